What follows belongs to an exercise in optimizing a design on an open flow for small area; a production flow would make more cautious choices.
RTL that was checked went through simulation tests only; none was proved equivalent to the original.
The runs stand in the order in which they began. Some may have run side by side, so a run need not build on the results above it, and the first need not be the original design.
Some runs may be left out. An edit can pass the tests and still lose a function that they never use.
Only the layout flow was run in run 6; the RTL was not checked for function there.

[run.sh]
#!/bin/bash
# synth_recipe.tcl (not shown) runs the flow's synth.tcl, then flattens the netlist and writes it again
# the make line also repeats each setting of config.mk as NAME=value (left out here)
make -C /OpenROAD-flow-scripts/flow DESIGN_CONFIG=/design/flow/config.mk WORK_HOME=/design/flow/orfs CLKGATE_MAP_FILE= SYNTH_SCRIPT=/design/flow/synth_recipe.tcl finish
[design.v]
`timescale 1ns / 1ps
module csm (
    input wire clk,
    input wire rst,
    input wire signed [15:0] x_in,
    input wire signed [16:0] coeff,
    output reg signed [31:0] y_out
);
    wire [15:0] abs_coeff = coeff[15:0];
    wire sign = coeff[16];
    wire signed [16:0] x = x_in;
    wire signed [16:0] x_s1 = x >>> 1;
    wire signed [16:0] x_s2 = x >>> 2;
    wire signed [16:0] bcs[0:7];
    assign bcs[0] = 0;
    assign bcs[1] = x_s2;
    assign bcs[2] = x_s1;
    assign bcs[3] = x_s1 + x_s2;
    assign bcs[4] = x;
    assign bcs[5] = x + x_s2;
    assign bcs[6] = x + x_s1;
    assign bcs[7] = x + x_s1 + x_s2;
    wire [2:0] sel[0:4];
    assign sel[0] = abs_coeff[15:13];
    assign sel[1] = abs_coeff[12:10];
    assign sel[2] = abs_coeff[9:7];
    assign sel[3] = abs_coeff[6:4];
    assign sel[4] = abs_coeff[3:1];
    wire sel6 = abs_coeff[0];
    reg signed [16:0] r[0:5];
    reg sign_s1;
    always @(posedge clk or posedge rst) begin
        if (rst) begin
            r[0] <= 0; r[1] <= 0; r[2] <= 0;
            r[3] <= 0; r[4] <= 0; r[5] <= 0;
            sign_s1 <= 0;
        end else begin
            r[0] <= bcs[sel[0]];
            r[1] <= bcs[sel[1]];
            r[2] <= bcs[sel[2]];
            r[3] <= bcs[sel[3]];
            r[4] <= bcs[sel[4]];
            r[5] <= sel6 ? bcs[4] : 0;
            sign_s1 <= sign;
        end
    end
    reg signed [31:0] sr[0:5];
    reg sign_s2;
    always @(posedge clk or posedge rst) begin
        if (rst) begin
            sr[0] <= 0; sr[1] <= 0; sr[2] <= 0;
            sr[3] <= 0; sr[4] <= 0; sr[5] <= 0;
            sign_s2 <= 0;
        end else begin
            sr[0] <= r[0] >>> 1;
            sr[1] <= r[1] >>> 4;
            sr[2] <= r[2] >>> 7;
            sr[3] <= r[3] >>> 10;
            sr[4] <= r[4] >>> 13;
            sr[5] <= r[5] >>> 16;
            sign_s2 <= sign_s1;
        end
    end
    wire signed [31:0] sum = sr[0] + sr[1] + sr[2] + sr[3] + sr[4] + sr[5];
    always @(posedge clk or posedge rst) begin
        if (rst)
            y_out <= 0;
        else
            y_out <= sign_s2 ? -sum : sum;
    end
endmodule
`timescale 1ns /1ps
module fir_csm #(
    parameter N = 16
)(
    input wire clk,
    input wire rst,
    input wire data_valid,
    input wire signed [15:0] x_in,
    output reg signed [31:0] y_out
);
     function automatic signed [16:0] get_coeff(input integer index);
    case (index)
        0: get_coeff = 17'b1_0000000010110100;
        1: get_coeff = 17'b0_0000000010100100;
        2: get_coeff = 17'b0_0000001101010111;
        3: get_coeff = 17'b1_0000000001110100;
        4: get_coeff = 17'b1_0000110110011101;
        5: get_coeff = 17'b1_0000011111000110;
        6: get_coeff = 17'b0_0010101110000011;
        7: get_coeff = 17'b0_0110011100001101;
        8: get_coeff = 17'b0_0110011100001101;
        9: get_coeff = 17'b0_0010101110000011;
        10: get_coeff = 17'b1_0000011111000110;
        11: get_coeff = 17'b1_0000110110011101;
        12: get_coeff = 17'b1_0000000001110100;
        13: get_coeff = 17'b0_0000001101010111;
        14: get_coeff = 17'b0_0000000010100100;
        15: get_coeff = 17'b1_0000000010110100;
        default: get_coeff = 17'sd0;
    endcase
endfunction
    reg signed [15:0] shift_reg[0:N-1];
 wire signed [15:0] gated_input [N-1:0];
generate
    for (genvar i = 0; i < N; i=i+1) begin : input_gate
        assign gated_input[i] = data_valid ? shift_reg[i] : 16'sd0;
    end
endgenerate
wire signed [31:0] tap_outputs [N-1:0];
generate
    for (genvar i = 0; i < N; i=i+1) begin : taps
    csm tap_inst (
        .clk(clk),
        .rst(rst),
        .x_in(gated_input[i]),
        .coeff(get_coeff(i)),
        .y_out(tap_outputs[i])
    );
end
endgenerate
    integer j;
    always @(posedge clk or posedge rst) begin
        if (rst) begin
            for (j = 0; j < N; j = j + 1)
                shift_reg[j] <= 0;
        end else if (data_valid) begin
            shift_reg[0] <= x_in;
            for (j = 1; j < N; j = j + 1)
                shift_reg[j] <= shift_reg[j-1];
        end
    end
    reg [2:0] valid_pipe;
    always @(posedge clk or posedge rst)
        if (rst) valid_pipe <= 0;
        else valid_pipe <= {valid_pipe[1:0], data_valid};
    integer k;
    reg signed [31:0] sum;
    always @(posedge clk or posedge rst) begin
        if (rst)
            y_out <= 0;
        else if (valid_pipe[2]) begin
            sum = 0;
            for (k = 0; k < N; k = k + 1)
                sum = sum + tap_outputs[k];
            y_out <= sum;
        end
    end
endmodule
[config.mk]
export PLATFORM = sky130hd
export DESIGN_NAME = fir_csm
export DESIGN_NICKNAME = fir_csm
export VERILOG_FILES = /design/flow/design.v
export SDC_FILE = /design/flow/constraint.sdc
export NUM_CORES = 4
export LEC_CHECK = 0
export CAP_MARGIN = 20
export CORE_MARGIN = 2
export CORE_UTILIZATION = 40
export PLACE_DENSITY = 0.6
export SLEW_MARGIN = 20
[constraint.sdc]
create_clock -name core_clock -period 10.0 [get_ports {clk}]
set_input_delay 2.0000 -clock core_clock [delete_from_list [all_inputs] [get_ports {clk}]]
set_output_delay 2.0000 -clock core_clock [all_outputs]
set_load 0.01 [all_outputs]
==> results of run 1 <==
## metrics by stage
step	instance area (µm²)	utilization (%)	setup WS, ns
final	80100	44.8	2.73
after global placement	75500	42.2	2.88
after floorplan	72200	-	-8.51
after CTS	80100	44.8	2.83
after detailed placement	75500	42.2	2.83
after global routing	80100	44.8	2.33
## final cells by class
class | instances | area, µm² | share of cell area (%)
clock buffer | 183 | 3870 | 4.83
tap | 2355 | 2950 | 3.68
multi-input combinational | 3978 | 38600 | 48.2
timing repair buffer | 77 | 807 | 1.01
clock inverter | 63 | 728 | 0.909
sequential | 1195 | 29900 | 37.3
inverter | 866 | 3250 | 4.06
## worst max-delay path, cell delays in order, from the launching register on
cell      delay (ns)
dfrtp_1         0.38
clkinv_1        0.82
fa_1            0.93
inv_1           0.10
fa_1            0.50
inv_1           0.06
fa_1            0.51
inv_1           0.05
fa_1            0.47
fa_1            0.55
inv_1           0.06
fa_1            0.53
inv_1           0.05
ha_1            0.38
a21oi_1         0.24
nand2b_1        0.08
a211o_1         0.31
nand3_1         0.19
a31oi_1         0.22
a311oi_1        0.37
xnor2_1         0.10
mux2_2          0.27
## cell usage after synthesis (33+ instances only)
library cell / instances / area share [%]
a211oi_1: 33 / 0.34
a21o_1: 127 / 1.3
a21oi_1: 295 / 2.0
and2_1: 238 / 2.1
clkbuf_1: 98 / 0.51
dfrtp_1: 1195 / 41
fa_1: 632 / 18
ha_1: 593 / 10
inv_1: 862 / 4.5
mux2_2: 272 / 4.2
nand2_1: 306 / 1.6
nand2b_1: 37 / 0.32
nand3_1: 57 / 0.40
nor2_1: 170 / 0.88
nor2b_1: 44 / 0.38
nor3_1: 59 / 0.41
o21a_1: 35 / 0.36
o21ai_0: 226 / 1.6
o21bai_1: 78 / 0.81
or3_1: 37 / 0.32
xnor2_1: 306 / 3.7
xor2_1: 99 / 1.2
## placed cells by master, fill, tap and decap left out, types with 9 or more instances in the layout
cell type / netlist / layout
fa_1: 632 / 632
clkbuf_16: 0 / 135
xnor2_1: 306 / 306
clkinv_2: 0 / 26
ha_1: 593 / 593
o21bai_1: 78 / 78
nand4_1: 21 / 21
nand3b_1: 10 / 10
clkdlybuf4s50_1: 0 / 49
clkbuf_8: 1 / 31
buf_4: 0 / 19
xor2_1: 99 / 99
bufinv_16: 0 / 9
o21a_1: 35 / 35
a21o_1: 127 / 127
nor2b_1: 44 / 44
nor3_1: 59 / 59
a21oi_1: 295 / 295
or3_1: 37 / 37
clkbuf_1: 98 / 17
a211o_1: 11 / 11
nand2b_1: 37 / 37
o2111ai_1: 11 / 11
inv_1: 862 / 858
dfrtp_1: 1195 / 1194
inv_6: 0 / 9
mux2_2: 272 / 272
o31ai_1: 15 / 15
a21boi_0: 9 / 9
o21ai_0: 226 / 226
nand2_1: 306 / 306
and2_1: 238 / 238
o21ai_1: 17 / 17
nand3_1: 57 / 57
o211ai_1: 18 / 18
a31oi_1: 28 / 28
nor2_1: 170 / 170
or2_2: 32 / 32
a211oi_1: 33 / 33
and3_1: 17 / 17
## logic make-up (layout without fill, tap and decap cells)
group,count (synthesis),in the layout
mux,275,275
other cells,1,1
buf+inv,974,1189
simple gates,1068,1068
fa+ha+maj,1225,1225
compound gates,1004,1004
xor+xnor,405,405
flops,1195,1195
## per-layer routing
layer  global-route usage [%]  routed length [µm]  up-vias
met1                     25.8               76300    21400
met4                     6.26                5340        4
met2                     27.7               71800      623
met5                        0                  27        -
li1                         -                   -    20500
met3                     2.48                5260      223
## final timing paths
check	slack, ns	to	start	cells past startpoint
worst max-delay path	2.73	y_out[26]$_DFFE_PP0P_	taps[14].tap_inst.y_out[30]$_DFF_PP0_	21
worst min-delay path	0.33	taps[14].tap_inst.sr[2][6]$_DFF_PP0_	taps[14].tap_inst.r[2][13]$_DFF_PP0_	0
worst max register to register	2.73	y_out[26]$_DFFE_PP0P_	taps[14].tap_inst.y_out[30]$_DFF_PP0_	21
worst min register to register	0.33	taps[14].tap_inst.sr[2][6]$_DFF_PP0_	taps[14].tap_inst.r[2][13]$_DFF_PP0_	0
max in group asynchronous	6.27	taps[9].tap_inst.sr[2][4]$_DFF_PP0_	rst	4
min in group asynchronous	1.65	taps[2].tap_inst.sr[2][4]$_DFF_PP0_	rst	2
==> notes.md, run 1 <==
- Status: no timing/DRC/antenna violations
- Postcts setup bufs: 0
- Post-synthesis compound-gate area fraction: 8.86%
- Routed wire per std cell: 18.2 µm
- GPL Wtd Cong: 0.909
- CTS Hold Bufs: 0
- First-pass GRT wire length: 258000 µm
- Kind of critical path: reg -> reg
- 1st-iter DRT viols: 2389
- Hold WC Path Type: reg -> reg
- Die height: 429 µm
- Worst slew pin tran: 1.10 ns
- Syn Inst Count: 6147
- Setup crit end kind: flop
- Synth warn: 6
- Sequential share of the synthesized area: 41.4%
- CTS H-tree lvls: 4
- Clk root buf: clkbuf_16
- Worst-Skew Late Latency: 0.80 ns
- WHS: 0.329 ns
- Die area: 0.184 mm²
- Worst endpoint data arrival time: 7.95 ns
- Row count: 155
- Antenna cells: 0
- Width of the die: 429 µm
- Total GRT Usage: 17.9%
- Post-synth EDFFs: 0
- Async SR Flop Fraction: 100%
- Post-layout nets: 7496
- Dominant combinational cell family by area after synthesis: adder cells
- Pins over their slew limit: 0
- Clk buf depth: 3
- IO buf count: 50
- Worst slew margin: 26.5%
- CTS tree: built
- RSZ-0062 raised after global routing: no
- Fin cells: 8717
- Final ANT Viol Nets: 0
- P&R area growth vs syn: 11.0%
- Setup violations, final: 0
- Max-cap viol count: 0
- Clock sink total: 1195
- Post-Route Setup TNS: 0 ns
- DRC viols: 0
- Largest net degree at the start of global routing: 162
- Core footprint: 0.179 mm²
- Drt total wl: 159000 µm
- Register bit total from synthesis: 1195
- Total number of vias: 42700
- Worst-path clk slew: 0.06 ns
- Placed Cells: 8470
- Filler Cells Inserted: 16300
- TritonCTS Buffers: 134
- Layout cells sized above 1: 9.53%
- Crit Path Max Fanout: 21
- XOR/XNOR Fraction of Synth Area: 4.91%
- Skew final: 0.0361 ns
- Starting Density: 40.4%
- Synth Area per Inst: 11.7 µm²
- CP startpoint kind: flop
- Average vias per placed instance: 4.90
- Io pins: 51
- Tmin final: 7.27 ns
- Post-cts resize count: 0
- Fmax: 138 MHz
- GRT overflow: 0
- Hpwl dp: 125000 µm
- Required time of the critical path: 10.68 ns
- Initial antenna violation count: 3
- Number of flip-flops in the largest register: 348
- Ys flop type: dfrtp_1
- Top flop regs: taps.tap_inst.y_out: 348 flops, taps.tap_inst.r: 278 flops, taps.tap_inst.sr: 278 flops
- Post-Syn Area: 0.0722 mm²
- Post-Synth Simple-Gate Area: 7.60%
- Cell variety after synth: 94
- DRT Pass-1 Iters: 7
- Adder-cell share of the synthesized area: 27.8%
- Multiplexer share of the synthesized area: 4.29%
- Endpoints failing hold: 0
- Vias in the first global route: 45200
- Largest Register: taps.tap_inst.y_out
- Period utilization: 72.7%
Power of run 1 is not shown: default switching activity piles up to over one toggle a cycle in this logic, so the estimate is an artifact.
==> run 2, diff against run 1 <==
==> design.v (replaced) <==
`timescale 1ns / 1ps
module csm #(
    parameter [16:0] COEFF = 17'd0
)(
    input  wire signed [15:0] x_in,
    output wire signed [17:0] p
);
    wire signed [16:0] x  = x_in;
    wire signed [16:0] x1 = x >>> 1;
    wire signed [16:0] x2 = x >>> 2;
    function automatic signed [16:0] bcs(input [2:0] k);
        bcs = (k[2] ? x : 17'sd0) + (k[1] ? x1 : 17'sd0) + (k[0] ? x2 : 17'sd0);
    endfunction
    wire signed [17:0] pm = (bcs(COEFF[15:13]) >>> 1) + (bcs(COEFF[12:10]) >>> 4)
                          + (bcs(COEFF[9:7]) >>> 7) + (bcs(COEFF[6:4]) >>> 10)
                          + (bcs(COEFF[3:1]) >>> 13) + ((COEFF[0] ? x : 17'sd0) >>> 16);
    assign p = COEFF[16] ? -pm : pm;
endmodule
`timescale 1ns / 1ps
module fir_csm #(
    parameter N = 16
)(
    input wire clk,
    input wire rst,
    input wire data_valid,
    input wire signed [15:0] x_in,
    output wire signed [31:0] y_out
);
    function automatic [16:0] get_coeff(input integer index);
        case (index)
            0: get_coeff = 17'b1_0000000010110100;
            1: get_coeff = 17'b0_0000000010100100;
            2: get_coeff = 17'b0_0000001101010111;
            3: get_coeff = 17'b1_0000000001110100;
            4: get_coeff = 17'b1_0000110110011101;
            5: get_coeff = 17'b1_0000011111000110;
            6: get_coeff = 17'b0_0010101110000011;
            7: get_coeff = 17'b0_0110011100001101;
            8: get_coeff = 17'b0_0110011100001101;
            9: get_coeff = 17'b0_0010101110000011;
            10: get_coeff = 17'b1_0000011111000110;
            11: get_coeff = 17'b1_0000110110011101;
            12: get_coeff = 17'b1_0000000001110100;
            13: get_coeff = 17'b0_0000001101010111;
            14: get_coeff = 17'b0_0000000010100100;
            15: get_coeff = 17'b1_0000000010110100;
            default: get_coeff = 17'd0;
        endcase
    endfunction
    function automatic integer rw(input integer k);
        case (k)
            0,1,2,3,4,5,6,7: rw = 17;
            8: rw = 16;
            9: rw = 15;
            10,11: rw = 13;
            12,13: rw = 11;
            14: rw = 9;
            default: rw = 8;
        endcase
    endfunction
    reg signed [15:0] xa, xb, xc;
    reg va, vb, vc;
    always @(posedge clk) begin
        xa <= x_in;
        xb <= xa;
        xc <= xb;
    end
    always @(posedge clk or posedge rst)
        if (rst) {va, vb, vc} <= 3'b0;
        else {va, vb, vc} <= {data_valid, va, vb};
    wire signed [17:0] p [0:N-1];
    wire signed [16:0] r [0:N];
    assign r[N] = 17'sd0;
    genvar i;
    generate
        for (i = 0; i < N; i = i + 1) begin : taps
            csm #(.COEFF(get_coeff(i))) mul (.x_in(xc), .p(p[i]));
            reg signed [rw(i)-1:0] acc;
            wire signed [16:0] nxt = r[i+1] + p[i];
            always @(posedge clk or posedge rst)
                if (rst) acc <= 0;
                else if (vc) acc <= nxt[rw(i)-1:0];
            assign r[i] = acc;
        end
    endgenerate
    reg signed [16:0] yr;
    always @(posedge clk or posedge rst)
        if (rst) yr <= 17'sd0;
        else if (vc) yr <= r[0];
    assign y_out = yr;
endmodule
==> notes.md, run 2 <==
- Status: no timing/DRC/antenna violations
- TritonCTS Buffers: 40
- FF+latch area: 0.00727 mm²
- Reg2reg start: xc[2]$_DFF_P_
- Fmax: 111 MHz
- Postcts setup bufs: 0
- Largest Register: taps.acc
- RSZ-0062 raised after global routing: no
- Clk buf depth: 3
- Max-cap viol count: 0
- Worst reg2reg path depth: 36
- CTS Hold Bufs: 0
- Post-layout nets: 3616
- CTS H-tree lvls: 2
- Setup crit end kind: flop
- Layout cells sized above 1: 10.0%
- Core footprint: 0.0716 mm²
- Width of the die: 273 µm
- Dominant combinational cell family by area after synthesis: adder cells
- CTS tree: built
- P&R area growth vs syn: 10.0%
- Clock sink total: 300
- Most frequent cells in the layout: 415 x ha_1, 251 x dfrtp_1, 233 x xnor2_1
- Worst Hold Path Cells: 0
- R2R Setup Slk: 0.97 ns
- Tmin final: 9.03 ns
- Ys flop type: dfrtp_1
- Multiplexer share of the synthesized area: 7.06%
- Io pins: 51
- Top cell type's share of synthesized area: 21.7%
- Pins over their slew limit: 0
- Required time of the critical path: 10.44 ns
- Post-synth EDFFs: 0
- Number of flip-flops in the largest register: 232
- Worst-Skew Late Latency: 0.58 ns
- Row count: 98
- Endpoints failing hold: 0
- WHS Endpoint: xc[8]$_DFF_P_
- XOR/XNOR Fraction of Synth Area: 9.34%
- Setup slack at placement: 1.12 ns
- Total number of vias: 22100
- GRT overflow: 0
- DRT Pass-1 Iters: 6
- 1st-iter DRT viols: 1166
- Worst endpoint data arrival time: 9.47 ns
- Initial antenna violation count: 0
- DRC viols: 0
- Slowest stage cell on the critical path: fa_1
- Gr busiest metal: met2
- Fin cells: 4051
- Crit Path Max Fanout: 7
- Clk root buf: clkbuf_16
- Vias in the first global route: 21700
- Placed Cells: 3981
- Sequential share of the synthesized area: 25.1%
- Filler Cells Inserted: 6998
- Met2 usage: 32.4%
- Hold WC Path Type: reg -> reg
- Post-Syn Area: 0.0290 mm²
- Post-synthesis compound-gate area fraction: 18.3%
- First-pass GRT wire length: 117000 µm
- Drt total wl: 73000 µm
- Skew final: 0.0264 ns
- Hpwl dp: 57100 µm
- Count leader, synth: ha_1
- Antenna cells: 0
- Kind of critical path: reg -> reg
- Worst slew pin tran: 0.967 ns
- Hold path start: xb[8]$_DFF_P_
- Post-cts resize count: 0
- PnR worst setup slack: 0.971 ns
- M3 GR Usage: 2.41%
- Area taken by multi-input logic gates: 0.0207 mm²
- Crit-path most repeated cell: ha_1
- GPL Wtd Cong: 0.903
- Synth area leader: dfrtp_1
- Routed wire per std cell: 18.0 µm
- Post-Route Setup TNS: 0 ns
- Most common cell after layout, fill and taps aside: ha_1
- Async SR Flop Fraction: 84.0%
- Cell variety after synth: 80
- Synth Area per Inst: 9.56 µm²
- Die area: 0.0747 mm²
- Worst slew margin: 35.4%
- Average vias per placed instance: 5.45
- Register bit total from synthesis: 300
- Reg2Reg Capture Point: taps[6].acc[16]$_DFFE_PP0P_
- IO buf count: 50
- Worst path max stage delay: 0.44 ns
- WHS: 0.316 ns
- Main area contributors after synthesis: dfrtp_1 22%, ha_1 18%, fa_1 7.5%
- Setup violations, final: 0
- Synth warn: 9
- M1 GR Usage: 26.6%
- CP startpoint kind: flop
- Syn Inst Count: 3034
- Post-Synth Simple-Gate Area: 11.1%
- Die height: 273 µm
- Adder-cell share of the synthesized area: 25.4%
- Final ANT Viol Nets: 0
- Worst-path clk slew: 0.06 ns
- Total GRT Usage: 19.5%
- Post-synth top cells: 415 x ha_1, 252 x dfrtp_1, 233 x xnor2_1
- Largest net degree at the start of global routing: 149
- Top flop regs: taps.acc: 232 flops, yr: 17 flops
- Period utilization: 90.3%
- Starting Density: 40.5%
## run 2: layout make-up
cell class | count | share of cell area, %
multi-input cells | 2463 | 64.7
flip-flops and latches | 300 | 22.8
clock buffers | 58 | 3.73
well taps | 950 | 3.73
inverters | 197 | 2.34
repair buffers | 71 | 2.10
clock inverters | 12 | 0.549
## run 2: how the worst max path moves through the flow
stage,start,endpoint,slack [ns],cells past startpoint
after CTS,xc[2]$_DFF_P_,taps[6].acc[16]$_DFFE_PP0P_,1.01,36
final,xc[2]$_DFF_P_,taps[6].acc[16]$_DFFE_PP0P_,0.97,36
after global placement,xc[2]$_DFF_P_,taps[6].acc[16]$_DFFE_PP0P_,1.15,36
after global routing,xc[2]$_DFF_P_,taps[6].acc[16]$_DFFE_PP0P_,0.39,36
after floorplan,xc[15]$_DFF_P_,taps[6].acc[16]$_DFFE_PP0P_,0.76,23
after detailed placement,xc[2]$_DFF_P_,taps[6].acc[16]$_DFFE_PP0P_,1.12,36
## run 2: kinds of logic (layout without fill, tap and decap cells)
family	after synthesis	in the layout
compound gates	786	786
simple gates	668	668
fa+ha+maj	524	524
xor+xnor	303	303
flops	300	300
buf+inv	271	338
mux	182	182
## run 2: critical path, delay by kind of cell (launching register included)
kind | cells | cell delay, ns
AO/OA/AOI/OAI | 15 | 3.90
flip-flops | 1 | 0.40
adder cells (fa/ha/maj) | 7 | 2.46
AND/OR/NAND/NOR | 9 | 1.07
buffers and inverters | 1 | 0.11
XOR/XNOR | 4 | 0.93
## run 2: routing by layer
layer | wire length (µm) | vias to the layer above | part of all wire (%)
met1 | 35000 | 10600 | 48
met3 | 2200 | 101 | 3.0
li1 | - | 11100 | -
met5 | 0 | - | 0
met4 | 1890 | 0 | 2.6
met2 | 33900 | 320 | 46
## run 2: through the flow
step / util, % / cell area [µm²]
after global placement: 42.6 / 30500
after CTS: 44.5 / 31900
after global routing: 44.6 / 31900
after floorplan: - / 29000
final: 44.6 / 31900
after detailed placement: 42.6 / 30500
Power of run 2 is left out for the same reason.
==> run 3, diff against run 2 <==
==> design.v (replaced) <==
`timescale 1ns / 1ps
module csm_fa (input wire a, input wire b, input wire c, output wire s, output wire co);
    assign s = a ^ b ^ c;
    assign co = (a & b) | (a & c) | (b & c);
endmodule
module csm_ha (input wire a, input wire b, output wire s, output wire co);
    assign s = a ^ b;
    assign co = a & b;
endmodule
module csm_hc (input wire a, input wire b, output wire s, output wire co);
    assign s = ~(a ^ b);
    assign co = a | b;
endmodule
`timescale 1ns / 1ps
module fir_csm #(
    parameter N = 16
)(
    input wire clk,
    input wire rst,
    input wire data_valid,
    input wire signed [15:0] x_in,
    output wire signed [31:0] y_out
);
    reg [15:0] xa, xb, xc;
    reg [11:0] cr;
    reg va, vb, vc;
    reg first;
    reg [16:0] yr;
    reg [16:0] r0;
    reg [16:0] r1;
    reg [16:0] r2;
    reg [16:0] r3;
    reg [16:0] r4;
    reg [16:0] r5;
    reg [16:0] r6;
    reg [16:0] r7;
    reg [15:0] r8;
    reg [14:0] r9;
    reg [12:0] r10;
    reg [12:0] r11;
    reg [10:0] r12;
    reg [10:0] r13;
    reg [8:0] r14;
    reg [7:0] r15;
    wire [15:0] x = xc;
    always @(posedge clk or posedge rst)
        if (rst) {va, vb, vc} <= 3'b000;
        else {va, vb, vc} <= {data_valid, va, vb};
    always @(posedge clk or posedge rst)
        if (rst) first <= 1'b1;
        else if (vc) first <= 1'b0;
    wire n1 = xb[1] & xb[2];
    wire n2 = (xb[2] & xb[3]) | (xb[2] & n1) | (xb[3] & n1);
    wire n3 = (xb[3] & xb[4]) | (xb[3] & n2) | (xb[4] & n2);
    wire n4 = (xb[4] & xb[5]) | (xb[4] & n3) | (xb[5] & n3);
    wire n5 = (xb[5] & xb[6]) | (xb[5] & n4) | (xb[6] & n4);
    wire n6 = (xb[6] & xb[7]) | (xb[6] & n5) | (xb[7] & n5);
    wire n7 = (xb[7] & xb[8]) | (xb[7] & n6) | (xb[8] & n6);
    wire n8 = (xb[8] & xb[9]) | (xb[8] & n7) | (xb[9] & n7);
    wire n9 = (xb[9] & xb[10]) | (xb[9] & n8) | (xb[10] & n8);
    wire n10 = (xb[10] & xb[11]) | (xb[10] & n9) | (xb[11] & n9);
    wire n11 = (xb[11] & xb[12]) | (xb[11] & n10) | (xb[12] & n10);
    wire n12 = (xb[12] & xb[13]) | (xb[12] & n11) | (xb[13] & n11);
    wire n13 = (xb[13] & xb[14]) | (xb[13] & n12) | (xb[14] & n12);
    wire n14 = xb[0] & xb[1];
    wire n15 = (xb[1] & xb[2]) | (xb[1] & n14) | (xb[2] & n14);
    wire n16 = (xb[2] & xb[3]) | (xb[2] & n15) | (xb[3] & n15);
    wire n17 = (xb[3] & xb[4]) | (xb[3] & n16) | (xb[4] & n16);
    wire n18 = (xb[4] & xb[5]) | (xb[4] & n17) | (xb[5] & n17);
    wire n19 = (xb[5] & xb[6]) | (xb[5] & n18) | (xb[6] & n18);
    wire n20 = (xb[6] & xb[7]) | (xb[6] & n19) | (xb[7] & n19);
    wire n21 = (xb[7] & xb[8]) | (xb[7] & n20) | (xb[8] & n20);
    wire n22 = (xb[8] & xb[9]) | (xb[8] & n21) | (xb[9] & n21);
    wire n23 = (xb[9] & xb[10]) | (xb[9] & n22) | (xb[10] & n22);
    wire n24 = (xb[10] & xb[11]) | (xb[10] & n23) | (xb[11] & n23);
    wire n25 = (xb[11] & xb[12]) | (xb[11] & n24) | (xb[12] & n24);
    wire n26 = (xb[12] & xb[13]) | (xb[12] & n25) | (xb[13] & n25);
    wire n27 = xb[0] & xb[2];
    wire n28 = (xb[1] & xb[3]) | (xb[1] & n27) | (xb[3] & n27);
    wire n29 = (xb[2] & xb[4]) | (xb[2] & n28) | (xb[4] & n28);
    wire n30 = (xb[3] & xb[5]) | (xb[3] & n29) | (xb[5] & n29);
    wire n31 = (xb[4] & xb[6]) | (xb[4] & n30) | (xb[6] & n30);
    wire n32 = (xb[5] & xb[7]) | (xb[5] & n31) | (xb[7] & n31);
    wire n33 = (xb[6] & xb[8]) | (xb[6] & n32) | (xb[8] & n32);
    wire n34 = (xb[7] & xb[9]) | (xb[7] & n33) | (xb[9] & n33);
    wire n35 = (xb[8] & xb[10]) | (xb[8] & n34) | (xb[10] & n34);
    wire n36 = (xb[9] & xb[11]) | (xb[9] & n35) | (xb[11] & n35);
    wire n37, n38;
    csm_fa un37 (.a(xb[0]), .b(xb[1]), .c(xb[2]), .s(n37), .co(n38));
    wire n39, n40;
    csm_fa un39 (.a(xb[1]), .b(xb[2]), .c(xb[3]), .s(n39), .co(n40));
    wire n41, n42;
    csm_fa un41 (.a(xb[2]), .b(xb[3]), .c(xb[4]), .s(n41), .co(n42));
    wire n43, n44;
    csm_fa un43 (.a(xb[3]), .b(xb[4]), .c(xb[5]), .s(n43), .co(n44));
    wire n45, n46;
    csm_fa un45 (.a(xb[4]), .b(xb[5]), .c(xb[6]), .s(n45), .co(n46));
    wire n47, n48;
    csm_fa un47 (.a(xb[5]), .b(xb[6]), .c(xb[7]), .s(n47), .co(n48));
    wire n49, n50;
    csm_fa un49 (.a(xb[6]), .b(xb[7]), .c(xb[8]), .s(n49), .co(n50));
    wire n51, n52;
    csm_fa un51 (.a(xb[7]), .b(xb[8]), .c(xb[9]), .s(n51), .co(n52));
    wire n53, n54;
    csm_fa un53 (.a(xb[8]), .b(xb[9]), .c(xb[10]), .s(n53), .co(n54));
    wire n55, n56;
    csm_fa un55 (.a(xb[9]), .b(xb[10]), .c(xb[11]), .s(n55), .co(n56));
    wire n57 = n39 & n38;
    wire n58 = (n41 & n40) | (n41 & n57) | (n40 & n57);
    wire n59 = (n43 & n42) | (n43 & n58) | (n42 & n58);
    wire n60 = (n45 & n44) | (n45 & n59) | (n44 & n59);
    wire n61 = (n47 & n46) | (n47 & n60) | (n46 & n60);
    wire n62 = (n49 & n48) | (n49 & n61) | (n48 & n61);
    wire n63 = (n51 & n50) | (n51 & n62) | (n50 & n62);
    wire n64 = (n53 & n52) | (n53 & n63) | (n52 & n63);
    wire n65 = (n55 & n54) | (n55 & n64) | (n54 & n64);
    wire [11:0] c_nxt = {n65, n56, n62, n50, n36, n26, n20, n13, n10, n7, n4, n1};
    always @(posedge clk) begin
        xa <= x_in;
        xb <= xa;
        xc <= {xb[15:2], 2'b00};
        cr <= c_nxt;
    end
    wire n66, n67;
    csm_fa un66 (.a(x[9]), .b(x[11]), .c(x[12]), .s(n66), .co(n67));
    wire n68, n69;
    csm_fa un68 (.a(cr[3]), .b(x[14]), .c(n66), .s(n68), .co(n69));
    wire n70, n71;
    csm_fa un70 (.a(x[10]), .b(x[12]), .c(x[13]), .s(n70), .co(n71));
    wire n72, n73;
    csm_fa un72 (.a(~x[15]), .b(n67), .c(n70), .s(n72), .co(n73));
    wire n74, n75;
    csm_ha un74 (.a(~n69), .b(~n72), .s(n74), .co(n75));
    wire n76, n77;
    csm_fa un76 (.a(x[11]), .b(x[13]), .c(x[14]), .s(n76), .co(n77));
    wire n78, n79;
    csm_fa un78 (.a(n71), .b(n76), .c(n73), .s(n78), .co(n79));
    wire n80, n81;
    csm_ha un80 (.a(n75), .b(~n78), .s(n80), .co(n81));
    wire n82, n83;
    csm_fa un82 (.a(x[12]), .b(x[14]), .c(~x[15]), .s(n82), .co(n83));
    wire n84, n85;
    csm_fa un84 (.a(n77), .b(n82), .c(n79), .s(n84), .co(n85));
    wire n86, n87;
    csm_ha un86 (.a(n81), .b(~n84), .s(n86), .co(n87));
    wire n88, n89;
    csm_fa un88 (.a(x[13]), .b(~x[15]), .c(n83), .s(n88), .co(n89));
    wire n90, n91;
    csm_fa un90 (.a(n88), .b(n85), .c(~n87), .s(n90), .co(n91));
    wire n92, n93;
    csm_fa un92 (.a(x[14]), .b(n89), .c(n91), .s(n92), .co(n93));
    wire n94, n95;
    csm_ha un94 (.a(x[15]), .b(~n93), .s(n94), .co(n95));
    wire n96, n97;
    csm_fa un96 (.a(x[9]), .b(x[11]), .c(x[14]), .s(n96), .co(n97));
    wire n98, n99;
    csm_fa un98 (.a(x[10]), .b(x[12]), .c(~x[15]), .s(n98), .co(n99));
    wire n100, n101;
    csm_ha un100 (.a(n97), .b(n98), .s(n100), .co(n101));
    wire n102, n103;
    csm_fa un102 (.a(x[11]), .b(x[13]), .c(n99), .s(n102), .co(n103));
    wire n104, n105;
    csm_ha un104 (.a(n101), .b(n102), .s(n104), .co(n105));
    wire n106, n107;
    csm_fa un106 (.a(x[12]), .b(x[14]), .c(n103), .s(n106), .co(n107));
    wire n108, n109;
    csm_ha un108 (.a(n105), .b(n106), .s(n108), .co(n109));
    wire n110, n111;
    csm_fa un110 (.a(x[13]), .b(~x[15]), .c(n107), .s(n110), .co(n111));
    wire n112, n113;
    csm_ha un112 (.a(n109), .b(n110), .s(n112), .co(n113));
    wire n114, n115;
    csm_fa un114 (.a(x[14]), .b(n111), .c(n113), .s(n114), .co(n115));
    wire n116, n117;
    csm_ha un116 (.a(~x[15]), .b(n115), .s(n116), .co(n117));
    wire n118, n119;
    csm_fa un118 (.a(x[7]), .b(x[8]), .c(cr[5]), .s(n118), .co(n119));
    wire n120, n121;
    csm_fa un120 (.a(x[10]), .b(x[12]), .c(cr[7]), .s(n120), .co(n121));
    wire n122, n123;
    csm_fa un122 (.a(x[14]), .b(~x[15]), .c(cr[4]), .s(n122), .co(n123));
    wire n124, n125;
    csm_fa un124 (.a(~x[15]), .b(n118), .c(n120), .s(n124), .co(n125));
    wire n126, n127;
    csm_ha un126 (.a(n122), .b(n124), .s(n126), .co(n127));
    wire n128, n129;
    csm_fa un128 (.a(x[8]), .b(x[9]), .c(x[11]), .s(n128), .co(n129));
    wire n130, n131;
    csm_fa un130 (.a(x[13]), .b(~x[15]), .c(n119), .s(n130), .co(n131));
    wire n132, n133;
    csm_fa un132 (.a(n121), .b(n123), .c(n128), .s(n132), .co(n133));
    wire n134, n135;
    csm_fa un134 (.a(n125), .b(n130), .c(n132), .s(n134), .co(n135));
    wire n136, n137;
    csm_ha un136 (.a(n127), .b(n134), .s(n136), .co(n137));
    wire n138, n139;
    csm_fa un138 (.a(x[9]), .b(x[10]), .c(x[12]), .s(n138), .co(n139));
    wire n140, n141;
    csm_fa un140 (.a(x[14]), .b(n129), .c(n138), .s(n140), .co(n141));
    wire n142, n143;
    csm_fa un142 (.a(n131), .b(n133), .c(n140), .s(n142), .co(n143));
    wire n144, n145;
    csm_fa un144 (.a(n135), .b(n142), .c(n137), .s(n144), .co(n145));
    wire n146, n147;
    csm_fa un146 (.a(x[10]), .b(x[11]), .c(x[13]), .s(n146), .co(n147));
    wire n148, n149;
    csm_fa un148 (.a(~x[15]), .b(n139), .c(n146), .s(n148), .co(n149));
    wire n150, n151;
    csm_fa un150 (.a(n141), .b(n148), .c(n143), .s(n150), .co(n151));
    wire n152, n153;
    csm_ha un152 (.a(n150), .b(n145), .s(n152), .co(n153));
    wire n154, n155;
    csm_fa un154 (.a(x[11]), .b(x[12]), .c(x[14]), .s(n154), .co(n155));
    wire n156, n157;
    csm_fa un156 (.a(n147), .b(n154), .c(n149), .s(n156), .co(n157));
    wire n158, n159;
    csm_fa un158 (.a(n156), .b(n151), .c(n153), .s(n158), .co(n159));
    wire n160, n161;
    csm_fa un160 (.a(x[12]), .b(x[13]), .c(~x[15]), .s(n160), .co(n161));
    wire n162, n163;
    csm_fa un162 (.a(n155), .b(n160), .c(n157), .s(n162), .co(n163));
    wire n164, n165;
    csm_ha un164 (.a(n162), .b(n159), .s(n164), .co(n165));
    wire n166, n167;
    csm_fa un166 (.a(x[13]), .b(x[14]), .c(n161), .s(n166), .co(n167));
    wire n168, n169;
    csm_fa un168 (.a(n166), .b(n163), .c(n165), .s(n168), .co(n169));
    wire n170, n171;
    csm_fa un170 (.a(x[14]), .b(~x[15]), .c(n167), .s(n170), .co(n171));
    wire n172, n173;
    csm_ha un172 (.a(n170), .b(n169), .s(n172), .co(n173));
    wire n174, n175;
    csm_fa un174 (.a(~x[15]), .b(n171), .c(n173), .s(n174), .co(n175));
    wire n176, n177;
    csm_fa un176 (.a(x[10]), .b(x[11]), .c(x[12]), .s(n176), .co(n177));
    wire n178, n179;
    csm_fa un178 (.a(cr[10]), .b(cr[11]), .c(x[14]), .s(n178), .co(n179));
    wire n180, n181;
    csm_ha un180 (.a(~n176), .b(~n178), .s(n180), .co(n181));
    wire n182, n183;
    csm_fa un182 (.a(x[11]), .b(x[12]), .c(x[13]), .s(n182), .co(n183));
    wire n184, n185;
    csm_fa un184 (.a(~x[15]), .b(n177), .c(n179), .s(n184), .co(n185));
    wire n186, n187;
    csm_fa un186 (.a(n182), .b(~n181), .c(n184), .s(n186), .co(n187));
    wire n188, n189;
    csm_fa un188 (.a(x[12]), .b(x[13]), .c(x[14]), .s(n188), .co(n189));
    wire n190, n191;
    csm_fa un190 (.a(n183), .b(n188), .c(n185), .s(n190), .co(n191));
    wire n192, n193;
    csm_ha un192 (.a(~n190), .b(~n187), .s(n192), .co(n193));
    wire n194, n195;
    csm_fa un194 (.a(x[13]), .b(x[14]), .c(~x[15]), .s(n194), .co(n195));
    wire n196, n197;
    csm_fa un196 (.a(n189), .b(n194), .c(n191), .s(n196), .co(n197));
    wire n198, n199;
    csm_ha un198 (.a(n193), .b(~n196), .s(n198), .co(n199));
    wire n200, n201;
    csm_fa un200 (.a(x[14]), .b(~x[15]), .c(n195), .s(n200), .co(n201));
    wire n202, n203;
    csm_fa un202 (.a(n200), .b(n197), .c(~n199), .s(n202), .co(n203));
    wire n204, n205;
    csm_fa un204 (.a(~x[15]), .b(n201), .c(n203), .s(n204), .co(n205));
    wire n206, n207;
    csm_fa un206 (.a(x[5]), .b(x[6]), .c(cr[1]), .s(n206), .co(n207));
    wire n208, n209;
    csm_fa un208 (.a(x[8]), .b(x[9]), .c(cr[2]), .s(n208), .co(n209));
    wire n210, n211;
    csm_fa un210 (.a(x[12]), .b(x[13]), .c(x[14]), .s(n210), .co(n211));
    wire n212, n213;
    csm_fa un212 (.a(cr[6]), .b(~x[15]), .c(n206), .s(n212), .co(n213));
    wire n214, n215;
    csm_fa un214 (.a(n208), .b(n210), .c(n212), .s(n214), .co(n215));
    wire n216, n217;
    csm_fa un216 (.a(x[6]), .b(x[7]), .c(x[9]), .s(n216), .co(n217));
    wire n218, n219;
    csm_fa un218 (.a(x[10]), .b(x[13]), .c(x[14]), .s(n218), .co(n219));
    wire n220, n221;
    csm_fa un220 (.a(~x[15]), .b(n207), .c(n209), .s(n220), .co(n221));
    wire n222, n223;
    csm_fa un222 (.a(n211), .b(n216), .c(n218), .s(n222), .co(n223));
    wire n224, n225;
    csm_fa un224 (.a(n213), .b(n220), .c(n222), .s(n224), .co(n225));
    wire n226, n227;
    csm_ha un226 (.a(~n215), .b(~n224), .s(n226), .co(n227));
    wire n228, n229;
    csm_fa un228 (.a(x[7]), .b(x[8]), .c(x[10]), .s(n228), .co(n229));
    wire n230, n231;
    csm_fa un230 (.a(x[11]), .b(x[14]), .c(~x[15]), .s(n230), .co(n231));
    wire n232, n233;
    csm_fa un232 (.a(n217), .b(n219), .c(n228), .s(n232), .co(n233));
    wire n234, n235;
    csm_fa un234 (.a(n230), .b(n221), .c(n223), .s(n234), .co(n235));
    wire n236, n237;
    csm_fa un236 (.a(n232), .b(n225), .c(n234), .s(n236), .co(n237));
    wire n238, n239;
    csm_ha un238 (.a(n227), .b(~n236), .s(n238), .co(n239));
    wire n240, n241;
    csm_fa un240 (.a(x[8]), .b(x[9]), .c(x[11]), .s(n240), .co(n241));
    wire n242, n243;
    csm_fa un242 (.a(x[12]), .b(~x[15]), .c(n229), .s(n242), .co(n243));
    wire n244, n245;
    csm_fa un244 (.a(n231), .b(n240), .c(n233), .s(n244), .co(n245));
    wire n246, n247;
    csm_fa un246 (.a(n242), .b(n235), .c(n244), .s(n246), .co(n247));
    wire n248, n249;
    csm_fa un248 (.a(n237), .b(n246), .c(~n239), .s(n248), .co(n249));
    wire n250, n251;
    csm_fa un250 (.a(x[9]), .b(x[10]), .c(x[12]), .s(n250), .co(n251));
    wire n252, n253;
    csm_fa un252 (.a(x[13]), .b(n241), .c(n250), .s(n252), .co(n253));
    wire n254, n255;
    csm_fa un254 (.a(n243), .b(n252), .c(n245), .s(n254), .co(n255));
    wire n256, n257;
    csm_fa un256 (.a(n254), .b(n247), .c(n249), .s(n256), .co(n257));
    wire n258, n259;
    csm_fa un258 (.a(x[10]), .b(x[11]), .c(x[13]), .s(n258), .co(n259));
    wire n260, n261;
    csm_fa un260 (.a(x[14]), .b(n251), .c(n258), .s(n260), .co(n261));
    wire n262, n263;
    csm_fa un262 (.a(n253), .b(n260), .c(n255), .s(n262), .co(n263));
    wire n264, n265;
    csm_ha un264 (.a(~n262), .b(~n257), .s(n264), .co(n265));
    wire n266, n267;
    csm_fa un266 (.a(x[11]), .b(x[12]), .c(x[14]), .s(n266), .co(n267));
    wire n268, n269;
    csm_fa un268 (.a(~x[15]), .b(n259), .c(n266), .s(n268), .co(n269));
    wire n270, n271;
    csm_fa un270 (.a(n261), .b(n268), .c(n263), .s(n270), .co(n271));
    wire n272, n273;
    csm_ha un272 (.a(~n270), .b(n265), .s(n272), .co(n273));
    wire n274, n275;
    csm_fa un274 (.a(x[12]), .b(x[13]), .c(~x[15]), .s(n274), .co(n275));
    wire n276, n277;
    csm_fa un276 (.a(n267), .b(n274), .c(n269), .s(n276), .co(n277));
    wire n278, n279;
    csm_fa un278 (.a(n276), .b(n271), .c(~n273), .s(n278), .co(n279));
    wire n280, n281;
    csm_fa un280 (.a(x[13]), .b(x[14]), .c(n275), .s(n280), .co(n281));
    wire n282, n283;
    csm_fa un282 (.a(n280), .b(n277), .c(n279), .s(n282), .co(n283));
    wire n284, n285;
    csm_fa un284 (.a(x[14]), .b(~x[15]), .c(n281), .s(n284), .co(n285));
    wire n286, n287;
    csm_ha un286 (.a(~n284), .b(~n283), .s(n286), .co(n287));
    wire n288, n289;
    csm_fa un288 (.a(x[15]), .b(~n285), .c(n287), .s(n288), .co(n289));
    wire n290, n291;
    csm_fa un290 (.a(x[6]), .b(x[7]), .c(x[8]), .s(n290), .co(n291));
    wire n292, n293;
    csm_fa un292 (.a(x[9]), .b(cr[8]), .c(cr[9]), .s(n292), .co(n293));
    wire n294, n295;
    csm_fa un294 (.a(x[10]), .b(x[14]), .c(cr[4]), .s(n294), .co(n295));
    wire n296, n297;
    csm_fa un296 (.a(~x[15]), .b(n290), .c(n292), .s(n296), .co(n297));
    wire n298, n299;
    csm_ha un298 (.a(~n294), .b(~n296), .s(n298), .co(n299));
    wire n300, n301;
    csm_fa un300 (.a(x[7]), .b(x[8]), .c(x[9]), .s(n300), .co(n301));
    wire n302, n303;
    csm_fa un302 (.a(x[10]), .b(x[11]), .c(~x[15]), .s(n302), .co(n303));
    wire n304, n305;
    csm_fa un304 (.a(n291), .b(n293), .c(n295), .s(n304), .co(n305));
    wire n306, n307;
    csm_fa un306 (.a(n300), .b(n302), .c(n297), .s(n306), .co(n307));
    wire n308, n309;
    csm_fa un308 (.a(n304), .b(~n299), .c(n306), .s(n308), .co(n309));
    wire n310, n311;
    csm_fa un310 (.a(x[8]), .b(x[9]), .c(x[10]), .s(n310), .co(n311));
    wire n312, n313;
    csm_fa un312 (.a(x[11]), .b(x[12]), .c(n301), .s(n312), .co(n313));
    wire n314, n315;
    csm_fa un314 (.a(n303), .b(n310), .c(n305), .s(n314), .co(n315));
    wire n316, n317;
    csm_fa un316 (.a(n312), .b(n307), .c(n314), .s(n316), .co(n317));
    wire n318, n319;
    csm_ha un318 (.a(~n316), .b(~n309), .s(n318), .co(n319));
    wire n320, n321;
    csm_fa un320 (.a(x[9]), .b(x[10]), .c(x[11]), .s(n320), .co(n321));
    wire n322, n323;
    csm_fa un322 (.a(x[12]), .b(x[13]), .c(n311), .s(n322), .co(n323));
    wire n324, n325;
    csm_fa un324 (.a(n320), .b(n313), .c(n322), .s(n324), .co(n325));
    wire n326, n327;
    csm_fa un326 (.a(n315), .b(n324), .c(n317), .s(n326), .co(n327));
    wire n328, n329;
    csm_ha un328 (.a(n319), .b(~n326), .s(n328), .co(n329));
    wire n330, n331;
    csm_fa un330 (.a(x[10]), .b(x[11]), .c(x[12]), .s(n330), .co(n331));
    wire n332, n333;
    csm_fa un332 (.a(x[13]), .b(x[14]), .c(n321), .s(n332), .co(n333));
    wire n334, n335;
    csm_fa un334 (.a(n330), .b(n323), .c(n332), .s(n334), .co(n335));
    wire n336, n337;
    csm_fa un336 (.a(n325), .b(n334), .c(n327), .s(n336), .co(n337));
    wire n338, n339;
    csm_ha un338 (.a(n329), .b(~n336), .s(n338), .co(n339));
    wire n340, n341;
    csm_fa un340 (.a(x[11]), .b(x[12]), .c(x[13]), .s(n340), .co(n341));
    wire n342, n343;
    csm_fa un342 (.a(x[14]), .b(~x[15]), .c(n331), .s(n342), .co(n343));
    wire n344, n345;
    csm_fa un344 (.a(n340), .b(n333), .c(n342), .s(n344), .co(n345));
    wire n346, n347;
    csm_fa un346 (.a(n335), .b(n344), .c(n337), .s(n346), .co(n347));
    wire n348, n349;
    csm_ha un348 (.a(n339), .b(~n346), .s(n348), .co(n349));
    wire n350, n351;
    csm_fa un350 (.a(x[12]), .b(x[13]), .c(x[14]), .s(n350), .co(n351));
    wire n352, n353;
    csm_fa un352 (.a(~x[15]), .b(n341), .c(n350), .s(n352), .co(n353));
    wire n354, n355;
    csm_fa un354 (.a(n343), .b(n352), .c(n345), .s(n354), .co(n355));
    wire n356, n357;
    csm_fa un356 (.a(n354), .b(n347), .c(~n349), .s(n356), .co(n357));
    wire n358, n359;
    csm_fa un358 (.a(x[13]), .b(x[14]), .c(~x[15]), .s(n358), .co(n359));
    wire n360, n361;
    csm_fa un360 (.a(n351), .b(n358), .c(n353), .s(n360), .co(n361));
    wire n362, n363;
    csm_fa un362 (.a(n360), .b(n355), .c(n357), .s(n362), .co(n363));
    wire n364, n365;
    csm_fa un364 (.a(x[14]), .b(~x[15]), .c(n359), .s(n364), .co(n365));
    wire n366, n367;
    csm_fa un366 (.a(n364), .b(n361), .c(n363), .s(n366), .co(n367));
    wire n368, n369;
    csm_fa un368 (.a(~x[15]), .b(n365), .c(n367), .s(n368), .co(n369));
    wire n370, n371;
    csm_fa un370 (.a(x[3]), .b(x[5]), .c(x[7]), .s(n370), .co(n371));
    wire n372, n373;
    csm_fa un372 (.a(x[8]), .b(x[9]), .c(cr[8]), .s(n372), .co(n373));
    wire n374, n375;
    csm_fa un374 (.a(~cr[9]), .b(x[15]), .c(x[15]), .s(n374), .co(n375));
    wire n376, n377;
    csm_fa un376 (.a(n370), .b(n372), .c(~n374), .s(n376), .co(n377));
    wire n378, n379;
    csm_fa un378 (.a(x[4]), .b(x[6]), .c(x[8]), .s(n378), .co(n379));
    wire n380, n381;
    csm_fa un380 (.a(x[9]), .b(x[10]), .c(n371), .s(n380), .co(n381));
    wire n382, n383;
    csm_fa un382 (.a(n373), .b(~n375), .c(n378), .s(n382), .co(n383));
    wire n384, n385;
    csm_fa un384 (.a(n380), .b(n377), .c(n382), .s(n384), .co(n385));
    wire n386, n387;
    csm_fa un386 (.a(x[5]), .b(x[7]), .c(x[9]), .s(n386), .co(n387));
    wire n388, n389;
    csm_fa un388 (.a(x[10]), .b(x[11]), .c(n379), .s(n388), .co(n389));
    wire n390, n391;
    csm_fa un390 (.a(n386), .b(n381), .c(n388), .s(n390), .co(n391));
    wire n392, n393;
    csm_fa un392 (.a(n383), .b(n390), .c(n385), .s(n392), .co(n393));
    wire n394, n395;
    csm_fa un394 (.a(x[6]), .b(x[8]), .c(x[10]), .s(n394), .co(n395));
    wire n396, n397;
    csm_fa un396 (.a(x[11]), .b(x[12]), .c(n387), .s(n396), .co(n397));
    wire n398, n399;
    csm_fa un398 (.a(n394), .b(n389), .c(n396), .s(n398), .co(n399));
    wire n400, n401;
    csm_fa un400 (.a(n391), .b(n398), .c(n393), .s(n400), .co(n401));
    wire n402, n403;
    csm_fa un402 (.a(x[7]), .b(x[9]), .c(x[11]), .s(n402), .co(n403));
    wire n404, n405;
    csm_fa un404 (.a(x[12]), .b(x[13]), .c(n395), .s(n404), .co(n405));
    wire n406, n407;
    csm_fa un406 (.a(n402), .b(n397), .c(n404), .s(n406), .co(n407));
    wire n408, n409;
    csm_fa un408 (.a(n399), .b(n406), .c(n401), .s(n408), .co(n409));
    wire n410, n411;
    csm_fa un410 (.a(x[8]), .b(x[10]), .c(x[12]), .s(n410), .co(n411));
    wire n412, n413;
    csm_fa un412 (.a(x[13]), .b(x[14]), .c(n403), .s(n412), .co(n413));
    wire n414, n415;
    csm_fa un414 (.a(n410), .b(n405), .c(n412), .s(n414), .co(n415));
    wire n416, n417;
    csm_fa un416 (.a(n407), .b(n414), .c(n409), .s(n416), .co(n417));
    wire n418, n419;
    csm_fa un418 (.a(x[9]), .b(x[11]), .c(x[13]), .s(n418), .co(n419));
    wire n420, n421;
    csm_fa un420 (.a(x[14]), .b(~x[15]), .c(n411), .s(n420), .co(n421));
    wire n422, n423;
    csm_fa un422 (.a(n418), .b(n413), .c(n420), .s(n422), .co(n423));
    wire n424, n425;
    csm_fa un424 (.a(n415), .b(n422), .c(n417), .s(n424), .co(n425));
    wire n426, n427;
    csm_fa un426 (.a(x[10]), .b(x[12]), .c(x[14]), .s(n426), .co(n427));
    wire n428, n429;
    csm_fa un428 (.a(~x[15]), .b(n419), .c(n426), .s(n428), .co(n429));
    wire n430, n431;
    csm_fa un430 (.a(n421), .b(n428), .c(n423), .s(n430), .co(n431));
    wire n432, n433;
    csm_ha un432 (.a(n430), .b(n425), .s(n432), .co(n433));
    wire n434, n435;
    csm_fa un434 (.a(x[11]), .b(x[13]), .c(~x[15]), .s(n434), .co(n435));
    wire n436, n437;
    csm_fa un436 (.a(n427), .b(n434), .c(n429), .s(n436), .co(n437));
    wire n438, n439;
    csm_fa un438 (.a(n436), .b(n431), .c(n433), .s(n438), .co(n439));
    wire n440, n441;
    csm_fa un440 (.a(x[12]), .b(x[14]), .c(n435), .s(n440), .co(n441));
    wire n442, n443;
    csm_fa un442 (.a(n440), .b(n437), .c(n439), .s(n442), .co(n443));
    wire n444, n445;
    csm_ha un444 (.a(n438), .b(n442), .s(n444), .co(n445));
    wire n446, n447;
    csm_fa un446 (.a(x[13]), .b(~x[15]), .c(n441), .s(n446), .co(n447));
    wire n448, n449;
    csm_fa un448 (.a(n446), .b(n443), .c(n445), .s(n448), .co(n449));
    wire n450, n451;
    csm_fa un450 (.a(x[14]), .b(n447), .c(n449), .s(n450), .co(n451));
    wire n452, n453;
    csm_ha un452 (.a(x[15]), .b(~n451), .s(n452), .co(n453));
    wire n454, n455;
    csm_fa un454 (.a(x[2]), .b(x[3]), .c(cr[0]), .s(n454), .co(n455));
    wire n456, n457;
    csm_fa un456 (.a(x[6]), .b(x[7]), .c(x[8]), .s(n456), .co(n457));
    wire n458, n459;
    csm_fa un458 (.a(cr[5]), .b(x[13]), .c(x[14]), .s(n458), .co(n459));
    wire n460, n461;
    csm_fa un460 (.a(cr[6]), .b(~x[15]), .c(n454), .s(n460), .co(n461));
    wire n462, n463;
    csm_fa un462 (.a(n456), .b(n458), .c(n460), .s(n462), .co(n463));
    wire n464, n465;
    csm_fa un464 (.a(x[3]), .b(x[4]), .c(x[7]), .s(n464), .co(n465));
    wire n466, n467;
    csm_fa un466 (.a(x[8]), .b(x[9]), .c(x[14]), .s(n466), .co(n467));
    wire n468, n469;
    csm_fa un468 (.a(~x[15]), .b(n455), .c(n457), .s(n468), .co(n469));
    wire n470, n471;
    csm_fa un470 (.a(n459), .b(n464), .c(n466), .s(n470), .co(n471));
    wire n472, n473;
    csm_fa un472 (.a(n461), .b(n468), .c(n470), .s(n472), .co(n473));
    wire n474, n475;
    csm_fa un474 (.a(n463), .b(n462), .c(n472), .s(n474), .co(n475));
    wire n476, n477;
    csm_fa un476 (.a(x[4]), .b(x[5]), .c(x[8]), .s(n476), .co(n477));
    wire n478, n479;
    csm_fa un478 (.a(x[9]), .b(x[10]), .c(~x[15]), .s(n478), .co(n479));
    wire n480, n481;
    csm_fa un480 (.a(n465), .b(n467), .c(n476), .s(n480), .co(n481));
    wire n482, n483;
    csm_fa un482 (.a(n478), .b(n469), .c(n471), .s(n482), .co(n483));
    wire n484, n485;
    csm_fa un484 (.a(n480), .b(n473), .c(n482), .s(n484), .co(n485));
    wire n486, n487;
    csm_ha un486 (.a(n475), .b(n484), .s(n486), .co(n487));
    wire n488, n489;
    csm_fa un488 (.a(x[5]), .b(x[6]), .c(x[9]), .s(n488), .co(n489));
    wire n490, n491;
    csm_fa un490 (.a(x[10]), .b(x[11]), .c(n477), .s(n490), .co(n491));
    wire n492, n493;
    csm_fa un492 (.a(n479), .b(n488), .c(n481), .s(n492), .co(n493));
    wire n494, n495;
    csm_fa un494 (.a(n490), .b(n483), .c(n492), .s(n494), .co(n495));
    wire n496, n497;
    csm_fa un496 (.a(n485), .b(n494), .c(n487), .s(n496), .co(n497));
    wire n498, n499;
    csm_fa un498 (.a(x[6]), .b(x[7]), .c(x[10]), .s(n498), .co(n499));
    wire n500, n501;
    csm_fa un500 (.a(x[11]), .b(x[12]), .c(n489), .s(n500), .co(n501));
    wire n502, n503;
    csm_fa un502 (.a(n498), .b(n491), .c(n500), .s(n502), .co(n503));
    wire n504, n505;
    csm_fa un504 (.a(n493), .b(n502), .c(n495), .s(n504), .co(n505));
    wire n506, n507;
    csm_ha un506 (.a(n504), .b(n497), .s(n506), .co(n507));
    wire n508, n509;
    csm_fa un508 (.a(x[7]), .b(x[8]), .c(x[11]), .s(n508), .co(n509));
    wire n510, n511;
    csm_fa un510 (.a(x[12]), .b(x[13]), .c(n499), .s(n510), .co(n511));
    wire n512, n513;
    csm_fa un512 (.a(n508), .b(n501), .c(n510), .s(n512), .co(n513));
    wire n514, n515;
    csm_fa un514 (.a(n503), .b(n512), .c(n505), .s(n514), .co(n515));
    wire n516, n517;
    csm_ha un516 (.a(n514), .b(n507), .s(n516), .co(n517));
    wire n518, n519;
    csm_fa un518 (.a(x[8]), .b(x[9]), .c(x[12]), .s(n518), .co(n519));
    wire n520, n521;
    csm_fa un520 (.a(x[13]), .b(x[14]), .c(n509), .s(n520), .co(n521));
    wire n522, n523;
    csm_fa un522 (.a(n518), .b(n511), .c(n520), .s(n522), .co(n523));
    wire n524, n525;
    csm_fa un524 (.a(n513), .b(n522), .c(n515), .s(n524), .co(n525));
    wire n526, n527;
    csm_ha un526 (.a(n517), .b(n524), .s(n526), .co(n527));
    wire n528, n529;
    csm_fa un528 (.a(x[9]), .b(x[10]), .c(x[13]), .s(n528), .co(n529));
    wire n530, n531;
    csm_fa un530 (.a(x[14]), .b(~x[15]), .c(n519), .s(n530), .co(n531));
    wire n532, n533;
    csm_fa un532 (.a(n528), .b(n521), .c(n530), .s(n532), .co(n533));
    wire n534, n535;
    csm_fa un534 (.a(n523), .b(n532), .c(n525), .s(n534), .co(n535));
    wire n536, n537;
    csm_ha un536 (.a(~n527), .b(~n534), .s(n536), .co(n537));
    wire n538, n539;
    csm_fa un538 (.a(x[10]), .b(x[11]), .c(x[14]), .s(n538), .co(n539));
    wire n540, n541;
    csm_fa un540 (.a(~x[15]), .b(n529), .c(n538), .s(n540), .co(n541));
    wire n542, n543;
    csm_fa un542 (.a(n531), .b(n540), .c(n533), .s(n542), .co(n543));
    wire n544, n545;
    csm_fa un544 (.a(n542), .b(n535), .c(~n537), .s(n544), .co(n545));
    wire n546, n547;
    csm_fa un546 (.a(x[11]), .b(x[12]), .c(~x[15]), .s(n546), .co(n547));
    wire n548, n549;
    csm_fa un548 (.a(n539), .b(n546), .c(n541), .s(n548), .co(n549));
    wire n550, n551;
    csm_fa un550 (.a(n548), .b(n543), .c(n545), .s(n550), .co(n551));
    wire n552, n553;
    csm_fa un552 (.a(x[12]), .b(x[13]), .c(n547), .s(n552), .co(n553));
    wire n554, n555;
    csm_fa un554 (.a(n552), .b(n549), .c(n551), .s(n554), .co(n555));
    wire n556, n557;
    csm_fa un556 (.a(x[13]), .b(x[14]), .c(n553), .s(n556), .co(n557));
    wire n558, n559;
    csm_ha un558 (.a(~n556), .b(~n555), .s(n558), .co(n559));
    wire n560, n561;
    csm_fa un560 (.a(x[14]), .b(~x[15]), .c(n557), .s(n560), .co(n561));
    wire n562, n563;
    csm_ha un562 (.a(~n560), .b(n559), .s(n562), .co(n563));
    wire n564, n565;
    csm_fa un564 (.a(x[15]), .b(~n561), .c(n563), .s(n564), .co(n565));
    wire [16:0] m1 = {(r1[16] & ~first), (r1[15] | first), (r1[14] | first), (r1[13] | first), (r1[12] | first), (r1[11] | first), (r1[10] | first), (r1[9] | first), (r1[8] | first), (r1[7] | first), (r1[6] & ~first), (r1[5] | first), (r1[4] & ~first), (r1[3] | first), (r1[2] & ~first), (r1[1] & ~first), (r1[0] | first)};
    wire [16:0] m2 = {(r2[16] & ~first), (r2[15] | first), (r2[14] | first), (r2[13] | first), (r2[12] | first), (r2[11] | first), (r2[10] | first), (r2[9] | first), (r2[8] | first), (r2[7] & ~first), (r2[6] | first), (r2[5] & ~first), (r2[4] | first), (r2[3] & ~first), (r2[2] | first), (r2[1] | first), (r2[0] | first)};
    wire [16:0] m3 = {(r3[16] & ~first), (r3[15] | first), (r3[14] | first), (r3[13] | first), (r3[12] | first), (r3[11] | first), (r3[10] | first), (r3[9] & ~first), (r3[8] | first), (r3[7] | first), (~r3[6] & ~first), (~r3[5] | first), (~r3[4] & ~first), (~r3[3] | first), (~r3[2] & ~first), (~r3[1] | first), (r3[0] | first)};
    wire [16:0] m4 = {(r4[16] & ~first), (r4[15] | first), (r4[14] | first), (r4[13] | first), (r4[12] | first), (r4[11] | first), (r4[10] | first), (r4[9] & ~first), (r4[8] | first), (r4[7] & ~first), (r4[6] | first), (r4[5] | first), (r4[4] | first), (r4[3] & ~first), (r4[2] & ~first), (r4[1] | first), (r4[0] | first)};
    wire [16:0] m5 = {(r5[16] & ~first), (r5[15] | first), (r5[14] | first), (r5[13] | first), (r5[12] | first), (r5[11] & ~first), (~r5[10] | first), (~r5[9] | first), (~r5[8] & ~first), (~r5[7] | first), (~r5[6] & ~first), (~r5[5] | first), (~r5[4] & ~first), (~r5[3] | first), (~r5[2] & ~first), (~r5[1] & ~first), (r5[0] | first)};
    wire [16:0] m6 = {(r6[16] & ~first), (r6[15] | first), (r6[14] | first), (~r6[13] | first), (~r6[12] | first), (~r6[11] & ~first), (~r6[10] & ~first), (~r6[9] | first), (~r6[8] & ~first), (r6[7] | first), (r6[6] | first), (r6[5] & ~first), (r6[4] & ~first), (r6[3] | first), (r6[2] & ~first), (r6[1] | first), (r6[0] & ~first)};
    wire [16:0] m7 = {(r7[16] & ~first), (r7[15] | first), (r7[14] | first), (r7[13] & ~first), (r7[12] & ~first), (r7[11] | first), (r7[10] | first), (r7[9] & ~first), (r7[8] & ~first), (r7[7] & ~first), (r7[6] & ~first), (r7[5] & ~first), (r7[4] & ~first), (r7[3] | first), (r7[2] & ~first), (r7[1] & ~first), (r7[0] & ~first)};
    wire [15:0] m8 = {(~r8[15] | first), (~r8[14] & ~first), (~r8[13] & ~first), (~r8[12] & ~first), (~r8[11] & ~first), (~r8[10] & ~first), (~r8[9] & ~first), (~r8[8] & ~first), (~r8[7] & ~first), (r8[6] & ~first), (r8[5] & ~first), (r8[4] & ~first), (r8[3] & ~first), (r8[2] & ~first), (r8[1] & ~first), (r8[0] & ~first)};
    wire [14:0] m9 = {(r9[14] & ~first), (r9[13] | first), (~r9[12] | first), (r9[11] & ~first), (r9[10] & ~first), (r9[9] | first), (r9[8] | first), (r9[7] | first), (r9[6] | first), (r9[5] | first), (r9[4] | first), (r9[3] | first), (r9[2] & ~first), (r9[1] & ~first), (r9[0] & ~first)};
    wire [12:0] m10 = {(r10[12] & ~first), (r10[11] | first), (~r10[10] | first), (~r10[9] & ~first), (~r10[8] | first), (~r10[7] & ~first), (~r10[6] & ~first), (~r10[5] | first), (~r10[4] | first), (~r10[3] & ~first), (~r10[2] | first), (~r10[1] | first), (r10[0] & ~first)};
    wire [12:0] m11 = {(r11[12] & ~first), (r11[11] | first), (~r11[10] & ~first), (~r11[9] & ~first), (~r11[8] | first), (~r11[7] & ~first), (r11[6] | first), (r11[5] & ~first), (r11[4] | first), (r11[3] & ~first), (r11[2] | first), (r11[1] | first), (r11[0] | first)};
    wire [10:0] m12 = {(r12[10] & ~first), (r12[9] | first), (r12[8] & ~first), (r12[7] | first), (~r12[6] & ~first), (~r12[5] & ~first), (~r12[4] & ~first), (~r12[3] | first), (~r12[2] | first), (~r12[1] & ~first), (r12[0] | first)};
    wire [10:0] m13 = {(r13[10] & ~first), (r13[9] | first), (r13[8] & ~first), (r13[7] & ~first), (r13[6] | first), (r13[5] & ~first), (r13[4] | first), (r13[3] & ~first), (r13[2] | first), (r13[1] & ~first), (r13[0] | first)};
    wire [8:0] m14 = {(r14[8] & ~first), (r14[7] | first), (r14[6] & ~first), (r14[5] | first), (r14[4] & ~first), (r14[3] | first), (r14[2] & ~first), (r14[1] & ~first), (r14[0] | first)};
    wire [7:0] m15 = {(r15[7] & ~first), (r15[6] | first), (~r15[5] & ~first), (~r15[4] | first), (r15[3] & ~first), (r15[2] | first), (r15[1] | first), (~r15[0] | first)};
    wire [7:0] s15 = {n95, n94, n92, n90, n86, n80, n74, n68};
    wire n566, n567;
    csm_ha un566 (.a(m15[0]), .b(n96), .s(n566), .co(n567));
    wire n568, n569;
    csm_fa un568 (.a(m15[1]), .b(n567), .c(n100), .s(n568), .co(n569));
    wire n570, n571;
    csm_fa un570 (.a(m15[2]), .b(n104), .c(n569), .s(n570), .co(n571));
    wire n572, n573;
    csm_fa un572 (.a(m15[3]), .b(n108), .c(n571), .s(n572), .co(n573));
    wire n574, n575;
    csm_fa un574 (.a(m15[4]), .b(n112), .c(n573), .s(n574), .co(n575));
    wire n576, n577;
    csm_fa un576 (.a(m15[5]), .b(n575), .c(n114), .s(n576), .co(n577));
    wire n578, n579;
    csm_fa un578 (.a(m15[6]), .b(n116), .c(n577), .s(n578), .co(n579));
    wire n580, n581;
    csm_fa un580 (.a(m15[7]), .b(n117), .c(n579), .s(n580), .co(n581));
    wire [8:0] s14 = {n581, n580, n578, n576, n574, n572, n570, n568, n566};
    wire n582, n583;
    csm_ha un582 (.a(m14[0]), .b(n126), .s(n582), .co(n583));
    wire n584, n585;
    csm_fa un584 (.a(m14[1]), .b(n583), .c(n136), .s(n584), .co(n585));
    wire n586, n587;
    csm_fa un586 (.a(m14[2]), .b(n585), .c(n144), .s(n586), .co(n587));
    wire n588, n589;
    csm_fa un588 (.a(m14[3]), .b(n152), .c(n587), .s(n588), .co(n589));
    wire n590, n591;
    csm_fa un590 (.a(m14[4]), .b(n158), .c(n589), .s(n590), .co(n591));
    wire n592, n593;
    csm_fa un592 (.a(m14[5]), .b(n164), .c(n591), .s(n592), .co(n593));
    wire n594, n595;
    csm_fa un594 (.a(m14[6]), .b(n168), .c(n593), .s(n594), .co(n595));
    wire n596, n597;
    csm_fa un596 (.a(m14[7]), .b(n172), .c(n595), .s(n596), .co(n597));
    wire n598, n599;
    csm_fa un598 (.a(m14[8]), .b(n174), .c(n597), .s(n598), .co(n599));
    wire n600, n601;
    csm_ha un600 (.a(n175), .b(n599), .s(n600), .co(n601));
    wire [10:0] s13 = {n601, n600, n598, n596, n594, n592, n590, n588, n586, n584, n582};
    wire n602, n603;
    csm_ha un602 (.a(m13[0]), .b(n180), .s(n602), .co(n603));
    wire n604, n605;
    csm_fa un604 (.a(~m13[1]), .b(~n603), .c(n186), .s(n604), .co(n605));
    wire n606, n607;
    csm_fa un606 (.a(~m13[2]), .b(~n192), .c(n605), .s(n606), .co(n607));
    wire n608, n609;
    csm_fa un608 (.a(~m13[3]), .b(~n198), .c(n607), .s(n608), .co(n609));
    wire n610, n611;
    csm_fa un610 (.a(~m13[4]), .b(n202), .c(n609), .s(n610), .co(n611));
    wire n612, n613;
    csm_fa un612 (.a(~m13[5]), .b(n204), .c(n611), .s(n612), .co(n613));
    wire n614, n615;
    csm_fa un614 (.a(~m13[6]), .b(n205), .c(n613), .s(n614), .co(n615));
    wire n616, n617;
    csm_ha un616 (.a(m13[7]), .b(~n615), .s(n616), .co(n617));
    wire n618, n619;
    csm_ha un618 (.a(m13[8]), .b(n617), .s(n618), .co(n619));
    wire n620, n621;
    csm_ha un620 (.a(m13[9]), .b(n619), .s(n620), .co(n621));
    wire n622 = m13[10] ^ n621;
    wire [10:0] s12 = {n622, n620, n618, n616, n614, n612, n610, n608, n606, n604, n602};
    wire n623, n624;
    csm_ha un623 (.a(m12[0]), .b(~n214), .s(n623), .co(n624));
    wire n625, n626;
    csm_fa un625 (.a(m12[1]), .b(n624), .c(n226), .s(n625), .co(n626));
    wire n627, n628;
    csm_fa un627 (.a(m12[2]), .b(n238), .c(n626), .s(n627), .co(n628));
    wire n629, n630;
    csm_fa un629 (.a(m12[3]), .b(n628), .c(~n248), .s(n629), .co(n630));
    wire n631, n632;
    csm_fa un631 (.a(m12[4]), .b(~n256), .c(n630), .s(n631), .co(n632));
    wire n633, n634;
    csm_fa un633 (.a(m12[5]), .b(n264), .c(n632), .s(n633), .co(n634));
    wire n635, n636;
    csm_fa un635 (.a(m12[6]), .b(n272), .c(n634), .s(n635), .co(n636));
    wire n637, n638;
    csm_fa un637 (.a(~m12[7]), .b(n278), .c(~n636), .s(n637), .co(n638));
    wire n639, n640;
    csm_fa un639 (.a(~m12[8]), .b(n282), .c(n638), .s(n639), .co(n640));
    wire n641, n642;
    csm_fa un641 (.a(~m12[9]), .b(~n286), .c(n640), .s(n641), .co(n642));
    wire n643, n644;
    csm_fa un643 (.a(~m12[10]), .b(~n288), .c(n642), .s(n643), .co(n644));
    wire n645, n646;
    csm_ha un645 (.a(n289), .b(~n644), .s(n645), .co(n646));
    wire [12:0] s11 = {n646, n645, n643, n641, n639, n637, n635, n633, n631, n629, n627, n625, n623};
    wire n647, n648;
    csm_ha un647 (.a(m11[0]), .b(n298), .s(n647), .co(n648));
    wire n649, n650;
    csm_fa un649 (.a(~m11[1]), .b(~n648), .c(n308), .s(n649), .co(n650));
    wire n651, n652;
    csm_fa un651 (.a(~m11[2]), .b(~n318), .c(n650), .s(n651), .co(n652));
    wire n653, n654;
    csm_fa un653 (.a(~m11[3]), .b(~n328), .c(n652), .s(n653), .co(n654));
    wire n655, n656;
    csm_fa un655 (.a(~m11[4]), .b(~n338), .c(n654), .s(n655), .co(n656));
    wire n657, n658;
    csm_fa un657 (.a(~m11[5]), .b(~n348), .c(n656), .s(n657), .co(n658));
    wire n659, n660;
    csm_fa un659 (.a(~m11[6]), .b(n356), .c(n658), .s(n659), .co(n660));
    wire n661, n662;
    csm_fa un661 (.a(~m11[7]), .b(n362), .c(n660), .s(n661), .co(n662));
    wire n663, n664;
    csm_fa un663 (.a(~m11[8]), .b(n366), .c(n662), .s(n663), .co(n664));
    wire n665, n666;
    csm_fa un665 (.a(~m11[9]), .b(n368), .c(n664), .s(n665), .co(n666));
    wire n667, n668;
    csm_fa un667 (.a(~m11[10]), .b(n369), .c(n666), .s(n667), .co(n668));
    wire n669, n670;
    csm_ha un669 (.a(m11[11]), .b(~n668), .s(n669), .co(n670));
    wire n671 = m11[12] ^ n670;
    wire [12:0] s10 = {n671, n669, n667, n665, n663, n661, n659, n657, n655, n653, n651, n649, n647};
    wire n672, n673;
    csm_ha un672 (.a(m10[0]), .b(n376), .s(n672), .co(n673));
    wire n674, n675;
    csm_fa un674 (.a(m10[1]), .b(n673), .c(n384), .s(n674), .co(n675));
    wire n676, n677;
    csm_fa un676 (.a(m10[2]), .b(n392), .c(n675), .s(n676), .co(n677));
    wire n678, n679;
    csm_fa un678 (.a(m10[3]), .b(n400), .c(n677), .s(n678), .co(n679));
    wire n680, n681;
    csm_fa un680 (.a(m10[4]), .b(n408), .c(n679), .s(n680), .co(n681));
    wire n682, n683;
    csm_fa un682 (.a(m10[5]), .b(n416), .c(n681), .s(n682), .co(n683));
    wire n684, n685;
    csm_fa un684 (.a(m10[6]), .b(n424), .c(n683), .s(n684), .co(n685));
    wire n686, n687;
    csm_fa un686 (.a(m10[7]), .b(n432), .c(n685), .s(n686), .co(n687));
    wire n688, n689;
    csm_fa un688 (.a(m10[8]), .b(~n438), .c(n687), .s(n688), .co(n689));
    wire n690, n691;
    csm_fa un690 (.a(m10[9]), .b(n689), .c(n444), .s(n690), .co(n691));
    wire n692, n693;
    csm_fa un692 (.a(m10[10]), .b(n691), .c(n448), .s(n692), .co(n693));
    wire n694, n695;
    csm_fa un694 (.a(m10[11]), .b(n450), .c(n693), .s(n694), .co(n695));
    wire n696, n697;
    csm_fa un696 (.a(~m10[12]), .b(n452), .c(~n695), .s(n696), .co(n697));
    wire n698, n699;
    csm_ha un698 (.a(~n453), .b(~n697), .s(n698), .co(n699));
    wire [14:0] s9 = {n699, n698, n696, n694, n692, n690, n688, n686, n684, n682, n680, n678, n676, n674, n672};
    wire n700, n701;
    csm_ha un700 (.a(m9[0]), .b(~n462), .s(n700), .co(n701));
    wire n702, n703;
    csm_fa un702 (.a(m9[1]), .b(n701), .c(n474), .s(n702), .co(n703));
    wire n704, n705;
    csm_fa un704 (.a(m9[2]), .b(n486), .c(n703), .s(n704), .co(n705));
    wire n706, n707;
    csm_fa un706 (.a(m9[3]), .b(n496), .c(n705), .s(n706), .co(n707));
    wire n708, n709;
    csm_fa un708 (.a(m9[4]), .b(n506), .c(n707), .s(n708), .co(n709));
    wire n710, n711;
    csm_fa un710 (.a(m9[5]), .b(n516), .c(n709), .s(n710), .co(n711));
    wire n712, n713;
    csm_fa un712 (.a(m9[6]), .b(n526), .c(n711), .s(n712), .co(n713));
    wire n714, n715;
    csm_fa un714 (.a(~m9[7]), .b(n536), .c(~n713), .s(n714), .co(n715));
    wire n716, n717;
    csm_fa un716 (.a(~m9[8]), .b(~n544), .c(n715), .s(n716), .co(n717));
    wire n718, n719;
    csm_fa un718 (.a(~m9[9]), .b(~n550), .c(n717), .s(n718), .co(n719));
    wire n720, n721;
    csm_fa un720 (.a(~m9[10]), .b(~n554), .c(n719), .s(n720), .co(n721));
    wire n722, n723;
    csm_fa un722 (.a(~m9[11]), .b(n558), .c(n721), .s(n722), .co(n723));
    wire n724, n725;
    csm_fa un724 (.a(~m9[12]), .b(n562), .c(n723), .s(n724), .co(n725));
    wire n726, n727;
    csm_fa un726 (.a(~m9[13]), .b(n564), .c(n725), .s(n726), .co(n727));
    wire n728, n729;
    csm_fa un728 (.a(~m9[14]), .b(n565), .c(n727), .s(n728), .co(n729));
    wire [15:0] s8 = {n729, n728, n726, n724, n722, n720, n718, n716, n714, n712, n710, n708, n706, n704, n702, n700};
    wire n730, n731;
    csm_ha un730 (.a(m8[0]), .b(~n462), .s(n730), .co(n731));
    wire n732, n733;
    csm_fa un732 (.a(m8[1]), .b(n731), .c(n474), .s(n732), .co(n733));
    wire n734, n735;
    csm_fa un734 (.a(m8[2]), .b(n486), .c(n733), .s(n734), .co(n735));
    wire n736, n737;
    csm_fa un736 (.a(m8[3]), .b(n496), .c(n735), .s(n736), .co(n737));
    wire n738, n739;
    csm_fa un738 (.a(m8[4]), .b(n506), .c(n737), .s(n738), .co(n739));
    wire n740, n741;
    csm_fa un740 (.a(m8[5]), .b(n516), .c(n739), .s(n740), .co(n741));
    wire n742, n743;
    csm_fa un742 (.a(m8[6]), .b(n526), .c(n741), .s(n742), .co(n743));
    wire n744, n745;
    csm_fa un744 (.a(m8[7]), .b(~n536), .c(n743), .s(n744), .co(n745));
    wire n746, n747;
    csm_fa un746 (.a(m8[8]), .b(n544), .c(n745), .s(n746), .co(n747));
    wire n748, n749;
    csm_fa un748 (.a(m8[9]), .b(n550), .c(n747), .s(n748), .co(n749));
    wire n750, n751;
    csm_fa un750 (.a(m8[10]), .b(n554), .c(n749), .s(n750), .co(n751));
    wire n752, n753;
    csm_fa un752 (.a(m8[11]), .b(~n558), .c(n751), .s(n752), .co(n753));
    wire n754, n755;
    csm_fa un754 (.a(m8[12]), .b(~n562), .c(n753), .s(n754), .co(n755));
    wire n756, n757;
    csm_fa un756 (.a(m8[13]), .b(~n564), .c(n755), .s(n756), .co(n757));
    wire n758, n759;
    csm_fa un758 (.a(m8[14]), .b(~n565), .c(n757), .s(n758), .co(n759));
    wire n760, n761;
    csm_ha un760 (.a(m8[15]), .b(n759), .s(n760), .co(n761));
    wire [16:0] s7 = {n761, n760, n758, n756, n754, n752, n750, n748, n746, n744, n742, n740, n738, n736, n734, n732, n730};
    wire n762, n763;
    csm_ha un762 (.a(m7[0]), .b(n376), .s(n762), .co(n763));
    wire n764, n765;
    csm_fa un764 (.a(m7[1]), .b(n763), .c(n384), .s(n764), .co(n765));
    wire n766, n767;
    csm_fa un766 (.a(m7[2]), .b(n392), .c(n765), .s(n766), .co(n767));
    wire n768, n769;
    csm_fa un768 (.a(m7[3]), .b(n400), .c(n767), .s(n768), .co(n769));
    wire n770, n771;
    csm_fa un770 (.a(m7[4]), .b(n408), .c(n769), .s(n770), .co(n771));
    wire n772, n773;
    csm_fa un772 (.a(m7[5]), .b(n416), .c(n771), .s(n772), .co(n773));
    wire n774, n775;
    csm_fa un774 (.a(m7[6]), .b(n424), .c(n773), .s(n774), .co(n775));
    wire n776, n777;
    csm_fa un776 (.a(m7[7]), .b(n432), .c(n775), .s(n776), .co(n777));
    wire n778, n779;
    csm_fa un778 (.a(~m7[8]), .b(n438), .c(~n777), .s(n778), .co(n779));
    wire n780, n781;
    csm_fa un780 (.a(~m7[9]), .b(n779), .c(~n444), .s(n780), .co(n781));
    wire n782, n783;
    csm_fa un782 (.a(~m7[10]), .b(~n448), .c(n781), .s(n782), .co(n783));
    wire n784, n785;
    csm_fa un784 (.a(~m7[11]), .b(~n450), .c(n783), .s(n784), .co(n785));
    wire n786, n787;
    csm_fa un786 (.a(~m7[12]), .b(n452), .c(n785), .s(n786), .co(n787));
    wire n788, n789;
    csm_fa un788 (.a(~m7[13]), .b(n453), .c(n787), .s(n788), .co(n789));
    wire n790, n791;
    csm_ha un790 (.a(m7[14]), .b(~n789), .s(n790), .co(n791));
    wire n792, n793;
    csm_ha un792 (.a(m7[15]), .b(n791), .s(n792), .co(n793));
    wire n794 = m7[16] ^ n793;
    wire [16:0] s6 = {n794, n792, n790, n788, n786, n784, n782, n780, n778, n776, n774, n772, n770, n768, n766, n764, n762};
    wire n795, n796;
    csm_ha un795 (.a(m6[0]), .b(n298), .s(n795), .co(n796));
    wire n797, n798;
    csm_fa un797 (.a(~m6[1]), .b(~n796), .c(n308), .s(n797), .co(n798));
    wire n799, n800;
    csm_fa un799 (.a(~m6[2]), .b(~n318), .c(n798), .s(n799), .co(n800));
    wire n801, n802;
    csm_fa un801 (.a(~m6[3]), .b(~n328), .c(n800), .s(n801), .co(n802));
    wire n803, n804;
    csm_fa un803 (.a(~m6[4]), .b(~n338), .c(n802), .s(n803), .co(n804));
    wire n805, n806;
    csm_fa un805 (.a(~m6[5]), .b(~n348), .c(n804), .s(n805), .co(n806));
    wire n807, n808;
    csm_fa un807 (.a(~m6[6]), .b(n356), .c(n806), .s(n807), .co(n808));
    wire n809, n810;
    csm_fa un809 (.a(~m6[7]), .b(n362), .c(n808), .s(n809), .co(n810));
    wire n811, n812;
    csm_fa un811 (.a(~m6[8]), .b(n366), .c(n810), .s(n811), .co(n812));
    wire n813, n814;
    csm_fa un813 (.a(~m6[9]), .b(n368), .c(n812), .s(n813), .co(n814));
    wire n815, n816;
    csm_fa un815 (.a(~m6[10]), .b(n369), .c(n814), .s(n815), .co(n816));
    wire n817, n818;
    csm_ha un817 (.a(m6[11]), .b(~n816), .s(n817), .co(n818));
    wire n819, n820;
    csm_ha un819 (.a(m6[12]), .b(n818), .s(n819), .co(n820));
    wire n821, n822;
    csm_ha un821 (.a(m6[13]), .b(n820), .s(n821), .co(n822));
    wire n823, n824;
    csm_ha un823 (.a(m6[14]), .b(n822), .s(n823), .co(n824));
    wire n825, n826;
    csm_ha un825 (.a(m6[15]), .b(n824), .s(n825), .co(n826));
    wire n827 = m6[16] ^ n826;
    wire [16:0] s5 = {n827, n825, n823, n821, n819, n817, n815, n813, n811, n809, n807, n805, n803, n801, n799, n797, n795};
    wire n828, n829;
    csm_ha un828 (.a(m5[0]), .b(~n214), .s(n828), .co(n829));
    wire n830, n831;
    csm_fa un830 (.a(m5[1]), .b(n829), .c(n226), .s(n830), .co(n831));
    wire n832, n833;
    csm_fa un832 (.a(m5[2]), .b(n238), .c(n831), .s(n832), .co(n833));
    wire n834, n835;
    csm_fa un834 (.a(m5[3]), .b(n833), .c(~n248), .s(n834), .co(n835));
    wire n836, n837;
    csm_fa un836 (.a(m5[4]), .b(~n256), .c(n835), .s(n836), .co(n837));
    wire n838, n839;
    csm_fa un838 (.a(m5[5]), .b(n264), .c(n837), .s(n838), .co(n839));
    wire n840, n841;
    csm_fa un840 (.a(m5[6]), .b(n272), .c(n839), .s(n840), .co(n841));
    wire n842, n843;
    csm_fa un842 (.a(m5[7]), .b(~n278), .c(n841), .s(n842), .co(n843));
    wire n844, n845;
    csm_fa un844 (.a(m5[8]), .b(~n282), .c(n843), .s(n844), .co(n845));
    wire n846, n847;
    csm_fa un846 (.a(m5[9]), .b(n286), .c(n845), .s(n846), .co(n847));
    wire n848, n849;
    csm_fa un848 (.a(m5[10]), .b(n288), .c(n847), .s(n848), .co(n849));
    wire n850, n851;
    csm_fa un850 (.a(m5[11]), .b(n289), .c(n849), .s(n850), .co(n851));
    wire n852, n853;
    csm_ha un852 (.a(m5[12]), .b(n851), .s(n852), .co(n853));
    wire n854, n855;
    csm_ha un854 (.a(m5[13]), .b(n853), .s(n854), .co(n855));
    wire n856, n857;
    csm_ha un856 (.a(m5[14]), .b(n855), .s(n856), .co(n857));
    wire n858, n859;
    csm_ha un858 (.a(m5[15]), .b(n857), .s(n858), .co(n859));
    wire n860 = m5[16] ^ n859;
    wire [16:0] s4 = {n860, n858, n856, n854, n852, n850, n848, n846, n844, n842, n840, n838, n836, n834, n832, n830, n828};
    wire n861, n862;
    csm_ha un861 (.a(m4[0]), .b(n180), .s(n861), .co(n862));
    wire n863, n864;
    csm_fa un863 (.a(~m4[1]), .b(~n862), .c(n186), .s(n863), .co(n864));
    wire n865, n866;
    csm_fa un865 (.a(~m4[2]), .b(~n192), .c(n864), .s(n865), .co(n866));
    wire n867, n868;
    csm_fa un867 (.a(~m4[3]), .b(~n198), .c(n866), .s(n867), .co(n868));
    wire n869, n870;
    csm_fa un869 (.a(~m4[4]), .b(n202), .c(n868), .s(n869), .co(n870));
    wire n871, n872;
    csm_fa un871 (.a(~m4[5]), .b(n204), .c(n870), .s(n871), .co(n872));
    wire n873, n874;
    csm_fa un873 (.a(~m4[6]), .b(n205), .c(n872), .s(n873), .co(n874));
    wire n875, n876;
    csm_ha un875 (.a(m4[7]), .b(~n874), .s(n875), .co(n876));
    wire n877, n878;
    csm_ha un877 (.a(m4[8]), .b(n876), .s(n877), .co(n878));
    wire n879, n880;
    csm_ha un879 (.a(m4[9]), .b(n878), .s(n879), .co(n880));
    wire n881, n882;
    csm_ha un881 (.a(m4[10]), .b(n880), .s(n881), .co(n882));
    wire n883, n884;
    csm_ha un883 (.a(m4[11]), .b(n882), .s(n883), .co(n884));
    wire n885, n886;
    csm_ha un885 (.a(m4[12]), .b(n884), .s(n885), .co(n886));
    wire n887, n888;
    csm_ha un887 (.a(m4[13]), .b(n886), .s(n887), .co(n888));
    wire n889, n890;
    csm_ha un889 (.a(m4[14]), .b(n888), .s(n889), .co(n890));
    wire n891, n892;
    csm_ha un891 (.a(m4[15]), .b(n890), .s(n891), .co(n892));
    wire n893 = m4[16] ^ n892;
    wire [16:0] s3 = {n893, n891, n889, n887, n885, n883, n881, n879, n877, n875, n873, n871, n869, n867, n865, n863, n861};
    wire n894, n895;
    csm_ha un894 (.a(m3[0]), .b(n126), .s(n894), .co(n895));
    wire n896, n897;
    csm_fa un896 (.a(m3[1]), .b(n895), .c(n136), .s(n896), .co(n897));
    wire n898, n899;
    csm_fa un898 (.a(m3[2]), .b(n897), .c(n144), .s(n898), .co(n899));
    wire n900, n901;
    csm_fa un900 (.a(m3[3]), .b(n152), .c(n899), .s(n900), .co(n901));
    wire n902, n903;
    csm_fa un902 (.a(m3[4]), .b(n158), .c(n901), .s(n902), .co(n903));
    wire n904, n905;
    csm_fa un904 (.a(m3[5]), .b(n164), .c(n903), .s(n904), .co(n905));
    wire n906, n907;
    csm_fa un906 (.a(m3[6]), .b(n168), .c(n905), .s(n906), .co(n907));
    wire n908, n909;
    csm_fa un908 (.a(m3[7]), .b(n172), .c(n907), .s(n908), .co(n909));
    wire n910, n911;
    csm_fa un910 (.a(m3[8]), .b(n174), .c(n909), .s(n910), .co(n911));
    wire n912, n913;
    csm_fa un912 (.a(m3[9]), .b(n175), .c(n911), .s(n912), .co(n913));
    wire n914, n915;
    csm_ha un914 (.a(m3[10]), .b(n913), .s(n914), .co(n915));
    wire n916, n917;
    csm_ha un916 (.a(m3[11]), .b(n915), .s(n916), .co(n917));
    wire n918, n919;
    csm_ha un918 (.a(m3[12]), .b(n917), .s(n918), .co(n919));
    wire n920, n921;
    csm_ha un920 (.a(m3[13]), .b(n919), .s(n920), .co(n921));
    wire n922, n923;
    csm_ha un922 (.a(m3[14]), .b(n921), .s(n922), .co(n923));
    wire n924, n925;
    csm_ha un924 (.a(m3[15]), .b(n923), .s(n924), .co(n925));
    wire n926 = m3[16] ^ n925;
    wire [16:0] s2 = {n926, n924, n922, n920, n918, n916, n914, n912, n910, n908, n906, n904, n902, n900, n898, n896, n894};
    wire n927, n928;
    csm_ha un927 (.a(m2[0]), .b(n96), .s(n927), .co(n928));
    wire n929, n930;
    csm_fa un929 (.a(m2[1]), .b(n928), .c(n100), .s(n929), .co(n930));
    wire n931, n932;
    csm_fa un931 (.a(m2[2]), .b(n104), .c(n930), .s(n931), .co(n932));
    wire n933, n934;
    csm_fa un933 (.a(m2[3]), .b(n108), .c(n932), .s(n933), .co(n934));
    wire n935, n936;
    csm_fa un935 (.a(m2[4]), .b(n112), .c(n934), .s(n935), .co(n936));
    wire n937, n938;
    csm_fa un937 (.a(m2[5]), .b(n936), .c(n114), .s(n937), .co(n938));
    wire n939, n940;
    csm_fa un939 (.a(m2[6]), .b(n116), .c(n938), .s(n939), .co(n940));
    wire n941, n942;
    csm_fa un941 (.a(m2[7]), .b(n117), .c(n940), .s(n941), .co(n942));
    wire n943, n944;
    csm_ha un943 (.a(m2[8]), .b(n942), .s(n943), .co(n944));
    wire n945, n946;
    csm_ha un945 (.a(m2[9]), .b(n944), .s(n945), .co(n946));
    wire n947, n948;
    csm_ha un947 (.a(m2[10]), .b(n946), .s(n947), .co(n948));
    wire n949, n950;
    csm_ha un949 (.a(m2[11]), .b(n948), .s(n949), .co(n950));
    wire n951, n952;
    csm_ha un951 (.a(m2[12]), .b(n950), .s(n951), .co(n952));
    wire n953, n954;
    csm_ha un953 (.a(m2[13]), .b(n952), .s(n953), .co(n954));
    wire n955, n956;
    csm_ha un955 (.a(m2[14]), .b(n954), .s(n955), .co(n956));
    wire n957, n958;
    csm_ha un957 (.a(m2[15]), .b(n956), .s(n957), .co(n958));
    wire n959 = m2[16] ^ n958;
    wire [16:0] s1 = {n959, n957, n955, n953, n951, n949, n947, n945, n943, n941, n939, n937, n935, n933, n931, n929, n927};
    wire n960, n961;
    csm_ha un960 (.a(m1[0]), .b(~n68), .s(n960), .co(n961));
    wire n962, n963;
    csm_fa un962 (.a(m1[1]), .b(n961), .c(n74), .s(n962), .co(n963));
    wire n964, n965;
    csm_fa un964 (.a(m1[2]), .b(n80), .c(n963), .s(n964), .co(n965));
    wire n966, n967;
    csm_fa un966 (.a(m1[3]), .b(n86), .c(n965), .s(n966), .co(n967));
    wire n968, n969;
    csm_fa un968 (.a(~m1[4]), .b(~n967), .c(n90), .s(n968), .co(n969));
    wire n970, n971;
    csm_fa un970 (.a(~m1[5]), .b(n92), .c(n969), .s(n970), .co(n971));
    wire n972, n973;
    csm_fa un972 (.a(~m1[6]), .b(~n94), .c(n971), .s(n972), .co(n973));
    wire n974, n975;
    csm_fa un974 (.a(~m1[7]), .b(~n95), .c(n973), .s(n974), .co(n975));
    wire n976, n977;
    csm_ha un976 (.a(m1[8]), .b(~n975), .s(n976), .co(n977));
    wire n978, n979;
    csm_ha un978 (.a(m1[9]), .b(n977), .s(n978), .co(n979));
    wire n980, n981;
    csm_ha un980 (.a(m1[10]), .b(n979), .s(n980), .co(n981));
    wire n982, n983;
    csm_ha un982 (.a(m1[11]), .b(n981), .s(n982), .co(n983));
    wire n984, n985;
    csm_ha un984 (.a(m1[12]), .b(n983), .s(n984), .co(n985));
    wire n986, n987;
    csm_ha un986 (.a(m1[13]), .b(n985), .s(n986), .co(n987));
    wire n988, n989;
    csm_ha un988 (.a(m1[14]), .b(n987), .s(n988), .co(n989));
    wire n990, n991;
    csm_ha un990 (.a(m1[15]), .b(n989), .s(n990), .co(n991));
    wire n992 = m1[16] ^ n991;
    wire [16:0] s0 = {n992, n990, n988, n986, n984, n982, n980, n978, n976, n974, n972, n970, n968, n966, n964, n962, n960};
    always @(posedge clk)
        if (vc) begin
            r0 <= s0;
            r1 <= s1;
            r2 <= s2;
            r3 <= s3;
            r4 <= s4;
            r5 <= s5;
            r6 <= s6;
            r7 <= s7;
            r8 <= s8;
            r9 <= s9;
            r10 <= s10;
            r11 <= s11;
            r12 <= s12;
            r13 <= s13;
            r14 <= s14;
            r15 <= s15;
        end
    always @(posedge clk or posedge rst)
        if (rst) yr <= 17'd0;
        else if (vc) yr <= first ? 17'd0 : (r0 ^ 17'b10000000011110000);
    assign y_out = {{15{yr[16]}}, yr};
endmodule
--- a/config.mk
+++ b/config.mk
@@ -12 +12,2 @@
 export SLEW_MARGIN = 20
+export SYNTH_HIERARCHICAL = 1
==> notes.md, run 3 <==
- Status: no timing/DRC/antenna violations
- Worst endpoint data arrival time: 9.06 ns
- Clk buf depth: 3
- Clock sink total: 311
- Post-Syn Area: 0.0199 mm²
- Period utilization: 87.7%
- Kind of critical path: reg -> reg
- Top cell type's share of synthesized area: 37.0%
- Die height: 227 µm
- Initial antenna violation count: 0
- Final ANT Viol Nets: 0
- Worst-Skew Late Latency: 0.55 ns
- Hpwl dp: 24800 µm
- Average vias per placed instance: 4.64
- Filler Cells Inserted: 4331
- Routed wire per std cell: 17.1 µm
- RSZ-0062 raised after global routing: no
- CTS tree: built
- Cell variety after synth: 43
- Register bit total from synthesis: 311
- Vias in the first global route: 10700
- Total GRT Usage: 14.8%
- Total number of vias: 9395
- CTS H-tree lvls: 2
- DRC viols: 0
- P&R area growth vs syn: 12.7%
- Async SR Flop Fraction: 6.75%
- Io pins: 51
- Die area: 0.0515 mm²
- Post-synth top cells: 367 x fa_1, 232 x edfxtp_1, 115 x inv_1
- Worst-path clk slew: 0.06 ns
- Fmax: 114 MHz
- Ys flop type: edfxtp_1
- Layout cells sized above 1: 6.55%
- GPL Wtd Cong: 0.795
- Row count: 81
- Main area contributors after synthesis: fa_1 37%, edfxtp_1 35%, ha_1 6.4%
- Post-synth EDFFs: 232
- Required time of the critical path: 10.29 ns
- Largest net degree at the start of global routing: 78
- Synth warn: 7
- Hold path start: xa[1]$_DFF_P_
- Hold WC Path Type: reg -> reg
- Clk root buf: clkbuf_16
- Skew final: 0.0161 ns
- Worst slew margin: 35.6%
- Most common cell after layout, fill and taps aside: fa_1
- Crit Path Max Fanout: 8
- Area taken by multi-input logic gates: 0.0105 mm²
- Pins over their slew limit: 0
- GRT overflow: 0
- Synth Area per Inst: 15.6 µm²
- CP startpoint kind: flop
- 1st-iter DRT viols: 555
- Sequential share of the synthesized area: 43.6%
- Post-cts resize count: 0
- Starting Density: 40.6%
- Tmin final: 8.77 ns
- FF+latch area: 0.00867 mm²
- Syn Inst Count: 1271
- Width of the die: 227 µm
- First-pass GRT wire length: 58400 µm
- CP Launch Point: xc[7]$_DFF_P_
- CTS Hold Bufs: 0
- TritonCTS Buffers: 38
- Setup crit end kind: flop
- Drt total wl: 34500 µm
- Max-cap viol count: 0
- Most frequent cells in the layout: 367 x fa_1, 232 x edfxtp_1, 114 x inv_1
- Reg2reg start: xc[7]$_DFF_P_
- Core footprint: 0.0490 mm²
- Postcts setup bufs: 0
- Antenna cells: 0
- Worst slew pin tran: 0.966 ns
- Post-layout nets: 1818
- Post-Route Setup TNS: 0 ns
- Endpoints failing hold: 0
- IO buf count: 50
- Count leader, synth: fa_1
- Setup violations, final: 0
- Synth area leader: fa_1
- DRT Pass-1 Iters: 4
[run 3: cell count changes in the layout (fill, tap and decap cells not counted), sizes merged, moves of 100 or more]
cell,delta
ha,-313
fa,+258
dfrtp,-232
edfxtp,+232
xnor2,-224
a21oi,-221
mux2,-181
nor2,-163
nand2,-112
a21o,-100
[run 3: routing by layer]
metal	track usage, %	wire length [µm]	up-vias
li1	-	-	4257
met3	2.28	1180	51
met5	0	0	-
met2	22.8	16500	100
met4	4.73	799	0
met1	21.7	16000	4987
[run 3: stage by stage]
step | setup WS, ns | instance area (µm²) | hold slack [ns] | std cells | utilization (%)
final | 1.23 | 22400 | 0.317 | 2023 | 45.7
after global routing | 0.878 | 22400 | 0.328 | 2023 | 45.7
after detailed placement | 1.17 | 21100 | 0.312 | 1954 | 43.1
after floorplan | 0.275 | 19900 | 0.310 | 1271 | -
after global placement | 1.25 | 21100 | 0.312 | 1954 | 43.1
after CTS | 1.16 | 22400 | 0.321 | 2023 | 45.7
[run 3: worst max-delay path, stage by stage, from the launching register on]
cell,delay (ns)
dfxtp_1,0.66
fa_1,0.55
fa_1,0.55
fa_1,0.43
fa_1,0.49
fa_1,0.41
fa_1,0.39
fa_1,0.44
fa_1,0.41
fa_1,0.40
fa_1,0.40
fa_1,0.39
fa_1,0.39
fa_1,0.39
fa_1,0.38
fa_1,0.39
fa_1,0.39
fa_1,0.38
fa_1,0.38
ha_1,0.27
[run 3: cells by family (layout without fill, tap and decap cells)]
| family | Yosys count | count (layout) | synth area share, % |
|---|---|---|---|
| adder cells (fa/ha/maj) | 470 | 470 | 43.5 |
| flip-flops | 311 | 311 | 43.6 |
| AND/OR/NAND/NOR | 253 | 253 | 7.02 |
| buffers and inverters | 162 | 250 | 3.37 |
| AO/OA/AOI/OAI | 66 | 66 | 2.21 |
| XOR/XNOR | 9 | 9 | 0.397 |
[run 3: worst paths after layout]
kind	to	slack (ns)	cells after the start
setup / recovery	r7[15]$_DFFE_PP_	1.23	19
hold / removal	xb[1]$_DFF_P_	0.32	0
setup reg to reg	r7[15]$_DFFE_PP_	1.23	19
hold reg to reg	xb[1]$_DFF_P_	0.32	0
max in group asynchronous	vc$_DFF_PP0_	7.54	2
min in group asynchronous	yr[16]$_DFFE_PP0P_	1.90	2
[run 3: area by class of cell]
cell class / instances / area share [%]
inverter: 115 / 1.93
clock inverter: 14 / 0.542
multi-input combinational: 798 / 47.1
sequential: 311 / 38.7
clock buffer: 55 / 5.25
tap: 664 / 3.71
timing repair buffer: 66 / 2.77
[run 3: modules after synthesis, one instance, submodules excluded]
module / flops+latches / cells inside
fir_csm: 311 / 802
csm_fa: 0 / 1
csm_ha: 0 / 1
Power of run 3 is not shown: the default activity estimate is doubtful for this run.
==> run 4, diff against run 3 <==
--- a/config.mk
+++ b/config.mk
@@ -10,2 +10,4 @@
 export CORE_UTILIZATION = 40
+export CTS_BUF_LIST = sky130_fd_sc_hd__clkbuf_2 sky130_fd_sc_hd__clkbuf_4
+export CTS_CLUSTER_SIZE = 30
 export PLACE_DENSITY = 0.6
==> notes.md, run 4 <==
- Total number of vias: 9684
- Most frequent cells in the layout: 367 x fa_1, 232 x edfxtp_1, 130 x clkbuf_4
- Core footprint: 0.0490 mm²
- Register bit total from synthesis: 311
- Postcts setup bufs: 0
- Post-synth EDFFs: 232
- Worst-Skew Late Latency: 0.83 ns
- Row count: 81
- Post-Route Setup TNS: 0 ns
- Clk buf depth: 3
- Kind of critical path: reg -> reg
- CTS Hold Bufs: 0
- Post-cts resize count: 0
- Main area contributors after synthesis: fa_1 37%, edfxtp_1 35%, ha_1 6.4%
- Worst slew margin: 35.6%
- Final ANT Viol Nets: 0
- Met2 usage: 23.3%
- Period utilization: 88.3%
- DRT Pass-1 Iters: 4
- Worst endpoint data arrival time: 9.36 ns
- Vias in the first global route: 11100
- Largest net degree at the start of global routing: 78
- Hpwl dp: 24800 µm
- DRC viols: 0
- CTS H-tree lvls: 3
- TritonCTS Buffers: 91
- Die area: 0.0515 mm²
- Status: no timing/DRC/antenna violations
- Most common cell after layout, fill and taps aside: fa_1
- Layout cells sized above 1: 11.8%
- Routed wire per std cell: 16.7 µm
- Tmin final: 8.83 ns
- Sequential share of the synthesized area: 43.6%
- Worst-path clk slew: 0.06 ns
- Async SR Flop Fraction: 6.75%
- GRT overflow: 0
- Synth area leader: fa_1
- CP Launch Point: xc[7]$_DFF_P_
- Syn Inst Count: 1271
- Setup crit end kind: flop
- Hold WC Path Type: reg -> reg
- Post-synth top cells: 367 x fa_1, 232 x edfxtp_1, 115 x inv_1
- IO buf count: 50
- GPL Wtd Cong: 0.795
- Synth warn: 7
- Synth Area per Inst: 15.6 µm²
- M1 GR Usage: 21.2%
- Pins over their slew limit: 0
- M3 GR Usage: 3.43%
- RSZ-0062 raised after global routing: no
- Setup violations, final: 0
- Starting Density: 40.6%
- Placed Cells: 1954
- Io pins: 51
- Worst slew pin tran: 0.967 ns
- CTS tree: built
- Max-cap viol count: 0
- Width of the die: 227 µm
- Post-layout nets: 1871
- CP startpoint kind: flop
- Fmax: 113 MHz
- Total GRT Usage: 15.3%
- Ys flop type: edfxtp_1
- Count leader, synth: fa_1
- Crit Path Max Fanout: 8
- Placed Area: 0.0211 mm²
- P&R area growth vs syn: 12.0%
- Endpoints failing hold: 0
- Required time of the critical path: 10.53 ns
- Average vias per placed instance: 4.56
- Post-Syn Area: 0.0199 mm²
- Initial antenna violation count: 1
- Reg2reg start: xc[7]$_DFF_P_
- First-pass GRT wire length: 59600 µm
- Die height: 227 µm
- 1st-iter DRT viols: 445
- Gr busiest metal: met2
- Cell variety after synth: 43
- Fin area: 0.0223 mm²
- Skew final: 0.0607 ns
- Drt total wl: 35400 µm
- Clock sink total: 311
- Fin cells: 2122
- Hold path start: xa[1]$_DFF_P_
- Top cell type's share of synthesized area: 37.0%
- Clk root buf: clkbuf_4
run 4: logic make-up after synthesis:
logic type      Yosys count  synth area share (%)
buf+inv                 162                  3.37
fa+ha+maj               470                  43.5
flops                   311                  43.6
xor+xnor                  9                 0.397
simple gates            253                  7.02
compound gates           66                  2.21
run 4: worst paths after layout:
path	endpoint	slack [ns]	cells past startpoint
setup / recovery	r7[15]$_DFFE_PP_	1.17	19
hold / removal	xb[1]$_DFF_P_	0.29	0
setup reg to reg	r7[15]$_DFFE_PP_	1.17	19
hold reg to reg	xb[1]$_DFF_P_	0.29	0
max in group asynchronous	vc$_DFF_PP0_	7.78	2
min in group asynchronous	vb$_DFF_PP0_	1.61	2
run 4: metal layers:
layer,vias up,share of wire (%)
li1,4434,-
met1,5065,46
met2,127,48
met3,58,3.9
met4,0,2.2
met5,-,0
run 4: area by class of cell:
cell class,instances,area (µm²)
clock buffers,130,976
fillers,4399,26700
multi-input cells,798,10500
repair buffers,66,621
flip-flops and latches,311,8670
diodes,1,2.50
well taps,664,831
inverters,115,432
clock inverters,37,183
run 4: metrics by stage:
step           hold slack [ns]  worst slack [ns]  util, %
6_report                 0.293              1.17     45.5
5_1_grt                  0.302             0.834     45.5
4_1_cts                  0.290              1.10     45.5
3_5_place_dp             0.312              1.17     43.1
3_3_place_gp             0.312              1.25     43.1
2_1_floorplan            0.310             0.275        -
run 4: critical path: stages (launching register included):
cell	delay, ns
dfxtp_1	0.67
fa_1	0.56
fa_1	0.55
fa_1	0.43
fa_1	0.49
fa_1	0.41
fa_1	0.39
fa_1	0.44
fa_1	0.41
fa_1	0.40
fa_1	0.39
fa_1	0.39
fa_1	0.39
fa_1	0.39
fa_1	0.40
fa_1	0.40
fa_1	0.40
fa_1	0.38
fa_1	0.38
ha_1	0.27
run 4: Yosys stat by module, one instance, submodules excluded:
module   cells inside  copies in the design
fir_csm           802                     1
csm_fa              1                   367
csm_ha              1                   102
Power of run 4 is not shown: the default activity estimate is doubtful for this run.
==> run 5, diff against run 4 <==
--- a/config.mk
+++ b/config.mk
@@ -10,4 +10,3 @@
 export CORE_UTILIZATION = 40
-export CTS_BUF_LIST = sky130_fd_sc_hd__clkbuf_2 sky130_fd_sc_hd__clkbuf_4
-export CTS_CLUSTER_SIZE = 30
+export CTS_BUF_LIST = sky130_fd_sc_hd__clkbuf_4
 export PLACE_DENSITY = 0.6
==> notes.md, run 5 <==
- Endpoints failing hold: 0
- Worst endpoint data arrival time: 9.36 ns
- IO buf count: 50
- Worst Hold Path Cells: 0
- Post-synth EDFFs: 232
- Most frequent cells in the layout: 367 x fa_1, 232 x edfxtp_1, 130 x clkbuf_4
- Drt total wl: 35400 µm
- Slowest stage cell on the critical path: dfxtp_1
- Syn Inst Count: 1271
- Worst-Skew Late Latency: 0.83 ns
- Synth Area per Inst: 15.6 µm²
- R2R Setup Slk: 1.17 ns
- Post-synthesis compound-gate area fraction: 2.21%
- Fin area: 0.0223 mm²
- Vias in the first global route: 11100
- Worst slew margin: 35.6%
- Io pins: 51
- TritonCTS Buffers: 91
- Ys flop type: edfxtp_1
- Postcts setup bufs: 0
- Adder-cell share of the synthesized area: 43.5%
- Worst-path clk slew: 0.06 ns
- Instance count on the critical path: 19
- Total GRT Usage: 15.3%
- Synth area leader: fa_1
- FF+latch area: 0.00867 mm²
- Period utilization: 88.3%
- Core footprint: 0.0490 mm²
- Fmax: 113 MHz
- Post-layout nets: 1871
- Required time of the critical path: 10.53 ns
- Skew final: 0.0607 ns
- GRT overflow: 0
- Worst reg2reg path depth: 19
- Filler Cells Inserted: 4399
- DRT Pass-1 Iters: 4
- CTS tree: built
- Pins over their slew limit: 0
- Largest net degree at the start of global routing: 78
- Most common cell after layout, fill and taps aside: fa_1
- Hpwl dp: 24800 µm
- GPL Wtd Cong: 0.795
- Hold WC Path Type: reg -> reg
- Status: no timing/DRC/antenna violations
- Clock sink total: 311
- Crit Path Max Fanout: 8
- Post-cts resize count: 0
- Crit-path cells: fa_1 -> fa_1 -> fa_1 -> fa_1 -> fa_1 -> fa_1 -> fa_1 -> fa_1 -> fa_1 -> fa_1 -> fa_1 -> fa_1 -> fa_1 -> fa_1 -> fa_1 -> fa_1 -> fa_1 -> fa_1 -> ha_1
- Tmin final: 8.83 ns
- Post-Route Setup TNS: 0 ns
- Layout cells sized above 1: 11.8%
- Worst path max stage delay: 0.67 ns
- CP delay by family, top: adder cells
- Worst slew pin tran: 0.967 ns
- Synth warn: 7
- Main area contributors after synthesis: fa_1 37%, edfxtp_1 35%, ha_1 6.4%
- Multiplexer share of the synthesized area: 0%
- Initial antenna violation count: 1
- 1st-iter DRT viols: 445
- Routed wire per std cell: 16.7 µm
- CTS H-tree lvls: 3
- Max-cap viol count: 0
- Placed Area: 0.0211 mm²
- Sequential share of the synthesized area: 43.6%
- Dominant combinational cell family by area after synthesis: adder cells
- Final ANT Viol Nets: 0
- Die area: 0.0515 mm²
- CP bufs+invs: 0
- Post-synth top cells: 367 x fa_1, 232 x edfxtp_1, 115 x inv_1
- Post-Synth Simple-Gate Area: 7.02%
- Setup crit end kind: flop
- Area taken by multi-input logic gates: 0.0105 mm²
- Setup violations, final: 0
- Kind of critical path: reg -> reg
- CTS Hold Bufs: 0
- XOR/XNOR Fraction of Synth Area: 0.397%
- Die height: 227 µm
- Register bit total from synthesis: 311
- RSZ-0062 raised after global routing: no
- Starting Density: 40.6%
- Crit-path most repeated cell: fa_1
- DRC viols: 0
- P&R area growth vs syn: 12.0%
- Count leader, synth: fa_1
- Async SR Flop Fraction: 6.75%
- Total number of vias: 9684
- Clk buf depth: 3
- Cell variety after synth: 43
- First-pass GRT wire length: 59600 µm
- Row count: 81
- Width of the die: 227 µm
- Post-Syn Area: 0.0199 mm²
- Top cell type's share of synthesized area: 37.0%
- Clk root buf: clkbuf_4
- Average vias per placed instance: 4.56
- CP startpoint kind: flop
run 5: cell counts in the layout (fill, tap and decap cells not counted):
Identical to the previous run, type by type.
run 5: cell families (layout without fill, tap and decap cells):
kind of cell               count (synthesis)  in the layout
xor gates and xnor gates                   9              9
and+or+nand+nor                          253            253
buffers and inverters                    162            348
AOI/OAI and AO/OA                         66             66
DFF                                      311            311
other                                      0              1
adders and majority gates                470            470
run 5: path summary, 6_finish.rpt:
path                          startpoint                to
max                        xc[7]$_DFF_P_  r7[15]$_DFFE_PP_
max in group asynchronous            rst      vc$_DFF_PP0_
min in group asynchronous            rst      vb$_DFF_PP0_
max reg2reg                xc[7]$_DFF_P_  r7[15]$_DFFE_PP_
min reg2reg                xa[1]$_DFF_P_     xb[1]$_DFF_P_
min                        xa[1]$_DFF_P_     xb[1]$_DFF_P_
run 5: cell type report:
| cell class | instances | area share (%) |
|---|---|---|
| Sequential cell | 311 | 38.9 |
| Timing Repair Buffer | 66 | 2.79 |
| Clock buffer | 130 | 4.38 |
| Clock inverter | 37 | 0.821 |
| Tap cell | 664 | 3.73 |
| Inverter | 115 | 1.94 |
| Antenna cell | 1 | 0.0112 |
| Multi-Input combinational cell | 798 | 47.4 |
run 5: per-module statistics from Yosys, one instance, submodules excluded:
module   cells inside  flops+latches
fir_csm           802            311
csm_ha              1              0
csm_fa              1              0
run 5: metal layers:
| metal | track usage (%) | part of all wire (%) |
|---|---|---|
| met1 | 21.2 | 46 |
| met2 | 23.3 | 48 |
| met3 | 3.43 | 3.9 |
| met4 | 6.05 | 2.2 |
| met5 | 0 | 0 |
run 5: stage by stage:
step	util (%)	setup WS, ns	instances	hold slack [ns]
after global routing	45.5	0.834	2122	0.302
after global placement	43.1	1.25	1954	0.312
after floorplan	-	0.275	1271	0.310
after CTS	45.5	1.10	2121	0.290
final	45.5	1.17	2122	0.293
after detailed placement	43.1	1.17	1954	0.312
Power of run 5 is not shown: the default activity estimate is doubtful for this run.
==> run 6: too many edits to list; what changed since run 5 <==
design.v: 1105 -> 1065 lines; modules unchanged: 3
  fir_csm: edited, 1091 -> 1051 lines, shown in part
==> module fir_csm, changes in run 6, first 35 of 1718 lines <==
@@ -110,959 +110,919 @@
     wire n66, n67;
-    csm_fa un66 (.a(x[9]), .b(x[11]), .c(x[12]), .s(n66), .co(n67));
+    csm_fa un66 (.a(x[7]), .b(x[8]), .c(cr[5]), .s(n66), .co(n67));
     wire n68, n69;
-    csm_fa un68 (.a(cr[3]), .b(x[14]), .c(n66), .s(n68), .co(n69));
+    csm_fa un68 (.a(x[8]), .b(x[9]), .c(n67), .s(n68), .co(n69));
     wire n70, n71;
-    csm_fa un70 (.a(x[10]), .b(x[12]), .c(x[13]), .s(n70), .co(n71));
+    csm_fa un70 (.a(x[9]), .b(x[10]), .c(n69), .s(n70), .co(n71));
     wire n72, n73;
-    csm_fa un72 (.a(~x[15]), .b(n67), .c(n70), .s(n72), .co(n73));
+    csm_fa un72 (.a(x[10]), .b(x[11]), .c(n71), .s(n72), .co(n73));
     wire n74, n75;
-    csm_ha un74 (.a(~n69), .b(~n72), .s(n74), .co(n75));
+    csm_fa un74 (.a(x[11]), .b(x[12]), .c(n73), .s(n74), .co(n75));
     wire n76, n77;
-    csm_fa un76 (.a(x[11]), .b(x[13]), .c(x[14]), .s(n76), .co(n77));
+    csm_fa un76 (.a(x[12]), .b(x[13]), .c(n75), .s(n76), .co(n77));
     wire n78, n79;
-    csm_fa un78 (.a(n71), .b(n76), .c(n73), .s(n78), .co(n79));
+    csm_fa un78 (.a(x[13]), .b(x[14]), .c(n77), .s(n78), .co(n79));
     wire n80, n81;
-    csm_ha un80 (.a(n75), .b(~n78), .s(n80), .co(n81));
+    csm_fa un80 (.a(x[14]), .b(~x[15]), .c(n79), .s(n80), .co(n81));
     wire n82, n83;
-    csm_fa un82 (.a(x[12]), .b(x[14]), .c(~x[15]), .s(n82), .co(n83));
+    csm_ha un82 (.a(~x[15]), .b(n81), .s(n82), .co(n83));
     wire n84, n85;
-    csm_fa un84 (.a(n77), .b(n82), .c(n79), .s(n84), .co(n85));
+    csm_fa un84 (.a(~cr[5]), .b(x[9]), .c(cr[8]), .s(n84), .co(n85));
     wire n86, n87;
-    csm_ha un86 (.a(n81), .b(~n84), .s(n86), .co(n87));
+    csm_fa un86 (.a(cr[9]), .b(n66), .c(n84), .s(n86), .co(n87));
     wire n88, n89;
--- a/config.mk
+++ b/config.mk
@@ -9,5 +9,7 @@
 export CORE_MARGIN = 2
-export CORE_UTILIZATION = 40
-export CTS_BUF_LIST = sky130_fd_sc_hd__clkbuf_4
-export PLACE_DENSITY = 0.6
+export CORE_UTILIZATION = 60
+export CTS_BUF_LIST = sky130_fd_sc_hd__clkbuf_16
+export CTS_CLUSTER_DIAMETER = 100
+export CTS_CLUSTER_SIZE = 30
+export PLACE_DENSITY = 0.75
 export SLEW_MARGIN = 20
==> notes.md, run 6 <==
- IO buf count: 50
- WHS: 0.312 ns
- Post-cts resize count: 0
- Largest net degree at the start of global routing: 171
- Synth Area per Inst: 15.4 µm²
- Post-Syn Area: 0.0193 mm²
- Synth area leader: edfxtp_1
- Worst reg2reg path depth: 21
- CP startpoint kind: flop
- Routed wire per std cell: 18.8 µm
- GPL Wtd Cong: 0.860
- Antenna cells: 0
- Worst slew pin tran: 0.977 ns
- Required time of the critical path: 10.28 ns
- Endpoints failing hold: 0
- Crit Path Max Fanout: 8
- Fmax: 107 MHz
- CTS Hold Bufs: 0
- Clk buf depth: 3
- Clk root buf: clkbuf_16
- Tmin final: 9.36 ns
- Layout cells sized above 1: 9.10%
- Period utilization: 93.6%
- P&R area growth vs syn: 6.84%
- Status: no timing/DRC/antenna violations
- Average vias per placed instance: 5.36
- Setup crit end kind: flop
- Syn Inst Count: 1256
- Total GRT Usage: 20.6%
- DRT Pass-1 Iters: 5
- Worst-path clk slew: 0.11 ns
- TritonCTS Buffers: 14
- Kind of critical path: reg -> reg
- 1st-iter DRT viols: 583
- First-pass GRT wire length: 52900 µm
- DRC viols: 0
- GRT overflow: 0
- Skew final: 0.0298 ns
- Width of the die: 183 µm
- Starting Density: 61.0%
- Placed Area: 0.0202 mm²
- CTS H-tree lvls: 1
- Final ANT Viol Nets: 0
- Row count: 65
- Sequential share of the synthesized area: 44.9%
- Io pins: 51
- Top cell type's share of synthesized area: 36.1%
- Synth warn: 7
- Die area: 0.0336 mm²
- Worst endpoint data arrival time: 9.63 ns
- Max-cap viol count: 0
- CTS tree: built
- Post-layout nets: 1754
- Post-synth EDFFs: 232
- Hpwl dp: 24400 µm
- RSZ-0062 raised after global routing: no
- Clock sink total: 311
- Main area contributors after synthesis: edfxtp_1 36%, fa_1 34%, ha_1 8.0%
- Total number of vias: 9108
- Worst slew margin: 34.9%
- Worst Hold Path Cells: 0
- Worst-Skew Late Latency: 0.52 ns
- Post-synth top cells: 323 x fa_1, 232 x edfxtp_1, 123 x ha_1
- Cell variety after synth: 44
- Vias in the first global route: 10100
- Postcts setup bufs: 0
- Fin util: 65.1%
- Hold WC Path Type: reg -> reg
- Core footprint: 0.0316 mm²
- Initial antenna violation count: 0
- Ys flop type: edfxtp_1
- Async SR Flop Fraction: 6.75%
- Most frequent cells in the layout: 323 x fa_1, 232 x edfxtp_1, 128 x inv_1
- Most common cell after layout, fill and taps aside: fa_1
- Setup violations, final: 0
- Register bit total from synthesis: 311
- Die height: 183 µm
- Fin area: 0.0206 mm²
- Drt total wl: 32000 µm
- Pins over their slew limit: 0
- Count leader, synth: fa_1
- Post-Route Setup TNS: 0 ns
run 6: cells by family after synthesis:
group	share of synthesized area, %
XOR/XNOR	0.681
AND/OR/NAND/NOR	7.28
adder cells (fa/ha/maj)	41.6
flip-flops	44.9
buffers and inverters	3.61
AO/OA/AOI/OAI	1.95
run 6: worst paths after layout:
check / start / slack [ns] / endpoint
worst max-delay path: xc[8]$_DFF_P_ / 0.64 / r7[15]$_DFFE_PP_
worst min-delay path: xa[9]$_DFF_P_ / 0.31 / xb[9]$_DFF_P_
max in group asynchronous: rst / 7.53 / vc$_DFF_PP0_
worst max register to register: xc[8]$_DFF_P_ / 0.64 / r7[15]$_DFFE_PP_
worst min register to register: xa[9]$_DFF_P_ / 0.31 / xb[9]$_DFF_P_
min in group asynchronous: rst / 1.91 / yr[10]$_DFFE_PP0P_
run 6: Yosys stat by module, one instance, submodules excluded:
module   flops+latches  cells  copies in the design
csm_ha               0      1                   123
fir_csm            311    810                     1
csm_fa               0      1                   323
run 6: cell type report:
type                       count  area, µm²
inverter                     122        458
tap                          402        503
multi-input combinational    775       9940
clock inverter                 9       46.3
timing repair buffer          65        626
fill                        2238      11000
sequential                   311       8660
clock buffer                  15        375
run 6: layer usage:
layer | vias to the layer above | GRT usage [%] | routed length [µm]
met5 | - | 0 | 0
met4 | 0 | 3.01 | 342
met3 | 28 | 3.99 | 1900
met2 | 185 | 34.2 | 15700
met1 | 4751 | 29.6 | 14000
li1 | 4144 | - | -
run 6: metrics by stage:
stage          instances  worst slack (ns)
2_1_floorplan       1256             0.132
3_3_place_gp        1675             0.781
3_5_place_dp        1675             0.615
4_1_cts             1699             0.570
5_1_grt             1699             0.354
6_report            1699             0.643
run 6: worst max-delay path: stages (launching register included):
cell,delay [ns]
dfxtp_1,0.49
fa_1,0.49
fa_1,0.39
fa_1,0.54
fa_1,0.48
fa_1,0.48
fa_1,0.43
fa_1,0.41
fa_1,0.40
fa_1,0.40
fa_1,0.41
fa_1,0.39
fa_1,0.45
ha_1,0.21
fa_1,0.37
fa_1,0.51
fa_1,0.40
fa_1,0.44
ha_1,0.32
fa_1,0.41
fa_1,0.40
ha_1,0.28
Power of run 6 is not shown: the default activity estimate is doubtful for this run.
## Run 7: large edit since run 6, in outline
design.v: 1065 -> 1061 lines; modules unchanged: 3
  fir_csm: edited, 1051 -> 1047 lines, shown in part
==> module fir_csm, changes in run 7, first 36 of 1270 lines <==
@@ -215,115 +215,115 @@
     wire n171, n172;
-    csm_ha un171 (.a(~n167), .b(~n169), .s(n171), .co(n172));
+    csm_fa un171 (.a(~x[15]), .b(n155), .c(n170), .s(n171), .co(n172));
     wire n173, n174;
-    csm_fa un173 (.a(~x[15]), .b(n155), .c(n170), .s(n173), .co(n174));
+    csm_ha un173 (.a(n159), .b(n172), .s(n173), .co(n174));
     wire n175, n176;
-    csm_ha un175 (.a(n172), .b(~n173), .s(n175), .co(n176));
+    csm_ha un175 (.a(n174), .b(n161), .s(n175), .co(n176));
     wire n177, n178;
-    csm_fa un177 (.a(n159), .b(n174), .c(~n176), .s(n177), .co(n178));
-    wire n179, n180;
-    csm_ha un179 (.a(n161), .b(n178), .s(n179), .co(n180));
-    wire n181, n182;
-    csm_ha un181 (.a(~n163), .b(~n180), .s(n181), .co(n182));
-    wire n183 = n164 ^ ~n182;
+    csm_ha un177 (.a(n163), .b(n176), .s(n177), .co(n178));
+    wire n179 = n164 ^ n178;
+    wire n180, n181;
+    csm_fa un180 (.a(x[10]), .b(x[12]), .c(cr[7]), .s(n180), .co(n181));
+    wire n182, n183;
+    csm_fa un182 (.a(x[14]), .b(~x[15]), .c(cr[4]), .s(n182), .co(n183));
     wire n184, n185;
-    csm_fa un184 (.a(x[10]), .b(x[12]), .c(cr[7]), .s(n184), .co(n185));
+    csm_fa un184 (.a(~x[15]), .b(n66), .c(n180), .s(n184), .co(n185));
     wire n186, n187;
-    csm_fa un186 (.a(x[14]), .b(~x[15]), .c(cr[4]), .s(n186), .co(n187));
+    csm_ha un186 (.a(n182), .b(n184), .s(n186), .co(n187));
     wire n188, n189;
-    csm_fa un188 (.a(~x[15]), .b(n66), .c(n184), .s(n188), .co(n189));
+    csm_fa un188 (.a(x[11]), .b(x[13]), .c(~x[15]), .s(n188), .co(n189));
     wire n190, n191;
-    csm_ha un190 (.a(n186), .b(n188), .s(n190), .co(n191));
+    csm_fa un190 (.a(n181), .b(n183), .c(n188), .s(n190), .co(n191));
     wire n192, n193;
==> notes.md, run 7 <==
- Most frequent cells in the layout: 321 x fa_1, 232 x edfxtp_1, 123 x ha_1
- Io pins: 51
- Setup crit end kind: flop
- Worst slew margin: 31.6%
- Antenna cells: 0
- Core footprint: 0.0314 mm²
- Clock sink total: 311
- Synth Area per Inst: 15.7 µm²
- Synth warn: 7
- Kind of critical path: reg -> reg
- Most common cell after layout, fill and taps aside: fa_1
- Initial antenna violation count: 0
- 1st-iter DRT viols: 622
- Worst slew pin tran: 1.03 ns
- Layout cells sized above 1: 8.32%
- Register bit total from synthesis: 311
- Endpoints failing hold: 0
- Setup violations, final: 0
- Total number of vias: 8931
- Max-cap viol count: 0
- Synth area leader: edfxtp_1
- Largest net degree at the start of global routing: 174
- Ys flop type: edfxtp_1
- Syn Inst Count: 1211
- Count leader, synth: fa_1
- GRT overflow: 0
- Clk buf depth: 3
- Sequential share of the synthesized area: 45.4%
- CP startpoint kind: flop
- DRC viols: 0
- RSZ-0062 raised after global routing: no
- Postcts setup bufs: 0
- Vias in the first global route: 9940
- CTS Hold Bufs: 0
- Post-Syn Area: 0.0190 mm²
- Top cell type's share of synthesized area: 36.6%
- Tmin final: 9.61 ns
- Skew final: 0.0263 ns
- Width of the die: 182 µm
- Crit-path cells: fa_1 -> fa_1 -> fa_1 -> fa_1 -> fa_1 -> fa_1 -> fa_1 -> fa_1 -> fa_1 -> fa_1 -> fa_1 -> fa_1 -> inv_1 -> ha_1 -> inv_1 -> fa_1 -> fa_1 -> ha_1 -> fa_1 -> fa_1 -> ha_1 -> fa_1 -> fa_1 -> ha_1
- P&R area growth vs syn: 7.23%
- Drt total wl: 32000 µm
- CTS tree: built
- TritonCTS Buffers: 15
- Fmax: 104 MHz
- CP delay by family, top: adder cells
- DRT Pass-1 Iters: 4
- Hpwl dp: 24300 µm
- Worst-Skew Late Latency: 0.52 ns
- Worst endpoint data arrival time: 9.86 ns
- Starting Density: 60.7%
- Post-Route Setup TNS: 0 ns
- Slowest stage cell on the critical path: dfxtp_1
- Routed wire per std cell: 19.4 µm
- Required time of the critical path: 10.26 ns
- Main area contributors after synthesis: edfxtp_1 37%, fa_1 34%, ha_1 8.1%
- CTS H-tree lvls: 1
- Post-synth EDFFs: 232
- Post-synth top cells: 321 x fa_1, 232 x edfxtp_1, 123 x ha_1
- Total GRT Usage: 21.1%
- Cell variety after synth: 44
- IO buf count: 50
- Post-cts resize count: 0
- Worst-path clk slew: 0.09 ns
- First-pass GRT wire length: 54000 µm
- Die height: 182 µm
- Post-layout nets: 1706
- Status: no timing/DRC/antenna violations
- Async SR Flop Fraction: 6.75%
- Worst path max stage delay: 0.72 ns
- GPL Wtd Cong: 0.836
- Average vias per placed instance: 5.41
- Crit Path Max Fanout: 8
- Pins over their slew limit: 0
- Filler Cells Inserted: 2190
- Die area: 0.0332 mm²
- CP bufs+invs: 2
- Final ANT Viol Nets: 0
- Crit-path most repeated cell: fa_1
- Period utilization: 96.1%
- Clk root buf: clkbuf_16
- Hold WC Path Type: reg -> reg
- Row count: 65
[run 7: final timing paths]
path / start / endpoint / slack (ns) / cells after the start
max: xc[7]$_DFF_P_ / r7[15]$_DFFE_PP_ / 0.39 / 24
min: xb[15]$_DFF_P_ / xc[15]$_DFF_P_ / 0.33 / 0
max reg2reg: xc[7]$_DFF_P_ / r7[15]$_DFFE_PP_ / 0.39 / 24
min reg2reg: xb[15]$_DFF_P_ / xc[15]$_DFF_P_ / 0.33 / 0
max in group asynchronous: rst / vc$_DFF_PP0_ / 7.52 / 2
min in group asynchronous: rst / yr[2]$_DFFE_PP0P_ / 1.91 / 2
[run 7: through the flow]
step / setup WS [ns] / hold slack [ns] / utilization [%] / area, µm² / instances
6_report: 0.395 / 0.333 / 65.1 / 20400 / 1652
5_1_grt: 0.0439 / 0.341 / 65.1 / 20400 / 1652
4_1_cts: 0.273 / 0.334 / 65.1 / 20400 / 1652
3_5_place_dp: 0.289 / 0.312 / 63.5 / 19900 / 1628
3_3_place_gp: 0.480 / 0.311 / 63.5 / 19900 / 1628
2_1_floorplan: 0.103 / 0.310 / - / 19100 / 1211
[run 7: per-module statistics from Yosys (local to each module, per instance)]
module   copies in the design  area [µm²]  flops+latches  cells
csm_ha                    123        12.5              0      1
csm_fa                    321        20.0              0      1
fir_csm                     1       11100            311    767
[run 7: area by class of cell]
class | instances | area, µm² | share of cell area, %
clock buffers | 15 | 375 | 1.84
multi-input cells | 770 | 9840 | 48.2
repair buffers | 64 | 618 | 3.03
inverters | 81 | 308 | 1.51
clock inverters | 9 | 111 | 0.545
flip-flops and latches | 311 | 8660 | 42.4
well taps | 402 | 503 | 2.46
[run 7: kinds of logic after synthesis]
family	Yosys count	share of synthesized area (%)
AO/OA/AOI/OAI	58	2.00
XOR/XNOR	15	0.690
adder cells (fa/ha/maj)	446	41.9
buffers and inverters	130	2.88
flip-flops	311	45.4
AND/OR/NAND/NOR	251	7.06
[run 7: worst register-to-register path: stages (launching register included)]
cell and delay (ns):
dfxtp_1 0.72, fa_1 0.54, fa_1 0.60, fa_1 0.44
fa_1 0.39, fa_1 0.38, fa_1 0.39, fa_1 0.39
fa_1 0.39, fa_1 0.39, fa_1 0.38, fa_1 0.39
fa_1 0.45, inv_1 0.07, ha_1 0.13, inv_1 0.04
fa_1 0.38, fa_1 0.44, ha_1 0.20, fa_1 0.38
fa_1 0.45, ha_1 0.33, fa_1 0.41, fa_1 0.40
ha_1 0.27
[run 7: metal layers]
metal	part of all wire [%]	track usage, %
met5	0	0
met1	45	31.6
met3	2.8	2.04
met4	1.9	4.10
met2	50	34.8
Power of run 7 is not shown: the default activity estimate is doubtful for this run.
==> run 8, diff against run 7 <==
==> design.v (replaced) <==
`timescale 1ns / 1ps
module csm_fa (input wire a, input wire b, input wire c, output wire s, output wire co);
    assign s = a ^ b ^ c;
    assign co = (a & b) | (a & c) | (b & c);
endmodule
module csm_ha (input wire a, input wire b, output wire s, output wire co);
    assign s = a ^ b;
    assign co = a & b;
endmodule
module csm_hc (input wire a, input wire b, output wire s, output wire co);
    assign s = ~(a ^ b);
    assign co = a | b;
endmodule
`timescale 1ns / 1ps
module fir_csm #(
    parameter N = 16
)(
    input wire clk,
    input wire rst,
    input wire data_valid,
    input wire signed [15:0] x_in,
    output wire signed [31:0] y_out
);
    reg [15:0] xa, xb, xc;
    reg [6:0] cr;
    reg [15:1] a1;
    reg va, vb, vc;
    reg first;
    reg [16:0] yr;
    reg [16:0] r0;
    reg [16:0] r1;
    reg [16:0] r2;
    reg [16:0] r3;
    reg [16:0] r4;
    reg [16:0] r5;
    reg [16:0] r6;
    reg [16:0] r7;
    reg [15:0] r8;
    reg [14:0] r9;
    reg [12:0] r10;
    reg [12:0] r11;
    reg [10:0] r12;
    reg [10:0] r13;
    reg [8:0] r14;
    reg [7:0] r15;
    wire [15:0] x = xc;
    always @(posedge clk or posedge rst)
        if (rst) {va, vb, vc} <= 3'b000;
        else {va, vb, vc} <= {data_valid, va, vb};
    always @(posedge clk or posedge rst)
        if (rst) first <= 1'b1;
        else if (vc) first <= 1'b0;
    wire n1 = xb[0] & xb[1];
    wire n2 = (xb[1] & xb[2]) | (xb[1] & n1) | (xb[2] & n1);
    wire n3 = (xb[2] & xb[3]) | (xb[2] & n2) | (xb[3] & n2);
    wire n4 = (xb[3] & xb[4]) | (xb[3] & n3) | (xb[4] & n3);
    wire n5 = (xb[4] & xb[5]) | (xb[4] & n4) | (xb[5] & n4);
    wire n6 = (xb[5] & xb[6]) | (xb[5] & n5) | (xb[6] & n5);
    wire n7 = (xb[6] & xb[7]) | (xb[6] & n6) | (xb[7] & n6);
    wire n8 = (xb[7] & xb[8]) | (xb[7] & n7) | (xb[8] & n7);
    wire n9 = (xb[8] & xb[9]) | (xb[8] & n8) | (xb[9] & n8);
    wire n10 = (xb[9] & xb[10]) | (xb[9] & n9) | (xb[10] & n9);
    wire n11 = (xb[10] & xb[11]) | (xb[10] & n10) | (xb[11] & n10);
    wire n12 = (xb[11] & xb[12]) | (xb[11] & n11) | (xb[12] & n11);
    wire n13 = (xb[12] & xb[13]) | (xb[12] & n12) | (xb[13] & n12);
    wire n14 = xb[0] & xb[2];
    wire n15 = (xb[1] & xb[3]) | (xb[1] & n14) | (xb[3] & n14);
    wire n16 = (xb[2] & xb[4]) | (xb[2] & n15) | (xb[4] & n15);
    wire n17 = (xb[3] & xb[5]) | (xb[3] & n16) | (xb[5] & n16);
    wire n18 = (xb[4] & xb[6]) | (xb[4] & n17) | (xb[6] & n17);
    wire n19 = (xb[5] & xb[7]) | (xb[5] & n18) | (xb[7] & n18);
    wire n20 = (xb[6] & xb[8]) | (xb[6] & n19) | (xb[8] & n19);
    wire n21 = (xb[7] & xb[9]) | (xb[7] & n20) | (xb[9] & n20);
    wire n22 = (xb[8] & xb[10]) | (xb[8] & n21) | (xb[10] & n21);
    wire n23 = (xb[9] & xb[11]) | (xb[9] & n22) | (xb[11] & n22);
    wire n24, n25;
    csm_fa un24 (.a(xb[0]), .b(xb[1]), .c(xb[2]), .s(n24), .co(n25));
    wire n26, n27;
    csm_fa un26 (.a(xb[1]), .b(xb[2]), .c(xb[3]), .s(n26), .co(n27));
    wire n28, n29;
    csm_fa un28 (.a(xb[2]), .b(xb[3]), .c(xb[4]), .s(n28), .co(n29));
    wire n30, n31;
    csm_fa un30 (.a(xb[3]), .b(xb[4]), .c(xb[5]), .s(n30), .co(n31));
    wire n32, n33;
    csm_fa un32 (.a(xb[4]), .b(xb[5]), .c(xb[6]), .s(n32), .co(n33));
    wire n34, n35;
    csm_fa un34 (.a(xb[5]), .b(xb[6]), .c(xb[7]), .s(n34), .co(n35));
    wire n36, n37;
    csm_fa un36 (.a(xb[6]), .b(xb[7]), .c(xb[8]), .s(n36), .co(n37));
    wire n38, n39;
    csm_fa un38 (.a(xb[7]), .b(xb[8]), .c(xb[9]), .s(n38), .co(n39));
    wire n40, n41;
    csm_fa un40 (.a(xb[8]), .b(xb[9]), .c(xb[10]), .s(n40), .co(n41));
    wire n42, n43;
    csm_fa un42 (.a(xb[9]), .b(xb[10]), .c(xb[11]), .s(n42), .co(n43));
    wire n44 = n26 & n25;
    wire n45 = (n28 & n27) | (n28 & n44) | (n27 & n44);
    wire n46 = (n30 & n29) | (n30 & n45) | (n29 & n45);
    wire n47 = (n32 & n31) | (n32 & n46) | (n31 & n46);
    wire n48 = (n34 & n33) | (n34 & n47) | (n33 & n47);
    wire n49 = (n36 & n35) | (n36 & n48) | (n35 & n48);
    wire n50 = (n38 & n37) | (n38 & n49) | (n37 & n49);
    wire n51 = (n40 & n39) | (n40 & n50) | (n39 & n50);
    wire n52 = (n42 & n41) | (n42 & n51) | (n41 & n51);
    wire n53, n54;
    csm_ha un53 (.a(xb[1]), .b(xb[2]), .s(n53), .co(n54));
    wire n55, n56;
    csm_fa un55 (.a(xb[2]), .b(xb[3]), .c(n54), .s(n55), .co(n56));
    wire n57, n58;
    csm_fa un57 (.a(xb[3]), .b(xb[4]), .c(n56), .s(n57), .co(n58));
    wire n59, n60;
    csm_fa un59 (.a(xb[4]), .b(xb[5]), .c(n58), .s(n59), .co(n60));
    wire n61, n62;
    csm_fa un61 (.a(xb[5]), .b(xb[6]), .c(n60), .s(n61), .co(n62));
    wire n63, n64;
    csm_fa un63 (.a(xb[6]), .b(xb[7]), .c(n62), .s(n63), .co(n64));
    wire n65, n66;
    csm_fa un65 (.a(xb[7]), .b(xb[8]), .c(n64), .s(n65), .co(n66));
    wire n67, n68;
    csm_fa un67 (.a(xb[8]), .b(xb[9]), .c(n66), .s(n67), .co(n68));
    wire n69, n70;
    csm_fa un69 (.a(xb[9]), .b(xb[10]), .c(n68), .s(n69), .co(n70));
    wire n71, n72;
    csm_fa un71 (.a(xb[10]), .b(xb[11]), .c(n70), .s(n71), .co(n72));
    wire n73, n74;
    csm_fa un73 (.a(xb[11]), .b(xb[12]), .c(n72), .s(n73), .co(n74));
    wire n75, n76;
    csm_fa un75 (.a(xb[12]), .b(xb[13]), .c(n74), .s(n75), .co(n76));
    wire n77, n78;
    csm_fa un77 (.a(xb[13]), .b(xb[14]), .c(n76), .s(n77), .co(n78));
    wire n79, n80;
    csm_fa un79 (.a(xb[14]), .b(xb[15]), .c(n78), .s(n79), .co(n80));
    wire n81, n82;
    csm_fa un81 (.a(xb[15]), .b(xb[15]), .c(n80), .s(n81), .co(n82));
    wire n83 = xb[15] ^ xb[15] ^ n82;
    wire [15:1] a1_nxt = {n83, n81, n79, n77, n75, n73, n71, n69, n67, n65, n63, n61, n59, n57, n55};
    wire [6:0] c_nxt = {n52, n43, n49, n37, n23, n13, n7};
    always @(posedge clk) begin
        xa <= x_in;
        xb <= xa;
        xc <= {xb[15:2], 2'b00};
        cr <= c_nxt;
        a1 <= a1_nxt;
    end
    wire n84, n85;
    csm_fa un84 (.a(x[7]), .b(x[8]), .c(cr[0]), .s(n84), .co(n85));
    wire n86, n87;
    csm_fa un86 (.a(x[8]), .b(x[9]), .c(n85), .s(n86), .co(n87));
    wire n88, n89;
    csm_fa un88 (.a(x[9]), .b(x[10]), .c(n87), .s(n88), .co(n89));
    wire n90, n91;
    csm_fa un90 (.a(x[10]), .b(x[11]), .c(n89), .s(n90), .co(n91));
    wire n92, n93;
    csm_fa un92 (.a(x[11]), .b(x[12]), .c(n91), .s(n92), .co(n93));
    wire n94, n95;
    csm_fa un94 (.a(x[12]), .b(x[13]), .c(n93), .s(n94), .co(n95));
    wire n96, n97;
    csm_fa un96 (.a(x[13]), .b(x[14]), .c(n95), .s(n96), .co(n97));
    wire n98, n99;
    csm_fa un98 (.a(x[14]), .b(~x[15]), .c(n97), .s(n98), .co(n99));
    wire n100, n101;
    csm_ha un100 (.a(~x[15]), .b(n99), .s(n100), .co(n101));
    wire n102, n103;
    csm_fa un102 (.a(~cr[0]), .b(x[9]), .c(cr[3]), .s(n102), .co(n103));
    wire n104, n105;
    csm_fa un104 (.a(cr[4]), .b(n84), .c(n102), .s(n104), .co(n105));
    wire n106, n107;
    csm_fa un106 (.a(x[10]), .b(n103), .c(n86), .s(n106), .co(n107));
    wire n108, n109;
    csm_ha un108 (.a(n105), .b(n106), .s(n108), .co(n109));
    wire n110, n111;
    csm_fa un110 (.a(x[11]), .b(n107), .c(n88), .s(n110), .co(n111));
    wire n112, n113;
    csm_ha un112 (.a(n109), .b(n110), .s(n112), .co(n113));
    wire n114, n115;
    csm_fa un114 (.a(x[12]), .b(n90), .c(n111), .s(n114), .co(n115));
    wire n116, n117;
    csm_ha un116 (.a(n113), .b(n114), .s(n116), .co(n117));
    wire n118, n119;
    csm_fa un118 (.a(x[13]), .b(n92), .c(n115), .s(n118), .co(n119));
    wire n120, n121;
    csm_ha un120 (.a(n117), .b(n118), .s(n120), .co(n121));
    wire n122, n123;
    csm_fa un122 (.a(x[14]), .b(n94), .c(n119), .s(n122), .co(n123));
    wire n124, n125;
    csm_ha un124 (.a(n121), .b(n122), .s(n124), .co(n125));
    wire n126, n127;
    csm_fa un126 (.a(~x[15]), .b(n96), .c(n123), .s(n126), .co(n127));
    wire n128, n129;
    csm_ha un128 (.a(n125), .b(n126), .s(n128), .co(n129));
    wire n130, n131;
    csm_fa un130 (.a(n98), .b(n127), .c(n129), .s(n130), .co(n131));
    wire n132, n133;
    csm_ha un132 (.a(n100), .b(n131), .s(n132), .co(n133));
    wire n134 = n101 ^ n133;
    wire n135, n136;
    csm_fa un135 (.a(x[13]), .b(x[14]), .c(cr[1]), .s(n135), .co(n136));
    wire n137, n138;
    csm_ha un137 (.a(~x[15]), .b(n135), .s(n137), .co(n138));
    wire n139, n140;
    csm_fa un139 (.a(x[14]), .b(~x[15]), .c(n136), .s(n139), .co(n140));
    wire n141, n142;
    csm_ha un141 (.a(n138), .b(n139), .s(n141), .co(n142));
    wire n143, n144;
    csm_fa un143 (.a(~x[15]), .b(n140), .c(n142), .s(n143), .co(n144));
    wire n145, n146;
    csm_fa un145 (.a(x[9]), .b(x[11]), .c(x[14]), .s(n145), .co(n146));
    wire n147, n148;
    csm_fa un147 (.a(x[10]), .b(x[12]), .c(~x[15]), .s(n147), .co(n148));
    wire n149, n150;
    csm_ha un149 (.a(n146), .b(n147), .s(n149), .co(n150));
    wire n151, n152;
    csm_fa un151 (.a(x[11]), .b(x[13]), .c(n148), .s(n151), .co(n152));
    wire n153, n154;
    csm_ha un153 (.a(n150), .b(n151), .s(n153), .co(n154));
    wire n155, n156;
    csm_fa un155 (.a(x[12]), .b(x[14]), .c(n152), .s(n155), .co(n156));
    wire n157, n158;
    csm_ha un157 (.a(n154), .b(n155), .s(n157), .co(n158));
    wire n159, n160;
    csm_fa un159 (.a(x[13]), .b(~x[15]), .c(n156), .s(n159), .co(n160));
    wire n161, n162;
    csm_ha un161 (.a(n158), .b(n159), .s(n161), .co(n162));
    wire n163, n164;
    csm_fa un163 (.a(x[14]), .b(n160), .c(n162), .s(n163), .co(n164));
    wire n165, n166;
    csm_ha un165 (.a(~x[15]), .b(n164), .s(n165), .co(n166));
    wire n167, n168;
    csm_fa un167 (.a(x[9]), .b(a1[10]), .c(x[14]), .s(n167), .co(n168));
    wire n169, n170;
    csm_fa un169 (.a(x[10]), .b(a1[11]), .c(~x[15]), .s(n169), .co(n170));
    wire n171, n172;
    csm_ha un171 (.a(n168), .b(n169), .s(n171), .co(n172));
    wire n173, n174;
    csm_fa un173 (.a(x[11]), .b(a1[12]), .c(n170), .s(n173), .co(n174));
    wire n175, n176;
    csm_ha un175 (.a(n172), .b(n173), .s(n175), .co(n176));
    wire n177, n178;
    csm_fa un177 (.a(x[12]), .b(a1[13]), .c(n174), .s(n177), .co(n178));
    wire n179, n180;
    csm_ha un179 (.a(n176), .b(n177), .s(n179), .co(n180));
    wire n181, n182;
    csm_fa un181 (.a(x[13]), .b(a1[14]), .c(n178), .s(n181), .co(n182));
    wire n183, n184;
    csm_ha un183 (.a(n180), .b(n181), .s(n183), .co(n184));
    wire n185, n186;
    csm_fa un185 (.a(x[14]), .b(~a1[15]), .c(n182), .s(n185), .co(n186));
    wire n187, n188;
    csm_ha un187 (.a(n184), .b(n185), .s(n187), .co(n188));
    wire n189, n190;
    csm_fa un189 (.a(~x[15]), .b(n186), .c(n188), .s(n189), .co(n190));
    wire n191, n192;
    csm_fa un191 (.a(x[10]), .b(x[12]), .c(cr[2]), .s(n191), .co(n192));
    wire n193, n194;
    csm_fa un193 (.a(a1[13]), .b(~x[15]), .c(n84), .s(n193), .co(n194));
    wire n195, n196;
    csm_ha un195 (.a(n191), .b(n193), .s(n195), .co(n196));
    wire n197, n198;
    csm_fa un197 (.a(x[11]), .b(x[13]), .c(a1[14]), .s(n197), .co(n198));
    wire n199, n200;
    csm_fa un199 (.a(n192), .b(n197), .c(n86), .s(n199), .co(n200));
    wire n201, n202;
    csm_fa un201 (.a(n194), .b(n196), .c(n199), .s(n201), .co(n202));
    wire n203, n204;
    csm_fa un203 (.a(x[12]), .b(x[14]), .c(~a1[15]), .s(n203), .co(n204));
    wire n205, n206;
    csm_fa un205 (.a(n198), .b(n203), .c(n200), .s(n205), .co(n206));
    wire n207, n208;
    csm_fa un207 (.a(n88), .b(n205), .c(n202), .s(n207), .co(n208));
    wire n209, n210;
    csm_fa un209 (.a(x[13]), .b(~x[15]), .c(n204), .s(n209), .co(n210));
    wire n211, n212;
    csm_fa un211 (.a(n209), .b(n90), .c(n206), .s(n211), .co(n212));
    wire n213, n214;
    csm_ha un213 (.a(n211), .b(n208), .s(n213), .co(n214));
    wire n215, n216;
    csm_fa un215 (.a(x[14]), .b(n210), .c(n92), .s(n215), .co(n216));
    wire n217, n218;
    csm_fa un217 (.a(n212), .b(n214), .c(n215), .s(n217), .co(n218));
    wire n219, n220;
    csm_fa un219 (.a(~x[15]), .b(n94), .c(n216), .s(n219), .co(n220));
    wire n221, n222;
    csm_ha un221 (.a(n218), .b(n219), .s(n221), .co(n222));
    wire n223, n224;
    csm_fa un223 (.a(n96), .b(n220), .c(n222), .s(n223), .co(n224));
    wire n225, n226;
    csm_ha un225 (.a(n98), .b(n224), .s(n225), .co(n226));
    wire n227, n228;
    csm_ha un227 (.a(n100), .b(n226), .s(n227), .co(n228));
    wire n229 = n101 ^ n228;
    wire n230, n231;
    csm_fa un230 (.a(x[10]), .b(x[11]), .c(x[12]), .s(n230), .co(n231));
    wire n232, n233;
    csm_fa un232 (.a(cr[5]), .b(cr[6]), .c(x[14]), .s(n232), .co(n233));
    wire n234, n235;
    csm_ha un234 (.a(n230), .b(n232), .s(n234), .co(n235));
    wire n236, n237;
    csm_fa un236 (.a(x[11]), .b(x[12]), .c(x[13]), .s(n236), .co(n237));
    wire n238, n239;
    csm_fa un238 (.a(~x[15]), .b(n231), .c(n233), .s(n238), .co(n239));
    wire n240, n241;
    csm_fa un240 (.a(n236), .b(n235), .c(n238), .s(n240), .co(n241));
    wire n242, n243;
    csm_fa un242 (.a(x[12]), .b(x[13]), .c(x[14]), .s(n242), .co(n243));
    wire n244, n245;
    csm_fa un244 (.a(n237), .b(n242), .c(n239), .s(n244), .co(n245));
    wire n246, n247;
    csm_ha un246 (.a(n241), .b(n244), .s(n246), .co(n247));
    wire n248, n249;
    csm_fa un248 (.a(x[13]), .b(x[14]), .c(~x[15]), .s(n248), .co(n249));
    wire n250, n251;
    csm_fa un250 (.a(n243), .b(n248), .c(n245), .s(n250), .co(n251));
    wire n252, n253;
    csm_ha un252 (.a(n247), .b(n250), .s(n252), .co(n253));
    wire n254, n255;
    csm_fa un254 (.a(x[14]), .b(~x[15]), .c(n249), .s(n254), .co(n255));
    wire n256, n257;
    csm_fa un256 (.a(n254), .b(n251), .c(n253), .s(n256), .co(n257));
    wire n258, n259;
    csm_fa un258 (.a(~x[15]), .b(n255), .c(n257), .s(n258), .co(n259));
    wire n260, n261;
    csm_fa un260 (.a(a1[4]), .b(a1[7]), .c(x[12]), .s(n260), .co(n261));
    wire n262, n263;
    csm_ha un262 (.a(n260), .b(n137), .s(n262), .co(n263));
    wire n264, n265;
    csm_fa un264 (.a(a1[5]), .b(a1[8]), .c(x[13]), .s(n264), .co(n265));
    wire n266, n267;
    csm_fa un266 (.a(n261), .b(n264), .c(n263), .s(n266), .co(n267));
    wire n268, n269;
    csm_ha un268 (.a(n141), .b(n266), .s(n268), .co(n269));
    wire n270, n271;
    csm_fa un270 (.a(a1[6]), .b(a1[9]), .c(x[14]), .s(n270), .co(n271));
    wire n272, n273;
    csm_fa un272 (.a(n265), .b(n270), .c(n267), .s(n272), .co(n273));
    wire n274, n275;
    csm_fa un274 (.a(n143), .b(n269), .c(n272), .s(n274), .co(n275));
    wire n276, n277;
    csm_fa un276 (.a(a1[7]), .b(a1[10]), .c(~x[15]), .s(n276), .co(n277));
    wire n278, n279;
    csm_fa un278 (.a(n271), .b(n276), .c(n144), .s(n278), .co(n279));
    wire n280, n281;
    csm_fa un280 (.a(n273), .b(n278), .c(n275), .s(n280), .co(n281));
    wire n282, n283;
    csm_fa un282 (.a(a1[8]), .b(a1[11]), .c(n277), .s(n282), .co(n283));
    wire n284, n285;
    csm_fa un284 (.a(n282), .b(n279), .c(n281), .s(n284), .co(n285));
    wire n286, n287;
    csm_fa un286 (.a(a1[9]), .b(a1[12]), .c(n283), .s(n286), .co(n287));
    wire n288, n289;
    csm_ha un288 (.a(n286), .b(n285), .s(n288), .co(n289));
    wire n290, n291;
    csm_fa un290 (.a(a1[10]), .b(a1[13]), .c(n287), .s(n290), .co(n291));
    wire n292, n293;
    csm_ha un292 (.a(n290), .b(n289), .s(n292), .co(n293));
    wire n294, n295;
    csm_fa un294 (.a(a1[11]), .b(a1[14]), .c(n291), .s(n294), .co(n295));
    wire n296, n297;
    csm_ha un296 (.a(n294), .b(n293), .s(n296), .co(n297));
    wire n298, n299;
    csm_fa un298 (.a(a1[12]), .b(~a1[15]), .c(n295), .s(n298), .co(n299));
    wire n300, n301;
    csm_ha un300 (.a(n298), .b(n297), .s(n300), .co(n301));
    wire n302, n303;
    csm_fa un302 (.a(a1[13]), .b(n299), .c(n301), .s(n302), .co(n303));
    wire n304, n305;
    csm_ha un304 (.a(a1[14]), .b(n303), .s(n304), .co(n305));
    wire n306 = ~a1[15] ^ n305;
    wire n307, n308;
    csm_fa un307 (.a(x[6]), .b(x[10]), .c(a1[13]), .s(n307), .co(n308));
    wire n309, n310;
    csm_ha un309 (.a(n307), .b(n104), .s(n309), .co(n310));
    wire n311, n312;
    csm_fa un311 (.a(x[7]), .b(x[11]), .c(a1[14]), .s(n311), .co(n312));
    wire n313, n314;
    csm_fa un313 (.a(n308), .b(n311), .c(n310), .s(n313), .co(n314));
    wire n315, n316;
    csm_ha un315 (.a(n108), .b(n313), .s(n315), .co(n316));
    wire n317, n318;
    csm_fa un317 (.a(x[8]), .b(x[12]), .c(~a1[15]), .s(n317), .co(n318));
    wire n319, n320;
    csm_fa un319 (.a(n312), .b(n317), .c(n314), .s(n319), .co(n320));
    wire n321, n322;
    csm_fa un321 (.a(n316), .b(n112), .c(n319), .s(n321), .co(n322));
    wire n323, n324;
    csm_fa un323 (.a(x[9]), .b(x[13]), .c(n318), .s(n323), .co(n324));
    wire n325, n326;
    csm_fa un325 (.a(n323), .b(n320), .c(n116), .s(n325), .co(n326));
    wire n327, n328;
    csm_ha un327 (.a(n322), .b(n325), .s(n327), .co(n328));
    wire n329, n330;
    csm_fa un329 (.a(x[10]), .b(x[14]), .c(n324), .s(n329), .co(n330));
    wire n331, n332;
    csm_fa un331 (.a(n329), .b(n120), .c(n326), .s(n331), .co(n332));
    wire n333, n334;
    csm_ha un333 (.a(n328), .b(n331), .s(n333), .co(n334));
    wire n335, n336;
    csm_fa un335 (.a(x[11]), .b(~x[15]), .c(n330), .s(n335), .co(n336));
    wire n337, n338;
    csm_fa un337 (.a(n335), .b(n124), .c(n332), .s(n337), .co(n338));
    wire n339, n340;
    csm_ha un339 (.a(n334), .b(n337), .s(n339), .co(n340));
    wire n341, n342;
    csm_fa un341 (.a(x[12]), .b(n336), .c(n128), .s(n341), .co(n342));
    wire n343, n344;
    csm_fa un343 (.a(n338), .b(n340), .c(n341), .s(n343), .co(n344));
    wire n345, n346;
    csm_fa un345 (.a(x[13]), .b(n342), .c(n130), .s(n345), .co(n346));
    wire n347, n348;
    csm_ha un347 (.a(n344), .b(n345), .s(n347), .co(n348));
    wire n349, n350;
    csm_fa un349 (.a(x[14]), .b(n132), .c(n346), .s(n349), .co(n350));
    wire n351, n352;
    csm_ha un351 (.a(n348), .b(n349), .s(n351), .co(n352));
    wire n353, n354;
    csm_fa un353 (.a(~x[15]), .b(n134), .c(n350), .s(n353), .co(n354));
    wire n355, n356;
    csm_ha un355 (.a(n352), .b(n353), .s(n355), .co(n356));
    wire n357 = n354 ^ n356;
    wire n358, n359;
    csm_fa un358 (.a(x[3]), .b(x[5]), .c(~x[15]), .s(n358), .co(n359));
    wire n360, n361;
    csm_fa un360 (.a(~x[15]), .b(n358), .c(n104), .s(n360), .co(n361));
    wire n362, n363;
    csm_fa un362 (.a(x[4]), .b(x[6]), .c(n359), .s(n362), .co(n363));
    wire n364, n365;
    csm_fa un364 (.a(n362), .b(n361), .c(n108), .s(n364), .co(n365));
    wire n366, n367;
    csm_fa un366 (.a(x[5]), .b(x[7]), .c(n363), .s(n366), .co(n367));
    wire n368, n369;
    csm_fa un368 (.a(n366), .b(n112), .c(n365), .s(n368), .co(n369));
    wire n370, n371;
    csm_fa un370 (.a(x[6]), .b(x[8]), .c(n367), .s(n370), .co(n371));
    wire n372, n373;
    csm_fa un372 (.a(n370), .b(n116), .c(n369), .s(n372), .co(n373));
    wire n374, n375;
    csm_fa un374 (.a(x[7]), .b(x[9]), .c(n371), .s(n374), .co(n375));
    wire n376, n377;
    csm_fa un376 (.a(n374), .b(n120), .c(n373), .s(n376), .co(n377));
    wire n378, n379;
    csm_fa un378 (.a(x[8]), .b(x[10]), .c(n375), .s(n378), .co(n379));
    wire n380, n381;
    csm_fa un380 (.a(n378), .b(n124), .c(n377), .s(n380), .co(n381));
    wire n382, n383;
    csm_fa un382 (.a(x[9]), .b(x[11]), .c(n379), .s(n382), .co(n383));
    wire n384, n385;
    csm_fa un384 (.a(n382), .b(n128), .c(n381), .s(n384), .co(n385));
    wire n386, n387;
    csm_fa un386 (.a(x[10]), .b(x[12]), .c(n383), .s(n386), .co(n387));
    wire n388, n389;
    csm_fa un388 (.a(n386), .b(n385), .c(n130), .s(n388), .co(n389));
    wire n390, n391;
    csm_fa un390 (.a(x[11]), .b(x[13]), .c(n387), .s(n390), .co(n391));
    wire n392, n393;
    csm_fa un392 (.a(n390), .b(n132), .c(n389), .s(n392), .co(n393));
    wire n394, n395;
    csm_fa un394 (.a(x[12]), .b(x[14]), .c(n391), .s(n394), .co(n395));
    wire n396, n397;
    csm_fa un396 (.a(n394), .b(n134), .c(n393), .s(n396), .co(n397));
    wire n398, n399;
    csm_fa un398 (.a(x[13]), .b(~x[15]), .c(n395), .s(n398), .co(n399));
    wire n400, n401;
    csm_ha un400 (.a(n398), .b(n397), .s(n400), .co(n401));
    wire n402, n403;
    csm_fa un402 (.a(x[14]), .b(n399), .c(n401), .s(n402), .co(n403));
    wire n404, n405;
    csm_ha un404 (.a(x[15]), .b(~n403), .s(n404), .co(n405));
    wire n406, n407;
    csm_fa un406 (.a(a1[1]), .b(x[6]), .c(n84), .s(n406), .co(n407));
    wire n408, n409;
    csm_ha un408 (.a(~n137), .b(~n406), .s(n408), .co(n409));
    wire n410, n411;
    csm_fa un410 (.a(a1[2]), .b(x[7]), .c(n86), .s(n410), .co(n411));
    wire n412, n413;
    csm_fa un412 (.a(n407), .b(n141), .c(n410), .s(n412), .co(n413));
    wire n414, n415;
    csm_ha un414 (.a(n409), .b(~n412), .s(n414), .co(n415));
    wire n416, n417;
    csm_fa un416 (.a(a1[3]), .b(x[8]), .c(n411), .s(n416), .co(n417));
    wire n418, n419;
    csm_fa un418 (.a(n88), .b(n143), .c(n416), .s(n418), .co(n419));
    wire n420, n421;
    csm_fa un420 (.a(n413), .b(~n415), .c(n418), .s(n420), .co(n421));
    wire n422, n423;
    csm_fa un422 (.a(a1[4]), .b(x[9]), .c(n144), .s(n422), .co(n423));
    wire n424, n425;
    csm_fa un424 (.a(n90), .b(n417), .c(n422), .s(n424), .co(n425));
    wire n426, n427;
    csm_fa un426 (.a(n419), .b(n424), .c(n421), .s(n426), .co(n427));
    wire n428, n429;
    csm_fa un428 (.a(a1[5]), .b(x[10]), .c(n423), .s(n428), .co(n429));
    wire n430, n431;
    csm_fa un430 (.a(n92), .b(n425), .c(n428), .s(n430), .co(n431));
    wire n432, n433;
    csm_fa un432 (.a(n430), .b(n427), .c(n426), .s(n432), .co(n433));
    wire n434, n435;
    csm_fa un434 (.a(a1[6]), .b(x[11]), .c(n429), .s(n434), .co(n435));
    wire n436, n437;
    csm_fa un436 (.a(n94), .b(n431), .c(n434), .s(n436), .co(n437));
    wire n438, n439;
    csm_ha un438 (.a(n436), .b(n433), .s(n438), .co(n439));
    wire n440, n441;
    csm_fa un440 (.a(a1[7]), .b(x[12]), .c(n435), .s(n440), .co(n441));
    wire n442, n443;
    csm_fa un442 (.a(n96), .b(n437), .c(n440), .s(n442), .co(n443));
    wire n444, n445;
    csm_ha un444 (.a(~n442), .b(~n439), .s(n444), .co(n445));
    wire n446, n447;
    csm_fa un446 (.a(a1[8]), .b(x[13]), .c(n441), .s(n446), .co(n447));
    wire n448, n449;
    csm_fa un448 (.a(n98), .b(n443), .c(n446), .s(n448), .co(n449));
    wire n450, n451;
    csm_ha un450 (.a(~n448), .b(n445), .s(n450), .co(n451));
    wire n452, n453;
    csm_fa un452 (.a(a1[9]), .b(x[14]), .c(n100), .s(n452), .co(n453));
    wire n454, n455;
    csm_fa un454 (.a(n447), .b(n452), .c(n449), .s(n454), .co(n455));
    wire n456, n457;
    csm_ha un456 (.a(~n451), .b(n454), .s(n456), .co(n457));
    wire n458, n459;
    csm_fa un458 (.a(a1[10]), .b(~x[15]), .c(n101), .s(n458), .co(n459));
    wire n460, n461;
    csm_fa un460 (.a(n453), .b(n458), .c(n455), .s(n460), .co(n461));
    wire n462, n463;
    csm_ha un462 (.a(n457), .b(n460), .s(n462), .co(n463));
    wire n464, n465;
    csm_fa un464 (.a(a1[11]), .b(n459), .c(n461), .s(n464), .co(n465));
    wire n466, n467;
    csm_ha un466 (.a(n463), .b(n464), .s(n466), .co(n467));
    wire n468, n469;
    csm_fa un468 (.a(a1[12]), .b(n465), .c(n467), .s(n468), .co(n469));
    wire n470, n471;
    csm_fa un470 (.a(a1[13]), .b(n469), .c(n468), .s(n470), .co(n471));
    wire n472, n473;
    csm_ha un472 (.a(a1[14]), .b(n471), .s(n472), .co(n473));
    wire n474 = ~a1[15] ^ n473;
    wire [16:0] m1 = {(r1[16] & ~first), (r1[15] | first), (r1[14] | first), (r1[13] | first), (r1[12] | first), (r1[11] | first), (r1[10] | first), (r1[9] | first), (r1[8] | first), (r1[7] & ~first), (r1[6] | first), (r1[5] | first), (r1[4] & ~first), (r1[3] & ~first), (r1[2] & ~first), (r1[1] | first), (r1[0] | first)};
    wire [16:0] m2 = {(r2[16] & ~first), (r2[15] | first), (r2[14] | first), (r2[13] | first), (r2[12] | first), (r2[11] | first), (r2[10] | first), (r2[9] | first), (r2[8] | first), (r2[7] & ~first), (r2[6] & ~first), (r2[5] & ~first), (r2[4] | first), (r2[3] & ~first), (r2[2] & ~first), (r2[1] & ~first), (r2[0] | first)};
    wire [16:0] m3 = {(r3[16] & ~first), (r3[15] | first), (r3[14] | first), (r3[13] | first), (r3[12] | first), (r3[11] | first), (r3[10] | first), (r3[9] & ~first), (r3[8] | first), (r3[7] & ~first), (~r3[6] | first), (~r3[5] | first), (~r3[4] & ~first), (~r3[3] & ~first), (~r3[2] | first), (~r3[1] & ~first), (r3[0] & ~first)};
    wire [16:0] m4 = {(r4[16] & ~first), (r4[15] | first), (r4[14] | first), (r4[13] | first), (r4[12] | first), (~r4[11] | first), (r4[10] | first), (r4[9] & ~first), (r4[8] | first), (r4[7] & ~first), (r4[6] & ~first), (r4[5] & ~first), (r4[4] | first), (r4[3] | first), (r4[2] | first), (r4[1] | first), (r4[0] | first)};
    wire [16:0] m5 = {(r5[16] & ~first), (r5[15] | first), (r5[14] | first), (r5[13] | first), (r5[12] | first), (r5[11] & ~first), (~r5[10] | first), (~r5[9] | first), (~r5[8] & ~first), (~r5[7] & ~first), (~r5[6] & ~first), (~r5[5] | first), (~r5[4] & ~first), (~r5[3] | first), (~r5[2] | first), (~r5[1] | first), (r5[0] | first)};
    wire [16:0] m6 = {(r6[16] & ~first), (r6[15] | first), (r6[14] | first), (~r6[13] | first), (~r6[12] | first), (r6[11] & ~first), (r6[10] & ~first), (r6[9] | first), (r6[8] & ~first), (r6[7] & ~first), (r6[6] & ~first), (r6[5] & ~first), (r6[4] | first), (r6[3] & ~first), (r6[2] | first), (r6[1] & ~first), (r6[0] | first)};
    wire [16:0] m7 = {(r7[16] & ~first), (r7[15] | first), (r7[14] | first), (r7[13] & ~first), (r7[12] & ~first), (r7[11] | first), (r7[10] | first), (r7[9] & ~first), (r7[8] & ~first), (r7[7] & ~first), (r7[6] | first), (r7[5] & ~first), (r7[4] | first), (r7[3] & ~first), (r7[2] & ~first), (r7[1] | first), (r7[0] & ~first)};
    wire [15:0] m8 = {(r8[15] | first), (r8[14] & ~first), (r8[13] & ~first), (r8[12] & ~first), (~r8[11] & ~first), (~r8[10] & ~first), (~r8[9] & ~first), (~r8[8] & ~first), (~r8[7] & ~first), (~r8[6] & ~first), (~r8[5] & ~first), (~r8[4] & ~first), (~r8[3] & ~first), (~r8[2] & ~first), (~r8[1] & ~first), (r8[0] & ~first)};
    wire [14:0] m9 = {(r9[14] & ~first), (r9[13] | first), (~r9[12] | first), (r9[11] & ~first), (r9[10] & ~first), (r9[9] | first), (r9[8] | first), (r9[7] | first), (r9[6] & ~first), (r9[5] | first), (r9[4] & ~first), (r9[3] | first), (r9[2] | first), (r9[1] | first), (r9[0] & ~first)};
    wire [12:0] m10 = {(r10[12] & ~first), (r10[11] | first), (~r10[10] | first), (~r10[9] & ~first), (~r10[8] | first), (~r10[7] | first), (~r10[6] | first), (~r10[5] | first), (~r10[4] & ~first), (~r10[3] | first), (~r10[2] & ~first), (~r10[1] | first), (r10[0] | first)};
    wire [12:0] m11 = {(r11[12] & ~first), (r11[11] | first), (~r11[10] & ~first), (~r11[9] & ~first), (~r11[8] | first), (~r11[7] | first), (r11[6] | first), (r11[5] & ~first), (r11[4] | first), (r11[3] & ~first), (r11[2] & ~first), (r11[1] & ~first), (r11[0] | first)};
    wire [10:0] m12 = {(r12[10] & ~first), (r12[9] | first), (r12[8] & ~first), (r12[7] | first), (~r12[6] | first), (~r12[5] | first), (~r12[4] & ~first), (~r12[3] & ~first), (~r12[2] & ~first), (~r12[1] & ~first), (r12[0] | first)};
    wire [10:0] m13 = {(r13[10] & ~first), (r13[9] | first), (r13[8] & ~first), (r13[7] | first), (r13[6] & ~first), (r13[5] & ~first), (r13[4] | first), (r13[3] | first), (r13[2] | first), (r13[1] & ~first), (r13[0] & ~first)};
    wire [8:0] m14 = {(r14[8] & ~first), (r14[7] | first), (r14[6] | first), (r14[5] | first), (r14[4] & ~first), (r14[3] | first), (r14[2] | first), (r14[1] | first), (r14[0] | first)};
    wire [7:0] m15 = {(~r15[7] | first), (~r15[6] & ~first), (~r15[5] & ~first), (~r15[4] | first), (~r15[3] | first), (~r15[2] | first), (~r15[1] & ~first), (~r15[0] | first)};
    wire [7:0] s15 = {n190, n189, n187, n183, n179, n175, n171, n167};
    wire n475, n476;
    csm_ha un475 (.a(m15[0]), .b(n145), .s(n475), .co(n476));
    wire n477, n478;
    csm_fa un477 (.a(m15[1]), .b(n476), .c(n149), .s(n477), .co(n478));
    wire n479, n480;
    csm_fa un479 (.a(m15[2]), .b(n153), .c(n478), .s(n479), .co(n480));
    wire n481, n482;
    csm_fa un481 (.a(m15[3]), .b(n157), .c(n480), .s(n481), .co(n482));
    wire n483, n484;
    csm_fa un483 (.a(m15[4]), .b(n161), .c(n482), .s(n483), .co(n484));
    wire n485, n486;
    csm_fa un485 (.a(m15[5]), .b(n484), .c(n163), .s(n485), .co(n486));
    wire n487, n488;
    csm_fa un487 (.a(m15[6]), .b(n165), .c(n486), .s(n487), .co(n488));
    wire n489, n490;
    csm_fa un489 (.a(m15[7]), .b(n166), .c(n488), .s(n489), .co(n490));
    wire [8:0] s14 = {n490, n489, n487, n485, n483, n481, n479, n477, n475};
    wire n491, n492;
    csm_ha un491 (.a(m14[0]), .b(n195), .s(n491), .co(n492));
    wire n493, n494;
    csm_fa un493 (.a(m14[1]), .b(n492), .c(n201), .s(n493), .co(n494));
    wire n495, n496;
    csm_fa un495 (.a(m14[2]), .b(n207), .c(n494), .s(n495), .co(n496));
    wire n497, n498;
    csm_fa un497 (.a(m14[3]), .b(n213), .c(n496), .s(n497), .co(n498));
    wire n499, n500;
    csm_fa un499 (.a(m14[4]), .b(n217), .c(n498), .s(n499), .co(n500));
    wire n501, n502;
    csm_fa un501 (.a(m14[5]), .b(n221), .c(n500), .s(n501), .co(n502));
    wire n503, n504;
    csm_fa un503 (.a(m14[6]), .b(n223), .c(n502), .s(n503), .co(n504));
    wire n505, n506;
    csm_fa un505 (.a(m14[7]), .b(n225), .c(n504), .s(n505), .co(n506));
    wire n507, n508;
    csm_fa un507 (.a(m14[8]), .b(n227), .c(n506), .s(n507), .co(n508));
    wire n509, n510;
    csm_ha un509 (.a(n229), .b(n508), .s(n509), .co(n510));
    wire [10:0] s13 = {n510, n509, n507, n505, n503, n501, n499, n497, n495, n493, n491};
    wire n511, n512;
    csm_ha un511 (.a(m13[0]), .b(~n234), .s(n511), .co(n512));
    wire n513, n514;
    csm_fa un513 (.a(~m13[1]), .b(~n512), .c(n240), .s(n513), .co(n514));
    wire n515, n516;
    csm_fa un515 (.a(~m13[2]), .b(n246), .c(n514), .s(n515), .co(n516));
    wire n517, n518;
    csm_fa un517 (.a(~m13[3]), .b(n252), .c(n516), .s(n517), .co(n518));
    wire n519, n520;
    csm_fa un519 (.a(~m13[4]), .b(n256), .c(n518), .s(n519), .co(n520));
    wire n521, n522;
    csm_fa un521 (.a(~m13[5]), .b(n258), .c(n520), .s(n521), .co(n522));
    wire n523, n524;
    csm_fa un523 (.a(~m13[6]), .b(n259), .c(n522), .s(n523), .co(n524));
    wire n525, n526;
    csm_ha un525 (.a(m13[7]), .b(~n524), .s(n525), .co(n526));
    wire n527, n528;
    csm_ha un527 (.a(m13[8]), .b(n526), .s(n527), .co(n528));
    wire n529, n530;
    csm_ha un529 (.a(m13[9]), .b(n528), .s(n529), .co(n530));
    wire n531 = m13[10] ^ n530;
    wire [10:0] s12 = {n531, n529, n527, n525, n523, n521, n519, n517, n515, n513, n511};
    wire n532, n533;
    csm_ha un532 (.a(m12[0]), .b(~n262), .s(n532), .co(n533));
    wire n534, n535;
    csm_fa un534 (.a(m12[1]), .b(n533), .c(~n268), .s(n534), .co(n535));
    wire n536, n537;
    csm_fa un536 (.a(m12[2]), .b(n535), .c(~n274), .s(n536), .co(n537));
    wire n538, n539;
    csm_fa un538 (.a(m12[3]), .b(~n280), .c(n537), .s(n538), .co(n539));
    wire n540, n541;
    csm_fa un540 (.a(m12[4]), .b(~n284), .c(n539), .s(n540), .co(n541));
    wire n542, n543;
    csm_fa un542 (.a(m12[5]), .b(~n288), .c(n541), .s(n542), .co(n543));
    wire n544, n545;
    csm_fa un544 (.a(m12[6]), .b(~n292), .c(n543), .s(n544), .co(n545));
    wire n546, n547;
    csm_fa un546 (.a(~m12[7]), .b(n296), .c(~n545), .s(n546), .co(n547));
    wire n548, n549;
    csm_fa un548 (.a(~m12[8]), .b(n300), .c(n547), .s(n548), .co(n549));
    wire n550, n551;
    csm_fa un550 (.a(~m12[9]), .b(n302), .c(n549), .s(n550), .co(n551));
    wire n552, n553;
    csm_fa un552 (.a(~m12[10]), .b(n304), .c(n551), .s(n552), .co(n553));
    wire n554, n555;
    csm_ha un554 (.a(~n306), .b(~n553), .s(n554), .co(n555));
    wire [12:0] s11 = {n555, n554, n552, n550, n548, n546, n544, n542, n540, n538, n536, n534, n532};
    wire n556, n557;
    csm_ha un556 (.a(m11[0]), .b(~n309), .s(n556), .co(n557));
    wire n558, n559;
    csm_fa un558 (.a(~m11[1]), .b(~n557), .c(n315), .s(n558), .co(n559));
    wire n560, n561;
    csm_fa un560 (.a(~m11[2]), .b(n559), .c(n321), .s(n560), .co(n561));
    wire n562, n563;
    csm_fa un562 (.a(~m11[3]), .b(n561), .c(n327), .s(n562), .co(n563));
    wire n564, n565;
    csm_fa un564 (.a(~m11[4]), .b(n563), .c(n333), .s(n564), .co(n565));
    wire n566, n567;
    csm_fa un566 (.a(~m11[5]), .b(n339), .c(n565), .s(n566), .co(n567));
    wire n568, n569;
    csm_fa un568 (.a(~m11[6]), .b(n567), .c(n343), .s(n568), .co(n569));
    wire n570, n571;
    csm_fa un570 (.a(~m11[7]), .b(n347), .c(n569), .s(n570), .co(n571));
    wire n572, n573;
    csm_fa un572 (.a(~m11[8]), .b(n351), .c(n571), .s(n572), .co(n573));
    wire n574, n575;
    csm_fa un574 (.a(~m11[9]), .b(n355), .c(n573), .s(n574), .co(n575));
    wire n576, n577;
    csm_fa un576 (.a(~m11[10]), .b(n357), .c(n575), .s(n576), .co(n577));
    wire n578, n579;
    csm_ha un578 (.a(m11[11]), .b(~n577), .s(n578), .co(n579));
    wire n580 = m11[12] ^ n579;
    wire [12:0] s10 = {n580, n578, n576, n574, n572, n570, n568, n566, n564, n562, n560, n558, n556};
    wire n581, n582;
    csm_ha un581 (.a(m10[0]), .b(n360), .s(n581), .co(n582));
    wire n583, n584;
    csm_fa un583 (.a(m10[1]), .b(n582), .c(n364), .s(n583), .co(n584));
    wire n585, n586;
    csm_fa un585 (.a(m10[2]), .b(n368), .c(n584), .s(n585), .co(n586));
    wire n587, n588;
    csm_fa un587 (.a(m10[3]), .b(n372), .c(n586), .s(n587), .co(n588));
    wire n589, n590;
    csm_fa un589 (.a(m10[4]), .b(n376), .c(n588), .s(n589), .co(n590));
    wire n591, n592;
    csm_fa un591 (.a(m10[5]), .b(n380), .c(n590), .s(n591), .co(n592));
    wire n593, n594;
    csm_fa un593 (.a(m10[6]), .b(n384), .c(n592), .s(n593), .co(n594));
    wire n595, n596;
    csm_fa un595 (.a(m10[7]), .b(n594), .c(n388), .s(n595), .co(n596));
    wire n597, n598;
    csm_fa un597 (.a(m10[8]), .b(n392), .c(n596), .s(n597), .co(n598));
    wire n599, n600;
    csm_fa un599 (.a(m10[9]), .b(n396), .c(n598), .s(n599), .co(n600));
    wire n601, n602;
    csm_fa un601 (.a(m10[10]), .b(n400), .c(n600), .s(n601), .co(n602));
    wire n603, n604;
    csm_fa un603 (.a(m10[11]), .b(n402), .c(n602), .s(n603), .co(n604));
    wire n605, n606;
    csm_fa un605 (.a(~m10[12]), .b(n404), .c(~n604), .s(n605), .co(n606));
    wire n607, n608;
    csm_ha un607 (.a(~n405), .b(~n606), .s(n607), .co(n608));
    wire [14:0] s9 = {n608, n607, n605, n603, n601, n599, n597, n595, n593, n591, n589, n587, n585, n583, n581};
    wire n609, n610;
    csm_ha un609 (.a(m9[0]), .b(~n408), .s(n609), .co(n610));
    wire n611, n612;
    csm_fa un611 (.a(~m9[1]), .b(~n610), .c(n414), .s(n611), .co(n612));
    wire n613, n614;
    csm_fa un613 (.a(~m9[2]), .b(n612), .c(~n420), .s(n613), .co(n614));
    wire n615, n616;
    csm_fa un615 (.a(~m9[3]), .b(n426), .c(n614), .s(n615), .co(n616));
    wire n617, n618;
    csm_fa un617 (.a(~m9[4]), .b(~n432), .c(n616), .s(n617), .co(n618));
    wire n619, n620;
    csm_fa un619 (.a(~m9[5]), .b(~n438), .c(n618), .s(n619), .co(n620));
    wire n621, n622;
    csm_fa un621 (.a(~m9[6]), .b(n444), .c(n620), .s(n621), .co(n622));
    wire n623, n624;
    csm_fa un623 (.a(~m9[7]), .b(n450), .c(n622), .s(n623), .co(n624));
    wire n625, n626;
    csm_fa un625 (.a(~m9[8]), .b(~n456), .c(n624), .s(n625), .co(n626));
    wire n627, n628;
    csm_fa un627 (.a(~m9[9]), .b(~n462), .c(n626), .s(n627), .co(n628));
    wire n629, n630;
    csm_fa un629 (.a(~m9[10]), .b(~n466), .c(n628), .s(n629), .co(n630));
    wire n631, n632;
    csm_fa un631 (.a(~m9[11]), .b(n468), .c(n630), .s(n631), .co(n632));
    wire n633, n634;
    csm_fa un633 (.a(m9[12]), .b(n470), .c(~n632), .s(n633), .co(n634));
    wire n635, n636;
    csm_fa un635 (.a(m9[13]), .b(n472), .c(n634), .s(n635), .co(n636));
    wire n637, n638;
    csm_fa un637 (.a(m9[14]), .b(n474), .c(n636), .s(n637), .co(n638));
    wire [15:0] s8 = {n638, n637, n635, n633, n631, n629, n627, n625, n623, n621, n619, n617, n615, n613, n611, n609};
    wire n639, n640;
    csm_ha un639 (.a(m8[0]), .b(~n408), .s(n639), .co(n640));
    wire n641, n642;
    csm_fa un641 (.a(m8[1]), .b(n640), .c(~n414), .s(n641), .co(n642));
    wire n643, n644;
    csm_fa un643 (.a(m8[2]), .b(n642), .c(n420), .s(n643), .co(n644));
    wire n645, n646;
    csm_fa un645 (.a(m8[3]), .b(~n426), .c(n644), .s(n645), .co(n646));
    wire n647, n648;
    csm_fa un647 (.a(m8[4]), .b(n432), .c(n646), .s(n647), .co(n648));
    wire n649, n650;
    csm_fa un649 (.a(m8[5]), .b(n438), .c(n648), .s(n649), .co(n650));
    wire n651, n652;
    csm_fa un651 (.a(m8[6]), .b(~n444), .c(n650), .s(n651), .co(n652));
    wire n653, n654;
    csm_fa un653 (.a(m8[7]), .b(~n450), .c(n652), .s(n653), .co(n654));
    wire n655, n656;
    csm_fa un655 (.a(m8[8]), .b(n456), .c(n654), .s(n655), .co(n656));
    wire n657, n658;
    csm_fa un657 (.a(m8[9]), .b(n462), .c(n656), .s(n657), .co(n658));
    wire n659, n660;
    csm_fa un659 (.a(m8[10]), .b(n466), .c(n658), .s(n659), .co(n660));
    wire n661, n662;
    csm_fa un661 (.a(m8[11]), .b(~n468), .c(n660), .s(n661), .co(n662));
    wire n663, n664;
    csm_fa un663 (.a(m8[12]), .b(n470), .c(n662), .s(n663), .co(n664));
    wire n665, n666;
    csm_fa un665 (.a(m8[13]), .b(n472), .c(n664), .s(n665), .co(n666));
    wire n667, n668;
    csm_fa un667 (.a(m8[14]), .b(n474), .c(n666), .s(n667), .co(n668));
    wire n669, n670;
    csm_ha un669 (.a(m8[15]), .b(n668), .s(n669), .co(n670));
    wire [16:0] s7 = {n670, n669, n667, n665, n663, n661, n659, n657, n655, n653, n651, n649, n647, n645, n643, n641, n639};
    wire n671, n672;
    csm_ha un671 (.a(m7[0]), .b(n360), .s(n671), .co(n672));
    wire n673, n674;
    csm_fa un673 (.a(m7[1]), .b(n672), .c(n364), .s(n673), .co(n674));
    wire n675, n676;
    csm_fa un675 (.a(m7[2]), .b(n368), .c(n674), .s(n675), .co(n676));
    wire n677, n678;
    csm_fa un677 (.a(m7[3]), .b(n372), .c(n676), .s(n677), .co(n678));
    wire n679, n680;
    csm_fa un679 (.a(m7[4]), .b(n376), .c(n678), .s(n679), .co(n680));
    wire n681, n682;
    csm_fa un681 (.a(m7[5]), .b(n380), .c(n680), .s(n681), .co(n682));
    wire n683, n684;
    csm_fa un683 (.a(m7[6]), .b(n384), .c(n682), .s(n683), .co(n684));
    wire n685, n686;
    csm_fa un685 (.a(m7[7]), .b(n684), .c(n388), .s(n685), .co(n686));
    wire n687, n688;
    csm_fa un687 (.a(m7[8]), .b(n392), .c(n686), .s(n687), .co(n688));
    wire n689, n690;
    csm_fa un689 (.a(m7[9]), .b(n396), .c(n688), .s(n689), .co(n690));
    wire n691, n692;
    csm_fa un691 (.a(m7[10]), .b(n400), .c(n690), .s(n691), .co(n692));
    wire n693, n694;
    csm_fa un693 (.a(m7[11]), .b(n402), .c(n692), .s(n693), .co(n694));
    wire n695, n696;
    csm_fa un695 (.a(~m7[12]), .b(n404), .c(~n694), .s(n695), .co(n696));
    wire n697, n698;
    csm_fa un697 (.a(~m7[13]), .b(n405), .c(n696), .s(n697), .co(n698));
    wire n699, n700;
    csm_ha un699 (.a(m7[14]), .b(~n698), .s(n699), .co(n700));
    wire n701, n702;
    csm_ha un701 (.a(m7[15]), .b(n700), .s(n701), .co(n702));
    wire n703 = m7[16] ^ n702;
    wire [16:0] s6 = {n703, n701, n699, n697, n695, n693, n691, n689, n687, n685, n683, n681, n679, n677, n675, n673, n671};
    wire n704, n705;
    csm_ha un704 (.a(m6[0]), .b(~n309), .s(n704), .co(n705));
    wire n706, n707;
    csm_fa un706 (.a(~m6[1]), .b(~n705), .c(n315), .s(n706), .co(n707));
    wire n708, n709;
    csm_fa un708 (.a(~m6[2]), .b(n707), .c(n321), .s(n708), .co(n709));
    wire n710, n711;
    csm_fa un710 (.a(~m6[3]), .b(n709), .c(n327), .s(n710), .co(n711));
    wire n712, n713;
    csm_fa un712 (.a(~m6[4]), .b(n711), .c(n333), .s(n712), .co(n713));
    wire n714, n715;
    csm_fa un714 (.a(~m6[5]), .b(n339), .c(n713), .s(n714), .co(n715));
    wire n716, n717;
    csm_fa un716 (.a(~m6[6]), .b(n715), .c(n343), .s(n716), .co(n717));
    wire n718, n719;
    csm_fa un718 (.a(~m6[7]), .b(n347), .c(n717), .s(n718), .co(n719));
    wire n720, n721;
    csm_fa un720 (.a(~m6[8]), .b(n351), .c(n719), .s(n720), .co(n721));
    wire n722, n723;
    csm_fa un722 (.a(~m6[9]), .b(n355), .c(n721), .s(n722), .co(n723));
    wire n724, n725;
    csm_fa un724 (.a(~m6[10]), .b(n357), .c(n723), .s(n724), .co(n725));
    wire n726, n727;
    csm_ha un726 (.a(m6[11]), .b(~n725), .s(n726), .co(n727));
    wire n728, n729;
    csm_ha un728 (.a(m6[12]), .b(n727), .s(n728), .co(n729));
    wire n730, n731;
    csm_ha un730 (.a(m6[13]), .b(n729), .s(n730), .co(n731));
    wire n732, n733;
    csm_ha un732 (.a(m6[14]), .b(n731), .s(n732), .co(n733));
    wire n734, n735;
    csm_ha un734 (.a(m6[15]), .b(n733), .s(n734), .co(n735));
    wire n736 = m6[16] ^ n735;
    wire [16:0] s5 = {n736, n734, n732, n730, n728, n726, n724, n722, n720, n718, n716, n714, n712, n710, n708, n706, n704};
    wire n737, n738;
    csm_ha un737 (.a(m5[0]), .b(~n262), .s(n737), .co(n738));
    wire n739, n740;
    csm_fa un739 (.a(m5[1]), .b(n738), .c(~n268), .s(n739), .co(n740));
    wire n741, n742;
    csm_fa un741 (.a(m5[2]), .b(n740), .c(~n274), .s(n741), .co(n742));
    wire n743, n744;
    csm_fa un743 (.a(m5[3]), .b(~n280), .c(n742), .s(n743), .co(n744));
    wire n745, n746;
    csm_fa un745 (.a(m5[4]), .b(~n284), .c(n744), .s(n745), .co(n746));
    wire n747, n748;
    csm_fa un747 (.a(m5[5]), .b(~n288), .c(n746), .s(n747), .co(n748));
    wire n749, n750;
    csm_fa un749 (.a(m5[6]), .b(~n292), .c(n748), .s(n749), .co(n750));
    wire n751, n752;
    csm_fa un751 (.a(m5[7]), .b(~n296), .c(n750), .s(n751), .co(n752));
    wire n753, n754;
    csm_fa un753 (.a(m5[8]), .b(~n300), .c(n752), .s(n753), .co(n754));
    wire n755, n756;
    csm_fa un755 (.a(m5[9]), .b(~n302), .c(n754), .s(n755), .co(n756));
    wire n757, n758;
    csm_fa un757 (.a(m5[10]), .b(~n304), .c(n756), .s(n757), .co(n758));
    wire n759, n760;
    csm_fa un759 (.a(~m5[11]), .b(n306), .c(~n758), .s(n759), .co(n760));
    wire n761, n762;
    csm_ha un761 (.a(m5[12]), .b(~n760), .s(n761), .co(n762));
    wire n763, n764;
    csm_ha un763 (.a(m5[13]), .b(n762), .s(n763), .co(n764));
    wire n765, n766;
    csm_ha un765 (.a(m5[14]), .b(n764), .s(n765), .co(n766));
    wire n767, n768;
    csm_ha un767 (.a(m5[15]), .b(n766), .s(n767), .co(n768));
    wire n769 = m5[16] ^ n768;
    wire [16:0] s4 = {n769, n767, n765, n763, n761, n759, n757, n755, n753, n751, n749, n747, n745, n743, n741, n739, n737};
    wire n770, n771;
    csm_ha un770 (.a(m4[0]), .b(~n234), .s(n770), .co(n771));
    wire n772, n773;
    csm_fa un772 (.a(~m4[1]), .b(~n771), .c(n240), .s(n772), .co(n773));
    wire n774, n775;
    csm_fa un774 (.a(~m4[2]), .b(n246), .c(n773), .s(n774), .co(n775));
    wire n776, n777;
    csm_fa un776 (.a(~m4[3]), .b(n252), .c(n775), .s(n776), .co(n777));
    wire n778, n779;
    csm_fa un778 (.a(~m4[4]), .b(n256), .c(n777), .s(n778), .co(n779));
    wire n780, n781;
    csm_fa un780 (.a(~m4[5]), .b(n258), .c(n779), .s(n780), .co(n781));
    wire n782, n783;
    csm_fa un782 (.a(~m4[6]), .b(n259), .c(n781), .s(n782), .co(n783));
    wire n784, n785;
    csm_ha un784 (.a(m4[7]), .b(~n783), .s(n784), .co(n785));
    wire n786, n787;
    csm_ha un786 (.a(m4[8]), .b(n785), .s(n786), .co(n787));
    wire n788, n789;
    csm_ha un788 (.a(m4[9]), .b(n787), .s(n788), .co(n789));
    wire n790, n791;
    csm_ha un790 (.a(m4[10]), .b(n789), .s(n790), .co(n791));
    wire n792, n793;
    csm_ha un792 (.a(m4[11]), .b(n791), .s(n792), .co(n793));
    wire n794, n795;
    csm_ha un794 (.a(m4[12]), .b(n793), .s(n794), .co(n795));
    wire n796, n797;
    csm_ha un796 (.a(m4[13]), .b(n795), .s(n796), .co(n797));
    wire n798, n799;
    csm_ha un798 (.a(m4[14]), .b(n797), .s(n798), .co(n799));
    wire n800, n801;
    csm_ha un800 (.a(m4[15]), .b(n799), .s(n800), .co(n801));
    wire n802 = m4[16] ^ n801;
    wire [16:0] s3 = {n802, n800, n798, n796, n794, n792, n790, n788, n786, n784, n782, n780, n778, n776, n774, n772, n770};
    wire n803, n804;
    csm_ha un803 (.a(m3[0]), .b(n195), .s(n803), .co(n804));
    wire n805, n806;
    csm_fa un805 (.a(m3[1]), .b(n804), .c(n201), .s(n805), .co(n806));
    wire n807, n808;
    csm_fa un807 (.a(m3[2]), .b(n207), .c(n806), .s(n807), .co(n808));
    wire n809, n810;
    csm_fa un809 (.a(m3[3]), .b(n213), .c(n808), .s(n809), .co(n810));
    wire n811, n812;
    csm_fa un811 (.a(m3[4]), .b(n217), .c(n810), .s(n811), .co(n812));
    wire n813, n814;
    csm_fa un813 (.a(m3[5]), .b(n221), .c(n812), .s(n813), .co(n814));
    wire n815, n816;
    csm_fa un815 (.a(m3[6]), .b(n223), .c(n814), .s(n815), .co(n816));
    wire n817, n818;
    csm_fa un817 (.a(m3[7]), .b(n225), .c(n816), .s(n817), .co(n818));
    wire n819, n820;
    csm_fa un819 (.a(m3[8]), .b(n227), .c(n818), .s(n819), .co(n820));
    wire n821, n822;
    csm_fa un821 (.a(m3[9]), .b(n229), .c(n820), .s(n821), .co(n822));
    wire n823, n824;
    csm_ha un823 (.a(m3[10]), .b(n822), .s(n823), .co(n824));
    wire n825, n826;
    csm_ha un825 (.a(m3[11]), .b(n824), .s(n825), .co(n826));
    wire n827, n828;
    csm_ha un827 (.a(m3[12]), .b(n826), .s(n827), .co(n828));
    wire n829, n830;
    csm_ha un829 (.a(m3[13]), .b(n828), .s(n829), .co(n830));
    wire n831, n832;
    csm_ha un831 (.a(m3[14]), .b(n830), .s(n831), .co(n832));
    wire n833, n834;
    csm_ha un833 (.a(m3[15]), .b(n832), .s(n833), .co(n834));
    wire n835 = m3[16] ^ n834;
    wire [16:0] s2 = {n835, n833, n831, n829, n827, n825, n823, n821, n819, n817, n815, n813, n811, n809, n807, n805, n803};
    wire n836, n837;
    csm_ha un836 (.a(m2[0]), .b(n145), .s(n836), .co(n837));
    wire n838, n839;
    csm_fa un838 (.a(m2[1]), .b(n837), .c(n149), .s(n838), .co(n839));
    wire n840, n841;
    csm_fa un840 (.a(m2[2]), .b(n153), .c(n839), .s(n840), .co(n841));
    wire n842, n843;
    csm_fa un842 (.a(m2[3]), .b(n157), .c(n841), .s(n842), .co(n843));
    wire n844, n845;
    csm_fa un844 (.a(m2[4]), .b(n161), .c(n843), .s(n844), .co(n845));
    wire n846, n847;
    csm_fa un846 (.a(m2[5]), .b(n845), .c(n163), .s(n846), .co(n847));
    wire n848, n849;
    csm_fa un848 (.a(m2[6]), .b(n165), .c(n847), .s(n848), .co(n849));
    wire n850, n851;
    csm_fa un850 (.a(m2[7]), .b(n166), .c(n849), .s(n850), .co(n851));
    wire n852, n853;
    csm_ha un852 (.a(m2[8]), .b(n851), .s(n852), .co(n853));
    wire n854, n855;
    csm_ha un854 (.a(m2[9]), .b(n853), .s(n854), .co(n855));
    wire n856, n857;
    csm_ha un856 (.a(m2[10]), .b(n855), .s(n856), .co(n857));
    wire n858, n859;
    csm_ha un858 (.a(m2[11]), .b(n857), .s(n858), .co(n859));
    wire n860, n861;
    csm_ha un860 (.a(m2[12]), .b(n859), .s(n860), .co(n861));
    wire n862, n863;
    csm_ha un862 (.a(m2[13]), .b(n861), .s(n862), .co(n863));
    wire n864, n865;
    csm_ha un864 (.a(m2[14]), .b(n863), .s(n864), .co(n865));
    wire n866, n867;
    csm_ha un866 (.a(m2[15]), .b(n865), .s(n866), .co(n867));
    wire n868 = m2[16] ^ n867;
    wire [16:0] s1 = {n868, n866, n864, n862, n860, n858, n856, n854, n852, n850, n848, n846, n844, n842, n840, n838, n836};
    wire n869, n870;
    csm_ha un869 (.a(m1[0]), .b(~n167), .s(n869), .co(n870));
    wire n871, n872;
    csm_fa un871 (.a(~m1[1]), .b(n171), .c(~n870), .s(n871), .co(n872));
    wire n873, n874;
    csm_fa un873 (.a(~m1[2]), .b(n175), .c(n872), .s(n873), .co(n874));
    wire n875, n876;
    csm_fa un875 (.a(~m1[3]), .b(n179), .c(n874), .s(n875), .co(n876));
    wire n877, n878;
    csm_fa un877 (.a(~m1[4]), .b(n183), .c(n876), .s(n877), .co(n878));
    wire n879, n880;
    csm_fa un879 (.a(~m1[5]), .b(n187), .c(n878), .s(n879), .co(n880));
    wire n881, n882;
    csm_fa un881 (.a(~m1[6]), .b(n189), .c(n880), .s(n881), .co(n882));
    wire n883, n884;
    csm_fa un883 (.a(~m1[7]), .b(n190), .c(n882), .s(n883), .co(n884));
    wire n885, n886;
    csm_ha un885 (.a(m1[8]), .b(~n884), .s(n885), .co(n886));
    wire n887, n888;
    csm_ha un887 (.a(m1[9]), .b(n886), .s(n887), .co(n888));
    wire n889, n890;
    csm_ha un889 (.a(m1[10]), .b(n888), .s(n889), .co(n890));
    wire n891, n892;
    csm_ha un891 (.a(m1[11]), .b(n890), .s(n891), .co(n892));
    wire n893, n894;
    csm_ha un893 (.a(m1[12]), .b(n892), .s(n893), .co(n894));
    wire n895, n896;
    csm_ha un895 (.a(m1[13]), .b(n894), .s(n895), .co(n896));
    wire n897, n898;
    csm_ha un897 (.a(m1[14]), .b(n896), .s(n897), .co(n898));
    wire n899, n900;
    csm_ha un899 (.a(m1[15]), .b(n898), .s(n899), .co(n900));
    wire n901 = m1[16] ^ n900;
    wire [16:0] s0 = {n901, n899, n897, n895, n893, n891, n889, n887, n885, n883, n881, n879, n877, n875, n873, n871, n869};
    always @(posedge clk)
        if (vc) begin
            r0 <= s0;
            r1 <= s1;
            r2 <= s2;
            r3 <= s3;
            r4 <= s4;
            r5 <= s5;
            r6 <= s6;
            r7 <= s7;
            r8 <= s8;
            r9 <= s9;
            r10 <= s10;
            r11 <= s11;
            r12 <= s12;
            r13 <= s13;
            r14 <= s14;
            r15 <= s15;
        end
    always @(posedge clk or posedge rst)
        if (rst) yr <= 17'd0;
        else if (vc) yr <= first ? 17'd0 : (r0 ^ 17'b10000000011111110);
    assign y_out = {{15{yr[16]}}, yr};
endmodule
==> notes.md, run 8 <==
- Synth warn: 7
- CTS Hold Bufs: 0
- Ys flop type: edfxtp_1
- Post-synth top cells: 307 x fa_1, 232 x edfxtp_1, 120 x ha_1
- Clk root buf: clkbuf_16
- CP startpoint kind: flop
- Total number of vias: 8801
- Slowest stage cell on the critical path: fa_1
- TritonCTS Buffers: 15
- 1st-iter DRT viols: 587
- P&R area growth vs syn: 7.04%
- Main area contributors after synthesis: edfxtp_1 37%, fa_1 33%, ha_1 8.0%
- Kind of critical path: reg -> reg
- Post-Syn Area: 0.0188 mm²
- Post-cts resize count: 0
- Post-layout nets: 1660
- Hold path start: xa[13]$_DFF_P_
- Layout cells sized above 1: 3.03%
- CTS tree: built
- Drt total wl: 31600 µm
- Routed wire per std cell: 19.5 µm
- Skew final: 0.0304 ns
- Crit-path cells: fa_1 -> fa_1 -> fa_1 -> fa_1 -> fa_1 -> fa_1 -> fa_1 -> fa_1 -> fa_1 -> fa_1 -> fa_1 -> fa_1 -> fa_1 -> fa_1 -> fa_1 -> fa_1 -> fa_1 -> fa_1 -> fa_1 -> ha_1
- Required time of the critical path: 10.27 ns
- Tmin final: 9.14 ns
- Count leader, synth: fa_1
- First-pass GRT wire length: 51600 µm
- Filler Cells Inserted: 2201
- Width of the die: 181 µm
- Core footprint: 0.0307 mm²
- Postcts setup bufs: 0
- CP delay by family, top: adder cells
- XOR/XNOR Fraction of Synth Area: 0.651%
- CP bufs+invs: 0
- Io pins: 51
- Row count: 64
- Final ANT Viol Nets: 0
- Crit Path Max Fanout: 5
- Worst endpoint data arrival time: 9.41 ns
- Starting Density: 61.3%
- Initial antenna violation count: 0
- Status: no timing/DRC/antenna violations
- Hpwl dp: 23300 µm
- CTS H-tree lvls: 1
- Post-synth EDFFs: 232
- Adder-cell share of the synthesized area: 40.8%
- Worst slew margin: 29.1%
- Vias in the first global route: 9710
- DRT Pass-1 Iters: 5
- Setup crit end kind: flop
- Die area: 0.0328 mm²
- Average vias per placed instance: 5.44
- Fin util: 65.6%
- Hold WC Path Type: reg -> reg
- Period utilization: 91.4%
- Endpoints failing hold: 0
- Worst-path clk slew: 0.12 ns
- Worst-Skew Late Latency: 0.52 ns
- Clk buf depth: 3
- RSZ-0062 raised after global routing: no
- Pins over their slew limit: 0
- Dominant combinational cell family by area after synthesis: adder cells
- Fmax: 109 MHz
- IO buf count: 50
- Max-cap viol count: 0
- Largest net degree at the start of global routing: 192
- GPL Wtd Cong: 0.838
- Multiplexer share of the synthesized area: 0%
- Post-Route Setup TNS: 0 ns
- Sequential share of the synthesized area: 46.9%
- Reg2reg start: xc[7]$_DFF_P_
- Most common cell after layout, fill and taps aside: fa_1
- Post-Synth Simple-Gate Area: 7.06%
- Async SR Flop Fraction: 6.56%
- Worst slew pin tran: 1.06 ns
- Crit-path most repeated cell: fa_1
- Synth area leader: edfxtp_1
- Synth Area per Inst: 16.0 µm²
- Register bit total from synthesis: 320
- Post-synthesis compound-gate area fraction: 1.83%
- Die height: 181 µm
- Clock sink total: 320
- Worst path max stage delay: 0.60 ns
- Top cell type's share of synthesized area: 37.0%
- Setup violations, final: 0
- Most frequent cells in the layout: 307 x fa_1, 232 x edfxtp_1, 120 x ha_1
- DRC viols: 0
- GRT overflow: 0
- Antenna cells: 0
- CP Launch Point: xc[7]$_DFF_P_
- Cell variety after synth: 38
- Total GRT Usage: 20.5%
- Syn Inst Count: 1179
-- run 8: changes by cell type after synthesis, sizes merged, moves of 3 or more --
cell	previous run	this run
fa	321	307
or2	62	66
nand2b	60	68
buf	19	26
nor2	73	58
clkbuf	30	17
dfxtp	58	67
ha	123	120
xor2	6	3
-- run 8: layer usage --
layer / up-vias / wire (µm) / share of wire (%) / global-route usage, %
met5: - / 0 / 0 / 0
li1: 3940 / - / - / -
met4: 0 / 415 / 1.3 / 3.12
met1: 4689 / 14200 / 45 / 30.7
met3: 21 / 1030 / 3.3 / 2.12
met2: 151 / 16000 / 51 / 34.0
-- run 8: metrics by stage --
step	std cells	area (µm²)	setup WS (ns)	hold slack [ns]
finish	1618	20200	0.865	0.337
global placement	1593	19700	0.969	0.310
global route	1618	20200	0.607	0.342
CTS	1618	20200	0.821	0.338
floorplan	1179	18800	0.778	0.310
detailed placement	1593	19700	0.839	0.312
-- run 8: worst paths after layout --
path	to	cells after the start	slack [ns]
max	r7[15]$_DFFE_PP_	20	0.86
min	xb[13]$_DFF_P_	0	0.34
max reg2reg	r7[15]$_DFFE_PP_	20	0.86
min reg2reg	xb[13]$_DFF_P_	0	0.34
max in group asynchronous	vc$_DFF_PP0_	2	7.53
min in group asynchronous	yr[4]$_DFFE_PP0P_	2	1.91
-- run 8: kinds of logic after synthesis --
group                      count (synthesis)
buffers and inverters                    122
and+or+nand+nor                          242
adders and majority gates                431
xor gates and xnor gates                  14
DFF                                      320
AOI/OAI and AO/OA                         50
-- run 8: final cells by class --
type	instances	area [µm²]	share of cell area (%)
clock inverter	9	60.1	0.298
inverter	79	297	1.47
clock buffer	16	400	1.98
sequential	320	8840	43.8
tap	396	495	2.46
timing repair buffer	61	596	2.95
multi-input combinational	737	9490	47.0
-- run 8: per-module statistics from Yosys, one instance, submodules excluded --
module	cells inside	times used	area [µm²]	flops+latches
csm_ha	1	120	12.5	0
csm_fa	1	307	20.0	0
fir_csm	752	1	11200	320
Power of run 8 is not shown: the default activity estimate is doubtful for this run.
==> run 9, diff against run 8 <==
==> design.v (replaced) <==
`timescale 1ns / 1ps
module csm_fa (input wire a, input wire b, input wire c, output wire s, output wire co);
    assign s = a ^ b ^ c;
    assign co = (a & b) | (a & c) | (b & c);
endmodule
module csm_ha (input wire a, input wire b, output wire s, output wire co);
    assign s = a ^ b;
    assign co = a & b;
endmodule
module csm_hc (input wire a, input wire b, output wire s, output wire co);
    assign s = ~(a ^ b);
    assign co = a | b;
endmodule
`timescale 1ns / 1ps
module fir_csm #(
    parameter N = 16
)(
    input wire clk,
    input wire rst,
    input wire data_valid,
    input wire signed [15:0] x_in,
    output wire signed [31:0] y_out
);
    reg [15:0] xa, xb, xc;
    reg [3:0] cr;
    reg [15:1] a1;
    reg va, vb, vc;
    reg first;
    reg [16:0] yr;
    reg [16:0] r0;
    reg [16:0] r1;
    reg [16:0] r2;
    reg [16:0] r3;
    reg [16:0] r4;
    reg [16:0] r5;
    reg [16:0] r6;
    reg [16:0] r7;
    reg [15:0] r8;
    reg [14:0] r9;
    reg [12:0] r10;
    reg [12:0] r11;
    reg [10:0] r12;
    reg [10:0] r13;
    reg [8:0] r14;
    reg [7:0] r15;
    wire [15:0] x = xc;
    always @(posedge clk or posedge rst)
        if (rst) {va, vb, vc} <= 3'b000;
        else {va, vb, vc} <= {data_valid, va, vb};
    always @(posedge clk or posedge rst)
        if (rst) first <= 1'b1;
        else if (vc) first <= 1'b0;
    wire n1 = xb[0] & xb[1];
    wire n2 = (xb[1] & xb[2]) | (xb[1] & n1) | (xb[2] & n1);
    wire n3 = (xb[2] & xb[3]) | (xb[2] & n2) | (xb[3] & n2);
    wire n4 = (xb[3] & xb[4]) | (xb[3] & n3) | (xb[4] & n3);
    wire n5 = (xb[4] & xb[5]) | (xb[4] & n4) | (xb[5] & n4);
    wire n6 = (xb[5] & xb[6]) | (xb[5] & n5) | (xb[6] & n5);
    wire n7 = (xb[6] & xb[7]) | (xb[6] & n6) | (xb[7] & n6);
    wire n8 = (xb[7] & xb[8]) | (xb[7] & n7) | (xb[8] & n7);
    wire n9 = (xb[8] & xb[9]) | (xb[8] & n8) | (xb[9] & n8);
    wire n10 = (xb[9] & xb[10]) | (xb[9] & n9) | (xb[10] & n9);
    wire n11 = (xb[10] & xb[11]) | (xb[10] & n10) | (xb[11] & n10);
    wire n12 = (xb[11] & xb[12]) | (xb[11] & n11) | (xb[12] & n11);
    wire n13 = (xb[12] & xb[13]) | (xb[12] & n12) | (xb[13] & n12);
    wire n14 = xb[0] & xb[2];
    wire n15 = (xb[1] & xb[3]) | (xb[1] & n14) | (xb[3] & n14);
    wire n16 = (xb[2] & xb[4]) | (xb[2] & n15) | (xb[4] & n15);
    wire n17 = (xb[3] & xb[5]) | (xb[3] & n16) | (xb[5] & n16);
    wire n18 = (xb[4] & xb[6]) | (xb[4] & n17) | (xb[6] & n17);
    wire n19 = (xb[5] & xb[7]) | (xb[5] & n18) | (xb[7] & n18);
    wire n20 = (xb[6] & xb[8]) | (xb[6] & n19) | (xb[8] & n19);
    wire n21 = (xb[7] & xb[9]) | (xb[7] & n20) | (xb[9] & n20);
    wire n22 = (xb[8] & xb[10]) | (xb[8] & n21) | (xb[10] & n21);
    wire n23 = (xb[9] & xb[11]) | (xb[9] & n22) | (xb[11] & n22);
    wire n24, n25;
    csm_ha un24 (.a(xb[1]), .b(xb[2]), .s(n24), .co(n25));
    wire n26, n27;
    csm_fa un26 (.a(xb[2]), .b(xb[3]), .c(n25), .s(n26), .co(n27));
    wire n28, n29;
    csm_fa un28 (.a(xb[3]), .b(xb[4]), .c(n27), .s(n28), .co(n29));
    wire n30, n31;
    csm_fa un30 (.a(xb[4]), .b(xb[5]), .c(n29), .s(n30), .co(n31));
    wire n32, n33;
    csm_fa un32 (.a(xb[5]), .b(xb[6]), .c(n31), .s(n32), .co(n33));
    wire n34, n35;
    csm_fa un34 (.a(xb[6]), .b(xb[7]), .c(n33), .s(n34), .co(n35));
    wire n36, n37;
    csm_fa un36 (.a(xb[7]), .b(xb[8]), .c(n35), .s(n36), .co(n37));
    wire n38, n39;
    csm_fa un38 (.a(xb[8]), .b(xb[9]), .c(n37), .s(n38), .co(n39));
    wire n40, n41;
    csm_fa un40 (.a(xb[9]), .b(xb[10]), .c(n39), .s(n40), .co(n41));
    wire n42, n43;
    csm_fa un42 (.a(xb[10]), .b(xb[11]), .c(n41), .s(n42), .co(n43));
    wire n44, n45;
    csm_fa un44 (.a(xb[11]), .b(xb[12]), .c(n43), .s(n44), .co(n45));
    wire n46, n47;
    csm_fa un46 (.a(xb[12]), .b(xb[13]), .c(n45), .s(n46), .co(n47));
    wire n48, n49;
    csm_fa un48 (.a(xb[13]), .b(xb[14]), .c(n47), .s(n48), .co(n49));
    wire n50, n51;
    csm_fa un50 (.a(xb[14]), .b(xb[15]), .c(n49), .s(n50), .co(n51));
    wire n52, n53;
    csm_fa un52 (.a(xb[15]), .b(xb[15]), .c(n51), .s(n52), .co(n53));
    wire n54 = xb[15] ^ xb[15] ^ n53;
    wire [15:1] a1_nxt = {n54, n52, n50, n48, n46, n44, n42, n40, n38, n36, n34, n32, n30, n28, n26};
    wire n55 = xb[0] & n24;
    wire n56 = (xb[1] & n26) | (xb[1] & n55) | (n26 & n55);
    wire n57 = (xb[2] & n28) | (xb[2] & n56) | (n28 & n56);
    wire n58 = (xb[3] & n30) | (xb[3] & n57) | (n30 & n57);
    wire n59 = (xb[4] & n32) | (xb[4] & n58) | (n32 & n58);
    wire n60 = (xb[5] & n34) | (xb[5] & n59) | (n34 & n59);
    wire n61 = (xb[6] & n36) | (xb[6] & n60) | (n36 & n60);
    wire [3:0] c_nxt = {n61, n23, n13, n7};
    always @(posedge clk) begin
        xa <= x_in;
        xb <= xa;
        xc <= {xb[15:2], 2'b00};
        cr <= c_nxt;
        a1 <= a1_nxt;
    end
    wire n62, n63;
    csm_fa un62 (.a(x[7]), .b(x[8]), .c(cr[0]), .s(n62), .co(n63));
    wire n64, n65;
    csm_fa un64 (.a(x[8]), .b(x[9]), .c(n63), .s(n64), .co(n65));
    wire n66, n67;
    csm_fa un66 (.a(x[9]), .b(x[10]), .c(n65), .s(n66), .co(n67));
    wire n68, n69;
    csm_fa un68 (.a(x[10]), .b(x[11]), .c(n67), .s(n68), .co(n69));
    wire n70, n71;
    csm_fa un70 (.a(x[11]), .b(x[12]), .c(n69), .s(n70), .co(n71));
    wire n72, n73;
    csm_fa un72 (.a(x[12]), .b(x[13]), .c(n71), .s(n72), .co(n73));
    wire n74, n75;
    csm_fa un74 (.a(x[13]), .b(x[14]), .c(n73), .s(n74), .co(n75));
    wire n76, n77;
    csm_fa un76 (.a(x[14]), .b(~x[15]), .c(n75), .s(n76), .co(n77));
    wire n78, n79;
    csm_ha un78 (.a(~x[15]), .b(n77), .s(n78), .co(n79));
    wire n80, n81;
    csm_fa un80 (.a(x[7]), .b(a1[7]), .c(cr[3]), .s(n80), .co(n81));
    wire n82, n83;
    csm_fa un82 (.a(x[8]), .b(a1[8]), .c(n81), .s(n82), .co(n83));
    wire n84, n85;
    csm_fa un84 (.a(x[9]), .b(a1[9]), .c(n83), .s(n84), .co(n85));
    wire n86, n87;
    csm_fa un86 (.a(x[10]), .b(a1[10]), .c(n85), .s(n86), .co(n87));
    wire n88, n89;
    csm_fa un88 (.a(x[11]), .b(a1[11]), .c(n87), .s(n88), .co(n89));
    wire n90, n91;
    csm_fa un90 (.a(x[12]), .b(a1[12]), .c(n89), .s(n90), .co(n91));
    wire n92, n93;
    csm_fa un92 (.a(x[13]), .b(a1[13]), .c(n91), .s(n92), .co(n93));
    wire n94, n95;
    csm_fa un94 (.a(x[14]), .b(a1[14]), .c(n93), .s(n94), .co(n95));
    wire n96, n97;
    csm_fa un96 (.a(~x[15]), .b(~a1[15]), .c(n95), .s(n96), .co(n97));
    wire n98, n99;
    csm_fa un98 (.a(x[13]), .b(x[14]), .c(cr[1]), .s(n98), .co(n99));
    wire n100, n101;
    csm_ha un100 (.a(~x[15]), .b(n98), .s(n100), .co(n101));
    wire n102, n103;
    csm_fa un102 (.a(x[14]), .b(~x[15]), .c(n99), .s(n102), .co(n103));
    wire n104, n105;
    csm_ha un104 (.a(n101), .b(n102), .s(n104), .co(n105));
    wire n106, n107;
    csm_fa un106 (.a(~x[15]), .b(n103), .c(n105), .s(n106), .co(n107));
    wire n108, n109;
    csm_fa un108 (.a(x[9]), .b(x[11]), .c(x[14]), .s(n108), .co(n109));
    wire n110, n111;
    csm_fa un110 (.a(x[10]), .b(x[12]), .c(~x[15]), .s(n110), .co(n111));
    wire n112, n113;
    csm_ha un112 (.a(n109), .b(n110), .s(n112), .co(n113));
    wire n114, n115;
    csm_fa un114 (.a(x[11]), .b(x[13]), .c(n111), .s(n114), .co(n115));
    wire n116, n117;
    csm_ha un116 (.a(n113), .b(n114), .s(n116), .co(n117));
    wire n118, n119;
    csm_fa un118 (.a(x[12]), .b(x[14]), .c(n115), .s(n118), .co(n119));
    wire n120, n121;
    csm_ha un120 (.a(n117), .b(n118), .s(n120), .co(n121));
    wire n122, n123;
    csm_fa un122 (.a(x[13]), .b(~x[15]), .c(n119), .s(n122), .co(n123));
    wire n124, n125;
    csm_ha un124 (.a(n121), .b(n122), .s(n124), .co(n125));
    wire n126, n127;
    csm_fa un126 (.a(x[14]), .b(n123), .c(n125), .s(n126), .co(n127));
    wire n128, n129;
    csm_ha un128 (.a(~x[15]), .b(n127), .s(n128), .co(n129));
    wire n130, n131;
    csm_fa un130 (.a(x[9]), .b(a1[10]), .c(x[14]), .s(n130), .co(n131));
    wire n132, n133;
    csm_fa un132 (.a(x[10]), .b(a1[11]), .c(~x[15]), .s(n132), .co(n133));
    wire n134, n135;
    csm_ha un134 (.a(n131), .b(n132), .s(n134), .co(n135));
    wire n136, n137;
    csm_fa un136 (.a(x[11]), .b(a1[12]), .c(n133), .s(n136), .co(n137));
    wire n138, n139;
    csm_ha un138 (.a(n135), .b(n136), .s(n138), .co(n139));
    wire n140, n141;
    csm_fa un140 (.a(x[12]), .b(a1[13]), .c(n137), .s(n140), .co(n141));
    wire n142, n143;
    csm_ha un142 (.a(n139), .b(n140), .s(n142), .co(n143));
    wire n144, n145;
    csm_fa un144 (.a(x[13]), .b(a1[14]), .c(n141), .s(n144), .co(n145));
    wire n146, n147;
    csm_ha un146 (.a(n143), .b(n144), .s(n146), .co(n147));
    wire n148, n149;
    csm_fa un148 (.a(x[14]), .b(~a1[15]), .c(n145), .s(n148), .co(n149));
    wire n150, n151;
    csm_ha un150 (.a(n147), .b(n148), .s(n150), .co(n151));
    wire n152, n153;
    csm_fa un152 (.a(~x[15]), .b(n149), .c(n151), .s(n152), .co(n153));
    wire n154, n155;
    csm_fa un154 (.a(x[10]), .b(x[12]), .c(cr[2]), .s(n154), .co(n155));
    wire n156, n157;
    csm_fa un156 (.a(a1[13]), .b(~x[15]), .c(n62), .s(n156), .co(n157));
    wire n158, n159;
    csm_ha un158 (.a(n154), .b(n156), .s(n158), .co(n159));
    wire n160, n161;
    csm_fa un160 (.a(x[11]), .b(x[13]), .c(a1[14]), .s(n160), .co(n161));
    wire n162, n163;
    csm_fa un162 (.a(n155), .b(n160), .c(n64), .s(n162), .co(n163));
    wire n164, n165;
    csm_fa un164 (.a(n157), .b(n159), .c(n162), .s(n164), .co(n165));
    wire n166, n167;
    csm_fa un166 (.a(x[12]), .b(x[14]), .c(~a1[15]), .s(n166), .co(n167));
    wire n168, n169;
    csm_fa un168 (.a(n161), .b(n166), .c(n163), .s(n168), .co(n169));
    wire n170, n171;
    csm_fa un170 (.a(n66), .b(n168), .c(n165), .s(n170), .co(n171));
    wire n172, n173;
    csm_fa un172 (.a(x[13]), .b(~x[15]), .c(n167), .s(n172), .co(n173));
    wire n174, n175;
    csm_fa un174 (.a(n172), .b(n68), .c(n169), .s(n174), .co(n175));
    wire n176, n177;
    csm_ha un176 (.a(n174), .b(n171), .s(n176), .co(n177));
    wire n178, n179;
    csm_fa un178 (.a(x[14]), .b(n173), .c(n70), .s(n178), .co(n179));
    wire n180, n181;
    csm_fa un180 (.a(n175), .b(n177), .c(n178), .s(n180), .co(n181));
    wire n182, n183;
    csm_fa un182 (.a(~x[15]), .b(n72), .c(n179), .s(n182), .co(n183));
    wire n184, n185;
    csm_ha un184 (.a(n181), .b(n182), .s(n184), .co(n185));
    wire n186, n187;
    csm_fa un186 (.a(n74), .b(n183), .c(n185), .s(n186), .co(n187));
    wire n188, n189;
    csm_ha un188 (.a(n76), .b(n187), .s(n188), .co(n189));
    wire n190, n191;
    csm_ha un190 (.a(n78), .b(n189), .s(n190), .co(n191));
    wire n192 = n79 ^ n191;
    wire n193, n194;
    csm_ha un193 (.a(x[14]), .b(n86), .s(n193), .co(n194));
    wire n195, n196;
    csm_fa un195 (.a(~x[15]), .b(n194), .c(n88), .s(n195), .co(n196));
    wire n197, n198;
    csm_ha un197 (.a(n90), .b(n196), .s(n197), .co(n198));
    wire n199, n200;
    csm_ha un199 (.a(n198), .b(n92), .s(n199), .co(n200));
    wire n201, n202;
    csm_ha un201 (.a(n200), .b(n94), .s(n201), .co(n202));
    wire n203, n204;
    csm_ha un203 (.a(n202), .b(n96), .s(n203), .co(n204));
    wire n205 = n97 ^ n204;
    wire n206, n207;
    csm_fa un206 (.a(a1[4]), .b(a1[7]), .c(x[12]), .s(n206), .co(n207));
    wire n208, n209;
    csm_ha un208 (.a(n206), .b(n100), .s(n208), .co(n209));
    wire n210, n211;
    csm_fa un210 (.a(a1[5]), .b(a1[8]), .c(x[13]), .s(n210), .co(n211));
    wire n212, n213;
    csm_fa un212 (.a(n207), .b(n210), .c(n209), .s(n212), .co(n213));
    wire n214, n215;
    csm_ha un214 (.a(n104), .b(n212), .s(n214), .co(n215));
    wire n216, n217;
    csm_fa un216 (.a(a1[6]), .b(a1[9]), .c(x[14]), .s(n216), .co(n217));
    wire n218, n219;
    csm_fa un218 (.a(n211), .b(n216), .c(n213), .s(n218), .co(n219));
    wire n220, n221;
    csm_fa un220 (.a(n106), .b(n215), .c(n218), .s(n220), .co(n221));
    wire n222, n223;
    csm_fa un222 (.a(a1[7]), .b(a1[10]), .c(~x[15]), .s(n222), .co(n223));
    wire n224, n225;
    csm_fa un224 (.a(n217), .b(n222), .c(n107), .s(n224), .co(n225));
    wire n226, n227;
    csm_fa un226 (.a(n219), .b(n224), .c(n221), .s(n226), .co(n227));
    wire n228, n229;
    csm_fa un228 (.a(a1[8]), .b(a1[11]), .c(n223), .s(n228), .co(n229));
    wire n230, n231;
    csm_fa un230 (.a(n228), .b(n225), .c(n227), .s(n230), .co(n231));
    wire n232, n233;
    csm_fa un232 (.a(a1[9]), .b(a1[12]), .c(n229), .s(n232), .co(n233));
    wire n234, n235;
    csm_ha un234 (.a(n232), .b(n231), .s(n234), .co(n235));
    wire n236, n237;
    csm_fa un236 (.a(a1[10]), .b(a1[13]), .c(n233), .s(n236), .co(n237));
    wire n238, n239;
    csm_ha un238 (.a(n236), .b(n235), .s(n238), .co(n239));
    wire n240, n241;
    csm_fa un240 (.a(a1[11]), .b(a1[14]), .c(n237), .s(n240), .co(n241));
    wire n242, n243;
    csm_ha un242 (.a(n240), .b(n239), .s(n242), .co(n243));
    wire n244, n245;
    csm_fa un244 (.a(a1[12]), .b(~a1[15]), .c(n241), .s(n244), .co(n245));
    wire n246, n247;
    csm_ha un246 (.a(n244), .b(n243), .s(n246), .co(n247));
    wire n248, n249;
    csm_fa un248 (.a(a1[13]), .b(n245), .c(n247), .s(n248), .co(n249));
    wire n250, n251;
    csm_ha un250 (.a(a1[14]), .b(n249), .s(n250), .co(n251));
    wire n252 = ~a1[15] ^ n251;
    wire n253, n254;
    csm_fa un253 (.a(x[6]), .b(x[10]), .c(a1[13]), .s(n253), .co(n254));
    wire n255, n256;
    csm_ha un255 (.a(n80), .b(n253), .s(n255), .co(n256));
    wire n257, n258;
    csm_fa un257 (.a(x[7]), .b(x[11]), .c(a1[14]), .s(n257), .co(n258));
    wire n259, n260;
    csm_fa un259 (.a(n254), .b(n257), .c(n256), .s(n259), .co(n260));
    wire n261, n262;
    csm_ha un261 (.a(n82), .b(n259), .s(n261), .co(n262));
    wire n263, n264;
    csm_fa un263 (.a(x[8]), .b(x[12]), .c(~a1[15]), .s(n263), .co(n264));
    wire n265, n266;
    csm_fa un265 (.a(n258), .b(n263), .c(n260), .s(n265), .co(n266));
    wire n267, n268;
    csm_fa un267 (.a(n84), .b(n262), .c(n265), .s(n267), .co(n268));
    wire n269, n270;
    csm_fa un269 (.a(x[9]), .b(x[13]), .c(n264), .s(n269), .co(n270));
    wire n271, n272;
    csm_fa un271 (.a(n269), .b(n266), .c(n86), .s(n271), .co(n272));
    wire n273, n274;
    csm_ha un273 (.a(n268), .b(n271), .s(n273), .co(n274));
    wire n275, n276;
    csm_fa un275 (.a(x[10]), .b(x[14]), .c(n270), .s(n275), .co(n276));
    wire n277, n278;
    csm_fa un277 (.a(n275), .b(n88), .c(n272), .s(n277), .co(n278));
    wire n279, n280;
    csm_ha un279 (.a(n274), .b(n277), .s(n279), .co(n280));
    wire n281, n282;
    csm_fa un281 (.a(x[11]), .b(~x[15]), .c(n276), .s(n281), .co(n282));
    wire n283, n284;
    csm_fa un283 (.a(n281), .b(n90), .c(n278), .s(n283), .co(n284));
    wire n285, n286;
    csm_ha un285 (.a(n280), .b(n283), .s(n285), .co(n286));
    wire n287, n288;
    csm_fa un287 (.a(x[12]), .b(n282), .c(n92), .s(n287), .co(n288));
    wire n289, n290;
    csm_fa un289 (.a(n284), .b(n286), .c(n287), .s(n289), .co(n290));
    wire n291, n292;
    csm_fa un291 (.a(x[13]), .b(n94), .c(n288), .s(n291), .co(n292));
    wire n293, n294;
    csm_fa un293 (.a(n290), .b(n291), .c(n289), .s(n293), .co(n294));
    wire n295, n296;
    csm_fa un295 (.a(x[14]), .b(n96), .c(n292), .s(n295), .co(n296));
    wire n297, n298;
    csm_fa un297 (.a(n295), .b(n294), .c(n293), .s(n297), .co(n298));
    wire n299, n300;
    csm_fa un299 (.a(~x[15]), .b(n97), .c(n296), .s(n299), .co(n300));
    wire n301, n302;
    csm_fa un301 (.a(n299), .b(n298), .c(n297), .s(n301), .co(n302));
    wire n303 = n300 ^ n302 ^ n301;
    wire n304, n305;
    csm_fa un304 (.a(x[3]), .b(x[5]), .c(~x[15]), .s(n304), .co(n305));
    wire n306, n307;
    csm_fa un306 (.a(~x[15]), .b(n80), .c(n304), .s(n306), .co(n307));
    wire n308, n309;
    csm_fa un308 (.a(x[4]), .b(x[6]), .c(n305), .s(n308), .co(n309));
    wire n310, n311;
    csm_fa un310 (.a(n82), .b(n307), .c(n308), .s(n310), .co(n311));
    wire n312, n313;
    csm_fa un312 (.a(x[5]), .b(x[7]), .c(n309), .s(n312), .co(n313));
    wire n314, n315;
    csm_fa un314 (.a(n311), .b(n84), .c(n312), .s(n314), .co(n315));
    wire n316, n317;
    csm_fa un316 (.a(x[6]), .b(x[8]), .c(n313), .s(n316), .co(n317));
    wire n318, n319;
    csm_fa un318 (.a(n86), .b(n316), .c(n315), .s(n318), .co(n319));
    wire n320, n321;
    csm_fa un320 (.a(x[7]), .b(x[9]), .c(n317), .s(n320), .co(n321));
    wire n322, n323;
    csm_fa un322 (.a(n88), .b(n320), .c(n319), .s(n322), .co(n323));
    wire n324, n325;
    csm_fa un324 (.a(x[8]), .b(x[10]), .c(n321), .s(n324), .co(n325));
    wire n326, n327;
    csm_fa un326 (.a(n90), .b(n324), .c(n323), .s(n326), .co(n327));
    wire n328, n329;
    csm_fa un328 (.a(x[9]), .b(x[11]), .c(n325), .s(n328), .co(n329));
    wire n330, n331;
    csm_fa un330 (.a(n92), .b(n328), .c(n327), .s(n330), .co(n331));
    wire n332, n333;
    csm_fa un332 (.a(x[10]), .b(x[12]), .c(n329), .s(n332), .co(n333));
    wire n334, n335;
    csm_fa un334 (.a(n94), .b(n331), .c(n332), .s(n334), .co(n335));
    wire n336, n337;
    csm_fa un336 (.a(x[11]), .b(x[13]), .c(n333), .s(n336), .co(n337));
    wire n338, n339;
    csm_fa un338 (.a(n96), .b(n335), .c(n336), .s(n338), .co(n339));
    wire n340, n341;
    csm_fa un340 (.a(x[12]), .b(x[14]), .c(n97), .s(n340), .co(n341));
    wire n342, n343;
    csm_fa un342 (.a(n337), .b(n339), .c(n340), .s(n342), .co(n343));
    wire n344, n345;
    csm_fa un344 (.a(x[13]), .b(~x[15]), .c(n341), .s(n344), .co(n345));
    wire n346, n347;
    csm_ha un346 (.a(n343), .b(n344), .s(n346), .co(n347));
    wire n348, n349;
    csm_fa un348 (.a(x[14]), .b(n345), .c(n347), .s(n348), .co(n349));
    wire n350, n351;
    csm_ha un350 (.a(x[15]), .b(~n349), .s(n350), .co(n351));
    wire n352, n353;
    csm_fa un352 (.a(a1[1]), .b(x[6]), .c(n62), .s(n352), .co(n353));
    wire n354, n355;
    csm_ha un354 (.a(~n100), .b(~n352), .s(n354), .co(n355));
    wire n356, n357;
    csm_fa un356 (.a(a1[2]), .b(x[7]), .c(n64), .s(n356), .co(n357));
    wire n358, n359;
    csm_fa un358 (.a(n353), .b(n104), .c(n356), .s(n358), .co(n359));
    wire n360, n361;
    csm_ha un360 (.a(n355), .b(~n358), .s(n360), .co(n361));
    wire n362, n363;
    csm_fa un362 (.a(a1[3]), .b(x[8]), .c(n357), .s(n362), .co(n363));
    wire n364, n365;
    csm_fa un364 (.a(n66), .b(n106), .c(n362), .s(n364), .co(n365));
    wire n366, n367;
    csm_fa un366 (.a(n359), .b(~n361), .c(n364), .s(n366), .co(n367));
    wire n368, n369;
    csm_fa un368 (.a(a1[4]), .b(x[9]), .c(n107), .s(n368), .co(n369));
    wire n370, n371;
    csm_fa un370 (.a(n68), .b(n363), .c(n368), .s(n370), .co(n371));
    wire n372, n373;
    csm_fa un372 (.a(n365), .b(n370), .c(n367), .s(n372), .co(n373));
    wire n374, n375;
    csm_fa un374 (.a(a1[5]), .b(x[10]), .c(n369), .s(n374), .co(n375));
    wire n376, n377;
    csm_fa un376 (.a(n70), .b(n371), .c(n374), .s(n376), .co(n377));
    wire n378, n379;
    csm_ha un378 (.a(~n376), .b(~n373), .s(n378), .co(n379));
    wire n380, n381;
    csm_fa un380 (.a(a1[6]), .b(x[11]), .c(n375), .s(n380), .co(n381));
    wire n382, n383;
    csm_fa un382 (.a(n72), .b(n377), .c(n380), .s(n382), .co(n383));
    wire n384, n385;
    csm_ha un384 (.a(n382), .b(~n379), .s(n384), .co(n385));
    wire n386, n387;
    csm_fa un386 (.a(a1[7]), .b(x[12]), .c(n381), .s(n386), .co(n387));
    wire n388, n389;
    csm_fa un388 (.a(n74), .b(n383), .c(n386), .s(n388), .co(n389));
    wire n390, n391;
    csm_ha un390 (.a(n388), .b(n385), .s(n390), .co(n391));
    wire n392, n393;
    csm_fa un392 (.a(a1[8]), .b(x[13]), .c(n387), .s(n392), .co(n393));
    wire n394, n395;
    csm_fa un394 (.a(n76), .b(n389), .c(n392), .s(n394), .co(n395));
    wire n396, n397;
    csm_ha un396 (.a(~n391), .b(~n394), .s(n396), .co(n397));
    wire n398, n399;
    csm_fa un398 (.a(a1[9]), .b(x[14]), .c(n78), .s(n398), .co(n399));
    wire n400, n401;
    csm_fa un400 (.a(n393), .b(n398), .c(n395), .s(n400), .co(n401));
    wire n402, n403;
    csm_ha un402 (.a(~n397), .b(n400), .s(n402), .co(n403));
    wire n404, n405;
    csm_fa un404 (.a(a1[10]), .b(~x[15]), .c(n79), .s(n404), .co(n405));
    wire n406, n407;
    csm_fa un406 (.a(n399), .b(n404), .c(n401), .s(n406), .co(n407));
    wire n408, n409;
    csm_ha un408 (.a(n403), .b(n406), .s(n408), .co(n409));
    wire n410, n411;
    csm_fa un410 (.a(a1[11]), .b(n405), .c(n407), .s(n410), .co(n411));
    wire n412, n413;
    csm_ha un412 (.a(n409), .b(n410), .s(n412), .co(n413));
    wire n414, n415;
    csm_fa un414 (.a(a1[12]), .b(n411), .c(n413), .s(n414), .co(n415));
    wire n416, n417;
    csm_fa un416 (.a(a1[13]), .b(n415), .c(n414), .s(n416), .co(n417));
    wire n418, n419;
    csm_ha un418 (.a(a1[14]), .b(n417), .s(n418), .co(n419));
    wire n420 = ~a1[15] ^ n419;
    wire [16:0] m1 = {(r1[16] & ~first), (r1[15] | first), (r1[14] | first), (r1[13] | first), (r1[12] | first), (r1[11] | first), (r1[10] | first), (r1[9] | first), (r1[8] | first), (r1[7] & ~first), (r1[6] | first), (r1[5] | first), (r1[4] & ~first), (r1[3] & ~first), (r1[2] & ~first), (r1[1] | first), (r1[0] | first)};
    wire [16:0] m2 = {(r2[16] & ~first), (r2[15] | first), (r2[14] | first), (r2[13] | first), (r2[12] | first), (r2[11] | first), (r2[10] | first), (r2[9] | first), (r2[8] | first), (r2[7] & ~first), (r2[6] & ~first), (r2[5] & ~first), (r2[4] | first), (r2[3] & ~first), (r2[2] & ~first), (r2[1] & ~first), (r2[0] | first)};
    wire [16:0] m3 = {(r3[16] & ~first), (r3[15] | first), (r3[14] | first), (r3[13] | first), (r3[12] | first), (r3[11] | first), (r3[10] | first), (r3[9] & ~first), (r3[8] | first), (r3[7] & ~first), (~r3[6] | first), (~r3[5] | first), (~r3[4] & ~first), (~r3[3] & ~first), (~r3[2] | first), (~r3[1] & ~first), (r3[0] & ~first)};
    wire [16:0] m4 = {(r4[16] & ~first), (r4[15] | first), (r4[14] | first), (r4[13] | first), (r4[12] | first), (~r4[11] | first), (r4[10] | first), (r4[9] & ~first), (r4[8] | first), (r4[7] & ~first), (r4[6] & ~first), (r4[5] | first), (r4[4] & ~first), (r4[3] & ~first), (r4[2] | first), (r4[1] | first), (r4[0] | first)};
    wire [16:0] m5 = {(r5[16] & ~first), (r5[15] | first), (r5[14] | first), (r5[13] | first), (r5[12] | first), (r5[11] & ~first), (~r5[10] | first), (~r5[9] | first), (~r5[8] & ~first), (~r5[7] & ~first), (~r5[6] & ~first), (~r5[5] | first), (~r5[4] | first), (~r5[3] & ~first), (~r5[2] | first), (~r5[1] | first), (r5[0] | first)};
    wire [16:0] m6 = {(r6[16] & ~first), (r6[15] | first), (r6[14] | first), (~r6[13] | first), (~r6[12] | first), (r6[11] & ~first), (r6[10] & ~first), (r6[9] | first), (r6[8] & ~first), (r6[7] & ~first), (r6[6] & ~first), (r6[5] & ~first), (r6[4] | first), (r6[3] | first), (r6[2] | first), (r6[1] & ~first), (r6[0] & ~first)};
    wire [16:0] m7 = {(r7[16] & ~first), (r7[15] | first), (r7[14] | first), (r7[13] & ~first), (r7[12] & ~first), (r7[11] | first), (r7[10] | first), (r7[9] & ~first), (r7[8] & ~first), (r7[7] & ~first), (r7[6] & ~first), (r7[5] & ~first), (r7[4] | first), (r7[3] | first), (r7[2] & ~first), (r7[1] | first), (r7[0] & ~first)};
    wire [15:0] m8 = {(r8[15] | first), (r8[14] & ~first), (r8[13] & ~first), (r8[12] & ~first), (~r8[11] & ~first), (~r8[10] & ~first), (~r8[9] & ~first), (~r8[8] & ~first), (~r8[7] & ~first), (~r8[6] & ~first), (~r8[5] & ~first), (~r8[4] & ~first), (~r8[3] & ~first), (~r8[2] & ~first), (~r8[1] & ~first), (r8[0] & ~first)};
    wire [14:0] m9 = {(r9[14] & ~first), (r9[13] | first), (~r9[12] | first), (r9[11] & ~first), (r9[10] & ~first), (r9[9] | first), (r9[8] | first), (r9[7] | first), (r9[6] | first), (r9[5] | first), (r9[4] & ~first), (r9[3] & ~first), (r9[2] | first), (r9[1] | first), (r9[0] & ~first)};
    wire [12:0] m10 = {(r10[12] & ~first), (r10[11] | first), (r10[10] | first), (r10[9] & ~first), (r10[8] | first), (r10[7] | first), (~r10[6] | first), (~r10[5] | first), (~r10[4] & ~first), (~r10[3] & ~first), (~r10[2] | first), (~r10[1] & ~first), (r10[0] & ~first)};
    wire [12:0] m11 = {(r11[12] & ~first), (r11[11] | first), (~r11[10] & ~first), (~r11[9] & ~first), (~r11[8] | first), (~r11[7] | first), (r11[6] | first), (r11[5] & ~first), (r11[4] & ~first), (r11[3] | first), (r11[2] & ~first), (r11[1] & ~first), (r11[0] | first)};
    wire [10:0] m12 = {(r12[10] & ~first), (r12[9] | first), (r12[8] & ~first), (r12[7] | first), (~r12[6] | first), (~r12[5] & ~first), (~r12[4] | first), (~r12[3] | first), (~r12[2] & ~first), (~r12[1] & ~first), (r12[0] | first)};
    wire [10:0] m13 = {(r13[10] & ~first), (r13[9] | first), (r13[8] & ~first), (r13[7] | first), (r13[6] & ~first), (r13[5] & ~first), (r13[4] | first), (r13[3] | first), (r13[2] | first), (r13[1] & ~first), (r13[0] & ~first)};
    wire [8:0] m14 = {(r14[8] & ~first), (r14[7] | first), (r14[6] | first), (r14[5] | first), (r14[4] & ~first), (r14[3] | first), (r14[2] | first), (r14[1] | first), (r14[0] | first)};
    wire [7:0] m15 = {(~r15[7] | first), (~r15[6] & ~first), (~r15[5] & ~first), (~r15[4] | first), (~r15[3] | first), (~r15[2] | first), (~r15[1] & ~first), (~r15[0] | first)};
    wire [7:0] s15 = {n153, n152, n150, n146, n142, n138, n134, n130};
    wire n421, n422;
    csm_ha un421 (.a(m15[0]), .b(n108), .s(n421), .co(n422));
    wire n423, n424;
    csm_fa un423 (.a(m15[1]), .b(n422), .c(n112), .s(n423), .co(n424));
    wire n425, n426;
    csm_fa un425 (.a(m15[2]), .b(n116), .c(n424), .s(n425), .co(n426));
    wire n427, n428;
    csm_fa un427 (.a(m15[3]), .b(n120), .c(n426), .s(n427), .co(n428));
    wire n429, n430;
    csm_fa un429 (.a(m15[4]), .b(n124), .c(n428), .s(n429), .co(n430));
    wire n431, n432;
    csm_fa un431 (.a(m15[5]), .b(n430), .c(n126), .s(n431), .co(n432));
    wire n433, n434;
    csm_fa un433 (.a(m15[6]), .b(n128), .c(n432), .s(n433), .co(n434));
    wire n435, n436;
    csm_fa un435 (.a(m15[7]), .b(n129), .c(n434), .s(n435), .co(n436));
    wire [8:0] s14 = {n436, n435, n433, n431, n429, n427, n425, n423, n421};
    wire n437, n438;
    csm_ha un437 (.a(m14[0]), .b(n158), .s(n437), .co(n438));
    wire n439, n440;
    csm_fa un439 (.a(m14[1]), .b(n438), .c(n164), .s(n439), .co(n440));
    wire n441, n442;
    csm_fa un441 (.a(m14[2]), .b(n170), .c(n440), .s(n441), .co(n442));
    wire n443, n444;
    csm_fa un443 (.a(m14[3]), .b(n176), .c(n442), .s(n443), .co(n444));
    wire n445, n446;
    csm_fa un445 (.a(m14[4]), .b(n180), .c(n444), .s(n445), .co(n446));
    wire n447, n448;
    csm_fa un447 (.a(m14[5]), .b(n184), .c(n446), .s(n447), .co(n448));
    wire n449, n450;
    csm_fa un449 (.a(m14[6]), .b(n186), .c(n448), .s(n449), .co(n450));
    wire n451, n452;
    csm_fa un451 (.a(m14[7]), .b(n188), .c(n450), .s(n451), .co(n452));
    wire n453, n454;
    csm_fa un453 (.a(m14[8]), .b(n190), .c(n452), .s(n453), .co(n454));
    wire n455, n456;
    csm_ha un455 (.a(n192), .b(n454), .s(n455), .co(n456));
    wire [10:0] s13 = {n456, n455, n453, n451, n449, n447, n445, n443, n441, n439, n437};
    wire n457, n458;
    csm_ha un457 (.a(m13[0]), .b(~n193), .s(n457), .co(n458));
    wire n459, n460;
    csm_fa un459 (.a(~m13[1]), .b(~n458), .c(n195), .s(n459), .co(n460));
    wire n461, n462;
    csm_fa un461 (.a(~m13[2]), .b(n197), .c(n460), .s(n461), .co(n462));
    wire n463, n464;
    csm_fa un463 (.a(~m13[3]), .b(n199), .c(n462), .s(n463), .co(n464));
    wire n465, n466;
    csm_fa un465 (.a(~m13[4]), .b(n201), .c(n464), .s(n465), .co(n466));
    wire n467, n468;
    csm_fa un467 (.a(~m13[5]), .b(n203), .c(n466), .s(n467), .co(n468));
    wire n469, n470;
    csm_fa un469 (.a(~m13[6]), .b(n205), .c(n468), .s(n469), .co(n470));
    wire n471, n472;
    csm_ha un471 (.a(m13[7]), .b(~n470), .s(n471), .co(n472));
    wire n473, n474;
    csm_ha un473 (.a(m13[8]), .b(n472), .s(n473), .co(n474));
    wire n475, n476;
    csm_ha un475 (.a(m13[9]), .b(n474), .s(n475), .co(n476));
    wire n477 = m13[10] ^ n476;
    wire [10:0] s12 = {n477, n475, n473, n471, n469, n467, n465, n463, n461, n459, n457};
    wire n478, n479;
    csm_ha un478 (.a(m12[0]), .b(~n208), .s(n478), .co(n479));
    wire n480, n481;
    csm_fa un480 (.a(m12[1]), .b(n479), .c(~n214), .s(n480), .co(n481));
    wire n482, n483;
    csm_fa un482 (.a(m12[2]), .b(n481), .c(~n220), .s(n482), .co(n483));
    wire n484, n485;
    csm_fa un484 (.a(m12[3]), .b(~n226), .c(n483), .s(n484), .co(n485));
    wire n486, n487;
    csm_fa un486 (.a(m12[4]), .b(~n230), .c(n485), .s(n486), .co(n487));
    wire n488, n489;
    csm_fa un488 (.a(m12[5]), .b(~n234), .c(n487), .s(n488), .co(n489));
    wire n490, n491;
    csm_fa un490 (.a(m12[6]), .b(~n238), .c(n489), .s(n490), .co(n491));
    wire n492, n493;
    csm_fa un492 (.a(~m12[7]), .b(n242), .c(~n491), .s(n492), .co(n493));
    wire n494, n495;
    csm_fa un494 (.a(~m12[8]), .b(n246), .c(n493), .s(n494), .co(n495));
    wire n496, n497;
    csm_fa un496 (.a(~m12[9]), .b(n248), .c(n495), .s(n496), .co(n497));
    wire n498, n499;
    csm_fa un498 (.a(~m12[10]), .b(n250), .c(n497), .s(n498), .co(n499));
    wire n500, n501;
    csm_ha un500 (.a(~n252), .b(~n499), .s(n500), .co(n501));
    wire [12:0] s11 = {n501, n500, n498, n496, n494, n492, n490, n488, n486, n484, n482, n480, n478};
    wire n502, n503;
    csm_ha un502 (.a(m11[0]), .b(~n255), .s(n502), .co(n503));
    wire n504, n505;
    csm_fa un504 (.a(~m11[1]), .b(~n503), .c(n261), .s(n504), .co(n505));
    wire n506, n507;
    csm_fa un506 (.a(~m11[2]), .b(n505), .c(n267), .s(n506), .co(n507));
    wire n508, n509;
    csm_fa un508 (.a(~m11[3]), .b(n273), .c(n507), .s(n508), .co(n509));
    wire n510, n511;
    csm_fa un510 (.a(~m11[4]), .b(n279), .c(n509), .s(n510), .co(n511));
    wire n512, n513;
    csm_fa un512 (.a(~m11[5]), .b(n285), .c(n511), .s(n512), .co(n513));
    wire n514, n515;
    csm_fa un514 (.a(~m11[6]), .b(n513), .c(~n289), .s(n514), .co(n515));
    wire n516, n517;
    csm_fa un516 (.a(m11[7]), .b(n293), .c(~n515), .s(n516), .co(n517));
    wire n518, n519;
    csm_fa un518 (.a(m11[8]), .b(n297), .c(n517), .s(n518), .co(n519));
    wire n520, n521;
    csm_fa un520 (.a(m11[9]), .b(n301), .c(n519), .s(n520), .co(n521));
    wire n522, n523;
    csm_fa un522 (.a(m11[10]), .b(n303), .c(n521), .s(n522), .co(n523));
    wire n524, n525;
    csm_ha un524 (.a(m11[11]), .b(n523), .s(n524), .co(n525));
    wire n526 = m11[12] ^ n525;
    wire [12:0] s10 = {n526, n524, n522, n520, n518, n516, n514, n512, n510, n508, n506, n504, n502};
    wire n527, n528;
    csm_ha un527 (.a(m10[0]), .b(n306), .s(n527), .co(n528));
    wire n529, n530;
    csm_fa un529 (.a(m10[1]), .b(n528), .c(n310), .s(n529), .co(n530));
    wire n531, n532;
    csm_fa un531 (.a(m10[2]), .b(n314), .c(n530), .s(n531), .co(n532));
    wire n533, n534;
    csm_fa un533 (.a(m10[3]), .b(n318), .c(n532), .s(n533), .co(n534));
    wire n535, n536;
    csm_fa un535 (.a(m10[4]), .b(n322), .c(n534), .s(n535), .co(n536));
    wire n537, n538;
    csm_fa un537 (.a(m10[5]), .b(n326), .c(n536), .s(n537), .co(n538));
    wire n539, n540;
    csm_fa un539 (.a(m10[6]), .b(n330), .c(n538), .s(n539), .co(n540));
    wire n541, n542;
    csm_fa un541 (.a(m10[7]), .b(n334), .c(n540), .s(n541), .co(n542));
    wire n543, n544;
    csm_fa un543 (.a(m10[8]), .b(n338), .c(n542), .s(n543), .co(n544));
    wire n545, n546;
    csm_fa un545 (.a(m10[9]), .b(n342), .c(n544), .s(n545), .co(n546));
    wire n547, n548;
    csm_fa un547 (.a(m10[10]), .b(n346), .c(n546), .s(n547), .co(n548));
    wire n549, n550;
    csm_fa un549 (.a(m10[11]), .b(n348), .c(n548), .s(n549), .co(n550));
    wire n551, n552;
    csm_fa un551 (.a(~m10[12]), .b(n350), .c(~n550), .s(n551), .co(n552));
    wire n553, n554;
    csm_ha un553 (.a(~n351), .b(~n552), .s(n553), .co(n554));
    wire [14:0] s9 = {n554, n553, n551, n549, n547, n545, n543, n541, n539, n537, n535, n533, n531, n529, n527};
    wire n555, n556;
    csm_ha un555 (.a(m9[0]), .b(~n354), .s(n555), .co(n556));
    wire n557, n558;
    csm_fa un557 (.a(~m9[1]), .b(~n556), .c(n360), .s(n557), .co(n558));
    wire n559, n560;
    csm_fa un559 (.a(~m9[2]), .b(n558), .c(~n366), .s(n559), .co(n560));
    wire n561, n562;
    csm_fa un561 (.a(~m9[3]), .b(~n372), .c(n560), .s(n561), .co(n562));
    wire n563, n564;
    csm_fa un563 (.a(~m9[4]), .b(n378), .c(n562), .s(n563), .co(n564));
    wire n565, n566;
    csm_fa un565 (.a(~m9[5]), .b(~n384), .c(n564), .s(n565), .co(n566));
    wire n567, n568;
    csm_fa un567 (.a(~m9[6]), .b(~n390), .c(n566), .s(n567), .co(n568));
    wire n569, n570;
    csm_fa un569 (.a(~m9[7]), .b(n396), .c(n568), .s(n569), .co(n570));
    wire n571, n572;
    csm_fa un571 (.a(~m9[8]), .b(~n402), .c(n570), .s(n571), .co(n572));
    wire n573, n574;
    csm_fa un573 (.a(~m9[9]), .b(~n408), .c(n572), .s(n573), .co(n574));
    wire n575, n576;
    csm_fa un575 (.a(~m9[10]), .b(~n412), .c(n574), .s(n575), .co(n576));
    wire n577, n578;
    csm_fa un577 (.a(~m9[11]), .b(n414), .c(n576), .s(n577), .co(n578));
    wire n579, n580;
    csm_fa un579 (.a(m9[12]), .b(n416), .c(~n578), .s(n579), .co(n580));
    wire n581, n582;
    csm_fa un581 (.a(m9[13]), .b(n418), .c(n580), .s(n581), .co(n582));
    wire n583, n584;
    csm_fa un583 (.a(m9[14]), .b(n420), .c(n582), .s(n583), .co(n584));
    wire [15:0] s8 = {n584, n583, n581, n579, n577, n575, n573, n571, n569, n567, n565, n563, n561, n559, n557, n555};
    wire n585, n586;
    csm_ha un585 (.a(m8[0]), .b(~n354), .s(n585), .co(n586));
    wire n587, n588;
    csm_fa un587 (.a(m8[1]), .b(n586), .c(~n360), .s(n587), .co(n588));
    wire n589, n590;
    csm_fa un589 (.a(m8[2]), .b(n588), .c(n366), .s(n589), .co(n590));
    wire n591, n592;
    csm_fa un591 (.a(m8[3]), .b(n372), .c(n590), .s(n591), .co(n592));
    wire n593, n594;
    csm_fa un593 (.a(m8[4]), .b(~n378), .c(n592), .s(n593), .co(n594));
    wire n595, n596;
    csm_fa un595 (.a(m8[5]), .b(n384), .c(n594), .s(n595), .co(n596));
    wire n597, n598;
    csm_fa un597 (.a(m8[6]), .b(n390), .c(n596), .s(n597), .co(n598));
    wire n599, n600;
    csm_fa un599 (.a(m8[7]), .b(~n396), .c(n598), .s(n599), .co(n600));
    wire n601, n602;
    csm_fa un601 (.a(m8[8]), .b(n402), .c(n600), .s(n601), .co(n602));
    wire n603, n604;
    csm_fa un603 (.a(m8[9]), .b(n408), .c(n602), .s(n603), .co(n604));
    wire n605, n606;
    csm_fa un605 (.a(m8[10]), .b(n412), .c(n604), .s(n605), .co(n606));
    wire n607, n608;
    csm_fa un607 (.a(m8[11]), .b(~n414), .c(n606), .s(n607), .co(n608));
    wire n609, n610;
    csm_fa un609 (.a(m8[12]), .b(n416), .c(n608), .s(n609), .co(n610));
    wire n611, n612;
    csm_fa un611 (.a(m8[13]), .b(n418), .c(n610), .s(n611), .co(n612));
    wire n613, n614;
    csm_fa un613 (.a(m8[14]), .b(n420), .c(n612), .s(n613), .co(n614));
    wire n615, n616;
    csm_ha un615 (.a(m8[15]), .b(n614), .s(n615), .co(n616));
    wire [16:0] s7 = {n616, n615, n613, n611, n609, n607, n605, n603, n601, n599, n597, n595, n593, n591, n589, n587, n585};
    wire n617, n618;
    csm_ha un617 (.a(m7[0]), .b(n306), .s(n617), .co(n618));
    wire n619, n620;
    csm_fa un619 (.a(m7[1]), .b(n618), .c(n310), .s(n619), .co(n620));
    wire n621, n622;
    csm_fa un621 (.a(m7[2]), .b(n314), .c(n620), .s(n621), .co(n622));
    wire n623, n624;
    csm_fa un623 (.a(m7[3]), .b(n318), .c(n622), .s(n623), .co(n624));
    wire n625, n626;
    csm_fa un625 (.a(m7[4]), .b(n322), .c(n624), .s(n625), .co(n626));
    wire n627, n628;
    csm_fa un627 (.a(m7[5]), .b(n326), .c(n626), .s(n627), .co(n628));
    wire n629, n630;
    csm_fa un629 (.a(m7[6]), .b(n330), .c(n628), .s(n629), .co(n630));
    wire n631, n632;
    csm_fa un631 (.a(m7[7]), .b(n334), .c(n630), .s(n631), .co(n632));
    wire n633, n634;
    csm_fa un633 (.a(m7[8]), .b(n338), .c(n632), .s(n633), .co(n634));
    wire n635, n636;
    csm_fa un635 (.a(m7[9]), .b(n342), .c(n634), .s(n635), .co(n636));
    wire n637, n638;
    csm_fa un637 (.a(m7[10]), .b(n346), .c(n636), .s(n637), .co(n638));
    wire n639, n640;
    csm_fa un639 (.a(m7[11]), .b(n348), .c(n638), .s(n639), .co(n640));
    wire n641, n642;
    csm_fa un641 (.a(~m7[12]), .b(n350), .c(~n640), .s(n641), .co(n642));
    wire n643, n644;
    csm_fa un643 (.a(~m7[13]), .b(n351), .c(n642), .s(n643), .co(n644));
    wire n645, n646;
    csm_ha un645 (.a(m7[14]), .b(~n644), .s(n645), .co(n646));
    wire n647, n648;
    csm_ha un647 (.a(m7[15]), .b(n646), .s(n647), .co(n648));
    wire n649 = m7[16] ^ n648;
    wire [16:0] s6 = {n649, n647, n645, n643, n641, n639, n637, n635, n633, n631, n629, n627, n625, n623, n621, n619, n617};
    wire n650, n651;
    csm_ha un650 (.a(m6[0]), .b(~n255), .s(n650), .co(n651));
    wire n652, n653;
    csm_fa un652 (.a(~m6[1]), .b(~n651), .c(n261), .s(n652), .co(n653));
    wire n654, n655;
    csm_fa un654 (.a(~m6[2]), .b(n653), .c(n267), .s(n654), .co(n655));
    wire n656, n657;
    csm_fa un656 (.a(~m6[3]), .b(n273), .c(n655), .s(n656), .co(n657));
    wire n658, n659;
    csm_fa un658 (.a(~m6[4]), .b(n279), .c(n657), .s(n658), .co(n659));
    wire n660, n661;
    csm_fa un660 (.a(~m6[5]), .b(n285), .c(n659), .s(n660), .co(n661));
    wire n662, n663;
    csm_fa un662 (.a(~m6[6]), .b(n661), .c(~n289), .s(n662), .co(n663));
    wire n664, n665;
    csm_fa un664 (.a(~m6[7]), .b(~n293), .c(n663), .s(n664), .co(n665));
    wire n666, n667;
    csm_fa un666 (.a(~m6[8]), .b(~n297), .c(n665), .s(n666), .co(n667));
    wire n668, n669;
    csm_fa un668 (.a(~m6[9]), .b(~n301), .c(n667), .s(n668), .co(n669));
    wire n670, n671;
    csm_fa un670 (.a(~m6[10]), .b(~n303), .c(n669), .s(n670), .co(n671));
    wire n672, n673;
    csm_ha un672 (.a(m6[11]), .b(~n671), .s(n672), .co(n673));
    wire n674, n675;
    csm_ha un674 (.a(m6[12]), .b(n673), .s(n674), .co(n675));
    wire n676, n677;
    csm_ha un676 (.a(m6[13]), .b(n675), .s(n676), .co(n677));
    wire n678, n679;
    csm_ha un678 (.a(m6[14]), .b(n677), .s(n678), .co(n679));
    wire n680, n681;
    csm_ha un680 (.a(m6[15]), .b(n679), .s(n680), .co(n681));
    wire n682 = m6[16] ^ n681;
    wire [16:0] s5 = {n682, n680, n678, n676, n674, n672, n670, n668, n666, n664, n662, n660, n658, n656, n654, n652, n650};
    wire n683, n684;
    csm_ha un683 (.a(m5[0]), .b(~n208), .s(n683), .co(n684));
    wire n685, n686;
    csm_fa un685 (.a(m5[1]), .b(n684), .c(~n214), .s(n685), .co(n686));
    wire n687, n688;
    csm_fa un687 (.a(m5[2]), .b(n686), .c(~n220), .s(n687), .co(n688));
    wire n689, n690;
    csm_fa un689 (.a(m5[3]), .b(~n226), .c(n688), .s(n689), .co(n690));
    wire n691, n692;
    csm_fa un691 (.a(m5[4]), .b(~n230), .c(n690), .s(n691), .co(n692));
    wire n693, n694;
    csm_fa un693 (.a(m5[5]), .b(~n234), .c(n692), .s(n693), .co(n694));
    wire n695, n696;
    csm_fa un695 (.a(m5[6]), .b(~n238), .c(n694), .s(n695), .co(n696));
    wire n697, n698;
    csm_fa un697 (.a(m5[7]), .b(~n242), .c(n696), .s(n697), .co(n698));
    wire n699, n700;
    csm_fa un699 (.a(m5[8]), .b(~n246), .c(n698), .s(n699), .co(n700));
    wire n701, n702;
    csm_fa un701 (.a(m5[9]), .b(~n248), .c(n700), .s(n701), .co(n702));
    wire n703, n704;
    csm_fa un703 (.a(m5[10]), .b(~n250), .c(n702), .s(n703), .co(n704));
    wire n705, n706;
    csm_fa un705 (.a(~m5[11]), .b(n252), .c(~n704), .s(n705), .co(n706));
    wire n707, n708;
    csm_ha un707 (.a(m5[12]), .b(~n706), .s(n707), .co(n708));
    wire n709, n710;
    csm_ha un709 (.a(m5[13]), .b(n708), .s(n709), .co(n710));
    wire n711, n712;
    csm_ha un711 (.a(m5[14]), .b(n710), .s(n711), .co(n712));
    wire n713, n714;
    csm_ha un713 (.a(m5[15]), .b(n712), .s(n713), .co(n714));
    wire n715 = m5[16] ^ n714;
    wire [16:0] s4 = {n715, n713, n711, n709, n707, n705, n703, n701, n699, n697, n695, n693, n691, n689, n687, n685, n683};
    wire n716, n717;
    csm_ha un716 (.a(m4[0]), .b(~n193), .s(n716), .co(n717));
    wire n718, n719;
    csm_fa un718 (.a(~m4[1]), .b(~n717), .c(n195), .s(n718), .co(n719));
    wire n720, n721;
    csm_fa un720 (.a(~m4[2]), .b(n197), .c(n719), .s(n720), .co(n721));
    wire n722, n723;
    csm_fa un722 (.a(~m4[3]), .b(n199), .c(n721), .s(n722), .co(n723));
    wire n724, n725;
    csm_fa un724 (.a(~m4[4]), .b(n201), .c(n723), .s(n724), .co(n725));
    wire n726, n727;
    csm_fa un726 (.a(~m4[5]), .b(n203), .c(n725), .s(n726), .co(n727));
    wire n728, n729;
    csm_fa un728 (.a(~m4[6]), .b(n205), .c(n727), .s(n728), .co(n729));
    wire n730, n731;
    csm_ha un730 (.a(m4[7]), .b(~n729), .s(n730), .co(n731));
    wire n732, n733;
    csm_ha un732 (.a(m4[8]), .b(n731), .s(n732), .co(n733));
    wire n734, n735;
    csm_ha un734 (.a(m4[9]), .b(n733), .s(n734), .co(n735));
    wire n736, n737;
    csm_ha un736 (.a(m4[10]), .b(n735), .s(n736), .co(n737));
    wire n738, n739;
    csm_ha un738 (.a(m4[11]), .b(n737), .s(n738), .co(n739));
    wire n740, n741;
    csm_ha un740 (.a(m4[12]), .b(n739), .s(n740), .co(n741));
    wire n742, n743;
    csm_ha un742 (.a(m4[13]), .b(n741), .s(n742), .co(n743));
    wire n744, n745;
    csm_ha un744 (.a(m4[14]), .b(n743), .s(n744), .co(n745));
    wire n746, n747;
    csm_ha un746 (.a(m4[15]), .b(n745), .s(n746), .co(n747));
    wire n748 = m4[16] ^ n747;
    wire [16:0] s3 = {n748, n746, n744, n742, n740, n738, n736, n734, n732, n730, n728, n726, n724, n722, n720, n718, n716};
    wire n749, n750;
    csm_ha un749 (.a(m3[0]), .b(n158), .s(n749), .co(n750));
    wire n751, n752;
    csm_fa un751 (.a(m3[1]), .b(n750), .c(n164), .s(n751), .co(n752));
    wire n753, n754;
    csm_fa un753 (.a(m3[2]), .b(n170), .c(n752), .s(n753), .co(n754));
    wire n755, n756;
    csm_fa un755 (.a(m3[3]), .b(n176), .c(n754), .s(n755), .co(n756));
    wire n757, n758;
    csm_fa un757 (.a(m3[4]), .b(n180), .c(n756), .s(n757), .co(n758));
    wire n759, n760;
    csm_fa un759 (.a(m3[5]), .b(n184), .c(n758), .s(n759), .co(n760));
    wire n761, n762;
    csm_fa un761 (.a(m3[6]), .b(n186), .c(n760), .s(n761), .co(n762));
    wire n763, n764;
    csm_fa un763 (.a(m3[7]), .b(n188), .c(n762), .s(n763), .co(n764));
    wire n765, n766;
    csm_fa un765 (.a(m3[8]), .b(n190), .c(n764), .s(n765), .co(n766));
    wire n767, n768;
    csm_fa un767 (.a(m3[9]), .b(n192), .c(n766), .s(n767), .co(n768));
    wire n769, n770;
    csm_ha un769 (.a(m3[10]), .b(n768), .s(n769), .co(n770));
    wire n771, n772;
    csm_ha un771 (.a(m3[11]), .b(n770), .s(n771), .co(n772));
    wire n773, n774;
    csm_ha un773 (.a(m3[12]), .b(n772), .s(n773), .co(n774));
    wire n775, n776;
    csm_ha un775 (.a(m3[13]), .b(n774), .s(n775), .co(n776));
    wire n777, n778;
    csm_ha un777 (.a(m3[14]), .b(n776), .s(n777), .co(n778));
    wire n779, n780;
    csm_ha un779 (.a(m3[15]), .b(n778), .s(n779), .co(n780));
    wire n781 = m3[16] ^ n780;
    wire [16:0] s2 = {n781, n779, n777, n775, n773, n771, n769, n767, n765, n763, n761, n759, n757, n755, n753, n751, n749};
    wire n782, n783;
    csm_ha un782 (.a(m2[0]), .b(n108), .s(n782), .co(n783));
    wire n784, n785;
    csm_fa un784 (.a(m2[1]), .b(n783), .c(n112), .s(n784), .co(n785));
    wire n786, n787;
    csm_fa un786 (.a(m2[2]), .b(n116), .c(n785), .s(n786), .co(n787));
    wire n788, n789;
    csm_fa un788 (.a(m2[3]), .b(n120), .c(n787), .s(n788), .co(n789));
    wire n790, n791;
    csm_fa un790 (.a(m2[4]), .b(n124), .c(n789), .s(n790), .co(n791));
    wire n792, n793;
    csm_fa un792 (.a(m2[5]), .b(n791), .c(n126), .s(n792), .co(n793));
    wire n794, n795;
    csm_fa un794 (.a(m2[6]), .b(n128), .c(n793), .s(n794), .co(n795));
    wire n796, n797;
    csm_fa un796 (.a(m2[7]), .b(n129), .c(n795), .s(n796), .co(n797));
    wire n798, n799;
    csm_ha un798 (.a(m2[8]), .b(n797), .s(n798), .co(n799));
    wire n800, n801;
    csm_ha un800 (.a(m2[9]), .b(n799), .s(n800), .co(n801));
    wire n802, n803;
    csm_ha un802 (.a(m2[10]), .b(n801), .s(n802), .co(n803));
    wire n804, n805;
    csm_ha un804 (.a(m2[11]), .b(n803), .s(n804), .co(n805));
    wire n806, n807;
    csm_ha un806 (.a(m2[12]), .b(n805), .s(n806), .co(n807));
    wire n808, n809;
    csm_ha un808 (.a(m2[13]), .b(n807), .s(n808), .co(n809));
    wire n810, n811;
    csm_ha un810 (.a(m2[14]), .b(n809), .s(n810), .co(n811));
    wire n812, n813;
    csm_ha un812 (.a(m2[15]), .b(n811), .s(n812), .co(n813));
    wire n814 = m2[16] ^ n813;
    wire [16:0] s1 = {n814, n812, n810, n808, n806, n804, n802, n800, n798, n796, n794, n792, n790, n788, n786, n784, n782};
    wire n815, n816;
    csm_ha un815 (.a(m1[0]), .b(~n130), .s(n815), .co(n816));
    wire n817, n818;
    csm_fa un817 (.a(~m1[1]), .b(n134), .c(~n816), .s(n817), .co(n818));
    wire n819, n820;
    csm_fa un819 (.a(~m1[2]), .b(n138), .c(n818), .s(n819), .co(n820));
    wire n821, n822;
    csm_fa un821 (.a(~m1[3]), .b(n142), .c(n820), .s(n821), .co(n822));
    wire n823, n824;
    csm_fa un823 (.a(~m1[4]), .b(n146), .c(n822), .s(n823), .co(n824));
    wire n825, n826;
    csm_fa un825 (.a(~m1[5]), .b(n150), .c(n824), .s(n825), .co(n826));
    wire n827, n828;
    csm_fa un827 (.a(~m1[6]), .b(n152), .c(n826), .s(n827), .co(n828));
    wire n829, n830;
    csm_fa un829 (.a(~m1[7]), .b(n153), .c(n828), .s(n829), .co(n830));
    wire n831, n832;
    csm_ha un831 (.a(m1[8]), .b(~n830), .s(n831), .co(n832));
    wire n833, n834;
    csm_ha un833 (.a(m1[9]), .b(n832), .s(n833), .co(n834));
    wire n835, n836;
    csm_ha un835 (.a(m1[10]), .b(n834), .s(n835), .co(n836));
    wire n837, n838;
    csm_ha un837 (.a(m1[11]), .b(n836), .s(n837), .co(n838));
    wire n839, n840;
    csm_ha un839 (.a(m1[12]), .b(n838), .s(n839), .co(n840));
    wire n841, n842;
    csm_ha un841 (.a(m1[13]), .b(n840), .s(n841), .co(n842));
    wire n843, n844;
    csm_ha un843 (.a(m1[14]), .b(n842), .s(n843), .co(n844));
    wire n845, n846;
    csm_ha un845 (.a(m1[15]), .b(n844), .s(n845), .co(n846));
    wire n847 = m1[16] ^ n846;
    wire [16:0] s0 = {n847, n845, n843, n841, n839, n837, n835, n833, n831, n829, n827, n825, n823, n821, n819, n817, n815};
    always @(posedge clk)
        if (vc) begin
            r0 <= s0;
            r1 <= s1;
            r2 <= s2;
            r3 <= s3;
            r4 <= s4;
            r5 <= s5;
            r6 <= s6;
            r7 <= s7;
            r8 <= s8;
            r9 <= s9;
            r10 <= s10;
            r11 <= s11;
            r12 <= s12;
            r13 <= s13;
            r14 <= s14;
            r15 <= s15;
        end
    always @(posedge clk or posedge rst)
        if (rst) yr <= 17'd0;
        else if (vc) yr <= first ? 17'd0 : (r0 ^ 17'b10000000011111110);
    assign y_out = {{15{yr[16]}}, yr};
endmodule
==> flow/run.sh (new file) <==
#!/bin/bash
# The standard layout (standard.sh: ORFS synthesis to finish, unchanged
# synthesis), except that the buffers ORFS puts on every input and output
# port are made from the smallest buffer cell. Tool output goes to standard.log.
set -o pipefail
export BUFFER_PORTS_ARGS="-buffer_cell sky130_fd_sc_hd__buf_1"
bash standard.sh > standard.log 2>&1
==> standard.sh (new file) <==
#!/bin/bash
# synth_recipe.tcl (not shown) runs the flow's synth.tcl, then flattens the netlist and writes it again
# the make line also repeats each setting of config.mk as NAME=value (left out here)
make -C /OpenROAD-flow-scripts/flow DESIGN_CONFIG=/design/flow/config.mk WORK_HOME=/design/flow/orfs CLKGATE_MAP_FILE= SYNTH_SCRIPT=/design/flow/synth_recipe.tcl "${@:-finish}"
--- a/config.mk
+++ b/config.mk
@@ -7,2 +7,3 @@
 export LEC_CHECK = 0
+export ABC_AREA = 1
 export CAP_MARGIN = 20
@@ -10,5 +11,5 @@
 export CORE_UTILIZATION = 60
-export CTS_BUF_LIST = sky130_fd_sc_hd__clkbuf_16
-export CTS_CLUSTER_DIAMETER = 100
-export CTS_CLUSTER_SIZE = 30
+export CTS_BUF_LIST = sky130_fd_sc_hd__clkbuf_8
+export CTS_CLUSTER_DIAMETER = 70
+export CTS_CLUSTER_SIZE = 16
 export PLACE_DENSITY = 0.75
removed: run.sh
==> notes.md, run 9 <==
- Io pins: 51
- Kind of critical path: reg -> reg
- Fin util: 64.5%
- CP startpoint kind: flop
- P&R area growth vs syn: 5.58%
- Post-Syn Area: 0.0182 mm²
- Post-cts resize count: 0
- Placed Area: 0.0188 mm²
- Setup crit end kind: flop
- Postcts setup bufs: 0
- CTS Hold Bufs: 0
- Async SR Flop Fraction: 6.62%
- Sequential share of the synthesized area: 48.2%
- Endpoints failing hold: 0
- Worst endpoint data arrival time: 9.35 ns
- Tmin final: 9.04 ns
- Skew final: 0.0243 ns
- Ys flop type: edfxtp_1
- Main area contributors after synthesis: edfxtp_1 38%, fa_1 32%, ha_1 7.8%
- Count leader, synth: fa_1
- Crit-path cells: fa_1 -> fa_1 -> fa_1 -> fa_1 -> fa_1 -> fa_1 -> fa_1 -> fa_1 -> fa_1 -> fa_1 -> fa_1 -> fa_1 -> fa_1 -> fa_1 -> fa_1 -> fa_1 -> fa_1 -> fa_1 -> fa_1 -> ha_1
- Total number of vias: 8820
- CP delay by family, top: adder cells
- Worst slew pin tran: 1.01 ns
- Routed wire per std cell: 18.4 µm
- TritonCTS Buffers: 25
- Slowest stage cell on the critical path: fa_1
- Synth warn: 7
- Total GRT Usage: 21.0%
- Worst path max stage delay: 0.51 ns
- Period utilization: 90.4%
- Worst slew margin: 32.8%
- Die height: 178 µm
- GPL Wtd Cong: 0.860
- RSZ-0062 raised after global routing: no
- Clock sink total: 317
- Register bit total from synthesis: 317
- Width of the die: 178 µm
- Worst-Skew Late Latency: 0.58 ns
- Hpwl dp: 22900 µm
- Top cell type's share of synthesized area: 38.3%
- CTS tree: built
- Final ANT Viol Nets: 0
- Drt total wl: 30700 µm
- Most common cell after layout, fill and taps aside: fa_1
- DRC viols: 0
- First-pass GRT wire length: 50500 µm
- DRT Pass-1 Iters: 7
- Required time of the critical path: 10.31 ns
- Row count: 63
- Post-Route Setup TNS: 0 ns
- Post-layout nets: 1685
- Hold WC Path Type: reg -> reg
- Core footprint: 0.0298 mm²
- Clk root buf: clkbuf_8
- Filler Cells Inserted: 2140
- CP bufs+invs: 0
- Fin area: 0.0192 mm²
- Layout cells sized above 1: 8.59%
- Post-synth EDFFs: 232
- Pins over their slew limit: 0
- Antenna cells: 0
- R2R Setup Slk: 0.96 ns
- Vias in the first global route: 9602
- CTS H-tree lvls: 1
- Die area: 0.0318 mm²
- Status: no timing/DRC/antenna violations
- GRT overflow: 0
- 1st-iter DRT viols: 627
- Crit Path Max Fanout: 7
- Clk buf depth: 3
- Cell variety after synth: 24
- Worst-path clk slew: 0.10 ns
- Most frequent cells in the layout: 288 x fa_1, 232 x edfxtp_1, 144 x inv_1
- Post-synth top cells: 288 x fa_1, 232 x edfxtp_1, 132 x inv_1
- IO buf count: 50
- Setup violations, final: 0
- Starting Density: 61.1%
- Average vias per placed instance: 5.28
- Crit-path most repeated cell: fa_1
- Initial antenna violation count: 0
- Largest net degree at the start of global routing: 81
- Max-cap viol count: 0
- Fmax: 111 MHz
- Synth area leader: edfxtp_1
- Synth Area per Inst: 15.0 µm²
- Syn Inst Count: 1218
## run 9: path summary, 6_finish.rpt
path,depth (start not counted),from,to
hold / removal,0,xa[9]$_DFF_P_,xb[9]$_DFF_P_
min in group asynchronous,2,rst,va$_DFF_PP0_
setup / recovery,20,xc[8]$_DFF_P_,r7[15]$_DFFE_PP_
setup reg to reg,20,xc[8]$_DFF_P_,r7[15]$_DFFE_PP_
max in group asynchronous,2,rst,vc$_DFF_PP0_
hold reg to reg,0,xa[9]$_DFF_P_,xb[9]$_DFF_P_
## run 9: layout make-up
type / instances / area, µm² / area share [%]
clock buffers: 25 / 344 / 1.79
clock inverters: 18 / 119 / 0.618
inverters: 132 / 495 / 2.58
multi-input cells: 727 / 8720 / 45.4
flip-flops and latches: 317 / 8780 / 45.7
well taps: 390 / 488 / 2.54
repair buffers: 62 / 278 / 1.44
## run 9: modules after synthesis, one instance, submodules excluded
module	flops+latches	cells inside
csm_ha	0	1
csm_fa	0	1
fir_csm	317	817
## run 9: logic make-up (layout without fill, tap and decap cells)
kind of cell	count (synthesis)	count (layout)	share of synthesized area (%)
AOI/OAI and AO/OA	33	33	1.02
xor gates and xnor gates	15	15	0.721
adders and majority gates	401	401	39.4
buffers and inverters	174	237	3.93
DFF	317	317	48.2
and+or+nand+nor	278	278	6.72
## run 9: worst reg2reg max path, stage by stage, from the launching register on
cell and delay [ns]:
dfxtp_1 0.48, fa_1 0.48, fa_1 0.50, fa_1 0.40, fa_1 0.51, fa_1 0.44, fa_1 0.39, fa_1 0.49
fa_1 0.45, fa_1 0.41, fa_1 0.40, fa_1 0.39, fa_1 0.42, fa_1 0.42, fa_1 0.39, fa_1 0.39
fa_1 0.39, fa_1 0.38, fa_1 0.38, fa_1 0.39, ha_1 0.28
## run 9: per-stage QoR
stage          std cells  hold slack [ns]  setup slack, ns
6_report            1671            0.328            0.958
3_3_place_gp        1628            0.310             1.13
5_1_grt             1671            0.339            0.740
2_1_floorplan       1218            0.310             1.01
3_5_place_dp        1628            0.312            0.959
4_1_cts             1671            0.334            0.921
## run 9: per-layer routing
layer / share of wire (%) / global-route usage [%]
met1: 44 / 31.0
met2: 49 / 34.8
met3: 4.9 / 2.81
met4: 1.6 / 3.56
met5: 0 / 0
Power of run 9 is not shown: default switching activity piles up to over one toggle a cycle in this logic, so the estimate is an artifact.
==> run 10, diff against run 9 <==
--- a/config.mk
+++ b/config.mk
@@ -10,7 +10,7 @@
 export CORE_MARGIN = 2
-export CORE_UTILIZATION = 60
+export CORE_UTILIZATION = 75
 export CTS_BUF_LIST = sky130_fd_sc_hd__clkbuf_8
-export CTS_CLUSTER_DIAMETER = 70
-export CTS_CLUSTER_SIZE = 16
-export PLACE_DENSITY = 0.75
+export CTS_CLUSTER_DIAMETER = 60
+export CTS_CLUSTER_SIZE = 20
+export PLACE_DENSITY = 0.85
 export SLEW_MARGIN = 20
==> notes.md, run 10 <==
- Skew final: 0.0299 ns
- Worst-path clk slew: 0.11 ns
- Period utilization: 89.8%
- Most common cell after layout, fill and taps aside: fa_1
- Worst-Skew Late Latency: 0.59 ns
- Crit-path most repeated cell: fa_1
- Required time of the critical path: 10.34 ns
- Antenna cells: 0
- Clock sink total: 317
- Worst path max stage delay: 0.51 ns
- CTS Hold Bufs: 0
- CTS tree: built
- Postcts setup bufs: 0
- Drt total wl: 32300 µm
- Clk buf depth: 3
- Fin cells: 1606
- Ys flop type: edfxtp_1
- R2R Setup Slk: 1.02 ns
- Async SR Flop Fraction: 6.62%
- Tmin final: 8.98 ns
- Slowest stage cell on the critical path: fa_1
- First-pass GRT wire length: 53300 µm
- GRT overflow: 0
- Fmax: 111 MHz
- DRC viols: 0
- Synth warn: 7
- Post-cts resize count: 0
- Worst slew pin tran: 1.05 ns
- Cell variety after synth: 24
- Hpwl dp: 24000 µm
- Placed Cells: 1559
- Top cell type's share of synthesized area: 38.3%
- P&R area growth vs syn: 5.92%
- Post-layout nets: 1683
- Post-synth EDFFs: 232
- Clk root buf: clkbuf_8
- CTS H-tree lvls: 1
- Setup violations, final: 0
- Io pins: 51
- Die area: 0.0255 mm²
- Main area contributors after synthesis: edfxtp_1 38%, fa_1 32%, ha_1 7.8%
- Starting Density: 75.5%
- Total number of vias: 9073
- Routed wire per std cell: 20.1 µm
- Synth area leader: edfxtp_1
- Post-Syn Area: 0.0182 mm²
- Status: no timing/DRC/antenna violations
- Largest net degree at the start of global routing: 121
- Initial antenna violation count: 0
- Layout cells sized above 1: 9.52%
- Pins over their slew limit: 0
- Average vias per placed instance: 5.65
- CP delay by family, top: adder cells
- Worst slew margin: 29.8%
- Hold WC Path Type: reg -> reg
- Count leader, synth: fa_1
- CP bufs+invs: 0
- Die height: 160 µm
- Worst endpoint data arrival time: 9.32 ns
- Max-cap viol count: 0
- TritonCTS Buffers: 26
- 1st-iter DRT viols: 741
- Register bit total from synthesis: 317
- Crit Path Max Fanout: 7
- Endpoints failing hold: 0
- Synth Area per Inst: 15.0 µm²
- Kind of critical path: reg -> reg
- IO buf count: 50
- Core footprint: 0.0241 mm²
- Sequential share of the synthesized area: 48.2%
- CP startpoint kind: flop
- DRT Pass-1 Iters: 5
- Row count: 57
- Fin util: 80.0%
- GPL Wtd Cong: 0.851
- Most frequent cells in the layout: 288 x fa_1, 232 x edfxtp_1, 133 x inv_1
- Final ANT Viol Nets: 0
- Vias in the first global route: 10400
- Total GRT Usage: 27.5%
- Post-Route Setup TNS: 0 ns
- Crit-path cells: fa_1 -> fa_1 -> fa_1 -> fa_1 -> fa_1 -> fa_1 -> fa_1 -> fa_1 -> fa_1 -> fa_1 -> fa_1 -> fa_1 -> fa_1 -> fa_1 -> fa_1 -> fa_1 -> fa_1 -> fa_1 -> fa_1 -> ha_1
- RSZ-0062 raised after global routing: no
- Syn Inst Count: 1218
- Width of the die: 160 µm
- Post-synth top cells: 288 x fa_1, 232 x edfxtp_1, 132 x inv_1
- Setup crit end kind: flop
[run 10: cell counts after synthesis]
Identical to the previous run, type by type.
[run 10: logic make-up (layout without fill, tap and decap cells)]
family	Yosys count	in the layout	synth area share, %
compound gates	33	33	1.02
xor+xnor	15	15	0.721
fa+ha+maj	401	401	39.4
buf+inv	174	238	3.93
flops	317	317	48.2
simple gates	278	278	6.72
[run 10: worst reg2reg max path: stages, from the launching register on]
cell and delay, ns:
dfxtp_1 0.49, fa_1 0.48, fa_1 0.51, fa_1 0.40
fa_1 0.52, fa_1 0.44, fa_1 0.41, fa_1 0.49
fa_1 0.45, fa_1 0.39, fa_1 0.40, fa_1 0.39
fa_1 0.40, fa_1 0.39, fa_1 0.38, fa_1 0.39
fa_1 0.39, fa_1 0.39, fa_1 0.39, fa_1 0.38
ha_1 0.28
[run 10: final cells by class]
cell class	instances	area [µm²]
flip-flops and latches	317	8780
multi-input cells	727	8720
fillers	1290	4820
inverters	132	495
well taps	324	405
clock buffers	28	385
repair buffers	59	268
clock inverters	19	233
[run 10: final timing paths]
check                                    start           endpoint  cells past startpoint
worst min-delay path            xa[13]$_DFF_P_     xb[13]$_DFF_P_                      0
worst max-delay path             xc[8]$_DFF_P_   r7[15]$_DFFE_PP_                     20
max in group asynchronous                  rst       vc$_DFF_PP0_                      2
worst min register to register  xa[13]$_DFF_P_     xb[13]$_DFF_P_                      0
min in group asynchronous                  rst  yr[2]$_DFFE_PP0P_                      2
worst max register to register   xc[8]$_DFF_P_   r7[15]$_DFFE_PP_                     20
[run 10: stage by stage]
step	setup WS, ns	hold WS (ns)	cell area, µm²
2_1_floorplan	1.01	0.310	18200
3_3_place_gp	1.15	0.310	18700
3_5_place_dp	1.05	0.312	18700
4_1_cts	1.00	0.336	19300
5_1_grt	0.733	0.340	19300
6_report	1.02	0.336	19300
[run 10: per-layer routing]
layer,up-vias,share of wire [%],GRT usage [%],wire (µm)
li1,4014,-,-,-
met1,4722,40,37.6,12800
met2,277,52,46.5,16700
met3,60,6.7,5.56,2150
met4,0,2.2,7.13,701
met5,-,0,0,0
[run 10: Yosys stat by module, one instance, submodules excluded]
module   cell area, µm²  cells inside  copies in the design  flip-flops and latches
fir_csm           11000           817                     1                     317
csm_ha             12.5             1                   113                       0
csm_fa             20.0             1                   288                       0
Power of run 10 is left out for the same reason.
==> run 11, diff against run 10 <==
==> design.v (replaced) <==
`timescale 1ns / 1ps
module csm_fa (input wire a, input wire b, input wire c, output wire s, output wire co);
    assign s = a ^ b ^ c;
    assign co = (a & b) | (a & c) | (b & c);
endmodule
module csm_ha (input wire a, input wire b, output wire s, output wire co);
    assign s = a ^ b;
    assign co = a & b;
endmodule
module csm_hc (input wire a, input wire b, output wire s, output wire co);
    assign s = ~(a ^ b);
    assign co = a | b;
endmodule
`timescale 1ns / 1ps
module fir_csm #(
    parameter N = 16
)(
    input wire clk,
    input wire rst,
    input wire data_valid,
    input wire signed [15:0] x_in,
    output wire signed [31:0] y_out
);
    reg [15:0] xa, xb, xc;
    reg [3:0] cr;
    reg [15:1] a1;
    reg va, vb, vc;
    reg first;
    reg [16:0] yr;
    reg [16:0] r0;
    reg [16:0] r1;
    reg [16:0] r2;
    reg [16:0] r3;
    reg [16:0] r4;
    reg [16:0] r5;
    reg [16:0] r6;
    reg [16:0] r7;
    reg [15:0] r8;
    reg [14:0] r9;
    reg [12:0] r10;
    reg [12:0] r11;
    reg [10:0] r12;
    reg [10:0] r13;
    reg [8:0] r14;
    reg [7:0] r15;
    reg dc1;
    reg dc3;
    wire [15:0] x = xc;
    always @(posedge clk or posedge rst)
        if (rst) {va, vb, vc} <= 3'b000;
        else {va, vb, vc} <= {data_valid, va, vb};
    always @(posedge clk or posedge rst)
        if (rst) first <= 1'b1;
        else if (vc) first <= 1'b0;
    wire n1 = xb[0] & xb[1];
    wire n2 = (xb[1] & xb[2]) | (xb[1] & n1) | (xb[2] & n1);
    wire n3 = (xb[2] & xb[3]) | (xb[2] & n2) | (xb[3] & n2);
    wire n4 = (xb[3] & xb[4]) | (xb[3] & n3) | (xb[4] & n3);
    wire n5 = (xb[4] & xb[5]) | (xb[4] & n4) | (xb[5] & n4);
    wire n6 = (xb[5] & xb[6]) | (xb[5] & n5) | (xb[6] & n5);
    wire n7 = (xb[6] & xb[7]) | (xb[6] & n6) | (xb[7] & n6);
    wire n8 = (xb[7] & xb[8]) | (xb[7] & n7) | (xb[8] & n7);
    wire n9 = (xb[8] & xb[9]) | (xb[8] & n8) | (xb[9] & n8);
    wire n10 = (xb[9] & xb[10]) | (xb[9] & n9) | (xb[10] & n9);
    wire n11 = (xb[10] & xb[11]) | (xb[10] & n10) | (xb[11] & n10);
    wire n12 = (xb[11] & xb[12]) | (xb[11] & n11) | (xb[12] & n11);
    wire n13 = (xb[12] & xb[13]) | (xb[12] & n12) | (xb[13] & n12);
    wire n14 = xb[0] & xb[2];
    wire n15 = (xb[1] & xb[3]) | (xb[1] & n14) | (xb[3] & n14);
    wire n16 = (xb[2] & xb[4]) | (xb[2] & n15) | (xb[4] & n15);
    wire n17 = (xb[3] & xb[5]) | (xb[3] & n16) | (xb[5] & n16);
    wire n18 = (xb[4] & xb[6]) | (xb[4] & n17) | (xb[6] & n17);
    wire n19 = (xb[5] & xb[7]) | (xb[5] & n18) | (xb[7] & n18);
    wire n20 = (xb[6] & xb[8]) | (xb[6] & n19) | (xb[8] & n19);
    wire n21 = (xb[7] & xb[9]) | (xb[7] & n20) | (xb[9] & n20);
    wire n22 = (xb[8] & xb[10]) | (xb[8] & n21) | (xb[10] & n21);
    wire n23 = (xb[9] & xb[11]) | (xb[9] & n22) | (xb[11] & n22);
    wire n24, n25;
    csm_ha un24 (.a(xb[1]), .b(xb[2]), .s(n24), .co(n25));
    wire n26, n27;
    csm_fa un26 (.a(xb[2]), .b(xb[3]), .c(n25), .s(n26), .co(n27));
    wire n28, n29;
    csm_fa un28 (.a(xb[3]), .b(xb[4]), .c(n27), .s(n28), .co(n29));
    wire n30, n31;
    csm_fa un30 (.a(xb[4]), .b(xb[5]), .c(n29), .s(n30), .co(n31));
    wire n32, n33;
    csm_fa un32 (.a(xb[5]), .b(xb[6]), .c(n31), .s(n32), .co(n33));
    wire n34, n35;
    csm_fa un34 (.a(xb[6]), .b(xb[7]), .c(n33), .s(n34), .co(n35));
    wire n36, n37;
    csm_fa un36 (.a(xb[7]), .b(xb[8]), .c(n35), .s(n36), .co(n37));
    wire n38, n39;
    csm_fa un38 (.a(xb[8]), .b(xb[9]), .c(n37), .s(n38), .co(n39));
    wire n40, n41;
    csm_fa un40 (.a(xb[9]), .b(xb[10]), .c(n39), .s(n40), .co(n41));
    wire n42, n43;
    csm_fa un42 (.a(xb[10]), .b(xb[11]), .c(n41), .s(n42), .co(n43));
    wire n44, n45;
    csm_fa un44 (.a(xb[11]), .b(xb[12]), .c(n43), .s(n44), .co(n45));
    wire n46, n47;
    csm_fa un46 (.a(xb[12]), .b(xb[13]), .c(n45), .s(n46), .co(n47));
    wire n48, n49;
    csm_fa un48 (.a(xb[13]), .b(xb[14]), .c(n47), .s(n48), .co(n49));
    wire n50, n51;
    csm_fa un50 (.a(xb[14]), .b(xb[15]), .c(n49), .s(n50), .co(n51));
    wire n52, n53;
    csm_fa un52 (.a(xb[15]), .b(xb[15]), .c(n51), .s(n52), .co(n53));
    wire n54 = xb[15] ^ xb[15] ^ n53;
    wire [15:1] a1_nxt = {n54, n52, n50, n48, n46, n44, n42, n40, n38, n36, n34, n32, n30, n28, n26};
    wire n55 = xb[0] & n24;
    wire n56 = (xb[1] & n26) | (xb[1] & n55) | (n26 & n55);
    wire n57 = (xb[2] & n28) | (xb[2] & n56) | (n28 & n56);
    wire n58 = (xb[3] & n30) | (xb[3] & n57) | (n30 & n57);
    wire n59 = (xb[4] & n32) | (xb[4] & n58) | (n32 & n58);
    wire n60 = (xb[5] & n34) | (xb[5] & n59) | (n34 & n59);
    wire n61 = (xb[6] & n36) | (xb[6] & n60) | (n36 & n60);
    wire [3:0] c_nxt = {n61, n23, n13, n7};
    always @(posedge clk) begin
        xa <= x_in;
        xb <= xa;
        xc <= {xb[15:2], 2'b00};
        cr <= c_nxt;
        a1 <= a1_nxt;
    end
    wire n62, n63;
    csm_fa un62 (.a(x[7]), .b(x[8]), .c(cr[0]), .s(n62), .co(n63));
    wire n64, n65;
    csm_fa un64 (.a(x[8]), .b(x[9]), .c(n63), .s(n64), .co(n65));
    wire n66, n67;
    csm_fa un66 (.a(x[9]), .b(x[10]), .c(n65), .s(n66), .co(n67));
    wire n68, n69;
    csm_fa un68 (.a(x[10]), .b(x[11]), .c(n67), .s(n68), .co(n69));
    wire n70, n71;
    csm_fa un70 (.a(x[11]), .b(x[12]), .c(n69), .s(n70), .co(n71));
    wire n72, n73;
    csm_fa un72 (.a(x[12]), .b(x[13]), .c(n71), .s(n72), .co(n73));
    wire n74, n75;
    csm_fa un74 (.a(x[13]), .b(x[14]), .c(n73), .s(n74), .co(n75));
    wire n76, n77;
    csm_fa un76 (.a(x[14]), .b(~x[15]), .c(n75), .s(n76), .co(n77));
    wire n78, n79;
    csm_ha un78 (.a(~x[15]), .b(n77), .s(n78), .co(n79));
    wire n80, n81;
    csm_fa un80 (.a(x[7]), .b(a1[7]), .c(cr[3]), .s(n80), .co(n81));
    wire n82, n83;
    csm_fa un82 (.a(x[8]), .b(a1[8]), .c(n81), .s(n82), .co(n83));
    wire n84, n85;
    csm_fa un84 (.a(x[9]), .b(a1[9]), .c(n83), .s(n84), .co(n85));
    wire n86, n87;
    csm_fa un86 (.a(x[10]), .b(a1[10]), .c(n85), .s(n86), .co(n87));
    wire n88, n89;
    csm_fa un88 (.a(x[11]), .b(a1[11]), .c(n87), .s(n88), .co(n89));
    wire n90, n91;
    csm_fa un90 (.a(x[12]), .b(a1[12]), .c(n89), .s(n90), .co(n91));
    wire n92, n93;
    csm_fa un92 (.a(x[13]), .b(a1[13]), .c(n91), .s(n92), .co(n93));
    wire n94, n95;
    csm_fa un94 (.a(x[14]), .b(a1[14]), .c(n93), .s(n94), .co(n95));
    wire n96, n97;
    csm_fa un96 (.a(~x[15]), .b(~a1[15]), .c(n95), .s(n96), .co(n97));
    wire n98, n99;
    csm_fa un98 (.a(x[13]), .b(x[14]), .c(cr[1]), .s(n98), .co(n99));
    wire n100, n101;
    csm_ha un100 (.a(~x[15]), .b(n98), .s(n100), .co(n101));
    wire n102, n103;
    csm_fa un102 (.a(x[14]), .b(~x[15]), .c(n99), .s(n102), .co(n103));
    wire n104, n105;
    csm_ha un104 (.a(n101), .b(n102), .s(n104), .co(n105));
    wire n106, n107;
    csm_fa un106 (.a(~x[15]), .b(n103), .c(n105), .s(n106), .co(n107));
    wire n108, n109;
    csm_fa un108 (.a(x[9]), .b(x[11]), .c(x[14]), .s(n108), .co(n109));
    wire n110, n111;
    csm_fa un110 (.a(x[10]), .b(x[12]), .c(~x[15]), .s(n110), .co(n111));
    wire n112, n113;
    csm_ha un112 (.a(n109), .b(n110), .s(n112), .co(n113));
    wire n114, n115;
    csm_fa un114 (.a(x[11]), .b(x[13]), .c(n111), .s(n114), .co(n115));
    wire n116, n117;
    csm_ha un116 (.a(n113), .b(n114), .s(n116), .co(n117));
    wire n118, n119;
    csm_fa un118 (.a(x[12]), .b(x[14]), .c(n115), .s(n118), .co(n119));
    wire n120, n121;
    csm_ha un120 (.a(n117), .b(n118), .s(n120), .co(n121));
    wire n122, n123;
    csm_fa un122 (.a(x[13]), .b(~x[15]), .c(n119), .s(n122), .co(n123));
    wire n124, n125;
    csm_ha un124 (.a(n121), .b(n122), .s(n124), .co(n125));
    wire n126, n127;
    csm_fa un126 (.a(x[14]), .b(n123), .c(n125), .s(n126), .co(n127));
    wire n128, n129;
    csm_ha un128 (.a(~x[15]), .b(n127), .s(n128), .co(n129));
    wire n130, n131;
    csm_fa un130 (.a(x[9]), .b(a1[10]), .c(x[14]), .s(n130), .co(n131));
    wire n132, n133;
    csm_fa un132 (.a(x[10]), .b(a1[11]), .c(~x[15]), .s(n132), .co(n133));
    wire n134, n135;
    csm_ha un134 (.a(n131), .b(n132), .s(n134), .co(n135));
    wire n136, n137;
    csm_fa un136 (.a(x[11]), .b(a1[12]), .c(n133), .s(n136), .co(n137));
    wire n138, n139;
    csm_ha un138 (.a(n135), .b(n136), .s(n138), .co(n139));
    wire n140, n141;
    csm_fa un140 (.a(x[12]), .b(a1[13]), .c(n137), .s(n140), .co(n141));
    wire n142, n143;
    csm_ha un142 (.a(n139), .b(n140), .s(n142), .co(n143));
    wire n144, n145;
    csm_fa un144 (.a(x[13]), .b(a1[14]), .c(n141), .s(n144), .co(n145));
    wire n146, n147;
    csm_ha un146 (.a(n143), .b(n144), .s(n146), .co(n147));
    wire n148, n149;
    csm_fa un148 (.a(x[14]), .b(~a1[15]), .c(n145), .s(n148), .co(n149));
    wire n150, n151;
    csm_ha un150 (.a(n147), .b(n148), .s(n150), .co(n151));
    wire n152, n153;
    csm_fa un152 (.a(~x[15]), .b(n149), .c(n151), .s(n152), .co(n153));
    wire n154, n155;
    csm_fa un154 (.a(x[10]), .b(x[12]), .c(cr[2]), .s(n154), .co(n155));
    wire n156, n157;
    csm_fa un156 (.a(a1[13]), .b(~x[15]), .c(n62), .s(n156), .co(n157));
    wire n158, n159;
    csm_ha un158 (.a(n154), .b(n156), .s(n158), .co(n159));
    wire n160, n161;
    csm_fa un160 (.a(x[11]), .b(x[13]), .c(a1[14]), .s(n160), .co(n161));
    wire n162, n163;
    csm_fa un162 (.a(n155), .b(n160), .c(n64), .s(n162), .co(n163));
    wire n164, n165;
    csm_fa un164 (.a(n157), .b(n159), .c(n162), .s(n164), .co(n165));
    wire n166, n167;
    csm_fa un166 (.a(x[12]), .b(x[14]), .c(~a1[15]), .s(n166), .co(n167));
    wire n168, n169;
    csm_fa un168 (.a(n161), .b(n166), .c(n163), .s(n168), .co(n169));
    wire n170, n171;
    csm_fa un170 (.a(n66), .b(n168), .c(n165), .s(n170), .co(n171));
    wire n172, n173;
    csm_fa un172 (.a(x[13]), .b(~x[15]), .c(n167), .s(n172), .co(n173));
    wire n174, n175;
    csm_fa un174 (.a(n172), .b(n68), .c(n169), .s(n174), .co(n175));
    wire n176, n177;
    csm_ha un176 (.a(n174), .b(n171), .s(n176), .co(n177));
    wire n178, n179;
    csm_fa un178 (.a(x[14]), .b(n173), .c(n70), .s(n178), .co(n179));
    wire n180, n181;
    csm_fa un180 (.a(n175), .b(n177), .c(n178), .s(n180), .co(n181));
    wire n182, n183;
    csm_fa un182 (.a(~x[15]), .b(n72), .c(n179), .s(n182), .co(n183));
    wire n184, n185;
    csm_ha un184 (.a(n181), .b(n182), .s(n184), .co(n185));
    wire n186, n187;
    csm_fa un186 (.a(n74), .b(n183), .c(n185), .s(n186), .co(n187));
    wire n188, n189;
    csm_ha un188 (.a(n76), .b(n187), .s(n188), .co(n189));
    wire n190, n191;
    csm_ha un190 (.a(n78), .b(n189), .s(n190), .co(n191));
    wire n192 = n79 ^ n191;
    wire n193, n194;
    csm_ha un193 (.a(x[14]), .b(n86), .s(n193), .co(n194));
    wire n195, n196;
    csm_fa un195 (.a(~x[15]), .b(n194), .c(n88), .s(n195), .co(n196));
    wire n197, n198;
    csm_ha un197 (.a(n90), .b(n196), .s(n197), .co(n198));
    wire n199, n200;
    csm_ha un199 (.a(n198), .b(n92), .s(n199), .co(n200));
    wire n201, n202;
    csm_ha un201 (.a(n200), .b(n94), .s(n201), .co(n202));
    wire n203, n204;
    csm_ha un203 (.a(n202), .b(n96), .s(n203), .co(n204));
    wire n205 = n97 ^ n204;
    wire n206, n207;
    csm_fa un206 (.a(a1[4]), .b(a1[7]), .c(x[12]), .s(n206), .co(n207));
    wire n208, n209;
    csm_ha un208 (.a(n206), .b(n100), .s(n208), .co(n209));
    wire n210, n211;
    csm_fa un210 (.a(a1[5]), .b(a1[8]), .c(x[13]), .s(n210), .co(n211));
    wire n212, n213;
    csm_fa un212 (.a(n207), .b(n210), .c(n209), .s(n212), .co(n213));
    wire n214, n215;
    csm_ha un214 (.a(n104), .b(n212), .s(n214), .co(n215));
    wire n216, n217;
    csm_fa un216 (.a(a1[6]), .b(a1[9]), .c(x[14]), .s(n216), .co(n217));
    wire n218, n219;
    csm_fa un218 (.a(n211), .b(n216), .c(n213), .s(n218), .co(n219));
    wire n220, n221;
    csm_fa un220 (.a(n106), .b(n215), .c(n218), .s(n220), .co(n221));
    wire n222, n223;
    csm_fa un222 (.a(a1[7]), .b(a1[10]), .c(~x[15]), .s(n222), .co(n223));
    wire n224, n225;
    csm_fa un224 (.a(n217), .b(n222), .c(n107), .s(n224), .co(n225));
    wire n226, n227;
    csm_fa un226 (.a(n219), .b(n224), .c(n221), .s(n226), .co(n227));
    wire n228, n229;
    csm_fa un228 (.a(a1[8]), .b(a1[11]), .c(n223), .s(n228), .co(n229));
    wire n230, n231;
    csm_fa un230 (.a(n228), .b(n225), .c(n227), .s(n230), .co(n231));
    wire n232, n233;
    csm_fa un232 (.a(a1[9]), .b(a1[12]), .c(n229), .s(n232), .co(n233));
    wire n234, n235;
    csm_ha un234 (.a(n232), .b(n231), .s(n234), .co(n235));
    wire n236, n237;
    csm_fa un236 (.a(a1[10]), .b(a1[13]), .c(n233), .s(n236), .co(n237));
    wire n238, n239;
    csm_ha un238 (.a(n236), .b(n235), .s(n238), .co(n239));
    wire n240, n241;
    csm_fa un240 (.a(a1[11]), .b(a1[14]), .c(n237), .s(n240), .co(n241));
    wire n242, n243;
    csm_ha un242 (.a(n240), .b(n239), .s(n242), .co(n243));
    wire n244, n245;
    csm_fa un244 (.a(a1[12]), .b(~a1[15]), .c(n241), .s(n244), .co(n245));
    wire n246, n247;
    csm_ha un246 (.a(n244), .b(n243), .s(n246), .co(n247));
    wire n248, n249;
    csm_fa un248 (.a(a1[13]), .b(n245), .c(n247), .s(n248), .co(n249));
    wire n250, n251;
    csm_ha un250 (.a(a1[14]), .b(n249), .s(n250), .co(n251));
    wire n252 = ~a1[15] ^ n251;
    wire n253, n254;
    csm_fa un253 (.a(x[6]), .b(x[10]), .c(a1[13]), .s(n253), .co(n254));
    wire n255, n256;
    csm_ha un255 (.a(n80), .b(n253), .s(n255), .co(n256));
    wire n257, n258;
    csm_fa un257 (.a(x[7]), .b(x[11]), .c(a1[14]), .s(n257), .co(n258));
    wire n259, n260;
    csm_fa un259 (.a(n254), .b(n257), .c(n256), .s(n259), .co(n260));
    wire n261, n262;
    csm_ha un261 (.a(n82), .b(n259), .s(n261), .co(n262));
    wire n263, n264;
    csm_fa un263 (.a(x[8]), .b(x[12]), .c(~a1[15]), .s(n263), .co(n264));
    wire n265, n266;
    csm_fa un265 (.a(n258), .b(n263), .c(n260), .s(n265), .co(n266));
    wire n267, n268;
    csm_fa un267 (.a(n84), .b(n262), .c(n265), .s(n267), .co(n268));
    wire n269, n270;
    csm_fa un269 (.a(x[9]), .b(x[13]), .c(n264), .s(n269), .co(n270));
    wire n271, n272;
    csm_fa un271 (.a(n269), .b(n266), .c(n86), .s(n271), .co(n272));
    wire n273, n274;
    csm_ha un273 (.a(n268), .b(n271), .s(n273), .co(n274));
    wire n275, n276;
    csm_fa un275 (.a(x[10]), .b(x[14]), .c(n270), .s(n275), .co(n276));
    wire n277, n278;
    csm_fa un277 (.a(n275), .b(n88), .c(n272), .s(n277), .co(n278));
    wire n279, n280;
    csm_ha un279 (.a(n274), .b(n277), .s(n279), .co(n280));
    wire n281, n282;
    csm_fa un281 (.a(x[11]), .b(~x[15]), .c(n276), .s(n281), .co(n282));
    wire n283, n284;
    csm_fa un283 (.a(n281), .b(n90), .c(n278), .s(n283), .co(n284));
    wire n285, n286;
    csm_ha un285 (.a(n280), .b(n283), .s(n285), .co(n286));
    wire n287, n288;
    csm_fa un287 (.a(x[12]), .b(n282), .c(n92), .s(n287), .co(n288));
    wire n289, n290;
    csm_fa un289 (.a(n284), .b(n286), .c(n287), .s(n289), .co(n290));
    wire n291, n292;
    csm_fa un291 (.a(x[13]), .b(n94), .c(n288), .s(n291), .co(n292));
    wire n293, n294;
    csm_ha un293 (.a(n290), .b(n291), .s(n293), .co(n294));
    wire n295, n296;
    csm_fa un295 (.a(x[14]), .b(n96), .c(n292), .s(n295), .co(n296));
    wire n297, n298;
    csm_ha un297 (.a(n294), .b(n295), .s(n297), .co(n298));
    wire n299, n300;
    csm_fa un299 (.a(~x[15]), .b(n97), .c(n296), .s(n299), .co(n300));
    wire n301, n302;
    csm_ha un301 (.a(n298), .b(n299), .s(n301), .co(n302));
    wire n303, n304;
    csm_ha un303 (.a(~n300), .b(~n302), .s(n303), .co(n304));
    wire n305, n306;
    csm_fa un305 (.a(x[3]), .b(x[5]), .c(~x[15]), .s(n305), .co(n306));
    wire n307, n308;
    csm_fa un307 (.a(~x[15]), .b(n80), .c(n305), .s(n307), .co(n308));
    wire n309, n310;
    csm_fa un309 (.a(x[4]), .b(x[6]), .c(n306), .s(n309), .co(n310));
    wire n311, n312;
    csm_fa un311 (.a(n82), .b(n308), .c(n309), .s(n311), .co(n312));
    wire n313, n314;
    csm_fa un313 (.a(x[5]), .b(x[7]), .c(n310), .s(n313), .co(n314));
    wire n315, n316;
    csm_fa un315 (.a(n312), .b(n84), .c(n313), .s(n315), .co(n316));
    wire n317, n318;
    csm_fa un317 (.a(x[6]), .b(x[8]), .c(n314), .s(n317), .co(n318));
    wire n319, n320;
    csm_fa un319 (.a(n86), .b(n317), .c(n316), .s(n319), .co(n320));
    wire n321, n322;
    csm_fa un321 (.a(x[7]), .b(x[9]), .c(n318), .s(n321), .co(n322));
    wire n323, n324;
    csm_fa un323 (.a(n88), .b(n321), .c(n320), .s(n323), .co(n324));
    wire n325, n326;
    csm_fa un325 (.a(x[8]), .b(x[10]), .c(n322), .s(n325), .co(n326));
    wire n327, n328;
    csm_fa un327 (.a(n90), .b(n325), .c(n324), .s(n327), .co(n328));
    wire n329, n330;
    csm_fa un329 (.a(x[9]), .b(x[11]), .c(n326), .s(n329), .co(n330));
    wire n331, n332;
    csm_fa un331 (.a(n92), .b(n329), .c(n328), .s(n331), .co(n332));
    wire n333, n334;
    csm_fa un333 (.a(x[10]), .b(x[12]), .c(n330), .s(n333), .co(n334));
    wire n335, n336;
    csm_fa un335 (.a(n94), .b(n332), .c(n333), .s(n335), .co(n336));
    wire n337, n338;
    csm_fa un337 (.a(x[11]), .b(x[13]), .c(n334), .s(n337), .co(n338));
    wire n339, n340;
    csm_fa un339 (.a(n96), .b(n336), .c(n337), .s(n339), .co(n340));
    wire n341, n342;
    csm_fa un341 (.a(x[12]), .b(x[14]), .c(n97), .s(n341), .co(n342));
    wire n343, n344;
    csm_fa un343 (.a(n338), .b(n340), .c(n341), .s(n343), .co(n344));
    wire n345, n346;
    csm_fa un345 (.a(x[13]), .b(~x[15]), .c(n342), .s(n345), .co(n346));
    wire n347, n348;
    csm_ha un347 (.a(n344), .b(n345), .s(n347), .co(n348));
    wire n349, n350;
    csm_fa un349 (.a(x[14]), .b(n346), .c(n348), .s(n349), .co(n350));
    wire n351, n352;
    csm_ha un351 (.a(x[15]), .b(~n350), .s(n351), .co(n352));
    wire n353, n354;
    csm_fa un353 (.a(a1[1]), .b(x[6]), .c(n62), .s(n353), .co(n354));
    wire n355, n356;
    csm_ha un355 (.a(~n100), .b(~n353), .s(n355), .co(n356));
    wire n357, n358;
    csm_fa un357 (.a(a1[2]), .b(x[7]), .c(n64), .s(n357), .co(n358));
    wire n359, n360;
    csm_fa un359 (.a(n354), .b(n104), .c(n357), .s(n359), .co(n360));
    wire n361, n362;
    csm_ha un361 (.a(n356), .b(~n359), .s(n361), .co(n362));
    wire n363, n364;
    csm_fa un363 (.a(a1[3]), .b(x[8]), .c(n358), .s(n363), .co(n364));
    wire n365, n366;
    csm_fa un365 (.a(n66), .b(n106), .c(n363), .s(n365), .co(n366));
    wire n367, n368;
    csm_fa un367 (.a(n360), .b(~n362), .c(n365), .s(n367), .co(n368));
    wire n369, n370;
    csm_fa un369 (.a(a1[4]), .b(x[9]), .c(n107), .s(n369), .co(n370));
    wire n371, n372;
    csm_fa un371 (.a(n68), .b(n364), .c(n369), .s(n371), .co(n372));
    wire n373, n374;
    csm_fa un373 (.a(n366), .b(n371), .c(n368), .s(n373), .co(n374));
    wire n375, n376;
    csm_fa un375 (.a(a1[5]), .b(x[10]), .c(n370), .s(n375), .co(n376));
    wire n377, n378;
    csm_fa un377 (.a(n70), .b(n372), .c(n375), .s(n377), .co(n378));
    wire n379, n380;
    csm_ha un379 (.a(~n377), .b(~n374), .s(n379), .co(n380));
    wire n381, n382;
    csm_fa un381 (.a(a1[6]), .b(x[11]), .c(n376), .s(n381), .co(n382));
    wire n383, n384;
    csm_fa un383 (.a(n72), .b(n378), .c(n381), .s(n383), .co(n384));
    wire n385, n386;
    csm_ha un385 (.a(n383), .b(~n380), .s(n385), .co(n386));
    wire n387, n388;
    csm_fa un387 (.a(a1[7]), .b(x[12]), .c(n382), .s(n387), .co(n388));
    wire n389, n390;
    csm_fa un389 (.a(n74), .b(n384), .c(n387), .s(n389), .co(n390));
    wire n391, n392;
    csm_ha un391 (.a(~n389), .b(~n386), .s(n391), .co(n392));
    wire n393, n394;
    csm_fa un393 (.a(a1[8]), .b(x[13]), .c(n388), .s(n393), .co(n394));
    wire n395, n396;
    csm_fa un395 (.a(n76), .b(n390), .c(n393), .s(n395), .co(n396));
    wire n397, n398;
    csm_ha un397 (.a(n392), .b(~n395), .s(n397), .co(n398));
    wire n399, n400;
    csm_fa un399 (.a(a1[9]), .b(x[14]), .c(n78), .s(n399), .co(n400));
    wire n401, n402;
    csm_fa un401 (.a(n394), .b(n399), .c(n396), .s(n401), .co(n402));
    wire n403, n404;
    csm_ha un403 (.a(~n398), .b(n401), .s(n403), .co(n404));
    wire n405, n406;
    csm_fa un405 (.a(a1[10]), .b(~x[15]), .c(n79), .s(n405), .co(n406));
    wire n407, n408;
    csm_fa un407 (.a(n400), .b(n405), .c(n402), .s(n407), .co(n408));
    wire n409, n410;
    csm_ha un409 (.a(n404), .b(n407), .s(n409), .co(n410));
    wire n411, n412;
    csm_fa un411 (.a(a1[11]), .b(n406), .c(n408), .s(n411), .co(n412));
    wire n413, n414;
    csm_ha un413 (.a(~n410), .b(~n411), .s(n413), .co(n414));
    wire n415, n416;
    csm_fa un415 (.a(a1[12]), .b(n412), .c(~n414), .s(n415), .co(n416));
    wire n417, n418;
    csm_ha un417 (.a(a1[13]), .b(n416), .s(n417), .co(n418));
    wire n419, n420;
    csm_ha un419 (.a(a1[14]), .b(n418), .s(n419), .co(n420));
    wire n421 = ~a1[15] ^ n420;
    wire [16:0] m1 = {(r1[16] & ~first), (r1[15] | first), (r1[14] | first), (r1[13] | first), (r1[12] | first), (r1[11] | first), (r1[10] | first), (r1[9] | first), (r1[8] | first), (r1[7] & ~first), (r1[6] | first), (r1[5] | first), (r1[4] & ~first), (r1[3] & ~first), (r1[2] & ~first), (r1[1] | first), (r1[0] | first)};
    wire mdc1 = dc1 & ~first;
    wire [16:0] m2 = {(r2[16] & ~first), (r2[15] | first), (r2[14] | first), (r2[13] | first), (r2[12] | first), (r2[11] | first), (r2[10] | first), (r2[9] | first), (r2[8] | first), (r2[7] & ~first), (r2[6] & ~first), (r2[5] & ~first), (r2[4] | first), (r2[3] & ~first), (r2[2] & ~first), (r2[1] & ~first), (r2[0] | first)};
    wire [16:0] m3 = {(r3[16] & ~first), (r3[15] | first), (r3[14] | first), (r3[13] | first), (r3[12] | first), (r3[11] | first), (r3[10] | first), (r3[9] & ~first), (r3[8] | first), (r3[7] & ~first), (~r3[6] | first), (~r3[5] | first), (~r3[4] & ~first), (~r3[3] & ~first), (~r3[2] | first), (~r3[1] & ~first), (r3[0] & ~first)};
    wire mdc3 = ~dc3 & ~first;
    wire [16:0] m4 = {(r4[16] & ~first), (r4[15] | first), (r4[14] | first), (r4[13] | first), (r4[12] | first), (r4[11] | first), (r4[10] | first), (r4[9] & ~first), (r4[8] | first), (r4[7] & ~first), (r4[6] & ~first), (r4[5] | first), (r4[4] & ~first), (r4[3] & ~first), (r4[2] | first), (r4[1] | first), (r4[0] | first)};
    wire [16:0] m5 = {(r5[16] & ~first), (r5[15] | first), (r5[14] | first), (r5[13] | first), (r5[12] | first), (~r5[11] & ~first), (~r5[10] | first), (~r5[9] | first), (~r5[8] & ~first), (~r5[7] & ~first), (~r5[6] & ~first), (~r5[5] | first), (~r5[4] | first), (~r5[3] & ~first), (~r5[2] | first), (~r5[1] | first), (r5[0] | first)};
    wire [16:0] m6 = {(r6[16] & ~first), (r6[15] | first), (r6[14] | first), (~r6[13] | first), (~r6[12] & ~first), (r6[11] | first), (r6[10] | first), (r6[9] | first), (r6[8] & ~first), (r6[7] & ~first), (r6[6] | first), (r6[5] & ~first), (r6[4] | first), (r6[3] | first), (r6[2] | first), (r6[1] & ~first), (r6[0] & ~first)};
    wire [16:0] m7 = {(r7[16] & ~first), (r7[15] | first), (r7[14] | first), (r7[13] & ~first), (r7[12] & ~first), (r7[11] | first), (r7[10] & ~first), (r7[9] & ~first), (r7[8] & ~first), (r7[7] & ~first), (r7[6] | first), (r7[5] & ~first), (r7[4] | first), (r7[3] | first), (r7[2] & ~first), (r7[1] | first), (r7[0] & ~first)};
    wire [15:0] m8 = {(r8[15] | first), (r8[14] & ~first), (r8[13] & ~first), (r8[12] & ~first), (~r8[11] & ~first), (~r8[10] & ~first), (~r8[9] & ~first), (~r8[8] & ~first), (~r8[7] & ~first), (~r8[6] & ~first), (~r8[5] & ~first), (~r8[4] & ~first), (~r8[3] & ~first), (~r8[2] & ~first), (~r8[1] & ~first), (r8[0] & ~first)};
    wire [14:0] m9 = {(r9[14] & ~first), (r9[13] | first), (~r9[12] | first), (r9[11] & ~first), (r9[10] | first), (r9[9] | first), (r9[8] | first), (r9[7] | first), (r9[6] & ~first), (r9[5] | first), (r9[4] & ~first), (r9[3] & ~first), (r9[2] | first), (r9[1] | first), (r9[0] & ~first)};
    wire [12:0] m10 = {(r10[12] | first), (r10[11] & ~first), (r10[10] & ~first), (~r10[9] & ~first), (~r10[8] | first), (~r10[7] | first), (~r10[6] & ~first), (~r10[5] | first), (~r10[4] & ~first), (~r10[3] & ~first), (~r10[2] | first), (~r10[1] & ~first), (r10[0] & ~first)};
    wire [12:0] m11 = {(r11[12] & ~first), (r11[11] | first), (~r11[10] & ~first), (~r11[9] & ~first), (~r11[8] | first), (~r11[7] | first), (r11[6] | first), (r11[5] & ~first), (r11[4] & ~first), (r11[3] | first), (r11[2] & ~first), (r11[1] & ~first), (r11[0] | first)};
    wire [10:0] m12 = {(r12[10] & ~first), (r12[9] | first), (r12[8] & ~first), (r12[7] | first), (~r12[6] | first), (~r12[5] & ~first), (~r12[4] | first), (~r12[3] | first), (~r12[2] & ~first), (~r12[1] & ~first), (r12[0] | first)};
    wire [10:0] m13 = {(r13[10] & ~first), (r13[9] | first), (r13[8] & ~first), (r13[7] | first), (r13[6] & ~first), (r13[5] & ~first), (r13[4] | first), (r13[3] | first), (r13[2] | first), (r13[1] & ~first), (r13[0] & ~first)};
    wire [8:0] m14 = {(r14[8] & ~first), (r14[7] | first), (r14[6] | first), (r14[5] | first), (r14[4] & ~first), (r14[3] | first), (r14[2] | first), (r14[1] | first), (r14[0] | first)};
    wire [7:0] m15 = {(~r15[7] | first), (~r15[6] & ~first), (~r15[5] & ~first), (~r15[4] | first), (~r15[3] | first), (~r15[2] | first), (~r15[1] & ~first), (~r15[0] | first)};
    wire [7:0] s15 = {n153, n152, n150, n146, n142, n138, n134, n130};
    wire n422, n423;
    csm_ha un422 (.a(m15[0]), .b(n108), .s(n422), .co(n423));
    wire n424, n425;
    csm_fa un424 (.a(m15[1]), .b(n423), .c(n112), .s(n424), .co(n425));
    wire n426, n427;
    csm_fa un426 (.a(m15[2]), .b(n116), .c(n425), .s(n426), .co(n427));
    wire n428, n429;
    csm_fa un428 (.a(m15[3]), .b(n120), .c(n427), .s(n428), .co(n429));
    wire n430, n431;
    csm_fa un430 (.a(m15[4]), .b(n124), .c(n429), .s(n430), .co(n431));
    wire n432, n433;
    csm_fa un432 (.a(m15[5]), .b(n431), .c(n126), .s(n432), .co(n433));
    wire n434, n435;
    csm_fa un434 (.a(m15[6]), .b(n128), .c(n433), .s(n434), .co(n435));
    wire n436, n437;
    csm_fa un436 (.a(m15[7]), .b(n129), .c(n435), .s(n436), .co(n437));
    wire [8:0] s14 = {n437, n436, n434, n432, n430, n428, n426, n424, n422};
    wire n438, n439;
    csm_ha un438 (.a(m14[0]), .b(n158), .s(n438), .co(n439));
    wire n440, n441;
    csm_fa un440 (.a(m14[1]), .b(n439), .c(n164), .s(n440), .co(n441));
    wire n442, n443;
    csm_fa un442 (.a(m14[2]), .b(n170), .c(n441), .s(n442), .co(n443));
    wire n444, n445;
    csm_fa un444 (.a(m14[3]), .b(n176), .c(n443), .s(n444), .co(n445));
    wire n446, n447;
    csm_fa un446 (.a(m14[4]), .b(n180), .c(n445), .s(n446), .co(n447));
    wire n448, n449;
    csm_fa un448 (.a(m14[5]), .b(n184), .c(n447), .s(n448), .co(n449));
    wire n450, n451;
    csm_fa un450 (.a(m14[6]), .b(n186), .c(n449), .s(n450), .co(n451));
    wire n452, n453;
    csm_fa un452 (.a(m14[7]), .b(n188), .c(n451), .s(n452), .co(n453));
    wire n454, n455;
    csm_fa un454 (.a(m14[8]), .b(n190), .c(n453), .s(n454), .co(n455));
    wire n456, n457;
    csm_ha un456 (.a(n192), .b(n455), .s(n456), .co(n457));
    wire [10:0] s13 = {n457, n456, n454, n452, n450, n448, n446, n444, n442, n440, n438};
    wire n458, n459;
    csm_ha un458 (.a(m13[0]), .b(~n193), .s(n458), .co(n459));
    wire n460, n461;
    csm_fa un460 (.a(~m13[1]), .b(~n459), .c(n195), .s(n460), .co(n461));
    wire n462, n463;
    csm_fa un462 (.a(~m13[2]), .b(n197), .c(n461), .s(n462), .co(n463));
    wire n464, n465;
    csm_fa un464 (.a(~m13[3]), .b(n199), .c(n463), .s(n464), .co(n465));
    wire n466, n467;
    csm_fa un466 (.a(~m13[4]), .b(n201), .c(n465), .s(n466), .co(n467));
    wire n468, n469;
    csm_fa un468 (.a(~m13[5]), .b(n203), .c(n467), .s(n468), .co(n469));
    wire n470, n471;
    csm_fa un470 (.a(~m13[6]), .b(n205), .c(n469), .s(n470), .co(n471));
    wire n472, n473;
    csm_ha un472 (.a(m13[7]), .b(~n471), .s(n472), .co(n473));
    wire n474, n475;
    csm_ha un474 (.a(m13[8]), .b(n473), .s(n474), .co(n475));
    wire n476, n477;
    csm_ha un476 (.a(m13[9]), .b(n475), .s(n476), .co(n477));
    wire n478 = m13[10] ^ n477;
    wire [10:0] s12 = {n478, n476, n474, n472, n470, n468, n466, n464, n462, n460, n458};
    wire n479, n480;
    csm_ha un479 (.a(m12[0]), .b(~n208), .s(n479), .co(n480));
    wire n481, n482;
    csm_fa un481 (.a(m12[1]), .b(n480), .c(~n214), .s(n481), .co(n482));
    wire n483, n484;
    csm_fa un483 (.a(m12[2]), .b(n482), .c(~n220), .s(n483), .co(n484));
    wire n485, n486;
    csm_fa un485 (.a(m12[3]), .b(~n226), .c(n484), .s(n485), .co(n486));
    wire n487, n488;
    csm_fa un487 (.a(m12[4]), .b(~n230), .c(n486), .s(n487), .co(n488));
    wire n489, n490;
    csm_fa un489 (.a(m12[5]), .b(~n234), .c(n488), .s(n489), .co(n490));
    wire n491, n492;
    csm_fa un491 (.a(m12[6]), .b(~n238), .c(n490), .s(n491), .co(n492));
    wire n493, n494;
    csm_fa un493 (.a(~m12[7]), .b(n242), .c(~n492), .s(n493), .co(n494));
    wire n495, n496;
    csm_fa un495 (.a(~m12[8]), .b(n246), .c(n494), .s(n495), .co(n496));
    wire n497, n498;
    csm_fa un497 (.a(~m12[9]), .b(n248), .c(n496), .s(n497), .co(n498));
    wire n499, n500;
    csm_fa un499 (.a(~m12[10]), .b(n250), .c(n498), .s(n499), .co(n500));
    wire n501, n502;
    csm_ha un501 (.a(~n252), .b(~n500), .s(n501), .co(n502));
    wire [12:0] s11 = {n502, n501, n499, n497, n495, n493, n491, n489, n487, n485, n483, n481, n479};
    wire n503, n504;
    csm_ha un503 (.a(m11[0]), .b(~n255), .s(n503), .co(n504));
    wire n505, n506;
    csm_fa un505 (.a(~m11[1]), .b(~n504), .c(n261), .s(n505), .co(n506));
    wire n507, n508;
    csm_fa un507 (.a(~m11[2]), .b(n506), .c(n267), .s(n507), .co(n508));
    wire n509, n510;
    csm_fa un509 (.a(~m11[3]), .b(n273), .c(n508), .s(n509), .co(n510));
    wire n511, n512;
    csm_fa un511 (.a(~m11[4]), .b(n279), .c(n510), .s(n511), .co(n512));
    wire n513, n514;
    csm_fa un513 (.a(~m11[5]), .b(n285), .c(n512), .s(n513), .co(n514));
    wire n515, n516;
    csm_fa un515 (.a(~m11[6]), .b(n514), .c(n289), .s(n515), .co(n516));
    wire n517, n518;
    csm_fa un517 (.a(~m11[7]), .b(n293), .c(n516), .s(n517), .co(n518));
    wire n519, n520;
    csm_fa un519 (.a(~m11[8]), .b(n297), .c(n518), .s(n519), .co(n520));
    wire n521, n522;
    csm_fa un521 (.a(~m11[9]), .b(n301), .c(n520), .s(n521), .co(n522));
    wire n523, n524;
    csm_fa un523 (.a(m11[10]), .b(n303), .c(~n522), .s(n523), .co(n524));
    wire n525, n526;
    csm_fa un525 (.a(m11[11]), .b(n304), .c(n524), .s(n525), .co(n526));
    wire n527 = m11[12] ^ n526;
    wire [12:0] s10 = {n527, n525, n523, n521, n519, n517, n515, n513, n511, n509, n507, n505, n503};
    wire n528, n529;
    csm_ha un528 (.a(m10[0]), .b(n307), .s(n528), .co(n529));
    wire n530, n531;
    csm_fa un530 (.a(m10[1]), .b(n529), .c(n311), .s(n530), .co(n531));
    wire n532, n533;
    csm_fa un532 (.a(m10[2]), .b(n315), .c(n531), .s(n532), .co(n533));
    wire n534, n535;
    csm_fa un534 (.a(m10[3]), .b(n319), .c(n533), .s(n534), .co(n535));
    wire n536, n537;
    csm_fa un536 (.a(m10[4]), .b(n323), .c(n535), .s(n536), .co(n537));
    wire n538, n539;
    csm_fa un538 (.a(m10[5]), .b(n327), .c(n537), .s(n538), .co(n539));
    wire n540, n541;
    csm_fa un540 (.a(m10[6]), .b(n331), .c(n539), .s(n540), .co(n541));
    wire n542, n543;
    csm_fa un542 (.a(m10[7]), .b(n335), .c(n541), .s(n542), .co(n543));
    wire n544, n545;
    csm_fa un544 (.a(m10[8]), .b(n339), .c(n543), .s(n544), .co(n545));
    wire n546, n547;
    csm_fa un546 (.a(m10[9]), .b(n343), .c(n545), .s(n546), .co(n547));
    wire n548, n549;
    csm_fa un548 (.a(m10[10]), .b(n347), .c(n547), .s(n548), .co(n549));
    wire n550, n551;
    csm_fa un550 (.a(m10[11]), .b(n349), .c(n549), .s(n550), .co(n551));
    wire n552, n553;
    csm_fa un552 (.a(~m10[12]), .b(n351), .c(~n551), .s(n552), .co(n553));
    wire n554, n555;
    csm_ha un554 (.a(~n352), .b(~n553), .s(n554), .co(n555));
    wire [14:0] s9 = {n555, n554, n552, n550, n548, n546, n544, n542, n540, n538, n536, n534, n532, n530, n528};
    wire n556, n557;
    csm_ha un556 (.a(m9[0]), .b(~n355), .s(n556), .co(n557));
    wire n558, n559;
    csm_fa un558 (.a(~m9[1]), .b(~n557), .c(n361), .s(n558), .co(n559));
    wire n560, n561;
    csm_fa un560 (.a(~m9[2]), .b(n559), .c(~n367), .s(n560), .co(n561));
    wire n562, n563;
    csm_fa un562 (.a(~m9[3]), .b(~n373), .c(n561), .s(n562), .co(n563));
    wire n564, n565;
    csm_fa un564 (.a(~m9[4]), .b(n379), .c(n563), .s(n564), .co(n565));
    wire n566, n567;
    csm_fa un566 (.a(~m9[5]), .b(~n385), .c(n565), .s(n566), .co(n567));
    wire n568, n569;
    csm_fa un568 (.a(~m9[6]), .b(n391), .c(n567), .s(n568), .co(n569));
    wire n570, n571;
    csm_fa un570 (.a(~m9[7]), .b(n397), .c(n569), .s(n570), .co(n571));
    wire n572, n573;
    csm_fa un572 (.a(~m9[8]), .b(~n403), .c(n571), .s(n572), .co(n573));
    wire n574, n575;
    csm_fa un574 (.a(~m9[9]), .b(~n409), .c(n573), .s(n574), .co(n575));
    wire n576, n577;
    csm_fa un576 (.a(~m9[10]), .b(n413), .c(n575), .s(n576), .co(n577));
    wire n578, n579;
    csm_fa un578 (.a(~m9[11]), .b(~n415), .c(n577), .s(n578), .co(n579));
    wire n580, n581;
    csm_fa un580 (.a(m9[12]), .b(n417), .c(~n579), .s(n580), .co(n581));
    wire n582, n583;
    csm_fa un582 (.a(m9[13]), .b(n419), .c(n581), .s(n582), .co(n583));
    wire n584, n585;
    csm_fa un584 (.a(m9[14]), .b(n421), .c(n583), .s(n584), .co(n585));
    wire [15:0] s8 = {n585, n584, n582, n580, n578, n576, n574, n572, n570, n568, n566, n564, n562, n560, n558, n556};
    wire n586, n587;
    csm_ha un586 (.a(m8[0]), .b(~n355), .s(n586), .co(n587));
    wire n588, n589;
    csm_fa un588 (.a(m8[1]), .b(n587), .c(~n361), .s(n588), .co(n589));
    wire n590, n591;
    csm_fa un590 (.a(m8[2]), .b(n589), .c(n367), .s(n590), .co(n591));
    wire n592, n593;
    csm_fa un592 (.a(m8[3]), .b(n373), .c(n591), .s(n592), .co(n593));
    wire n594, n595;
    csm_fa un594 (.a(m8[4]), .b(~n379), .c(n593), .s(n594), .co(n595));
    wire n596, n597;
    csm_fa un596 (.a(m8[5]), .b(n385), .c(n595), .s(n596), .co(n597));
    wire n598, n599;
    csm_fa un598 (.a(m8[6]), .b(~n391), .c(n597), .s(n598), .co(n599));
    wire n600, n601;
    csm_fa un600 (.a(m8[7]), .b(~n397), .c(n599), .s(n600), .co(n601));
    wire n602, n603;
    csm_fa un602 (.a(m8[8]), .b(n403), .c(n601), .s(n602), .co(n603));
    wire n604, n605;
    csm_fa un604 (.a(m8[9]), .b(n409), .c(n603), .s(n604), .co(n605));
    wire n606, n607;
    csm_fa un606 (.a(m8[10]), .b(~n413), .c(n605), .s(n606), .co(n607));
    wire n608, n609;
    csm_fa un608 (.a(m8[11]), .b(n415), .c(n607), .s(n608), .co(n609));
    wire n610, n611;
    csm_fa un610 (.a(m8[12]), .b(n417), .c(n609), .s(n610), .co(n611));
    wire n612, n613;
    csm_fa un612 (.a(m8[13]), .b(n419), .c(n611), .s(n612), .co(n613));
    wire n614, n615;
    csm_fa un614 (.a(m8[14]), .b(n421), .c(n613), .s(n614), .co(n615));
    wire n616, n617;
    csm_ha un616 (.a(m8[15]), .b(n615), .s(n616), .co(n617));
    wire [16:0] s7 = {n617, n616, n614, n612, n610, n608, n606, n604, n602, n600, n598, n596, n594, n592, n590, n588, n586};
    wire n618, n619;
    csm_ha un618 (.a(m7[0]), .b(n307), .s(n618), .co(n619));
    wire n620, n621;
    csm_fa un620 (.a(m7[1]), .b(n619), .c(n311), .s(n620), .co(n621));
    wire n622, n623;
    csm_fa un622 (.a(m7[2]), .b(n315), .c(n621), .s(n622), .co(n623));
    wire n624, n625;
    csm_fa un624 (.a(m7[3]), .b(n319), .c(n623), .s(n624), .co(n625));
    wire n626, n627;
    csm_fa un626 (.a(m7[4]), .b(n323), .c(n625), .s(n626), .co(n627));
    wire n628, n629;
    csm_fa un628 (.a(m7[5]), .b(n327), .c(n627), .s(n628), .co(n629));
    wire n630, n631;
    csm_fa un630 (.a(m7[6]), .b(n331), .c(n629), .s(n630), .co(n631));
    wire n632, n633;
    csm_fa un632 (.a(m7[7]), .b(n335), .c(n631), .s(n632), .co(n633));
    wire n634, n635;
    csm_fa un634 (.a(m7[8]), .b(n339), .c(n633), .s(n634), .co(n635));
    wire n636, n637;
    csm_fa un636 (.a(m7[9]), .b(n343), .c(n635), .s(n636), .co(n637));
    wire n638, n639;
    csm_fa un638 (.a(m7[10]), .b(n347), .c(n637), .s(n638), .co(n639));
    wire n640, n641;
    csm_fa un640 (.a(m7[11]), .b(n349), .c(n639), .s(n640), .co(n641));
    wire n642, n643;
    csm_fa un642 (.a(~m7[12]), .b(n351), .c(~n641), .s(n642), .co(n643));
    wire n644, n645;
    csm_fa un644 (.a(~m7[13]), .b(n352), .c(n643), .s(n644), .co(n645));
    wire n646, n647;
    csm_ha un646 (.a(m7[14]), .b(~n645), .s(n646), .co(n647));
    wire n648, n649;
    csm_ha un648 (.a(m7[15]), .b(n647), .s(n648), .co(n649));
    wire n650 = m7[16] ^ n649;
    wire [16:0] s6 = {n650, n648, n646, n644, n642, n640, n638, n636, n634, n632, n630, n628, n626, n624, n622, n620, n618};
    wire n651, n652;
    csm_ha un651 (.a(m6[0]), .b(~n255), .s(n651), .co(n652));
    wire n653, n654;
    csm_fa un653 (.a(~m6[1]), .b(~n652), .c(n261), .s(n653), .co(n654));
    wire n655, n656;
    csm_fa un655 (.a(~m6[2]), .b(n654), .c(n267), .s(n655), .co(n656));
    wire n657, n658;
    csm_fa un657 (.a(~m6[3]), .b(n273), .c(n656), .s(n657), .co(n658));
    wire n659, n660;
    csm_fa un659 (.a(~m6[4]), .b(n279), .c(n658), .s(n659), .co(n660));
    wire n661, n662;
    csm_fa un661 (.a(~m6[5]), .b(n285), .c(n660), .s(n661), .co(n662));
    wire n663, n664;
    csm_fa un663 (.a(~m6[6]), .b(n662), .c(n289), .s(n663), .co(n664));
    wire n665, n666;
    csm_fa un665 (.a(~m6[7]), .b(n293), .c(n664), .s(n665), .co(n666));
    wire n667, n668;
    csm_fa un667 (.a(~m6[8]), .b(n297), .c(n666), .s(n667), .co(n668));
    wire n669, n670;
    csm_fa un669 (.a(~m6[9]), .b(n301), .c(n668), .s(n669), .co(n670));
    wire n671, n672;
    csm_fa un671 (.a(~m6[10]), .b(~n303), .c(n670), .s(n671), .co(n672));
    wire n673, n674;
    csm_fa un673 (.a(~m6[11]), .b(~n304), .c(n672), .s(n673), .co(n674));
    wire n675, n676;
    csm_ha un675 (.a(m6[12]), .b(~n674), .s(n675), .co(n676));
    wire n677, n678;
    csm_ha un677 (.a(m6[13]), .b(n676), .s(n677), .co(n678));
    wire n679, n680;
    csm_ha un679 (.a(m6[14]), .b(n678), .s(n679), .co(n680));
    wire n681, n682;
    csm_ha un681 (.a(m6[15]), .b(n680), .s(n681), .co(n682));
    wire n683 = m6[16] ^ n682;
    wire [16:0] s5 = {n683, n681, n679, n677, n675, n673, n671, n669, n667, n665, n663, n661, n659, n657, n655, n653, n651};
    wire n684, n685;
    csm_ha un684 (.a(m5[0]), .b(~n208), .s(n684), .co(n685));
    wire n686, n687;
    csm_fa un686 (.a(m5[1]), .b(n685), .c(~n214), .s(n686), .co(n687));
    wire n688, n689;
    csm_fa un688 (.a(m5[2]), .b(n687), .c(~n220), .s(n688), .co(n689));
    wire n690, n691;
    csm_fa un690 (.a(m5[3]), .b(~n226), .c(n689), .s(n690), .co(n691));
    wire n692, n693;
    csm_fa un692 (.a(m5[4]), .b(~n230), .c(n691), .s(n692), .co(n693));
    wire n694, n695;
    csm_fa un694 (.a(m5[5]), .b(~n234), .c(n693), .s(n694), .co(n695));
    wire n696, n697;
    csm_fa un696 (.a(m5[6]), .b(~n238), .c(n695), .s(n696), .co(n697));
    wire n698, n699;
    csm_fa un698 (.a(m5[7]), .b(~n242), .c(n697), .s(n698), .co(n699));
    wire n700, n701;
    csm_fa un700 (.a(m5[8]), .b(~n246), .c(n699), .s(n700), .co(n701));
    wire n702, n703;
    csm_fa un702 (.a(m5[9]), .b(~n248), .c(n701), .s(n702), .co(n703));
    wire n704, n705;
    csm_fa un704 (.a(m5[10]), .b(~n250), .c(n703), .s(n704), .co(n705));
    wire n706, n707;
    csm_fa un706 (.a(m5[11]), .b(~n252), .c(n705), .s(n706), .co(n707));
    wire n708, n709;
    csm_ha un708 (.a(m5[12]), .b(n707), .s(n708), .co(n709));
    wire n710, n711;
    csm_ha un710 (.a(m5[13]), .b(n709), .s(n710), .co(n711));
    wire n712, n713;
    csm_ha un712 (.a(m5[14]), .b(n711), .s(n712), .co(n713));
    wire n714, n715;
    csm_ha un714 (.a(m5[15]), .b(n713), .s(n714), .co(n715));
    wire n716 = m5[16] ^ n715;
    wire [16:0] s4 = {n716, n714, n712, n710, n708, n706, n704, n702, n700, n698, n696, n694, n692, n690, n688, n686, n684};
    wire n717, n718;
    csm_ha un717 (.a(m4[0]), .b(~n193), .s(n717), .co(n718));
    wire n719, n720;
    csm_fa un719 (.a(~m4[1]), .b(~n718), .c(n195), .s(n719), .co(n720));
    wire n721, n722;
    csm_fa un721 (.a(~m4[2]), .b(n197), .c(n720), .s(n721), .co(n722));
    wire n723, n724;
    csm_fa un723 (.a(~m4[3]), .b(n199), .c(n722), .s(n723), .co(n724));
    wire n725, n726;
    csm_fa un725 (.a(~m4[4]), .b(n201), .c(n724), .s(n725), .co(n726));
    wire n727, n728;
    csm_fa un727 (.a(~m4[5]), .b(n203), .c(n726), .s(n727), .co(n728));
    wire n729, n730;
    csm_fa un729 (.a(~m4[6]), .b(n205), .c(n728), .s(n729), .co(n730));
    wire dcn3 = n730;
    wire [16:0] s3 = {m4[16:7], n729, n727, n725, n723, n721, n719, n717};
    wire n731, n732;
    csm_ha un731 (.a(m3[0]), .b(n158), .s(n731), .co(n732));
    wire n733, n734;
    csm_fa un733 (.a(m3[1]), .b(n732), .c(n164), .s(n733), .co(n734));
    wire n735, n736;
    csm_fa un735 (.a(m3[2]), .b(n170), .c(n734), .s(n735), .co(n736));
    wire n737, n738;
    csm_fa un737 (.a(m3[3]), .b(n176), .c(n736), .s(n737), .co(n738));
    wire n739, n740;
    csm_fa un739 (.a(m3[4]), .b(n180), .c(n738), .s(n739), .co(n740));
    wire n741, n742;
    csm_fa un741 (.a(m3[5]), .b(n184), .c(n740), .s(n741), .co(n742));
    wire n743, n744;
    csm_fa un743 (.a(m3[6]), .b(n186), .c(n742), .s(n743), .co(n744));
    wire n745, n746;
    csm_fa un745 (.a(m3[7]), .b(mdc3), .c(n188), .s(n745), .co(n746));
    wire n747, n748;
    csm_ha un747 (.a(n744), .b(n745), .s(n747), .co(n748));
    wire n749, n750;
    csm_fa un749 (.a(m3[8]), .b(n190), .c(n746), .s(n749), .co(n750));
    wire n751, n752;
    csm_ha un751 (.a(n748), .b(n749), .s(n751), .co(n752));
    wire n753, n754;
    csm_fa un753 (.a(m3[9]), .b(n192), .c(n750), .s(n753), .co(n754));
    wire n755, n756;
    csm_ha un755 (.a(n752), .b(n753), .s(n755), .co(n756));
    wire n757, n758;
    csm_fa un757 (.a(m3[10]), .b(n754), .c(n756), .s(n757), .co(n758));
    wire n759, n760;
    csm_ha un759 (.a(m3[11]), .b(n758), .s(n759), .co(n760));
    wire n761, n762;
    csm_ha un761 (.a(m3[12]), .b(n760), .s(n761), .co(n762));
    wire n763, n764;
    csm_ha un763 (.a(m3[13]), .b(n762), .s(n763), .co(n764));
    wire n765, n766;
    csm_ha un765 (.a(m3[14]), .b(n764), .s(n765), .co(n766));
    wire n767, n768;
    csm_ha un767 (.a(m3[15]), .b(n766), .s(n767), .co(n768));
    wire n769 = m3[16] ^ n768;
    wire [16:0] s2 = {n769, n767, n765, n763, n761, n759, n757, n755, n751, n747, n743, n741, n739, n737, n735, n733, n731};
    wire n770, n771;
    csm_ha un770 (.a(m2[0]), .b(n108), .s(n770), .co(n771));
    wire n772, n773;
    csm_fa un772 (.a(m2[1]), .b(n771), .c(n112), .s(n772), .co(n773));
    wire n774, n775;
    csm_fa un774 (.a(m2[2]), .b(n116), .c(n773), .s(n774), .co(n775));
    wire n776, n777;
    csm_fa un776 (.a(m2[3]), .b(n120), .c(n775), .s(n776), .co(n777));
    wire n778, n779;
    csm_fa un778 (.a(m2[4]), .b(n124), .c(n777), .s(n778), .co(n779));
    wire n780, n781;
    csm_fa un780 (.a(m2[5]), .b(n779), .c(n126), .s(n780), .co(n781));
    wire n782, n783;
    csm_fa un782 (.a(m2[6]), .b(n128), .c(n781), .s(n782), .co(n783));
    wire n784, n785;
    csm_fa un784 (.a(m2[7]), .b(n129), .c(n783), .s(n784), .co(n785));
    wire dcn1 = n785;
    wire [16:0] s1 = {m2[16:8], n784, n782, n780, n778, n776, n774, n772, n770};
    wire n786, n787;
    csm_ha un786 (.a(m1[0]), .b(~n130), .s(n786), .co(n787));
    wire n788, n789;
    csm_fa un788 (.a(~m1[1]), .b(n134), .c(~n787), .s(n788), .co(n789));
    wire n790, n791;
    csm_fa un790 (.a(~m1[2]), .b(n138), .c(n789), .s(n790), .co(n791));
    wire n792, n793;
    csm_fa un792 (.a(~m1[3]), .b(n142), .c(n791), .s(n792), .co(n793));
    wire n794, n795;
    csm_fa un794 (.a(~m1[4]), .b(n146), .c(n793), .s(n794), .co(n795));
    wire n796, n797;
    csm_fa un796 (.a(~m1[5]), .b(n150), .c(n795), .s(n796), .co(n797));
    wire n798, n799;
    csm_fa un798 (.a(~m1[6]), .b(n152), .c(n797), .s(n798), .co(n799));
    wire n800, n801;
    csm_fa un800 (.a(~m1[7]), .b(n153), .c(n799), .s(n800), .co(n801));
    wire n802, n803;
    csm_fa un802 (.a(~m1[8]), .b(~mdc1), .c(n801), .s(n802), .co(n803));
    wire n804, n805;
    csm_ha un804 (.a(m1[9]), .b(~n803), .s(n804), .co(n805));
    wire n806, n807;
    csm_ha un806 (.a(m1[10]), .b(n805), .s(n806), .co(n807));
    wire n808, n809;
    csm_ha un808 (.a(m1[11]), .b(n807), .s(n808), .co(n809));
    wire n810, n811;
    csm_ha un810 (.a(m1[12]), .b(n809), .s(n810), .co(n811));
    wire n812, n813;
    csm_ha un812 (.a(m1[13]), .b(n811), .s(n812), .co(n813));
    wire n814, n815;
    csm_ha un814 (.a(m1[14]), .b(n813), .s(n814), .co(n815));
    wire n816, n817;
    csm_ha un816 (.a(m1[15]), .b(n815), .s(n816), .co(n817));
    wire n818 = m1[16] ^ n817;
    wire [16:0] s0 = {n818, n816, n814, n812, n810, n808, n806, n804, n802, n800, n798, n796, n794, n792, n790, n788, n786};
    always @(posedge clk)
        if (vc) begin
            r0 <= s0;
            r1 <= s1;
            r2 <= s2;
            r3 <= s3;
            r4 <= s4;
            r5 <= s5;
            r6 <= s6;
            r7 <= s7;
            r8 <= s8;
            r9 <= s9;
            r10 <= s10;
            r11 <= s11;
            r12 <= s12;
            r13 <= s13;
            r14 <= s14;
            r15 <= s15;
            dc1 <= dcn1;
            dc3 <= dcn3;
        end
    always @(posedge clk or posedge rst)
        if (rst) yr <= 17'd0;
        else if (vc) yr <= first ? 17'd0 : (r0 ^ 17'b10000000111111110);
    assign y_out = {{15{yr[16]}}, yr};
endmodule
--- a/config.mk
+++ b/config.mk
@@ -10,7 +10,7 @@
 export CORE_MARGIN = 2
-export CORE_UTILIZATION = 75
+export CORE_UTILIZATION = 60
 export CTS_BUF_LIST = sky130_fd_sc_hd__clkbuf_8
-export CTS_CLUSTER_DIAMETER = 60
-export CTS_CLUSTER_SIZE = 20
-export PLACE_DENSITY = 0.85
+export CTS_CLUSTER_DIAMETER = 70
+export CTS_CLUSTER_SIZE = 16
+export PLACE_DENSITY = 0.75
 export SLEW_MARGIN = 20
==> notes.md, run 11 <==
- Status: no timing/DRC/antenna violations
- Core footprint: 0.0297 mm²
- Postcts setup bufs: 0
- Most frequent cells in the layout: 288 x fa_1, 234 x edfxtp_1, 151 x inv_1
- Clk buf depth: 3
- DRC viols: 0
- Top cell type's share of synthesized area: 38.8%
- Antenna cells: 0
- Hold WC Path Type: reg -> reg
- Count leader, synth: fa_1
- Worst endpoint data arrival time: 9.33 ns
- GRT overflow: 0
- Synth warn: 7
- 1st-iter DRT viols: 638
- Die height: 178 µm
- Tmin final: 8.98 ns
- Synth Area per Inst: 15.0 µm²
- DRT Pass-1 Iters: 5
- Sequential share of the synthesized area: 48.8%
- Largest net degree at the start of global routing: 86
- Vias in the first global route: 9429
- Setup violations, final: 0
- Max-cap viol count: 0
- Io pins: 51
- Endpoints failing hold: 0
- Worst-path clk slew: 0.11 ns
- Kind of critical path: reg -> reg
- Async SR Flop Fraction: 6.58%
- Clock sink total: 319
- Worst slew margin: 30.1%
- Post-synth top cells: 288 x fa_1, 234 x edfxtp_1, 139 x inv_1
- Pins over their slew limit: 0
- Post-Route Setup TNS: 0 ns
- Drt total wl: 31400 µm
- Crit Path Max Fanout: 7
- Most common cell after layout, fill and taps aside: fa_1
- CTS H-tree lvls: 1
- TritonCTS Buffers: 25
- Width of the die: 178 µm
- Main area contributors after synthesis: edfxtp_1 39%, fa_1 32%, dfxtp_1 7.1%
- Routed wire per std cell: 18.9 µm
- P&R area growth vs syn: 5.52%
- Row count: 63
- Hpwl dp: 23700 µm
- Register bit total from synthesis: 319
- Ys flop type: edfxtp_1
- Layout cells sized above 1: 8.96%
- Period utilization: 89.8%
- Fmax: 111 MHz
- R2R Setup Slk: 1.02 ns
- CTS Hold Bufs: 0
- Die area: 0.0316 mm²
- Required time of the critical path: 10.35 ns
- Post-synth EDFFs: 234
- Post-layout nets: 1663
- Total GRT Usage: 21.7%
- Total number of vias: 8678
- Average vias per placed instance: 5.22
- Cell variety after synth: 27
- CP startpoint kind: flop
- IO buf count: 50
- Syn Inst Count: 1208
- GPL Wtd Cong: 0.850
- Worst slew pin tran: 1.05 ns
- First-pass GRT wire length: 51600 µm
- Final ANT Viol Nets: 0
- Synth area leader: edfxtp_1
- Post-cts resize count: 0
- Initial antenna violation count: 0
- Skew final: 0.0226 ns
- Clk root buf: clkbuf_8
- RSZ-0062 raised after global routing: no
- Filler Cells Inserted: 2094
- Starting Density: 61.0%
- Setup crit end kind: flop
- Post-Syn Area: 0.0181 mm²
- Worst-Skew Late Latency: 0.59 ns
- CTS tree: built
[run 11: cell count changes in the layout (fill, tap and decap cells not counted), moves of 4 or more]
cell / before / now
inv_1: 133 / 151
buf_4: 8 / 14
ha_1: 113 / 100
nand2_1: 106 / 91
nor2_1: 93 / 104
clkinv_8: 4 / 0
[run 11: final timing paths]
check | start | to | depth (start not counted)
worst min-delay path | xa[9]$_DFF_P_ | xb[9]$_DFF_P_ | 0
worst min register to register | xa[9]$_DFF_P_ | xb[9]$_DFF_P_ | 0
worst max register to register | xc[8]$_DFF_P_ | r7[15]$_DFFE_PP_ | 20
max in group asynchronous | rst | vc$_DFF_PP0_ | 2
min in group asynchronous | rst | yr[2]$_DFFE_PP0P_ | 2
worst max-delay path | xc[8]$_DFF_P_ | r7[15]$_DFFE_PP_ | 20
[run 11: Yosys stat by module, one instance, submodules excluded]
| module | times used | cells | flip-flops and latches | cell area [µm²] |
|---|---|---|---|---|
| csm_ha | 100 | 1 | 0 | 12.5 |
| csm_fa | 288 | 1 | 0 | 20.0 |
| fir_csm | 1 | 820 | 319 | 11100 |
[run 11: worst max-delay path, cell delays in order, from the launching register on]
cell,delay [ns]
dfxtp_1,0.47
fa_1,0.47
fa_1,0.50
fa_1,0.41
fa_1,0.51
fa_1,0.44
fa_1,0.40
fa_1,0.49
fa_1,0.42
fa_1,0.39
fa_1,0.42
fa_1,0.41
fa_1,0.39
fa_1,0.39
fa_1,0.40
fa_1,0.40
fa_1,0.39
fa_1,0.40
fa_1,0.40
fa_1,0.38
ha_1,0.27
[run 11: cell families after synthesis]
group / count (synthesis) / synth area share (%)
simple gates: 271 / 6.57
xor+xnor: 11 / 0.532
flops: 319 / 48.8
fa+ha+maj: 388 / 38.7
buf+inv: 184 / 4.26
compound gates: 35 / 1.17
[run 11: final cells by class]
type / count / area [µm²] / area share (%)
multi-input combinational: 705 / 8520 / 44.5
clock inverter: 19 / 111 / 0.582
inverter: 141 / 529 / 2.77
timing repair buffer: 64 / 293 / 1.53
clock buffer: 25 / 344 / 1.80
sequential: 319 / 8840 / 46.2
tap: 390 / 488 / 2.55
[run 11: routing by layer]
layer	up-vias	GRT usage [%]	part of all wire [%]
met5	-	0	0
li1	3963	-	-
met3	34	3.30	4.5
met1	4504	32.3	44
met4	0	3.65	1.6
met2	177	35.0	50
[run 11: metrics by stage]
step                      worst slack, ns  util (%)  area [µm²]  instances  hold WS [ns]
after floorplan                      1.07         -       18100       1208         0.310
after global routing                0.738      64.4       19100       1663         0.343
after global placement               1.19      62.8       18700       1619         0.310
after CTS                           0.960      64.4       19100       1663         0.337
after detailed placement            0.903      62.8       18700       1619         0.315
final                                1.02      64.4       19100       1663         0.335
Power of run 11 is not shown: the default activity estimate is doubtful for this run.
==> run 12, diff against run 11 <==
--- a/config.mk
+++ b/config.mk
@@ -10,3 +10,3 @@
 export CORE_MARGIN = 2
-export CORE_UTILIZATION = 60
+export CORE_UTILIZATION = 50
 export CTS_BUF_LIST = sky130_fd_sc_hd__clkbuf_8
@@ -14,3 +14,3 @@
 export CTS_CLUSTER_SIZE = 16
-export PLACE_DENSITY = 0.75
+export PLACE_DENSITY = 0.65
 export SLEW_MARGIN = 20
==> notes.md, run 12 <==
- Status: no timing/DRC/antenna violations
- Width of the die: 194 µm
- Hpwl dp: 24000 µm
- Worst endpoint data arrival time: 9.30 ns
- Count leader, synth: fa_1
- Worst-path clk slew: 0.11 ns
- Die area: 0.0378 mm²
- Top cell type's share of synthesized area: 38.8%
- R2R Setup Slk: 1.06 ns
- Average vias per placed instance: 5.07
- WL met3: 1370 µm
- Synth area leader: edfxtp_1
- Total GRT Usage: 18.3%
- Endpoints failing hold: 0
- Post-layout nets: 1665
- Post-cts resize count: 0
- Sequential share of the synthesized area: 48.8%
- GRT overflow: 0
- IO buf count: 50
- Starting Density: 50.8%
- 1st-iter DRT viols: 567
- Main area contributors after synthesis: edfxtp_1 39%, fa_1 32%, dfxtp_1 7.1%
- RSZ-0062 raised after global routing: no
- Clock sink total: 319
- Hold WC Path Type: reg -> reg
- CTS tree: built
- Worst slew margin: 26.9%
- Crit Path Max Fanout: 7
- Initial antenna violation count: 0
- Die height: 194 µm
- Clk buf depth: 3
- CTS Hold Bufs: 0
- Ys flop type: edfxtp_1
- Cell variety after synth: 27
- Final ANT Viol Nets: 0
- Fin util: 54.1%
- CTS H-tree lvls: 1
- Post-synth top cells: 288 x fa_1, 234 x edfxtp_1, 139 x inv_1
- Tmin final: 8.94 ns
- Kind of critical path: reg -> reg
- Required time of the critical path: 10.36 ns
- Pins over their slew limit: 0
- Register bit total from synthesis: 319
- Worst Hold Path Cells: 0
- Hold path start: xa[2]$_DFF_P_
- Synth warn: 7
- Met1 Routed Length: 14900 µm
- Setup violations, final: 0
- Layout cells sized above 1: 9.48%
- GPL Wtd Cong: 0.821
- Skew final: 0.0234 ns
- Row count: 69
- Most frequent cells in the layout: 288 x fa_1, 234 x edfxtp_1, 148 x inv_1
- Worst-Skew Late Latency: 0.60 ns
- Drt total wl: 32700 µm
- Antenna cells: 0
- Filler Cells Inserted: 2925
- Max-cap viol count: 0
- Post-Route Setup TNS: 0 ns
- Synth Area per Inst: 15.0 µm²
- Io pins: 51
- Routed met2 length: 15800 µm
- Total number of vias: 8811
- Post-synth EDFFs: 234
- DRT Pass-1 Iters: 20
- WHS Endpoint: xb[2]$_DFF_P_
- Fmax: 112 MHz
- Vias in the first global route: 9639
- Async SR Flop Fraction: 6.58%
- Reg2reg start: xc[8]$_DFF_P_
- Period utilization: 89.4%
- Worst reg2reg path depth: 20
- Core footprint: 0.0357 mm²
- Setup crit end kind: flop
- Reg2Reg Capture Point: r7[15]$_DFFE_PP_
- TritonCTS Buffers: 27
- First-pass GRT wire length: 53600 µm
- Postcts setup bufs: 0
- Post-Syn Area: 0.0181 mm²
- Clk root buf: clkbuf_8
- Top sig layer: met4
- P&R area growth vs syn: 6.41%
- Largest net degree at the start of global routing: 83
- Worst slew pin tran: 1.10 ns
- Routed wire per std cell: 18.8 µm
- Most common cell after layout, fill and taps aside: fa_1
- CP startpoint kind: flop
- DRC viols: 0
- Syn Inst Count: 1208
-- run 12: cell families after synthesis --
logic type,count (synthesis),synth area share (%)
simple gates,271,6.57
buf+inv,184,4.26
xor+xnor,11,0.532
fa+ha+maj,388,38.7
flops,319,48.8
compound gates,35,1.17
-- run 12: area by class of cell --
class,count,area [µm²],area share (%)
inverter,141,529,2.74
clock buffer,30,413,2.14
sequential,319,8840,45.9
clock inverter,18,114,0.590
tap,461,577,2.99
timing repair buffer,64,293,1.52
multi-input combinational,705,8520,44.2
-- run 12: how the worst max path moves through the flow --
stage,start,endpoint,slack [ns]
after global placement,xc[8]$_DFF_P_,r7[15]$_DFFE_PP_,1.16
after detailed placement,xc[8]$_DFF_P_,r7[15]$_DFFE_PP_,1.01
after CTS,xc[8]$_DFF_P_,r7[15]$_DFFE_PP_,1.02
after floorplan,xc[14]$_DFF_P_,r7[15]$_DFFE_PP_,1.07
final,xc[8]$_DFF_P_,r7[15]$_DFFE_PP_,1.06
after global routing,xc[8]$_DFF_P_,r7[15]$_DFFE_PP_,0.82
-- run 12: per-module statistics from Yosys (local to each module, per instance) --
| module | times used | cells inside | flip-flops and latches | cell area (µm²) |
|---|---|---|---|---|
| fir_csm | 1 | 820 | 319 | 11100 |
| csm_ha | 100 | 1 | 0 | 12.5 |
| csm_fa | 288 | 1 | 0 | 20.0 |
-- run 12: metal layers --
layer  vias to the layer above  global-route usage [%]
met2                       136                    29.1
met4                         0                    3.87
li1                       3974                       -
met1                      4654                    27.0
met5                         -                       0
met3                        47                    3.18
-- run 12: metrics by stage --
stage / area (µm²) / instances / hold slack, ns / setup slack [ns]
floorplan: 18100 / 1208 / 0.310 / 1.07
finish: 19300 / 1738 / 0.324 / 1.06
global placement: 18800 / 1690 / 0.310 / 1.16
CTS: 19300 / 1738 / 0.329 / 1.02
detailed placement: 18800 / 1690 / 0.313 / 1.01
global route: 19300 / 1738 / 0.340 / 0.822
-- run 12: critical path: stages, from the launching register on --
cell	delay, ns
dfxtp_1	0.48
fa_1	0.49
fa_1	0.50
fa_1	0.40
fa_1	0.51
fa_1	0.43
fa_1	0.39
fa_1	0.49
fa_1	0.43
fa_1	0.41
fa_1	0.39
fa_1	0.39
fa_1	0.38
fa_1	0.39
fa_1	0.38
fa_1	0.40
fa_1	0.41
fa_1	0.39
fa_1	0.39
fa_1	0.38
ha_1	0.28
Power of run 12 is not shown: the default activity estimate is doubtful for this run.
==> run 13, diff against run 12 <==
--- a/config.mk
+++ b/config.mk
@@ -10,7 +10,7 @@
 export CORE_MARGIN = 2
-export CORE_UTILIZATION = 50
+export CORE_UTILIZATION = 60
 export CTS_BUF_LIST = sky130_fd_sc_hd__clkbuf_8
 export CTS_CLUSTER_DIAMETER = 70
-export CTS_CLUSTER_SIZE = 16
-export PLACE_DENSITY = 0.65
+export CTS_CLUSTER_SIZE = 18
+export PLACE_DENSITY = 0.75
 export SLEW_MARGIN = 20
==> notes.md, run 13 <==
- Most frequent cells in the layout: 288 x fa_1, 234 x edfxtp_1, 148 x inv_1
- Placed Area: 0.0187 mm²
- Met1 Routed Length: 13700 µm
- Endpoints failing hold: 0
- FF+latch area: 0.00884 mm²
- Synth Area per Inst: 15.0 µm²
- Post-Syn Area: 0.0181 mm²
- Hpwl dp: 23700 µm
- Vias in the first global route: 9465
- 1st-iter DRT viols: 618
- Largest net degree at the start of global routing: 86
- Fin area: 0.0192 mm²
- Worst-path clk slew: 0.11 ns
- Average vias per placed instance: 5.21
- Sequential share of the synthesized area: 48.8%
- IO buf count: 50
- CTS H-tree lvls: 1
- Clock sink total: 319
- Clk buf depth: 3
- Ys flop type: edfxtp_1
- Worst reg2reg path depth: 20
- R2R Setup Slk: 1.03 ns
- CP startpoint kind: flop
- DRT Pass-1 Iters: 5
- Async SR Flop Fraction: 6.58%
- DRC viols: 0
- Top sig layer: met4
- Worst-Skew Late Latency: 0.59 ns
- Worst endpoint data arrival time: 9.32 ns
- Tmin final: 8.97 ns
- Total GRT Usage: 21.8%
- Antenna cells: 0
- Crit Path Max Fanout: 7
- WL met3: 1860 µm
- Cell variety after synth: 27
- Skew final: 0.0321 ns
- P&R area growth vs syn: 5.74%
- GPL Wtd Cong: 0.850
- Width of the die: 178 µm
- TritonCTS Buffers: 24
- Max-cap viol count: 0
- Worst slew margin: 29.8%
- Post-synth top cells: 288 x fa_1, 234 x edfxtp_1, 139 x inv_1
- Final ANT Viol Nets: 0
- Setup crit end kind: flop
- Synth warn: 7
- Postcts setup bufs: 0
- Post-layout nets: 1662
- Register bit total from synthesis: 319
- Routed met2 length: 15600 µm
- Area taken by multi-input logic gates: 0.00852 mm²
- Fin util: 64.5%
- Fmax: 111 MHz
- Period utilization: 89.7%
- Core footprint: 0.0297 mm²
- Starting Density: 61.0%
- Most common cell after layout, fill and taps aside: fa_1
- Clk root buf: clkbuf_8
- Pins over their slew limit: 0
- Die height: 178 µm
- Post-Route Setup TNS: 0 ns
- Reg2reg start: xc[8]$_DFF_P_
- Io pins: 51
- Worst slew pin tran: 1.05 ns
- Hold WC Path Type: reg -> reg
- Top cell type's share of synthesized area: 38.8%
- Initial antenna violation count: 0
- GRT overflow: 0
- Drt total wl: 31700 µm
- First-pass GRT wire length: 51800 µm
- Synth area leader: edfxtp_1
- Worst Hold Path Cells: 0
- RSZ-0062 raised after global routing: no
- Post-cts resize count: 0
- CTS Hold Bufs: 0
- Routed wire per std cell: 19.1 µm
- Filler Cells Inserted: 2100
- Status: no timing/DRC/antenna violations
- Die area: 0.0316 mm²
- CTS tree: built
- Total number of vias: 8667
- Count leader, synth: fa_1
- Required time of the critical path: 10.34 ns
- Reg2Reg Capture Point: r7[15]$_DFFE_PP_
- Post-synth EDFFs: 234
- Syn Inst Count: 1208
- Hold path start: xa[6]$_DFF_P_
- Setup violations, final: 0
- Row count: 63
- WHS Endpoint: xb[6]$_DFF_P_
- Kind of critical path: reg -> reg
- Main area contributors after synthesis: edfxtp_1 39%, fa_1 32%, dfxtp_1 7.1%
- Layout cells sized above 1: 9.12%
[run 13: worst max-delay path by stage]
stage                   start                to  slack, ns  cells past startpoint
3_5_place_dp    xc[8]$_DFF_P_  r7[15]$_DFFE_PP_       0.90                     20
6_report        xc[8]$_DFF_P_  r7[15]$_DFFE_PP_       1.03                     20
4_1_cts         xc[8]$_DFF_P_  r7[15]$_DFFE_PP_       0.97                     20
5_1_grt         xc[8]$_DFF_P_  r7[15]$_DFFE_PP_       0.75                     20
2_1_floorplan  xc[14]$_DFF_P_  r7[15]$_DFFE_PP_       1.07                     22
3_3_place_gp    xc[8]$_DFF_P_  r7[15]$_DFFE_PP_       1.19                     20
[run 13: critical path, stage by stage (launching register included)]
cell     delay (ns)
dfxtp_1        0.47
fa_1           0.47
fa_1           0.50
fa_1           0.41
fa_1           0.51
fa_1           0.43
fa_1           0.40
fa_1           0.49
fa_1           0.42
fa_1           0.39
fa_1           0.41
fa_1           0.41
fa_1           0.39
fa_1           0.39
fa_1           0.40
fa_1           0.40
fa_1           0.39
fa_1           0.40
fa_1           0.40
fa_1           0.38
ha_1           0.27
[run 13: routing by layer]
metal  GRT usage [%]  up-vias
met4            4.17        0
met5               0        -
met2            35.0      222
li1                -     3960
met1            32.0     4455
met3            3.86       30
[run 13: kinds of logic after synthesis]
| kind of cell | count (synthesis) | synth area share [%] |
|---|---|---|
| adder cells (fa/ha/maj) | 388 | 38.7 |
| flip-flops | 319 | 48.8 |
| AND/OR/NAND/NOR | 271 | 6.57 |
| buffers and inverters | 184 | 4.26 |
| AO/OA/AOI/OAI | 35 | 1.17 |
| XOR/XNOR | 11 | 0.532 |
[run 13: per-module statistics from Yosys, one instance, submodules excluded]
module | times used | flops+latches
fir_csm | 1 | 319
csm_ha | 100 | 0
csm_fa | 288 | 0
[run 13: layout make-up]
class,count,share of cell area [%]
clock inverter,17,0.718
multi-input combinational,705,44.4
tap,390,2.55
timing repair buffer,64,1.53
inverter,141,2.76
clock buffer,26,1.87
sequential,319,46.1
[run 13: per-stage QoR]
stage / std cells / setup slack (ns) / hold slack (ns)
2_1_floorplan: 1208 / 1.07 / 0.310
3_3_place_gp: 1619 / 1.19 / 0.310
3_5_place_dp: 1619 / 0.903 / 0.315
4_1_cts: 1662 / 0.969 / 0.335
5_1_grt: 1662 / 0.748 / 0.343
6_report: 1662 / 1.03 / 0.336
Power of run 13 is not shown: the default activity estimate is doubtful for this run.
==> run 14, diff against run 13 <==
--- a/flow/run.sh
+++ b/flow/run.sh
@@ -6,2 +6,3 @@
 export BUFFER_PORTS_ARGS="-buffer_cell sky130_fd_sc_hd__buf_1"
+export REMOVE_ABC_BUFFERS=1
 bash standard.sh > standard.log 2>&1
--- a/config.mk
+++ b/config.mk
@@ -13,3 +13,3 @@
 export CTS_CLUSTER_DIAMETER = 70
-export CTS_CLUSTER_SIZE = 18
+export CTS_CLUSTER_SIZE = 16
 export PLACE_DENSITY = 0.75
==> notes.md, run 14 <==
- Clk buf depth: 3
- Reg2Reg Capture Point: r7[15]$_DFFE_PP_
- Worst Hold Path Cells: 0
- Max-cap viol count: 0
- Cell variety after synth: 27
- WHS: 0.333 ns
- Skew final: 0.0384 ns
- Filler Cells Inserted: 2168
- Kind of critical path: reg -> reg
- Width of the die: 178 µm
- Antenna cells: 0
- Core footprint: 0.0297 mm²
- Post-Route Setup TNS: 0 ns
- Synth Area per Inst: 15.0 µm²
- Placed Area: 0.0187 mm²
- R2R Setup Slk: 1.10 ns
- Total number of vias: 8649
- CTS tree: built
- Pins over their slew limit: 0
- M3 GR Usage: 3.56%
- Register bit total from synthesis: 319
- Fmax: 112 MHz
- CTS Hold Bufs: 0
- GRT overflow: 0
- Layout cells sized above 1: 8.81%
- Sequential share of the synthesized area: 48.8%
- Initial antenna violation count: 0
- Worst slew margin: 35.3%
- Gr busiest metal: met2
- Fin area: 0.0191 mm²
- Worst-path clk slew: 0.10 ns
- Die area: 0.0316 mm²
- GPL Wtd Cong: 0.843
- Main area contributors after synthesis: edfxtp_1 39%, fa_1 32%, dfxtp_1 7.1%
- DRT Pass-1 Iters: 5
- Post-cts resize count: 0
- Required time of the critical path: 10.34 ns
- Die height: 178 µm
- Post-synth top cells: 288 x fa_1, 234 x edfxtp_1, 139 x inv_1
- Hold WC Path Type: reg -> reg
- Total GRT Usage: 21.5%
- Postcts setup bufs: 0
- IO buf count: 50
- Crit Path Max Fanout: 7
- 1st-iter DRT viols: 579
- TritonCTS Buffers: 25
- Syn Inst Count: 1208
- Post-synth EDFFs: 234
- Clk root buf: clkbuf_8
- Post-layout nets: 1661
- Routed wire per std cell: 18.6 µm
- M1 GR Usage: 31.4%
- Status: no timing/DRC/antenna violations
- Largest net degree at the start of global routing: 203
- Worst endpoint data arrival time: 9.24 ns
- Drt total wl: 30900 µm
- Post-Syn Area: 0.0181 mm²
- Met2 usage: 34.0%
- RSZ-0062 raised after global routing: no
- Endpoints failing hold: 0
- CTS H-tree lvls: 1
- Async SR Flop Fraction: 6.58%
- Vias in the first global route: 9584
- Synth area leader: edfxtp_1
- Clock sink total: 319
- Setup violations, final: 0
- Hpwl dp: 22800 µm
- Tmin final: 8.90 ns
- Most common cell after layout, fill and taps aside: fa_1
- Final ANT Viol Nets: 0
- Worst-Skew Late Latency: 0.59 ns
- Worst slew pin tran: 0.969 ns
- First-pass GRT wire length: 51400 µm
- WHS Endpoint: xb[5]$_DFF_P_
- CP startpoint kind: flop
- Reg2reg start: xc[8]$_DFF_P_
- Average vias per placed instance: 5.21
- Starting Density: 61.0%
- Hold path start: xa[5]$_DFF_P_
- Ys flop type: edfxtp_1
- Io pins: 51
- Most frequent cells in the layout: 288 x fa_1, 234 x edfxtp_1, 151 x inv_1
- Synth warn: 7
- Count leader, synth: fa_1
- Row count: 63
- Setup crit end kind: flop
- P&R area growth vs syn: 5.51%
- Top cell type's share of synthesized area: 38.8%
- Worst reg2reg path depth: 20
- Fin util: 64.3%
- Period utilization: 89.0%
- DRC viols: 0
## run 14: cell counts after synthesis
No cell type changed its count.
## run 14: logic make-up after synthesis
kind of cell               Yosys count  synth area share, %
DFF                                319                 48.8
buffers and inverters              184                 4.26
xor gates and xnor gates            11                0.532
AOI/OAI and AO/OA                   35                 1.17
and+or+nand+nor                    271                 6.57
adders and majority gates          388                 38.7
## run 14: layout make-up
class / instances / area [µm²] / area share (%)
Clock buffer: 25 / 344 / 1.80
Clock inverter: 19 / 91.3 / 0.478
Inverter: 141 / 529 / 2.77
Multi-Input combinational cell: 705 / 8520 / 44.5
Sequential cell: 319 / 8840 / 46.2
Tap cell: 390 / 488 / 2.55
Timing Repair Buffer: 62 / 310 / 1.62
## run 14: critical path, cell delays in order (launching register included)
cell     delay (ns)
dfxtp_1        0.47
fa_1           0.47
fa_1           0.50
fa_1           0.40
fa_1           0.50
fa_1           0.43
fa_1           0.39
fa_1           0.49
fa_1           0.44
fa_1           0.39
fa_1           0.39
fa_1           0.40
fa_1           0.38
fa_1           0.39
fa_1           0.39
fa_1           0.38
fa_1           0.39
fa_1           0.39
fa_1           0.39
fa_1           0.37
ha_1           0.28
## run 14: worst max path at each step
| stage | start | to | depth (start not counted) |
|---|---|---|---|
| 6_report | xc[8]$_DFF_P_ | r7[15]$_DFFE_PP_ | 20 |
| 5_1_grt | xc[8]$_DFF_P_ | r7[15]$_DFFE_PP_ | 20 |
| 4_1_cts | xc[8]$_DFF_P_ | r7[15]$_DFFE_PP_ | 20 |
| 3_5_place_dp | xc[8]$_DFF_P_ | r7[15]$_DFFE_PP_ | 20 |
| 3_3_place_gp | xc[8]$_DFF_P_ | r7[15]$_DFFE_PP_ | 20 |
| 2_1_floorplan | xc[14]$_DFF_P_ | r7[15]$_DFFE_PP_ | 22 |
## run 14: Yosys stat by module, one instance, submodules excluded
| module | area, µm² | cells inside | flops+latches | times used |
|---|---|---|---|---|
| csm_ha | 12.5 | 1 | 0 | 100 |
| fir_csm | 11100 | 820 | 319 | 1 |
| csm_fa | 20.0 | 1 | 0 | 288 |
## run 14: per-layer routing
metal,up-vias,routed length (µm)
li1,3958,-
met3,48,1410
met5,-,0
met1,4479,13600
met2,164,15100
met4,0,837
## run 14: through the flow
| step | setup slack (ns) | cells |
|---|---|---|
| floorplan | 1.07 | 1165 |
| global placement | 1.17 | 1616 |
| detailed placement | 0.986 | 1616 |
| CTS | 1.02 | 1660 |
| finish | 1.10 | 1661 |
| global route | 0.790 | 1661 |
Power of run 14 is not shown: the default activity estimate is doubtful for this run.
==> run 15, diff against run 14 <==
--- a/flow/run.sh
+++ b/flow/run.sh
@@ -6,3 +6,2 @@
 export BUFFER_PORTS_ARGS="-buffer_cell sky130_fd_sc_hd__buf_1"
-export REMOVE_ABC_BUFFERS=1
 bash standard.sh > standard.log 2>&1
--- a/config.mk
+++ b/config.mk
@@ -7,3 +7,2 @@
 export LEC_CHECK = 0
-export ABC_AREA = 1
 export CAP_MARGIN = 20
==> notes.md, run 15 <==
- CP startpoint kind: flop
- Post-synth EDFFs: 234
- Worst-path clk slew: 0.10 ns
- Hold WC Path Type: reg -> reg
- Post-cts resize count: 0
- Antenna cells: 0
- Post-layout nets: 1587
- XOR/XNOR Fraction of Synth Area: 0.530%
- Final ANT Viol Nets: 0
- Crit Path Max Fanout: 6
- Worst path max stage delay: 0.51 ns
- Placed Cells: 1543
- Die area: 0.0317 mm²
- TritonCTS Buffers: 25
- Ys flop type: edfxtp_1
- Multiplexer share of the synthesized area: 0%
- Endpoints failing hold: 0
- Initial antenna violation count: 0
- Routed wire per std cell: 18.9 µm
- GPL Wtd Cong: 0.834
- Vias in the first global route: 9287
- Placed Area: 0.0187 mm²
- Crit-path cells: fa_1 -> fa_1 -> fa_1 -> fa_1 -> fa_1 -> fa_1 -> fa_1 -> fa_1 -> fa_1 -> fa_1 -> fa_1 -> fa_1 -> fa_1 -> fa_1 -> fa_1 -> fa_1 -> fa_1 -> fa_1 -> fa_1 -> ha_1
- Required time of the critical path: 10.32 ns
- Drt total wl: 29900 µm
- Postcts setup bufs: 0
- CTS Hold Bufs: 0
- Register bit total from synthesis: 319
- Core footprint: 0.0297 mm²
- Sequential share of the synthesized area: 48.6%
- Syn Inst Count: 1139
- Worst endpoint data arrival time: 9.16 ns
- Main area contributors after synthesis: edfxtp_1 39%, fa_1 32%, dfxtp_1 7.0%
- Post-synthesis compound-gate area fraction: 1.84%
- 1st-iter DRT viols: 613
- Fin cells: 1587
- Tmin final: 8.84 ns
- GRT overflow: 0
- Setup crit end kind: flop
- Adder-cell share of the synthesized area: 38.7%
- Top cell type's share of synthesized area: 38.6%
- Count leader, synth: fa_1
- First-pass GRT wire length: 49800 µm
- Average vias per placed instance: 5.28
- Cell variety after synth: 45
- CTS H-tree lvls: 1
- Post-synth top cells: 288 x fa_1, 234 x edfxtp_1, 100 x ha_1
- DRC viols: 0
- Hpwl dp: 22300 µm
- Layout cells sized above 1: 8.77%
- CTS tree: built
- Worst-Skew Late Latency: 0.56 ns
- IO buf count: 50
- Kind of critical path: reg -> reg
- Total number of vias: 8386
- Post-Synth Simple-Gate Area: 7.17%
- Die height: 178 µm
- Worst slew pin tran: 1.06 ns
- Pins over their slew limit: 0
- RSZ-0062 raised after global routing: no
- Post-Route Setup TNS: 0 ns
- Filler Cells Inserted: 2129
- Synth area leader: edfxtp_1
- Period utilization: 88.4%
- P&R area growth vs syn: 5.28%
- Async SR Flop Fraction: 6.58%
- Total GRT Usage: 20.7%
- Io pins: 51
- Most common cell after layout, fill and taps aside: fa_1
- Max-cap viol count: 0
- Width of the die: 178 µm
- Row count: 63
- DRT Pass-1 Iters: 4
- Setup violations, final: 0
- Fin area: 0.0191 mm²
- Clk buf depth: 3
- Crit-path most repeated cell: fa_1
- Clock sink total: 319
- Clk root buf: clkbuf_8
- Synth warn: 7
- Synth Area per Inst: 16.0 µm²
- Slowest stage cell on the critical path: fa_1
- Starting Density: 61.2%
- Most frequent cells in the layout: 288 x fa_1, 234 x edfxtp_1, 100 x ha_1
- Largest net degree at the start of global routing: 196
- Worst slew margin: 29.1%
- Post-Syn Area: 0.0182 mm²
- Dominant combinational cell family by area after synthesis: adder cells
- Status: no timing/DRC/antenna violations
- Fmax: 113 MHz
- Skew final: 0.0320 ns
-- run 15: cell families (layout without fill, tap and decap cells) --
logic type | count (synthesis) | in the layout
AO/OA/AOI/OAI | 49 | 49
XOR/XNOR | 11 | 11
adder cells (fa/ha/maj) | 390 | 390
buffers and inverters | 130 | 188
flip-flops | 319 | 319
AND/OR/NAND/NOR | 240 | 240
-- run 15: layer usage --
metal	wire length [µm]	global-route usage (%)	up-vias
li1	-	-	3828
met1	13200	30.6	4395
met2	14900	33.4	136
met3	1340	3.60	27
met4	441	3.72	0
met5	0	0	-
-- run 15: Yosys stat by module (local to each module, per instance) --
module | times used | flip-flops and latches
csm_ha | 100 | 0
fir_csm | 1 | 319
csm_fa | 288 | 0
-- run 15: layout make-up --
| cell class | instances | area, µm² | share of cell area, % |
|---|---|---|---|
| Clock buffer | 25 | 344 | 1.80 |
| Tap cell | 390 | 488 | 2.55 |
| Clock inverter | 19 | 91.3 | 0.477 |
| Sequential cell | 319 | 8840 | 46.2 |
| Inverter | 84 | 315 | 1.65 |
| Timing Repair Buffer | 60 | 288 | 1.50 |
| Multi-Input combinational cell | 690 | 8770 | 45.8 |
-- run 15: per-stage QoR --
step	hold slack [ns]	utilization [%]	setup WS (ns)
final	0.329	64.4	1.16
after global placement	0.310	62.9	1.16
after floorplan	0.310	-	1.07
after global routing	0.338	64.4	0.868
after detailed placement	0.312	62.9	1.02
after CTS	0.329	64.4	1.08
-- run 15: final timing paths --
check,cells past startpoint,from,slack [ns],to
min in group asynchronous,2,rst,1.54,yr[0]$_DFFE_PP0P_
worst min-delay path,0,xa[5]$_DFF_P_,0.33,xb[5]$_DFF_P_
worst max register to register,20,xc[7]$_DFF_P_,1.16,r7[15]$_DFFE_PP_
worst min register to register,0,xa[5]$_DFF_P_,0.33,xb[5]$_DFF_P_
max in group asynchronous,2,rst,7.90,vc$_DFF_PP0_
worst max-delay path,20,xc[7]$_DFF_P_,1.16,r7[15]$_DFFE_PP_
-- run 15: critical path: cells and delay by family (launching register included) --
family	cells	cell delay, ns
flip-flops	1	0.46
adder cells (fa/ha/maj)	20	8.15
Power of run 15 is not shown: the default activity estimate is doubtful for this run.

## what the ideal ports hide
The flow's constraints put no driver on any port. The routed layouts listed below were extracted and timed again, unchanged, in two steps.
Step 1 assumes that a clkbuf_16 drives the clock port and a buf_2 every other input.
Step 2 moves the port delays by t, midway between the first and last clock arrival at a register: inputs arrive t later, outputs are due t later. That takes back most of the time a late clock gives input paths.
Three values: ideal, step 1, step 2; two values: the first two.
run	shift t [ns]	slack for setup (ns)	worst setup path after step 2	latest minus earliest clock arrival (ns)
run 1	0.874	2.732 / 2.732 / 2.732	register to register	0.036 / 0.036
run 2	0.631	0.971 / 0.971 / 0.971	register to register	0.027 / 0.027
run 3	0.601	1.233 / 1.233 / 1.233	register to register	0.017 / 0.017
run 4	0.855	1.170 / 1.170 / 1.170	register to register	0.061 / 0.061
run 5	0.855	1.170 / 1.170 / 1.170	register to register	0.061 / 0.061
run 6	0.557	0.643 / 0.643 / 0.643	register to register	0.030 / 0.030
run 7	0.555	0.395 / 0.395 / 0.395	register to register	0.027 / 0.026
run 8	0.560	0.865 / 0.865 / 0.865	register to register	0.031 / 0.030
run 9	0.611	0.958 / 0.958 / 0.958	register to register	0.025 / 0.024
run 10	0.623	1.025 / 1.025 / 1.025	register to register	0.031 / 0.031
run 11	0.621	1.025 / 1.025 / 1.025	register to register	0.027 / 0.027
run 12	0.635	1.062 / 1.062 / 1.062	register to register	0.023 / 0.024
run 13	0.614	1.027 / 1.027 / 1.027	register to register	0.032 / 0.032
run 14	0.615	1.105 / 1.105 / 1.105	register to register	0.039 / 0.039
run 15	0.589	1.163 / 1.163 / 1.163	register to register	0.033 / 0.033
After both steps every run listed still meets setup and hold.
